Context: an optimization exercise on an open-source flow, tuned for small area. The choices shown serve that exercise and are no tape-out recipe. RTL that was checked went through simulation tests only; none was proved equivalent to the original. Runs are listed by start time; runs that overlapped did not see each other's results, and the first one shown may already differ from the original design. Not every run is shown, and edits may drop behaviour that the tests do not exercise. Only the layout flow was run in runs 1 to 11 and 31; the RTL was not checked for function there. No activity file was given, so power comes from the tool's default toggle rates.

**design.v**
```verilog
module processor(
    input clk,
    input reset,
    input [24-1:0]  instruction,
    output reg[16-1:0] data,
    output[8-1:0]          pcCounter,
    output reg[2-1:0] rwToMem,
    output reg[16-1:0] addrToMem,
    output reg[16-1:0] dataToMem,
    input wire cacheEn,
    input wire[16-1:0] dataFromMem,
    output [2-1:0] cpuState,
    output [4-1:0] regId,
    output [16-1:0] r0,
    output [16-1:0] r1
);
reg[8-1:0]          counter;
reg[2-1:0] state;
reg[16-1:0]        regFile[4-1:0]; 
wire[4-1:0] op        = instruction[(24-1)-:4];
wire[4-1:0] regIdx   = instruction[(24-4-1)-:4];
wire[16-1:0] insData = instruction[24-4-4-1:0];
assign pcCounter = counter;
assign cpuState  = state;
assign r0        = regFile[0];
assign r1        = regFile[1];
assign regId     = regIdx;
reg [16-1:0] data_v;
reg [2-1:0] rwToMem_v;
reg [8-1:0] counter_v;
reg [2-1:0] state_v;
reg [16-1:0] addrToMem_v;
reg [16-1:0] dataToMem_v;
always @(posedge clk) begin 
    data_v = data;
    rwToMem_v = rwToMem;
    counter_v = counter;
    state_v = state;
    addrToMem_v = addrToMem;
    dataToMem_v = dataToMem;
    if(reset) begin 
        data_v       = 0;
        rwToMem_v    = 2'd2;
        counter_v    = 0;
        state_v      = 2'd0;
        regFile[0] <= 0;
        regFile[1] <= 0;
        regFile[2] <= 0;
        regFile[3] <= 0;
        addrToMem_v  = 0;
        dataToMem_v  = 0;
    end 
    else if(state_v == 2'd3) begin 
        state_v = 2'd3;
    end 
    else if(state_v == 2'd0) begin 
        state_v   = 2'd1;
        rwToMem_v = 2'd2;
    end 
    else if(state_v == 2'd1) begin 
        case(op) 
            4'd0 : begin 
                rwToMem_v = 2'd2;
                counter_v = counter_v + 1'b1;
                regFile[0] <= regFile[0];
                regFile[1] <= regFile[1];
                state_v   = 2'd0;
            end
            4'd3 : begin 
                rwToMem_v         = 2'd2;
                regFile[regIdx[1:0]] <= insData;
                counter_v         = counter_v + 1'b1;
                state_v           = 2'd0;
            end 
            4'd4 : begin
                rwToMem_v = 2'd2;
                data_v    = regFile[regIdx[1:0]];
                counter_v = counter_v + 1'b1;
                state_v   = 2'd0;
            end
            4'd1  : begin 
                rwToMem_v   = 2'd0;
                addrToMem_v = insData;
                state_v     = 2'd2;
            end 
            4'd2  : begin 
                rwToMem_v   = 2'd1;
                addrToMem_v = insData;
                dataToMem_v = regFile[regIdx[1:0]];
                state_v     = 2'd2;
            end
            default:
                state_v = 2'd3;
        endcase
    end 
    else if(state_v == 2'd2) begin 
        case(op) 
            4'd0,4'd3 : begin 
                state_v   = 2'd3;
            end
            4'd1  : begin 
                if(! cacheEn) 
                    state_v = 2'd2;
                else begin 
                    regFile[regIdx[1:0]] <= dataFromMem;
                    rwToMem_v         = 2'd2;
                    counter_v         = counter_v + 1'b1;
                    state_v           = 2'd0;
                end 
            end 
            4'd2  : begin 
                if(! cacheEn) 
                    state_v = 2'd2;
                else begin 
                    rwToMem_v = 2'd2;
                    counter_v = counter_v + 1'b1;
                    state_v   = 2'd0;
                end 
            end
            default:
                state_v = 2'd3;
        endcase
    end 
    data <= data_v;
    rwToMem <= rwToMem_v;
    counter <= counter_v;
    state <= state_v;
    addrToMem <= addrToMem_v;
    dataToMem <= dataToMem_v;
end 
endmodule
module cache(
    input clk,
    input reset,
    input[2-1:0] rwFromCPU,
    input[16-1:0]    addrFromCPU,
    input[16-1:0]    dataFromCPU,
    input[16-1:0]    dataFromMem,
    input                 memEn,
    input                 havMsgFromCache,
    input                 allowReadFromCache,
    input                 rmFromCache,
    input                 wmFromCache,
    input                 invFromCache,
    input[16-1:0] allowReadFromCacheAddr,
    input[16-1:0] addrFromCache,
    output reg                    cacheEnToCPU,
    output reg[16-1:0]    dataToCPU,
    output reg[2-1:0] rwToMem,
    output reg[16-1:0]    addrToMem,
    output reg[16-1:0]    dataToMem,
    output reg havMsgToCache,
    output reg allowReadToCache,
    output reg[16-1:0] allowReadToCacheAddr,
    output reg[16-1:0] addrToCache,
    output reg rmToCache,
    output reg wmToCache,
    output reg invToCache,
    output [4-1:0] debugState,
    output [16-1:0] debugCacheLine
);
reg [4-1:0] state;
reg [16-1:0]  addr;
reg [16-1:0]  cacheLine;
reg [4-1:0]   errReg;  
wire isInvalid = (state == 4'hb) || (state == 4'hc) || (state == 4'hd);
wire idel      = (rwFromCPU == 2'd2);
wire rm        = (rwFromCPU == 2'd0  ) && (isInvalid  || addrFromCPU != addr);
wire rh        = (rwFromCPU == 2'd0  ) && (!isInvalid && addrFromCPU == addr);
wire wm        = (rwFromCPU == 2'd1  ) && (isInvalid  || addrFromCPU != addr);
wire wh        = (rwFromCPU == 2'd1  ) && (!isInvalid && addrFromCPU == addr);
wire snoopRm   = havMsgFromCache && (addrFromCache == addr) && rmFromCache;
wire snoopWm   = havMsgFromCache && (addrFromCache == addr) && wmFromCache;
wire snoopInv  = havMsgFromCache && (addrFromCache == addr) && invFromCache;
assign debugState     = state;
assign debugCacheLine = cacheLine;
reg stall;
reg cacheEnToCPU_v;
reg [2-1:0] rwToMem_v;
reg havMsgToCache_v;
reg allowReadToCache_v;
reg rmToCache_v;
reg wmToCache_v;
reg invToCache_v;
reg [4-1:0] state_v;
reg [16-1:0] cacheLine_v;
reg stall_v;
reg [16-1:0] addr_v;
reg [16-1:0] dataToCPU_v;
reg [16-1:0] addrToMem_v;
reg [16-1:0] dataToMem_v;
reg [16-1:0] allowReadToCacheAddr_v;
reg [16-1:0] addrToCache_v;
reg [4-1:0] errReg_v;
always @(posedge clk) begin
    cacheEnToCPU_v = cacheEnToCPU;
    rwToMem_v = rwToMem;
    havMsgToCache_v = havMsgToCache;
    allowReadToCache_v = allowReadToCache;
    rmToCache_v = rmToCache;
    wmToCache_v = wmToCache;
    invToCache_v = invToCache;
    state_v = state;
    cacheLine_v = cacheLine;
    stall_v = stall;
    addr_v = addr;
    dataToCPU_v = dataToCPU;
    addrToMem_v = addrToMem;
    dataToMem_v = dataToMem;
    allowReadToCacheAddr_v = allowReadToCacheAddr;
    addrToCache_v = addrToCache;
    errReg_v = errReg;
    if(reset) begin 
        cacheEnToCPU_v     = 0;
        rwToMem_v          = 2'd2;
        havMsgToCache_v    = 0;
        allowReadToCache_v = 1;  
        rmToCache_v        = 0;
        wmToCache_v        = 0;
        invToCache_v       = 0;
        state_v            = 4'hb;
        cacheLine_v        = 0;
        stall_v            = 0;
        addr_v             = 0;
        dataToCPU_v          = 0;
        addrToMem_v          = 0;
        dataToMem_v          = 0;
        allowReadToCacheAddr_v = 0;
        addrToCache_v        = 0;
        errReg_v             = 4'd3;
    end
    else begin 
        cacheEnToCPU_v = 0;
        case(state_v) 
            4'h1: begin 
                if(snoopRm) begin 
                    cacheEnToCPU_v         = 0;
                    dataToCPU_v            = 0;
                    rwToMem_v              = 2'd1;
                    addrToMem_v            = addr_v;
                    dataToMem_v            = cacheLine_v;
                    havMsgToCache_v        = 0;
                    allowReadToCache_v     = 0;
                    allowReadToCacheAddr_v = addr_v;
                    rmToCache_v            = 0;
                    wmToCache_v            = 0;
                    invToCache_v           = 0;
                    stall_v                = 0;
                    state_v                = 4'h2;
                end 
                else if(snoopWm) begin
                    cacheEnToCPU_v         = 0;
                    dataToCPU_v            = 0;
                    rwToMem_v              = 2'd1;
                    addrToMem_v            = addr_v;
                    dataToMem_v            = cacheLine_v;
                    havMsgToCache_v        = 0;
                    allowReadToCache_v     = 0;
                    allowReadToCacheAddr_v = addr_v;
                    stall_v                = 0;
                    state_v                = 4'h3;
                end
                else if(rh) begin 
                    cacheEnToCPU_v         = 1;
                    dataToCPU_v            = cacheLine_v;
                    rwToMem_v              = 2'd2;
                    addrToMem_v            = 0;
                    dataToMem_v            = 0;
                    havMsgToCache_v        = 0;
                    allowReadToCache_v     = 1;
                    allowReadToCacheAddr_v = 0;
                    addrToMem_v            = 0;
                    rmToCache_v            = 0;
                    wmToCache_v            = 0;
                    invToCache_v           = 0;
                    stall_v                = 0;
                    addr_v                 = addr_v;
                    cacheLine_v            = cacheLine_v;
                    state_v                = state_v;
                end 
                else if(wh) begin 
                    cacheEnToCPU_v         = 1;
                    dataToCPU_v            = 0;
                    rwToMem_v              = 2'd2;
                    addrToMem_v            = 0;
                    dataToMem_v            = 0;
                    havMsgToCache_v        = 0;
                    allowReadToCache_v     = 0;
                    allowReadToCacheAddr_v = 0;
                    addrToCache_v          = 0;
                    rmToCache_v            = 0;
                    wmToCache_v            = 0;
                    invToCache_v           = 0;
                    stall_v                = 0;
                    state_v                = state_v;
                    addr_v                 = addr_v;
                    cacheLine_v            = dataFromCPU;
                end 
                else if(rm) begin 
                    cacheEnToCPU_v         = 0;
                    dataToCPU_v            = 0;
                    rwToMem_v              = 2'd1;
                    addrToMem_v            = addr_v;
                    dataToMem_v            = cacheLine_v;
                    havMsgToCache_v        = 1;
                    allowReadToCache_v     = 0;
                    allowReadToCacheAddr_v = addr_v;
                    addrToCache_v          = addrFromCPU;
                    rmToCache_v            = 1;
                    wmToCache_v            = 0;
                    invToCache_v           = 0;
                    stall_v                = 0;
                    state_v                = 4'h5;
                    addr_v                 = addr_v;
                    cacheLine_v            = dataFromCPU;
                end 
                else if(wm) begin 
                    cacheEnToCPU_v         = 0;
                    dataToCPU_v            = 0;
                    rwToMem_v              = 2'd1;
                    addrToMem_v            = addr_v;
                    dataToMem_v            = cacheLine_v;
                    havMsgToCache_v        = 1;
                    allowReadToCache_v     = 0;
                    allowReadToCacheAddr_v = addr_v;
                    addrToCache_v          = addrFromCPU;
                    rmToCache_v            = 0;
                    wmToCache_v            = 1;
                    invToCache_v           = 0;
                    stall_v                = 0;
                    addr_v                 = addr_v;
                    cacheLine_v            = dataFromCPU;
                    state_v                = 4'h4;
                end 
                else if(idel) begin 
                    cacheEnToCPU_v         = cacheEnToCPU_v;
                    dataToCPU_v            = dataToCPU_v;
                    rwToMem_v              = rwToMem_v;
                    addrToMem_v            = addrToMem_v;
                    dataToMem_v            = dataToMem_v;
                    havMsgToCache_v        = havMsgToCache_v;
                    allowReadToCache_v     = allowReadToCache_v;
                    allowReadToCacheAddr_v = allowReadToCacheAddr_v;
                    addrToCache_v          = addrFromCPU;
                    rmToCache_v            = rmToCache_v;
                    wmToCache_v            = wmToCache_v;
                    invToCache_v           = invToCache_v;
                    stall_v                = stall_v;
                    addr_v                 = addr_v;
                    cacheLine_v            = cacheLine_v;
                    state_v                = state_v;
                end 
                else begin 
                    errReg_v    = 4'd0;
                    state_v = 4'h0;
                end
            end
            4'h2: begin 
                if(memEn) begin 
                    rwToMem_v = 2'd2;
                    cacheEnToCPU_v = 0;
                    allowReadToCache_v = 1;
                    state_v            = 4'h8;
                end
                else begin 
                    cacheEnToCPU_v     = 0;
                    allowReadToCache_v = 0;
                    state_v            = 4'h2;
                end
            end
            4'h3: begin 
                if(memEn) begin 
                    rwToMem_v = 2'd2;
                    cacheEnToCPU_v = 0;
                    state_v            = 4'hb;
                    allowReadToCache_v = 1;
                    if(rwFromCPU != 2'd2) begin 
                        stall_v = 1;
                    end 
                    else begin 
                        stall_v = 0;
                    end
                end
                else begin 
                    state_v = 4'h3;
                end
            end
            4'h4: begin 
                if(memEn) begin 
                    if(allowReadFromCache || allowReadFromCacheAddr != addrFromCPU) begin
                        rwToMem_v              = 2'd0;
                        addrToMem_v            = addrFromCPU;
                        allowReadToCache_v     = 0;
                        allowReadToCacheAddr_v = addrFromCPU;
                        state_v                = 4'h6;
                    end
                    else 
                        state_v = 4'h4;
                end
                else begin 
                    state_v = 4'h4;
                end
            end
            4'h5:begin 
                if(memEn) begin 
                    if(allowReadFromCache || allowReadToCacheAddr_v != addrFromCPU) begin
                        rwToMem_v   = 2'd0;
                        addrToMem_v = addrFromCPU;
                        state_v     = 4'h7;
                    end
                    else
                        state_v = 4'h5;
                end 
                else  state_v = 4'h5; 
            end
            4'h6: begin 
                if(memEn) begin  
                    if(addrFromCPU == addrToMem_v) begin 
                        cacheLine_v     = dataFromMem;
                        addr_v          = addrToMem_v;
                        cacheLine_v     = dataFromCPU;
                        rwToMem_v       = 2'd2;
                        cacheEnToCPU_v  = 1;
                        havMsgToCache_v = 0;
                        wmToCache_v     = 0;
                        state_v         = 4'h1;
                    end 
                    else begin 
                        state_v = 4'h0;
                        errReg_v    = 4'd1;
                    end
                end
                else state_v = 4'h6;
            end
            4'h7: begin 
                if(memEn) begin  
                    if(addrFromCPU == addrToMem_v) begin
                        cacheLine_v        = dataFromMem;
                        addr_v             = addrToMem_v;
                        dataToCPU_v        = cacheLine_v;
                        rwToMem_v          = 2'd2;
                        cacheEnToCPU_v     = 1;
                        allowReadToCache_v = 1;
                        havMsgToCache_v    = 0;
                        rmToCache_v        = 0;
                        state_v            = 4'h8;
                    end 
                    else begin 
                        state_v = 4'h0;
                        errReg_v    = 4'd1;
                    end 
                end
                else state_v = 4'h7;
            end 
            4'h8:begin 
                if(snoopRm) begin 
                    state_v = 4'h8;
                end 
                else if(snoopWm) begin
                    state_v = 4'hb;
                end
                else if(snoopInv) begin 
                    state_v = 4'hb;
                end 
                else if(rh) begin 
                    dataToCPU_v    = cacheLine_v;
                    cacheEnToCPU_v = 1;
                    state_v        = 4'h8;
                end 
                else if(wh) begin 
                    cacheLine_v    = dataFromCPU;
                    cacheEnToCPU_v = 1;
                    state_v        = 4'h1;
                end 
                else if(rm) begin 
                    havMsgToCache_v = 1;
                    rmToCache_v     = 1;  
                    addrToCache_v   = addrFromCPU;
                    cacheEnToCPU_v  = 0;
                    if(allowReadFromCache || allowReadFromCacheAddr != addrFromCPU) begin 
                        rwToMem_v   = 2'd0;
                        addrToMem_v = addrFromCPU;
                        state_v     = 4'h9;
                    end
                    else begin 
                        state_v = 4'h8; 
                    end
                end 
                else if(wm) begin 
                    havMsgToCache_v = 1;
                    wmToCache_v     = 1;
                    addrToCache_v   = addrFromCPU;
                    cacheEnToCPU_v  = 0;
                    if(allowReadFromCache || allowReadToCacheAddr_v != addrFromCPU) begin 
                        rwToMem_v              = 2'd0;
                        addrToMem_v            = addrFromCPU;
                        state_v                = 4'ha;
                        allowReadToCache_v     = 0;
                        allowReadToCacheAddr_v = addrFromCPU;
                    end 
                    else begin 
                        state_v = 4'h8; 
                    end
                end 
                else if(idel) begin 
                    havMsgToCache_v = 0;
                    wmToCache_v     = 0;
                    rmToCache_v     = 0;
                    invToCache_v    = 0;
                    state_v     = 4'h8;
                end 
                else begin 
                    havMsgToCache_v = 0;
                    errReg_v        = 4'd0;
                    state_v     = 4'h0;
                end
            end
            4'h9: begin 
                havMsgToCache_v = 1;
                rmToCache_v     = 1;
                if(memEn) begin  
                    if(addrToMem_v == addrFromCPU) begin 
                        cacheLine_v     = dataFromMem;
                        addr_v          = addrToMem_v;
                        dataToCPU_v     = cacheLine_v;
                        rwToMem_v       = 2'd2;
                        cacheEnToCPU_v  = 1;
                        havMsgToCache_v = 0;
                        rmToCache_v     = 0;
                        state_v         = 4'h8;
                    end 
                    else begin 
                        state_v = 4'h0;
                        errReg_v    = 4'd1;
                    end 
                end
                else state_v = 4'h9;
            end
            4'ha: begin 
                havMsgToCache_v = 1;
                wmToCache_v     = 1;
                if(memEn) begin  
                    if(addrFromCPU == addrToMem_v) begin 
                        cacheLine_v     = dataFromMem;
                        addr_v          = addrToMem_v;
                        cacheLine_v     = dataFromCPU;
                        rwToMem_v       = 2'd2;
                        cacheEnToCPU_v  = 1;
                        havMsgToCache_v = 0;
                        rmToCache_v     = 0;
                        state_v         = 4'h1;
                    end 
                    else begin 
                        state_v = 4'h0;
                        errReg_v    = 4'd1;
                    end
                end
                else state_v = 4'ha;
            end
            4'hb: begin 
                if(rm) begin 
                    havMsgToCache_v = 1;
                    rmToCache_v     = 1;
                    addrToCache_v   = addrFromCPU;
                    cacheEnToCPU_v  = 0;
                    if(allowReadFromCache || allowReadToCacheAddr_v != addrFromCPU) begin 
                        if(stall_v == 0) begin 
                            rwToMem_v   = 2'd0;
                            addrToMem_v = addrFromCPU;
                            state_v = 4'hc;
                        end
                        else begin 
                            stall_v = 0;
                            state_v = 4'hb;
                        end
                    end 
                    else begin 
                        state_v = 4'hb;
                    end
                end 
                else if(wm) begin 
                    havMsgToCache_v = 1;
                    addrToCache_v   = addrFromCPU;
                    wmToCache_v     = 1;
                    cacheEnToCPU_v  = 0;
                    if(allowReadFromCache || allowReadFromCacheAddr != addrFromCPU) begin 
                        if(stall_v == 0) begin
                            rwToMem_v              = 2'd0;
                            addrToMem_v            = addrFromCPU;
                            state_v            = 4'hd;
                            allowReadToCache_v     = 0;
                            allowReadToCacheAddr_v = addrFromCPU;
                        end 
                        else begin 
                            stall_v     = 0;
                            state_v = 4'hb;
                        end
                    end 
                    else begin 
                        state_v = 4'hb;
                    end 
                end 
                else if(idel) begin 
                    havMsgToCache_v = 0;
                    state_v     = 4'hb;
                end 
                else begin 
                    state_v = 4'h0;
                    errReg_v    = 4'd0;
                end 
            end
            4'hc: begin   
                havMsgToCache_v = 1;
                if(memEn) begin  
                    if(addrToMem_v == addrFromCPU) begin 
                        cacheLine_v    = dataFromMem;
                        addr_v         = addrToMem_v;
                        dataToCPU_v    = cacheLine_v;
                        rwToMem_v      = 2'd2;
                        cacheEnToCPU_v = 1;
                        rmToCache_v    = 0;
                        state_v        = 4'h8;
                    end 
                    else begin 
                        state_v = 4'h0;
                        errReg_v    = 4'd1;
                    end 
                end
                else state_v = 4'hc;
            end 
            4'hd: begin 
                if(memEn) begin  
                    if(addrFromCPU == addrToMem_v) begin 
                        cacheLine_v     = dataFromMem;
                        addr_v          = addrToMem_v;
                        cacheLine_v     = dataFromCPU;
                        rwToMem_v       = 2'd2;
                        cacheEnToCPU_v  = 1;
                        havMsgToCache_v = 0;
                        wmToCache_v     = 0;
                        state_v         = 4'h1;
                    end 
                    else begin 
                        state_v = 4'h0;
                        errReg_v    = 4'd1;
                    end
                end
                else state_v = 4'hd;
            end
            default: 
                state_v = 4'h0;
        endcase
    end
    cacheEnToCPU <= cacheEnToCPU_v;
    rwToMem <= rwToMem_v;
    havMsgToCache <= havMsgToCache_v;
    allowReadToCache <= allowReadToCache_v;
    rmToCache <= rmToCache_v;
    wmToCache <= wmToCache_v;
    invToCache <= invToCache_v;
    state <= state_v;
    cacheLine <= cacheLine_v;
    stall <= stall_v;
    addr <= addr_v;
    dataToCPU <= dataToCPU_v;
    addrToMem <= addrToMem_v;
    dataToMem <= dataToMem_v;
    allowReadToCacheAddr <= allowReadToCacheAddr_v;
    addrToCache <= addrToCache_v;
    errReg <= errReg_v;
end
endmodule
module memBus(
    input clk,
    input reset,
    input wire[2-1:0] rwFromCacheA,
    input wire[16-1:0]    addrFromCacheA,
    input wire[16-1:0]    dataFromCacheA,
    output reg[16-1:0]    dataToCacheA,
    output reg memEnA,
    input wire[2-1:0] rwFromCacheB,
    input wire[16-1:0]    addrFromCacheB,
    input wire[16-1:0]    dataFromCacheB,
    output reg[16-1:0]    dataToCacheB,
    output reg memEnB,
    output reg[4-1:0] errReg,
    output[2-1:0] debugRwToMem,
    output[7:0] debugDelay
);
reg[2-1:0]  rwToMem; 
reg[16-1:0]     addrToMem;
reg[16-1:0]     dataToMem;
reg[7:0] delay; 
reg[16-1:0] mem[0:32-1];
integer i;
parameter MEMDELAY = 5;
parameter CA       = 1'b0;
parameter CB       = 1'b1;
reg chipSelect;
reg prefer;
assign debugRwToMem = rwToMem;
assign debugDelay   = delay;
reg stall;
reg memEnA_v;
reg memEnB_v;
reg [2-1:0] rwToMem_v;
reg [7:0] delay_v;
reg prefer_v;
reg stall_v;
reg chipSelect_v;
reg [16-1:0] addrToMem_v;
reg [16-1:0] dataToMem_v;
reg [16-1:0] dataToCacheA_v;
reg [16-1:0] dataToCacheB_v;
always @(posedge clk) begin 
    memEnA_v = memEnA;
    memEnB_v = memEnB;
    rwToMem_v = rwToMem;
    delay_v = delay;
    prefer_v = prefer;
    stall_v = stall;
    chipSelect_v = chipSelect;
    addrToMem_v = addrToMem;
    dataToMem_v = dataToMem;
    dataToCacheA_v = dataToCacheA;
    dataToCacheB_v = dataToCacheB;
    if(reset)begin 
        memEnA_v     = 0;
        memEnB_v     = 0;
        rwToMem_v    = 2'd2;
        delay_v      = MEMDELAY;
        for(i = 0; i < 32; i = i + 1)
            mem[i] <= 0;
        prefer_v     = CA;  
        stall_v = 0;
        dataToCacheA_v = 0;
        dataToCacheB_v = 0;
        chipSelect_v   = CA;
        addrToMem_v    = 0;
        dataToMem_v    = 0;
    end
    else begin 
        if(rwToMem_v == 2'd2) begin 
            if(stall_v > 0) begin 
                rwToMem_v = 2'd2;
                stall_v   = 0;
            end
            else begin 
                memEnA_v = 0;
                memEnB_v = 0;
                if(prefer_v == CA) begin
                    if(rwFromCacheA != 2'd2) begin 
                        chipSelect_v     = CA;
                        rwToMem_v        = rwFromCacheA;
                        addrToMem_v      = addrFromCacheA;
                        dataToMem_v      = dataFromCacheA;
                    end
                    else if(rwFromCacheB != 2'd2) begin 
                        chipSelect_v     = CB;
                        rwToMem_v        = rwFromCacheB;
                        addrToMem_v      = addrFromCacheB;
                        dataToMem_v      = dataFromCacheB;
                    end
                    else begin 
                        rwToMem_v = 2'd2;
                    end
                end
                else begin  
                    if(rwFromCacheB != 2'd2) begin 
                        chipSelect_v     = CB;
                        rwToMem_v        = rwFromCacheB;
                        addrToMem_v      = addrFromCacheB;
                        dataToMem_v      = dataFromCacheB;
                    end
                    else if(rwFromCacheA != 2'd2) begin 
                        chipSelect_v     = CA;
                        rwToMem_v        = rwFromCacheA;
                        addrToMem_v      = addrFromCacheA;
                        dataToMem_v      = dataFromCacheA;
                    end
                    else begin 
                        rwToMem_v = 2'd2;
                    end
                end
            end
        end
        else if(rwToMem_v ==2'd0) begin 
            if(delay_v == 0) begin 
                rwToMem_v = 2'd2;
                stall_v   = 1;
                delay_v   = MEMDELAY;
                if(chipSelect_v == CA) begin 
                    dataToCacheA_v = mem[addrToMem_v[4:0]];
                    memEnA_v       = 1;
                    memEnB_v       = 0;
                    prefer_v       = CB;
                end
                else begin 
                    dataToCacheB_v = mem[addrToMem_v[4:0]];
                    memEnB_v       = 1;
                    memEnA_v       = 0;
                    prefer_v       = CA;
                end
            end
            else begin 
                delay_v = delay_v -1;
            end
        end 
        else if(rwToMem_v == 2'd1) begin 
            if(delay_v == 0) begin 
                rwToMem_v = 2'd2;
                stall_v   = 1;
                delay_v   = MEMDELAY;
                mem[addrToMem_v[4:0]] <= dataToMem_v;
                if(chipSelect_v == CA) begin
                    memEnA_v = 1;
                    memEnB_v = 0;
                    prefer_v = CB;
                end
                else begin
                    memEnB_v = 1;
                    memEnA_v = 0;
                    prefer_v = CA;
                end
            end 
            else begin 
                delay_v = delay_v -1;
            end
        end
        else begin 
        end
    end
    memEnA <= memEnA_v;
    memEnB <= memEnB_v;
    rwToMem <= rwToMem_v;
    delay <= delay_v;
    prefer <= prefer_v;
    stall <= stall_v;
    chipSelect <= chipSelect_v;
    addrToMem <= addrToMem_v;
    dataToMem <= dataToMem_v;
    dataToCacheA <= dataToCacheA_v;
    dataToCacheB <= dataToCacheB_v;
end
endmodule
module dualcore(
    input clk,
    input reset,
    input  [24-1:0]  ins_code1_proc1,
    input  [24-1:0]  ins_code2_proc2,
    output [8-1:0]   pc_proc1_code1,
    output [8-1:0]   pc_proc2_code2,
    output [16-1:0] dataOut1,
    output [16-1:0] dataOut2
);
wire[2-1:0] rw_P1_C1,rw_P2_C2;
wire                  en_C1_P1,en_C2_P2;
wire [16-1:0] addr_P1_C1,addr_P2_C2;
wire [16-1:0] data_P1_C1,data_P2_C2;
wire [16-1:0] data_C1_P1,data_C2_P2;
wire[16-1:0]data_M_C1,data_M_C2;
wire en_M_C1,en_M_C2;
wire[2-1:0]rw_C1_M,rw_C2_M;
wire[16-1:0] addr_C1_M,addr_C2_M;
wire[16-1:0] data_C1_M,data_C2_M;
wire msg_C2_C1,msg_C1_C2;
wire allowRead_C2_C1,allowRead_C1_C2;
wire [16-1:0] allowReadAddr_C1_C2,allowReadAddr_C2_C1;
wire[16-1:0] addr_C2_C1,addr_C1_C2;
wire rm_C2_C1,rm_C1_C2,wm_C2_C1,wm_C1_C2,inv_C1_C2,inv_C2_C1;
wire[2-1:0] stateP1,stateP2;
wire[16-1:0]r0P1,r0P2,r1P1,r1P2;
wire[4-1:0] regIdxP1,regIdxP2;
wire [4-1:0] debugStateC1,debugStateC2;
wire [16-1:0] debugCacheLineC1,debugCacheLineC2;
wire[2-1:0] debugRwToMem;
wire[7:0] debugDelay;
wire[4-1:0] errMb;
processor P1(
    .clk(clk),
    .reset(reset),
    .instruction(ins_code1_proc1),
    .data(dataOut1),
    .pcCounter(pc_proc1_code1),
    .rwToMem(rw_P1_C1),
    .addrToMem(addr_P1_C1),
    .dataToMem(data_P1_C1),
    .cacheEn(en_C1_P1),
    .dataFromMem(data_C1_P1),
    .cpuState(stateP1),
    .r0(r0P1),
    .r1(r1P1),
    .regId(regIdxP1)
);
processor P2(
    .clk(clk),
    .reset(reset),
    .instruction(ins_code2_proc2),
    .data(dataOut2),
    .pcCounter(pc_proc2_code2),
    .rwToMem(rw_P2_C2),
    .addrToMem(addr_P2_C2),
    .dataToMem(data_P2_C2),
    .cacheEn(en_C2_P2),
    .dataFromMem(data_C2_P2),
    .cpuState(stateP2),
    .r0(r0P2),
    .r1(r1P2),
    .regId(regIdxP2)
);
cache C1(
    .clk(clk),
    .reset(reset),
    .rwFromCPU(rw_P1_C1),
    .addrFromCPU(addr_P1_C1),
    .dataFromCPU(data_P1_C1),
    .cacheEnToCPU(en_C1_P1),
    .dataToCPU(data_C1_P1),
    .dataFromMem(data_M_C1),
    .memEn(en_M_C1),
    .rwToMem(rw_C1_M),
    .addrToMem(addr_C1_M),
    .dataToMem(data_C1_M),
    .havMsgFromCache(msg_C2_C1),
    .allowReadFromCache(allowRead_C2_C1),
    .allowReadFromCacheAddr(allowReadAddr_C2_C1),
    .addrFromCache(addr_C2_C1),
    .rmFromCache(rm_C2_C1),
    .wmFromCache(wm_C2_C1),
    .invFromCache(inv_C2_C1),
    .havMsgToCache(msg_C1_C2),
    .allowReadToCache(allowRead_C1_C2),
    .allowReadToCacheAddr(allowReadAddr_C1_C2),
    .addrToCache(addr_C1_C2),
    .rmToCache(rm_C1_C2),
    .wmToCache(wm_C1_C2),
    .invToCache(inv_C1_C2),
    .debugState(debugStateC1),
    .debugCacheLine(debugCacheLineC1)
);
cache C2(
    .clk(clk),
    .reset(reset),
    .rwFromCPU(rw_P2_C2),
    .addrFromCPU(addr_P2_C2),
    .dataFromCPU(data_P2_C2),
    .cacheEnToCPU(en_C2_P2),
    .dataToCPU(data_C2_P2),
    .dataFromMem(data_M_C2),
    .memEn(en_M_C2),
    .rwToMem(rw_C2_M),
    .addrToMem(addr_C2_M),
    .dataToMem(data_C2_M),
    .havMsgFromCache(msg_C1_C2),
    .allowReadFromCache(allowRead_C1_C2),
    .allowReadFromCacheAddr(allowReadAddr_C1_C2),
    .addrFromCache(addr_C1_C2),
    .rmFromCache(rm_C1_C2),
    .wmFromCache(wm_C1_C2),
    .invFromCache(inv_C1_C2),
    .havMsgToCache(msg_C2_C1),
    .allowReadToCache(allowRead_C2_C1),
    .allowReadToCacheAddr(allowReadAddr_C2_C1),
    .addrToCache(addr_C2_C1),
    .rmToCache(rm_C2_C1),
    .wmToCache(wm_C2_C1),
    .invToCache(inv_C2_C1),
    .debugState(debugStateC2),
    .debugCacheLine(debugCacheLineC2)
);
memBus mb(
    .clk(clk),
    .reset(reset),
    .rwFromCacheA(rw_C1_M),
    .addrFromCacheA(addr_C1_M),
    .dataFromCacheA(data_C1_M),
    .dataToCacheA(data_M_C1),
    .memEnA(en_M_C1),
    .rwFromCacheB(rw_C2_M),
    .addrFromCacheB(addr_C2_M),
    .dataFromCacheB(data_C2_M),
    .dataToCacheB(data_M_C2),
    .memEnB(en_M_C2),
    .errReg(errMb),
    .debugRwToMem(debugRwToMem),
    .debugDelay(debugDelay)
);
endmodule
```
**run.sh**
```bash
#!/bin/bash
# synth_recipe.tcl (not shown) runs the flow's synth.tcl, then flattens the netlist and writes it again
# the make line also repeats each setting of config.mk as NAME=value (left out here)
make -C /OpenROAD-flow-scripts/flow DESIGN_CONFIG=/design/flow/config.mk WORK_HOME=/design/flow/orfs CLKGATE_MAP_FILE= SYNTH_SCRIPT=/design/flow/synth_recipe.tcl finish
```
**config.mk**
```make
export PLATFORM = sky130hd
export DESIGN_NAME = dualcore
export DESIGN_NICKNAME = dualcore
export VERILOG_FILES = /design/flow/design.v
export SDC_FILE = /design/flow/constraint.sdc
export NUM_CORES = 8
export LEC_CHECK = 0
export CAP_MARGIN = 20
export CORE_MARGIN = 2
export CORE_UTILIZATION = 40
export SLEW_MARGIN = 20
```
**constraint.sdc**
```tcl
create_clock -name core_clock -period 10.0 [get_ports {clk}]
set_input_delay 2.0000 -clock core_clock [delete_from_list [all_inputs] [get_ports {clk}]]
set_output_delay 2.0000 -clock core_clock [all_outputs]
set_load 0.01 [all_outputs]
```
==> results of run 1 <==
## power by group through the flow
stage | Clock, mW | Combinational (mW) | Sequential [mW]
CTS | 4.42 | 4.09 | 5.31
global placement | 0 | 4.04 | 5.39
floorplan | 0 | 2.90 | 5.21
global route | 4.60 | 4.46 | 5.32
finish | 4.35 | 4.20 | 5.28
detailed placement | 0 | 4.07 | 5.40
## worst max path at each step
stage          slack [ns]  cells past startpoint           endpoint           startpoint
5_1_grt              4.68                      8     mb.mem[19][11]                reset
3_5_place_dp         3.93                      7  P1.regFile[1][12]                reset
2_1_floorplan        5.41                      9   P1.regFile[1][0]  ins_code1_proc1[22]
3_3_place_gp         3.95                      7  P1.regFile[1][10]                reset
4_1_cts              4.69                      7  P1.regFile[1][12]                reset
6_report             4.81                      8      mb.mem[19][7]                reset
## Yosys cell counts, types with 8 or more instances
cell       instances  share of area
a2111oi_2         10         0.0029
a211oi_1          92          0.013
a21oi_1          200          0.020
a221oi_1          19         0.0033
a22o_1            33         0.0056
a311oi_1          13         0.0022
a31oi_1           46         0.0056
and2_1           521          0.064
buf_1             25         0.0018
buf_2             57         0.0056
buf_6              8         0.0018
clkbuf_1         288          0.021
dfxtp_1          441           0.17
edfxtp_1         640           0.38
ha_1              12         0.0029
inv_1             27         0.0020
mux2i_1          208          0.041
mux4_2           192          0.084
nand2_1          265          0.019
nand2b_1          32         0.0039
nand3_1          114          0.011
nand3b_1           9         0.0013
nand4_1           30         0.0037
nor2_1           463          0.034
nor2b_1           45         0.0055
nor3_1            53         0.0052
nor3b_1            8         0.0012
nor4_1            26         0.0032
o211ai_1          22         0.0032
o21a_1            12         0.0018
o21ai_0          144          0.014
o221ai_1          20         0.0034
o22ai_1            8        0.00098
o41ai_1           13         0.0022
or3_1             25         0.0031
xnor2_1           77          0.013
xor2_1            97          0.017
## kinds of logic (layout without fill, tap and decap cells)
family | count (synthesis) | in the layout | synth area share
fa+ha+maj | 12 | 12 | 0.00293
mux | 402 | 402 | 0.126
simple gates | 1635 | 1635 | 0.163
compound gates | 731 | 731 | 0.0975
flops | 1081 | 1081 | 0.548
buf+inv | 416 | 450 | 0.0336
xor+xnor | 174 | 174 | 0.0298
## routing by layer
metal  vias to the layer above  global-route usage
met3                       244              0.0322
met5                         -                   0
met2                      1146               0.365
met1                     17300               0.294
met4                         2              0.0602
li1                      16100                   -
## cells in the final DEF (no fill, tap or decap), drive strengths merged, types with 114 or more instances in the layout
cell type	netlist	routed
nand3	114	114
dfxtp	441	441
and2	522	522
edfxtp	640	640
o21ai	148	148
nor2	463	463
a21oi	203	203
nand2	265	265
mux2i	208	208
clkbuf	290	177
mux4	192	192
## area by class of cell
cell class,instances,area [µm²],share of cell area
Sequential cell,1081,28100,0.488
Inverter,30,115,0.00200
Clock buffer,177,3450,0.0600
Clock inverter,43,418,0.00727
Multi-Input combinational cell,2954,21600,0.375
Tap cell,1662,2080,0.0362
Timing Repair Buffer,200,1800,0.0314
## through the flow
stage               total power [mW]  hold slack (ns)  cells  utilization  setup slack (ns)
detailed placement              9.47            0.447   5922        0.420              3.93
finish                          13.8            0.454   6147        0.451              4.81
floorplan                       8.12            0.431   4451            -              5.41
global route                    14.4            0.468   6147        0.451              4.68
CTS                             13.8            0.455   6142        0.450              4.69
global placement                9.44            0.442   5919        0.420              3.95
## critical path, stage by stage
cell and delay, ns:
buf_8 0.23, inv_4 0.42, buf_4 0.43, nand3_1 0.33
inv_1 0.12, nand3_1 0.67, o21ai_1 1.02, buf_4 0.32
==> impl_metrics.csv, run 1 <==
group,metric,value,unit
run_status,status,"no timing/DRC/antenna violations",
drt,wl_per_cell,23.7,µm
worst_setup_path,end_kind,"register",
layout,regMostFlops,"mb.mem",
power_and_ir_drop,p_comb_frac,0.304,
logic_synthesis,synthFlopType,"edfxtp_1",
layout,largest_reg_flops,512,
drt,drt-initial-drc-count,3587,
layout,area_growth,12.3,%
worst_hold_path,hp-start,"P1.data[2]",
worst_setup_path,regToRegEndpoint,"C1.rwToMem[1]",
grt,globalRouteOverflowTotal,0,
place,dpl_cell_area,53500,µm²
timing,maxSlewViolCount,0,
drt,met3_length,8560,µm
cts,hold_buffers,0,
layout,drive_gt1_frac,0.126,
layout,fin_area,57500,µm²
cts,cts_resized,0,
drt,drc,0,
worst_hold_path,min_to,"P1.data[2]",
place,gp_congestion,0.910,
logic_synthesis,yosys_register_bits,1081,
cts,cts_inserted_buffers,115,
worst_setup_path,cp.required,10.40,ns
floorplanning,dieWidth,362,µm
power_and_ir_drop,power.leakage,20.8,nW
layout,fill_cells,11600,
floorplanning,fp.dieH,362,µm
grt,grt_pass1_vias,34000,
drt,via_count,34800,
worst_hold_path,hold_path_class,"reg2reg",
logic_synthesis,netlist_area,51200,µm²
place,port_buffers,93,
logic_synthesis,yosysSeqAreaShare,0.548,
floorplanning,core-area,127000,µm²
cts,cts_buffer_depth,3,
worst_setup_path,worstPathMaxFanout,76,
grt,grt_max_degree,179,
grt,grt_first_pass_wirelength,217000,µm
floorplanning,design.portCount,98,
power_and_ir_drop,share_seq_of_total_power,0.382,
timing,period_minus_slack,5.19,ns
worst_setup_path,r2r_cells,8,
worst_setup_path,crit_path_start_kind,"input pin",
timing,hold_viol_final,0,
logic_synthesis,synthArstFlopShare,0,
floorplanning,start_util,0.402,
drt,via_per_inst,5.67,
grt,antenna_found_initial,1,
cts,cts_sinks,1081,
power_and_ir_drop,pwr-share-clk,0.315,
worst_setup_path,cp.arrival,5.59,ns
power_and_ir_drop,powerDensity,241,nW/µm²
logic_synthesis,syn_inst,4451,
logic_synthesis,avgSynthCellArea,11.5,µm²
logic_synthesis,yosys_warnings,3,
flow_run,maxCapViolCount,0,
drt,postRouteAntennaNets,0,
timing,rsz0062_at_grt,"false",
grt,grtUsageTotal,0.218,
timing,maxSlewHeadroom,0.235,
drt,top_layer,"met5",
power_and_ir_drop,peakVddDrop,0.163,mV
drt,dr.pass1.iters,6,
floorplanning,die_area,131000,µm²
logic_synthesis,synth_edf_count,640,
layout,top_regs,"mb.mem (512), P1.regFile (64), P2.regFile (64)",
timing,fin_tns_setup,0,ns
worst_setup_path,critical_path.reg2reg.startpoint,"P1.addrToMem[1]",
cts,clkLatencyLatePin,0.71,ns
timing,fmax,0.193,GHz
timing,setup_viol,0,
timing,tightest_slew,1.14,ns
power_and_ir_drop,intPower,8.95,mW
cts,post-cts-setup-buffers,0,
layout,antennaDiodeCount,0,
worst_setup_path,r2r_slack,5.89,ns
power_and_ir_drop,swShare,0.353,
cts,cts.htree.levels,3,
drt,wl_met2,71500,µm
cts,path_clk_slew,0.06,ns
logic_synthesis,synthDistinctLibCells,94,
cts,root_buffer,"clkbuf_16",
timing,fin_worst_skew,0.0240,ns
layout,final_nets,4444,
place,dp_hpwl,94700,µm
timing,fin_crit_sh,0.519,
floorplanning,rows,131,
worst_setup_path,crit_type,"in2reg",
drt,wl_met1,61400,µm
logic_synthesis,syn_nets,4513,
power_and_ir_drop,p_sw,4.89,mW
drt,routed_wl,145000,µm
cts,tritoncts,"done",
worst_hold_path,min_path_cells,2,
==> inputs of run 2 (changes only) <==
==> design.v (replaced) <==
module processor(
    input clk,
    input reset,
    input [24-1:0]  instruction,
    output reg[16-1:0] data,
    output[8-1:0]          pcCounter,
    output [2-1:0] rwToMem,
    output [16-1:0] addrToMem,
    output [16-1:0] dataToMem,
    input wire cacheEn,
    input wire[16-1:0] dataFromMem
);
reg[8-1:0]          counter;
reg[2-1:0] state;
reg[16-1:0]        regFile[4-1:0];
wire[4-1:0] op        = instruction[23:20];
wire[1:0] ri                 = instruction[17:16];
wire[16-1:0] insData = instruction[15:0];
wire [16-1:0] rdata  = regFile[ri];
assign pcCounter = counter;
wire inMem = (state == 2'd2);
assign rwToMem   = inMem ? {1'b0, op[1]} : 2'd2;
assign addrToMem = insData;
assign dataToMem = rdata;
always @(posedge clk) begin
    if(reset) begin
        data       <= 0;
        counter    <= 0;
        state      <= 2'd0;
        regFile[0] <= 0;
        regFile[1] <= 0;
        regFile[2] <= 0;
        regFile[3] <= 0;
    end
    else case(state)
        2'd0: state <= 2'd1;
        2'd1: case(op)
            4'd0: begin counter <= counter + 1'b1; state <= 2'd0; end
            4'd3: begin regFile[ri] <= insData; counter <= counter + 1'b1; state <= 2'd0; end
            4'd4: begin data <= rdata; counter <= counter + 1'b1; state <= 2'd0; end
            4'd1, 4'd2: state <= 2'd2;
            default: state <= 2'd3;
        endcase
        2'd2: if(cacheEn) begin
            if(!op[1]) regFile[ri] <= dataFromMem;
            counter <= counter + 1'b1;
            state   <= 2'd0;
        end
        default: ;
    endcase
end
endmodule
module cache(
    input clk,
    input reset,
    input[2-1:0] rwFromCPU,
    input[16-1:0]    addrFromCPU,
    input[16-1:0]    dataFromCPU,
    input[16-1:0]    dataFromMem,
    input                 memEn,
    input                 havMsgFromCache,
    input                 allowReadFromCache,
    input                 rmFromCache,
    input                 wmFromCache,
    input[16-1:0] allowReadFromCacheAddr,
    input[16-1:0] addrFromCache,
    output reg                    cacheEnToCPU,
    output [16-1:0]    dataToCPU,
    output [2-1:0] rwToMem,
    output [16-1:0]    addrToMem,
    output [16-1:0]    dataToMem,
    output reg havMsgToCache,
    output reg allowReadToCache,
    output reg[16-1:0] allowReadToCacheAddr,
    output [16-1:0] addrToCache,
    output reg rmToCache,
    output reg wmToCache
);
reg [4-1:0] state;
reg [16-1:0]  addr;
reg [16-1:0]  cacheLine;
reg stall;
reg bcTag;    
wire isInvalid = (state == 4'hb) || (state == 4'hc) || (state == 4'hd);
wire idel      = (rwFromCPU == 2'd2);
wire match     = (addrFromCPU == addr);
wire rm        = (rwFromCPU == 2'd0  ) && (isInvalid  || !match);
wire rh        = (rwFromCPU == 2'd0  ) && (!isInvalid && match);
wire wm        = (rwFromCPU == 2'd1  ) && (isInvalid  || !match);
wire wh        = (rwFromCPU == 2'd1  ) && (!isInvalid && match);
wire snoop     = havMsgFromCache && (addrFromCache == addr);
wire snoopRm   = snoop && rmFromCache;
wire snoopWm   = snoop && wmFromCache;
wire okOther   = allowReadFromCache || allowReadFromCacheAddr != addrFromCPU;
wire okOwn     = allowReadFromCache || allowReadToCacheAddr   != addrFromCPU;
wire isWB = (state == 4'h2) || (state == 4'h3) ||
            (state == 4'h4)  || (state == 4'h5);
wire isRD = (state == 4'h6) || (state == 4'h7) || (state == 4'h9) ||
            (state == 4'ha) || (state == 4'hc) || (state == 4'hd);
assign rwToMem     = isWB ? 2'd1 : isRD ? 2'd0 : 2'd2;
assign addrToMem   = isWB ? addr : addrFromCPU;
assign dataToMem   = cacheLine;
assign dataToCPU   = cacheLine;
assign addrToCache = bcTag ? addr : addrFromCPU;
always @(posedge clk) begin
    if(reset) begin
        cacheEnToCPU         <= 0;
        havMsgToCache        <= 0;
        allowReadToCache     <= 1;
        rmToCache            <= 0;
        wmToCache            <= 0;
        state                <= 4'hb;
        cacheLine            <= 0;
        stall                <= 0;
        addr                 <= 0;
        allowReadToCacheAddr <= 0;
        bcTag                <= 1;
    end
    else begin
        cacheEnToCPU <= 0;
        case(state)
            4'h1: begin
                if(snoopRm) begin
                    havMsgToCache        <= 0;
                    allowReadToCache     <= 0;
                    allowReadToCacheAddr <= addr;
                    rmToCache            <= 0;
                    wmToCache            <= 0;
                    stall                <= 0;
                    state                <= 4'h2;
                end
                else if(snoopWm) begin
                    havMsgToCache        <= 0;
                    allowReadToCache     <= 0;
                    allowReadToCacheAddr <= addr;
                    stall                <= 0;
                    state                <= 4'h3;
                end
                else if(rh) begin
                    cacheEnToCPU         <= 1;
                    havMsgToCache        <= 0;
                    allowReadToCache     <= 1;
                    allowReadToCacheAddr <= 0;
                    rmToCache            <= 0;
                    wmToCache            <= 0;
                    stall                <= 0;
                end
                else if(wh) begin
                    cacheEnToCPU         <= 1;
                    havMsgToCache        <= 0;
                    allowReadToCache     <= 0;
                    allowReadToCacheAddr <= 0;
                    rmToCache            <= 0;
                    wmToCache            <= 0;
                    stall                <= 0;
                    cacheLine            <= dataFromCPU;
                end
                else if(rm) begin
                    havMsgToCache        <= 1;
                    allowReadToCache     <= 0;
                    allowReadToCacheAddr <= addr;
                    bcTag                <= 0;
                    rmToCache            <= 1;
                    wmToCache            <= 0;
                    stall                <= 0;
                    state                <= 4'h5;
                end
                else if(wm) begin
                    havMsgToCache        <= 1;
                    allowReadToCache     <= 0;
                    allowReadToCacheAddr <= addr;
                    bcTag                <= 0;
                    rmToCache            <= 0;
                    wmToCache            <= 1;
                    stall                <= 0;
                    state                <= 4'h4;
                end
            end
            4'h2: begin
                if(memEn) begin
                    allowReadToCache <= 1;
                    state            <= 4'h8;
                end
                else
                    allowReadToCache <= 0;
            end
            4'h3: begin
                if(memEn) begin
                    state            <= 4'hb;
                    allowReadToCache <= 1;
                    stall            <= !idel;
                end
            end
            4'h4: begin
                if(memEn && okOther) begin
                    allowReadToCache     <= 0;
                    allowReadToCacheAddr <= addrFromCPU;
                    state                <= 4'h6;
                end
            end
            4'h5: begin
                if(memEn)
                    state <= 4'h7;
            end
            4'h6: begin
                if(memEn) begin
                    addr          <= addrFromCPU;
                    cacheLine     <= dataFromCPU;
                    cacheEnToCPU  <= 1;
                    havMsgToCache <= 0;
                    wmToCache     <= 0;
                    bcTag         <= 1;
                    state         <= 4'h1;
                end
            end
            4'h7: begin
                if(memEn) begin
                    cacheLine        <= dataFromMem;
                    addr             <= addrFromCPU;
                    cacheEnToCPU     <= 1;
                    allowReadToCache <= 1;
                    havMsgToCache    <= 0;
                    rmToCache        <= 0;
                    bcTag            <= 1;
                    state            <= 4'h8;
                end
            end
            4'h8: begin
                if(snoopRm) begin
                end
                else if(snoopWm) begin
                    state <= 4'hb;
                end
                else if(rh) begin
                    cacheEnToCPU <= 1;
                end
                else if(wh) begin
                    cacheLine    <= dataFromCPU;
                    cacheEnToCPU <= 1;
                    state        <= 4'h1;
                end
                else if(rm) begin
                    havMsgToCache <= 1;
                    rmToCache     <= 1;
                    bcTag         <= 0;
                    if(okOther)
                        state <= 4'h9;
                end
                else if(wm) begin
                    havMsgToCache <= 1;
                    wmToCache     <= 1;
                    bcTag         <= 0;
                    if(okOwn) begin
                        state                <= 4'ha;
                        allowReadToCache     <= 0;
                        allowReadToCacheAddr <= addrFromCPU;
                    end
                end
                else begin
                    havMsgToCache <= 0;
                    wmToCache     <= 0;
                    rmToCache     <= 0;
                end
            end
            4'h9: begin
                if(memEn) begin
                    cacheLine     <= dataFromMem;
                    addr          <= addrFromCPU;
                    cacheEnToCPU  <= 1;
                    havMsgToCache <= 0;
                    rmToCache     <= 0;
                    bcTag         <= 1;
                    state         <= 4'h8;
                end
            end
            4'ha: begin
                if(memEn) begin
                    addr          <= addrFromCPU;
                    cacheLine     <= dataFromCPU;
                    cacheEnToCPU  <= 1;
                    havMsgToCache <= 0;
                    rmToCache     <= 0;
                    bcTag         <= 1;
                    state         <= 4'h1;
                end
            end
            4'hb: begin
                if(rm) begin
                    havMsgToCache <= 1;
                    rmToCache     <= 1;
                    bcTag         <= 0;
                    if(okOwn) begin
                        if(!stall)
                            state <= 4'hc;
                        else
                            stall <= 0;
                    end
                end
                else if(wm) begin
                    havMsgToCache <= 1;
                    wmToCache     <= 1;
                    bcTag         <= 0;
                    if(okOther) begin
                        if(!stall) begin
                            state                <= 4'hd;
                            allowReadToCache     <= 0;
                            allowReadToCacheAddr <= addrFromCPU;
                        end
                        else
                            stall <= 0;
                    end
                end
                else
                    havMsgToCache <= 0;
            end
            4'hc: begin
                if(memEn) begin
                    cacheLine    <= dataFromMem;
                    addr         <= addrFromCPU;
                    cacheEnToCPU <= 1;
                    rmToCache    <= 0;
                    bcTag        <= 1;
                    state        <= 4'h8;
                end
            end
            4'hd: begin
                if(memEn) begin
                    addr          <= addrFromCPU;
                    cacheLine     <= dataFromCPU;
                    cacheEnToCPU  <= 1;
                    havMsgToCache <= 0;
                    wmToCache     <= 0;
                    bcTag         <= 1;
                    state         <= 4'h1;
                end
            end
            default: ;
        endcase
    end
end
endmodule
module memBus(
    input clk,
    input reset,
    input wire[2-1:0] rwFromCacheA,
    input wire[16-1:0]    addrFromCacheA,
    input wire[16-1:0]    dataFromCacheA,
    output reg[16-1:0]    dataToCacheA,
    output memEnA,
    input wire[2-1:0] rwFromCacheB,
    input wire[16-1:0]    addrFromCacheB,
    input wire[16-1:0]    dataFromCacheB,
    output reg[16-1:0]    dataToCacheB,
    output memEnB
);
reg [2:0] phase;     
reg       isWr;
reg       prefer;    
reg       cs;        
reg       memEn;
reg [4:0] maddr;
reg [4:0] ph;
assign memEnA = memEn & ~cs;
assign memEnB = memEn &  cs;
wire reqA = (rwFromCacheA != 2'd2);
wire reqB = (rwFromCacheB != 2'd2);
wire selB = prefer ? reqB : !reqA;
always @(posedge clk) begin
    if(reset) begin
        phase  <= 0;
        isWr   <= 0;
        prefer <= 0;
        cs     <= 0;
        memEn  <= 0;
        maddr  <= 0;
    end
    else case(phase)
        3'd0: begin
            memEn <= 0;
            if(reqA || reqB) begin
                cs    <= selB;
                isWr  <= selB ? rwFromCacheB == 2'd1 : rwFromCacheA == 2'd1;
                maddr <= selB ? addrFromCacheB[4:0] : addrFromCacheA[4:0];
                phase <= 1;
            end
        end
        3'd6: begin
            memEn  <= 1;
            prefer <= ~cs;
            phase  <= 7;
        end
        3'd7: phase <= 0;
        default: phase <= phase + 1'b1;
    endcase
end
localparam integer NT = 6;
localparam [29:0] TAPS = {5'd27, 5'd22, 5'd16, 5'd11, 5'd6, 5'd0};
reg [16-1:0] ring [0:31];
reg [31:0] valid;
always @(posedge clk) begin
    if(reset) ph <= 0;
    else      ph <= ph + 1'b1;
end
wire busy = (phase != 0) && (phase != 7);
wire [4:0] pos  = maddr + ph;
wire [4:0] posw = pos + 1'b1;
wire [16-1:0] wdata = cs ? dataFromCacheB : dataFromCacheA;
reg [16-1:0] rdata;
reg hit;
integer j;
always @* begin
    rdata = 0;
    hit   = 0;
    for(j = 0; j < NT; j = j + 1)
        if(pos == TAPS[5*j +: 5]) begin
            hit = 1;
            rdata = valid[TAPS[5*j +: 5]] ? ring[TAPS[5*j +: 5]] : 0;
        end
end
genvar p;
generate for(p = 0; p < 32; p = p + 1) begin : g_ring
    localparam integer PREV = (p + 31) % 32;
    localparam IS_TAP = (p == 0) || (p == 6) || (p == 11) || (p == 16) || (p == 22) || (p == 27);
    wire ins = IS_TAP && busy && isWr && (posw == p);
    always @(posedge clk) begin
        ring[p]  <= ins ? wdata : ring[PREV];
        valid[p] <= reset ? 1'b0 : ins ? 1'b1 : valid[PREV];
    end
end endgenerate
always @(posedge clk) begin
    if(reset) begin
        dataToCacheA <= 0;
        dataToCacheB <= 0;
    end
    else if(busy && !isWr && hit) begin
        if(cs) dataToCacheB <= rdata;
        else   dataToCacheA <= rdata;
    end
end
endmodule
module dualcore(
    input clk,
    input reset,
    input  [24-1:0]  ins_code1_proc1,
    input  [24-1:0]  ins_code2_proc2,
    output [8-1:0]   pc_proc1_code1,
    output [8-1:0]   pc_proc2_code2,
    output [16-1:0] dataOut1,
    output [16-1:0] dataOut2
);
wire[2-1:0] rw_P1_C1,rw_P2_C2;
wire                  en_C1_P1,en_C2_P2;
wire [16-1:0] addr_P1_C1,addr_P2_C2;
wire [16-1:0] data_P1_C1,data_P2_C2;
wire [16-1:0] data_C1_P1,data_C2_P2;
wire[16-1:0]data_M_C1,data_M_C2;
wire en_M_C1,en_M_C2;
wire[2-1:0]rw_C1_M,rw_C2_M;
wire[16-1:0] addr_C1_M,addr_C2_M;
wire[16-1:0] data_C1_M,data_C2_M;
wire msg_C2_C1,msg_C1_C2;
wire allowRead_C2_C1,allowRead_C1_C2;
wire [16-1:0] allowReadAddr_C1_C2,allowReadAddr_C2_C1;
wire[16-1:0] addr_C2_C1,addr_C1_C2;
wire rm_C2_C1,rm_C1_C2,wm_C2_C1,wm_C1_C2;
processor P1(
    .clk(clk), .reset(reset),
    .instruction(ins_code1_proc1), .data(dataOut1), .pcCounter(pc_proc1_code1),
    .rwToMem(rw_P1_C1), .addrToMem(addr_P1_C1), .dataToMem(data_P1_C1),
    .cacheEn(en_C1_P1), .dataFromMem(data_C1_P1)
);
processor P2(
    .clk(clk), .reset(reset),
    .instruction(ins_code2_proc2), .data(dataOut2), .pcCounter(pc_proc2_code2),
    .rwToMem(rw_P2_C2), .addrToMem(addr_P2_C2), .dataToMem(data_P2_C2),
    .cacheEn(en_C2_P2), .dataFromMem(data_C2_P2)
);
cache C1(
    .clk(clk), .reset(reset),
    .rwFromCPU(rw_P1_C1), .addrFromCPU(addr_P1_C1), .dataFromCPU(data_P1_C1),
    .cacheEnToCPU(en_C1_P1), .dataToCPU(data_C1_P1),
    .dataFromMem(data_M_C1), .memEn(en_M_C1), .rwToMem(rw_C1_M),
    .addrToMem(addr_C1_M), .dataToMem(data_C1_M),
    .havMsgFromCache(msg_C2_C1), .allowReadFromCache(allowRead_C2_C1),
    .allowReadFromCacheAddr(allowReadAddr_C2_C1), .addrFromCache(addr_C2_C1),
    .rmFromCache(rm_C2_C1), .wmFromCache(wm_C2_C1),
    .havMsgToCache(msg_C1_C2), .allowReadToCache(allowRead_C1_C2),
    .allowReadToCacheAddr(allowReadAddr_C1_C2), .addrToCache(addr_C1_C2),
    .rmToCache(rm_C1_C2), .wmToCache(wm_C1_C2)
);
cache C2(
    .clk(clk), .reset(reset),
    .rwFromCPU(rw_P2_C2), .addrFromCPU(addr_P2_C2), .dataFromCPU(data_P2_C2),
    .cacheEnToCPU(en_C2_P2), .dataToCPU(data_C2_P2),
    .dataFromMem(data_M_C2), .memEn(en_M_C2), .rwToMem(rw_C2_M),
    .addrToMem(addr_C2_M), .dataToMem(data_C2_M),
    .havMsgFromCache(msg_C1_C2), .allowReadFromCache(allowRead_C1_C2),
    .allowReadFromCacheAddr(allowReadAddr_C1_C2), .addrFromCache(addr_C1_C2),
    .rmFromCache(rm_C1_C2), .wmFromCache(wm_C1_C2),
    .havMsgToCache(msg_C2_C1), .allowReadToCache(allowRead_C2_C1),
    .allowReadToCacheAddr(allowReadAddr_C2_C1), .addrToCache(addr_C2_C1),
    .rmToCache(rm_C2_C1), .wmToCache(wm_C2_C1)
);
memBus mb(
    .clk(clk), .reset(reset),
    .rwFromCacheA(rw_C1_M), .addrFromCacheA(addr_C1_M), .dataFromCacheA(data_C1_M),
    .dataToCacheA(data_M_C1), .memEnA(en_M_C1),
    .rwFromCacheB(rw_C2_M), .addrFromCacheB(addr_C2_M), .dataFromCacheB(data_C2_M),
    .dataToCacheB(data_M_C2), .memEnB(en_M_C2)
);
endmodule
==> impl_metrics.csv, run 2 <==
group,metric,value,unit
worst_setup_path,cp.arrival,6.02,ns
cts,cts_inserted_buffers,89,
logic_synthesis,synthSimpleGateAreaFrac,0.122,
worst_setup_path,crit_chain,"clkdlybuf4s50_1, mux2_2, nor3b_1, o2111ai_1, nor4_4, a211oi_1, nor4_1, and3_2, nor2_1, a311oi_1",
cts,cts_resized,0,
drt,wl_per_cell,21.5,µm
grt,grtUsageTotal,0.211,
grt,grt_max_degree,101,
drt,via_per_inst,5.39,
worst_hold_path,hold_path_class,"reg2reg",
logic_synthesis,syn_inst,2916,
timing,maxSlewViolCount,0,
layout,top_regs,"mb.ring (512), P1.regFile (64), P2.regFile (64)",
grt,grt_first_pass_wirelength,132000,µm
cts,cts_buffer_depth,3,
floorplanning,fp.dieH,285,µm
cts,clkLatencyLatePin,0.67,ns
grt,grt_pass1_vias,21600,
logic_synthesis,synth-compound-area-share,0.109,
worst_setup_path,end_kind,"register",
timing,fin_worst_skew,0.0699,ns
place,port_buffers,93,
logic_synthesis,avgSynthCellArea,10.8,µm²
place,dpl_cell_area,33500,µm²
floorplanning,rows,103,
logic_synthesis,synth_area_leaders,"dfxtp_1, edfxtp_1, mux2i_1",
grt,antenna_found_initial,4,
timing,period_minus_slack,5.50,ns
layout,fill_cells,7187,
power_and_ir_drop,power.leakage,13.8,nW
timing,whs,0.299,ns
layout,area_growth,15.1,%
logic_synthesis,synthTopCellsByCount,"dfxtp_1, nor2_1, nand2_1",
logic_synthesis,syn_nets,2986,
timing,fin_crit_sh,0.550,
worst_setup_path,cp.required,10.52,ns
place,dp_hpwl,59000,µm
logic_synthesis,netlist_area,31600,µm²
cts,cts.htree.levels,3,
cts,cts_sinks,891,
layout,fin_area,36400,µm²
floorplanning,design.portCount,98,
power_and_ir_drop,peakVddDrop,0.171,mV
layout,final_nets,3017,
layout,largest_reg_flops,512,
floorplanning,start_util,0.402,
logic_synthesis,yosys_register_bits,891,
layout,layout_common_cells,"dfxtp_1, nor2_1, nand2_1",
logic_synthesis,synth_top_family_by_area,"simple AND/OR/NAND/NOR gates",
timing,fin_tns_setup,0,ns
logic_synthesis,synth_top_area_share,0.483,
worst_setup_path,crit_path_start_kind,"input pin",
worst_setup_path,worstPathMaxFanout,32,
logic_synthesis,yosysSeqAreaShare,0.604,
cts,path_clk_slew,0.06,ns
logic_synthesis,synthDistinctLibCells,78,
cts,hold_buffers,0,
cts,tritoncts,"done",
logic_synthesis,synth_most_common_cell,"dfxtp_1",
logic_synthesis,synthFlopType,"dfxtp_1",
floorplanning,core-area,78600,µm²
timing,hold_viol_final,0,
logic_synthesis,synthXorXnorAreaFrac,0.0432,
logic_synthesis,yosys.area_share.adder,0.00815,
grt,globalRouteOverflowTotal,0,
timing,maxSlewHeadroom,0.211,
timing,setup_viol,0,
floorplanning,die_area,81300,µm²
drt,routed_wl,87500,µm
place,gp_congestion,0.879,
run_status,status,"no timing/DRC/antenna violations",
logic_synthesis,synth_edf_count,128,
cts,post-cts-setup-buffers,0,
logic_synthesis,yosys_warnings,4,
drt,dr.pass1.iters,5,
worst_setup_path,crit_type,"in2reg",
floorplanning,dieWidth,285,µm
timing,tightest_slew,1.18,ns
drt,drc,0,
layout,regMostFlops,"mb.ring",
flow_run,maxCapViolCount,0,
timing,rsz0062_at_grt,"false",
layout,final_common_cell,"dfxtp_1",
logic_synthesis,muxShareOfSynthArea,0.0826,
power_and_ir_drop,powerDensity,250,nW/µm²
timing,fmax,0.182,GHz
cts,root_buffer,"clkbuf_16",
logic_synthesis,synthArstFlopShare,0,
worst_setup_path,slowest_delay,0.70,ns
power_and_ir_drop,finalPower,9.10,mW
layout,drive_gt1_frac,0.0862,
drt,postRouteAntennaNets,0,
logic_synthesis,synth.largest_area_cell,"dfxtp_1",
drt,drt-initial-drc-count,1965,
worst_setup_path,slowest_stage,"clkdlybuf4s50_1",
layout,fin_util,0.463,
drt,via_count,21900,
[run 2: cell count changes after synthesis, moves of 49 or more]
cell	before	now
and2_1	521	7
buf_2	57	8
clkbuf_1	288	171
dfxtp_1	441	763
edfxtp_1	640	128
mux4_2	192	32
nand3_1	114	32
o21ai_0	144	88
[run 2: final timing paths]
check / slack, ns / to / cells after the start / start
hold reg to reg: 0.30 / mb.ring[14][5] / 0 / mb.ring[13][5]
setup / recovery: 4.50 / C2.allowReadToCacheAddr[4] / 10 / ins_code1_proc1[4]
setup reg to reg: 5.62 / C2.allowReadToCacheAddr[4] / 9 / C1.bcTag
hold / removal: 0.30 / mb.ring[14][5] / 0 / mb.ring[13][5]
[run 2: cells by family (layout without fill, tap and decap cells)]
kind of cell	after synthesis	after routing
flip-flops	891	891
AND/OR/NAND/NOR	882	882
AO/OA/AOI/OAI	511	511
XOR/XNOR	156	156
buffers and inverters	236	337
other	0	4
multiplexers	220	220
adder cells (fa/ha/maj)	20	20
[run 2: critical path: cells and delay by family]
family                 cells  cell delay (ns)
AND/OR/NAND/NOR            5             2.07
multiplexers               1             0.42
AO/OA/AOI/OAI              3             0.81
buffers and inverters      1             0.70
[run 2: cell type report]
cell class,count,area (µm²),area share
Antenna cell,4,10.0,0.000275
Sequential cell,891,19100,0.525
Inverter,36,135,0.00371
Timing Repair Buffer,140,1290,0.0354
Clock inverter,27,385,0.0106
Tap cell,1050,1310,0.0361
Clock buffer,134,2560,0.0702
Multi-Input combinational cell,1789,11600,0.319
[run 2: metal layers]
layer | global-route usage | wire [µm] | vias up
li1 | - | - | 10200
met1 | 0.297 | 40000 | 10900
met2 | 0.332 | 39700 | 694
met3 | 0.0303 | 4950 | 146
met4 | 0.0746 | 2720 | 0
met5 | 0 | 0 | -
[run 2: power by group]
group | leakage (nW) | total (mW) | switching, mW | internal, mW
clock | 1.42 | 3.28 | 1.41 | 1.87
combinational | 4.92 | 1.81 | 1.13 | 0.686
sequential | 7.48 | 4.00 | 0.181 | 3.82
[run 2: metrics by stage]
stage                     worst slack (ns)  cells
after global placement                3.77   3906
after floorplan                       5.33   2916
final                                 4.50   4071
after global routing                  4.37   4071
after detailed placement              3.60   3906
after CTS                             4.26   4067
==> inputs of run 3 (changes only) <==
--- a/config.mk
+++ b/config.mk
@@ -5,6 +5,7 @@
 export SDC_FILE = /design/flow/constraint.sdc
 export NUM_CORES = 8
 export LEC_CHECK = 0
+export ABC_AREA = 1
 export CAP_MARGIN = 20
 export CORE_MARGIN = 2
 export CORE_UTILIZATION = 40
==> impl_metrics.csv, run 3 <==
group,metric,value,unit
timing,fin_tns_setup,0,ns
logic_synthesis,synthTopCellsByCount,"nand2_1, dfxtp_1, nor2_1",
logic_synthesis,synth_area_leaders,"dfxtp_1, edfxtp_1, nand2_1",
floorplanning,design.portCount,98,
timing,fin_ws,4.92,ns
place,dpl_cell_area,34800,µm²
timing,setup_viol,0,
logic_synthesis,synth_edf_count,128,
layout,area_growth,14.2,%
cts,post-cts-setup-buffers,0,
drt,drt-initial-drc-count,2416,
timing,hold_viol_final,0,
floorplanning,dieWidth,291,µm
cts,root_buffer,"clkbuf_16",
floorplanning,rows,105,
cts,cts.htree.levels,3,
floorplanning,die_area,84900,µm²
layout,fin_area,37700,µm²
timing,fmax,0.197,GHz
worst_hold_path,hp-start,"mb.ring[18][2]",
timing,tightest_slew,1.16,ns
cts,cts_sinks,891,
worst_setup_path,end_kind,"register",
layout,layout_common_cells,"nand2_1, dfxtp_1, nor2_1",
layout,final_nets,4002,
timing,period_minus_slack,5.08,ns
floorplanning,start_util,0.403,
cts,hold_buffers,0,
logic_synthesis,syn_nets,3967,
worst_hold_path,hold_path_class,"reg2reg",
floorplanning,fp.dieH,291,µm
cts,clkLatencyLatePin,0.67,ns
drt,dr.pass1.iters,5,
worst_setup_path,crit_type,"in2reg",
timing,rsz0062_at_grt,"false",
floorplanning,core-area,82000,µm²
logic_synthesis,synthArstFlopShare,0,
logic_synthesis,yosys_warnings,4,
timing,fin_crit_sh,0.508,
layout,drive_gt1_frac,0.0580,
power_and_ir_drop,power.leakage,15.5,nW
layout,final_common_cell,"nand2_1",
logic_synthesis,yosysSeqAreaShare,0.579,
power_and_ir_drop,finalPower,9.70,mW
power_and_ir_drop,powerDensity,257,nW/µm²
drt,postRouteAntennaNets,0,
logic_synthesis,avgSynthCellArea,8.48,µm²
power_and_ir_drop,peakVddDrop,0.153,mV
worst_setup_path,cp.arrival,5.61,ns
logic_synthesis,syn_inst,3897,
timing,fin_worst_skew,0.0665,ns
cts,cts_resized,0,
cts,cts_inserted_buffers,88,
layout,top_regs,"mb.ring (512), P1.regFile (64), P2.regFile (64)",
worst_setup_path,cp.required,10.53,ns
grt,grtUsageTotal,0.215,
grt,antenna_found_initial,4,
place,port_buffers,93,
layout,largest_reg_flops,512,
drt,via_count,25800,
grt,grt_first_pass_wirelength,141000,µm
logic_synthesis,synth.largest_area_cell,"dfxtp_1",
worst_setup_path,worstPathMaxFanout,32,
drt,drc,0,
cts,path_clk_slew,0.06,ns
layout,antennaDiodeCount,0,
logic_synthesis,netlist_area,33000,µm²
drt,routed_wl,93100,µm
cts,tritoncts,"done",
drt,via_per_inst,5.10,
place,dp_hpwl,63600,µm
grt,globalRouteOverflowTotal,0,
logic_synthesis,synth_top_area_share,0.462,
cts,cts_buffer_depth,3,
worst_setup_path,crit_path_start_kind,"input pin",
layout,regMostFlops,"mb.ring",
drt,wl_per_cell,18.4,µm
worst_setup_path,critical_path.startpoint,"ins_code2_proc2[13]",
flow_run,maxCapViolCount,0,
logic_synthesis,yosys_register_bits,891,
logic_synthesis,synthDistinctLibCells,62,
logic_synthesis,synthFlopType,"dfxtp_1",
grt,grt_pass1_vias,23700,
place,pre_cts_slack,4.33,ns
worst_setup_path,critical_path.reg2reg.startpoint,"P2.state[1]",
grt,grt_max_degree,77,
place,gp_congestion,0.961,
timing,maxSlewHeadroom,0.224,
run_status,status,"no timing/DRC/antenna violations",
logic_synthesis,synth_most_common_cell,"nand2_1",
timing,maxSlewViolCount,0,
[run 3: area by class of cell]
cell class	count	area, µm²
clock buffer	130	2570
multi-input combinational	2460	11800
sequential	891	19100
clock inverter	28	369
tap	1070	1340
timing repair buffer	119	1120
inverter	372	1400
fill	8054	44200
[run 3: through the flow]
| step | utilization | hold WS (ns) | instances |
|---|---|---|---|
| 4_1_cts | 0.460 | 0.271 | 5070 |
| 5_1_grt | 0.460 | 0.282 | 5070 |
| 6_report | 0.460 | 0.280 | 5070 |
| 3_5_place_dp | 0.424 | 0.312 | 4912 |
| 3_3_place_gp | 0.424 | 0.310 | 4912 |
| 2_1_floorplan | - | 0.310 | 3897 |
[run 3: worst paths after layout]
| path | to | slack [ns] | cells past startpoint |
|---|---|---|---|
| worst max-delay path | C2.allowReadToCacheAddr[13] | 4.92 | 14 |
| worst min register to register | mb.ring[19][2] | 0.28 | 0 |
| worst min-delay path | mb.ring[19][2] | 0.28 | 0 |
| worst max register to register | P2.regFile[1][6] | 6.01 | 12 |
[run 3: critical path: stages]
cell and delay [ns]:
clkdlybuf4s50_1 0.86, inv_1 0.23, nand2_1 0.12, nand4_1 0.11, nor3_1 0.49, nand3_2 0.37
nand3_1 0.15, nand2_1 0.06, nor2_1 0.08, nand2_1 0.06, nor2_1 0.12, nand3_2 0.55
nor2_1 0.30, nor2_1 0.07
[run 3: power by group]
| group | internal, mW | switching [mW] |
|---|---|---|
| Combinational | 0.721 | 1.58 |
| Sequential | 3.89 | 0.224 |
| Clock | 1.86 | 1.44 |
| Total | 6.47 | 3.24 |
[run 3: cells by family after synthesis]
| family | synth area share |
|---|---|
| xor+xnor | 0.0135 |
| flops | 0.579 |
| fa+ha+maj | 0.00780 |
| compound gates | 0.122 |
| buf+inv | 0.0656 |
| simple gates | 0.212 |
[run 3: per-layer routing]
metal | GRT usage | up-vias | wire, µm
met5 | 0 | - | 12
met4 | 0.0636 | 2 | 2540
met3 | 0.0321 | 159 | 6250
met2 | 0.333 | 815 | 41000
met1 | 0.310 | 12100 | 43300
li1 | - | 12800 | -
==> inputs of run 4 (changes only) <==
--- a/config.mk
+++ b/config.mk
@@ -8,5 +8,6 @@
 export ABC_AREA = 1
 export CAP_MARGIN = 20
 export CORE_MARGIN = 2
-export CORE_UTILIZATION = 40
+export CORE_UTILIZATION = 60
+export CTS_BUF_LIST = sky130_fd_sc_hd__clkbuf_4
 export SLEW_MARGIN = 20
==> impl_metrics.csv, run 4 <==
group,metric,value,unit
grt,globalRouteOverflowTotal,0,
worst_setup_path,r2r_cells,13,
timing,fin_worst_skew,0.0688,ns
drt,drt-initial-drc-count,2724,
logic_synthesis,synth-compound-area-share,0.122,
logic_synthesis,yosys_register_bits,891,
drt,wl_per_cell,19.1,µm
worst_setup_path,regToRegEndpoint,"P2.regFile[0][1]",
cts,tritoncts,"done",
power_and_ir_drop,pwr-share-clk,0.304,
floorplanning,core-area,54800,µm²
cts,cts_inserted_buffers,207,
worst_setup_path,crit_path_start_kind,"input pin",
worst_hold_path,min_path_cells,0,
timing,period_minus_slack,4.72,ns
grt,grt_max_degree,71,
power_and_ir_drop,swShare,0.354,
worst_setup_path,slowest_stage,"nand2_1",
grt,grtUsageTotal,0.329,
timing,fin_crit_sh,0.472,
drt,via_count,27500,
worst_setup_path,cp.arrival,5.37,ns
logic_synthesis,yosys.area_share.adder,0.00780,
layout,layout_common_cells,"nand2_1, dfxtp_1, nor2_1",
logic_synthesis,syn_inst,3897,
timing,hold_viol_final,0,
timing,maxSlewViolCount,0,
floorplanning,die_area,56900,µm²
power_and_ir_drop,power.leakage,15.6,nW
logic_synthesis,synthXorXnorAreaFrac,0.0135,
layout,final_common_cell,"nand2_1",
cts,cts_sinks,891,
timing,rsz0062_at_grt,"false",
timing,setup_viol,0,
logic_synthesis,netlist_area,33000,µm²
floorplanning,start_util,0.603,
worst_setup_path,crit_chain,"clkdlybuf4s50_1, nor2_1, nand3_1, buf_4, nand2_1, inv_1, nor2_1, nand2_1, nand2_1",
logic_synthesis,syn_nets,3967,
cts,post-cts-setup-buffers,0,
logic_synthesis,avgSynthCellArea,8.48,µm²
layout,largest_reg_flops,512,
worst_setup_path,cpMostUsedCell,"nand2_1",
power_and_ir_drop,p_comb_frac,0.251,
logic_synthesis,synth_top_area_share,0.462,
cts,cts_resized,0,
timing,fin_ws,5.28,ns
cts,hold_buffers,0,
worst_setup_path,worstPathMaxFanout,33,
timing,tightest_slew,1.17,ns
drt,drc,0,
worst_hold_path,min_to,"mb.ring[9][8]",
floorplanning,design.portCount,98,
logic_synthesis,synthFlopType,"dfxtp_1",
cts,cts.htree.levels,4,
power_and_ir_drop,powerDensity,251,nW/µm²
power_and_ir_drop,share_seq_of_total_power,0.444,
power_and_ir_drop,intPower,6.00,mW
place,pre_cts_slack,4.33,ns
floorplanning,dieWidth,239,µm
flow_run,maxCapViolCount,0,
worst_hold_path,hold_path_class,"reg2reg",
power_and_ir_drop,peakVddDrop,0.164,mV
place,port_buffers,93,
logic_synthesis,synth_top_family_by_area,"simple AND/OR/NAND/NOR gates",
layout,regMostFlops,"mb.ring",
timing,maxSlewHeadroom,0.216,
worst_setup_path,end_kind,"register",
logic_synthesis,synth_area_leaders,"dfxtp_1, edfxtp_1, nand2_1",
floorplanning,rows,86,
logic_synthesis,yosys_warnings,4,
grt,grt_pass1_vias,26300,
worst_setup_path,crit_type,"in2reg",
cts,path_clk_slew,0.06,ns
worst_setup_path,cp.required,10.65,ns
logic_synthesis,synth.largest_area_cell,"dfxtp_1",
cts,cts_buffer_depth,3,
logic_synthesis,synthDistinctLibCells,62,
timing,fmax,0.212,GHz
cts,clkLatencyLatePin,1.07,ns
place,dp_hpwl,63700,µm
drt,postRouteAntennaNets,0,
worst_setup_path,r2r_slack,5.93,ns
timing,fin_tns_setup,0,ns
floorplanning,fp.dieH,239,µm
layout,top_regs,"mb.ring (512), P1.regFile (64), P2.regFile (64)",
logic_synthesis,synth_most_common_cell,"nand2_1",
layout,final_nets,4122,
logic_synthesis,yosysSeqAreaShare,0.579,
worst_setup_path,slowest_delay,0.81,ns
drt,dr.pass1.iters,6,
logic_synthesis,synthSimpleGateAreaFrac,0.212,
grt,grt_first_pass_wirelength,144000,µm
logic_synthesis,muxShareOfSynthArea,0,
place,gp_congestion,0.989,
logic_synthesis,synth_edf_count,128,
drt,via_per_inst,5.60,
drt,routed_wl,93700,µm
run_status,status,"no timing/DRC/antenna violations",
logic_synthesis,synthArstFlopShare,0,
layout,area_growth,11.8,%
worst_setup_path,critical_path.reg2reg.startpoint,"P2.state[0]",
cts,root_buffer,"clkbuf_4",
logic_synthesis,synthTopCellsByCount,"nand2_1, dfxtp_1, nor2_1",
power_and_ir_drop,p_sw,3.29,mW
grt,antenna_found_initial,3,
layout,drive_gt1_frac,0.0996,
worst_hold_path,hp-start,"mb.ring[8][8]",
[run 4: cell count changes in the layout (fill, tap and decap cells not counted), sizes merged]
| cell | change |
|---|---|
| clkinvlp | -1 |
| diode | +4 |
| clkbuf | +168 |
| bufinv | -2 |
| buf | +1 |
| clkinv | +25 |
| inv | +4 |
[run 4: worst max-delay path, delay by kind of cell]
family                 cells  cell delay, ns
buffers and inverters      3            1.05
AND/OR/NAND/NOR            6            2.26
[run 4: cell type report]
cell class	instances	area, µm²
timing repair buffer	120	1140
antenna	4	10.0
clock inverter	54	349
sequential	891	19100
multi-input combinational	2460	11800
tap	704	881
fill	4475	17800
clock buffer	298	2240
inverter	372	1400
[run 4: kinds of logic after synthesis]
family                     count (synthesis)
AOI/OAI and AO/OA                        711
xor gates and xnor gates                  50
adders and majority gates                 20
buffers and inverters                    546
DFF                                      891
and+or+nand+nor                         1679
[run 4: power groups by stage]
| stage | sequential (mW) | clock (mW) | combinational (mW) |
|---|---|---|---|
| floorplan | 4.10 | 0 | 1.69 |
| CTS | 4.13 | 2.87 | 2.27 |
| detailed placement | 4.20 | 0 | 2.26 |
| finish | 4.13 | 2.83 | 2.34 |
| global route | 4.15 | 3.06 | 2.58 |
| global placement | 4.19 | 0 | 2.21 |
[run 4: worst max-delay path by stage]
stage,startpoint,endpoint,slack (ns),cells after the start
finish,ins_code1_proc1[21],P1.regFile[1][15],5.28,9
global placement,ins_code2_proc2[21],P2.regFile[0][15],4.34,11
CTS,ins_code1_proc1[21],P1.regFile[1][15],5.47,9
global route,ins_code2_proc2[21],P2.regFile[1][0],5.18,11
detailed placement,ins_code1_proc1[21],P1.regFile[1][5],4.33,9
floorplan,reset,P1.regFile[1][0],5.89,9
[run 4: through the flow]
step | power [mW] | util | cell area, µm² | hold slack, ns | instances
floorplan | 5.79 | - | 33000 | 0.310 | 3897
global placement | 6.41 | 0.626 | 34300 | 0.310 | 4545
detailed placement | 6.47 | 0.627 | 34300 | 0.312 | 4546
CTS | 9.28 | 0.674 | 36900 | 0.284 | 4898
global route | 9.80 | 0.675 | 36900 | 0.281 | 4903
finish | 9.29 | 0.675 | 36900 | 0.285 | 4903
[run 4: routing by layer]
metal	GRT usage	up-vias	wire, µm
met5	0	-	0
met4	0.138	0	2940
met3	0.0777	187	8360
met2	0.512	1183	42400
met1	0.442	12900	40000
li1	-	13200	-
==> inputs of run 5 (changes only) <==
==> config.mk (replaced) <==
export PLATFORM = sky130hd
export DESIGN_NAME = dualcore
export DESIGN_NICKNAME = dualcore
export VERILOG_FILES = /design/flow/design.v
export SDC_FILE = /design/flow/constraint.sdc
export NUM_CORES = 8
export LEC_CHECK = 0
export CAP_MARGIN = 20
export CORE_MARGIN = 2
export CORE_UTILIZATION = 40
export CTS_BUF_LIST = sky130_fd_sc_hd__clkbuf_16
export CTS_CLUSTER_DIAMETER = 60
export CTS_CLUSTER_SIZE = 25
export SLEW_MARGIN = 20
==> impl_metrics.csv, run 5 <==
group,metric,value,unit
run_status,status,"no timing/DRC/antenna violations",
place,gp_congestion,0.879,
cts,post-cts-setup-buffers,0,
power_and_ir_drop,powerDensity,236,nW/µm²
logic_synthesis,yosys.area_share.adder,0.00815,
layout,area_growth,12.2,%
logic_synthesis,yosys_warnings,4,
logic_synthesis,synth.largest_area_cell,"dfxtp_1",
grt,grt_pass1_vias,21200,
floorplanning,design.portCount,98,
place,port_buffers,93,
layout,final_common_cell,"dfxtp_1",
worst_setup_path,cp.required,10.53,ns
worst_setup_path,cp_num_buf_inv,1,
logic_synthesis,yosysSeqAreaShare,0.604,
layout,regMostFlops,"mb.ring",
cts,clkLatencyLatePin,0.69,ns
cts,tritoncts,"done",
layout,final_nets,2988,
logic_synthesis,muxShareOfSynthArea,0.0826,
worst_setup_path,crit_family,"simple AND/OR/NAND/NOR gates",
grt,grtUsageMet3,0.0238,
layout,fill_cells,7288,
timing,fin_crit_sh,0.550,
cts,cts.htree.levels,2,
timing,fin_ws,4.50,ns
logic_synthesis,synthXorXnorAreaFrac,0.0432,
drt,postRouteAntennaNets,0,
logic_synthesis,avgSynthCellArea,10.8,µm²
worst_setup_path,slowest_stage,"clkdlybuf4s50_1",
drt,via_per_inst,5.41,
logic_synthesis,yosys_register_bits,891,
grt,grt_first_pass_wirelength,131000,µm
power_and_ir_drop,power.leakage,13.4,nW
worst_setup_path,worstPathMaxFanout,32,
logic_synthesis,synth_area_leaders,"dfxtp_1, edfxtp_1, mux2i_1",
drt,dr.pass1.iters,5,
logic_synthesis,synth_top_family_by_area,"simple AND/OR/NAND/NOR gates",
floorplanning,rows,103,
power_and_ir_drop,peakVddDrop,0.183,mV
worst_setup_path,crit_path_start_kind,"input pin",
logic_synthesis,synthTopCellsByCount,"dfxtp_1, nor2_1, nand2_1",
cts,cts_resized,0,
drt,routed_wl,86600,µm
worst_setup_path,end_kind,"register",
logic_synthesis,synth-compound-area-share,0.109,
drt,wl_per_cell,21.6,µm
timing,hold_viol_final,0,
logic_synthesis,synth_top_area_share,0.483,
logic_synthesis,syn_nets,2986,
floorplanning,dieWidth,285,µm
timing,maxSlewViolCount,0,
layout,top_regs,"mb.ring (512), P1.regFile (64), P2.regFile (64)",
floorplanning,die_area,81300,µm²
worst_setup_path,cp.arrival,6.03,ns
drt,drc,0,
flow_run,maxCapViolCount,0,
place,pre_cts_slack,3.60,ns
grt,grt_max_degree,101,
drt,drt-initial-drc-count,2070,
drt,via_count,21700,
logic_synthesis,synthArstFlopShare,0,
timing,rsz0062_at_grt,"false",
layout,drive_gt1_frac,0.0764,
worst_setup_path,crit_chain,"clkdlybuf4s50_1, mux2_2, nor3b_1, o2111ai_1, nor4_4, a211oi_1, nor4_1, and3_2, nor2_1, a311oi_1",
layout,fin_util,0.451,
timing,fin_tns_setup,0,ns
layout,largest_reg_flops,512,
grt,grt_busiest_layer,"met2",
timing,tightest_slew,1.20,ns
grt,gr-usage-met1,0.297,
cts,hold_buffers,0,
layout,layout_common_cells,"dfxtp_1, nor2_1, nand2_1",
logic_synthesis,synthFlopType,"dfxtp_1",
logic_synthesis,syn_inst,2916,
floorplanning,fp.dieH,285,µm
grt,grtUsageTotal,0.209,
cts,root_buffer,"clkbuf_16",
timing,period_minus_slack,5.50,ns
logic_synthesis,synth_most_common_cell,"dfxtp_1",
timing,setup_viol,0,
grt,globalRouteOverflowTotal,0,
logic_synthesis,synthDistinctLibCells,78,
cts,cts_inserted_buffers,60,
timing,fmax,0.182,GHz
worst_hold_path,hold_path_class,"reg2reg",
timing,fin_worst_skew,0.0689,ns
logic_synthesis,synthSimpleGateAreaFrac,0.122,
cts,cts_sinks,891,
worst_setup_path,slowest_delay,0.69,ns
logic_synthesis,netlist_area,31600,µm²
timing,maxSlewHeadroom,0.201,
grt,antenna_found_initial,4,
floorplanning,core-area,78600,µm²
grt,met2_usage,0.328,
floorplanning,start_util,0.402,
cts,path_clk_slew,0.10,ns
logic_synthesis,synth_edf_count,128,
cts,cts_buffer_depth,3,
worst_setup_path,crit_type,"in2reg",
place,dp_hpwl,59000,µm
-- run 5: cell type report --
cell class / instances / area (µm²) / area share
Antenna cell: 4 / 10.0 / 0.000282
Timing Repair Buffer: 140 / 1290 / 0.0363
Sequential cell: 891 / 19100 / 0.539
Inverter: 36 / 135 / 0.00381
Multi-Input combinational cell: 1789 / 11600 / 0.327
Tap cell: 1050 / 1310 / 0.0370
Clock buffer: 61 / 1530 / 0.0430
Clock inverter: 42 / 489 / 0.0138
-- run 5: per-layer routing --
metal  vias to the layer above  routed length, µm
met3                       152               4200
met1                     10700              40600
met4                         0               2740
met2                       645              39200
li1                      10200                  -
met5                         -                  0
-- run 5: kinds of logic after synthesis --
family | Yosys count
flops | 891
simple gates | 882
compound gates | 511
buf+inv | 236
mux | 220
xor+xnor | 156
fa+ha+maj | 20
-- run 5: metrics by stage --
step	area (µm²)	std cells	hold slack, ns	total power [mW]
after floorplan	31600	2916	0.310	5.42
after global placement	33500	3906	0.309	5.84
after detailed placement	33500	3906	0.312	5.87
after CTS	35500	4009	0.290	8.41
after global routing	35500	4013	0.298	8.75
final	35500	4013	0.295	8.37
-- run 5: final timing paths --
check                          endpoint               start  cells past startpoint  slack (ns)
max          C2.allowReadToCacheAddr[4]  ins_code1_proc1[4]                     10        4.50
min                      mb.ring[13][5]      mb.ring[12][5]                      0        0.30
max reg2reg  C2.allowReadToCacheAddr[4]            C1.bcTag                      9        5.59
min reg2reg              mb.ring[13][5]      mb.ring[12][5]                      0        0.30
-- run 5: report_power, final --
group          switching [mW]  internal (mW)
sequential              0.180           3.81
clock                    1.34           1.22
combinational            1.13          0.686
==> inputs of run 6 (changes only) <==
--- a/config.mk
+++ b/config.mk
@@ -8,7 +8,7 @@
 export CAP_MARGIN = 20
 export CORE_MARGIN = 2
 export CORE_UTILIZATION = 40
-export CTS_BUF_LIST = sky130_fd_sc_hd__clkbuf_16
-export CTS_CLUSTER_DIAMETER = 60
-export CTS_CLUSTER_SIZE = 25
+export CTS_BUF_LIST = sky130_fd_sc_hd__clkbuf_8
+export CTS_CLUSTER_DIAMETER = 50
+export CTS_CLUSTER_SIZE = 20
 export SLEW_MARGIN = 20
==> impl_metrics.csv, run 6 <==
group,metric,value,unit
floorplanning,die_area,81300,µm²
timing,fin_worst_skew,0.0961,ns
logic_synthesis,syn_nets,2986,
layout,fin_area,35600,µm²
layout,drive_gt1_frac,0.0951,
worst_hold_path,min_path_cells,0,
drt,wl_met2,39600,µm
grt,grtUsageTotal,0.211,
drt,met3_length,4850,µm
cts,cts_resized,0,
cts,cts_buffer_depth,3,
place,gp_congestion,0.879,
cts,hold_buffers,0,
timing,rsz0062_at_grt,"false",
logic_synthesis,yosysSeqAreaShare,0.604,
timing,setup_viol,0,
logic_synthesis,yosys_register_bits,891,
worst_setup_path,r2r_cells,10,
floorplanning,design.portCount,98,
drt,via_per_inst,5.40,
worst_setup_path,cp.depth,10,
floorplanning,start_util,0.402,
run_status,status,"no timing/DRC/antenna violations",
power_and_ir_drop,power.leakage,13.5,nW
grt,antenna_found_initial,5,
floorplanning,rows,103,
cts,post-cts-setup-buffers,0,
drt,drc,0,
worst_setup_path,cp.arrival,5.99,ns
grt,grt_pass1_vias,21600,
floorplanning,dieWidth,285,µm
worst_hold_path,hold_path_class,"reg2reg",
worst_setup_path,crit_path_start_kind,"input pin",
logic_synthesis,synth_edf_count,128,
cts,cts_sinks,891,
grt,grt_first_pass_wirelength,132000,µm
timing,maxSlewViolCount,0,
place,port_buffers,93,
floorplanning,core-area,78600,µm²
power_and_ir_drop,peakVddDrop,0.164,mV
timing,fmax,0.186,GHz
timing,period_minus_slack,5.36,ns
drt,drt-initial-drc-count,1947,
place,dp_hpwl,59000,µm
cts,cts.htree.levels,3,
layout,regMostFlops,"mb.ring",
logic_synthesis,synth_top_area_share,0.483,
drt,postRouteAntennaNets,0,
timing,hold_viol_final,0,
drt,wl_met1,40000,µm
timing,fin_crit_sh,0.536,
logic_synthesis,syn_inst,2916,
worst_setup_path,crit_type,"in2reg",
logic_synthesis,synth_area_leaders,"dfxtp_1, edfxtp_1, mux2i_1",
drt,wl_per_cell,21.5,µm
cts,cts_inserted_buffers,86,
drt,dr.pass1.iters,5,
drt,routed_wl,87400,µm
cts,root_buffer,"clkbuf_8",
cts,path_clk_slew,0.10,ns
grt,globalRouteOverflowTotal,0,
layout,final_nets,3014,
worst_setup_path,crit_family,"simple AND/OR/NAND/NOR gates",
logic_synthesis,synthTopCellsByCount,"dfxtp_1, nor2_1, nand2_1",
logic_synthesis,synth_most_common_cell,"dfxtp_1",
layout,area_growth,12.5,%
flow_run,maxCapViolCount,0,
drt,via_count,22000,
timing,whs,0.301,ns
logic_synthesis,netlist_area,31600,µm²
logic_synthesis,synthDistinctLibCells,78,
logic_synthesis,synth.largest_area_cell,"dfxtp_1",
floorplanning,fp.dieH,285,µm
layout,top_regs,"mb.ring (512), P1.regFile (64), P2.regFile (64)",
place,dpl_cell_area,33500,µm²
worst_setup_path,cp.required,10.62,ns
power_and_ir_drop,powerDensity,236,nW/µm²
worst_setup_path,worstPathMaxFanout,32,
timing,maxSlewHeadroom,0.224,
timing,tightest_slew,1.16,ns
logic_synthesis,avgSynthCellArea,10.8,µm²
worst_setup_path,cp_num_buf_inv,1,
logic_synthesis,synthArstFlopShare,0,
timing,fin_tns_setup,0,ns
logic_synthesis,synthFlopType,"dfxtp_1",
layout,layout_common_cells,"dfxtp_1, nor2_1, nand2_1",
layout,final_common_cell,"dfxtp_1",
drt,top_layer,"met4",
layout,largest_reg_flops,512,
worst_setup_path,slowest_delay,0.71,ns
worst_setup_path,crit_chain,"clkdlybuf4s50_1, mux2_2, nor3b_1, o2111ai_1, nor4_4, a211oi_1, nor4_1, and3_2, nor2_1, a311oi_1",
worst_setup_path,slowest_stage,"clkdlybuf4s50_1",
grt,grt_max_degree,101,
worst_setup_path,end_kind,"register",
cts,tritoncts,"done",
logic_synthesis,yosys_warnings,4,
cts,clkLatencyLatePin,0.76,ns
-- run 6: cells by family (layout without fill, tap and decap cells) --
logic type | after synthesis | after routing | synth area share
flops | 891 | 891 | 0.604
simple gates | 882 | 882 | 0.122
compound gates | 511 | 511 | 0.109
buf+inv | 236 | 338 | 0.0304
mux | 220 | 220 | 0.0826
xor+xnor | 156 | 156 | 0.0432
fa+ha+maj | 20 | 20 | 0.00815
other cells | 0 | 5 | 0
-- run 6: worst paths after layout --
kind,slack [ns],from,end
worst min register to register,0.30,mb.ring[25][12],mb.ring[26][12]
worst max-delay path,4.64,ins_code1_proc1[4],C2.allowReadToCacheAddr[6]
worst max register to register,5.67,C2.bcTag,C1.allowReadToCacheAddr[0]
worst min-delay path,0.30,mb.ring[25][12],mb.ring[26][12]
-- run 6: power by group --
group / total [mW] / switching [mW] / internal (mW)
combinational: 1.81 / 1.13 / 0.686
sequential: 3.99 / 0.180 / 3.81
clock: 2.59 / 1.43 / 1.16
-- run 6: per-layer routing --
layer | vias to the layer above | track usage
met3 | 167 | 0.0310
li1 | 10300 | -
met1 | 10900 | 0.297
met4 | 0 | 0.0749
met2 | 699 | 0.332
met5 | - | 0
-- run 6: area by class of cell --
class                      instances  area (µm²)
antenna                            5        12.5
clock buffer                      95        1310
clock inverter                    67         811
fill                            7287       43000
inverter                          36         135
multi-input combinational       1789       11600
sequential                       891       19100
tap                             1050        1310
timing repair buffer             140        1290
-- run 6: worst register-to-register path, cell delays in order, from the launching register on --
cell      delay (ns)
dfxtp_1         0.98
mux2i_1         0.37
mux2_1          0.36
or4_4           0.43
nor4_4          0.53
o21a_2          0.42
nor2_2          0.13
nor4_4          0.25
buf_4           0.40
nor2_1          0.08
a211oi_1        0.23
-- run 6: per-stage QoR --
step | utilization | cells | setup slack (ns) | total power [mW]
5_1_grt | 0.453 | 4073 | 4.49 | 8.79
3_5_place_dp | 0.426 | 3906 | 3.60 | 5.87
4_1_cts | 0.453 | 4068 | 4.38 | 8.44
2_1_floorplan | - | 2916 | 5.33 | 5.42
6_report | 0.453 | 4073 | 4.64 | 8.40
3_3_place_gp | 0.426 | 3906 | 3.77 | 5.84
==> inputs of run 7 (changes only) <==
--- a/design.v
+++ b/design.v
@@ -110,11 +110,8 @@
         rmToCache            <= 0;
         wmToCache            <= 0;
         state                <= 4'hb;
-        cacheLine            <= 0;
         stall                <= 0;
-        addr                 <= 0;
         allowReadToCacheAddr <= 0;
-        bcTag                <= 1;
     end
     else begin
         cacheEnToCPU <= 0;
@@ -362,25 +359,26 @@
 reg [4:0] ph;
 assign memEnA = memEn & ~cs;
 assign memEnB = memEn &  cs;
-wire reqA = (rwFromCacheA != 2'd2);
-wire reqB = (rwFromCacheB != 2'd2);
-wire selB = prefer ? reqB : !reqA;
+wire reqA  = (rwFromCacheA != 2'd2);
+wire reqB  = (rwFromCacheB != 2'd2);
+wire idle  = (phase == 0);
+wire grant = idle && (reqA || reqB);
+wire selB  = prefer ? reqB : !reqA;
+wire [2-1:0] rwSel = selB ? rwFromCacheB : rwFromCacheA;
+wire [4:0] addrSel = selB ? addrFromCacheB[4:0] : addrFromCacheA[4:0];
 always @(posedge clk) begin
     if(reset) begin
         phase  <= 0;
-        isWr   <= 0;
         prefer <= 0;
-        cs     <= 0;
         memEn  <= 0;
-        maddr  <= 0;
     end
     else case(phase)
         3'd0: begin
             memEn <= 0;
-            if(reqA || reqB) begin
+            if(grant) begin
                 cs    <= selB;
-                isWr  <= selB ? rwFromCacheB == 2'd1 : rwFromCacheA == 2'd1;
-                maddr <= selB ? addrFromCacheB[4:0] : addrFromCacheA[4:0];
+                isWr  <= rwSel == 2'd1;
+                maddr <= addrSel;
                 phase <= 1;
             end
         end
@@ -393,48 +391,52 @@
         default: phase <= phase + 1'b1;
     endcase
 end
-localparam integer NT = 6;
-localparam [29:0] TAPS = {5'd27, 5'd22, 5'd16, 5'd11, 5'd6, 5'd0};
-reg [16-1:0] ring [0:31];
-reg [31:0] valid;
 always @(posedge clk) begin
     if(reset) ph <= 0;
     else      ph <= ph + 1'b1;
 end
-wire busy = (phase != 0) && (phase != 7);
-wire [4:0] pos  = maddr + ph;
-wire [4:0] posw = pos + 1'b1;
-wire [16-1:0] wdata = cs ? dataFromCacheB : dataFromCacheA;
+wire       curB  = idle ? selB : cs;
+wire       curWr = idle ? (rwSel == 2'd1) : isWr;
+wire [4:0] pos   = (idle ? addrSel : maddr) + ph;
+wire       rdWin = !reset && (grant || (phase != 0 && phase != 7)) && !curWr;
+wire       wrWin = !reset && (grant || phase != 0) && curWr;
+wire [16-1:0] wdata = curB ? dataFromCacheB : dataFromCacheA;
+reg [16-1:0] ring [0:31];
+reg [31:0] valid;
 reg [16-1:0] rdata;
 reg hit;
-integer j;
 always @* begin
-    rdata = 0;
-    hit   = 0;
-    for(j = 0; j < NT; j = j + 1)
-        if(pos == TAPS[5*j +: 5]) begin
-            hit = 1;
-            rdata = valid[TAPS[5*j +: 5]] ? ring[TAPS[5*j +: 5]] : 0;
-        end
+    hit = 1'b1;
+    case(pos)
+        5'd0:  rdata = valid[0]  ? ring[0]  : 0;
+        5'd7:  rdata = valid[7]  ? ring[7]  : 0;
+        5'd14: rdata = valid[14] ? ring[14] : 0;
+        5'd21: rdata = valid[21] ? ring[21] : 0;
+        5'd27: rdata = valid[27] ? ring[27] : 0;
+        default: begin hit = 1'b0; rdata = {16{1'bx}}; end
+    endcase
 end
 genvar p;
 generate for(p = 0; p < 32; p = p + 1) begin : g_ring
     localparam integer PREV = (p + 31) % 32;
-    localparam IS_TAP = (p == 0) || (p == 6) || (p == 11) || (p == 16) || (p == 22) || (p == 27);
-    wire ins = IS_TAP && busy && isWr && (posw == p);
-    always @(posedge clk) begin
-        ring[p]  <= ins ? wdata : ring[PREV];
-        valid[p] <= reset ? 1'b0 : ins ? 1'b1 : valid[PREV];
+    if(p % 8 == 0) begin : g_tap
+        wire ins = wrWin && (pos == PREV);
+        always @(posedge clk) begin
+            ring[p]  <= ins ? wdata : ring[PREV];
+            valid[p] <= !reset && (ins || valid[PREV]);
+        end
+    end
+    else begin : g_pass
+        always @(posedge clk) begin
+            ring[p]  <= ring[PREV];
+            valid[p] <= !reset && valid[PREV];
+        end
     end
 end endgenerate
 always @(posedge clk) begin
-    if(reset) begin
-        dataToCacheA <= 0;
-        dataToCacheB <= 0;
-    end
-    else if(busy && !isWr && hit) begin
-        if(cs) dataToCacheB <= rdata;
-        else   dataToCacheA <= rdata;
+    if(rdWin && hit) begin
+        if(curB) dataToCacheB <= rdata;
+        else     dataToCacheA <= rdata;
     end
 end
 endmodule
--- a/config.mk
+++ b/config.mk
@@ -7,8 +7,8 @@
 export LEC_CHECK = 0
 export CAP_MARGIN = 20
 export CORE_MARGIN = 2
-export CORE_UTILIZATION = 40
-export CTS_BUF_LIST = sky130_fd_sc_hd__clkbuf_8
-export CTS_CLUSTER_DIAMETER = 50
-export CTS_CLUSTER_SIZE = 20
+export CORE_UTILIZATION = 65
+export CTS_BUF_LIST = sky130_fd_sc_hd__clkbuf_16
+export CTS_CLUSTER_DIAMETER = 60
+export CTS_CLUSTER_SIZE = 25
 export SLEW_MARGIN = 20
==> impl_metrics.csv, run 7 <==
group,metric,value,unit
run_status,status,"no timing/DRC/antenna violations",
layout,drive_gt1_frac,0.114,
grt,grt_first_pass_wirelength,125000,µm
layout,regArea,20200,µm²
cts,cts_sinks,891,
worst_setup_path,cp.required,10.39,ns
floorplanning,core-area,47900,µm²
grt,grt_pass1_vias,19900,
worst_setup_path,crit_type,"in2reg",
floorplanning,design.portCount,98,
cts,cts_inserted_buffers,50,
grt,grt_max_degree,81,
worst_setup_path,cp.arrival,6.96,ns
layout,final_common_cell,"dfxtp_1",
timing,maxSlewHeadroom,0.247,
logic_synthesis,yosys_warnings,4,
timing,tightest_slew,1.13,ns
cts,clkLatencyLatePin,0.65,ns
place,port_buffers,93,
timing,hold_viol_final,0,
worst_hold_path,hp-start,"mb.ring[29][1]",
timing,fin_crit_sh,0.657,
logic_synthesis,synthTopCellsByCount,"dfxtp_1, nor2_1, edfxtp_1",
worst_setup_path,slowest_stage,"clkdlybuf4s50_1",
logic_synthesis,synthFlopType,"dfxtp_1",
place,dp_hpwl,55400,µm
worst_setup_path,end_kind,"register",
logic_synthesis,synth_most_common_cell,"dfxtp_1",
grt,antenna_found_initial,4,
worst_setup_path,r2r_cells,20,
flow_run,maxCapViolCount,0,
cts,tritoncts,"done",
logic_synthesis,synthDistinctLibCells,87,
cts,cts_buffer_depth,3,
drt,routed_wl,83200,µm
drt,via_per_inst,6.28,
drt,postRouteAntennaNets,0,
floorplanning,die_area,50500,µm²
cts,cts.htree.levels,2,
logic_synthesis,syn_inst,2597,
timing,fin_tns_setup,0,ns
grt,globalRouteOverflowTotal,0,
worst_setup_path,regToRegEndpoint,"mb.dataToCacheB[3]",
logic_synthesis,synth_top_area_share,0.416,
worst_hold_path,min_to,"mb.ring[30][1]",
timing,fmax,0.152,GHz
logic_synthesis,synth_edf_count,233,
worst_hold_path,min_path_cells,0,
worst_setup_path,crit_chain,"clkdlybuf4s50_1, mux2_2, o21ai_0, o21ai_0, inv_1, fa_1, inv_1, a21o_1, a21oi_1, xnor2_1, xnor2_4, buf_4, nand2_1, nor2_2, a21oi_1, o21ai_0",
drt,via_count,20500,
timing,fin_worst_skew,0.0820,ns
timing,maxSlewViolCount,0,
place,gp_congestion,0.957,
floorplanning,start_util,0.660,
drt,dr.pass1.iters,6,
layout,area_growth,9.03,%
timing,period_minus_slack,6.57,ns
timing,whs,0.317,ns
drt,wl_per_cell,25.5,µm
cts,root_buffer,"clkbuf_16",
power_and_ir_drop,powerDensity,271,nW/µm²
worst_setup_path,critical_path.reg2reg.startpoint,"C2.state[1]",
drt,drt-initial-drc-count,2430,
worst_setup_path,slowest_delay,0.88,ns
layout,top_regs,"mb.ring (512), P1.regFile (64), P2.regFile (64)",
cts,hold_buffers,0,
worst_hold_path,hold_path_class,"reg2reg",
layout,multiInputGateArea,10700,µm²
layout,largest_reg_flops,512,
cts,post-cts-setup-buffers,0,
layout,final_nets,2683,
logic_synthesis,synth_area_leaders,"dfxtp_1, edfxtp_1, mux2_2",
logic_synthesis,synth.largest_area_cell,"dfxtp_1",
worst_setup_path,crit_path_start_kind,"input pin",
logic_synthesis,synthArstFlopShare,0,
logic_synthesis,avgSynthCellArea,12.2,µm²
grt,grtUsageTotal,0.330,
worst_setup_path,worstPathMaxFanout,42,
layout,layout_common_cells,"dfxtp_1, nor2_1, edfxtp_1",
floorplanning,dieWidth,225,µm
logic_synthesis,netlist_area,31700,µm²
logic_synthesis,yosysSeqAreaShare,0.637,
cts,path_clk_slew,0.10,ns
logic_synthesis,syn_nets,2667,
drt,drc,0,
logic_synthesis,yosys_register_bits,891,
timing,setup_viol,0,
floorplanning,rows,80,
timing,rsz0062_at_grt,"false",
power_and_ir_drop,power.leakage,12.9,nW
worst_setup_path,r2r_slack,4.22,ns
power_and_ir_drop,peakVddDrop,0.253,mV
floorplanning,fp.dieH,225,µm
worst_setup_path,cpMostUsedCell,"o21ai_0",
cts,cts_resized,0,
layout,regMostFlops,"mb.ring",
layout,fill_cells,3221,
## run 7: cell families (layout without fill, tap and decap cells)
kind of cell | Yosys count | count (layout) | synth area share
other cells | 0 | 3 | 0
compound gates | 411 | 411 | 0.0896
simple gates | 679 | 679 | 0.100
xor+xnor | 152 | 152 | 0.0423
fa+ha+maj | 20 | 20 | 0.00814
mux | 251 | 251 | 0.0972
flops | 891 | 891 | 0.637
buf+inv | 193 | 235 | 0.0255
## run 7: how the worst max path moves through the flow
| stage | startpoint | cells after the start | end |
|---|---|---|---|
| floorplan | ins_code2_proc2[0] | 17 | mb.dataToCacheB[0] |
| global placement | ins_code2_proc2[1] | 16 | mb.dataToCacheA[3] |
| detailed placement | ins_code1_proc1[1] | 17 | mb.dataToCacheB[3] |
| CTS | ins_code1_proc1[1] | 17 | mb.dataToCacheB[3] |
| global route | ins_code2_proc2[1] | 16 | mb.dataToCacheB[3] |
| finish | ins_code2_proc2[1] | 16 | mb.dataToCacheB[3] |
## run 7: layer usage
metal | vias to the layer above | wire length, µm | track usage
li1 | 9173 | - | -
met1 | 10200 | 35100 | 0.461
met2 | 920 | 39400 | 0.541
met3 | 167 | 6280 | 0.0477
met4 | 2 | 2450 | 0.0985
met5 | - | 18 | 0
## run 7: worst max-delay path: cells and delay by family
| kind | cells | cell delay, ns |
|---|---|---|
| AO/OA/AOI/OAI | 6 | 1.12 |
| XOR/XNOR | 2 | 0.49 |
| adder cells (fa/ha/maj) | 1 | 0.50 |
| buffers and inverters | 4 | 1.56 |
| multiplexers | 1 | 0.28 |
| AND/OR/NAND/NOR | 2 | 1.02 |
## run 7: area by class of cell
cell class / count / share of cell area
multi-input combinational: 1513 / 0.311
antenna: 3 / 0.000217
inverter: 33 / 0.00359
sequential: 891 / 0.584
tap: 615 / 0.0223
clock inverter: 28 / 0.00830
timing repair buffer: 124 / 0.0337
clock buffer: 50 / 0.0362
## run 7: stage by stage
| stage | setup WS, ns | util | power, mW | instances | cell area (µm²) |
|---|---|---|---|---|---|
| 6_report | 3.43 | 0.720 | 9.37 | 3257 | 34500 |
| 5_1_grt | 3.22 | 0.720 | 9.75 | 3256 | 34500 |
| 3_3_place_gp | 2.98 | 0.687 | 7.08 | 3176 | 33000 |
| 2_1_floorplan | 4.04 | - | 6.42 | 2597 | 31700 |
| 4_1_cts | 3.52 | 0.720 | 9.34 | 3254 | 34500 |
| 3_5_place_dp | 2.91 | 0.687 | 7.18 | 3176 | 33000 |
## run 7: power breakdown
group          total [mW]  internal [mW]  switching (mW)  leakage (nW)
clock                2.16          0.951            1.21         0.772
combinational        2.52          0.931            1.58          4.53
sequential           4.70           4.38           0.320          7.60
total                9.37           6.26            3.11          12.9
==> inputs of run 8 (changes only) <==
--- a/config.mk
+++ b/config.mk
@@ -7,7 +7,7 @@
 export LEC_CHECK = 0
 export CAP_MARGIN = 20
 export CORE_MARGIN = 2
-export CORE_UTILIZATION = 65
+export CORE_UTILIZATION = 40
 export CTS_BUF_LIST = sky130_fd_sc_hd__clkbuf_16
 export CTS_CLUSTER_DIAMETER = 60
 export CTS_CLUSTER_SIZE = 25
==> impl_metrics.csv, run 8 <==
group,metric,value,unit
drt,via_count,19800,
layout,regMostFlops,"mb.ring",
layout,area_growth,12.5,%
place,gp_congestion,0.901,
run_status,status,"no timing/DRC/antenna violations",
worst_hold_path,hp-start,"mb.ring[30][7]",
timing,fin_ws,3.54,ns
layout,final_nets,2694,
layout,layout_common_cells,"dfxtp_1, nor2_1, edfxtp_1",
grt,globalRouteOverflowTotal,0,
place,port_buffers,93,
grt,grtUsageTotal,0.198,
power_and_ir_drop,peakVddDrop,0.193,mV
layout,regArea,20200,µm²
cts,cts_resized,0,
logic_synthesis,syn_inst,2597,
drt,dr.pass1.iters,6,
cts,path_clk_slew,0.09,ns
timing,setup_viol,0,
worst_setup_path,crit_path_start_kind,"input pin",
layout,fill_cells,7175,
layout,drive_gt1_frac,0.123,
floorplanning,design.portCount,98,
layout,final_common_cell,"dfxtp_1",
place,dp_hpwl,55900,µm
timing,hold_viol_final,0,
drt,postRouteAntennaNets,0,
cts,root_buffer,"clkbuf_16",
cts,post-cts-setup-buffers,0,
logic_synthesis,synth.largest_area_cell,"dfxtp_1",
logic_synthesis,syn_nets,2667,
timing,rsz0062_at_grt,"false",
cts,hold_buffers,0,
floorplanning,fp.dieH,285,µm
worst_setup_path,cp.required,10.55,ns
cts,cts.htree.levels,2,
logic_synthesis,netlist_area,31700,µm²
power_and_ir_drop,powerDensity,273,nW/µm²
flow_run,maxCapViolCount,0,
logic_synthesis,synthDistinctLibCells,87,
timing,maxSlewHeadroom,0.223,
place,place_inst,3612,
grt,grt_first_pass_wirelength,124000,µm
drt,routed_wl,81700,µm
timing,tightest_slew,1.17,ns
logic_synthesis,synthTopCellsByCount,"dfxtp_1, nor2_1, edfxtp_1",
timing,fin_worst_skew,0.0517,ns
worst_hold_path,hold_path_class,"reg2reg",
layout,top_regs,"mb.ring (512), P1.regFile (64), P2.regFile (64)",
drt,drt-initial-drc-count,1769,
drt,drc,0,
logic_synthesis,synth_most_common_cell,"dfxtp_1",
layout,fin_area,35600,µm²
logic_synthesis,synth_top_area_share,0.416,
power_and_ir_drop,finalPower,9.71,mW
timing,fin_tns_setup,0,ns
floorplanning,dieWidth,285,µm
worst_setup_path,cp.arrival,7.01,ns
logic_synthesis,avgSynthCellArea,12.2,µm²
timing,maxSlewViolCount,0,
cts,cts_buffer_depth,3,
timing,period_minus_slack,6.46,ns
cts,clkLatencyLatePin,0.67,ns
floorplanning,core-area,78600,µm²
worst_setup_path,critical_path.reg2reg.startpoint,"C1.state[1]",
cts,cts_sinks,891,
layout,fin_util,0.453,
layout,largest_reg_flops,512,
floorplanning,rows,103,
logic_synthesis,synth_area_leaders,"dfxtp_1, edfxtp_1, mux2_2",
cts,cts_inserted_buffers,60,
logic_synthesis,synth_edf_count,233,
power_and_ir_drop,power.leakage,13.1,nW
floorplanning,die_area,81400,µm²
timing,fin_crit_sh,0.646,
layout,stdcell_count,3720,
place,pre_cts_slack,2.91,ns
grt,antenna_found_initial,3,
place,dpl_cell_area,33500,µm²
logic_synthesis,yosysSeqAreaShare,0.637,
layout,multiInputGateArea,10700,µm²
worst_setup_path,end_kind,"register",
timing,whs,0.326,ns
worst_setup_path,critical_path.startpoint,"ins_code1_proc1[1]",
timing,fmax,0.155,GHz
worst_setup_path,crit_type,"in2reg",
drt,wl_per_cell,22.0,µm
worst_setup_path,worstPathMaxFanout,42,
grt,grt_max_degree,83,
logic_synthesis,yosys_register_bits,891,
logic_synthesis,synthArstFlopShare,0,
drt,via_per_inst,5.31,
floorplanning,start_util,0.403,
logic_synthesis,yosys_warnings,4,
cts,tritoncts,"done",
grt,grt_pass1_vias,19700,
logic_synthesis,synthFlopType,"dfxtp_1",
-- run 8: logic make-up (layout without fill, tap and decap cells) --
logic type | after synthesis | in the layout | share of synthesized area
DFF | 891 | 891 | 0.637
other | 0 | 4 | 0
and+or+nand+nor | 679 | 679 | 0.100
xor gates and xnor gates | 152 | 152 | 0.0423
muxes | 251 | 251 | 0.0972
AOI/OAI and AO/OA | 411 | 411 | 0.0896
adders and majority gates | 20 | 20 | 0.00814
buffers and inverters | 193 | 262 | 0.0255
-- run 8: final cells by class --
cell class | instances | share of cell area
tap | 1050 | 0.0369
inverter | 33 | 0.00348
clock buffer | 62 | 0.0436
timing repair buffer | 125 | 0.0329
clock inverter | 42 | 0.0144
sequential | 891 | 0.567
antenna | 4 | 0.000281
multi-input combinational | 1513 | 0.302
-- run 8: where the power goes --
| group | switching (mW) | internal (mW) |
|---|---|---|
| clock | 1.35 | 1.22 |
| sequential | 0.266 | 4.37 |
| combinational | 1.56 | 0.932 |
-- run 8: path summary, 6_finish.rpt --
check / to / slack, ns / depth (start not counted)
min reg2reg: mb.ring[31][7] / 0.33 / 0
max reg2reg: mb.ring[16][4] / 4.27 / 17
min: mb.ring[31][7] / 0.33 / 0
max: mb.ring[16][4] / 3.54 / 15
-- run 8: worst max-delay path, stage by stage --
cell and delay [ns]:
clkdlybuf4s50_1 0.91, mux2i_1 0.21, nand2_1 0.11, o21ai_0 0.15, o21ai_0 0.34, inv_1 0.11, fa_1 0.49, inv_1 0.08
a21o_1 0.11, a21oi_1 0.08, xnor2_1 0.35, xnor2_4 0.15, buf_4 0.49, or3_1 0.98, mux2_2 0.43
-- run 8: layer usage --
layer	GRT usage	part of all wire	up-vias
met5	0	0.00012	-
met2	0.321	0.46	595
met3	0.0230	0.052	130
met1	0.277	0.45	9804
li1	-	-	9224
met4	0.0692	0.032	2
==> inputs of run 9 (changes only) <==
--- a/design.v
+++ b/design.v
@@ -22,27 +22,30 @@
 assign rwToMem   = inMem ? {1'b0, op[1]} : 2'd2;
 assign addrToMem = insData;
 assign dataToMem = rdata;
+wire setW = (state == 2'd1) && (op == 4'd3);
+wire ldW  = (state == 2'd2) && cacheEn && !op[1];
+wire [16-1:0] wd = ({16{setW && !reset}} & insData) |
+                           ({16{ldW  && !reset}} & dataFromMem);
+integer k;
+always @(posedge clk)
+    for(k = 0; k < 4; k = k + 1)
+        if(reset || ((setW || ldW) && ri == k))
+            regFile[k] <= wd;
 always @(posedge clk) begin
     if(reset) begin
         data       <= 0;
         counter    <= 0;
         state      <= 2'd0;
-        regFile[0] <= 0;
-        regFile[1] <= 0;
-        regFile[2] <= 0;
-        regFile[3] <= 0;
     end
     else case(state)
         2'd0: state <= 2'd1;
         2'd1: case(op)
-            4'd0: begin counter <= counter + 1'b1; state <= 2'd0; end
-            4'd3: begin regFile[ri] <= insData; counter <= counter + 1'b1; state <= 2'd0; end
+            4'd0, 4'd3: begin counter <= counter + 1'b1; state <= 2'd0; end
             4'd4: begin data <= rdata; counter <= counter + 1'b1; state <= 2'd0; end
             4'd1, 4'd2: state <= 2'd2;
             default: state <= 2'd3;
         endcase
         2'd2: if(cacheEn) begin
-            if(!op[1]) regFile[ri] <= dataFromMem;
             counter <= counter + 1'b1;
             state   <= 2'd0;
         end
@@ -402,35 +405,36 @@
 wire       wrWin = !reset && (grant || phase != 0) && curWr;
 wire [16-1:0] wdata = curB ? dataFromCacheB : dataFromCacheA;
 reg [16-1:0] ring [0:31];
-reg [31:0] valid;
+reg [2:0] zcnt;
+always @(posedge clk) begin
+    if(reset)              zcnt <= 0;
+    else if(zcnt != 3'd7)  zcnt <= zcnt + 1'b1;
+end
+wire zero = reset || (zcnt != 3'd7);
 reg [16-1:0] rdata;
 reg hit;
 always @* begin
     hit = 1'b1;
     case(pos)
-        5'd0:  rdata = valid[0]  ? ring[0]  : 0;
-        5'd7:  rdata = valid[7]  ? ring[7]  : 0;
-        5'd14: rdata = valid[14] ? ring[14] : 0;
-        5'd21: rdata = valid[21] ? ring[21] : 0;
-        5'd27: rdata = valid[27] ? ring[27] : 0;
+        5'd0:  rdata = ring[0];
+        5'd7:  rdata = ring[7];
+        5'd14: rdata = ring[14];
+        5'd21: rdata = ring[21];
+        5'd27: rdata = ring[27];
         default: begin hit = 1'b0; rdata = {16{1'bx}}; end
     endcase
 end
 genvar p;
 generate for(p = 0; p < 32; p = p + 1) begin : g_ring
     localparam integer PREV = (p + 31) % 32;
-    if(p % 8 == 0) begin : g_tap
+    if((p == 0) || (p == 7) || (p == 14) || (p == 21) || (p == 27)) begin : g_tap
         wire ins = wrWin && (pos == PREV);
-        always @(posedge clk) begin
-            ring[p]  <= ins ? wdata : ring[PREV];
-            valid[p] <= !reset && (ins || valid[PREV]);
-        end
+        always @(posedge clk)
+            ring[p] <= ins ? wdata : zero ? {16{1'b0}} : ring[PREV];
     end
     else begin : g_pass
-        always @(posedge clk) begin
-            ring[p]  <= ring[PREV];
-            valid[p] <= !reset && valid[PREV];
-        end
+        always @(posedge clk)
+            ring[p] <= ring[PREV];
     end
 end endgenerate
 always @(posedge clk) begin
==> impl_metrics.csv, run 9 <==
group,metric,value,unit
grt,grtUsageTotal,0.195,
floorplanning,dieWidth,278,µm
layout,fin_util,0.455,
floorplanning,fp.dieH,278,µm
worst_setup_path,worstPathMaxFanout,36,
layout,antennaDiodeCount,0,
worst_setup_path,end_kind,"register",
cts,clkLatencyLatePin,0.66,ns
layout,top_regs,"mb.ring (512), P1.regFile (64), P2.regFile (64)",
timing,period_minus_slack,6.53,ns
logic_synthesis,synth_top_area_share,0.418,
logic_synthesis,avgSynthCellArea,12.5,µm²
worst_setup_path,critical_path.startpoint,"ins_code2_proc2[0]",
floorplanning,die_area,77500,µm²
worst_setup_path,slowest_delay,0.82,ns
floorplanning,start_util,0.405,
timing,maxSlewViolCount,0,
place,dp_hpwl,52800,µm
logic_synthesis,syn_nets,2482,
logic_synthesis,synthFlopType,"dfxtp_1",
cts,path_clk_slew,0.10,ns
timing,fmax,0.153,GHz
logic_synthesis,synth_edf_count,233,
cts,cts_buffer_depth,3,
logic_synthesis,yosysSeqAreaShare,0.650,
worst_setup_path,cp.arrival,6.86,ns
timing,rsz0062_at_grt,"false",
floorplanning,core-area,74400,µm²
worst_hold_path,min_path_cells,0,
worst_setup_path,crit_chain,"clkdlybuf4s50_1, mux2i_1, o21ai_0, nand2_1, nand2_1, ha_1, inv_1, fa_1, inv_1, a21o_1, a21oi_1, xor2_1, xnor2_4, buf_4, mux2_2, a211o_1, nor2_1, buf_4",
drt,postRouteAntennaNets,0,
logic_synthesis,yosys_register_bits,862,
power_and_ir_drop,power.leakage,13.1,nW
cts,cts_inserted_buffers,56,
timing,tightest_slew,1.10,ns
timing,hold_viol_final,0,
timing,setup_viol,0,
worst_setup_path,r2r_slack,4.11,ns
worst_setup_path,cp.depth,18,
worst_setup_path,cp.required,10.33,ns
layout,stdcell_count,3460,
flow_run,maxCapViolCount,0,
power_and_ir_drop,powerDensity,271,nW/µm²
worst_setup_path,crit_path_start_kind,"input pin",
logic_synthesis,synth_area_leaders,"dfxtp_1, edfxtp_1, mux2i_1",
layout,regMostFlops,"mb.ring",
timing,fin_tns_setup,0,ns
place,port_buffers,93,
cts,hold_buffers,0,
layout,layout_common_cells,"dfxtp_1, nand2_1, edfxtp_1",
power_and_ir_drop,peakVddDrop,0.186,mV
cts,cts_sinks,862,
layout,area_growth,12.6,%
layout,final_nets,2522,
cts,tritoncts,"done",
grt,grt_first_pass_wirelength,116000,µm
logic_synthesis,synthArstFlopShare,0,
drt,drt-initial-drc-count,1715,
worst_hold_path,hold_path_class,"reg2reg",
layout,largest_reg_flops,512,
worst_setup_path,r2r_cells,20,
drt,dr.pass1.iters,6,
drt,drc,0,
logic_synthesis,synthTopCellsByCount,"dfxtp_1, nand2_1, edfxtp_1",
drt,routed_wl,76600,µm
cts,cts_resized,0,
run_status,status,"no timing/DRC/antenna violations",
grt,grt_max_degree,81,
drt,top_layer,"met4",
floorplanning,rows,100,
worst_setup_path,crit_family,"buffers and inverters",
drt,via_per_inst,5.39,
logic_synthesis,synthDistinctLibCells,88,
worst_setup_path,regToRegEndpoint,"mb.dataToCacheA[8]",
place,gp_congestion,0.900,
cts,cts.htree.levels,2,
grt,antenna_found_initial,0,
timing,fin_worst_skew,0.0405,ns
layout,final_common_cell,"dfxtp_1",
cts,root_buffer,"clkbuf_16",
logic_synthesis,syn_inst,2412,
place,place_inst,3363,
grt,globalRouteOverflowTotal,0,
grt,grt_pass1_vias,18600,
floorplanning,design.portCount,98,
cts,post-cts-setup-buffers,0,
worst_setup_path,critical_path.reg2reg.startpoint,"C2.state[1]",
worst_setup_path,crit_end,"mb.dataToCacheA[8]",
worst_setup_path,crit_type,"in2reg",
logic_synthesis,synth_most_common_cell,"dfxtp_1",
drt,wl_met1,34400,µm
drt,met3_length,3720,µm
drt,via_count,18600,
worst_setup_path,slowest_stage,"clkdlybuf4s50_1",
logic_synthesis,synth.largest_area_cell,"dfxtp_1",
layout,drive_gt1_frac,0.0967,
logic_synthesis,yosys_warnings,5,
logic_synthesis,netlist_area,30100,µm²
timing,maxSlewHeadroom,0.263,
timing,fin_crit_sh,0.653,
drt,wl_met2,36200,µm
worst_setup_path,cp_num_buf_inv,5,
drt,wl_per_cell,22.1,µm
==> run 9: cell types whose count changed after synthesis, sizes merged, moves of 26 or more <==
cell   previous run  this run
nor2b            42        16
a22oi            21        49
mux2i            98       151
mux2            121        37
nand2           209       242
dfxtp           658       629
nor2            256       131
==> run 9: kinds of logic (layout without fill, tap and decap cells) <==
group,after synthesis,count (layout),synth area share
DFF,862,862,0.650
muxes,220,220,0.0885
adders and majority gates,20,20,0.00856
buffers and inverters,180,259,0.0253
and+or+nand+nor,542,542,0.0826
xor gates and xnor gates,153,153,0.0451
AOI/OAI and AO/OA,435,435,0.0997
==> run 9: worst min-delay path by stage <==
| stage | endpoint | slack [ns] | from |
|---|---|---|---|
| 3_5_place_dp | mb.ring[31][10] | 0.31 | mb.ring[30][10] |
| 6_report | mb.ring[2][9] | 0.30 | mb.ring[1][9] |
| 3_3_place_gp | mb.ring[17][6] | 0.31 | mb.ring[16][6] |
| 4_1_cts | mb.ring[2][9] | 0.29 | mb.ring[1][9] |
| 2_1_floorplan | mb.ring[10][0] | 0.31 | mb.ring[9][0] |
| 5_1_grt | mb.ring[2][9] | 0.31 | mb.ring[1][9] |
==> run 9: power by group <==
part | internal (mW) | switching, mW | total, mW
combinational | 0.945 | 1.72 | 2.66
sequential | 3.89 | 0.195 | 4.09
clock | 1.13 | 1.31 | 2.44
==> run 9: layer usage <==
| metal | global-route usage | vias up |
|---|---|---|
| li1 | - | 8709 |
| met1 | 0.269 | 9247 |
| met2 | 0.319 | 556 |
| met3 | 0.0236 | 125 |
| met4 | 0.0626 | 0 |
| met5 | 0 | - |
==> run 9: layout make-up <==
class | count | area (µm²)
Clock buffer | 57 | 1430
Multi-Input combinational cell | 1370 | 9830
Timing Repair Buffer | 134 | 1240
Clock inverter | 40 | 502
Sequential cell | 862 | 19600
Inverter | 28 | 105
Fill cell | 6706 | 40500
Tap cell | 969 | 1210
==> run 9: per-stage QoR <==
stage               instance area, µm²  hold WS (ns)  setup slack, ns  power (mW)
CTS                              33900         0.295             3.53        9.22
detailed placement               32000         0.312             2.88        6.78
global route                     33900         0.313             3.20        9.63
finish                           33900         0.299             3.47        9.19
global placement                 32000         0.310             2.87        6.73
floorplan                        30100         0.310             4.13        5.98
==> inputs of run 10 (changes only) <==
==> flow/run.sh (new file) <==
#!/bin/bash
# Own layout flow: the standard ORFS flow (standard.sh), with two changes:
#  - synthesis maps logic with an area-oriented ABC script (abc_area.script
#    here) instead of ORFS's delay-driven one; everything else in synthesis,
#    including flip-flop mapping, is the standard synthesis script
#    (synth_recipe.tcl), which synth.tcl here sources;
#  - the input and output port buffers are the smallest buffer cell.
# Each tool's output is in the ORFS logs under orfs/logs; make's own output
# goes to make.log in this folder.
set -euo pipefail
WORK=$(pwd)
export OWN_ABC_SCRIPT="$WORK/flow/abc_area.script"
export FLOW_SYNTH_TCL="$WORK/synth_recipe.tcl"
sed -e "s#SYNTH_SCRIPT=[^ ]*#SYNTH_SCRIPT=$WORK/flow/synth.tcl#" standard.sh > standard_own.sh
bash standard_own.sh "BUFFER_PORTS_ARGS=-buffer_cell sky130_fd_sc_hd__buf_1" finish > make.log 2>&1
==> flow/abc_area.script (new file) <==
strash
ifraig
scorr
dc2
strash
&get -n
&dch -f
&nf -R 1000
&put
topo
==> flow/synth.tcl (new file) <==
# The standard synthesis (synth_recipe.tcl), with ABC run on our own
# script: the -script argument that ORFS passes to abc is replaced.
proc abc {args} {
  set i [lsearch -exact $args -script]
  if { $i >= 0 } {
    lset args [expr { $i + 1 }] $::env(OWN_ABC_SCRIPT)
  }
  yosys abc {*}$args
}
source $::env(FLOW_SYNTH_TCL)
==> standard.sh (new file) <==
#!/bin/bash
# synth_recipe.tcl (not shown) runs the flow's synth.tcl, then flattens the netlist and writes it again
# the make line also repeats each setting of config.mk as NAME=value (left out here)
make -C /OpenROAD-flow-scripts/flow DESIGN_CONFIG=/design/flow/config.mk WORK_HOME=/design/flow/orfs CLKGATE_MAP_FILE= SYNTH_SCRIPT=/design/flow/synth_recipe.tcl "${@:-finish}"
removed: run.sh
==> impl_metrics.csv, run 10 <==
group,metric,value,unit
cts,hold_buffers,0,
cts,cts_buffer_depth,3,
logic_synthesis,synth_area_leaders,"dfxtp_1, edfxtp_1, a21oi_1",
timing,fin_tns_setup,0,ns
cts,root_buffer,"clkbuf_16",
power_and_ir_drop,intPower,5.67,mW
logic_synthesis,synth_top_area_share,0.447,
cts,path_clk_slew,0.09,ns
layout,fill_cells,6264,
drt,dr.pass1.iters,8,
logic_synthesis,synth.largest_area_cell,"dfxtp_1",
floorplanning,core-area,69800,µm²
drt,routed_wl,79600,µm
logic_synthesis,syn_nets,2355,
worst_setup_path,slowest_stage,"xnor2_1",
grt,grt_first_pass_wirelength,119000,µm
power_and_ir_drop,powerDensity,269,nW/µm²
cts,cts.htree.levels,2,
worst_setup_path,crit_type,"reg2reg",
floorplanning,start_util,0.403,
run_status,status,"no timing/DRC/antenna violations",
cts,cts_sinks,862,
layout,area_growth,13.4,%
drt,drc,0,
grt,antenna_found_initial,5,
cts,tritoncts,"done",
floorplanning,design.portCount,98,
timing,rsz0062_at_grt,"false",
logic_synthesis,syn_inst,2285,
timing,maxSlewHeadroom,0.219,
worst_setup_path,worstPathMaxFanout,34,
timing,maxSlewViolCount,0,
place,gp_congestion,0.917,
timing,fin_worst_skew,0.0670,ns
floorplanning,die_area,72500,µm²
cts,post-cts-setup-buffers,0,
timing,fin_crit_sh,0.746,
grt,grtUsageTotal,0.214,
floorplanning,dieWidth,269,µm
power_and_ir_drop,power.leakage,11.9,nW
grt,grt_max_degree,68,
layout,regMostFlops,"mb.ring",
drt,via_per_inst,5.64,
cts,cts_inserted_buffers,52,
worst_setup_path,crit_path_start_kind,"register",
power_and_ir_drop,share_seq_of_total_power,0.492,
drt,wl_per_cell,23.0,µm
logic_synthesis,synth_edf_count,233,
layout,final_common_cell,"dfxtp_1",
logic_synthesis,yosysSeqAreaShare,0.696,
timing,fmax,0.134,GHz
worst_setup_path,slowest_delay,0.67,ns
drt,via_count,19500,
layout,drive_gt1_frac,0.0635,
logic_synthesis,yosys_warnings,5,
power_and_ir_drop,p_sw,2.90,mW
logic_synthesis,synthDistinctLibCells,55,
drt,postRouteAntennaNets,0,
logic_synthesis,avgSynthCellArea,12.3,µm²
flow_run,maxCapViolCount,0,
logic_synthesis,synthFlopType,"dfxtp_1",
logic_synthesis,yosys_register_bits,862,
cts,cts_resized,0,
logic_synthesis,netlist_area,28100,µm²
logic_synthesis,synth_most_common_cell,"dfxtp_1",
floorplanning,fp.dieH,269,µm
layout,layout_common_cells,"dfxtp_1, edfxtp_1, a21oi_1",
cts,clkLatencyLatePin,0.66,ns
layout,largest_reg_flops,512,
grt,grt_pass1_vias,18700,
power_and_ir_drop,p_comb_frac,0.243,
layout,top_regs,"mb.ring (512), P1.regFile (64), P2.regFile (64)",
logic_synthesis,synthArstFlopShare,0,
floorplanning,rows,97,
layout,final_nets,2557,
power_and_ir_drop,peakVddDrop,0.168,mV
worst_setup_path,cp.required,10.38,ns
timing,tightest_slew,1.16,ns
worst_setup_path,cp.arrival,7.84,ns
power_and_ir_drop,pwr-share-clk,0.265,
power_and_ir_drop,swShare,0.339,
place,dp_hpwl,53300,µm
worst_hold_path,hold_path_class,"reg2reg",
timing,setup_viol,0,
grt,globalRouteOverflowTotal,0,
timing,hold_viol_final,0,
place,port_buffers,93,
drt,drt-initial-drc-count,1861,
logic_synthesis,synthTopCellsByCount,"dfxtp_1, a21oi_1, edfxtp_1",
worst_setup_path,end_kind,"register",
timing,period_minus_slack,7.46,ns
timing,whs,0.323,ns
-- run 10: cell count changes after synthesis, sizes merged, moves of 32 or more --
cell,change
a222oi,+50
a21oi,+121
xor2,-79
clkinv,+56
clkbuf,-112
nor2,+79
mux2i,-91
mux2,-34
mux4,-32
a31oi,+59
nand2,-104
buf,-40
-- run 10: worst paths after layout --
| path | startpoint | endpoint | slack [ns] | cells past startpoint |
|---|---|---|---|---|
| max | C1.state[1] | mb.dataToCacheA[5] | 2.54 | 29 |
| min | mb.ring[3][5] | mb.ring[4][5] | 0.32 | 0 |
| max reg2reg | C1.state[1] | mb.dataToCacheA[5] | 2.54 | 29 |
| min reg2reg | mb.ring[3][5] | mb.ring[4][5] | 0.32 | 0 |
-- run 10: per-stage QoR --
step	total power, mW	setup slack [ns]	cell area, µm²	util	cells
6_report	8.58	2.54	31900	0.457	3461
3_5_place_dp	6.34	2.58	30200	0.433	3373
4_1_cts	8.61	2.57	31900	0.457	3460
5_1_grt	8.98	2.08	31900	0.457	3460
3_3_place_gp	6.31	2.68	30200	0.433	3373
2_1_floorplan	5.53	1.04	28100	-	2285
-- run 10: cells by family (layout without fill, tap and decap cells) --
logic type / count (synthesis) / in the layout / share of synthesized area
flops: 862 / 862 / 0.696
compound gates: 630 / 630 / 0.145
simple gates: 570 / 570 / 0.0935
xor+xnor: 83 / 83 / 0.0258
fa+ha+maj: 20 / 20 / 0.00916
buf+inv: 57 / 292 / 0.00760
other cells: 0 / 1 / 0
mux: 63 / 63 / 0.0225
-- run 10: power groups by stage --
| stage | Combinational, mW | Sequential (mW) | Clock [mW] |
|---|---|---|---|
| final | 2.09 | 4.22 | 2.27 |
| after global routing | 2.27 | 4.25 | 2.46 |
| after CTS | 2.07 | 4.21 | 2.33 |
| after detailed placement | 2.06 | 4.29 | 0 |
| after global placement | 2.03 | 4.28 | 0 |
| after floorplan | 1.35 | 4.18 | 0 |
-- run 10: final cells by class --
cell class                      instances  area, µm²  share of cell area
Multi-Input combinational cell       1366       8450               0.265
Tap cell                              940       1180              0.0369
Clock inverter                         34        387              0.0121
Timing Repair Buffer                  148        766              0.0240
Inverter                               57        214             0.00670
Sequential cell                       862      19600               0.614
Antenna cell                            1       2.50           0.0000784
Clock buffer                           53       1330              0.0416
-- run 10: worst max-delay path: cells and delay by family, from the launching register on --
| family | cells | cell delay [ns] |
|---|---|---|
| AO/OA/AOI/OAI | 7 | 1.27 |
| XOR/XNOR | 2 | 0.82 |
| buffers and inverters | 7 | 1.70 |
| AND/OR/NAND/NOR | 11 | 2.23 |
| adder cells (fa/ha/maj) | 2 | 0.63 |
| flip-flops | 1 | 0.59 |
-- run 10: per-layer routing --
metal	share of wire	track usage	vias to the layer above	routed length, µm
met5	0.00052	0	-	41
met4	0.027	0.0619	6	2110
met3	0.077	0.0395	130	6120
met2	0.46	0.342	756	36800
met1	0.43	0.296	9671	34500
li1	-	-	8946	-
==> inputs of run 11 (changes only) <==
--- a/design.v
+++ b/design.v
@@ -66,6 +66,8 @@
     input                 rmFromCache,
     input                 wmFromCache,
     input[16-1:0] allowReadFromCacheAddr,
+    input                 bcTagFromCache,
+    input                 tagsEqual,
     input[16-1:0] addrFromCache,
     output reg                    cacheEnToCPU,
     output [16-1:0]    dataToCPU,
@@ -75,15 +77,16 @@
     output reg havMsgToCache,
     output reg allowReadToCache,
     output reg[16-1:0] allowReadToCacheAddr,
-    output [16-1:0] addrToCache,
+    output [16-1:0] tag,
+    output reg bcTag,
     output reg rmToCache,
     output reg wmToCache
 );
 reg [4-1:0] state;
 reg [16-1:0]  addr;
+assign tag = addr;
 reg [16-1:0]  cacheLine;
 reg stall;
-reg bcTag;    
 wire isInvalid = (state == 4'hb) || (state == 4'hc) || (state == 4'hd);
 wire idel      = (rwFromCPU == 2'd2);
 wire match     = (addrFromCPU == addr);
@@ -91,7 +94,7 @@
 wire rh        = (rwFromCPU == 2'd0  ) && (!isInvalid && match);
 wire wm        = (rwFromCPU == 2'd1  ) && (isInvalid  || !match);
 wire wh        = (rwFromCPU == 2'd1  ) && (!isInvalid && match);
-wire snoop     = havMsgFromCache && (addrFromCache == addr);
+wire snoop     = havMsgFromCache && (bcTagFromCache ? tagsEqual : addrFromCache == addr);
 wire snoopRm   = snoop && rmFromCache;
 wire snoopWm   = snoop && wmFromCache;
 wire okOther   = allowReadFromCache || allowReadFromCacheAddr != addrFromCPU;
@@ -104,7 +107,6 @@
 assign addrToMem   = isWB ? addr : addrFromCPU;
 assign dataToMem   = cacheLine;
 assign dataToCPU   = cacheLine;
-assign addrToCache = bcTag ? addr : addrFromCPU;
 always @(posedge clk) begin
     if(reset) begin
         cacheEnToCPU         <= 0;
@@ -398,19 +400,19 @@
     if(reset) ph <= 0;
     else      ph <= ph + 1'b1;
 end
+reg [2:0] zcnt;
+always @(posedge clk) begin
+    if(reset)              zcnt <= 0;
+    else if(zcnt != 3'd7)  zcnt <= zcnt + 1'b1;
+end
 wire       curB  = idle ? selB : cs;
 wire       curWr = idle ? (rwSel == 2'd1) : isWr;
 wire [4:0] pos   = (idle ? addrSel : maddr) + ph;
+wire       zero  = reset || (zcnt != 3'd7);
 wire       rdWin = !reset && (grant || (phase != 0 && phase != 7)) && !curWr;
 wire       wrWin = !reset && (grant || phase != 0) && curWr;
-wire [16-1:0] wdata = curB ? dataFromCacheB : dataFromCacheA;
+wire [16-1:0] wdata = zero ? {16{1'b0}} : curB ? dataFromCacheB : dataFromCacheA;
 reg [16-1:0] ring [0:31];
-reg [2:0] zcnt;
-always @(posedge clk) begin
-    if(reset)              zcnt <= 0;
-    else if(zcnt != 3'd7)  zcnt <= zcnt + 1'b1;
-end
-wire zero = reset || (zcnt != 3'd7);
 reg [16-1:0] rdata;
 reg hit;
 always @* begin
@@ -428,9 +430,9 @@
 generate for(p = 0; p < 32; p = p + 1) begin : g_ring
     localparam integer PREV = (p + 31) % 32;
     if((p == 0) || (p == 7) || (p == 14) || (p == 21) || (p == 27)) begin : g_tap
-        wire ins = wrWin && (pos == PREV);
+        wire ins = zero || (wrWin && (pos == PREV));
         always @(posedge clk)
-            ring[p] <= ins ? wdata : zero ? {16{1'b0}} : ring[PREV];
+            ring[p] <= ins ? wdata : ring[PREV];
     end
     else begin : g_pass
         always @(posedge clk)
@@ -467,7 +469,9 @@
 wire msg_C2_C1,msg_C1_C2;
 wire allowRead_C2_C1,allowRead_C1_C2;
 wire [16-1:0] allowReadAddr_C1_C2,allowReadAddr_C2_C1;
-wire[16-1:0] addr_C2_C1,addr_C1_C2;
+wire[16-1:0] tag_C1,tag_C2;
+wire bcTag_C1,bcTag_C2;
+wire tagsEqual = (tag_C1 == tag_C2);
 wire rm_C2_C1,rm_C1_C2,wm_C2_C1,wm_C1_C2;
 processor P1(
     .clk(clk), .reset(reset),
@@ -488,10 +492,11 @@
     .dataFromMem(data_M_C1), .memEn(en_M_C1), .rwToMem(rw_C1_M),
     .addrToMem(addr_C1_M), .dataToMem(data_C1_M),
     .havMsgFromCache(msg_C2_C1), .allowReadFromCache(allowRead_C2_C1),
-    .allowReadFromCacheAddr(allowReadAddr_C2_C1), .addrFromCache(addr_C2_C1),
+    .allowReadFromCacheAddr(allowReadAddr_C2_C1), .addrFromCache(addr_P2_C2),
+    .bcTagFromCache(bcTag_C2), .tagsEqual(tagsEqual),
     .rmFromCache(rm_C2_C1), .wmFromCache(wm_C2_C1),
     .havMsgToCache(msg_C1_C2), .allowReadToCache(allowRead_C1_C2),
-    .allowReadToCacheAddr(allowReadAddr_C1_C2), .addrToCache(addr_C1_C2),
+    .allowReadToCacheAddr(allowReadAddr_C1_C2), .tag(tag_C1), .bcTag(bcTag_C1),
     .rmToCache(rm_C1_C2), .wmToCache(wm_C1_C2)
 );
 cache C2(
@@ -501,10 +506,11 @@
     .dataFromMem(data_M_C2), .memEn(en_M_C2), .rwToMem(rw_C2_M),
     .addrToMem(addr_C2_M), .dataToMem(data_C2_M),
     .havMsgFromCache(msg_C1_C2), .allowReadFromCache(allowRead_C1_C2),
-    .allowReadFromCacheAddr(allowReadAddr_C1_C2), .addrFromCache(addr_C1_C2),
+    .allowReadFromCacheAddr(allowReadAddr_C1_C2), .addrFromCache(addr_P1_C1),
+    .bcTagFromCache(bcTag_C1), .tagsEqual(tagsEqual),
     .rmFromCache(rm_C1_C2), .wmFromCache(wm_C1_C2),
     .havMsgToCache(msg_C2_C1), .allowReadToCache(allowRead_C2_C1),
-    .allowReadToCacheAddr(allowReadAddr_C2_C1), .addrToCache(addr_C2_C1),
+    .allowReadToCacheAddr(allowReadAddr_C2_C1), .tag(tag_C2), .bcTag(bcTag_C2),
     .rmToCache(rm_C2_C1), .wmToCache(wm_C2_C1)
 );
 memBus mb(
==> config.mk (replaced) <==
export PLATFORM = sky130hd
export DESIGN_NAME = dualcore
export DESIGN_NICKNAME = dualcore
export VERILOG_FILES = /design/flow/design.v
export SDC_FILE = /design/flow/constraint.sdc
export NUM_CORES = 8
export LEC_CHECK = 0
export CAP_MARGIN = 0
export CORE_MARGIN = 2
export CORE_UTILIZATION = 65
export CTS_BUF_LIST = sky130_fd_sc_hd__clkbuf_16
export CTS_CLUSTER_DIAMETER = 60
export CTS_CLUSTER_SIZE = 25
export SLEW_MARGIN = 0
==> impl_metrics.csv, run 11 <==
group,metric,value,unit
worst_setup_path,cpMostUsedCell,"nor2_1",
floorplanning,design.portCount,98,
logic_synthesis,yosys_warnings,5,
place,gp_congestion,0.937,
floorplanning,start_util,0.654,
layout,layout_common_cells,"dfxtp_1, nor2_1, nand2_1",
timing,setup_viol,0,
logic_synthesis,synth_area_leaders,"dfxtp_1, edfxtp_1, nor2_1",
worst_hold_path,hold_path_class,"reg2reg",
logic_synthesis,synth.largest_area_cell,"dfxtp_1",
worst_setup_path,cp.required,10.30,ns
power_and_ir_drop,powerDensity,258,nW/µm²
timing,fin_crit_sh,0.702,
layout,drive_gt1_frac,0.0498,
power_and_ir_drop,p_sw,2.61,mW
logic_synthesis,avgSynthCellArea,12.0,µm²
floorplanning,die_area,44700,µm²
worst_setup_path,crit_type,"reg2reg",
layout,regMostFlops,"mb.ring",
timing,maxSlewHeadroom,0.116,
logic_synthesis,netlist_area,28000,µm²
logic_synthesis,synth_edf_count,233,
logic_synthesis,yosysSeqAreaShare,0.700,
drt,drc,0,
cts,cts_inserted_buffers,48,
timing,period_minus_slack,7.02,ns
timing,rsz0062_at_grt,"false",
cts,clkLatencyLatePin,0.62,ns
grt,antenna_found_initial,6,
logic_synthesis,syn_inst,2335,
drt,via_per_inst,6.28,
layout,regArea,19600,µm²
drt,via_count,19400,
cts,cts_sinks,862,
cts,post-cts-setup-buffers,0,
timing,fmax,0.142,GHz
logic_synthesis,synthArstFlopShare,0,
timing,fin_worst_skew,0.0231,ns
drt,wl_per_cell,23.6,µm
flow_run,maxCapViolCount,0,
floorplanning,rows,76,
timing,maxSlewViolCount,0,
grt,globalRouteOverflowTotal,0,
logic_synthesis,synth_top_area_share,0.450,
layout,largest_reg_flops,512,
drt,postRouteAntennaNets,0,
grt,grt_max_degree,81,
worst_setup_path,crit_path_start_kind,"register",
logic_synthesis,synthDistinctLibCells,54,
worst_setup_path,cp.arrival,7.32,ns
logic_synthesis,synth_most_common_cell,"dfxtp_1",
worst_setup_path,slowest_delay,0.64,ns
grt,grt_first_pass_wirelength,110000,µm
floorplanning,dieWidth,211,µm
cts,root_buffer,"clkbuf_16",
cts,tritoncts,"done",
power_and_ir_drop,power.leakage,11.6,nW
layout,multiInputGateArea,8220,µm²
cts,path_clk_slew,0.10,ns
worst_setup_path,worstPathMaxFanout,35,
cts,cts_resized,0,
power_and_ir_drop,pwr-share-clk,0.266,
logic_synthesis,synthFlopType,"dfxtp_1",
worst_setup_path,slowest_stage,"xnor2_1",
layout,area_growth,10.6,%
logic_synthesis,synthTopCellsByCount,"dfxtp_1, nor2_1, nand2_1",
power_and_ir_drop,intPower,5.36,mW
floorplanning,core-area,42800,µm²
timing,hold_viol_final,0,
logic_synthesis,yosys_register_bits,862,
grt,grtUsageTotal,0.326,
layout,fin_util,0.723,
cts,cts_buffer_depth,3,
power_and_ir_drop,swShare,0.328,
timing,fin_tns_setup,0,ns
layout,fill_cells,2902,
place,dp_hpwl,48700,µm
drt,dr.pass1.iters,10,
grt,grt_pass1_vias,18700,
timing,tightest_slew,1.32,ns
drt,drt-initial-drc-count,2269,
cts,cts.htree.levels,2,
run_status,status,"no timing/DRC/antenna violations",
power_and_ir_drop,share_seq_of_total_power,0.509,
cts,hold_buffers,0,
floorplanning,fp.dieH,211,µm
layout,top_regs,"mb.ring (512), P1.regFile (64), P2.regFile (64)",
worst_setup_path,end_kind,"register",
power_and_ir_drop,peakVddDrop,0.232,mV
layout,final_nets,2595,
logic_synthesis,syn_nets,2405,
layout,final_common_cell,"dfxtp_1",
place,port_buffers,93,
drt,routed_wl,73100,µm
power_and_ir_drop,p_comb_frac,0.225,
[run 11: changes by cell type in the layout (fill, tap and decap cells not counted), moves of 29 or more]
cell	before	now
mux2i_1	60	14
a21oi_1	233	80
a211oi_1	43	13
nand2_1	138	234
nand3_1	19	64
a311oi_1	3	44
nor3_1	52	81
nor2_1	205	303
a31oi_1	74	45
[run 11: layer usage]
| layer | track usage | wire length, µm |
|---|---|---|
| met3 | 0.0561 | 6580 |
| met1 | 0.452 | 30200 |
| met4 | 0.118 | 2350 |
| met2 | 0.522 | 33900 |
| met5 | 0 | 60 |
[run 11: power by group through the flow]
stage                     logic, mW  clock network (mW)  registers (mW)
after floorplan                1.17                   0            4.04
after global placement         1.71                   0            4.12
after detailed placement       1.74                   0            4.13
after CTS                      1.75                2.13            4.05
after global routing           1.96                2.25            4.08
final                          1.80                2.12            4.06
[run 11: worst max-delay path: cells and delay by family, from the launching register on]
| family | cells | cell delay, ns |
|---|---|---|
| flops | 1 | 0.53 |
| simple gates | 11 | 1.83 |
| fa+ha+maj | 2 | 0.64 |
| xor+xnor | 2 | 0.80 |
| compound gates | 8 | 1.22 |
| buf+inv | 7 | 1.66 |
[run 11: layout make-up]
class	count	share of cell area
Inverter	61	0.00740
Clock buffer	49	0.0396
Multi-Input combinational cell	1412	0.266
Clock inverter	25	0.00922
Timing Repair Buffer	140	0.0228
Tap cell	546	0.0221
Sequential cell	862	0.633
Antenna cell	1	0.0000809
[run 11: final timing paths]
| kind | end | slack (ns) | from | cells after the start |
|---|---|---|---|---|
| max reg2reg | mb.dataToCacheB[3] | 2.98 | C1.state[3] | 30 |
| min reg2reg | mb.ring[2][13] | 0.32 | mb.ring[1][13] | 0 |
| min | mb.ring[2][13] | 0.32 | mb.ring[1][13] | 0 |
| max | mb.dataToCacheB[3] | 2.98 | C1.state[3] | 30 |
[run 11: kinds of logic after synthesis]
| family | Yosys count | synth area share |
|---|---|---|
| AO/OA/AOI/OAI | 463 | 0.118 |
| adder cells (fa/ha/maj) | 20 | 0.00921 |
| flip-flops | 862 | 0.700 |
| buffers and inverters | 61 | 0.00819 |
| multiplexers | 16 | 0.00581 |
| XOR/XNOR | 102 | 0.0319 |
| AND/OR/NAND/NOR | 811 | 0.127 |
[run 11: metrics by stage]
stage | worst slack (ns) | total power, mW | area, µm² | hold WS (ns) | instances
2_1_floorplan | 2.34 | 5.21 | 28000 | 0.310 | 2335
3_3_place_gp | 3.07 | 5.83 | 29400 | 0.310 | 3021
3_5_place_dp | 2.92 | 5.88 | 29400 | 0.312 | 3021
4_1_cts | 3.06 | 7.94 | 30900 | 0.325 | 3095
5_1_grt | 2.49 | 8.29 | 30900 | 0.331 | 3096
6_report | 2.98 | 7.98 | 30900 | 0.325 | 3096
==> inputs of run 12 (changes only) <==
--- a/design.v
+++ b/design.v
@@ -400,15 +400,15 @@
     if(reset) ph <= 0;
     else      ph <= ph + 1'b1;
 end
-reg [2:0] zcnt;
+reg zdone;
 always @(posedge clk) begin
-    if(reset)              zcnt <= 0;
-    else if(zcnt != 3'd7)  zcnt <= zcnt + 1'b1;
+    if(reset)          zdone <= 0;
+    else if(ph == 5'd7) zdone <= 1;
 end
+wire zero = reset || !zdone;
 wire       curB  = idle ? selB : cs;
 wire       curWr = idle ? (rwSel == 2'd1) : isWr;
 wire [4:0] pos   = (idle ? addrSel : maddr) + ph;
-wire       zero  = reset || (zcnt != 3'd7);
 wire       rdWin = !reset && (grant || (phase != 0 && phase != 7)) && !curWr;
 wire       wrWin = !reset && (grant || phase != 0) && curWr;
 wire [16-1:0] wdata = zero ? {16{1'b0}} : curB ? dataFromCacheB : dataFromCacheA;
@@ -429,7 +429,7 @@
 genvar p;
 generate for(p = 0; p < 32; p = p + 1) begin : g_ring
     localparam integer PREV = (p + 31) % 32;
-    if((p == 0) || (p == 7) || (p == 14) || (p == 21) || (p == 27)) begin : g_tap
+    if(p % 8 == 0) begin : g_tap
         wire ins = zero || (wrWin && (pos == PREV));
         always @(posedge clk)
             ring[p] <= ins ? wdata : ring[PREV];
@@ -439,10 +439,11 @@
             ring[p] <= ring[PREV];
     end
 end endgenerate
+wire [16-1:0] rword = zero ? {16{1'b0}} : rdata;
 always @(posedge clk) begin
     if(rdWin && hit) begin
-        if(curB) dataToCacheB <= rdata;
-        else     dataToCacheA <= rdata;
+        if(curB) dataToCacheB <= rword;
+        else     dataToCacheA <= rword;
     end
 end
 endmodule
--- a/config.mk
+++ b/config.mk
@@ -8,7 +8,7 @@
 export CAP_MARGIN = 0
 export CORE_MARGIN = 2
 export CORE_UTILIZATION = 65
-export CTS_BUF_LIST = sky130_fd_sc_hd__clkbuf_16
+export CTS_BUF_LIST = sky130_fd_sc_hd__clkbuf_8 sky130_fd_sc_hd__clkbuf_16
 export CTS_CLUSTER_DIAMETER = 60
 export CTS_CLUSTER_SIZE = 25
 export SLEW_MARGIN = 0
==> impl_metrics.csv, run 12 <==
group,metric,value,unit
worst_setup_path,crit_family,"compound AO/OA/AOI/OAI gates",
layout,largest_reg_flops,512,
power_and_ir_drop,powerDensity,261,nW/µm²
layout,area_growth,11.0,%
worst_setup_path,r2r_cells,24,
logic_synthesis,synth_area_leaders,"dfxtp_1, edfxtp_1, nand2_1",
cts,post-cts-setup-buffers,0,
floorplanning,fp.dieH,210,µm
layout,layout_common_cells,"dfxtp_1, edfxtp_1, nand2_1",
grt,grt_first_pass_wirelength,119000,µm
logic_synthesis,netlist_area,27600,µm²
worst_setup_path,cp.required,10.39,ns
timing,maxSlewHeadroom,0.133,
floorplanning,rows,75,
layout,final_nets,2481,
drt,drt-initial-drc-count,2489,
grt,globalRouteOverflowTotal,0,
worst_setup_path,cp_num_buf_inv,5,
cts,cts.htree.levels,2,
place,dp_hpwl,51200,µm
cts,path_clk_slew,0.11,ns
floorplanning,dieWidth,210,µm
drt,via_per_inst,6.60,
worst_setup_path,worstPathMaxFanout,17,
worst_setup_path,cpMostUsedCell,"nor2_1",
drt,routed_wl,80000,µm
worst_hold_path,hold_path_class,"reg2reg",
drt,drc,0,
place,gp_congestion,0.973,
logic_synthesis,synth_edf_count,233,
logic_synthesis,synthDistinctLibCells,55,
cts,tritoncts,"done",
timing,fin_tns_setup,0,ns
layout,regMostFlops,"mb.ring",
grt,grtUsageTotal,0.362,
power_and_ir_drop,power.leakage,11.3,nW
timing,fin_worst_skew,0.0347,ns
timing,fin_crit_sh,0.707,
logic_synthesis,synthArstFlopShare,0,
worst_setup_path,crit_path_start_kind,"register",
layout,top_regs,"mb.ring (512), P1.regFile (64), P2.regFile (64)",
worst_setup_path,slowest_stage,"a21oi_1",
floorplanning,start_util,0.658,
worst_setup_path,end_kind,"register",
logic_synthesis,synthFlopType,"dfxtp_1",
floorplanning,design.portCount,98,
cts,hold_buffers,0,
worst_setup_path,slowest_delay,0.72,ns
worst_hold_path,min_path_cells,0,
logic_synthesis,syn_inst,2219,
floorplanning,die_area,44100,µm²
logic_synthesis,synthTopCellsByCount,"dfxtp_1, edfxtp_1, nand2_1",
layout,drive_gt1_frac,0.0557,
timing,tightest_slew,1.30,ns
worst_setup_path,cp.arrival,7.46,ns
timing,hold_viol_final,0,
logic_synthesis,yosys_warnings,5,
cts,cts_buffer_depth,3,
grt,grt_pass1_vias,19100,
flow_run,maxCapViolCount,0,
timing,setup_viol,0,
logic_synthesis,yosys_register_bits,860,
logic_synthesis,synth.largest_area_cell,"dfxtp_1",
cts,cts_resized,0,
drt,dr.pass1.iters,8,
logic_synthesis,synth_most_common_cell,"dfxtp_1",
drt,postRouteAntennaNets,0,
grt,antenna_found_initial,1,
drt,via_count,19600,
logic_synthesis,syn_nets,2287,
power_and_ir_drop,finalPower,8.00,mW
cts,root_buffer,"clkbuf_16",
worst_setup_path,cp.depth,24,
grt,grt_max_degree,63,
timing,rsz0062_at_grt,"false",
timing,period_minus_slack,7.07,ns
timing,maxSlewViolCount,0,
worst_setup_path,crit_chain,"nand2b_1, nor2_1, a21oi_1, nand2_1, o21ai_0, buf_4, o211ai_1, o21ai_0, nor2_1, nor2_1, ha_1, clkinv_1, fa_1, clkinv_1, a21o_1, a21oi_1, xor2_1, xnor2_1, nor2_1, buf_4, nor4_2, buf_4, a222oi_1, a21oi_1",
logic_synthesis,avgSynthCellArea,12.4,µm²
cts,cts_inserted_buffers,48,
timing,fmax,0.141,GHz
run_status,status,"no timing/DRC/antenna violations",
floorplanning,core-area,41900,µm²
worst_setup_path,crit_type,"reg2reg",
power_and_ir_drop,peakVddDrop,0.196,mV
logic_synthesis,yosysSeqAreaShare,0.708,
layout,final_common_cell,"dfxtp_1",
logic_synthesis,synth_top_area_share,0.455,
cts,cts_sinks,860,
place,port_buffers,93,
layout,antennaDiodeCount,0,
drt,wl_per_cell,26.9,µm
cts,clkLatencyLatePin,0.65,ns
run 12: routing by layer:
metal / track usage / up-vias / share of wire
li1: - / 8619 / -
met4: 0.177 / 0 / 0.054
met5: 0 / - / 0
met2: 0.580 / 1335 / 0.47
met1: 0.483 / 9451 / 0.38
met3: 0.0617 / 244 / 0.10
run 12: through the flow:
step | setup slack (ns) | instances | util | area (µm²) | hold slack (ns)
floorplan | 1.95 | 2219 | - | 27600 | 0.310
global placement | 3.09 | 2902 | 0.693 | 29100 | 0.309
detailed placement | 3.02 | 2902 | 0.693 | 29100 | 0.312
CTS | 3.10 | 2979 | 0.731 | 30700 | 0.324
global route | 2.51 | 2979 | 0.731 | 30700 | 0.324
finish | 2.93 | 2979 | 0.731 | 30700 | 0.312
run 12: cell type report:
class / count / area [µm²]
clock buffers: 50 / 1240
inverters: 59 / 221
well taps: 539 / 674
fillers: 2609 / 11300
clock inverters: 27 / 324
multi-input cells: 1300 / 7910
repair buffers: 144 / 733
flip-flops and latches: 860 / 19500
run 12: logic make-up (layout without fill, tap and decap cells):
family                     after synthesis  count (layout)  share of synthesized area
muxes                                   16              16                    0.00594
DFF                                    860             860                      0.708
adders and majority gates               18              18                    0.00843
and+or+nand+nor                        630             630                      0.103
xor gates and xnor gates               104             104                     0.0330
buffers and inverters                   59             280                    0.00802
AOI/OAI and AO/OA                      532             532                      0.134
run 12: final timing paths:
path	startpoint	endpoint	slack, ns
setup / recovery	C1.state[3]	mb.dataToCacheA[3]	2.93
setup reg to reg	C1.state[3]	mb.dataToCacheA[3]	2.93
hold / removal	mb.ring[6][3]	mb.ring[7][3]	0.31
hold reg to reg	mb.ring[6][3]	mb.ring[7][3]	0.31
run 12: worst reg2reg max path, cell delays in order (launching register included):
cell	delay [ns]
dfxtp_1	0.53
nand2b_1	0.25
nor2_1	0.12
a21oi_1	0.73
nand2_1	0.35
o21ai_0	0.23
buf_4	0.21
o211ai_1	0.10
o21ai_0	0.16
nor2_1	0.07
nor2_1	0.18
ha_1	0.21
clkinv_1	0.09
fa_1	0.44
clkinv_1	0.08
a21o_1	0.14
a21oi_1	0.11
xor2_1	0.18
xnor2_1	0.60
nor2_1	0.12
buf_4	0.27
nor4_2	0.70
buf_4	0.39
a222oi_1	0.17
a21oi_1	0.40
run 12: power breakdown:
| group | total, mW | leakage (nW) | internal, mW | switching, mW |
|---|---|---|---|---|
| Sequential | 4.00 | 7.38 | 3.81 | 0.188 |
| Clock | 2.19 | 0.787 | 0.980 | 1.21 |
| Combinational | 1.81 | 3.12 | 0.565 | 1.25 |
==> inputs of run 13 (changes only) <==
--- a/config.mk
+++ b/config.mk
@@ -8,7 +8,7 @@
 export CAP_MARGIN = 0
 export CORE_MARGIN = 2
 export CORE_UTILIZATION = 65
-export CTS_BUF_LIST = sky130_fd_sc_hd__clkbuf_8 sky130_fd_sc_hd__clkbuf_16
+export CTS_BUF_LIST = sky130_fd_sc_hd__clkbuf_16
 export CTS_CLUSTER_DIAMETER = 60
-export CTS_CLUSTER_SIZE = 25
+export CTS_CLUSTER_SIZE = 30
 export SLEW_MARGIN = 0
==> impl_metrics.csv, run 13 <==
group,metric,value,unit
timing,setup_viol,0,
drt,routed_wl,80500,µm
logic_synthesis,synth_edf_count,233,
logic_synthesis,avgSynthCellArea,12.4,µm²
worst_setup_path,crit_path_start_kind,"register",
logic_synthesis,synthDistinctLibCells,55,
worst_setup_path,worstPathMaxFanout,17,
logic_synthesis,syn_nets,2287,
cts,cts_sinks,860,
floorplanning,core-area,41900,µm²
place,dp_hpwl,51200,µm
worst_setup_path,cp_num_buf_inv,6,
layout,drive_gt1_frac,0.0549,
layout,top_regs,"mb.ring (512), P1.regFile (64), P2.regFile (64)",
flow_run,maxCapViolCount,0,
timing,fmax,0.144,GHz
cts,path_clk_slew,0.12,ns
logic_synthesis,synth_area_leaders,"dfxtp_1, edfxtp_1, nand2_1",
place,place_inst,2902,
timing,fin_crit_sh,0.694,
power_and_ir_drop,finalPower,7.93,mW
worst_setup_path,slowest_stage,"nor4_2",
cts,root_buffer,"clkbuf_16",
logic_synthesis,synth_top_family_by_area,"compound AO/OA/AOI/OAI gates",
drt,top_layer,"met5",
logic_synthesis,synth.largest_area_cell,"dfxtp_1",
layout,fin_area,30600,µm²
drt,met3_length,8000,µm
floorplanning,rows,75,
power_and_ir_drop,peakVddDrop,0.237,mV
drt,via_count,19700,
layout,stdcell_count,2980,
timing,hold_viol_final,0,
cts,cts.htree.levels,2,
layout,area_growth,10.8,%
layout,layout_common_cells,"dfxtp_1, edfxtp_1, nand2_1",
logic_synthesis,synthSimpleGateAreaFrac,0.103,
drt,drc,0,
layout,fin_util,0.729,
logic_synthesis,yosysSeqAreaShare,0.708,
place,pre_cts_slack,3.02,ns
layout,regMostFlops,"mb.ring",
logic_synthesis,synthArstFlopShare,0,
cts,cts_resized,0,
drt,wl_met1,30700,µm
floorplanning,dieWidth,210,µm
logic_synthesis,synthTopCellsByCount,"dfxtp_1, edfxtp_1, nand2_1",
drt,drt-initial-drc-count,2574,
cts,cts_buffer_depth,3,
floorplanning,fp.dieH,210,µm
timing,fin_worst_skew,0.0412,ns
floorplanning,start_util,0.658,
cts,post-cts-setup-buffers,0,
grt,grtUsageTotal,0.363,
timing,fin_tns_setup,0,ns
worst_setup_path,cp.required,10.35,ns
drt,dr.pass1.iters,6,
grt,grt_max_degree,63,
logic_synthesis,synth_most_common_cell,"dfxtp_1",
floorplanning,design.portCount,98,
timing,fin_ws,3.06,ns
worst_setup_path,crit_family,"simple AND/OR/NAND/NOR gates",
grt,globalRouteOverflowTotal,0,
timing,whs,0.327,ns
layout,fill_cells,2614,
logic_synthesis,synthXorXnorAreaFrac,0.0330,
cts,cts_inserted_buffers,45,
cts,clkLatencyLatePin,0.62,ns
logic_synthesis,syn_inst,2219,
timing,maxSlewViolCount,0,
drt,wl_met2,37300,µm
cts,hold_buffers,0,
drt,via_per_inst,6.61,
timing,period_minus_slack,6.94,ns
place,dpl_cell_area,29100,µm²
worst_setup_path,cpMostUsedCell,"nor2_1",
place,gp_congestion,0.973,
run_status,status,"no timing/DRC/antenna violations",
place,port_buffers,93,
worst_setup_path,end_kind,"register",
logic_synthesis,synthFlopType,"dfxtp_1",
floorplanning,die_area,44100,µm²
layout,final_nets,2478,
logic_synthesis,yosys_register_bits,860,
timing,maxSlewHeadroom,0.0644,
logic_synthesis,yosys_warnings,5,
timing,rsz0062_at_grt,"false",
cts,tritoncts,"done",
layout,largest_reg_flops,512,
logic_synthesis,synth-compound-area-share,0.134,
worst_setup_path,slowest_delay,0.62,ns
drt,wl_per_cell,27.0,µm
grt,grt_first_pass_wirelength,119000,µm
layout,final_common_cell,"dfxtp_1",
logic_synthesis,synth_top_area_share,0.455,
worst_setup_path,crit_type,"reg2reg",
grt,antenna_found_initial,3,
timing,tightest_slew,1.40,ns
worst_hold_path,hold_path_class,"reg2reg",
grt,grt_pass1_vias,19000,
drt,postRouteAntennaNets,0,
power_and_ir_drop,power.leakage,11.3,nW
worst_setup_path,cp.arrival,7.29,ns
power_and_ir_drop,powerDensity,259,nW/µm²
logic_synthesis,muxShareOfSynthArea,0.00594,
logic_synthesis,netlist_area,27600,µm²
logic_synthesis,yosys.area_share.adder,0.00843,
[run 13: layout make-up]
cell class                 count  area, µm²  area share
multi-input combinational   1300       7910       0.258
timing repair buffer         144        733      0.0240
tap                          539        674      0.0220
sequential                   860      19500       0.639
clock inverter                29        328      0.0107
antenna                        2       5.00    0.000164
clock buffer                  47       1180      0.0384
inverter                      59        221     0.00724
[run 13: worst paths after layout]
check,startpoint,endpoint,slack (ns),cells past startpoint
min,mb.ring[16][12],mb.ring[17][12],0.33,0
max reg2reg,C2.state[2],mb.dataToCacheB[3],3.06,27
min reg2reg,mb.ring[16][12],mb.ring[17][12],0.33,0
max,C2.state[2],mb.dataToCacheB[3],3.06,27
[run 13: cells by family (layout without fill, tap and decap cells)]
| kind of cell | after synthesis | after routing |
|---|---|---|
| buffers and inverters | 59 | 279 |
| DFF | 860 | 860 |
| adders and majority gates | 18 | 18 |
| xor gates and xnor gates | 104 | 104 |
| and+or+nand+nor | 630 | 630 |
| other | 0 | 2 |
| muxes | 16 | 16 |
| AOI/OAI and AO/OA | 532 | 532 |
[run 13: power by group]
| part | switching (mW) | internal (mW) |
|---|---|---|
| Sequential | 0.188 | 3.81 |
| Combinational | 1.24 | 0.564 |
| Clock | 1.17 | 0.955 |
| Total | 2.60 | 5.33 |
[run 13: metal layers]
layer | global-route usage | up-vias
met5 | 0 | -
met2 | 0.581 | 1273
met1 | 0.487 | 9552
met3 | 0.0544 | 250
li1 | - | 8607
met4 | 0.183 | 2
==> inputs of run 14 (changes only) <==
--- a/flow/run.sh
+++ b/flow/run.sh
@@ -1,6 +1,7 @@
 #!/bin/bash
 # Own layout flow: the standard ORFS flow (standard.sh), with two changes:
-#  - synthesis maps logic with an area-oriented ABC script (abc_area.script
+#  - synthesis maps logic with an area-oriented ABC script (abc_area.script,
+#    which runs ABC's &deepsyn for five minutes
 #    here) instead of ORFS's delay-driven one; everything else in synthesis,
 #    including flip-flop mapping, is the standard synthesis script
 #    (synth_recipe.tcl), which synth.tcl here sources;
==> flow/abc_area.script (replaced) <==
strash
ifraig
scorr
dc2
strash
&get -n
&deepsyn -T 300
&dch -f
&nf -R 1000
&put
topo
--- a/config.mk
+++ b/config.mk
@@ -10,5 +10,5 @@
 export CORE_UTILIZATION = 65
 export CTS_BUF_LIST = sky130_fd_sc_hd__clkbuf_16
 export CTS_CLUSTER_DIAMETER = 60
-export CTS_CLUSTER_SIZE = 30
+export CTS_CLUSTER_SIZE = 25
 export SLEW_MARGIN = 0
==> impl_metrics.csv, run 14 <==
group,metric,value,unit
logic_synthesis,syn_inst,2042,
floorplanning,design.portCount,98,
cts,hold_buffers,0,
timing,fin_tns_setup,0,ns
floorplanning,rows,74,
worst_setup_path,crit_path_start_kind,"register",
layout,largest_reg_flops,512,
worst_setup_path,end_kind,"register",
timing,period_minus_slack,7.51,ns
grt,grt_pass1_vias,18200,
power_and_ir_drop,swShare,0.311,
worst_setup_path,slowest_stage,"nor2_2",
worst_setup_path,cp_num_buf_inv,5,
place,port_buffers,93,
worst_setup_path,slowest_delay,0.99,ns
power_and_ir_drop,power.leakage,11.0,nW
logic_synthesis,yosys.area_share.adder,0.00862,
cts,cts_inserted_buffers,49,
logic_synthesis,syn_nets,2110,
cts,post-cts-setup-buffers,0,
worst_setup_path,crit_family,"simple AND/OR/NAND/NOR gates",
flow_run,maxCapViolCount,0,
worst_setup_path,crit_type,"reg2reg",
cts,cts_resized,0,
layout,layout_common_cells,"dfxtp_1, edfxtp_1, a22o_1",
place,dp_hpwl,50400,µm
worst_hold_path,hold_path_class,"reg2reg",
cts,clkLatencyLatePin,0.63,ns
power_and_ir_drop,powerDensity,257,nW/µm²
drt,routed_wl,77800,µm
place,pre_cts_slack,3.07,ns
logic_synthesis,synth_top_area_share,0.465,
layout,regMostFlops,"mb.ring",
worst_setup_path,cpMostUsedCell,"clkinv_1",
floorplanning,start_util,0.659,
layout,multiInputGateArea,7010,µm²
power_and_ir_drop,finalPower,7.64,mW
place,place_inst,2695,
floorplanning,fp.dieH,208,µm
logic_synthesis,synthXorXnorAreaFrac,0.0117,
power_and_ir_drop,intPower,5.27,mW
layout,area_growth,10.4,%
logic_synthesis,synth_most_common_cell,"dfxtp_1",
floorplanning,core-area,40900,µm²
logic_synthesis,synthDistinctLibCells,57,
drt,drc,0,
logic_synthesis,yosysSeqAreaShare,0.724,
power_and_ir_drop,p_comb_frac,0.184,
run_status,status,"no timing/DRC/antenna violations",
logic_synthesis,synthArstFlopShare,0,
cts,path_clk_slew,0.10,ns
logic_synthesis,synthTopCellsByCount,"dfxtp_1, edfxtp_1, a22o_1",
place,gp_congestion,1.02,
logic_synthesis,synth.largest_area_cell,"dfxtp_1",
layout,top_regs,"mb.ring (512), P1.regFile (64), P2.regFile (64)",
grt,antenna_found_initial,7,
timing,fin_worst_skew,0.0318,ns
logic_synthesis,synthSimpleGateAreaFrac,0.0773,
power_and_ir_drop,pwr-share-clk,0.280,
worst_setup_path,worstPathMaxFanout,16,
floorplanning,dieWidth,208,µm
grt,grtUsageTotal,0.356,
worst_setup_path,cp.arrival,7.96,ns
drt,dr.pass1.iters,9,
logic_synthesis,synthFlopType,"dfxtp_1",
timing,hold_viol_final,0,
worst_setup_path,cp.required,10.45,ns
grt,grt_first_pass_wirelength,116000,µm
logic_synthesis,netlist_area,27000,µm²
timing,rsz0062_at_grt,"false",
cts,tritoncts,"done",
drt,via_count,18600,
power_and_ir_drop,share_seq_of_total_power,0.537,
layout,fill_cells,2526,
power_and_ir_drop,peakVddDrop,0.190,mV
logic_synthesis,synth_top_family_by_area,"compound AO/OA/AOI/OAI gates",
grt,globalRouteOverflowTotal,0,
floorplanning,die_area,43200,µm²
cts,cts_buffer_depth,3,
timing,fin_ws,2.49,ns
cts,root_buffer,"clkbuf_16",
cts,cts.htree.levels,2,
logic_synthesis,muxShareOfSynthArea,0.00668,
layout,drive_gt1_frac,0.0513,
drt,via_per_inst,6.71,
drt,postRouteAntennaNets,0,
layout,stdcell_count,2775,
logic_synthesis,yosys_register_bits,860,
layout,final_nets,2282,
power_and_ir_drop,p_sw,2.37,mW
timing,setup_viol,0,
cts,cts_sinks,860,
layout,fin_util,0.728,
logic_synthesis,synth_area_leaders,"dfxtp_1, edfxtp_1, a22o_1",
logic_synthesis,synth-compound-area-share,0.153,
timing,fin_crit_sh,0.751,
logic_synthesis,avgSynthCellArea,13.2,µm²
logic_synthesis,synth_edf_count,233,
timing,maxSlewViolCount,0,
timing,fmax,0.133,GHz
drt,drt-initial-drc-count,2670,
layout,final_common_cell,"dfxtp_1",
timing,maxSlewHeadroom,0.108,
layout,regArea,19500,µm²
timing,tightest_slew,1.34,ns
logic_synthesis,yosys_warnings,5,
grt,grt_max_degree,29,
drt,wl_per_cell,28.1,µm
-- run 14: cell types whose count changed after synthesis, moves of 16 or more --
cell / previous run / this run
nand2_1: 211 / 127
clkinv_1: 59 / 130
nor2_1: 189 / 114
nor3_1: 51 / 35
a21oi_1: 71 / 50
a31oi_1: 92 / 23
xor2_1: 55 / 24
a22o_1: 64 / 143
o21ai_0: 113 / 56
a222oi_1: 52 / 82
xnor2_1: 49 / 12
a311oi_1: 18 / 2
o22ai_1: 18 / 85
-- run 14: power groups by stage --
stage,Clock (mW),Sequential (mW),Combinational [mW]
2_1_floorplan,0,4.06,0.948
3_3_place_gp,0,4.17,1.31
3_5_place_dp,0,4.17,1.34
4_1_cts,2.15,4.09,1.37
5_1_grt,2.25,4.12,1.53
6_report,2.14,4.10,1.40
-- run 14: kinds of logic (layout without fill, tap and decap cells) --
kind of cell | count (synthesis) | count (layout)
DFF | 860 | 860
other | 0 | 2
xor gates and xnor gates | 36 | 36
buffers and inverters | 130 | 329
muxes | 16 | 16
AOI/OAI and AO/OA | 541 | 541
adders and majority gates | 18 | 18
and+or+nand+nor | 441 | 441
-- run 14: area by class of cell --
type / instances / share of cell area
well taps: 532 / 0.0223
inverters: 130 / 0.0164
clock inverters: 28 / 0.00915
repair buffers: 121 / 0.0188
diodes: 2 / 0.000168
clock buffers: 50 / 0.0420
flip-flops and latches: 860 / 0.656
multi-input cells: 1052 / 0.235
-- run 14: stage by stage --
step                      cell area (µm²)  hold slack (ns)
after floorplan                     27000            0.310
after global placement              28300            0.310
after detailed placement            28300            0.312
after CTS                           29800            0.328
after global routing                29800            0.331
final                               29800            0.328
-- run 14: final timing paths --
kind	from	end	slack [ns]	cells past startpoint
worst min register to register	mb.ring[20][1]	mb.ring[21][1]	0.33	0
worst min-delay path	mb.ring[20][1]	mb.ring[21][1]	0.33	0
worst max register to register	C2.state[1]	mb.dataToCacheB[12]	2.49	27
worst max-delay path	C2.state[1]	mb.dataToCacheB[12]	2.49	27
-- run 14: layer usage --
| metal | vias to the layer above | track usage | wire length [µm] |
|---|---|---|---|
| met5 | - | 0 | 41 |
| met4 | 6 | 0.158 | 3720 |
| met3 | 263 | 0.0658 | 7520 |
| met2 | 1199 | 0.580 | 36900 |
| met1 | 9091 | 0.469 | 29600 |
| li1 | 8063 | - | - |
==> inputs of run 15 (changes only) <==
--- a/flow/run.sh
+++ b/flow/run.sh
@@ -1,8 +1,8 @@
 #!/bin/bash
 # Own layout flow: the standard ORFS flow (standard.sh), with two changes:
-#  - synthesis maps logic with an area-oriented ABC script (abc_area.script,
-#    which runs ABC's &deepsyn for five minutes
-#    here) instead of ORFS's delay-driven one; everything else in synthesis,
+#  - synthesis maps logic with an area-oriented ABC script (abc_area.script
+#    here, which runs ABC's &deepsyn for five minutes) instead of ORFS's
+#    delay-driven one; everything else in synthesis,
 #    including flip-flop mapping, is the standard synthesis script
 #    (synth_recipe.tcl), which synth.tcl here sources;
 #  - the input and output port buffers are the smallest buffer cell.
==> impl_metrics.csv, run 15 <==
group,metric,value,unit
grt,grt_max_degree,29,
timing,rsz0062_at_grt,"false",
layout,layout_common_cells,"dfxtp_1, edfxtp_1, a22o_1",
timing,maxSlewViolCount,0,
timing,fin_ws,2.49,ns
worst_setup_path,critical_path.reg2reg.startpoint,"C2.state[1]",
worst_setup_path,r2r_slack,2.49,ns
grt,antenna_found_initial,7,
layout,area_growth,10.4,%
drt,wl_per_cell,28.1,µm
timing,whs,0.328,ns
timing,setup_viol,0,
timing,hold_viol_final,0,
power_and_ir_drop,swShare,0.311,
worst_setup_path,crit_path_start_kind,"register",
logic_synthesis,synth_area_leaders,"dfxtp_1, edfxtp_1, a22o_1",
logic_synthesis,yosysSeqAreaShare,0.724,
place,dpl_cell_area,28300,µm²
cts,root_buffer,"clkbuf_16",
cts,cts_resized,0,
logic_synthesis,synthArstFlopShare,0,
cts,cts_sinks,860,
floorplanning,core-area,40900,µm²
timing,maxSlewHeadroom,0.108,
worst_setup_path,worstPathMaxFanout,16,
logic_synthesis,syn_inst,2042,
place,gp_congestion,1.02,
layout,final_nets,2282,
power_and_ir_drop,p_sw,2.37,mW
floorplanning,start_util,0.659,
cts,cts_inserted_buffers,49,
drt,wl_met2,36900,µm
cts,cts.htree.levels,2,
place,place_inst,2695,
drt,postRouteAntennaNets,0,
layout,fin_area,29800,µm²
floorplanning,fp.dieH,208,µm
power_and_ir_drop,share_seq_of_total_power,0.537,
worst_setup_path,regToRegEndpoint,"mb.dataToCacheB[12]",
cts,tritoncts,"done",
power_and_ir_drop,power.leakage,11.0,nW
logic_synthesis,synth.largest_area_cell,"dfxtp_1",
layout,fill_cells,2526,
cts,clkLatencyLatePin,0.63,ns
drt,drt-initial-drc-count,2670,
grt,grtUsageTotal,0.356,
worst_setup_path,cp.required,10.45,ns
logic_synthesis,synthDistinctLibCells,57,
timing,fin_tns_setup,0,ns
cts,post-cts-setup-buffers,0,
grt,globalRouteOverflowTotal,0,
logic_synthesis,avgSynthCellArea,13.2,µm²
worst_setup_path,critical_path.startpoint,"C2.state[1]",
worst_setup_path,r2r_cells,27,
place,pre_cts_slack,3.07,ns
drt,routed_wl,77800,µm
floorplanning,rows,74,
worst_hold_path,hold_path_class,"reg2reg",
flow_run,maxCapViolCount,0,
place,dp_hpwl,50400,µm
logic_synthesis,yosys_warnings,5,
layout,drive_gt1_frac,0.0513,
power_and_ir_drop,intPower,5.27,mW
power_and_ir_drop,peakVddDrop,0.190,mV
drt,wl_met1,29600,µm
grt,grt_pass1_vias,18200,
layout,final_common_cell,"dfxtp_1",
run_status,status,"no timing/DRC/antenna violations",
floorplanning,die_area,43200,µm²
drt,via_per_inst,6.71,
place,port_buffers,93,
layout,stdcell_count,2775,
timing,tightest_slew,1.34,ns
worst_setup_path,end_kind,"register",
logic_synthesis,syn_nets,2110,
timing,period_minus_slack,7.51,ns
worst_setup_path,crit_end,"mb.dataToCacheB[12]",
drt,top_layer,"met5",
grt,grt_first_pass_wirelength,116000,µm
timing,fmax,0.133,GHz
layout,regMostFlops,"mb.ring",
worst_setup_path,crit_type,"reg2reg",
power_and_ir_drop,pwr-share-clk,0.280,
timing,fin_worst_skew,0.0318,ns
cts,path_clk_slew,0.10,ns
logic_synthesis,synthFlopType,"dfxtp_1",
drt,via_count,18600,
cts,cts_buffer_depth,3,
logic_synthesis,yosys_register_bits,860,
power_and_ir_drop,powerDensity,257,nW/µm²
cts,hold_buffers,0,
logic_synthesis,synth_edf_count,233,
power_and_ir_drop,p_comb_frac,0.184,
logic_synthesis,synth_most_common_cell,"dfxtp_1",
drt,dr.pass1.iters,9,
logic_synthesis,synthTopCellsByCount,"dfxtp_1, edfxtp_1, a22o_1",
floorplanning,dieWidth,208,µm
logic_synthesis,synth_top_area_share,0.465,
layout,top_regs,"mb.ring (512), P1.regFile (64), P2.regFile (64)",
layout,largest_reg_flops,512,
timing,fin_crit_sh,0.751,
drt,met3_length,7520,µm
drt,drc,0,
floorplanning,design.portCount,98,
worst_setup_path,cp.arrival,7.96,ns
logic_synthesis,netlist_area,27000,µm²
## run 15: logic make-up (layout without fill, tap and decap cells)
logic type	count (synthesis)	count (layout)	share of synthesized area
buffers and inverters	130	329	0.0181
xor gates and xnor gates	36	36	0.0117
other	0	2	0
AOI/OAI and AO/OA	541	541	0.153
adders and majority gates	18	18	0.00862
and+or+nand+nor	441	441	0.0773
muxes	16	16	0.00668
DFF	860	860	0.724
## run 15: worst min path at each step
stage	from	endpoint	slack (ns)	cells after the start
after floorplan	mb.ring[9][0]	mb.ring[10][0]	0.31	0
after global placement	mb.ring[10][5]	mb.ring[11][5]	0.31	0
after detailed placement	mb.ring[22][4]	mb.ring[23][4]	0.31	0
after global routing	mb.ring[20][2]	mb.ring[21][2]	0.33	0
after CTS	mb.ring[20][1]	mb.ring[21][1]	0.33	0
final	mb.ring[20][1]	mb.ring[21][1]	0.33	0
## run 15: per-layer routing
layer,track usage,vias to the layer above
li1,-,8063
met1,0.469,9091
met2,0.580,1199
met3,0.0658,263
met4,0.158,6
met5,0,-
## run 15: per-stage QoR
step | total power, mW | util
3_5_place_dp | 5.51 | 0.691
4_1_cts | 7.61 | 0.728
3_3_place_gp | 5.48 | 0.691
2_1_floorplan | 5.00 | -
6_report | 7.64 | 0.728
5_1_grt | 7.90 | 0.728
## run 15: critical path: stages, from the launching register on
cell and delay (ns):
dfxtp_1 0.59, clkinv_1 0.25, nor2_1 0.37, nand2_1 0.09
o21ai_0 0.11, a211oi_1 0.10, nor2_1 0.27, or2_0 0.30
nand2_1 0.11, o21a_1 0.15, clkinv_1 0.08, and2_0 0.33
a222oi_1 0.17, a31oi_1 0.34, ha_1 0.23, clkinv_1 0.08
fa_1 0.46, clkinv_1 0.07, a21o_1 0.11, a21oi_1 0.07
xnor2_1 0.14, xnor2_1 0.53, clkinv_1 0.33, nor2_1 0.27
nand3_1 0.14, nor2_2 0.99, a222oi_1 0.37, nand3_1 0.28
## run 15: final cells by class
class | count | area (µm²) | share of cell area
clock buffer | 50 | 1250 | 0.0420
multi-input combinational | 1052 | 7010 | 0.235
timing repair buffer | 121 | 561 | 0.0188
sequential | 860 | 19500 | 0.656
inverter | 130 | 488 | 0.0164
antenna | 2 | 5.00 | 0.000168
clock inverter | 28 | 273 | 0.00915
tap | 532 | 666 | 0.0223
## run 15: power groups by stage
stage | sequential [mW] | clock (mW) | combinational [mW]
global route | 4.12 | 2.25 | 1.53
global placement | 4.17 | 0 | 1.31
CTS | 4.09 | 2.15 | 1.37
floorplan | 4.06 | 0 | 0.948
finish | 4.10 | 2.14 | 1.40
detailed placement | 4.17 | 0 | 1.34
==> inputs of run 16 (changes only) <==
--- a/flow/run.sh
+++ b/flow/run.sh
@@ -1,8 +1,7 @@
 #!/bin/bash
 # Own layout flow: the standard ORFS flow (standard.sh), with two changes:
 #  - synthesis maps logic with an area-oriented ABC script (abc_area.script
-#    here, which runs ABC's &deepsyn for five minutes) instead of ORFS's
-#    delay-driven one; everything else in synthesis,
+#    here) instead of ORFS's delay-driven one; everything else in synthesis,
 #    including flip-flop mapping, is the standard synthesis script
 #    (synth_recipe.tcl), which synth.tcl here sources;
 #  - the input and output port buffers are the smallest buffer cell.
==> flow/abc_area.script (replaced) <==
strash
ifraig
scorr
dc2
strash
&get -n
&dch -f
&nf -R 1000
&put
topo
--- a/config.mk
+++ b/config.mk
@@ -8,7 +8,7 @@
 export CAP_MARGIN = 0
 export CORE_MARGIN = 2
 export CORE_UTILIZATION = 65
-export CTS_BUF_LIST = sky130_fd_sc_hd__clkbuf_16
-export CTS_CLUSTER_DIAMETER = 60
-export CTS_CLUSTER_SIZE = 25
+export CTS_BUF_LIST = sky130_fd_sc_hd__clkbuf_8
+export CTS_CLUSTER_DIAMETER = 45
+export CTS_CLUSTER_SIZE = 18
 export SLEW_MARGIN = 0
==> impl_metrics.csv, run 16 <==
group,metric,value,unit
layout,layout_common_cells,"dfxtp_1, edfxtp_1, nand2_1",
layout,largest_reg_flops,512,
logic_synthesis,avgSynthCellArea,12.4,µm²
power_and_ir_drop,peakVddDrop,0.255,mV
logic_synthesis,yosys_register_bits,860,
grt,grt_pass1_vias,19000,
logic_synthesis,netlist_area,27600,µm²
drt,wl_met2,36600,µm
power_and_ir_drop,power.leakage,11.3,nW
timing,maxSlewHeadroom,0.120,
timing,rsz0062_at_grt,"false",
worst_setup_path,cp.arrival,7.19,ns
worst_hold_path,hold_path_class,"reg2reg",
grt,grtUsageTotal,0.356,
floorplanning,fp.dieH,210,µm
floorplanning,dieWidth,210,µm
timing,fin_tns_setup,0,ns
layout,regMostFlops,"mb.ring",
drt,dr.pass1.iters,6,
floorplanning,core-area,41900,µm²
logic_synthesis,synth_top_area_share,0.455,
worst_setup_path,slowest_stage,"nor4_2",
drt,wl_per_cell,26.0,µm
place,dp_hpwl,51200,µm
cts,cts_buffer_depth,3,
place,gp_congestion,0.973,
cts,tritoncts,"done",
cts,cts.htree.levels,3,
drt,drt-initial-drc-count,2513,
logic_synthesis,yosysSeqAreaShare,0.708,
logic_synthesis,yosys_warnings,5,
cts,post-cts-setup-buffers,0,
logic_synthesis,synth_most_common_cell,"dfxtp_1",
worst_setup_path,slowest_delay,0.64,ns
grt,antenna_found_initial,2,
cts,clkLatencyLatePin,0.69,ns
drt,drc,0,
logic_synthesis,synthFlopType,"dfxtp_1",
worst_setup_path,end_kind,"register",
cts,root_buffer,"clkbuf_8",
timing,hold_viol_final,0,
logic_synthesis,synthDistinctLibCells,55,
grt,globalRouteOverflowTotal,0,
flow_run,maxCapViolCount,0,
drt,routed_wl,78300,µm
drt,wl_met1,30100,µm
layout,drive_gt1_frac,0.0670,
logic_synthesis,synthTopCellsByCount,"dfxtp_1, edfxtp_1, nand2_1",
drt,via_count,19600,
grt,grt_first_pass_wirelength,117000,µm
layout,top_regs,"mb.ring (512), P1.regFile (64), P2.regFile (64)",
worst_setup_path,crit_type,"reg2reg",
worst_setup_path,cp.required,10.42,ns
cts,cts_resized,0,
cts,cts_sinks,860,
floorplanning,start_util,0.658,
grt,grt_max_degree,63,
run_status,status,"no timing/DRC/antenna violations",
power_and_ir_drop,powerDensity,257,nW/µm²
logic_synthesis,syn_nets,2287,
drt,top_layer,"met4",
worst_setup_path,cpMostUsedCell,"nor2_1",
timing,fin_crit_sh,0.678,
timing,fin_worst_skew,0.0618,ns
layout,final_common_cell,"dfxtp_1",
layout,area_growth,10.7,%
cts,hold_buffers,0,
drt,postRouteAntennaNets,0,
floorplanning,die_area,44100,µm²
logic_synthesis,synth.largest_area_cell,"dfxtp_1",
timing,tightest_slew,1.32,ns
cts,cts_inserted_buffers,71,
logic_synthesis,syn_inst,2219,
floorplanning,design.portCount,98,
layout,fin_util,0.729,
drt,met3_length,7550,µm
timing,maxSlewViolCount,0,
cts,path_clk_slew,0.10,ns
place,port_buffers,93,
layout,final_nets,2504,
worst_setup_path,crit_path_start_kind,"register",
worst_setup_path,worstPathMaxFanout,17,
logic_synthesis,synth_area_leaders,"dfxtp_1, edfxtp_1, nand2_1",
logic_synthesis,synthArstFlopShare,0,
timing,period_minus_slack,6.78,ns
drt,via_per_inst,6.49,
floorplanning,rows,75,
timing,setup_viol,0,
logic_synthesis,synth_edf_count,233,
timing,fmax,0.148,GHz
==> run 16: changes by cell type after synthesis, moves of 37 or more <==
cell / change
a22o_1: -79
a31oi_1: +69
clkinv_1: -71
nand2_1: +84
nor2_1: +75
o21ai_0: +57
o22ai_1: -67
xnor2_1: +37
==> run 16: power by group <==
part / internal, mW / switching (mW) / total (mW)
sequential: 3.81 / 0.188 / 4.00
clock: 0.912 / 1.16 / 2.07
combinational: 0.564 / 1.22 / 1.78
total: 5.29 / 2.56 / 7.85
==> run 16: kinds of logic after synthesis <==
family	Yosys count	share of synthesized area
flip-flops	860	0.708
multiplexers	16	0.00594
buffers and inverters	59	0.00802
AND/OR/NAND/NOR	630	0.103
AO/OA/AOI/OAI	532	0.134
adder cells (fa/ha/maj)	18	0.00843
XOR/XNOR	104	0.0330
==> run 16: worst paths after layout <==
| check | start | end | slack (ns) | cells after the start |
|---|---|---|---|---|
| setup / recovery | C2.state[2] | mb.dataToCacheB[6] | 3.22 | 29 |
| hold / removal | mb.ring[26][14] | mb.ring[27][14] | 0.30 | 0 |
| setup reg to reg | C2.state[2] | mb.dataToCacheB[6] | 3.22 | 29 |
| hold reg to reg | mb.ring[26][14] | mb.ring[27][14] | 0.30 | 0 |
==> run 16: layer usage <==
| layer | track usage | vias up |
|---|---|---|
| met2 | 0.573 | 1260 |
| li1 | - | 8666 |
| met4 | 0.172 | 0 |
| met5 | 0 | - |
| met3 | 0.0684 | 239 |
| met1 | 0.468 | 9400 |
==> run 16: cell type report <==
type	count	area, µm²
Clock buffer	76	1050
Inverter	59	221
Tap cell	539	674
Antenna cell	1	2.50
Fill cell	2656	11400
Timing Repair Buffer	144	733
Multi-Input combinational cell	1300	7910
Clock inverter	37	432
Sequential cell	860	19500
==> run 16: critical path: cells and delay by family, from the launching register on <==
family | cells | cell delay [ns]
AO/OA/AOI/OAI | 7 | 1.17
XOR/XNOR | 2 | 0.66
adder cells (fa/ha/maj) | 2 | 0.65
buffers and inverters | 7 | 1.32
flip-flops | 1 | 0.52
AND/OR/NAND/NOR | 11 | 2.17
==> run 16: through the flow <==
step / power [mW] / hold slack [ns] / std cells / worst slack [ns] / cell area, µm²
floorplan: 5.13 / 0.310 / 2219 / 1.95 / 27600
global placement: 5.76 / 0.309 / 2902 / 3.09 / 29100
detailed placement: 5.80 / 0.312 / 2902 / 3.02 / 29100
CTS: 7.81 / 0.304 / 3015 / 3.39 / 30600
global route: 8.14 / 0.312 / 3015 / 2.75 / 30600
finish: 7.85 / 0.302 / 3016 / 3.22 / 30600
==> inputs of run 17 (changes only) <==
--- a/flow/run.sh
+++ b/flow/run.sh
@@ -1,7 +1,8 @@
 #!/bin/bash
 # Own layout flow: the standard ORFS flow (standard.sh), with two changes:
 #  - synthesis maps logic with an area-oriented ABC script (abc_area.script
-#    here) instead of ORFS's delay-driven one; everything else in synthesis,
+#    here, which runs ABC's &deepsyn for ten minutes) instead of ORFS's
+#    delay-driven one; everything else in synthesis,
 #    including flip-flop mapping, is the standard synthesis script
 #    (synth_recipe.tcl), which synth.tcl here sources;
 #  - the input and output port buffers are the smallest buffer cell.
==> flow/abc_area.script (replaced) <==
strash
ifraig
scorr
dc2
strash
&get -n
&deepsyn -T 600
&dch -f
&nf -R 1000
&put
topo
--- a/config.mk
+++ b/config.mk
@@ -8,7 +8,7 @@
 export CAP_MARGIN = 0
 export CORE_MARGIN = 2
 export CORE_UTILIZATION = 65
-export CTS_BUF_LIST = sky130_fd_sc_hd__clkbuf_8
-export CTS_CLUSTER_DIAMETER = 45
-export CTS_CLUSTER_SIZE = 18
+export CTS_BUF_LIST = sky130_fd_sc_hd__clkbuf_16
+export CTS_CLUSTER_DIAMETER = 60
+export CTS_CLUSTER_SIZE = 25
 export SLEW_MARGIN = 0
==> impl_metrics.csv, run 17 <==
group,metric,value,unit
logic_synthesis,synthTopCellsByCount,"dfxtp_1, edfxtp_1, a22o_1",
floorplanning,die_area,43200,µm²
worst_setup_path,crit_path_start_kind,"register",
logic_synthesis,synth_top_area_share,0.465,
drt,dr.pass1.iters,9,
cts,root_buffer,"clkbuf_16",
worst_setup_path,cp.required,10.45,ns
drt,via_per_inst,6.71,
drt,drc,0,
place,port_buffers,93,
worst_setup_path,end_kind,"register",
cts,path_clk_slew,0.10,ns
timing,setup_viol,0,
layout,top_regs,"mb.ring (512), P1.regFile (64), P2.regFile (64)",
worst_setup_path,cp.arrival,7.96,ns
power_and_ir_drop,swShare,0.311,
logic_synthesis,synth_most_common_cell,"dfxtp_1",
logic_synthesis,yosysSeqAreaShare,0.724,
logic_synthesis,synth.largest_area_cell,"dfxtp_1",
cts,clkLatencyLatePin,0.63,ns
logic_synthesis,synth_area_leaders,"dfxtp_1, edfxtp_1, a22o_1",
timing,fin_crit_sh,0.751,
timing,tightest_slew,1.34,ns
layout,regMostFlops,"mb.ring",
cts,cts_buffer_depth,3,
logic_synthesis,avgSynthCellArea,13.2,µm²
cts,cts.htree.levels,2,
power_and_ir_drop,pwr-share-clk,0.280,
place,gp_congestion,1.02,
logic_synthesis,syn_inst,2042,
layout,area_growth,10.4,%
logic_synthesis,synthDistinctLibCells,57,
timing,fin_tns_setup,0,ns
power_and_ir_drop,p_comb_frac,0.184,
worst_setup_path,crit_type,"reg2reg",
timing,hold_viol_final,0,
timing,rsz0062_at_grt,"false",
logic_synthesis,yosys_warnings,5,
floorplanning,core-area,40900,µm²
logic_synthesis,synthArstFlopShare,0,
drt,drt-initial-drc-count,2670,
place,place_inst,2695,
worst_hold_path,hold_path_class,"reg2reg",
worst_setup_path,r2r_slack,2.49,ns
cts,cts_inserted_buffers,49,
power_and_ir_drop,p_sw,2.37,mW
layout,largest_reg_flops,512,
floorplanning,fp.dieH,208,µm
power_and_ir_drop,powerDensity,257,nW/µm²
cts,cts_resized,0,
flow_run,maxCapViolCount,0,
timing,maxSlewHeadroom,0.108,
layout,layout_common_cells,"dfxtp_1, edfxtp_1, a22o_1",
power_and_ir_drop,power.leakage,11.0,nW
place,dp_hpwl,50400,µm
timing,fin_worst_skew,0.0318,ns
power_and_ir_drop,share_seq_of_total_power,0.537,
floorplanning,dieWidth,208,µm
layout,drive_gt1_frac,0.0513,
cts,cts_sinks,860,
power_and_ir_drop,peakVddDrop,0.190,mV
place,dpl_cell_area,28300,µm²
grt,antenna_found_initial,7,
grt,globalRouteOverflowTotal,0,
grt,grtUsageTotal,0.356,
logic_synthesis,synthFlopType,"dfxtp_1",
floorplanning,start_util,0.659,
layout,stdcell_count,2775,
grt,grt_first_pass_wirelength,116000,µm
grt,grt_pass1_vias,18200,
worst_setup_path,worstPathMaxFanout,16,
drt,wl_per_cell,28.1,µm
drt,postRouteAntennaNets,0,
timing,period_minus_slack,7.51,ns
layout,final_nets,2282,
logic_synthesis,synth_edf_count,233,
timing,fmax,0.133,GHz
logic_synthesis,yosys_register_bits,860,
floorplanning,rows,74,
run_status,status,"no timing/DRC/antenna violations",
cts,hold_buffers,0,
logic_synthesis,syn_nets,2110,
logic_synthesis,netlist_area,27000,µm²
layout,fin_area,29800,µm²
timing,fin_ws,2.49,ns
floorplanning,design.portCount,98,
cts,post-cts-setup-buffers,0,
place,pre_cts_slack,3.07,ns
layout,fill_cells,2526,
layout,final_common_cell,"dfxtp_1",
power_and_ir_drop,intPower,5.27,mW
drt,routed_wl,77800,µm
cts,tritoncts,"done",
grt,grt_max_degree,29,
timing,whs,0.328,ns
drt,via_count,18600,
timing,maxSlewViolCount,0,
run 17: layout make-up:
type	count	area [µm²]	area share
Sequential cell	860	19500	0.656
Timing Repair Buffer	121	561	0.0188
Multi-Input combinational cell	1052	7010	0.235
Clock buffer	50	1250	0.0420
Tap cell	532	666	0.0223
Inverter	130	488	0.0164
Antenna cell	2	5.00	0.000168
Clock inverter	28	273	0.00915
run 17: cell families after synthesis:
| family | share of synthesized area |
|---|---|
| flops | 0.724 |
| compound gates | 0.153 |
| simple gates | 0.0773 |
| buf+inv | 0.0181 |
| xor+xnor | 0.0117 |
| fa+ha+maj | 0.00862 |
| mux | 0.00668 |
run 17: path summary, 6_finish.rpt:
check,depth (start not counted),to,startpoint
worst max-delay path,27,mb.dataToCacheB[12],C2.state[1]
worst min-delay path,0,mb.ring[21][1],mb.ring[20][1]
worst max register to register,27,mb.dataToCacheB[12],C2.state[1]
worst min register to register,0,mb.ring[21][1],mb.ring[20][1]
run 17: layer usage:
| layer | routed length, µm | part of all wire | global-route usage |
|---|---|---|---|
| met5 | 41 | 0.00053 | 0 |
| met4 | 3720 | 0.048 | 0.158 |
| met3 | 7520 | 0.097 | 0.0658 |
| met2 | 36900 | 0.47 | 0.580 |
| met1 | 29600 | 0.38 | 0.469 |
run 17: power groups by stage:
| stage | sequential (mW) | clock [mW] | combinational, mW |
|---|---|---|---|
| final | 4.10 | 2.14 | 1.40 |
| after global routing | 4.12 | 2.25 | 1.53 |
| after CTS | 4.09 | 2.15 | 1.37 |
| after detailed placement | 4.17 | 0 | 1.34 |
| after global placement | 4.17 | 0 | 1.31 |
| after floorplan | 4.06 | 0 | 0.948 |
run 17: through the flow:
| step | util | total power, mW |
|---|---|---|
| CTS | 0.728 | 7.61 |
| global placement | 0.691 | 5.48 |
| global route | 0.728 | 7.90 |
| detailed placement | 0.691 | 5.51 |
| floorplan | - | 5.00 |
| finish | 0.728 | 7.64 |
run 17: critical path, cell delays in order, from the launching register on:
cell	delay (ns)
dfxtp_1	0.59
clkinv_1	0.25
nor2_1	0.37
nand2_1	0.09
o21ai_0	0.11
a211oi_1	0.10
nor2_1	0.27
or2_0	0.30
nand2_1	0.11
o21a_1	0.15
clkinv_1	0.08
and2_0	0.33
a222oi_1	0.17
a31oi_1	0.34
ha_1	0.23
clkinv_1	0.08
fa_1	0.46
clkinv_1	0.07
a21o_1	0.11
a21oi_1	0.07
xnor2_1	0.14
xnor2_1	0.53
clkinv_1	0.33
nor2_1	0.27
nand3_1	0.14
nor2_2	0.99
a222oi_1	0.37
nand3_1	0.28
==> inputs of run 18 (changes only) <==
--- a/flow/run.sh
+++ b/flow/run.sh
@@ -1,7 +1,7 @@
 #!/bin/bash
 # Own layout flow: the standard ORFS flow (standard.sh), with two changes:
 #  - synthesis maps logic with an area-oriented ABC script (abc_area.script
-#    here, which runs ABC's &deepsyn for ten minutes) instead of ORFS's
+#    here, which runs ABC's &deepsyn for five minutes) instead of ORFS's
 #    delay-driven one; everything else in synthesis,
 #    including flip-flop mapping, is the standard synthesis script
 #    (synth_recipe.tcl), which synth.tcl here sources;
==> flow/abc_area.script (replaced) <==
strash
ifraig
scorr
dc2
strash
&get -n
&deepsyn -T 300
&dch -f
&nf -R 1000
&put
topo
--- a/config.mk
+++ b/config.mk
@@ -7,7 +7,7 @@
 export LEC_CHECK = 0
 export CAP_MARGIN = 0
 export CORE_MARGIN = 2
-export CORE_UTILIZATION = 65
+export CORE_UTILIZATION = 70
 export CTS_BUF_LIST = sky130_fd_sc_hd__clkbuf_16
 export CTS_CLUSTER_DIAMETER = 60
 export CTS_CLUSTER_SIZE = 25
==> impl_metrics.csv, run 18 <==
group,metric,value,unit
drt,via_count,19500,
worst_setup_path,cp.required,10.49,ns
cts,cts.htree.levels,2,
logic_synthesis,muxShareOfSynthArea,0.00668,
grt,grtUsageTotal,0.406,
drt,routed_wl,81800,µm
layout,final_common_cell,"dfxtp_1",
logic_synthesis,yosysSeqAreaShare,0.724,
drt,via_per_inst,7.07,
logic_synthesis,synthArstFlopShare,0,
layout,largest_reg_flops,512,
layout,regMostFlops,"mb.ring",
timing,whs,0.322,ns
place,dp_hpwl,51300,µm
place,pre_cts_slack,2.89,ns
logic_synthesis,syn_nets,2110,
cts,post-cts-setup-buffers,0,
worst_setup_path,crit_path_start_kind,"register",
run_status,status,"no timing/DRC/antenna violations",
layout,final_nets,2281,
timing,fin_crit_sh,0.797,
drt,wl_per_cell,29.7,µm
power_and_ir_drop,powerDensity,261,nW/µm²
worst_hold_path,hold_path_class,"reg2reg",
logic_synthesis,yosys.area_share.adder,0.00862,
logic_synthesis,synth_top_area_share,0.465,
worst_setup_path,cp.arrival,8.46,ns
timing,fin_tns_setup,0,ns
logic_synthesis,yosys_register_bits,860,
grt,globalRouteOverflowTotal,0,
floorplanning,fp.dieH,200,µm
logic_synthesis,synth_most_common_cell,"dfxtp_1",
layout,regArea,19500,µm²
logic_synthesis,synth-compound-area-share,0.153,
logic_synthesis,yosys_warnings,5,
drt,drc,0,
logic_synthesis,synthDistinctLibCells,57,
floorplanning,start_util,0.713,
cts,path_clk_slew,0.10,ns
floorplanning,core-area,37800,µm²
timing,period_minus_slack,7.97,ns
worst_setup_path,worstPathMaxFanout,16,
logic_synthesis,synth_area_leaders,"dfxtp_1, edfxtp_1, a22o_1",
logic_synthesis,netlist_area,27000,µm²
cts,cts_buffer_depth,3,
cts,cts_inserted_buffers,48,
logic_synthesis,synthTopCellsByCount,"dfxtp_1, edfxtp_1, a22o_1",
logic_synthesis,synth.largest_area_cell,"dfxtp_1",
drt,drt-initial-drc-count,3227,
timing,fin_worst_skew,0.0598,ns
logic_synthesis,synth_edf_count,233,
layout,drive_gt1_frac,0.0495,
logic_synthesis,synthFlopType,"dfxtp_1",
cts,clkLatencyLatePin,0.66,ns
timing,fmax,0.125,GHz
power_and_ir_drop,finalPower,7.76,mW
grt,antenna_found_initial,3,
timing,setup_viol,0,
cts,cts_resized,0,
grt,grt_max_degree,51,
logic_synthesis,synthXorXnorAreaFrac,0.0117,
cts,root_buffer,"clkbuf_16",
layout,multiInputGateArea,7000,µm²
floorplanning,dieWidth,200,µm
layout,fill_cells,1980,
layout,area_growth,10.4,%
power_and_ir_drop,peakVddDrop,0.276,mV
layout,fin_util,0.787,
floorplanning,die_area,40100,µm²
grt,grt_pass1_vias,18800,
cts,cts_sinks,860,
place,gp_congestion,1.02,
cts,tritoncts,"done",
place,port_buffers,93,
logic_synthesis,synthSimpleGateAreaFrac,0.0773,
drt,dr.pass1.iters,10,
logic_synthesis,syn_inst,2042,
timing,maxSlewViolCount,0,
worst_setup_path,end_kind,"register",
timing,rsz0062_at_grt,"false",
cts,hold_buffers,0,
timing,maxSlewHeadroom,0.0664,
floorplanning,rows,71,
layout,top_regs,"mb.ring (512), P1.regFile (64), P2.regFile (64)",
power_and_ir_drop,power.leakage,11.0,nW
logic_synthesis,avgSynthCellArea,13.2,µm²
drt,postRouteAntennaNets,0,
layout,layout_common_cells,"dfxtp_1, edfxtp_1, a22o_1",
timing,hold_viol_final,0,
timing,fin_ws,2.03,ns
flow_run,maxCapViolCount,0,
floorplanning,design.portCount,98,
timing,tightest_slew,1.40,ns
grt,grt_first_pass_wirelength,122000,µm
logic_synthesis,synth_top_family_by_area,"compound AO/OA/AOI/OAI gates",
worst_setup_path,crit_type,"reg2reg",
run 18: layout make-up:
class	count	share of cell area
Antenna cell	3	0.000252
Clock buffer	49	0.0412
Clock inverter	29	0.0108
Inverter	130	0.0164
Multi-Input combinational cell	1052	0.235
Sequential cell	860	0.656
Tap cell	511	0.0215
Timing Repair Buffer	121	0.0188
run 18: report_power, final:
| group | leakage [nW] | total [mW] | internal, mW | switching, mW |
|---|---|---|---|---|
| logic | 2.83 | 1.49 | 0.490 | 1.00 |
| registers | 7.38 | 4.11 | 3.83 | 0.274 |
| clock network | 0.786 | 2.17 | 0.945 | 1.22 |
| total | 11.0 | 7.76 | 5.27 | 2.49 |
run 18: kinds of logic after synthesis:
group | after synthesis
flops | 860
buf+inv | 130
xor+xnor | 36
fa+ha+maj | 18
compound gates | 541
simple gates | 441
mux | 16
run 18: stage by stage:
step,cell area [µm²],instances
2_1_floorplan,27000,2042
3_3_place_gp,28200,2674
3_5_place_dp,28200,2674
4_1_cts,29800,2752
5_1_grt,29800,2752
6_report,29800,2755
run 18: layer usage:
layer,routed length [µm],GRT usage,vias up,share of wire
met2,37600,0.642,1764,0.46
met1,28600,0.525,9256,0.35
met3,10700,0.102,402,0.13
met5,0,0,-,0
met4,4990,0.207,0,0.061
li1,-,-,8055,-
run 18: path summary, 6_finish.rpt:
kind                   startpoint             endpoint  slack, ns  cells past startpoint
setup / recovery      C1.state[1]  mb.dataToCacheB[12]       2.03                     27
hold / removal    mb.ring[10][11]      mb.ring[11][11]       0.32                      0
setup reg to reg      C1.state[1]  mb.dataToCacheB[12]       2.03                     27
hold reg to reg   mb.ring[10][11]      mb.ring[11][11]       0.32                      0
run 18: critical path: stages, from the launching register on:
cell and delay, ns:
dfxtp_1 0.45, nor2_1 0.29, clkinv_1 0.19, o21ai_0 0.37, nor2_1 0.15, nor2_1 0.24
o21ai_0 0.13, buf_4 0.18, nand2b_1 0.14, o21a_1 0.22, clkinv_1 0.11, and2_0 0.25
a222oi_1 0.43, a31oi_1 0.25, ha_1 0.29, clkinv_1 0.07, fa_1 0.26, clkinv_1 0.10
a21o_1 0.20, a21oi_1 0.24, xnor2_1 0.14, xnor2_1 0.64, clkinv_1 0.32, nor2_1 0.38
nand3_1 0.19, nor2_2 0.91, a222oi_1 0.40, nand3_1 0.26
==> inputs of run 19 (changes only) <==
--- a/flow/run.sh
+++ b/flow/run.sh
@@ -13,4 +13,6 @@
 export OWN_ABC_SCRIPT="$WORK/flow/abc_area.script"
 export FLOW_SYNTH_TCL="$WORK/synth_recipe.tcl"
 sed -e "s#SYNTH_SCRIPT=[^ ]*#SYNTH_SCRIPT=$WORK/flow/synth.tcl#" standard.sh > standard_own.sh
-bash standard_own.sh "BUFFER_PORTS_ARGS=-buffer_cell sky130_fd_sc_hd__buf_1" finish > make.log 2>&1
+bash standard_own.sh "BUFFER_PORTS_ARGS=-buffer_cell sky130_fd_sc_hd__buf_1" \
+  "CTS_ARGS=-sink_clustering_enable -repair_clock_nets -buf_list sky130_fd_sc_hd__clkbuf_16 -sink_clustering_size 25 -sink_clustering_max_diameter 60 -dont_use_dummy_load" \
+  finish > make.log 2>&1
--- a/config.mk
+++ b/config.mk
@@ -7,7 +7,7 @@
 export LEC_CHECK = 0
 export CAP_MARGIN = 0
 export CORE_MARGIN = 2
-export CORE_UTILIZATION = 70
+export CORE_UTILIZATION = 65
 export CTS_BUF_LIST = sky130_fd_sc_hd__clkbuf_16
 export CTS_CLUSTER_DIAMETER = 60
 export CTS_CLUSTER_SIZE = 25
==> impl_metrics.csv, run 19 <==
group,metric,value,unit
layout,area_growth,9.34,%
logic_synthesis,yosysSeqAreaShare,0.724,
cts,root_buffer,"clkbuf_16",
logic_synthesis,avgSynthCellArea,13.2,µm²
flow_run,maxCapViolCount,0,
logic_synthesis,synth.largest_area_cell,"dfxtp_1",
logic_synthesis,synthTopCellsByCount,"dfxtp_1, edfxtp_1, a22o_1",
logic_synthesis,syn_nets,2110,
worst_setup_path,critical_path.startpoint,"C1.state[1]",
timing,fin_tns_setup,0,ns
drt,via_per_inst,6.70,
drt,routed_wl,77000,µm
floorplanning,rows,74,
timing,period_minus_slack,7.48,ns
logic_synthesis,synthArstFlopShare,0,
timing,tightest_slew,1.35,ns
worst_setup_path,crit_type,"reg2reg",
timing,maxSlewHeadroom,0.100,
logic_synthesis,netlist_area,27000,µm²
worst_setup_path,worstPathMaxFanout,16,
cts,post-cts-setup-buffers,0,
worst_setup_path,cp.arrival,7.93,ns
power_and_ir_drop,powerDensity,252,nW/µm²
logic_synthesis,yosys_warnings,5,
power_and_ir_drop,pwr-share-clk,0.258,
timing,setup_viol,0,
logic_synthesis,synth_top_area_share,0.465,
logic_synthesis,synthFlopType,"dfxtp_1",
layout,fin_area,29500,µm²
layout,largest_reg_flops,512,
power_and_ir_drop,p_sw,2.25,mW
place,gp_congestion,1.02,
floorplanning,die_area,43200,µm²
worst_setup_path,cp.required,10.44,ns
logic_synthesis,synth_edf_count,233,
timing,maxSlewViolCount,0,
layout,drive_gt1_frac,0.0425,
timing,fin_worst_skew,0.0885,ns
floorplanning,start_util,0.659,
drt,via_count,18400,
power_and_ir_drop,finalPower,7.44,mW
grt,globalRouteOverflowTotal,0,
layout,final_nets,2282,
layout,final_common_cell,"dfxtp_1",
cts,cts_sinks,860,
worst_setup_path,crit_path_start_kind,"register",
cts,hold_buffers,0,
power_and_ir_drop,p_comb_frac,0.191,
power_and_ir_drop,share_seq_of_total_power,0.552,
timing,hold_viol_final,0,
logic_synthesis,synth_most_common_cell,"dfxtp_1",
layout,regMostFlops,"mb.ring",
run_status,status,"no timing/DRC/antenna violations",
worst_hold_path,hp-start,"mb.ring[20][9]",
timing,rsz0062_at_grt,"false",
layout,fin_util,0.721,
layout,regArea,19500,µm²
layout,multiInputGateArea,7010,µm²
grt,grt_first_pass_wirelength,115000,µm
power_and_ir_drop,intPower,5.19,mW
cts,cts_inserted_buffers,49,
grt,grt_max_degree,29,
floorplanning,core-area,40900,µm²
timing,fin_crit_sh,0.748,
cts,cts_resized,0,
place,port_buffers,93,
place,dp_hpwl,50400,µm
floorplanning,dieWidth,208,µm
layout,fill_cells,2548,
place,pre_cts_slack,3.07,ns
worst_hold_path,hold_path_class,"reg2reg",
grt,grtUsageTotal,0.353,
power_and_ir_drop,peakVddDrop,0.192,mV
power_and_ir_drop,power.leakage,10.8,nW
layout,layout_common_cells,"dfxtp_1, edfxtp_1, a22o_1",
drt,wl_per_cell,28.0,µm
cts,cts_buffer_depth,3,
power_and_ir_drop,swShare,0.302,
floorplanning,design.portCount,98,
worst_setup_path,end_kind,"register",
drt,postRouteAntennaNets,0,
cts,tritoncts,"done",
layout,top_regs,"mb.ring (512), P1.regFile (64), P2.regFile (64)",
drt,drt-initial-drc-count,2740,
worst_setup_path,critical_path.reg2reg.startpoint,"C1.state[1]",
place,dpl_cell_area,28300,µm²
cts,path_clk_slew,0.09,ns
timing,fin_ws,2.52,ns
timing,fmax,0.134,GHz
floorplanning,fp.dieH,208,µm
logic_synthesis,synthDistinctLibCells,57,
logic_synthesis,yosys_register_bits,860,
logic_synthesis,syn_inst,2042,
cts,clkLatencyLatePin,0.63,ns
drt,dr.pass1.iters,9,
logic_synthesis,synth_area_leaders,"dfxtp_1, edfxtp_1, a22o_1",
drt,drc,0,
grt,antenna_found_initial,5,
cts,cts.htree.levels,2,
grt,grt_pass1_vias,18000,
-- run 19: cell counts after synthesis --
Identical to the previous run, type by type.
-- run 19: final cells by class --
class	count	share of cell area
inverter	130	0.0165
antenna	2	0.000170
clock buffer	49	0.0416
tap	532	0.0226
timing repair buffer	121	0.0190
multi-input combinational	1052	0.238
sequential	860	0.663
-- run 19: final timing paths --
path                               to  slack (ns)  cells after the start
setup / recovery  mb.dataToCacheB[14]        2.52                     26
hold / removal         mb.ring[21][9]        0.29                      0
setup reg to reg  mb.dataToCacheB[14]        2.52                     26
hold reg to reg        mb.ring[21][9]        0.29                      0
-- run 19: power by group through the flow --
stage	clock network, mW	logic [mW]	registers (mW)
after CTS	1.92	1.38	4.09
after detailed placement	0	1.34	4.17
after floorplan	0	0.948	4.06
after global placement	0	1.31	4.17
after global routing	2.03	1.54	4.12
final	1.92	1.42	4.10
-- run 19: cells by family (layout without fill, tap and decap cells) --
logic type	count (synthesis)	in the layout	synth area share
buffers and inverters	130	300	0.0181
other	0	2	0
DFF	860	860	0.724
muxes	16	16	0.00668
xor gates and xnor gates	36	36	0.0117
AOI/OAI and AO/OA	541	541	0.153
adders and majority gates	18	18	0.00862
and+or+nand+nor	441	441	0.0773
-- run 19: metal layers --
layer  routed length, µm  up-vias  track usage
met5                   0        -            0
met1               29800     8994        0.472
met2               36500     1117        0.570
met3                7350      235       0.0661
met4                3340        0        0.149
li1                    -     8052            -
-- run 19: through the flow --
stage | hold slack [ns] | std cells
6_report | 0.286 | 2746
5_1_grt | 0.291 | 2744
4_1_cts | 0.288 | 2744
3_5_place_dp | 0.312 | 2695
3_3_place_gp | 0.310 | 2695
2_1_floorplan | 0.310 | 2042
-- run 19: worst max-delay path, stage by stage, from the launching register on --
cell and delay [ns]:
dfxtp_1 0.45, nor2_1 0.29, clkinv_1 0.16, o21ai_0 0.40, nor2_1 0.16, nor2_1 0.27, o21ai_0 0.24, nand2b_1 0.18
o21a_1 0.19, clkinv_1 0.12, nor2_1 0.33, nand2_1 0.12, a31oi_1 0.36, ha_1 0.27, clkinv_1 0.10, fa_1 0.47
clkinv_1 0.07, a21o_1 0.11, a21oi_1 0.07, xnor2_1 0.14, xnor2_1 0.58, clkinv_1 0.30, nor2_1 0.26, nand3_1 0.12
nor2_2 0.94, a222oi_1 0.35, nand3_1 0.28
==> inputs of run 20 (changes only) <==
--- a/flow/run.sh
+++ b/flow/run.sh
@@ -14,5 +14,5 @@
 export FLOW_SYNTH_TCL="$WORK/synth_recipe.tcl"
 sed -e "s#SYNTH_SCRIPT=[^ ]*#SYNTH_SCRIPT=$WORK/flow/synth.tcl#" standard.sh > standard_own.sh
 bash standard_own.sh "BUFFER_PORTS_ARGS=-buffer_cell sky130_fd_sc_hd__buf_1" \
-  "CTS_ARGS=-sink_clustering_enable -repair_clock_nets -buf_list sky130_fd_sc_hd__clkbuf_16 -sink_clustering_size 25 -sink_clustering_max_diameter 60 -dont_use_dummy_load" \
+  "CTS_ARGS=-sink_clustering_enable -repair_clock_nets -buf_list sky130_fd_sc_hd__clkbuf_16 -sink_clustering_size 40 -sink_clustering_max_diameter 45 -dont_use_dummy_load" \
   finish > make.log 2>&1
==> impl_metrics.csv, run 20 <==
group,metric,value,unit
run_status,status,"no timing/DRC/antenna violations",
cts,root_buffer,"clkbuf_16",
worst_setup_path,cp.required,10.41,ns
power_and_ir_drop,p_sw,2.32,mW
cts,cts.htree.levels,3,
cts,cts_sinks,860,
place,dp_hpwl,50400,µm
power_and_ir_drop,share_seq_of_total_power,0.526,
drt,met3_length,7580,µm
layout,largest_reg_flops,512,
timing,setup_viol,0,
grt,antenna_found_initial,6,
grt,globalRouteOverflowTotal,0,
power_and_ir_drop,intPower,5.49,mW
logic_synthesis,yosys_warnings,5,
place,port_buffers,93,
worst_setup_path,critical_path.startpoint,"C2.state[1]",
timing,fin_ws,2.66,ns
power_and_ir_drop,power.leakage,11.0,nW
logic_synthesis,synthDistinctLibCells,57,
drt,wl_met1,29900,µm
drt,routed_wl,78300,µm
logic_synthesis,synthFlopType,"dfxtp_1",
floorplanning,core-area,40900,µm²
timing,fin_crit_sh,0.734,
cts,cts_buffer_depth,3,
timing,maxSlewViolCount,0,
worst_setup_path,crit_path_start_kind,"register",
worst_setup_path,critical_path.reg2reg.startpoint,"C2.state[1]",
cts,post-cts-setup-buffers,0,
timing,hold_viol_final,0,
logic_synthesis,syn_inst,2042,
logic_synthesis,synth_top_area_share,0.465,
worst_hold_path,hp-start,"mb.ring[9][0]",
power_and_ir_drop,peakVddDrop,0.183,mV
floorplanning,design.portCount,98,
floorplanning,rows,74,
worst_setup_path,worstPathMaxFanout,16,
grt,grt_pass1_vias,18400,
grt,grt_max_degree,32,
power_and_ir_drop,powerDensity,261,nW/µm²
layout,drive_gt1_frac,0.0498,
drt,drc,0,
cts,clkLatencyLatePin,0.64,ns
cts,path_clk_slew,0.11,ns
floorplanning,dieWidth,208,µm
timing,fmax,0.136,GHz
drt,postRouteAntennaNets,0,
timing,fin_worst_skew,0.106,ns
drt,via_per_inst,6.73,
logic_synthesis,synth_edf_count,233,
layout,top_regs,"mb.ring (512), P1.regFile (64), P2.regFile (64)",
floorplanning,start_util,0.659,
logic_synthesis,yosys_register_bits,860,
worst_setup_path,crit_type,"reg2reg",
timing,tightest_slew,1.35,ns
place,pre_cts_slack,3.07,ns
grt,grt_first_pass_wirelength,116000,µm
worst_setup_path,end_kind,"register",
cts,cts_inserted_buffers,66,
power_and_ir_drop,swShare,0.297,
layout,layout_common_cells,"dfxtp_1, edfxtp_1, a22o_1",
worst_setup_path,cp.arrival,7.75,ns
drt,wl_met2,37200,µm
place,gp_congestion,1.02,
cts,cts_resized,0,
logic_synthesis,syn_nets,2110,
logic_synthesis,synthArstFlopShare,0,
timing,maxSlewHeadroom,0.102,
logic_synthesis,synth_most_common_cell,"dfxtp_1",
logic_synthesis,yosysSeqAreaShare,0.724,
power_and_ir_drop,finalPower,7.81,mW
cts,hold_buffers,0,
logic_synthesis,synthTopCellsByCount,"dfxtp_1, edfxtp_1, a22o_1",
logic_synthesis,netlist_area,27000,µm²
power_and_ir_drop,p_comb_frac,0.181,
layout,final_nets,2299,
cts,tritoncts,"done",
drt,via_count,18600,
floorplanning,die_area,43200,µm²
timing,period_minus_slack,7.34,ns
logic_synthesis,synth_area_leaders,"dfxtp_1, edfxtp_1, a22o_1",
drt,wl_per_cell,28.3,µm
power_and_ir_drop,pwr-share-clk,0.293,
layout,regMostFlops,"mb.ring",
logic_synthesis,avgSynthCellArea,13.2,µm²
logic_synthesis,synth.largest_area_cell,"dfxtp_1",
drt,dr.pass1.iters,11,
floorplanning,fp.dieH,208,µm
layout,area_growth,10.9,%
timing,fin_tns_setup,0,ns
timing,rsz0062_at_grt,"false",
flow_run,maxCapViolCount,0,
drt,drt-initial-drc-count,2699,
grt,grtUsageTotal,0.359,
drt,top_layer,"met5",
layout,final_common_cell,"dfxtp_1",
worst_hold_path,hold_path_class,"reg2reg",
-- run 20: cell families after synthesis --
logic type,synth area share
AO/OA/AOI/OAI,0.153
multiplexers,0.00668
buffers and inverters,0.0181
adder cells (fa/ha/maj),0.00862
flip-flops,0.724
AND/OR/NAND/NOR,0.0773
XOR/XNOR,0.0117
-- run 20: path summary, 6_finish.rpt --
path | to | slack [ns] | cells past startpoint
worst max register to register | mb.dataToCacheB[12] | 2.66 | 27
worst min register to register | mb.ring[10][0] | 0.29 | 0
worst min-delay path | mb.ring[10][0] | 0.29 | 0
worst max-delay path | mb.dataToCacheB[12] | 2.66 | 27
-- run 20: metal layers --
layer,up-vias,GRT usage
met2,1159,0.580
met1,9125,0.468
met4,4,0.162
met5,-,0
li1,8075,-
met3,248,0.0785
-- run 20: worst max-delay path: stages, from the launching register on --
cell      delay [ns]
dfxtp_1         0.58
clkinv_1        0.24
nor2_1          0.36
nand2_1         0.10
o21ai_0         0.11
a211oi_1        0.10
nor2_1          0.31
or2_0           0.31
nand2_1         0.11
o21a_1          0.15
clkinv_1        0.08
and2_0          0.32
a222oi_1        0.18
a31oi_1         0.33
ha_1            0.23
clkinv_1        0.08
fa_1            0.46
clkinv_1        0.07
a21o_1          0.10
a21oi_1         0.07
xnor2_1         0.14
xnor2_1         0.51
clkinv_1        0.30
nor2_1          0.26
nand3_1         0.13
nor2_2          0.94
a222oi_1        0.36
nand3_1         0.25
-- run 20: power by group through the flow --
stage                     logic, mW  registers [mW]  clock network [mW]
final                          1.41            4.11                2.29
after global placement         1.31            4.17                   0
after floorplan               0.948            4.06                   0
after global routing           1.52            4.12                2.40
after detailed placement       1.34            4.17                   0
after CTS                      1.37            4.10                2.30
-- run 20: final cells by class --
class	count	area [µm²]
Inverter	130	488
Multi-Input combinational cell	1052	7010
Tap cell	532	666
Fill cell	2485	11000
Antenna cell	3	7.51
Timing Repair Buffer	121	561
Clock buffer	66	1650
Sequential cell	860	19500
-- run 20: through the flow --
| step | cells | utilization | area (µm²) | hold WS [ns] |
|---|---|---|---|---|
| floorplan | 2042 | - | 27000 | 0.310 |
| global placement | 2695 | 0.691 | 28300 | 0.310 |
| detailed placement | 2695 | 0.691 | 28300 | 0.312 |
| CTS | 2761 | 0.731 | 29900 | 0.292 |
| global route | 2761 | 0.731 | 29900 | 0.289 |
| finish | 2764 | 0.731 | 29900 | 0.287 |
==> inputs of run 21 (changes only) <==
--- a/flow/run.sh
+++ b/flow/run.sh
@@ -14,5 +14,5 @@
 export FLOW_SYNTH_TCL="$WORK/synth_recipe.tcl"
 sed -e "s#SYNTH_SCRIPT=[^ ]*#SYNTH_SCRIPT=$WORK/flow/synth.tcl#" standard.sh > standard_own.sh
 bash standard_own.sh "BUFFER_PORTS_ARGS=-buffer_cell sky130_fd_sc_hd__buf_1" \
-  "CTS_ARGS=-sink_clustering_enable -repair_clock_nets -buf_list sky130_fd_sc_hd__clkbuf_16 -sink_clustering_size 40 -sink_clustering_max_diameter 45 -dont_use_dummy_load" \
+  "CTS_ARGS=-sink_clustering_enable -repair_clock_nets -buf_list sky130_fd_sc_hd__clkbuf_16 -sink_clustering_size 32 -sink_clustering_max_diameter 50 -dont_use_dummy_load" \
   finish > make.log 2>&1
==> impl_metrics.csv, run 21 <==
group,metric,value,unit
run_status,status,"no timing/DRC/antenna violations",
layout,drive_gt1_frac,0.0429,
power_and_ir_drop,peakVddDrop,0.189,mV
cts,cts_buffer_depth,3,
floorplanning,die_area,43200,µm²
timing,maxSlewHeadroom,0.133,
layout,final_nets,2283,
grt,grt_first_pass_wirelength,113000,µm
drt,postRouteAntennaNets,0,
drt,via_count,18400,
logic_synthesis,synth_edf_count,233,
worst_setup_path,regToRegEndpoint,"mb.dataToCacheA[14]",
worst_setup_path,r2r_cells,27,
logic_synthesis,syn_inst,2042,
logic_synthesis,synthFlopType,"dfxtp_1",
logic_synthesis,syn_nets,2110,
cts,clkLatencyLatePin,0.64,ns
worst_setup_path,cp.required,10.45,ns
floorplanning,dieWidth,208,µm
power_and_ir_drop,power.leakage,10.8,nW
timing,fin_crit_sh,0.725,
logic_synthesis,yosysSeqAreaShare,0.724,
worst_hold_path,min_to,"mb.ring[20][10]",
logic_synthesis,synth_top_area_share,0.465,
logic_synthesis,avgSynthCellArea,13.2,µm²
layout,area_growth,9.43,%
layout,layout_common_cells,"dfxtp_1, edfxtp_1, a22o_1",
logic_synthesis,yosys_register_bits,860,
layout,final_common_cell,"dfxtp_1",
logic_synthesis,synthArstFlopShare,0,
worst_hold_path,min_path_cells,0,
drt,dr.pass1.iters,8,
grt,grt_pass1_vias,18000,
grt,antenna_found_initial,6,
worst_setup_path,critical_path.reg2reg.startpoint,"C2.state[1]",
logic_synthesis,synth.largest_area_cell,"dfxtp_1",
timing,fin_ws,2.75,ns
timing,rsz0062_at_grt,"false",
logic_synthesis,synth_most_common_cell,"dfxtp_1",
timing,whs,0.263,ns
worst_setup_path,worstPathMaxFanout,16,
layout,fin_area,29500,µm²
worst_hold_path,hp-start,"mb.ring[19][10]",
timing,maxSlewViolCount,0,
drt,wl_per_cell,27.7,µm
logic_synthesis,synthDistinctLibCells,57,
logic_synthesis,synth_area_leaders,"dfxtp_1, edfxtp_1, a22o_1",
grt,globalRouteOverflowTotal,0,
worst_setup_path,end_kind,"register",
floorplanning,fp.dieH,208,µm
place,dpl_cell_area,28300,µm²
power_and_ir_drop,powerDensity,252,nW/µm²
cts,hold_buffers,0,
floorplanning,design.portCount,98,
worst_setup_path,crit_type,"reg2reg",
place,dp_hpwl,50400,µm
floorplanning,rows,74,
floorplanning,core-area,40900,µm²
worst_setup_path,crit_path_start_kind,"register",
cts,cts_sinks,860,
timing,fin_tns_setup,0,ns
worst_setup_path,cp.arrival,7.70,ns
timing,period_minus_slack,7.25,ns
logic_synthesis,synthTopCellsByCount,"dfxtp_1, edfxtp_1, a22o_1",
logic_synthesis,yosys_warnings,5,
timing,hold_viol_final,0,
cts,cts_resized,0,
layout,regMostFlops,"mb.ring",
grt,grtUsageTotal,0.347,
layout,stdcell_count,2747,
drt,via_per_inst,6.69,
place,gp_congestion,1.02,
cts,cts.htree.levels,2,
drt,drt-initial-drc-count,2407,
worst_hold_path,hold_path_class,"reg2reg",
flow_run,maxCapViolCount,0,
drt,routed_wl,76000,µm
drt,drc,0,
cts,post-cts-setup-buffers,0,
timing,fmax,0.138,GHz
worst_setup_path,r2r_slack,2.75,ns
timing,setup_viol,0,
cts,path_clk_slew,0.11,ns
place,port_buffers,93,
cts,tritoncts,"done",
grt,grt_max_degree,33,
timing,tightest_slew,1.30,ns
cts,cts_inserted_buffers,50,
layout,largest_reg_flops,512,
logic_synthesis,netlist_area,27000,µm²
place,place_inst,2695,
timing,fin_worst_skew,0.0814,ns
cts,root_buffer,"clkbuf_16",
layout,top_regs,"mb.ring (512), P1.regFile (64), P2.regFile (64)",
place,pre_cts_slack,3.07,ns
floorplanning,start_util,0.659,
run 21: cell counts after synthesis:
Identical to the previous run, type by type.
run 21: power by group:
part	leakage (nW)	internal (mW)	switching (mW)
clock	0.616	0.885	1.05
sequential	7.38	3.84	0.269
combinational	2.83	0.485	0.903
total	10.8	5.21	2.23
run 21: worst max-delay path by stage:
stage	start	to	slack [ns]	cells after the start
after floorplan	C1.state[1]	mb.dataToCacheB[0]	4.19	27
after global placement	C1.state[1]	mb.dataToCacheA[14]	3.24	26
after detailed placement	C1.state[1]	mb.dataToCacheA[14]	3.07	26
after CTS	C1.state[1]	mb.dataToCacheA[14]	2.94	26
after global routing	C1.state[3]	mb.dataToCacheB[14]	2.20	26
final	C2.state[1]	mb.dataToCacheA[14]	2.75	27
run 21: layout make-up:
class / count / area [µm²]
antenna: 2 / 5.00
clock buffer: 50 / 1250
fill: 2585 / 11400
inverter: 130 / 488
multi-input combinational: 1052 / 7010
sequential: 860 / 19500
tap: 532 / 666
timing repair buffer: 121 / 561
run 21: cells by family (layout without fill, tap and decap cells):
kind of cell               after synthesis  after routing  synth area share
AOI/OAI and AO/OA                      541            541             0.153
xor gates and xnor gates                36             36            0.0117
adders and majority gates               18             18           0.00862
buffers and inverters                  130            301            0.0181
DFF                                    860            860             0.724
muxes                                   16             16           0.00668
other                                    0              2                 0
and+or+nand+nor                        441            441            0.0773
run 21: stage by stage:
stage,power (mW),util
final,7.43,0.722
after global placement,5.48,0.691
after global routing,7.69,0.721
after floorplan,5.00,-
after detailed placement,5.51,0.691
after CTS,7.39,0.721
run 21: worst max-delay path: stages, from the launching register on:
cell and delay [ns]:
dfxtp_1 0.58, clkinv_1 0.24, nor2_1 0.36, nand2_1 0.09, o21ai_0 0.11, a211oi_1 0.11, nor2_1 0.28, or2_0 0.30
nand2_1 0.11, o21a_1 0.15, clkinv_1 0.08, and2_0 0.34, a222oi_1 0.18, a31oi_1 0.34, ha_1 0.23, clkinv_1 0.08
fa_1 0.46, clkinv_1 0.07, a21o_1 0.10, a21oi_1 0.07, xnor2_1 0.14, xnor2_1 0.49, clkinv_1 0.25, nor2_1 0.23
nand3_1 0.12, nor2_2 0.94, a222oi_1 0.38, nand3_1 0.27
run 21: per-layer routing:
metal,share of wire,track usage
met5,0.00042,0
met4,0.045,0.156
met3,0.10,0.0750
met2,0.47,0.557
met1,0.38,0.457
==> inputs of run 22 (changes only) <==
--- a/flow/run.sh
+++ b/flow/run.sh
@@ -14,5 +14,5 @@
 export FLOW_SYNTH_TCL="$WORK/synth_recipe.tcl"
 sed -e "s#SYNTH_SCRIPT=[^ ]*#SYNTH_SCRIPT=$WORK/flow/synth.tcl#" standard.sh > standard_own.sh
 bash standard_own.sh "BUFFER_PORTS_ARGS=-buffer_cell sky130_fd_sc_hd__buf_1" \
-  "CTS_ARGS=-sink_clustering_enable -repair_clock_nets -buf_list sky130_fd_sc_hd__clkbuf_16 -sink_clustering_size 32 -sink_clustering_max_diameter 50 -dont_use_dummy_load" \
+  "CTS_ARGS=-sink_clustering_enable -repair_clock_nets -buf_list sky130_fd_sc_hd__clkbuf_8 -root_buf sky130_fd_sc_hd__clkbuf_16 -sink_clustering_size 18 -sink_clustering_max_diameter 45 -dont_use_dummy_load" \
   finish > make.log 2>&1
==> impl_metrics.csv, run 22 <==
group,metric,value,unit
layout,stdcell_count,2770,
drt,via_count,18300,
cts,cts_buffer_depth,3,
layout,final_common_cell,"dfxtp_1",
timing,setup_viol,0,
cts,cts_sinks,860,
drt,postRouteAntennaNets,0,
place,dpl_cell_area,28300,µm²
layout,regMostFlops,"mb.ring",
grt,grt_max_degree,29,
power_and_ir_drop,powerDensity,248,nW/µm²
floorplanning,rows,74,
place,place_inst,2695,
layout,fin_util,0.718,
run_status,status,"no timing/DRC/antenna violations",
cts,tritoncts,"done",
worst_setup_path,crit_type,"reg2reg",
timing,tightest_slew,1.28,ns
floorplanning,fp.dieH,208,µm
place,gp_congestion,1.02,
timing,period_minus_slack,7.14,ns
drt,drt-initial-drc-count,2474,
floorplanning,die_area,43200,µm²
worst_hold_path,hold_path_class,"reg2reg",
logic_synthesis,synth_most_common_cell,"dfxtp_1",
cts,root_buffer,"clkbuf_16",
layout,area_growth,8.89,%
power_and_ir_drop,finalPower,7.27,mW
logic_synthesis,syn_inst,2042,
place,port_buffers,93,
logic_synthesis,synthArstFlopShare,0,
cts,post-cts-setup-buffers,0,
worst_setup_path,crit_path_start_kind,"register",
floorplanning,start_util,0.659,
drt,top_layer,"met5",
layout,regArea,19500,µm²
floorplanning,design.portCount,98,
logic_synthesis,syn_nets,2110,
worst_setup_path,critical_path.startpoint,"C2.state[1]",
power_and_ir_drop,peakVddDrop,0.239,mV
worst_setup_path,critical_path.reg2reg.startpoint,"C2.state[1]",
grt,grt_first_pass_wirelength,111000,µm
floorplanning,dieWidth,208,µm
logic_synthesis,synthFlopType,"dfxtp_1",
drt,drc,0,
drt,dr.pass1.iters,9,
worst_setup_path,cp.arrival,7.55,ns
flow_run,maxCapViolCount,0,
layout,fin_area,29400,µm²
power_and_ir_drop,power.leakage,10.8,nW
worst_setup_path,cp.required,10.42,ns
logic_synthesis,avgSynthCellArea,13.2,µm²
layout,layout_common_cells,"dfxtp_1, edfxtp_1, a22o_1",
timing,fin_worst_skew,0.0926,ns
timing,fin_ws,2.86,ns
drt,routed_wl,74600,µm
cts,clkLatencyLatePin,0.60,ns
logic_synthesis,yosysSeqAreaShare,0.724,
drt,via_per_inst,6.60,
layout,final_nets,2306,
floorplanning,core-area,40900,µm²
logic_synthesis,synth_top_area_share,0.465,
layout,drive_gt1_frac,0.0528,
cts,cts_inserted_buffers,73,
grt,grt_pass1_vias,17800,
grt,globalRouteOverflowTotal,0,
timing,whs,0.307,ns
worst_setup_path,end_kind,"register",
cts,path_clk_slew,0.11,ns
timing,maxSlewHeadroom,0.147,
drt,met3_length,7160,µm
logic_synthesis,yosys_warnings,5,
cts,cts.htree.levels,3,
grt,antenna_found_initial,5,
worst_hold_path,hp-start,"mb.ring[25][6]",
place,pre_cts_slack,3.07,ns
drt,wl_met2,34800,µm
cts,hold_buffers,0,
logic_synthesis,synth_area_leaders,"dfxtp_1, edfxtp_1, a22o_1",
place,dp_hpwl,50400,µm
logic_synthesis,synthDistinctLibCells,57,
layout,largest_reg_flops,512,
layout,fill_cells,2639,
timing,maxSlewViolCount,0,
logic_synthesis,netlist_area,27000,µm²
timing,hold_viol_final,0,
logic_synthesis,synth_edf_count,233,
timing,rsz0062_at_grt,"false",
layout,top_regs,"mb.ring (512), P1.regFile (64), P2.regFile (64)",
drt,wl_per_cell,26.9,µm
cts,cts_resized,0,
timing,fmax,0.140,GHz
layout,multiInputGateArea,7010,µm²
logic_synthesis,synth.largest_area_cell,"dfxtp_1",
logic_synthesis,yosys_register_bits,860,
timing,fin_crit_sh,0.714,
drt,wl_met1,29200,µm
grt,grtUsageTotal,0.342,
worst_setup_path,worstPathMaxFanout,16,
logic_synthesis,synthTopCellsByCount,"dfxtp_1, edfxtp_1, a22o_1",
timing,fin_tns_setup,0,ns
==> run 22: cell counts after synthesis <==
Identical to the previous run, type by type.
==> run 22: kinds of logic (layout without fill, tap and decap cells) <==
group	count (synthesis)	after routing	share of synthesized area
xor gates and xnor gates	36	36	0.0117
DFF	860	860	0.724
other	0	2	0
muxes	16	16	0.00668
adders and majority gates	18	18	0.00862
buffers and inverters	130	324	0.0181
AOI/OAI and AO/OA	541	541	0.153
and+or+nand+nor	441	441	0.0773
==> run 22: final cells by class <==
| class | count | area share |
|---|---|---|
| diodes | 2 | 0.000170 |
| clock buffers | 73 | 0.0376 |
| inverters | 130 | 0.0166 |
| multi-input cells | 1052 | 0.239 |
| flip-flops and latches | 860 | 0.665 |
| well taps | 532 | 0.0227 |
| repair buffers | 121 | 0.0191 |
==> run 22: power by group <==
group	switching, mW	internal (mW)
Combinational	0.895	0.485
Clock	1.05	0.737
Sequential	0.267	3.84
==> run 22: final timing paths <==
path	endpoint	slack [ns]	cells after the start
setup reg to reg	mb.dataToCacheA[14]	2.86	27
setup / recovery	mb.dataToCacheA[14]	2.86	27
hold / removal	mb.ring[26][6]	0.31	0
hold reg to reg	mb.ring[26][6]	0.31	0
==> run 22: critical path, cell delays in order, from the launching register on <==
cell	delay [ns]
dfxtp_1	0.57
clkinv_1	0.24
nor2_1	0.36
nand2_1	0.09
o21ai_0	0.11
a211oi_1	0.11
nor2_1	0.28
or2_0	0.31
nand2_1	0.11
o21a_1	0.15
clkinv_1	0.08
and2_0	0.33
a222oi_1	0.18
a31oi_1	0.34
ha_1	0.23
clkinv_1	0.08
fa_1	0.46
clkinv_1	0.07
a21o_1	0.10
a21oi_1	0.07
xnor2_1	0.14
xnor2_1	0.47
clkinv_1	0.24
nor2_1	0.22
nand3_1	0.12
nor2_2	0.90
a222oi_1	0.35
nand3_1	0.26
==> run 22: routing by layer <==
layer  global-route usage  vias to the layer above
met3               0.0793                      249
met4                0.153                        2
met2                0.538                     1072
li1                     -                     8082
met1                0.457                     8879
met5                    0                        -
==> inputs of run 23 (changes only) <==
==> flow/run.sh (replaced) <==
#!/bin/bash
# Own layout flow: the standard ORFS flow (standard.sh), with these
# changes:
#  - synthesis maps logic with an area-oriented ABC script (abc_area.script
#    here, which runs ABC's &deepsyn for five minutes) instead of ORFS's
#    delay-driven one; everything else in synthesis, including flip-flop
#    mapping, is the standard synthesis script (synth_recipe.tcl), which
#    synth.tcl here sources;
#  - the input and output port buffers are the smallest buffer cell;
#  - clock tree synthesis uses clkbuf_8 sink buffers (clkbuf_16 at the root),
#    clusters of up to 18 sinks within 45 um, and no dummy loads.
# Each tool's output is in the ORFS logs under orfs/logs; make's own output
# goes to make.log in this folder.
set -euo pipefail
WORK=$(pwd)
export OWN_ABC_SCRIPT="$WORK/flow/abc_area.script"
export FLOW_SYNTH_TCL="$WORK/synth_recipe.tcl"
sed -e "s#SYNTH_SCRIPT=[^ ]*#SYNTH_SCRIPT=$WORK/flow/synth.tcl#" standard.sh > standard_own.sh
bash standard_own.sh "BUFFER_PORTS_ARGS=-buffer_cell sky130_fd_sc_hd__buf_1" \
  "CTS_ARGS=-sink_clustering_enable -repair_clock_nets -buf_list sky130_fd_sc_hd__clkbuf_4 -root_buf sky130_fd_sc_hd__clkbuf_16 -sink_clustering_size 10 -sink_clustering_max_diameter 30 -dont_use_dummy_load" \
  finish > make.log 2>&1
--- a/config.mk
+++ b/config.mk
@@ -8,7 +8,4 @@
 export CAP_MARGIN = 0
 export CORE_MARGIN = 2
 export CORE_UTILIZATION = 65
-export CTS_BUF_LIST = sky130_fd_sc_hd__clkbuf_16
-export CTS_CLUSTER_DIAMETER = 60
-export CTS_CLUSTER_SIZE = 25
 export SLEW_MARGIN = 0
==> impl_metrics.csv, run 23 <==
group,metric,value,unit
floorplanning,dieWidth,208,µm
timing,period_minus_slack,7.18,ns
logic_synthesis,synth_area_leaders,"dfxtp_1, edfxtp_1, a22o_1",
cts,path_clk_slew,0.11,ns
floorplanning,rows,74,
power_and_ir_drop,powerDensity,245,nW/µm²
worst_setup_path,worstPathMaxFanout,16,
logic_synthesis,synth.largest_area_cell,"dfxtp_1",
worst_setup_path,critical_path.startpoint,"C1.state[1]",
logic_synthesis,avgSynthCellArea,13.2,µm²
timing,fin_tns_setup,0,ns
cts,cts_resized,0,
worst_setup_path,cp.arrival,7.64,ns
worst_setup_path,crit_end,"mb.dataToCacheB[0]",
grt,globalRouteOverflowTotal,0,
cts,cts_sinks,860,
worst_setup_path,crit_type,"reg2reg",
timing,maxSlewHeadroom,0.140,
worst_setup_path,r2r_cells,26,
layout,largest_reg_flops,512,
logic_synthesis,synthDistinctLibCells,57,
drt,dr.pass1.iters,7,
layout,regMostFlops,"mb.ring",
drt,routed_wl,75800,µm
timing,setup_viol,0,
logic_synthesis,synthFlopType,"dfxtp_1",
drt,via_count,18800,
layout,fin_area,29300,µm²
worst_setup_path,regToRegEndpoint,"mb.dataToCacheB[0]",
place,dp_hpwl,50400,µm
logic_synthesis,synth_top_area_share,0.465,
logic_synthesis,synth_most_common_cell,"dfxtp_1",
floorplanning,die_area,43200,µm²
layout,top_regs,"mb.ring (512), P1.regFile (64), P2.regFile (64)",
timing,fin_crit_sh,0.718,
logic_synthesis,netlist_area,27000,µm²
flow_run,maxCapViolCount,0,
logic_synthesis,syn_nets,2110,
layout,drive_gt1_frac,0.0767,
timing,fin_worst_skew,0.108,ns
layout,area_growth,8.50,%
cts,cts_inserted_buffers,131,
cts,clkLatencyLatePin,0.65,ns
worst_setup_path,critical_path.reg2reg.startpoint,"C1.state[1]",
layout,stdcell_count,2828,
floorplanning,core-area,40900,µm²
worst_setup_path,r2r_slack,2.82,ns
logic_synthesis,yosys_register_bits,860,
place,pre_cts_slack,3.07,ns
place,dpl_cell_area,28300,µm²
grt,grtUsageTotal,0.349,
timing,rsz0062_at_grt,"false",
power_and_ir_drop,finalPower,7.18,mW
cts,post-cts-setup-buffers,0,
drt,via_per_inst,6.63,
layout,layout_common_cells,"dfxtp_1, edfxtp_1, a22o_1",
drt,postRouteAntennaNets,0,
power_and_ir_drop,peakVddDrop,0.184,mV
logic_synthesis,synth_edf_count,233,
drt,drc,0,
timing,hold_viol_final,0,
worst_setup_path,cp.required,10.46,ns
layout,final_common_cell,"dfxtp_1",
power_and_ir_drop,power.leakage,10.8,nW
timing,tightest_slew,1.29,ns
floorplanning,design.portCount,98,
cts,tritoncts,"done",
cts,root_buffer,"clkbuf_16",
logic_synthesis,syn_inst,2042,
floorplanning,start_util,0.659,
drt,wl_per_cell,26.8,µm
layout,final_nets,2364,
timing,fin_ws,2.82,ns
timing,fmax,0.139,GHz
timing,maxSlewViolCount,0,
drt,drt-initial-drc-count,2369,
place,gp_congestion,1.02,
cts,hold_buffers,0,
cts,cts_buffer_depth,3,
grt,antenna_found_initial,4,
grt,grt_first_pass_wirelength,113000,µm
worst_hold_path,hp-start,"mb.ring[1][8]",
logic_synthesis,yosys_warnings,5,
worst_hold_path,hold_path_class,"reg2reg",
logic_synthesis,synthTopCellsByCount,"dfxtp_1, edfxtp_1, a22o_1",
place,port_buffers,93,
place,place_inst,2695,
grt,grt_pass1_vias,18500,
worst_setup_path,crit_path_start_kind,"register",
logic_synthesis,synthArstFlopShare,0,
cts,cts.htree.levels,4,
worst_setup_path,end_kind,"register",
layout,fin_util,0.715,
logic_synthesis,yosysSeqAreaShare,0.724,
grt,grt_max_degree,29,
floorplanning,fp.dieH,208,µm
run_status,status,"no timing/DRC/antenna violations",
timing,whs,0.304,ns
-- run 23: final cells by class --
cell class,count,area (µm²)
Antenna cell,2,5.00
Clock buffer,131,1000
Fill cell,2690,11600
Inverter,130,488
Multi-Input combinational cell,1052,7010
Tap cell,532,666
Sequential cell,860,19500
Timing Repair Buffer,121,561
-- run 23: layer usage --
metal	wire, µm	share of wire	global-route usage	vias up
met5	11	0.00015	0	-
met4	3270	0.043	0.162	2
met3	7300	0.096	0.0785	238
met2	35900	0.47	0.558	1157
met1	29400	0.39	0.457	9139
li1	-	-	-	8219
-- run 23: where the power goes --
part	total, mW	switching [mW]	internal [mW]
registers	4.10	0.266	3.84
logic	1.38	0.900	0.485
clock network	1.69	1.07	0.617
-- run 23: cells by family (layout without fill, tap and decap cells) --
group / count (synthesis) / count (layout) / share of synthesized area
other: 0 / 2 / 0
adders and majority gates: 18 / 18 / 0.00862
xor gates and xnor gates: 36 / 36 / 0.0117
buffers and inverters: 130 / 382 / 0.0181
AOI/OAI and AO/OA: 541 / 541 / 0.153
DFF: 860 / 860 / 0.724
and+or+nand+nor: 441 / 441 / 0.0773
muxes: 16 / 16 / 0.00668
-- run 23: critical path, stage by stage, from the launching register on --
cell,delay [ns]
dfxtp_1,0.45
nor2_1,0.28
clkinv_1,0.15
o21ai_0,0.42
nor2_1,0.17
nor2_1,0.27
o21ai_0,0.24
nand2b_1,0.18
o21a_1,0.19
clkinv_1,0.12
and2_0,0.29
a222oi_1,0.41
a31oi_1,0.21
ha_1,0.25
clkinv_1,0.06
fa_1,0.24
clkinv_1,0.08
a21o_1,0.17
a21oi_1,0.17
xnor2_1,0.10
xnor2_1,0.50
clkinv_1,0.25
nor2_1,0.23
nand3_1,0.12
nor2_2,0.90
a222oi_1,0.38
nand3_1,0.23
-- run 23: how the worst min path moves through the flow --
stage	to	cells past startpoint	slack (ns)
4_1_cts	mb.ring[2][8]	0	0.30
5_1_grt	mb.ring[2][8]	0	0.31
3_3_place_gp	mb.ring[11][5]	0	0.31
3_5_place_dp	mb.ring[23][4]	0	0.31
6_report	mb.ring[2][8]	0	0.30
2_1_floorplan	mb.ring[10][0]	0	0.31
==> inputs of run 24 (changes only) <==
--- a/flow/run.sh
+++ b/flow/run.sh
@@ -7,8 +7,8 @@
 #    mapping, is the standard synthesis script (synth_recipe.tcl), which
 #    synth.tcl here sources;
 #  - the input and output port buffers are the smallest buffer cell;
-#  - clock tree synthesis uses clkbuf_8 sink buffers (clkbuf_16 at the root),
-#    clusters of up to 18 sinks within 45 um, and no dummy loads.
+#  - clock tree synthesis uses clkbuf_4 sink buffers (clkbuf_16 at the root),
+#    clusters of up to 10 sinks within 30 um, and no dummy loads.
 # Each tool's output is in the ORFS logs under orfs/logs; make's own output
 # goes to make.log in this folder.
 set -euo pipefail
==> impl_metrics.csv, run 24 <==
group,metric,value,unit
run_status,status,"no timing/DRC/antenna violations",
layout,top_regs,"mb.ring (512), P1.regFile (64), P2.regFile (64)",
logic_synthesis,netlist_area,27000,µm²
grt,grtUsageTotal,0.349,
worst_setup_path,worstPathMaxFanout,16,
timing,fin_ws,2.82,ns
grt,grt_max_degree,29,
logic_synthesis,synthArstFlopShare,0,
floorplanning,dieWidth,208,µm
place,gp_congestion,1.02,
logic_synthesis,synth_most_common_cell,"dfxtp_1",
logic_synthesis,yosysSeqAreaShare,0.724,
layout,regMostFlops,"mb.ring",
logic_synthesis,yosys_warnings,5,
worst_setup_path,crit_type,"reg2reg",
drt,dr.pass1.iters,7,
worst_setup_path,cpMostUsedCell,"clkinv_1",
cts,tritoncts,"done",
logic_synthesis,synthFlopType,"dfxtp_1",
place,dp_hpwl,50400,µm
power_and_ir_drop,share_seq_of_total_power,0.571,
timing,rsz0062_at_grt,"false",
timing,tightest_slew,1.29,ns
grt,globalRouteOverflowTotal,0,
worst_setup_path,cp.depth,26,
logic_synthesis,synth_area_leaders,"dfxtp_1, edfxtp_1, a22o_1",
floorplanning,die_area,43200,µm²
layout,fin_util,0.715,
logic_synthesis,avgSynthCellArea,13.2,µm²
power_and_ir_drop,peakVddDrop,0.184,mV
layout,layout_common_cells,"dfxtp_1, edfxtp_1, a22o_1",
worst_hold_path,hp-start,"mb.ring[1][8]",
power_and_ir_drop,intPower,4.94,mW
power_and_ir_drop,p_comb_frac,0.193,
power_and_ir_drop,p_sw,2.24,mW
cts,post-cts-setup-buffers,0,
grt,grt_pass1_vias,18500,
worst_setup_path,r2r_cells,26,
timing,whs,0.304,ns
timing,fmax,0.139,GHz
cts,root_buffer,"clkbuf_16",
worst_setup_path,cp_num_buf_inv,5,
floorplanning,design.portCount,98,
drt,wl_per_cell,26.8,µm
place,port_buffers,93,
worst_setup_path,crit_path_start_kind,"register",
logic_synthesis,synth_edf_count,233,
worst_setup_path,cp.required,10.46,ns
grt,antenna_found_initial,4,
floorplanning,rows,74,
grt,grt_first_pass_wirelength,113000,µm
worst_setup_path,r2r_slack,2.82,ns
cts,cts_inserted_buffers,131,
worst_setup_path,cp.arrival,7.64,ns
layout,drive_gt1_frac,0.0767,
floorplanning,core-area,40900,µm²
timing,fin_crit_sh,0.718,
drt,via_count,18800,
worst_setup_path,regToRegEndpoint,"mb.dataToCacheB[0]",
timing,fin_tns_setup,0,ns
logic_synthesis,yosys_register_bits,860,
floorplanning,fp.dieH,208,µm
worst_hold_path,min_path_cells,0,
drt,via_per_inst,6.63,
timing,period_minus_slack,7.18,ns
timing,setup_viol,0,
cts,path_clk_slew,0.11,ns
power_and_ir_drop,pwr-share-clk,0.236,
logic_synthesis,syn_nets,2110,
layout,final_nets,2364,
drt,routed_wl,75800,µm
drt,postRouteAntennaNets,0,
power_and_ir_drop,power.leakage,10.8,nW
logic_synthesis,synthDistinctLibCells,57,
worst_setup_path,end_kind,"register",
logic_synthesis,syn_inst,2042,
timing,hold_viol_final,0,
timing,maxSlewHeadroom,0.140,
worst_hold_path,hold_path_class,"reg2reg",
logic_synthesis,synthTopCellsByCount,"dfxtp_1, edfxtp_1, a22o_1",
layout,largest_reg_flops,512,
cts,hold_buffers,0,
worst_hold_path,min_to,"mb.ring[2][8]",
power_and_ir_drop,swShare,0.312,
cts,cts_resized,0,
floorplanning,start_util,0.659,
logic_synthesis,synth_top_area_share,0.465,
flow_run,maxCapViolCount,0,
drt,drc,0,
cts,cts_sinks,860,
layout,area_growth,8.50,%
drt,drt-initial-drc-count,2369,
worst_setup_path,slowest_delay,0.90,ns
timing,fin_worst_skew,0.108,ns
timing,maxSlewViolCount,0,
worst_setup_path,slowest_stage,"nor2_2",
worst_setup_path,crit_family,"simple AND/OR/NAND/NOR gates",
cts,cts_buffer_depth,3,
cts,clkLatencyLatePin,0.65,ns
place,pre_cts_slack,3.07,ns
worst_setup_path,critical_path.reg2reg.startpoint,"C1.state[1]",
cts,cts.htree.levels,4,
power_and_ir_drop,powerDensity,245,nW/µm²
logic_synthesis,synth.largest_area_cell,"dfxtp_1",
layout,final_common_cell,"dfxtp_1",
-- run 24: worst max path at each step --
| stage | from | end |
|---|---|---|
| floorplan | C1.state[1] | mb.dataToCacheB[0] |
| CTS | C1.state[1] | mb.dataToCacheB[0] |
| detailed placement | C1.state[1] | mb.dataToCacheA[14] |
| global placement | C1.state[1] | mb.dataToCacheA[14] |
| finish | C1.state[1] | mb.dataToCacheB[0] |
| global route | C1.state[1] | mb.dataToCacheB[14] |
-- run 24: area by class of cell --
cell class	instances	area, µm²
Fill cell	2690	11600
Antenna cell	2	5.00
Sequential cell	860	19500
Clock buffer	131	1000
Tap cell	532	666
Timing Repair Buffer	121	561
Multi-Input combinational cell	1052	7010
Inverter	130	488
-- run 24: power by group through the flow --
stage / clock network (mW) / logic (mW) / registers [mW]
3_3_place_gp: 0 / 1.31 / 4.17
4_1_cts: 1.71 / 1.35 / 4.09
6_report: 1.69 / 1.38 / 4.10
2_1_floorplan: 0 / 0.948 / 4.06
5_1_grt: 1.84 / 1.51 / 4.12
3_5_place_dp: 0 / 1.34 / 4.17
-- run 24: stage by stage --
step,std cells,power [mW],instance area (µm²)
4_1_cts,2826,7.15,29300
5_1_grt,2826,7.46,29300
2_1_floorplan,2042,5.00,27000
3_5_place_dp,2695,5.51,28300
3_3_place_gp,2695,5.48,28300
6_report,2828,7.18,29300
-- run 24: routing by layer --
layer,wire [µm],track usage,up-vias
met4,3270,0.162,2
met5,11,0,-
met2,35900,0.558,1157
met3,7300,0.0785,238
met1,29400,0.457,9139
li1,-,-,8219
-- run 24: logic make-up (layout without fill, tap and decap cells) --
group	after synthesis	in the layout	synth area share
XOR/XNOR	36	36	0.0117
AO/OA/AOI/OAI	541	541	0.153
buffers and inverters	130	382	0.0181
flip-flops	860	860	0.724
multiplexers	16	16	0.00668
adder cells (fa/ha/maj)	18	18	0.00862
AND/OR/NAND/NOR	441	441	0.0773
other	0	2	0
==> inputs of run 25 (changes only) <==
--- a/flow/run.sh
+++ b/flow/run.sh
@@ -8,7 +8,7 @@
 #    synth.tcl here sources;
 #  - the input and output port buffers are the smallest buffer cell;
 #  - clock tree synthesis uses clkbuf_4 sink buffers (clkbuf_16 at the root),
-#    clusters of up to 10 sinks within 30 um, and no dummy loads.
+#    clusters of up to 12 sinks within 35 um, and no dummy loads.
 # Each tool's output is in the ORFS logs under orfs/logs; make's own output
 # goes to make.log in this folder.
 set -euo pipefail
@@ -17,5 +17,5 @@
 export FLOW_SYNTH_TCL="$WORK/synth_recipe.tcl"
 sed -e "s#SYNTH_SCRIPT=[^ ]*#SYNTH_SCRIPT=$WORK/flow/synth.tcl#" standard.sh > standard_own.sh
 bash standard_own.sh "BUFFER_PORTS_ARGS=-buffer_cell sky130_fd_sc_hd__buf_1" \
-  "CTS_ARGS=-sink_clustering_enable -repair_clock_nets -buf_list sky130_fd_sc_hd__clkbuf_4 -root_buf sky130_fd_sc_hd__clkbuf_16 -sink_clustering_size 10 -sink_clustering_max_diameter 30 -dont_use_dummy_load" \
+  "CTS_ARGS=-sink_clustering_enable -repair_clock_nets -buf_list sky130_fd_sc_hd__clkbuf_4 -root_buf sky130_fd_sc_hd__clkbuf_16 -sink_clustering_size 12 -sink_clustering_max_diameter 35 -dont_use_dummy_load" \
   finish > make.log 2>&1
==> impl_metrics.csv, run 25 <==
group,metric,value,unit
logic_synthesis,synth-compound-area-share,0.153,
cts,cts_sinks,860,
drt,wl_met2,34900,µm
drt,met3_length,7520,µm
layout,final_nets,2340,
cts,cts_resized,0,
floorplanning,die_area,43200,µm²
logic_synthesis,synthArstFlopShare,0,
worst_setup_path,worstPathMaxFanout,16,
grt,grtUsageTotal,0.343,
worst_hold_path,hp-start,"mb.ring[2][10]",
power_and_ir_drop,power.leakage,10.8,nW
layout,stdcell_count,2804,
logic_synthesis,netlist_area,27000,µm²
layout,top_regs,"mb.ring (512), P1.regFile (64), P2.regFile (64)",
power_and_ir_drop,intPower,4.94,mW
worst_setup_path,crit_path_start_kind,"register",
grt,antenna_found_initial,4,
cts,cts_buffer_depth,3,
logic_synthesis,yosys_register_bits,860,
timing,fmax,0.138,GHz
timing,maxSlewViolCount,0,
layout,multiInputGateArea,7010,µm²
cts,cts_inserted_buffers,107,
logic_synthesis,synth_area_leaders,"dfxtp_1, edfxtp_1, a22o_1",
power_and_ir_drop,powerDensity,245,nW/µm²
layout,fill_cells,2703,
run_status,status,"no timing/DRC/antenna violations",
flow_run,maxCapViolCount,0,
logic_synthesis,avgSynthCellArea,13.2,µm²
layout,fin_util,0.714,
worst_hold_path,hold_path_class,"reg2reg",
power_and_ir_drop,p_sw,2.22,mW
drt,drt-initial-drc-count,2374,
logic_synthesis,synth_most_common_cell,"dfxtp_1",
cts,post-cts-setup-buffers,0,
logic_synthesis,yosysSeqAreaShare,0.724,
logic_synthesis,synth_top_area_share,0.465,
power_and_ir_drop,peakVddDrop,0.200,mV
drt,postRouteAntennaNets,0,
logic_synthesis,muxShareOfSynthArea,0.00668,
worst_setup_path,cp.required,10.43,ns
timing,maxSlewHeadroom,0.135,
timing,fin_worst_skew,0.0906,ns
worst_setup_path,critical_path.startpoint,"C1.state[1]",
timing,fin_tns_setup,0,ns
logic_synthesis,yosys.area_share.adder,0.00862,
layout,drive_gt1_frac,0.0670,
drt,via_per_inst,6.62,
worst_setup_path,end_kind,"register",
layout,layout_common_cells,"dfxtp_1, edfxtp_1, a22o_1",
logic_synthesis,syn_inst,2042,
drt,wl_met1,28800,µm
timing,fin_crit_sh,0.725,
floorplanning,core-area,40900,µm²
drt,via_count,18600,
worst_setup_path,critical_path.reg2reg.startpoint,"C1.state[1]",
power_and_ir_drop,pwr-share-clk,0.234,
cts,hold_buffers,0,
cts,root_buffer,"clkbuf_16",
layout,regMostFlops,"mb.ring",
logic_synthesis,synthXorXnorAreaFrac,0.0117,
grt,grt_pass1_vias,18200,
drt,routed_wl,74900,µm
logic_synthesis,synth.largest_area_cell,"dfxtp_1",
drt,dr.pass1.iters,8,
layout,regArea,19500,µm²
cts,clkLatencyLatePin,0.62,ns
timing,setup_viol,0,
drt,wl_per_cell,26.7,µm
layout,area_growth,8.36,%
timing,rsz0062_at_grt,"false",
logic_synthesis,yosys_warnings,5,
timing,hold_viol_final,0,
grt,globalRouteOverflowTotal,0,
floorplanning,dieWidth,208,µm
cts,tritoncts,"done",
layout,final_common_cell,"dfxtp_1",
grt,grt_max_degree,29,
floorplanning,start_util,0.659,
timing,period_minus_slack,7.25,ns
floorplanning,rows,74,
cts,cts.htree.levels,3,
worst_setup_path,crit_type,"reg2reg",
power_and_ir_drop,finalPower,7.16,mW
logic_synthesis,synthTopCellsByCount,"dfxtp_1, edfxtp_1, a22o_1",
power_and_ir_drop,share_seq_of_total_power,0.573,
logic_synthesis,synth_edf_count,233,
floorplanning,design.portCount,98,
floorplanning,fp.dieH,208,µm
power_and_ir_drop,p_comb_frac,0.193,
logic_synthesis,synth_top_family_by_area,"compound AO/OA/AOI/OAI gates",
power_and_ir_drop,swShare,0.310,
drt,drc,0,
place,place_inst,2695,
place,gp_congestion,1.02,
drt,top_layer,"met5",
worst_setup_path,cp.arrival,7.67,ns
logic_synthesis,syn_nets,2110,
logic_synthesis,synthSimpleGateAreaFrac,0.0773,
logic_synthesis,synthFlopType,"dfxtp_1",
place,port_buffers,93,
layout,largest_reg_flops,512,
cts,path_clk_slew,0.11,ns
place,dp_hpwl,50400,µm
timing,tightest_slew,1.30,ns
logic_synthesis,synthDistinctLibCells,57,
grt,grt_first_pass_wirelength,112000,µm
run 25: layout make-up:
cell class | instances | share of cell area
Antenna cell | 2 | 0.000171
Clock buffer | 107 | 0.0329
Inverter | 130 | 0.0167
Multi-Input combinational cell | 1052 | 0.240
Sequential cell | 860 | 0.669
Tap cell | 532 | 0.0228
Timing Repair Buffer | 121 | 0.0192
run 25: final timing paths:
check                                           end  slack [ns]  cells past startpoint
worst min register to register       mb.ring[3][10]        0.28                      0
worst max-delay path            mb.dataToCacheB[14]        2.75                     26
worst max register to register  mb.dataToCacheB[14]        2.75                     26
worst min-delay path                 mb.ring[3][10]        0.28                      0
run 25: power groups by stage:
stage                     registers [mW]  logic [mW]  clock network, mW
final                               4.10        1.38               1.67
after detailed placement            4.17        1.34                  0
after global placement              4.17        1.31                  0
after CTS                           4.09        1.35               1.70
after floorplan                     4.06       0.948                  0
after global routing                4.12        1.51               1.81
run 25: routing by layer:
layer,GRT usage,up-vias
met5,0,-
met4,0.162,2
met3,0.0790,265
met2,0.543,1143
met1,0.452,8979
li1,-,8175
run 25: through the flow:
| step | hold slack, ns | area [µm²] | setup slack, ns |
|---|---|---|---|
| finish | 0.281 | 29200 | 2.75 |
| global route | 0.277 | 29200 | 2.29 |
| CTS | 0.279 | 29200 | 2.95 |
| detailed placement | 0.312 | 28300 | 3.07 |
| global placement | 0.310 | 28300 | 3.24 |
| floorplan | 0.310 | 27000 | 4.19 |
run 25: cell families after synthesis:
| family | count (synthesis) |
|---|---|
| xor+xnor | 36 |
| buf+inv | 130 |
| mux | 16 |
| fa+ha+maj | 18 |
| compound gates | 541 |
| simple gates | 441 |
| flops | 860 |
run 25: critical path, cell delays in order (launching register included):
cell and delay [ns]:
dfxtp_1 0.47, nor2_1 0.29, clkinv_1 0.15, o21ai_0 0.40, nor2_1 0.17, nor2_1 0.27, o21ai_0 0.22, nand2b_1 0.17
o21a_1 0.19, clkinv_1 0.12, and2_0 0.28, a222oi_1 0.40, a31oi_1 0.22, ha_1 0.25, clkinv_1 0.06, fa_1 0.24
clkinv_1 0.08, a21o_1 0.18, a21oi_1 0.17, xnor2_1 0.11, xnor2_1 0.50, clkinv_1 0.25, nor2_1 0.22, nand3_1 0.12
nor2_2 0.92, a222oi_1 0.38, nand3_1 0.27
==> inputs of run 26 (changes only) <==
--- a/flow/run.sh
+++ b/flow/run.sh
@@ -8,7 +8,7 @@
 #    synth.tcl here sources;
 #  - the input and output port buffers are the smallest buffer cell;
 #  - clock tree synthesis uses clkbuf_4 sink buffers (clkbuf_16 at the root),
-#    clusters of up to 12 sinks within 35 um, and no dummy loads.
+#    clusters of up to 10 sinks within 30 um, and no dummy loads.
 # Each tool's output is in the ORFS logs under orfs/logs; make's own output
 # goes to make.log in this folder.
 set -euo pipefail
@@ -17,5 +17,5 @@
 export FLOW_SYNTH_TCL="$WORK/synth_recipe.tcl"
 sed -e "s#SYNTH_SCRIPT=[^ ]*#SYNTH_SCRIPT=$WORK/flow/synth.tcl#" standard.sh > standard_own.sh
 bash standard_own.sh "BUFFER_PORTS_ARGS=-buffer_cell sky130_fd_sc_hd__buf_1" \
-  "CTS_ARGS=-sink_clustering_enable -repair_clock_nets -buf_list sky130_fd_sc_hd__clkbuf_4 -root_buf sky130_fd_sc_hd__clkbuf_16 -sink_clustering_size 12 -sink_clustering_max_diameter 35 -dont_use_dummy_load" \
+  "CTS_ARGS=-sink_clustering_enable -repair_clock_nets -buf_list sky130_fd_sc_hd__clkbuf_4 -root_buf sky130_fd_sc_hd__clkbuf_16 -sink_clustering_size 10 -sink_clustering_max_diameter 30 -dont_use_dummy_load" \
   finish > make.log 2>&1
--- a/config.mk
+++ b/config.mk
@@ -7,5 +7,5 @@
 export LEC_CHECK = 0
 export CAP_MARGIN = 0
 export CORE_MARGIN = 2
-export CORE_UTILIZATION = 65
+export CORE_UTILIZATION = 60
 export SLEW_MARGIN = 0
==> impl_metrics.csv, run 26 <==
group,metric,value,unit
drt,dr.pass1.iters,7,
logic_synthesis,syn_nets,2110,
cts,post-cts-setup-buffers,0,
grt,grt_pass1_vias,18000,
floorplanning,fp.dieH,216,µm
logic_synthesis,yosysSeqAreaShare,0.724,
worst_setup_path,critical_path.reg2reg.startpoint,"C1.state[1]",
cts,cts.htree.levels,4,
place,dpl_cell_area,28400,µm²
place,dp_hpwl,49300,µm
drt,routed_wl,71700,µm
timing,fmax,0.140,GHz
timing,fin_tns_setup,0,ns
cts,root_buffer,"clkbuf_16",
timing,setup_viol,0,
power_and_ir_drop,powerDensity,243,nW/µm²
drt,drc,0,
cts,cts_resized,0,
floorplanning,dieWidth,216,µm
worst_setup_path,r2r_slack,2.86,ns
timing,maxSlewHeadroom,0.109,
drt,drt-initial-drc-count,2242,
logic_synthesis,syn_inst,2042,
floorplanning,rows,77,
cts,path_clk_slew,0.09,ns
logic_synthesis,synthArstFlopShare,0,
timing,tightest_slew,1.33,ns
flow_run,maxCapViolCount,0,
logic_synthesis,synth.largest_area_cell,"dfxtp_1",
logic_synthesis,synthDistinctLibCells,57,
cts,clkLatencyLatePin,0.71,ns
worst_setup_path,crit_type,"reg2reg",
layout,regMostFlops,"mb.ring",
worst_hold_path,min_path_cells,0,
floorplanning,core-area,44300,µm²
logic_synthesis,synth_top_area_share,0.465,
logic_synthesis,synthTopCellsByCount,"dfxtp_1, edfxtp_1, a22o_1",
worst_setup_path,crit_family,"simple AND/OR/NAND/NOR gates",
place,port_buffers,93,
place,gp_congestion,1.01,
timing,fin_crit_sh,0.714,
floorplanning,die_area,46700,µm²
drt,postRouteAntennaNets,0,
drt,via_per_inst,6.29,
logic_synthesis,avgSynthCellArea,13.2,µm²
cts,tritoncts,"done",
worst_setup_path,cp.arrival,7.58,ns
logic_synthesis,yosys_warnings,5,
layout,layout_common_cells,"dfxtp_1, edfxtp_1, a22o_1",
worst_setup_path,worstPathMaxFanout,16,
cts,cts_buffer_depth,3,
floorplanning,design.portCount,98,
floorplanning,start_util,0.609,
cts,hold_buffers,0,
layout,area_growth,9.01,%
drt,wl_per_cell,24.7,µm
worst_hold_path,min_to,"mb.ring[29][1]",
timing,period_minus_slack,7.14,ns
run_status,status,"no timing/DRC/antenna violations",
worst_hold_path,hold_path_class,"reg2reg",
grt,antenna_found_initial,7,
power_and_ir_drop,power.leakage,10.9,nW
power_and_ir_drop,peakVddDrop,0.216,mV
worst_setup_path,regToRegEndpoint,"mb.dataToCacheA[12]",
timing,whs,0.279,ns
logic_synthesis,synth_edf_count,233,
timing,fin_worst_skew,0.123,ns
layout,final_common_cell,"dfxtp_1",
layout,final_nets,2371,
grt,grtUsageTotal,0.308,
worst_setup_path,crit_path_start_kind,"register",
logic_synthesis,synth_most_common_cell,"dfxtp_1",
worst_setup_path,cpMostUsedCell,"clkinv_1",
layout,fin_area,29400,µm²
layout,drive_gt1_frac,0.0795,
grt,grt_max_degree,29,
logic_synthesis,synthFlopType,"dfxtp_1",
worst_setup_path,r2r_cells,27,
drt,via_count,18200,
logic_synthesis,yosys_register_bits,860,
worst_setup_path,cp_num_buf_inv,6,
grt,grt_first_pass_wirelength,108000,µm
logic_synthesis,synth_area_leaders,"dfxtp_1, edfxtp_1, a22o_1",
worst_setup_path,slowest_stage,"nor2_2",
timing,maxSlewViolCount,0,
layout,fin_util,0.664,
worst_setup_path,cp.required,10.44,ns
grt,globalRouteOverflowTotal,0,
layout,top_regs,"mb.ring (512), P1.regFile (64), P2.regFile (64)",
timing,rsz0062_at_grt,"false",
timing,hold_viol_final,0,
cts,cts_sinks,860,
logic_synthesis,netlist_area,27000,µm²
layout,largest_reg_flops,512,
worst_setup_path,end_kind,"register",
worst_hold_path,hp-start,"mb.ring[28][1]",
cts,cts_inserted_buffers,132,
worst_setup_path,slowest_delay,0.91,ns
run 26: changes by cell type in the layout (fill, tap and decap cells not counted), sizes merged:
cell    before  now
diode        2    5
buf        120  126
clkbuf     108  133
run 26: worst max-delay path by stage:
stage / start / endpoint / slack [ns] / cells past startpoint
2_1_floorplan: C1.state[1] / mb.dataToCacheB[0] / 4.19 / 27
3_3_place_gp: C1.state[1] / mb.dataToCacheA[14] / 3.24 / 27
3_5_place_dp: C2.state[1] / mb.dataToCacheA[12] / 3.11 / 27
4_1_cts: C1.state[1] / mb.dataToCacheA[12] / 3.07 / 27
5_1_grt: C1.state[1] / mb.dataToCacheA[12] / 2.38 / 27
6_report: C1.state[1] / mb.dataToCacheA[12] / 2.86 / 27
run 26: final cells by class:
cell class,count,area [µm²]
well taps,592,741
clock buffers,132,1010
fillers,3328,14900
diodes,5,12.5
flip-flops and latches,860,19500
multi-input cells,1052,7010
repair buffers,127,606
inverters,130,488
run 26: cell families (layout without fill, tap and decap cells):
family                   count (synthesis)  after routing  share of synthesized area
AND/OR/NAND/NOR                        441            441                     0.0773
buffers and inverters                  130            389                     0.0181
other                                    0              5                          0
adder cells (fa/ha/maj)                 18             18                    0.00862
XOR/XNOR                                36             36                     0.0117
flip-flops                             860            860                      0.724
AO/OA/AOI/OAI                          541            541                      0.153
multiplexers                            16             16                    0.00668
run 26: worst register-to-register path, delay by kind of cell, from the launching register on:
family                   cells  cell delay (ns)
XOR/XNOR                     2             0.56
AND/OR/NAND/NOR              9             2.63
AO/OA/AOI/OAI                8             1.98
adder cells (fa/ha/maj)      2             0.50
buffers and inverters        6             0.82
flip-flops                   1             0.47
run 26: power breakdown:
part	switching [mW]	internal [mW]	total [mW]
combinational	0.888	0.485	1.37
sequential	0.265	3.84	4.10
clock	1.05	0.621	1.67
run 26: through the flow:
stage | cells | setup WS, ns | power [mW]
floorplan | 2042 | 4.19 | 5.00
global placement | 2761 | 3.24 | 5.49
detailed placement | 2761 | 3.11 | 5.51
CTS | 2893 | 3.07 | 7.14
global route | 2895 | 2.38 | 7.47
finish | 2898 | 2.86 | 7.15
run 26: routing by layer:
layer  track usage  part of all wire  vias to the layer above
met3        0.0824             0.091                      193
met4         0.143             0.038                        6
met2         0.471              0.46                      926
met1         0.413              0.41                     8841
li1              -                 -                     8253
met5             0           0.00064                        -
==> inputs of run 27 (changes only) <==
--- a/flow/run.sh
+++ b/flow/run.sh
@@ -5,7 +5,8 @@
 #    here, which runs ABC's &deepsyn for five minutes) instead of ORFS's
 #    delay-driven one; everything else in synthesis, including flip-flop
 #    mapping, is the standard synthesis script (synth_recipe.tcl), which
-#    synth.tcl here sources;
+#    synth.tcl here sources, except that adders are left to ABC instead of
+#    being mapped to the platform's adder cells (ADDER_MAP_FILE empty);
 #  - the input and output port buffers are the smallest buffer cell;
 #  - clock tree synthesis uses clkbuf_4 sink buffers (clkbuf_16 at the root),
 #    clusters of up to 10 sinks within 30 um, and no dummy loads.
@@ -17,5 +18,6 @@
 export FLOW_SYNTH_TCL="$WORK/synth_recipe.tcl"
 sed -e "s#SYNTH_SCRIPT=[^ ]*#SYNTH_SCRIPT=$WORK/flow/synth.tcl#" standard.sh > standard_own.sh
 bash standard_own.sh "BUFFER_PORTS_ARGS=-buffer_cell sky130_fd_sc_hd__buf_1" \
+  "ADDER_MAP_FILE=" \
   "CTS_ARGS=-sink_clustering_enable -repair_clock_nets -buf_list sky130_fd_sc_hd__clkbuf_4 -root_buf sky130_fd_sc_hd__clkbuf_16 -sink_clustering_size 10 -sink_clustering_max_diameter 30 -dont_use_dummy_load" \
   finish > make.log 2>&1
--- a/config.mk
+++ b/config.mk
@@ -7,5 +7,5 @@
 export LEC_CHECK = 0
 export CAP_MARGIN = 0
 export CORE_MARGIN = 2
-export CORE_UTILIZATION = 60
+export CORE_UTILIZATION = 65
 export SLEW_MARGIN = 0
==> impl_metrics.csv, run 27 <==
group,metric,value,unit
timing,fin_worst_skew,0.0918,ns
timing,fin_tns_setup,0,ns
worst_hold_path,hold_path_class,"reg2reg",
grt,antenna_found_initial,1,
drt,postRouteAntennaNets,0,
drt,drc,0,
floorplanning,fp.dieH,207,µm
worst_setup_path,slowest_stage,"xnor2_1",
layout,area_growth,8.85,%
power_and_ir_drop,peakVddDrop,0.217,mV
floorplanning,start_util,0.657,
layout,regArea,19500,µm²
worst_setup_path,crit_chain,"nand2b_1, or2_0, o21ai_0, nor2b_1, nor2_1, nor2_1, a21o_1, clkinv_1, and2_0, a222oi_1, a31oi_1, xor2_1, a21oi_1, maj3_1, xnor2_1, nand3_1, or3b_1, nand3_1, o2111ai_1, nor2_1, buf_4",
layout,top_regs,"mb.ring (512), P1.regFile (64), P2.regFile (64)",
drt,dr.pass1.iters,9,
cts,path_clk_slew,0.10,ns
drt,via_count,18600,
worst_setup_path,r2r_cells,21,
layout,regMostFlops,"mb.ring",
cts,clkLatencyLatePin,0.64,ns
cts,hold_buffers,0,
worst_setup_path,cpMostUsedCell,"nor2_1",
timing,maxSlewViolCount,0,
logic_synthesis,synth_top_area_share,0.470,
logic_synthesis,synth.largest_area_cell,"dfxtp_1",
drt,via_per_inst,6.73,
timing,period_minus_slack,7.62,ns
layout,multiInputGateArea,6810,µm²
logic_synthesis,synthTopCellsByCount,"dfxtp_1, edfxtp_1, a22o_1",
worst_setup_path,r2r_slack,2.38,ns
layout,largest_reg_flops,512,
cts,cts_resized,0,
run_status,status,"no timing/DRC/antenna violations",
grt,globalRouteOverflowTotal,0,
timing,hold_viol_final,0,
logic_synthesis,syn_inst,1993,
place,place_inst,2653,
logic_synthesis,syn_nets,2043,
layout,drive_gt1_frac,0.0733,
logic_synthesis,synthFlopType,"dfxtp_1",
power_and_ir_drop,power.leakage,10.7,nW
grt,grt_max_degree,53,
drt,drt-initial-drc-count,2605,
timing,fin_crit_sh,0.762,
timing,fin_ws,2.38,ns
timing,rsz0062_at_grt,"false",
timing,tightest_slew,1.27,ns
logic_synthesis,synth_most_common_cell,"dfxtp_1",
worst_hold_path,min_path_cells,0,
power_and_ir_drop,powerDensity,261,nW/µm²
cts,cts_buffer_depth,3,
layout,final_nets,2290,
timing,setup_viol,0,
floorplanning,core-area,40600,µm²
worst_setup_path,critical_path.startpoint,"C1.state[2]",
logic_synthesis,yosys_warnings,5,
worst_setup_path,cp.arrival,7.94,ns
place,port_buffers,93,
layout,fill_cells,2524,
worst_setup_path,crit_type,"reg2reg",
drt,routed_wl,79600,µm
layout,layout_common_cells,"dfxtp_1, edfxtp_1, a22o_1",
logic_synthesis,synth_edf_count,233,
worst_hold_path,min_to,"mb.ring[25][9]",
logic_synthesis,synth_area_leaders,"dfxtp_1, edfxtp_1, a22o_1",
logic_synthesis,netlist_area,26700,µm²
place,dp_hpwl,52300,µm
cts,cts_sinks,860,
layout,stdcell_count,2770,
logic_synthesis,avgSynthCellArea,13.4,µm²
layout,final_common_cell,"dfxtp_1",
drt,wl_per_cell,28.7,µm
worst_setup_path,worstPathMaxFanout,17,
timing,maxSlewHeadroom,0.154,
logic_synthesis,yosys_register_bits,860,
worst_setup_path,slowest_delay,0.71,ns
logic_synthesis,synthArstFlopShare,0,
worst_setup_path,regToRegEndpoint,"mb.dataToCacheA[13]",
cts,tritoncts,"done",
place,pre_cts_slack,2.90,ns
worst_setup_path,cp.required,10.32,ns
floorplanning,rows,74,
flow_run,maxCapViolCount,0,
worst_hold_path,hp-start,"mb.ring[24][9]",
cts,cts_inserted_buffers,117,
grt,grt_first_pass_wirelength,117000,µm
place,gp_congestion,0.950,
cts,post-cts-setup-buffers,0,
floorplanning,dieWidth,207,µm
logic_synthesis,synthDistinctLibCells,57,
layout,antennaDiodeCount,0,
cts,cts.htree.levels,3,
worst_setup_path,crit_path_start_kind,"register",
grt,grt_pass1_vias,18600,
floorplanning,design.portCount,98,
cts,root_buffer,"clkbuf_16",
grt,grtUsageTotal,0.377,
logic_synthesis,yosysSeqAreaShare,0.732,
worst_setup_path,end_kind,"register",
timing,fmax,0.131,GHz
floorplanning,die_area,42700,µm²
worst_setup_path,critical_path.reg2reg.startpoint,"C1.state[2]",
-- run 27: changes by cell type in the layout (fill, tap and decap cells not counted), sizes merged, moves of 7 or more --
| cell | before | now |
|---|---|---|
| a21boi | 14 | 1 |
| a21oi | 50 | 40 |
| a222oi | 82 | 66 |
| a22o | 143 | 155 |
| a22oi | 6 | 36 |
| and2 | 11 | 18 |
| clkbuf | 133 | 118 |
| clkinv | 130 | 105 |
| ha | 17 | 0 |
| nor2b | 25 | 18 |
| o21ai | 56 | 25 |
| o22ai | 85 | 77 |
| or2 | 5 | 12 |
| xnor2 | 12 | 20 |
-- run 27: layout make-up --
cell class,instances,share of cell area
clock buffer,117,0.0356
inverter,105,0.0136
multi-input combinational,1028,0.234
sequential,860,0.673
tap,532,0.0229
timing repair buffer,128,0.0211
-- run 27: how the worst max path moves through the flow --
stage / to / slack (ns) / cells after the start
finish: mb.dataToCacheA[13] / 2.38 / 21
global route: mb.dataToCacheA[12] / 1.95 / 21
floorplan: mb.dataToCacheA[0] / 4.45 / 11
global placement: C2.allowReadToCacheAddr[4] / 2.92 / 15
detailed placement: mb.dataToCacheA[8] / 2.90 / 21
CTS: mb.dataToCacheA[12] / 2.71 / 21
-- run 27: kinds of logic (layout without fill, tap and decap cells) --
family,after synthesis,in the layout,share of synthesized area
AO/OA/AOI/OAI,518,518,0.151
XOR/XNOR,44,44,0.0144
adder cells (fa/ha/maj),2,2,0.000750
multiplexers,17,17,0.00708
AND/OR/NAND/NOR,447,447,0.0794
flip-flops,860,860,0.732
buffers and inverters,105,350,0.0148
-- run 27: critical path: cells and delay by family (launching register included) --
kind            cells  cell delay, ns
buf+inv             2            0.45
flops               1            0.64
xor+xnor            2            1.22
fa+ha+maj           1            0.43
simple gates       10            3.11
compound gates      6            1.52
-- run 27: report_power, final --
part	switching, mW	internal, mW	leakage, nW
clock network	1.08	0.663	0.608
registers	0.320	3.90	7.36
logic	1.09	0.537	2.73
total	2.49	5.10	10.7
-- run 27: stage by stage --
step / cell area [µm²] / power, mW / hold slack [ns] / util
final: 29100 / 7.59 / 0.296 / 0.715
after global routing: 29100 / 7.86 / 0.297 / 0.715
after CTS: 29100 / 7.52 / 0.294 / 0.715
after detailed placement: 28000 / 5.80 / 0.312 / 0.690
after global placement: 28000 / 5.76 / 0.310 / 0.690
after floorplan: 26700 / 5.19 / 0.310 / -
-- run 27: per-layer routing --
| metal | global-route usage | part of all wire | vias to the layer above |
|---|---|---|---|
| li1 | - | - | 8041 |
| met1 | 0.480 | 0.37 | 8976 |
| met2 | 0.596 | 0.47 | 1297 |
| met3 | 0.0860 | 0.098 | 315 |
| met4 | 0.223 | 0.062 | 2 |
| met5 | 0 | 0.000088 | - |
==> inputs of run 28 (changes only) <==
--- a/flow/run.sh
+++ b/flow/run.sh
@@ -9,7 +9,7 @@
 #    being mapped to the platform's adder cells (ADDER_MAP_FILE empty);
 #  - the input and output port buffers are the smallest buffer cell;
 #  - clock tree synthesis uses clkbuf_4 sink buffers (clkbuf_16 at the root),
-#    clusters of up to 10 sinks within 30 um, and no dummy loads.
+#    clusters of up to 9 sinks within 28 um, and no dummy loads.
 # Each tool's output is in the ORFS logs under orfs/logs; make's own output
 # goes to make.log in this folder.
 set -euo pipefail
@@ -19,5 +19,5 @@
 sed -e "s#SYNTH_SCRIPT=[^ ]*#SYNTH_SCRIPT=$WORK/flow/synth.tcl#" standard.sh > standard_own.sh
 bash standard_own.sh "BUFFER_PORTS_ARGS=-buffer_cell sky130_fd_sc_hd__buf_1" \
   "ADDER_MAP_FILE=" \
-  "CTS_ARGS=-sink_clustering_enable -repair_clock_nets -buf_list sky130_fd_sc_hd__clkbuf_4 -root_buf sky130_fd_sc_hd__clkbuf_16 -sink_clustering_size 10 -sink_clustering_max_diameter 30 -dont_use_dummy_load" \
+  "CTS_ARGS=-sink_clustering_enable -repair_clock_nets -buf_list sky130_fd_sc_hd__clkbuf_4 -root_buf sky130_fd_sc_hd__clkbuf_16 -sink_clustering_size 9 -sink_clustering_max_diameter 28 -dont_use_dummy_load" \
   finish > make.log 2>&1
==> impl_metrics.csv, run 28 <==
group,metric,value,unit
drt,postRouteAntennaNets,0,
floorplanning,dieWidth,207,µm
cts,hold_buffers,0,
layout,drive_gt1_frac,0.0815,
drt,drt-initial-drc-count,2775,
worst_setup_path,end_kind,"register",
power_and_ir_drop,peakVddDrop,0.185,mV
timing,fin_crit_sh,0.752,
timing,hold_viol_final,0,
logic_synthesis,synth_edf_count,233,
logic_synthesis,yosys_warnings,5,
layout,regMostFlops,"mb.ring",
layout,fin_util,0.715,
cts,post-cts-setup-buffers,0,
cts,cts_resized,0,
drt,wl_per_cell,28.3,µm
layout,final_nets,2310,
timing,fmax,0.133,GHz
power_and_ir_drop,finalPower,7.58,mW
place,place_inst,2653,
cts,cts_sinks,860,
cts,cts.htree.levels,4,
floorplanning,rows,74,
cts,cts_inserted_buffers,137,
logic_synthesis,syn_nets,2043,
cts,root_buffer,"clkbuf_16",
cts,clkLatencyLatePin,0.71,ns
worst_setup_path,slowest_stage,"xnor2_1",
run_status,status,"no timing/DRC/antenna violations",
layout,area_growth,8.90,%
drt,drc,0,
logic_synthesis,yosys_register_bits,860,
logic_synthesis,avgSynthCellArea,13.4,µm²
timing,fin_tns_setup,0,ns
logic_synthesis,netlist_area,26700,µm²
timing,setup_viol,0,
worst_setup_path,cp.required,10.36,ns
drt,routed_wl,79100,µm
grt,grt_max_degree,53,
power_and_ir_drop,power.leakage,10.7,nW
timing,maxSlewHeadroom,0.147,
timing,tightest_slew,1.28,ns
worst_hold_path,hold_path_class,"reg2reg",
worst_setup_path,cp_num_buf_inv,2,
worst_setup_path,slowest_delay,0.74,ns
logic_synthesis,synthArstFlopShare,0,
timing,period_minus_slack,7.52,ns
timing,fin_ws,2.48,ns
timing,fin_worst_skew,0.114,ns
logic_synthesis,synthDistinctLibCells,57,
worst_setup_path,crit_type,"reg2reg",
worst_setup_path,crit_chain,"nand2b_1, or2_0, o21ai_0, nor2b_1, nor2_1, nor2_1, a21o_1, clkinv_1, a21oi_1, nand2_1, a31oi_1, xor2_1, a21oi_1, maj3_1, xnor2_1, nand3_1, or3b_1, nand3_1, o2111ai_1, nor2_1, buf_4",
layout,largest_reg_flops,512,
floorplanning,design.portCount,98,
drt,via_per_inst,6.69,
layout,top_regs,"mb.ring (512), P1.regFile (64), P2.regFile (64)",
worst_setup_path,cp.arrival,7.88,ns
floorplanning,fp.dieH,207,µm
power_and_ir_drop,powerDensity,261,nW/µm²
logic_synthesis,synth_most_common_cell,"dfxtp_1",
timing,maxSlewViolCount,0,
layout,stdcell_count,2792,
logic_synthesis,synthFlopType,"dfxtp_1",
drt,dr.pass1.iters,8,
worst_setup_path,cpMostUsedCell,"nor2_1",
grt,grtUsageTotal,0.376,
worst_setup_path,crit_path_start_kind,"register",
grt,globalRouteOverflowTotal,0,
place,port_buffers,93,
grt,antenna_found_initial,1,
cts,path_clk_slew,0.10,ns
timing,rsz0062_at_grt,"false",
worst_setup_path,crit_family,"simple AND/OR/NAND/NOR gates",
logic_synthesis,synthTopCellsByCount,"dfxtp_1, edfxtp_1, a22o_1",
flow_run,maxCapViolCount,0,
layout,final_common_cell,"dfxtp_1",
logic_synthesis,syn_inst,1993,
cts,tritoncts,"done",
layout,layout_common_cells,"dfxtp_1, edfxtp_1, a22o_1",
grt,grt_pass1_vias,18600,
drt,via_count,18700,
logic_synthesis,synth_top_area_share,0.470,
place,dp_hpwl,52300,µm
logic_synthesis,yosysSeqAreaShare,0.732,
logic_synthesis,synth.largest_area_cell,"dfxtp_1",
grt,grt_first_pass_wirelength,116000,µm
floorplanning,die_area,42700,µm²
worst_setup_path,worstPathMaxFanout,17,
floorplanning,start_util,0.657,
place,gp_congestion,0.950,
cts,cts_buffer_depth,3,
floorplanning,core-area,40600,µm²
place,pre_cts_slack,2.90,ns
logic_synthesis,synth_area_leaders,"dfxtp_1, edfxtp_1, a22o_1",
==> run 28: cell counts after synthesis <==
No cell type changed its count.
==> run 28: cell families after synthesis <==
kind of cell,count (synthesis),synth area share
buf+inv,105,0.0148
flops,860,0.732
mux,17,0.00708
xor+xnor,44,0.0144
fa+ha+maj,2,0.000750
simple gates,447,0.0794
compound gates,518,0.151
==> run 28: per-layer routing <==
metal / GRT usage / vias to the layer above / part of all wire
li1: - / 8089 / -
met1: 0.484 / 9014 / 0.38
met2: 0.593 / 1320 / 0.47
met3: 0.0862 / 261 / 0.10
met4: 0.210 / 4 / 0.053
met5: 0 / - / 0.00078
==> run 28: through the flow <==
stage                     hold slack, ns  instance area (µm²)
after detailed placement           0.312                28000
after global placement             0.310                28000
after global routing               0.259                29100
after CTS                          0.256                29100
after floorplan                    0.310                26700
final                              0.253                29100
==> run 28: path summary, 6_finish.rpt <==
kind / start / end / slack [ns] / depth (start not counted)
max: C1.state[2] / mb.dataToCacheB[2] / 2.48 / 21
min: mb.ring[25][6] / mb.ring[26][6] / 0.25 / 0
max reg2reg: C1.state[2] / mb.dataToCacheB[2] / 2.48 / 21
min reg2reg: mb.ring[25][6] / mb.ring[26][6] / 0.25 / 0
==> run 28: cell type report <==
type                       count  area, µm²
timing repair buffer         128        613
tap                          532        666
inverter                     105        394
multi-input combinational   1028       6810
fill                        2580      11600
clock buffer                 137       1050
antenna                        2       5.00
sequential                   860      19500
==> run 28: report_power, final <==
| part | leakage [nW] | internal, mW | switching (mW) |
|---|---|---|---|
| clock network | 0.638 | 0.645 | 1.11 |
| logic | 2.73 | 0.537 | 1.07 |
| registers | 7.36 | 3.90 | 0.319 |
| total | 10.7 | 5.08 | 2.50 |
==> inputs of run 29 (changes only) <==
--- a/flow/run.sh
+++ b/flow/run.sh
@@ -8,8 +8,8 @@
 #    synth.tcl here sources, except that adders are left to ABC instead of
 #    being mapped to the platform's adder cells (ADDER_MAP_FILE empty);
 #  - the input and output port buffers are the smallest buffer cell;
-#  - clock tree synthesis uses clkbuf_4 sink buffers (clkbuf_16 at the root),
-#    clusters of up to 9 sinks within 28 um, and no dummy loads.
+#  - clock tree synthesis uses clkbuf_8 sink buffers (clkbuf_16 at the root),
+#    clusters of up to 18 sinks within 45 um, and no dummy loads.
 # Each tool's output is in the ORFS logs under orfs/logs; make's own output
 # goes to make.log in this folder.
 set -euo pipefail
@@ -19,5 +19,5 @@
 sed -e "s#SYNTH_SCRIPT=[^ ]*#SYNTH_SCRIPT=$WORK/flow/synth.tcl#" standard.sh > standard_own.sh
 bash standard_own.sh "BUFFER_PORTS_ARGS=-buffer_cell sky130_fd_sc_hd__buf_1" \
   "ADDER_MAP_FILE=" \
-  "CTS_ARGS=-sink_clustering_enable -repair_clock_nets -buf_list sky130_fd_sc_hd__clkbuf_4 -root_buf sky130_fd_sc_hd__clkbuf_16 -sink_clustering_size 9 -sink_clustering_max_diameter 28 -dont_use_dummy_load" \
+  "CTS_ARGS=-sink_clustering_enable -repair_clock_nets -buf_list sky130_fd_sc_hd__clkbuf_8 -root_buf sky130_fd_sc_hd__clkbuf_16 -sink_clustering_size 18 -sink_clustering_max_diameter 45 -dont_use_dummy_load" \
   finish > make.log 2>&1
==> impl_metrics.csv, run 29 <==
group,metric,value,unit
logic_synthesis,synth_area_leaders,"dfxtp_1, edfxtp_1, a22o_1",
worst_setup_path,crit_path_start_kind,"register",
worst_setup_path,slowest_stage,"nor2_1",
floorplanning,start_util,0.657,
layout,layout_common_cells,"dfxtp_1, edfxtp_1, a22o_1",
logic_synthesis,synth_top_family_by_area,"compound AO/OA/AOI/OAI gates",
worst_setup_path,crit_chain,"nand2b_1, or2_0, o21ai_0, nor2b_1, nor2_1, nor2_1, a21o_1, clkinv_1, a21oi_1, nand2_1, a31oi_1, xor2_1, a21oi_1, maj3_1, xnor2_1, nand3_1, or3b_1, nand3_1, o2111ai_1, nor2_1, buf_4",
cts,cts_sinks,860,
grt,grt_pass1_vias,18200,
logic_synthesis,syn_inst,1993,
worst_setup_path,worstPathMaxFanout,17,
worst_setup_path,cp.required,10.28,ns
logic_synthesis,netlist_area,26700,µm²
grt,antenna_found_initial,2,
worst_setup_path,cpMostUsedCell,"nor2_1",
worst_setup_path,cp.arrival,7.80,ns
timing,hold_viol_final,0,
worst_setup_path,r2r_cells,21,
layout,area_growth,8.97,%
cts,cts.htree.levels,3,
layout,fill_cells,2523,
logic_synthesis,syn_nets,2043,
logic_synthesis,synth_edf_count,233,
layout,regMostFlops,"mb.ring",
cts,clkLatencyLatePin,0.60,ns
floorplanning,die_area,42700,µm²
cts,hold_buffers,0,
drt,drc,0,
logic_synthesis,synth.largest_area_cell,"dfxtp_1",
layout,largest_reg_flops,512,
cts,cts_inserted_buffers,70,
layout,top_regs,"mb.ring (512), P1.regFile (64), P2.regFile (64)",
logic_synthesis,synth-compound-area-share,0.151,
logic_synthesis,yosys_register_bits,860,
power_and_ir_drop,finalPower,7.60,mW
power_and_ir_drop,peakVddDrop,0.223,mV
grt,grt_max_degree,53,
place,gp_congestion,0.950,
cts,cts_buffer_depth,3,
logic_synthesis,yosys_warnings,5,
timing,tightest_slew,1.22,ns
timing,fmax,0.133,GHz
logic_synthesis,synthTopCellsByCount,"dfxtp_1, edfxtp_1, a22o_1",
floorplanning,design.portCount,98,
drt,via_count,18400,
logic_synthesis,synthXorXnorAreaFrac,0.0144,
run_status,status,"no timing/DRC/antenna violations",
cts,path_clk_slew,0.10,ns
logic_synthesis,synthFlopType,"dfxtp_1",
drt,drt-initial-drc-count,2584,
floorplanning,core-area,40600,µm²
layout,final_common_cell,"dfxtp_1",
floorplanning,dieWidth,207,µm
grt,grtUsageTotal,0.376,
layout,final_nets,2243,
drt,routed_wl,79800,µm
drt,dr.pass1.iters,9,
logic_synthesis,avgSynthCellArea,13.4,µm²
timing,fin_crit_sh,0.751,
logic_synthesis,muxShareOfSynthArea,0.00708,
power_and_ir_drop,powerDensity,261,nW/µm²
layout,antennaDiodeCount,0,
logic_synthesis,yosys.area_share.adder,0.000750,
timing,rsz0062_at_grt,"false",
drt,wl_per_cell,29.3,µm
power_and_ir_drop,power.leakage,10.6,nW
worst_setup_path,slowest_delay,0.68,ns
timing,maxSlewHeadroom,0.165,
place,dp_hpwl,52300,µm
timing,fin_worst_skew,0.0758,ns
logic_synthesis,synthArstFlopShare,0,
logic_synthesis,synthDistinctLibCells,57,
drt,via_per_inst,6.77,
worst_setup_path,r2r_slack,2.49,ns
grt,grt_first_pass_wirelength,117000,µm
worst_hold_path,hold_path_class,"reg2reg",
cts,root_buffer,"clkbuf_16",
place,port_buffers,93,
floorplanning,rows,74,
floorplanning,fp.dieH,207,µm
worst_hold_path,min_path_cells,0,
logic_synthesis,yosysSeqAreaShare,0.732,
logic_synthesis,synth_top_area_share,0.470,
worst_setup_path,end_kind,"register",
logic_synthesis,synthSimpleGateAreaFrac,0.0794,
drt,postRouteAntennaNets,0,
timing,fin_tns_setup,0,ns
flow_run,maxCapViolCount,0,
cts,cts_resized,0,
cts,tritoncts,"done",
cts,post-cts-setup-buffers,0,
timing,period_minus_slack,7.51,ns
grt,globalRouteOverflowTotal,0,
logic_synthesis,synth_most_common_cell,"dfxtp_1",
layout,drive_gt1_frac,0.0539,
timing,maxSlewViolCount,0,
worst_setup_path,crit_type,"reg2reg",
timing,setup_viol,0,
## run 29: cell counts after synthesis
No cell type changed its count.
## run 29: logic make-up after synthesis
kind of cell | count (synthesis)
xor gates and xnor gates | 44
muxes | 17
adders and majority gates | 2
AOI/OAI and AO/OA | 518
buffers and inverters | 105
and+or+nand+nor | 447
DFF | 860
## run 29: cell type report
type,count,area (µm²),area share
Clock buffer,70,1060,0.0366
Inverter,105,394,0.0135
Multi-Input combinational cell,1028,6810,0.234
Sequential cell,860,19500,0.672
Tap cell,532,666,0.0229
Timing Repair Buffer,128,613,0.0211
## run 29: per-layer routing
layer  global-route usage  vias up  wire (µm)
met5                    0        -         21
met4                0.218        4       4640
met3               0.0677      277       7430
met2                0.604     1284      37600
met1                0.483     8952      30100
li1                     -     7913          -
## run 29: final timing paths
kind / startpoint / end
max: C1.state[2] / mb.dataToCacheA[13]
min: mb.ring[22][11] / mb.ring[23][11]
max reg2reg: C1.state[2] / mb.dataToCacheA[13]
min reg2reg: mb.ring[22][11] / mb.ring[23][11]
## run 29: per-stage QoR
step / instances / worst slack [ns] / utilization / cell area [µm²] / hold WS (ns)
after global routing: 2723 / 2.06 / 0.716 / 29100 / 0.321
final: 2723 / 2.49 / 0.716 / 29100 / 0.313
after floorplan: 1993 / 4.45 / - / 26700 / 0.310
after detailed placement: 2653 / 2.90 / 0.690 / 28000 / 0.312
after global placement: 2653 / 2.92 / 0.690 / 28000 / 0.310
after CTS: 2723 / 2.79 / 0.716 / 29100 / 0.312
## run 29: report_power, final
part / internal (mW) / switching, mW / leakage (nW) / total (mW)
Sequential: 3.90 / 0.318 / 7.36 / 4.22
Combinational: 0.538 / 1.07 / 2.73 / 1.61
Clock: 0.712 / 1.06 / 0.549 / 1.77
Total: 5.15 / 2.45 / 10.6 / 7.60
## run 29: critical path, delay by kind of cell, from the launching register on
kind                       cells  cell delay (ns)
adders and majority gates      1             0.42
buffers and inverters          2             0.45
and+or+nand+nor               10             3.01
AOI/OAI and AO/OA              6             1.58
DFF                            1             0.64
xor gates and xnor gates       2             1.14
==> inputs of run 30 (changes only) <==
--- a/design.v
+++ b/design.v
@@ -76,7 +76,7 @@
     output [16-1:0]    dataToMem,
     output reg havMsgToCache,
     output reg allowReadToCache,
-    output reg[16-1:0] allowReadToCacheAddr,
+    output [16-1:0] allowReadToCacheAddr,
     output [16-1:0] tag,
     output reg bcTag,
     output reg rmToCache,
@@ -84,6 +84,8 @@
 );
 reg [4-1:0] state;
 reg [16-1:0]  addr;
+reg [16-1:0]  allowReadAddrN;
+assign allowReadToCacheAddr = ~allowReadAddrN;
 assign tag = addr;
 reg [16-1:0]  cacheLine;
 reg stall;
@@ -116,7 +118,7 @@
         wmToCache            <= 0;
         state                <= 4'hb;
         stall                <= 0;
-        allowReadToCacheAddr <= 0;
+        allowReadAddrN <= {16{1'b1}};
     end
     else begin
         cacheEnToCPU <= 0;
@@ -125,7 +127,7 @@
                 if(snoopRm) begin
                     havMsgToCache        <= 0;
                     allowReadToCache     <= 0;
-                    allowReadToCacheAddr <= addr;
+                    allowReadAddrN <= ~addr;
                     rmToCache            <= 0;
                     wmToCache            <= 0;
                     stall                <= 0;
@@ -134,7 +136,7 @@
                 else if(snoopWm) begin
                     havMsgToCache        <= 0;
                     allowReadToCache     <= 0;
-                    allowReadToCacheAddr <= addr;
+                    allowReadAddrN <= ~addr;
                     stall                <= 0;
                     state                <= 4'h3;
                 end
@@ -142,7 +144,7 @@
                     cacheEnToCPU         <= 1;
                     havMsgToCache        <= 0;
                     allowReadToCache     <= 1;
-                    allowReadToCacheAddr <= 0;
+                    allowReadAddrN <= {16{1'b1}};
                     rmToCache            <= 0;
                     wmToCache            <= 0;
                     stall                <= 0;
@@ -151,7 +153,7 @@
                     cacheEnToCPU         <= 1;
                     havMsgToCache        <= 0;
                     allowReadToCache     <= 0;
-                    allowReadToCacheAddr <= 0;
+                    allowReadAddrN <= {16{1'b1}};
                     rmToCache            <= 0;
                     wmToCache            <= 0;
                     stall                <= 0;
@@ -160,7 +162,7 @@
                 else if(rm) begin
                     havMsgToCache        <= 1;
                     allowReadToCache     <= 0;
-                    allowReadToCacheAddr <= addr;
+                    allowReadAddrN <= ~addr;
                     bcTag                <= 0;
                     rmToCache            <= 1;
                     wmToCache            <= 0;
@@ -170,7 +172,7 @@
                 else if(wm) begin
                     havMsgToCache        <= 1;
                     allowReadToCache     <= 0;
-                    allowReadToCacheAddr <= addr;
+                    allowReadAddrN <= ~addr;
                     bcTag                <= 0;
                     rmToCache            <= 0;
                     wmToCache            <= 1;
@@ -196,7 +198,7 @@
             4'h4: begin
                 if(memEn && okOther) begin
                     allowReadToCache     <= 0;
-                    allowReadToCacheAddr <= addrFromCPU;
+                    allowReadAddrN <= ~addrFromCPU;
                     state                <= 4'h6;
                 end
             end
@@ -255,7 +257,7 @@
                     if(okOwn) begin
                         state                <= 4'ha;
                         allowReadToCache     <= 0;
-                        allowReadToCacheAddr <= addrFromCPU;
+                        allowReadAddrN <= ~addrFromCPU;
                     end
                 end
                 else begin
@@ -306,7 +308,7 @@
                         if(!stall) begin
                             state                <= 4'hd;
                             allowReadToCache     <= 0;
-                            allowReadToCacheAddr <= addrFromCPU;
+                            allowReadAddrN <= ~addrFromCPU;
                         end
                         else
                             stall <= 0;
==> impl_metrics.csv, run 30 <==
group,metric,value,unit
logic_synthesis,avgSynthCellArea,12.8,µm²
worst_hold_path,hold_path_class,"reg2reg",
drt,via_per_inst,6.46,
layout,final_nets,2328,
run_status,status,"no timing/DRC/antenna violations",
worst_setup_path,end_kind,"register",
power_and_ir_drop,share_seq_of_total_power,0.581,
layout,fin_area,29000,µm²
power_and_ir_drop,pwr-share-clk,0.251,
logic_synthesis,synthDistinctLibCells,52,
drt,routed_wl,69700,µm
layout,largest_reg_flops,512,
logic_synthesis,synth_area_leaders,"dfxtp_1, edfxtp_1, nand2_1",
worst_setup_path,cp.required,10.42,ns
floorplanning,design.portCount,98,
cts,cts_resized,0,
flow_run,maxCapViolCount,0,
floorplanning,core-area,40600,µm²
worst_setup_path,worstPathMaxFanout,16,
logic_synthesis,netlist_area,26500,µm²
worst_setup_path,crit_chain,"buf_1, clkinv_1, a222oi_1, o21ai_0, a2111oi_0, o2111ai_1, a2111oi_0, a22oi_1, nor2b_1, nand2_1, nand2_1, nor2_1, and2_0, a21oi_1, and4_1, a21boi_0, or2_0, nor2_1, a221oi_1",
drt,wl_per_cell,24.8,µm
timing,fin_worst_skew,0.0753,ns
power_and_ir_drop,p_comb_frac,0.168,
drt,via_count,18100,
logic_synthesis,synthArstFlopShare,0,
grt,grtUsageTotal,0.330,
drt,drc,0,
timing,maxSlewHeadroom,0.173,
logic_synthesis,synth.largest_area_cell,"dfxtp_1",
cts,path_clk_slew,0.11,ns
logic_synthesis,syn_inst,2067,
timing,fin_tns_setup,0,ns
power_and_ir_drop,powerDensity,239,nW/µm²
grt,grt_first_pass_wirelength,103000,µm
timing,fmax,0.139,GHz
power_and_ir_drop,power.leakage,10.6,nW
layout,top_regs,"mb.ring (512), P1.regFile (64), P2.regFile (64)",
worst_setup_path,crit_type,"in2reg",
logic_synthesis,synth_top_area_share,0.473,
timing,whs,0.292,ns
floorplanning,fp.dieH,206,µm
grt,antenna_found_initial,5,
timing,tightest_slew,1.23,ns
logic_synthesis,yosys_register_bits,860,
layout,layout_common_cells,"dfxtp_1, edfxtp_1, nand2_1",
drt,drt-initial-drc-count,2344,
power_and_ir_drop,finalPower,6.95,mW
drt,wl_met2,31600,µm
logic_synthesis,syn_nets,2117,
drt,postRouteAntennaNets,0,
timing,maxSlewViolCount,0,
layout,final_common_cell,"dfxtp_1",
drt,wl_met1,27900,µm
layout,fin_util,0.716,
timing,period_minus_slack,7.21,ns
place,port_buffers,93,
worst_setup_path,slowest_stage,"or2_0",
grt,grt_pass1_vias,17300,
timing,hold_viol_final,0,
drt,top_layer,"met5",
worst_setup_path,cp.arrival,7.63,ns
floorplanning,rows,74,
floorplanning,dieWidth,206,µm
cts,post-cts-setup-buffers,0,
place,dpl_cell_area,27900,µm²
cts,cts_buffer_depth,3,
cts,root_buffer,"clkbuf_16",
power_and_ir_drop,swShare,0.289,
cts,hold_buffers,0,
timing,fin_crit_sh,0.721,
logic_synthesis,synth_most_common_cell,"dfxtp_1",
drt,met3_length,7050,µm
cts,cts_sinks,860,
power_and_ir_drop,p_sw,2.01,mW
cts,tritoncts,"done",
grt,grt_max_degree,33,
worst_setup_path,cp_num_buf_inv,2,
place,dp_hpwl,46800,µm
worst_setup_path,crit_family,"compound AO/OA/AOI/OAI gates",
floorplanning,start_util,0.655,
logic_synthesis,synthTopCellsByCount,"dfxtp_1, edfxtp_1, nand2_1",
layout,area_growth,9.31,%
drt,dr.pass1.iters,8,
logic_synthesis,synth_edf_count,233,
grt,globalRouteOverflowTotal,0,
power_and_ir_drop,peakVddDrop,0.179,mV
power_and_ir_drop,intPower,4.94,mW
timing,rsz0062_at_grt,"false",
cts,cts_inserted_buffers,72,
floorplanning,die_area,42500,µm²
logic_synthesis,yosysSeqAreaShare,0.736,
cts,clkLatencyLatePin,0.59,ns
layout,regMostFlops,"mb.ring",
cts,cts.htree.levels,3,
worst_setup_path,slowest_delay,0.79,ns
worst_setup_path,crit_path_start_kind,"input pin",
logic_synthesis,synthFlopType,"dfxtp_1",
place,gp_congestion,0.959,
timing,setup_viol,0,
logic_synthesis,yosys_warnings,5,
layout,drive_gt1_frac,0.0545,
[run 30: metal layers]
metal,global-route usage,up-vias
li1,-,8103
met1,0.440,8815
met2,0.515,999
met3,0.0769,222
met4,0.153,4
met5,0,-
[run 30: final timing paths]
| kind | from | endpoint | slack (ns) | cells past startpoint |
|---|---|---|---|---|
| max | ins_code1_proc1[7] | C2.allowReadAddrN[8] | 2.79 | 19 |
| min | mb.ring[3][10] | mb.ring[4][10] | 0.29 | 0 |
| max reg2reg | C1.state[1] | mb.dataToCacheA[4] | 3.31 | 27 |
| min reg2reg | mb.ring[3][10] | mb.ring[4][10] | 0.29 | 0 |
[run 30: logic make-up (layout without fill, tap and decap cells)]
| group | Yosys count | after routing | synth area share |
|---|---|---|---|
| DFF | 860 | 860 | 0.736 |
| AOI/OAI and AO/OA | 546 | 546 | 0.145 |
| and+or+nand+nor | 542 | 542 | 0.0906 |
| buffers and inverters | 67 | 276 | 0.00947 |
| xor gates and xnor gates | 35 | 35 | 0.0115 |
| muxes | 17 | 17 | 0.00716 |
| other | 0 | 1 | 0 |
[run 30: area by class of cell]
| type | instances | area, µm² |
|---|---|---|
| clock buffer | 72 | 1090 |
| inverter | 67 | 251 |
| timing repair buffer | 137 | 681 |
| multi-input combinational | 1140 | 6780 |
| antenna | 1 | 2.50 |
| tap | 532 | 666 |
| sequential | 860 | 19500 |
| fill | 2695 | 11500 |
[run 30: power by group through the flow]
stage                     Clock, mW  Sequential (mW)  Combinational (mW)
after floorplan                   0             4.00               0.809
after global placement            0             4.10                1.11
after detailed placement          0             4.10                1.13
after CTS                      1.77             4.02                1.14
after global routing           1.88             4.05                1.29
final                          1.74             4.03                1.17
[run 30: through the flow]
stage	std cells	setup WS, ns
4_1_cts	2808	3.08
3_5_place_dp	2736	2.53
6_report	2809	2.79
2_1_floorplan	2067	4.14
5_1_grt	2808	2.29
3_3_place_gp	2736	2.75
==> inputs of run 31 (changes only) <==
--- a/design.v
+++ b/design.v
@@ -87,7 +87,8 @@
 reg [16-1:0]  allowReadAddrN;
 assign allowReadToCacheAddr = ~allowReadAddrN;
 assign tag = addr;
-reg [16-1:0]  cacheLine;
+reg [16-1:0]  cacheLineN;
+wire [16-1:0] cacheLine = ~cacheLineN;
 reg stall;
 wire isInvalid = (state == 4'hb) || (state == 4'hc) || (state == 4'hd);
 wire idel      = (rwFromCPU == 2'd2);
@@ -157,7 +158,7 @@
                     rmToCache            <= 0;
                     wmToCache            <= 0;
                     stall                <= 0;
-                    cacheLine            <= dataFromCPU;
+                    cacheLineN            <= ~dataFromCPU;
                 end
                 else if(rm) begin
                     havMsgToCache        <= 1;
@@ -209,7 +210,7 @@
             4'h6: begin
                 if(memEn) begin
                     addr          <= addrFromCPU;
-                    cacheLine     <= dataFromCPU;
+                    cacheLineN     <= ~dataFromCPU;
                     cacheEnToCPU  <= 1;
                     havMsgToCache <= 0;
                     wmToCache     <= 0;
@@ -219,7 +220,7 @@
             end
             4'h7: begin
                 if(memEn) begin
-                    cacheLine        <= dataFromMem;
+                    cacheLineN        <= ~dataFromMem;
                     addr             <= addrFromCPU;
                     cacheEnToCPU     <= 1;
                     allowReadToCache <= 1;
@@ -239,7 +240,7 @@
                     cacheEnToCPU <= 1;
                 end
                 else if(wh) begin
-                    cacheLine    <= dataFromCPU;
+                    cacheLineN    <= ~dataFromCPU;
                     cacheEnToCPU <= 1;
                     state        <= 4'h1;
                 end
@@ -268,7 +269,7 @@
             end
             4'h9: begin
                 if(memEn) begin
-                    cacheLine     <= dataFromMem;
+                    cacheLineN     <= ~dataFromMem;
                     addr          <= addrFromCPU;
                     cacheEnToCPU  <= 1;
                     havMsgToCache <= 0;
@@ -280,7 +281,7 @@
             4'ha: begin
                 if(memEn) begin
                     addr          <= addrFromCPU;
-                    cacheLine     <= dataFromCPU;
+                    cacheLineN     <= ~dataFromCPU;
                     cacheEnToCPU  <= 1;
                     havMsgToCache <= 0;
                     rmToCache     <= 0;
@@ -319,7 +320,7 @@
             end
             4'hc: begin
                 if(memEn) begin
-                    cacheLine    <= dataFromMem;
+                    cacheLineN    <= ~dataFromMem;
                     addr         <= addrFromCPU;
                     cacheEnToCPU <= 1;
                     rmToCache    <= 0;
@@ -330,7 +331,7 @@
             4'hd: begin
                 if(memEn) begin
                     addr          <= addrFromCPU;
-                    cacheLine     <= dataFromCPU;
+                    cacheLineN     <= ~dataFromCPU;
                     cacheEnToCPU  <= 1;
                     havMsgToCache <= 0;
                     wmToCache     <= 0;
==> impl_metrics.csv, run 31 <==
group,metric,value,unit
place,gp_congestion,0.984,
timing,hold_viol_final,0,
layout,fin_util,0.715,
logic_synthesis,synth_top_area_share,0.472,
cts,post-cts-setup-buffers,0,
worst_setup_path,worstPathMaxFanout,17,
layout,area_growth,9.23,%
grt,grt_first_pass_wirelength,110000,µm
timing,setup_viol,0,
place,dp_hpwl,49400,µm
logic_synthesis,synth.largest_area_cell,"dfxtp_1",
power_and_ir_drop,power.leakage,10.6,nW
flow_run,maxCapViolCount,0,
layout,top_regs,"mb.ring (512), P1.regFile (64), P2.regFile (64)",
logic_synthesis,synthArstFlopShare,0,
cts,cts_resized,0,
worst_setup_path,critical_path.reg2reg.startpoint,"C2.state[2]",
grt,antenna_found_initial,0,
logic_synthesis,netlist_area,26600,µm²
grt,grt_pass1_vias,18000,
floorplanning,design.portCount,98,
timing,rsz0062_at_grt,"false",
power_and_ir_drop,peakVddDrop,0.191,mV
logic_synthesis,synthDistinctLibCells,55,
cts,hold_buffers,0,
cts,cts_inserted_buffers,71,
drt,postRouteAntennaNets,0,
drt,wl_per_cell,26.5,µm
drt,via_count,18400,
logic_synthesis,synthTopCellsByCount,"dfxtp_1, nand2_1, edfxtp_1",
timing,fin_tns_setup,0,ns
logic_synthesis,synth_edf_count,233,
cts,cts_sinks,860,
grt,globalRouteOverflowTotal,0,
drt,routed_wl,74600,µm
logic_synthesis,syn_nets,2135,
cts,clkLatencyLatePin,0.63,ns
floorplanning,fp.dieH,206,µm
layout,regMostFlops,"mb.ring",
floorplanning,rows,74,
grt,grt_max_degree,41,
timing,maxSlewHeadroom,0.136,
drt,drc,0,
layout,final_common_cell,"dfxtp_1",
run_status,status,"no timing/DRC/antenna violations",
worst_setup_path,crit_path_start_kind,"register",
drt,dr.pass1.iters,8,
drt,drt-initial-drc-count,2295,
logic_synthesis,synth_area_leaders,"dfxtp_1, edfxtp_1, nand2_1",
timing,period_minus_slack,7.54,ns
power_and_ir_drop,powerDensity,237,nW/µm²
logic_synthesis,yosys_warnings,5,
timing,fmax,0.133,GHz
worst_setup_path,end_kind,"register",
floorplanning,core-area,40600,µm²
cts,cts_buffer_depth,3,
cts,root_buffer,"clkbuf_16",
layout,antennaDiodeCount,0,
cts,tritoncts,"done",
timing,fin_worst_skew,0.0994,ns
floorplanning,dieWidth,206,µm
worst_hold_path,hp-start,"mb.ring[4][7]",
timing,tightest_slew,1.29,ns
logic_synthesis,synth_most_common_cell,"dfxtp_1",
layout,drive_gt1_frac,0.0533,
timing,whs,0.279,ns
layout,layout_common_cells,"dfxtp_1, nand2_1, edfxtp_1",
floorplanning,start_util,0.654,
layout,largest_reg_flops,512,
worst_setup_path,critical_path.startpoint,"C2.state[2]",
drt,via_per_inst,6.51,
place,port_buffers,93,
worst_setup_path,crit_type,"reg2reg",
cts,path_clk_slew,0.10,ns
logic_synthesis,yosysSeqAreaShare,0.735,
timing,fin_crit_sh,0.754,
layout,final_nets,2341,
worst_hold_path,hold_path_class,"reg2reg",
grt,grtUsageTotal,0.353,
logic_synthesis,synthFlopType,"dfxtp_1",
logic_synthesis,avgSynthCellArea,12.8,µm²
worst_setup_path,cp.required,10.20,ns
worst_setup_path,cp.arrival,7.74,ns
timing,maxSlewViolCount,0,
cts,cts.htree.levels,3,
logic_synthesis,yosys_register_bits,860,
logic_synthesis,syn_inst,2085,
floorplanning,die_area,42500,µm²
run 31: changes by cell type after synthesis, sizes merged, moves of 12 or more:
| cell | change |
|---|---|
| a22oi | -34 |
| mux2 | -15 |
| o22a | +16 |
| nor2 | -31 |
| or2 | -12 |
| mux2i | +33 |
| nand2 | +50 |
| o21ai | +39 |
run 31: cells by family (layout without fill, tap and decap cells):
group / count (synthesis) / in the layout / share of synthesized area
flops: 860 / 860 / 0.735
compound gates: 537 / 537 / 0.138
fa+ha+maj: 3 / 3 / 0.00113
xor+xnor: 36 / 36 / 0.0119
mux: 35 / 35 / 0.0132
buf+inv: 57 / 261 / 0.00805
simple gates: 557 / 557 / 0.0922
run 31: layout make-up:
cell class | instances | area (µm²)
multi-input cells | 1168 | 6890
flip-flops and latches | 860 | 19500
clock buffers | 71 | 1080
well taps | 532 | 666
fillers | 2699 | 11600
repair buffers | 133 | 651
inverters | 57 | 214
run 31: final timing paths:
check	endpoint	slack (ns)	cells past startpoint
hold reg to reg	mb.ring[5][7]	0.28	0
hold / removal	mb.ring[5][7]	0.28	0
setup reg to reg	mb.dataToCacheB[0]	2.46	21
setup / recovery	mb.dataToCacheB[0]	2.46	21
run 31: metal layers:
metal / part of all wire / GRT usage / vias to the layer above
met5: 0 / 0 / -
met4: 0.059 / 0.194 / 0
met3: 0.097 / 0.0721 / 283
met2: 0.47 / 0.571 / 1177
met1: 0.37 / 0.449 / 8813
li1: - / - / 8100
run 31: critical path, stage by stage, from the launching register on:
cell      delay [ns]
dfxtp_1         0.67
or2_0           0.44
nor2_1          0.19
a311o_1         0.47
and2_0          0.21
a21oi_1         0.33
nor3_1          0.22
a222oi_1        0.56
nand3_1         0.14
o21ai_0         0.30
nor2b_1         0.18
maj3_1          0.43
maj3_1          0.40
maj3_1          0.35
xnor2_1         0.20
nand2b_1        0.22
nor3_2          0.18
buf_4           0.34
nor3_1          0.11
o21ai_0         0.12
and3_1          0.21
and2_0          0.91
run 31: power by group:
group / switching (mW) / total, mW / internal, mW
clock network: 1.05 / 1.76 / 0.719
logic: 0.851 / 1.26 / 0.413
registers: 0.126 / 3.85 / 3.72
total: 2.02 / 6.88 / 4.85
run 31: through the flow:
step	area, µm²	setup slack [ns]	power, mW	instances
after floorplan	26600	3.49	4.68	2085
after global placement	28000	2.87	5.10	2750
after detailed placement	28000	2.61	5.13	2750
after CTS	29000	2.60	6.85	2821
after global routing	29000	2.13	7.09	2821
final	29000	2.46	6.88	2821
==> inputs of run 32 (changes only) <==
==> design.v: back to that of run 30 <==
--- a/flow/run.sh
+++ b/flow/run.sh
@@ -19,5 +19,5 @@
 sed -e "s#SYNTH_SCRIPT=[^ ]*#SYNTH_SCRIPT=$WORK/flow/synth.tcl#" standard.sh > standard_own.sh
 bash standard_own.sh "BUFFER_PORTS_ARGS=-buffer_cell sky130_fd_sc_hd__buf_1" \
   "ADDER_MAP_FILE=" \
-  "CTS_ARGS=-sink_clustering_enable -repair_clock_nets -buf_list sky130_fd_sc_hd__clkbuf_8 -root_buf sky130_fd_sc_hd__clkbuf_16 -sink_clustering_size 18 -sink_clustering_max_diameter 45 -dont_use_dummy_load" \
+  "CTS_ARGS=-sink_clustering_enable -repair_clock_nets -buf_list sky130_fd_sc_hd__clkbuf_8 -root_buf sky130_fd_sc_hd__clkbuf_16 -tree_buf sky130_fd_sc_hd__clkbuf_8 -sink_clustering_size 18 -sink_clustering_max_diameter 45 -dont_use_dummy_load" \
   finish > make.log 2>&1
==> impl_metrics.csv, run 32 <==
group,metric,value,unit
layout,regMostFlops,"mb.ring",
drt,via_count,18100,
grt,antenna_found_initial,5,
logic_synthesis,synthTopCellsByCount,"dfxtp_1, edfxtp_1, nand2_1",
cts,clkLatencyLatePin,0.59,ns
logic_synthesis,yosys_warnings,5,
worst_hold_path,hold_path_class,"reg2reg",
drt,routed_wl,69700,µm
cts,post-cts-setup-buffers,0,
power_and_ir_drop,powerDensity,239,nW/µm²
timing,setup_viol,0,
drt,wl_per_cell,24.8,µm
cts,hold_buffers,0,
floorplanning,fp.dieH,206,µm
logic_synthesis,synth_edf_count,233,
timing,fin_worst_skew,0.0753,ns
drt,postRouteAntennaNets,0,
grt,grtUsageTotal,0.330,
cts,root_buffer,"clkbuf_16",
logic_synthesis,avgSynthCellArea,12.8,µm²
logic_synthesis,synth_area_leaders,"dfxtp_1, edfxtp_1, nand2_1",
drt,drc,0,
layout,top_regs,"mb.ring (512), P1.regFile (64), P2.regFile (64)",
timing,period_minus_slack,7.21,ns
timing,rsz0062_at_grt,"false",
drt,drt-initial-drc-count,2344,
layout,drive_gt1_frac,0.0545,
place,dp_hpwl,46800,µm
worst_setup_path,slowest_delay,0.79,ns
layout,final_nets,2328,
drt,dr.pass1.iters,8,
logic_synthesis,yosys_register_bits,860,
cts,cts_buffer_depth,3,
timing,whs,0.292,ns
layout,layout_common_cells,"dfxtp_1, edfxtp_1, nand2_1",
cts,cts_sinks,860,
power_and_ir_drop,peakVddDrop,0.179,mV
timing,hold_viol_final,0,
floorplanning,start_util,0.655,
layout,final_common_cell,"dfxtp_1",
logic_synthesis,yosysSeqAreaShare,0.736,
timing,maxSlewHeadroom,0.173,
logic_synthesis,syn_nets,2117,
place,port_buffers,93,
grt,grt_first_pass_wirelength,103000,µm
cts,cts.htree.levels,3,
floorplanning,design.portCount,98,
floorplanning,dieWidth,206,µm
worst_setup_path,cp.required,10.42,ns
floorplanning,rows,74,
worst_setup_path,crit_path_start_kind,"input pin",
worst_setup_path,worstPathMaxFanout,16,
worst_setup_path,cp.arrival,7.63,ns
drt,via_per_inst,6.46,
flow_run,maxCapViolCount,0,
logic_synthesis,syn_inst,2067,
grt,globalRouteOverflowTotal,0,
floorplanning,core-area,40600,µm²
logic_synthesis,synthArstFlopShare,0,
logic_synthesis,synth_top_area_share,0.473,
floorplanning,die_area,42500,µm²
grt,grt_max_degree,33,
logic_synthesis,synth_most_common_cell,"dfxtp_1",
timing,fmax,0.139,GHz
layout,area_growth,9.31,%
timing,tightest_slew,1.23,ns
cts,path_clk_slew,0.11,ns
logic_synthesis,netlist_area,26500,µm²
run_status,status,"no timing/DRC/antenna violations",
worst_setup_path,crit_chain,"buf_1, clkinv_1, a222oi_1, o21ai_0, a2111oi_0, o2111ai_1, a2111oi_0, a22oi_1, nor2b_1, nand2_1, nand2_1, nor2_1, and2_0, a21oi_1, and4_1, a21boi_0, or2_0, nor2_1, a221oi_1",
logic_synthesis,synthFlopType,"dfxtp_1",
cts,tritoncts,"done",
place,gp_congestion,0.959,
power_and_ir_drop,power.leakage,10.6,nW
timing,maxSlewViolCount,0,
layout,largest_reg_flops,512,
worst_setup_path,crit_type,"in2reg",
worst_setup_path,end_kind,"register",
logic_synthesis,synthDistinctLibCells,52,
timing,fin_tns_setup,0,ns
cts,cts_resized,0,
grt,grt_pass1_vias,17300,
cts,cts_inserted_buffers,72,
timing,fin_crit_sh,0.721,
worst_setup_path,slowest_stage,"or2_0",
logic_synthesis,synth.largest_area_cell,"dfxtp_1",
run 32: cell types whose count changed in the layout (fill, tap and decap cells not counted), sizes merged, moves of 16 or more:
cell / change
o21ai: -39
nor2: +31
a22oi: +34
o22a: -16
nand2: -50
mux2i: -33
run 32: where the power goes:
| group | switching, mW | leakage, nW | internal (mW) |
|---|---|---|---|
| Combinational | 0.761 | 2.61 | 0.409 |
| Clock | 1.01 | 0.564 | 0.728 |
| Sequential | 0.231 | 7.37 | 3.80 |
run 32: path summary, 6_finish.rpt:
check	cells past startpoint	start	slack (ns)	to
worst min register to register	0	mb.ring[3][10]	0.29	mb.ring[4][10]
worst max-delay path	19	ins_code1_proc1[7]	2.79	C2.allowReadAddrN[8]
worst max register to register	27	C1.state[1]	3.31	mb.dataToCacheA[4]
worst min-delay path	0	mb.ring[3][10]	0.29	mb.ring[4][10]
run 32: area by class of cell:
cell class,count,area [µm²]
Sequential cell,860,19500
Fill cell,2695,11500
Multi-Input combinational cell,1140,6780
Clock buffer,72,1090
Timing Repair Buffer,137,681
Tap cell,532,666
Inverter,67,251
Antenna cell,1,2.50
run 32: cells by family (layout without fill, tap and decap cells):
| logic type | count (synthesis) | count (layout) | synth area share |
|---|---|---|---|
| other cells | 0 | 1 | 0 |
| mux | 17 | 17 | 0.00716 |
| compound gates | 546 | 546 | 0.145 |
| simple gates | 542 | 542 | 0.0906 |
| xor+xnor | 35 | 35 | 0.0115 |
| flops | 860 | 860 | 0.736 |
| buf+inv | 67 | 276 | 0.00947 |
run 32: per-stage QoR:
step           instances  area, µm²  setup WS [ns]  utilization  total power, mW
6_report            2809      29000           2.79        0.716             6.95
5_1_grt             2808      29000           2.29        0.716             7.22
4_1_cts             2808      29000           3.08        0.716             6.94
3_5_place_dp        2736      27900           2.53        0.689             5.23
3_3_place_gp        2736      27900           2.75        0.689             5.21
2_1_floorplan       2067      26500           4.14            -             4.81
run 32: critical path: cells and delay by family:
kind / cells / cell delay [ns]
compound gates: 9 / 2.53
buf+inv: 2 / 0.84
simple gates: 8 / 2.26
run 32: layer usage:
layer / global-route usage / share of wire / routed length (µm) / up-vias
li1: - / - / - / 8103
met3: 0.0769 / 0.10 / 7050 / 222
met2: 0.515 / 0.45 / 31600 / 999
met5: 0 / 0.00037 / 26 / -
met1: 0.440 / 0.40 / 27900 / 8815
met4: 0.153 / 0.044 / 3090 / 4
==> inputs of run 33 (changes only) <==
--- a/flow/run.sh
+++ b/flow/run.sh
@@ -19,5 +19,5 @@
 sed -e "s#SYNTH_SCRIPT=[^ ]*#SYNTH_SCRIPT=$WORK/flow/synth.tcl#" standard.sh > standard_own.sh
 bash standard_own.sh "BUFFER_PORTS_ARGS=-buffer_cell sky130_fd_sc_hd__buf_1" \
   "ADDER_MAP_FILE=" \
-  "CTS_ARGS=-sink_clustering_enable -repair_clock_nets -buf_list sky130_fd_sc_hd__clkbuf_8 -root_buf sky130_fd_sc_hd__clkbuf_16 -tree_buf sky130_fd_sc_hd__clkbuf_8 -sink_clustering_size 18 -sink_clustering_max_diameter 45 -dont_use_dummy_load" \
+  "CTS_ARGS=-sink_clustering_enable -repair_clock_nets -buf_list sky130_fd_sc_hd__clkbuf_4 -root_buf sky130_fd_sc_hd__clkbuf_16 -tree_buf sky130_fd_sc_hd__clkbuf_8 -sink_clustering_size 10 -sink_clustering_max_diameter 30 -dont_use_dummy_load" \
   finish > make.log 2>&1
==> impl_metrics.csv, run 33 <==
group,metric,value,unit
worst_setup_path,r2r_cells,26,
worst_setup_path,cp.arrival,7.70,ns
cts,cts_sinks,860,
floorplanning,dieWidth,206,µm
timing,period_minus_slack,7.23,ns
power_and_ir_drop,powerDensity,239,nW/µm²
logic_synthesis,yosys_warnings,5,
power_and_ir_drop,finalPower,6.92,mW
logic_synthesis,yosys_register_bits,860,
timing,tightest_slew,1.26,ns
grt,gr-usage-met1,0.438,
floorplanning,start_util,0.655,
cts,cts_buffer_depth,3,
timing,fin_worst_skew,0.0640,ns
floorplanning,design.portCount,98,
logic_synthesis,synth.largest_area_cell,"dfxtp_1",
power_and_ir_drop,power.leakage,10.6,nW
logic_synthesis,yosysSeqAreaShare,0.736,
layout,fill_cells,2745,
layout,antennaDiodeCount,0,
cts,path_clk_slew,0.10,ns
cts,cts.htree.levels,3,
drt,drt-initial-drc-count,2454,
drt,routed_wl,69700,µm
timing,fmax,0.138,GHz
timing,hold_viol_final,0,
logic_synthesis,synth_area_leaders,"dfxtp_1, edfxtp_1, nand2_1",
layout,area_growth,9.17,%
grt,grt_first_pass_wirelength,103000,µm
worst_hold_path,hold_path_class,"reg2reg",
logic_synthesis,synth_most_common_cell,"dfxtp_1",
worst_setup_path,cp.required,10.46,ns
drt,drc,0,
power_and_ir_drop,p_comb_frac,0.169,
layout,layout_common_cells,"dfxtp_1, edfxtp_1, nand2_1",
cts,tritoncts,"done",
cts,root_buffer,"clkbuf_16",
timing,maxSlewViolCount,0,
floorplanning,fp.dieH,206,µm
worst_hold_path,min_path_cells,0,
logic_synthesis,synthArstFlopShare,0,
place,dp_hpwl,46800,µm
grt,grt_pass1_vias,17600,
floorplanning,core-area,40600,µm²
power_and_ir_drop,intPower,4.89,mW
timing,setup_viol,0,
place,port_buffers,93,
worst_setup_path,r2r_slack,3.31,ns
worst_setup_path,crit_path_start_kind,"input pin",
drt,wl_per_cell,24.4,µm
worst_setup_path,end_kind,"register",
power_and_ir_drop,p_sw,2.03,mW
logic_synthesis,synthDistinctLibCells,52,
worst_setup_path,critical_path.reg2reg.startpoint,"C1.state[2]",
cts,post-cts-setup-buffers,0,
timing,maxSlewHeadroom,0.153,
layout,final_common_cell,"dfxtp_1",
grt,grtUsageMet3,0.0833,
logic_synthesis,syn_nets,2117,
logic_synthesis,synthFlopType,"dfxtp_1",
timing,rsz0062_at_grt,"false",
timing,fin_tns_setup,0,ns
floorplanning,die_area,42500,µm²
place,dpl_cell_area,27900,µm²
grt,antenna_found_initial,5,
drt,dr.pass1.iters,8,
worst_setup_path,worstPathMaxFanout,16,
drt,postRouteAntennaNets,0,
cts,hold_buffers,0,
worst_hold_path,min_to,"mb.ring[31][10]",
layout,fin_util,0.715,
worst_setup_path,crit_type,"in2reg",
grt,grt_busiest_layer,"met2",
grt,grtUsageTotal,0.330,
grt,globalRouteOverflowTotal,0,
layout,regMostFlops,"mb.ring",
cts,cts_resized,0,
power_and_ir_drop,swShare,0.293,
drt,via_count,18200,
drt,via_per_inst,6.39,
layout,fin_area,29000,µm²
worst_hold_path,hp-start,"mb.ring[30][10]",
timing,whs,0.303,ns
cts,clkLatencyLatePin,0.60,ns
logic_synthesis,avgSynthCellArea,12.8,µm²
grt,met2_usage,0.511,
logic_synthesis,syn_inst,2067,
place,gp_congestion,0.959,
layout,top_regs,"mb.ring (512), P1.regFile (64), P2.regFile (64)",
run_status,status,"no timing/DRC/antenna violations",
flow_run,maxCapViolCount,0,
power_and_ir_drop,share_seq_of_total_power,0.584,
logic_synthesis,synthTopCellsByCount,"dfxtp_1, edfxtp_1, nand2_1",
layout,largest_reg_flops,512,
layout,final_nets,2376,
timing,fin_crit_sh,0.723,
grt,grt_max_degree,33,
logic_synthesis,netlist_area,26500,µm²
logic_synthesis,synth_top_area_share,0.473,
power_and_ir_drop,pwr-share-clk,0.247,
cts,cts_inserted_buffers,120,
power_and_ir_drop,peakVddDrop,0.182,mV
worst_setup_path,regToRegEndpoint,"mb.dataToCacheA[8]",
floorplanning,rows,74,
logic_synthesis,synth_edf_count,233,
layout,drive_gt1_frac,0.0740,
-- run 33: through the flow --
| stage | setup WS [ns] | cells |
|---|---|---|
| floorplan | 4.14 | 2067 |
| global placement | 2.75 | 2736 |
| detailed placement | 2.53 | 2736 |
| CTS | 3.12 | 2856 |
| global route | 2.41 | 2856 |
| finish | 2.77 | 2856 |
-- run 33: kinds of logic (layout without fill, tap and decap cells) --
kind of cell	count (synthesis)	in the layout	synth area share
mux	17	17	0.00716
xor+xnor	35	35	0.0115
flops	860	860	0.736
buf+inv	67	324	0.00947
simple gates	542	542	0.0906
compound gates	546	546	0.145
-- run 33: area by class of cell --
cell class | instances | area, µm² | area share
Clock buffer | 120 | 1060 | 0.0365
Inverter | 67 | 251 | 0.00868
Multi-Input combinational cell | 1140 | 6780 | 0.234
Sequential cell | 860 | 19500 | 0.674
Tap cell | 532 | 666 | 0.0230
Timing Repair Buffer | 137 | 681 | 0.0235
-- run 33: worst max path at each step --
stage | from | end | slack [ns] | cells past startpoint
final | ins_code1_proc1[7] | C2.allowReadAddrN[8] | 2.77 | 19
after global routing | ins_code1_proc1[7] | C2.allowReadAddrN[8] | 2.41 | 19
after CTS | ins_code1_proc1[7] | C2.allowReadAddrN[8] | 3.12 | 19
after detailed placement | ins_code1_proc1[7] | C2.allowReadAddrN[8] | 2.53 | 19
after global placement | ins_code1_proc1[7] | C2.allowReadAddrN[15] | 2.75 | 19
after floorplan | ins_code1_proc1[7] | C2.allowReadAddrN[0] | 4.14 | 17
-- run 33: critical path, stage by stage --
cell and delay (ns):
buf_1 0.51, clkinv_1 0.33, a222oi_1 0.38, o21ai_0 0.16, a2111oi_0 0.38, o2111ai_1 0.18, a2111oi_0 0.65, a22oi_1 0.19
nor2b_1 0.42, nand2_1 0.27, nand2_1 0.15, nor2_1 0.06, and2_0 0.20, a21oi_1 0.19, and4_1 0.22, a21boi_0 0.28
or2_0 0.77, nor2_1 0.10, a221oi_1 0.25
-- run 33: power groups by stage --
stage	sequential, mW	combinational (mW)	clock [mW]
after global placement	4.10	1.11	0
after detailed placement	4.10	1.13	0
after floorplan	4.00	0.809	0
after CTS	4.02	1.14	1.74
after global routing	4.05	1.29	1.88
final	4.04	1.17	1.71
-- run 33: metal layers --
layer | vias up | part of all wire
met2 | 1072 | 0.45
met1 | 8720 | 0.40
met5 | - | 0.00055
met3 | 207 | 0.11
li1 | 8244 | -
met4 | 6 | 0.041
==> inputs of run 34 (changes only) <==
==> flow/run.sh (replaced) <==
#!/bin/bash
# Own layout flow: the standard ORFS flow (standard.sh), with these
# changes:
#  - synthesis maps logic with an area-oriented ABC script (abc_area.script
#    here, which runs ABC's &deepsyn for five minutes) instead of ORFS's
#    delay-driven one; everything else in synthesis, including flip-flop
#    mapping, is the standard synthesis script (synth_recipe.tcl), which
#    synth.tcl here sources, except that adders are left to ABC instead of
#    being mapped to the platform's adder cells (ADDER_MAP_FILE empty);
#  - the input and output port buffers are the smallest buffer cell, and the
#    larger plain buffers are not used;
#  - clock tree synthesis uses clkbuf_8 sink buffers (clkbuf_16 at the root),
#    clusters of up to 18 sinks within 45 um, and no dummy loads.
# Each tool's output is in the ORFS logs under orfs/logs; make's own output
# goes to make.log in this folder.
set -euo pipefail
WORK=$(pwd)
export OWN_ABC_SCRIPT="$WORK/flow/abc_area.script"
export FLOW_SYNTH_TCL="$WORK/synth_recipe.tcl"
# the platform's don't-use cells, plus the larger plain buffers, so that
# repair_design buffers high-fanout nets with small buffers
DONT_USE="$(awk '/^export DONT_USE_CELLS/{on=1} on{print; if ($0 !~ /\\$/) exit}' $FLOW_HOME/platforms/sky130hd/config.mk | tr -s ' \\\n' '\n' | grep '^sky130_' | tr '\n' ' ')"
DONT_USE="$DONT_USE sky130_fd_sc_hd__buf_4 sky130_fd_sc_hd__buf_6 sky130_fd_sc_hd__buf_8 sky130_fd_sc_hd__buf_12 sky130_fd_sc_hd__buf_16 sky130_fd_sc_hd__bufbuf_8 sky130_fd_sc_hd__bufbuf_16 sky130_fd_sc_hd__clkbuf_4"
echo "DONT_USE_CELLS=$DONT_USE" > dont_use.txt
sed -e "s#SYNTH_SCRIPT=[^ ]*#SYNTH_SCRIPT=$WORK/flow/synth.tcl#" standard.sh > standard_own.sh
bash standard_own.sh "BUFFER_PORTS_ARGS=-buffer_cell sky130_fd_sc_hd__buf_1" \
  "ADDER_MAP_FILE=" \
  "DONT_USE_CELLS=$DONT_USE" \
  "CTS_ARGS=-sink_clustering_enable -repair_clock_nets -buf_list sky130_fd_sc_hd__clkbuf_8 -root_buf sky130_fd_sc_hd__clkbuf_16 -sink_clustering_size 18 -sink_clustering_max_diameter 45 -dont_use_dummy_load" \
  finish > make.log 2>&1
==> impl_metrics.csv, run 34 <==
group,metric,value,unit
timing,fmax,0.137,GHz
power_and_ir_drop,power.leakage,10.4,nW
logic_synthesis,yosys_register_bits,860,
floorplanning,design.portCount,98,
layout,final_common_cell,"dfxtp_1",
power_and_ir_drop,peakVddDrop,0.186,mV
run_status,status,"no timing/DRC/antenna violations",
logic_synthesis,netlist_area,26500,µm²
worst_setup_path,cp_num_buf_inv,3,
timing,fin_worst_skew,0.0757,ns
layout,fin_util,0.711,
logic_synthesis,syn_inst,2067,
cts,cts_inserted_buffers,71,
logic_synthesis,synth_edf_count,233,
worst_hold_path,hold_path_class,"reg2reg",
logic_synthesis,syn_nets,2117,
logic_synthesis,yosysSeqAreaShare,0.736,
worst_setup_path,worstPathMaxFanout,18,
cts,clkLatencyLatePin,0.59,ns
power_and_ir_drop,powerDensity,242,nW/µm²
floorplanning,fp.dieH,206,µm
worst_setup_path,crit_family,"compound AO/OA/AOI/OAI gates",
logic_synthesis,avgSynthCellArea,12.8,µm²
logic_synthesis,synth.largest_area_cell,"dfxtp_1",
place,place_inst,2735,
floorplanning,rows,74,
logic_synthesis,synth-compound-area-share,0.145,
drt,routed_wl,75000,µm
logic_synthesis,yosys.area_share.adder,0,
worst_setup_path,cpMostUsedCell,"nand2_1",
place,dpl_cell_area,27800,µm²
timing,whs,0.288,ns
cts,cts_buffer_depth,3,
power_and_ir_drop,finalPower,6.98,mW
worst_setup_path,critical_path.reg2reg.startpoint,"C1.state[2]",
worst_setup_path,slowest_stage,"dfxtp_1",
place,gp_congestion,0.987,
layout,top_regs,"mb.ring (512), P1.regFile (64), P2.regFile (64)",
grt,antenna_found_initial,4,
place,pre_cts_slack,2.76,ns
timing,tightest_slew,1.30,ns
place,port_buffers,93,
logic_synthesis,synthSimpleGateAreaFrac,0.0906,
worst_setup_path,cp.required,10.43,ns
worst_setup_path,crit_path_start_kind,"register",
grt,grt_pass1_vias,18200,
cts,cts.htree.levels,3,
worst_setup_path,r2r_slack,2.72,ns
worst_setup_path,crit_type,"reg2reg",
timing,fin_tns_setup,0,ns
cts,hold_buffers,0,
timing,hold_viol_final,0,
drt,via_count,18400,
timing,period_minus_slack,7.28,ns
layout,largest_reg_flops,512,
worst_setup_path,cp.arrival,7.71,ns
timing,setup_viol,0,
place,dp_hpwl,51000,µm
floorplanning,dieWidth,206,µm
worst_setup_path,critical_path.startpoint,"C1.state[2]",
logic_synthesis,synth_top_family_by_area,"compound AO/OA/AOI/OAI gates",
grt,globalRouteOverflowTotal,0,
logic_synthesis,synthArstFlopShare,0,
floorplanning,core-area,40600,µm²
worst_setup_path,cp.depth,26,
drt,drc,0,
drt,postRouteAntennaNets,0,
grt,grt_max_degree,37,
logic_synthesis,synthDistinctLibCells,52,
logic_synthesis,muxShareOfSynthArea,0.00716,
timing,rsz0062_at_grt,"false",
cts,cts_sinks,860,
drt,drt-initial-drc-count,2306,
timing,maxSlewHeadroom,0.132,
logic_synthesis,synth_area_leaders,"dfxtp_1, edfxtp_1, nand2_1",
layout,stdcell_count,2808,
layout,regMostFlops,"mb.ring",
cts,tritoncts,"done",
worst_setup_path,regToRegEndpoint,"mb.dataToCacheB[4]",
layout,layout_common_cells,"dfxtp_1, edfxtp_1, nand2_1",
timing,maxSlewViolCount,0,
grt,grt_first_pass_wirelength,111000,µm
cts,cts_resized,0,
logic_synthesis,synth_top_area_share,0.473,
logic_synthesis,synthTopCellsByCount,"dfxtp_1, edfxtp_1, nand2_1",
cts,path_clk_slew,0.10,ns
logic_synthesis,synthXorXnorAreaFrac,0.0115,
logic_synthesis,synth_most_common_cell,"dfxtp_1",
flow_run,maxCapViolCount,0,
drt,wl_per_cell,26.7,µm
floorplanning,die_area,42500,µm²
drt,via_per_inst,6.55,
layout,fin_area,28800,µm²
timing,fin_ws,2.72,ns
cts,root_buffer,"clkbuf_16",
layout,drive_gt1_frac,0.0356,
drt,dr.pass1.iters,10,
floorplanning,start_util,0.655,
worst_setup_path,slowest_delay,0.74,ns
layout,fill_cells,2678,
layout,final_nets,2326,
timing,fin_crit_sh,0.728,
logic_synthesis,yosys_warnings,5,
cts,post-cts-setup-buffers,0,
logic_synthesis,synthFlopType,"dfxtp_1",
worst_setup_path,r2r_cells,26,
worst_setup_path,crit_end,"mb.dataToCacheB[4]",
grt,grtUsageTotal,0.356,
worst_setup_path,end_kind,"register",
layout,area_growth,8.64,%
==> run 34: cell counts after synthesis <==
No cell type changed its count.
==> run 34: how the worst min path moves through the flow <==
stage	startpoint	endpoint	slack, ns	cells after the start
after floorplan	mb.ring[9][0]	mb.ring[10][0]	0.31	0
after global placement	mb.ring[4][1]	mb.ring[5][1]	0.31	0
after detailed placement	mb.ring[10][14]	mb.ring[11][14]	0.31	0
after CTS	mb.ring[29][7]	mb.ring[30][7]	0.29	0
after global routing	mb.ring[29][7]	mb.ring[30][7]	0.30	0
final	mb.ring[29][7]	mb.ring[30][7]	0.29	0
==> run 34: kinds of logic after synthesis <==
group	count (synthesis)
flops	860
compound gates	546
simple gates	542
buf+inv	67
xor+xnor	35
mux	17
==> run 34: layout make-up <==
class | count | area [µm²] | share of cell area
repair buffers | 136 | 514 | 0.0178
diodes | 2 | 5.00 | 0.000174
well taps | 532 | 666 | 0.0231
inverters | 67 | 251 | 0.00872
clock buffers | 71 | 1080 | 0.0374
flip-flops and latches | 860 | 19500 | 0.678
multi-input cells | 1140 | 6780 | 0.235
==> run 34: routing by layer <==
metal	wire [µm]	vias to the layer above	global-route usage
met5	26	-	0
met4	4420	6	0.198
met1	28900	8892	0.459
li1	-	8089	-
met3	7710	259	0.0847
met2	34000	1156	0.557
==> run 34: worst register-to-register path, cell delays in order (launching register included) <==
cell and delay [ns]:
dfxtp_1 0.74, or2_0 0.43, nand2_1 0.17, o21ai_0 0.30, a21oi_1 0.13, o21ai_0 0.34
o21a_1 0.30, clkinv_1 0.13, a21oi_1 0.32, a221o_1 0.26, nand2_1 0.07, nand2_1 0.14
xor2_1 0.11, a32o_1 0.30, nand2_1 0.07, o21ai_0 0.14, nand2_1 0.09, o21ai_0 0.09
xnor2_1 0.46, clkinv_1 0.13, a221oi_1 0.26, o21ai_0 0.17, or2_0 0.27, nor2_1 0.71
buf_1 0.64, a22oi_1 0.21, nand2_1 0.19
==> run 34: report_power, final <==
group | leakage [nW] | internal (mW) | switching, mW | total, mW
logic | 2.45 | 0.398 | 0.778 | 1.18
registers | 7.37 | 3.80 | 0.248 | 4.05
clock network | 0.557 | 0.719 | 1.04 | 1.75
==> inputs of run 35 (changes only) <==
--- a/flow/run.sh
+++ b/flow/run.sh
@@ -9,7 +9,7 @@
 #    being mapped to the platform's adder cells (ADDER_MAP_FILE empty);
 #  - the input and output port buffers are the smallest buffer cell, and the
 #    larger plain buffers are not used;
-#  - clock tree synthesis uses clkbuf_8 sink buffers (clkbuf_16 at the root),
+#  - clock tree synthesis uses clkbuf_8 buffers throughout,
 #    clusters of up to 18 sinks within 45 um, and no dummy loads.
 # Each tool's output is in the ORFS logs under orfs/logs; make's own output
 # goes to make.log in this folder.
@@ -26,5 +26,5 @@
 bash standard_own.sh "BUFFER_PORTS_ARGS=-buffer_cell sky130_fd_sc_hd__buf_1" \
   "ADDER_MAP_FILE=" \
   "DONT_USE_CELLS=$DONT_USE" \
-  "CTS_ARGS=-sink_clustering_enable -repair_clock_nets -buf_list sky130_fd_sc_hd__clkbuf_8 -root_buf sky130_fd_sc_hd__clkbuf_16 -sink_clustering_size 18 -sink_clustering_max_diameter 45 -dont_use_dummy_load" \
+  "CTS_ARGS=-sink_clustering_enable -repair_clock_nets -buf_list sky130_fd_sc_hd__clkbuf_8 -root_buf sky130_fd_sc_hd__clkbuf_8 -sink_clustering_size 18 -sink_clustering_max_diameter 45 -dont_use_dummy_load" \
   finish > make.log 2>&1
==> impl_metrics.csv, run 35 <==
group,metric,value,unit
logic_synthesis,synthFlopType,"dfxtp_1",
drt,wl_met1,29000,µm
worst_setup_path,end_kind,"register",
worst_setup_path,cp.required,10.53,ns
cts,cts.htree.levels,3,
power_and_ir_drop,p_comb_frac,0.171,
drt,postRouteAntennaNets,0,
power_and_ir_drop,power.leakage,10.3,nW
drt,dr.pass1.iters,10,
layout,fill_cells,2689,
timing,tightest_slew,1.31,ns
power_and_ir_drop,intPower,4.84,mW
drt,wl_per_cell,26.3,µm
cts,path_clk_slew,0.10,ns
timing,maxSlewHeadroom,0.120,
timing,fin_worst_skew,0.0848,ns
worst_setup_path,cpMostUsedCell,"nand2_1",
logic_synthesis,syn_inst,2067,
timing,hold_viol_final,0,
logic_synthesis,synth_edf_count,233,
run_status,status,"no timing/DRC/antenna violations",
logic_synthesis,synth_most_common_cell,"dfxtp_1",
grt,globalRouteOverflowTotal,0,
grt,antenna_found_initial,5,
floorplanning,fp.dieH,206,µm
layout,top_regs,"mb.ring (512), P1.regFile (64), P2.regFile (64)",
drt,drc,0,
place,dp_hpwl,51000,µm
timing,maxSlewViolCount,0,
cts,cts_sinks,860,
timing,rsz0062_at_grt,"false",
drt,routed_wl,73900,µm
timing,fin_crit_sh,0.722,
layout,drive_gt1_frac,0.0356,
grt,grtUsageTotal,0.352,
logic_synthesis,avgSynthCellArea,12.8,µm²
worst_hold_path,hold_path_class,"reg2reg",
cts,cts_buffer_depth,3,
logic_synthesis,syn_nets,2117,
logic_synthesis,synthTopCellsByCount,"dfxtp_1, edfxtp_1, nand2_1",
worst_hold_path,hp-start,"mb.ring[29][7]",
floorplanning,dieWidth,206,µm
floorplanning,start_util,0.655,
grt,grt_first_pass_wirelength,109000,µm
logic_synthesis,synthDistinctLibCells,52,
layout,area_growth,8.25,%
grt,grt_max_degree,37,
cts,hold_buffers,0,
power_and_ir_drop,powerDensity,239,nW/µm²
timing,fin_ws,2.78,ns
timing,fmax,0.139,GHz
logic_synthesis,yosys_register_bits,860,
floorplanning,design.portCount,98,
logic_synthesis,synth.largest_area_cell,"dfxtp_1",
power_and_ir_drop,swShare,0.297,
drt,top_layer,"met5",
logic_synthesis,yosysSeqAreaShare,0.736,
place,port_buffers,93,
logic_synthesis,synthArstFlopShare,0,
floorplanning,rows,74,
cts,clkLatencyLatePin,0.69,ns
worst_setup_path,cp.arrival,7.74,ns
drt,via_count,18300,
layout,layout_common_cells,"dfxtp_1, edfxtp_1, nand2_1",
cts,cts_inserted_buffers,71,
place,pre_cts_slack,2.76,ns
flow_run,maxCapViolCount,0,
worst_setup_path,crit_path_start_kind,"register",
floorplanning,die_area,42500,µm²
worst_setup_path,crit_family,"simple AND/OR/NAND/NOR gates",
drt,via_per_inst,6.52,
layout,final_common_cell,"dfxtp_1",
drt,wl_met2,33300,µm
timing,fin_tns_setup,0,ns
logic_synthesis,netlist_area,26500,µm²
timing,period_minus_slack,7.22,ns
worst_setup_path,slowest_stage,"nor2_1",
layout,largest_reg_flops,512,
cts,root_buffer,"clkbuf_8",
drt,drt-initial-drc-count,2131,
cts,cts_resized,0,
logic_synthesis,yosys_warnings,5,
worst_setup_path,worstPathMaxFanout,12,
power_and_ir_drop,p_sw,2.04,mW
logic_synthesis,synth_top_area_share,0.473,
logic_synthesis,synth_area_leaders,"dfxtp_1, edfxtp_1, nand2_1",
power_and_ir_drop,peakVddDrop,0.238,mV
layout,fin_util,0.709,
place,gp_congestion,0.987,
worst_setup_path,crit_type,"reg2reg",
cts,tritoncts,"done",
drt,met3_length,7300,µm
timing,setup_viol,0,
layout,final_nets,2326,
worst_setup_path,critical_path.startpoint,"C2.state[3]",
cts,post-cts-setup-buffers,0,
floorplanning,core-area,40600,µm²
worst_setup_path,slowest_delay,0.66,ns
layout,regMostFlops,"mb.ring",
power_and_ir_drop,share_seq_of_total_power,0.589,
power_and_ir_drop,pwr-share-clk,0.241,
worst_setup_path,cp_num_buf_inv,3,
worst_setup_path,critical_path.reg2reg.startpoint,"C2.state[3]",
grt,grt_pass1_vias,18100,
## run 35: changes by cell type in the layout (fill, tap and decap cells not counted), sizes merged
cell and change:
diode -1
## run 35: area by class of cell
type,instances,area (µm²),area share
Antenna cell,1,2.50,0.0000871
Clock buffer,71,977,0.0340
Inverter,67,251,0.00875
Multi-Input combinational cell,1140,6780,0.236
Sequential cell,860,19500,0.680
Tap cell,532,666,0.0232
Timing Repair Buffer,136,514,0.0179
## run 35: kinds of logic (layout without fill, tap and decap cells)
logic type,Yosys count,count (layout),synth area share
other,0,1,0
and+or+nand+nor,542,542,0.0906
AOI/OAI and AO/OA,546,546,0.145
buffers and inverters,67,274,0.00947
DFF,860,860,0.736
xor gates and xnor gates,35,35,0.0115
muxes,17,17,0.00716
## run 35: metrics by stage
step,hold slack [ns],instances,total power [mW],area (µm²)
2_1_floorplan,0.310,2067,4.81,26500
3_3_place_gp,0.310,2735,5.23,27800
3_5_place_dp,0.312,2735,5.25,27800
4_1_cts,0.278,2806,6.85,28700
5_1_grt,0.292,2807,7.13,28700
6_report,0.287,2807,6.88,28700
## run 35: power by group through the flow
stage	registers (mW)	clock network (mW)	logic (mW)
finish	4.05	1.66	1.17
global route	4.07	1.78	1.28
CTS	4.04	1.68	1.14
detailed placement	4.11	0	1.13
global placement	4.11	0	1.12
floorplan	4.00	0	0.809
## run 35: final timing paths
check	slack (ns)	end	cells past startpoint
worst min register to register	0.29	mb.ring[30][7]	0
worst max-delay path	2.78	mb.dataToCacheA[12]	26
worst min-delay path	0.29	mb.ring[30][7]	0
worst max register to register	2.78	mb.dataToCacheA[12]	26
## run 35: routing by layer
metal | up-vias | global-route usage
met1 | 8873 | 0.454
met2 | 1068 | 0.543
li1 | 8096 | -
met4 | 4 | 0.198
met3 | 264 | 0.0911
met5 | - | 0
==> inputs of run 36 (changes only) <==
--- a/design.v
+++ b/design.v
@@ -68,6 +68,8 @@
     input[16-1:0] allowReadFromCacheAddr,
     input                 bcTagFromCache,
     input                 tagsEqual,
+    output                addrFromCacheIsTag,
+    output                tagLoad,
     input[16-1:0] addrFromCache,
     output reg                    cacheEnToCPU,
     output [16-1:0]    dataToCPU,
@@ -77,7 +79,6 @@
     output reg havMsgToCache,
     output reg allowReadToCache,
     output [16-1:0] allowReadToCacheAddr,
-    output [16-1:0] tag,
     output reg bcTag,
     output reg rmToCache,
     output reg wmToCache
@@ -96,7 +97,8 @@
 wire rh        = (rwFromCPU == 2'd0  ) && (!isInvalid && match);
 wire wm        = (rwFromCPU == 2'd1  ) && (isInvalid  || !match);
 wire wh        = (rwFromCPU == 2'd1  ) && (!isInvalid && match);
-wire snoop     = havMsgFromCache && (bcTagFromCache ? tagsEqual : addrFromCache == addr);
+assign addrFromCacheIsTag = (addrFromCache == addr);
+wire snoop     = havMsgFromCache && (bcTagFromCache ? tagsEqual : addrFromCacheIsTag);
 wire snoopRm   = snoop && rmFromCache;
 wire snoopWm   = snoop && wmFromCache;
 wire okOther   = allowReadFromCache || allowReadFromCacheAddr != addrFromCPU;
@@ -106,6 +108,7 @@
 wire isRD = (state == 4'h6) || (state == 4'h7) || (state == 4'h9) ||
             (state == 4'ha) || (state == 4'hc) || (state == 4'hd);
 assign rwToMem     = isWB ? 2'd1 : isRD ? 2'd0 : 2'd2;
+assign tagLoad     = memEn && isRD;
 assign addrToMem   = isWB ? addr : addrFromCPU;
 assign dataToMem   = cacheLine;
 assign dataToCPU   = cacheLine;
@@ -472,9 +475,14 @@
 wire msg_C2_C1,msg_C1_C2;
 wire allowRead_C2_C1,allowRead_C1_C2;
 wire [16-1:0] allowReadAddr_C1_C2,allowReadAddr_C2_C1;
-wire[16-1:0] tag_C1,tag_C2;
 wire bcTag_C1,bcTag_C2;
-wire tagsEqual = (tag_C1 == tag_C2);
+wire tagLoad_C1,tagLoad_C2;
+wire p2IsTag1,p1IsTag2;    
+reg tagsEqual;
+always @(posedge clk) begin
+    if(tagLoad_C1)      tagsEqual <= p1IsTag2;
+    else if(tagLoad_C2) tagsEqual <= p2IsTag1;
+end
 wire rm_C2_C1,rm_C1_C2,wm_C2_C1,wm_C1_C2;
 processor P1(
     .clk(clk), .reset(reset),
@@ -499,7 +507,8 @@
     .bcTagFromCache(bcTag_C2), .tagsEqual(tagsEqual),
     .rmFromCache(rm_C2_C1), .wmFromCache(wm_C2_C1),
     .havMsgToCache(msg_C1_C2), .allowReadToCache(allowRead_C1_C2),
-    .allowReadToCacheAddr(allowReadAddr_C1_C2), .tag(tag_C1), .bcTag(bcTag_C1),
+    .allowReadToCacheAddr(allowReadAddr_C1_C2), .bcTag(bcTag_C1),
+    .addrFromCacheIsTag(p2IsTag1), .tagLoad(tagLoad_C1),
     .rmToCache(rm_C1_C2), .wmToCache(wm_C1_C2)
 );
 cache C2(
@@ -513,7 +522,8 @@
     .bcTagFromCache(bcTag_C1), .tagsEqual(tagsEqual),
     .rmFromCache(rm_C1_C2), .wmFromCache(wm_C1_C2),
     .havMsgToCache(msg_C2_C1), .allowReadToCache(allowRead_C2_C1),
-    .allowReadToCacheAddr(allowReadAddr_C2_C1), .tag(tag_C2), .bcTag(bcTag_C2),
+    .allowReadToCacheAddr(allowReadAddr_C2_C1), .bcTag(bcTag_C2),
+    .addrFromCacheIsTag(p1IsTag2), .tagLoad(tagLoad_C2),
     .rmToCache(rm_C2_C1), .wmToCache(wm_C2_C1)
 );
 memBus mb(
==> impl_metrics.csv, run 36 <==
group,metric,value,unit
drt,via_count,17500,
drt,wl_per_cell,26.7,µm
cts,clkLatencyLatePin,0.66,ns
logic_synthesis,yosys_warnings,7,
floorplanning,core-area,39900,µm²
flow_run,maxCapViolCount,0,
grt,grt_pass1_vias,17000,
worst_setup_path,cp_num_buf_inv,3,
logic_synthesis,synthTopCellsByCount,"dfxtp_1, edfxtp_1, nand2_1",
logic_synthesis,yosysSeqAreaShare,0.742,
cts,post-cts-setup-buffers,0,
layout,final_common_cell,"dfxtp_1",
layout,top_regs,"mb.ring (512), P1.regFile (64), P2.regFile (64)",
worst_setup_path,end_kind,"register",
timing,fin_tns_setup,0,ns
drt,postRouteAntennaNets,0,
cts,cts_resized,0,
timing,setup_viol,0,
logic_synthesis,synth-compound-area-share,0.145,
logic_synthesis,synthXorXnorAreaFrac,0.0199,
logic_synthesis,yosys.area_share.adder,0.00114,
timing,tightest_slew,1.27,ns
worst_setup_path,crit_family,"simple AND/OR/NAND/NOR gates",
worst_setup_path,cp.required,10.44,ns
logic_synthesis,synthFlopType,"dfxtp_1",
drt,dr.pass1.iters,8,
place,gp_congestion,1.01,
logic_synthesis,synth_most_common_cell,"dfxtp_1",
logic_synthesis,netlist_area,26400,µm²
power_and_ir_drop,finalPower,6.86,mW
layout,regMostFlops,"mb.ring",
layout,layout_common_cells,"dfxtp_1, edfxtp_1, nand2_1",
timing,maxSlewViolCount,0,
logic_synthesis,avgSynthCellArea,13.5,µm²
grt,grt_first_pass_wirelength,106000,µm
place,dp_hpwl,48600,µm
place,port_buffers,93,
grt,grtUsageTotal,0.341,
logic_synthesis,synth_top_area_share,0.476,
cts,cts_buffer_depth,3,
worst_setup_path,worstPathMaxFanout,15,
logic_synthesis,synthSimpleGateAreaFrac,0.0772,
worst_hold_path,hold_path_class,"reg2reg",
drt,routed_wl,71800,µm
power_and_ir_drop,swShare,0.297,
worst_setup_path,crit_chain,"or2_0, nor2_1, nor2_1, nand2_1, a21oi_1, a21o_1, clkinv_1, nor2_1, a222oi_1, nand3_1, o21ai_0, clkinv_1, nand2_1, maj3_1, maj3_1, maj3_1, xnor2_1, nor2b_1, nand3_1, nor2_1, buf_1, a22oi_1, nand3_1",
timing,hold_viol_final,0,
layout,final_nets,2211,
layout,stdcell_count,2686,
worst_setup_path,crit_path_start_kind,"register",
logic_synthesis,synth_edf_count,234,
logic_synthesis,synthArstFlopShare,0,
power_and_ir_drop,pwr-share-clk,0.240,
drt,drc,0,
logic_synthesis,yosys_register_bits,861,
cts,root_buffer,"clkbuf_8",
logic_synthesis,synth.largest_area_cell,"dfxtp_1",
timing,fin_crit_sh,0.713,
layout,drive_gt1_frac,0.0366,
grt,globalRouteOverflowTotal,0,
worst_setup_path,cp.arrival,7.57,ns
logic_synthesis,synth_area_leaders,"dfxtp_1, edfxtp_1, a22o_1",
timing,rsz0062_at_grt,"false",
cts,tritoncts,"done",
logic_synthesis,muxShareOfSynthArea,0.00593,
power_and_ir_drop,powerDensity,241,nW/µm²
layout,area_growth,8.09,%
run_status,status,"no timing/DRC/antenna violations",
worst_setup_path,crit_type,"reg2reg",
logic_synthesis,syn_inst,1958,
layout,largest_reg_flops,512,
drt,via_per_inst,6.51,
floorplanning,design.portCount,98,
cts,cts_sinks,861,
timing,fin_worst_skew,0.0949,ns
power_and_ir_drop,p_comb_frac,0.183,
logic_synthesis,syn_nets,2008,
power_and_ir_drop,power.leakage,10.4,nW
worst_setup_path,cpMostUsedCell,"nor2_1",
timing,fin_ws,2.87,ns
timing,maxSlewHeadroom,0.147,
cts,cts.htree.levels,3,
power_and_ir_drop,peakVddDrop,0.238,mV
floorplanning,die_area,42200,µm²
place,pre_cts_slack,3.04,ns
logic_synthesis,synth_top_family_by_area,"compound AO/OA/AOI/OAI gates",
power_and_ir_drop,share_seq_of_total_power,0.577,
place,place_inst,2615,
timing,fmax,0.140,GHz
cts,path_clk_slew,0.10,ns
power_and_ir_drop,p_sw,2.04,mW
drt,drt-initial-drc-count,1912,
grt,antenna_found_initial,1,
grt,grt_max_degree,32,
cts,hold_buffers,0,
floorplanning,rows,73,
floorplanning,fp.dieH,206,µm
cts,cts_inserted_buffers,69,
floorplanning,dieWidth,206,µm
worst_setup_path,slowest_delay,0.93,ns
worst_setup_path,slowest_stage,"nor2_1",
timing,period_minus_slack,7.13,ns
logic_synthesis,synthDistinctLibCells,52,
floorplanning,start_util,0.661,
layout,fin_util,0.715,
power_and_ir_drop,intPower,4.82,mW
run 36: cell count changes in the layout (fill, tap and decap cells not counted), sizes merged, moves of 22 or more:
cell    previous run  this run
o22ai             75        51
a221oi            54        30
nor2             159       137
nand2            216       149
o21ai            112        40
xnor2             18        40
a22o              62       148
run 36: worst reg2reg max path: cells and delay by family (launching register included):
| kind | cells | cell delay, ns |
|---|---|---|
| compound gates | 5 | 1.03 |
| buf+inv | 3 | 0.80 |
| fa+ha+maj | 3 | 1.13 |
| xor+xnor | 1 | 0.46 |
| flops | 1 | 0.62 |
| simple gates | 11 | 2.97 |
run 36: per-layer routing:
metal / GRT usage / routed length, µm / vias to the layer above
met4: 0.159 / 3380 / 2
met2: 0.545 / 33200 / 1031
met3: 0.0624 / 6730 / 222
met5: 0 / 16 / -
li1: - / - / 7715
met1: 0.455 / 28400 / 8507
run 36: through the flow:
stage                     cell area (µm²)  hold WS, ns
after global routing                28500        0.294
after floorplan                     26400        0.310
final                               28500        0.294
after global placement              27600        0.310
after CTS                           28500        0.297
after detailed placement            27600        0.312
run 36: final timing paths:
check | start | end | slack, ns | cells past startpoint
max | C1.state[1] | mb.dataToCacheA[3] | 2.87 | 23
min reg2reg | mb.ring[18][12] | mb.ring[19][12] | 0.29 | 0
min | mb.ring[18][12] | mb.ring[19][12] | 0.29 | 0
max reg2reg | C1.state[1] | mb.dataToCacheA[3] | 2.87 | 23
run 36: cells by family (layout without fill, tap and decap cells):
kind of cell | Yosys count | count (layout)
muxes | 14 | 14
DFF | 861 | 861
buffers and inverters | 65 | 266
other | 0 | 2
and+or+nand+nor | 452 | 452
adders and majority gates | 3 | 3
AOI/OAI and AO/OA | 503 | 503
xor gates and xnor gates | 60 | 60
run 36: power by group through the flow:
stage / registers (mW) / clock network, mW / logic [mW]
detailed placement: 4.03 / 0 / 1.21
CTS: 3.95 / 1.66 / 1.22
global placement: 4.03 / 0 / 1.18
floorplan: 3.96 / 0 / 0.852
global route: 3.98 / 1.78 / 1.36
finish: 3.96 / 1.65 / 1.26
run 36: final cells by class:
class / instances / area (µm²)
inverter: 65 / 244
timing repair buffer: 132 / 499
fill: 2531 / 11400
clock buffer: 69 / 950
antenna: 2 / 5.00
sequential: 861 / 19600
multi-input combinational: 1032 / 6600
tap: 525 / 657
==> inputs of run 37 (changes only) <==
==> flow/run.sh (replaced) <==
#!/bin/bash
# Own layout flow: the standard ORFS flow (standard.sh), with these
# changes:
#  - synthesis maps logic with an area-oriented ABC script (abc_area.script
#    here, which runs ABC's &deepsyn for five minutes) instead of ORFS's
#    delay-driven one; everything else in synthesis, including flip-flop
#    mapping, is the standard synthesis script (synth_recipe.tcl), which
#    synth.tcl here sources, except that adders are left to ABC instead of
#    being mapped to the platform's adder cells (ADDER_MAP_FILE empty);
#  - the input and output port buffers are the smallest buffer cell, and the
#    larger plain buffers are not used;
#  - clock tree synthesis uses clkbuf_4 sink buffers (clkbuf_8 at the root),
#    clusters of up to 10 sinks within 30 um, and no dummy loads.
# Each tool's output is in the ORFS logs under orfs/logs; make's own output
# goes to make.log in this folder.
set -euo pipefail
WORK=$(pwd)
export OWN_ABC_SCRIPT="$WORK/flow/abc_area.script"
export FLOW_SYNTH_TCL="$WORK/synth_recipe.tcl"
# the platform's don't-use cells, plus the larger plain buffers, so that
# repair_design buffers high-fanout nets with small buffers
DONT_USE="$(awk '/^export DONT_USE_CELLS/{on=1} on{print; if ($0 !~ /\\$/) exit}' $FLOW_HOME/platforms/sky130hd/config.mk | tr -s ' \\\n' '\n' | grep '^sky130_' | tr '\n' ' ')"
DONT_USE="$DONT_USE sky130_fd_sc_hd__buf_4 sky130_fd_sc_hd__buf_6 sky130_fd_sc_hd__buf_8 sky130_fd_sc_hd__buf_12 sky130_fd_sc_hd__buf_16 sky130_fd_sc_hd__bufbuf_8 sky130_fd_sc_hd__bufbuf_16"
echo "DONT_USE_CELLS=$DONT_USE" > dont_use.txt
sed -e "s#SYNTH_SCRIPT=[^ ]*#SYNTH_SCRIPT=$WORK/flow/synth.tcl#" standard.sh > standard_own.sh
bash standard_own.sh "BUFFER_PORTS_ARGS=-buffer_cell sky130_fd_sc_hd__buf_1" \
  "ADDER_MAP_FILE=" \
  "DONT_USE_CELLS=$DONT_USE" \
  "CTS_ARGS=-sink_clustering_enable -repair_clock_nets -buf_list sky130_fd_sc_hd__clkbuf_4 -root_buf sky130_fd_sc_hd__clkbuf_8 -sink_clustering_size 10 -sink_clustering_max_diameter 30 -dont_use_dummy_load" \
  finish > make.log 2>&1
==> impl_metrics.csv, run 37 <==
group,metric,value,unit
timing,fmax,0.141,GHz
grt,grt_pass1_vias,17300,
worst_hold_path,hold_path_class,"reg2reg",
power_and_ir_drop,powerDensity,241,nW/µm²
drt,via_count,17600,
layout,layout_common_cells,"dfxtp_1, edfxtp_1, nand2_1",
worst_setup_path,slowest_stage,"nor2_1",
floorplanning,design.portCount,98,
grt,antenna_found_initial,3,
timing,fin_tns_setup,0,ns
cts,clkLatencyLatePin,0.83,ns
floorplanning,core-area,39900,µm²
power_and_ir_drop,p_sw,2.07,mW
layout,largest_reg_flops,512,
worst_setup_path,cp_num_buf_inv,2,
cts,cts_resized,0,
floorplanning,fp.dieH,206,µm
timing,fin_crit_sh,0.711,
cts,cts.htree.levels,4,
drt,postRouteAntennaNets,0,
logic_synthesis,avgSynthCellArea,13.5,µm²
worst_setup_path,crit_family,"simple AND/OR/NAND/NOR gates",
worst_setup_path,crit_type,"reg2reg",
logic_synthesis,synth_area_leaders,"dfxtp_1, edfxtp_1, a22o_1",
worst_setup_path,cpMostUsedCell,"nor2_1",
cts,post-cts-setup-buffers,0,
layout,area_growth,8.35,%
timing,rsz0062_at_grt,"false",
logic_synthesis,yosysSeqAreaShare,0.742,
power_and_ir_drop,p_comb_frac,0.182,
logic_synthesis,synthArstFlopShare,0,
cts,hold_buffers,0,
floorplanning,dieWidth,206,µm
timing,tightest_slew,1.30,ns
timing,period_minus_slack,7.11,ns
logic_synthesis,synthFlopType,"dfxtp_1",
drt,via_per_inst,6.40,
floorplanning,start_util,0.661,
place,gp_congestion,1.01,
layout,final_nets,2276,
power_and_ir_drop,share_seq_of_total_power,0.574,
worst_setup_path,crit_chain,"or2_0, nor2_1, nor3_1, nor2_1, a21o_1, nor2_1, a222oi_1, nand3_1, o21ai_0, clkinv_1, nand2_1, maj3_1, maj3_1, maj3_1, xnor2_1, nor2b_1, nand3_1, nor2_1, buf_1, a22oi_1, nand3_1",
layout,regMostFlops,"mb.ring",
drt,routed_wl,71300,µm
drt,drt-initial-drc-count,1978,
worst_setup_path,cp.arrival,7.66,ns
floorplanning,die_area,42200,µm²
layout,final_common_cell,"dfxtp_1",
flow_run,maxCapViolCount,0,
cts,path_clk_slew,0.10,ns
layout,fin_util,0.717,
worst_setup_path,crit_path_start_kind,"register",
timing,setup_viol,0,
worst_setup_path,slowest_delay,0.89,ns
grt,gr-usage-met1,0.442,
logic_synthesis,syn_inst,1958,
power_and_ir_drop,swShare,0.301,
run_status,status,"no timing/DRC/antenna violations",
timing,hold_viol_final,0,
timing,maxSlewHeadroom,0.128,
cts,cts_buffer_depth,3,
place,port_buffers,93,
cts,cts_sinks,861,
logic_synthesis,synth.largest_area_cell,"dfxtp_1",
grt,grt_busiest_layer,"met2",
grt,grt_first_pass_wirelength,105000,µm
logic_synthesis,yosys_register_bits,861,
worst_setup_path,worstPathMaxFanout,14,
grt,met2_usage,0.532,
grt,grtUsageTotal,0.343,
layout,drive_gt1_frac,0.0647,
drt,dr.pass1.iters,7,
place,dp_hpwl,48600,µm
cts,root_buffer,"clkbuf_8",
power_and_ir_drop,power.leakage,10.5,nW
logic_synthesis,synthTopCellsByCount,"dfxtp_1, edfxtp_1, nand2_1",
drt,drc,0,
cts,cts_inserted_buffers,134,
logic_synthesis,synth_edf_count,234,
grt,globalRouteOverflowTotal,0,
logic_synthesis,synthDistinctLibCells,52,
logic_synthesis,syn_nets,2008,
power_and_ir_drop,intPower,4.82,mW
floorplanning,rows,73,
logic_synthesis,synth_top_area_share,0.476,
worst_setup_path,end_kind,"register",
power_and_ir_drop,peakVddDrop,0.192,mV
timing,maxSlewViolCount,0,
timing,fin_worst_skew,0.135,ns
grt,grtUsageMet3,0.0960,
grt,grt_max_degree,32,
layout,top_regs,"mb.ring (512), P1.regFile (64), P2.regFile (64)",
drt,wl_per_cell,25.9,µm
worst_setup_path,cp.required,10.55,ns
logic_synthesis,yosys_warnings,7,
cts,tritoncts,"done",
logic_synthesis,netlist_area,26400,µm²
power_and_ir_drop,pwr-share-clk,0.244,
logic_synthesis,synth_most_common_cell,"dfxtp_1",
## run 37: cell counts after synthesis
No cell type changed its count.
## run 37: layer usage
| layer | up-vias | routed length, µm |
|---|---|---|
| li1 | 7895 | - |
| met4 | 2 | 3160 |
| met2 | 1003 | 32700 |
| met3 | 210 | 7410 |
| met5 | - | 9 |
| met1 | 8516 | 28000 |
## run 37: kinds of logic (layout without fill, tap and decap cells)
kind of cell / count (synthesis) / count (layout) / synth area share
flops: 861 / 861 / 0.742
compound gates: 503 / 503 / 0.145
simple gates: 452 / 452 / 0.0772
buf+inv: 65 / 331 / 0.00924
xor+xnor: 60 / 60 / 0.0199
mux: 14 / 14 / 0.00593
fa+ha+maj: 3 / 3 / 0.00114
other cells: 0 / 5 / 0
## run 37: worst register-to-register path: stages (launching register included)
cell      delay, ns
dfxtp_1        0.64
or2_0          0.31
nor2_1         0.16
nor3_1         0.64
nor2_1         0.08
a21o_1         0.23
nor2_1         0.26
a222oi_1       0.17
nand3_1        0.12
o21ai_0        0.21
clkinv_1       0.10
nand2_1        0.09
maj3_1         0.40
maj3_1         0.38
maj3_1         0.35
xnor2_1        0.42
nor2b_1        0.24
nand3_1        0.12
nor2_1         0.89
buf_1          0.62
a22oi_1        0.23
nand3_1        0.32
## run 37: layout make-up
class                   instances  area, µm²
multi-input cells            1032       6600
diodes                          5       12.5
clock buffers                 134       1010
repair buffers                132        499
flip-flops and latches        861      19600
fillers                      2572      11300
well taps                     525        657
inverters                      65        244
## run 37: stage by stage
step	instance area [µm²]	hold WS, ns	std cells	setup slack (ns)	power, mW
after global routing	28600	0.282	2752	2.57	7.18
after floorplan	26400	0.310	1958	4.43	4.81
after global placement	27600	0.310	2615	3.06	5.21
after CTS	28600	0.265	2749	3.14	6.88
final	28600	0.267	2754	2.89	6.90
after detailed placement	27600	0.312	2615	3.04	5.24
## run 37: worst paths after layout
check                                    from                  to  slack, ns  cells past startpoint
worst min-delay path            mb.ring[3][0]       mb.ring[4][0]       0.27                      0
worst min register to register  mb.ring[3][0]       mb.ring[4][0]       0.27                      0
worst max register to register    C2.state[0]  mb.dataToCacheB[3]       2.89                     21
worst max-delay path              C2.state[0]  mb.dataToCacheB[3]       2.89                     21
## run 37: power groups by stage
stage	Sequential [mW]	Combinational [mW]	Clock, mW
floorplan	3.96	0.852	0
global placement	4.03	1.18	0
detailed placement	4.03	1.21	0
CTS	3.95	1.22	1.71
global route	3.98	1.36	1.85
finish	3.96	1.25	1.69

## separate check: timing with driven ports
In the flow no input, the clock included, has a driving cell. The finished layouts below were timed again as built, in two steps. Step 1 (the two cells are an assumption about what drives the block):
set clk [get_ports {clk}]
set_driving_cell -lib_cell sky130_fd_sc_hd__clkbuf_16 $clk
set_driving_cell -lib_cell sky130_fd_sc_hd__buf_2 [delete_from_list [all_inputs] $clk]
Step 2, shift: input delay + t, output delay - t, t = (earliest + latest rising clock arrival at the registers) / 2. This alone moves slack from input paths to output paths. a / b / c = no drivers / after step 1 / after step 2; a / b = the first two.
| run | t, ns | setup slack, ns | worst setup path after step 2 |
|---|---|---|---|
| run 1 | 0.771 | 4.812 / 4.841 / 4.070 | input to register |
| run 2 | 0.711 | 4.502 / 4.492 / 3.781 | input to register |
| run 3 | 0.702 | 4.918 / 4.955 / 4.253 | input to register |
| run 4 | 1.090 | 5.285 / 5.320 / 4.231 | input to register |
| run 5 | 0.722 | 4.500 / 4.486 / 3.765 | input to register |
| run 6 | 0.788 | 4.636 / 4.622 / 3.833 | input to register |
| run 7 | 0.671 | 3.425 / 3.401 / 2.730 | input to register |
| run 8 | 0.708 | 3.540 / 3.520 / 2.813 | input to register |
| run 9 | 0.701 | 3.466 / 3.503 / 2.802 | input to register |
| run 10 | 0.694 | 2.541 / 2.541 / 2.541 | register to register |
| run 11 | 0.666 | 2.977 / 2.977 / 2.754 | input to register |
| run 12 | 0.683 | 2.930 / 2.930 / 2.541 | input to register |
| run 13 | 0.653 | 3.061 / 3.061 / 2.627 | input to register |
| run 14 | 0.676 | 2.486 / 2.486 / 2.486 | register to register |
| run 15 | 0.676 | 2.486 / 2.486 / 2.486 | register to register |
| run 16 | 0.718 | 3.223 / 3.223 / 2.869 | input to register |
| run 17 | 0.676 | 2.486 / 2.486 / 2.486 | register to register |
| run 18 | 0.686 | 2.027 / 2.027 / 2.027 | register to register |
| run 19 | 0.649 | 2.515 / 2.515 / 2.515 | register to register |
| run 20 | 0.649 | 2.658 / 2.658 / 2.658 | register to register |
| run 21 | 0.663 | 2.749 / 2.748 / 2.748 | register to register |
| run 22 | 0.621 | 2.865 / 2.865 / 2.865 | register to register |
| run 23 | 0.655 | 2.821 / 2.821 / 2.821 | register to register |
| run 24 | 0.655 | 2.821 / 2.821 / 2.821 | register to register |
| run 25 | 0.634 | 2.751 / 2.751 / 2.751 | register to register |
| run 26 | 0.718 | 2.859 / 2.859 / 2.859 | register to register |
| run 27 | 0.651 | 2.384 / 2.384 / 2.384 | register to register |
| run 28 | 0.706 | 2.480 / 2.480 / 2.480 | register to register |
| run 29 | 0.621 | 2.488 / 2.488 / 2.488 | register to register |
| run 30 | 0.612 | 2.794 / 2.828 / 2.216 | input to register |
| run 31 | 0.632 | 2.458 / 2.458 / 2.458 | register to register |
| run 32 | 0.612 | 2.794 / 2.828 / 2.216 | input to register |
| run 33 | 0.619 | 2.769 / 2.800 / 2.181 | input to register |
| run 34 | 0.615 | 2.717 / 2.717 / 2.427 | input to register |
| run 35 | 0.695 | 2.783 / 2.783 / 2.389 | input to register |
| run 36 | 0.667 | 2.868 / 2.868 / 2.707 | input to register |
| run 37 | 0.809 | 2.891 / 2.891 / 2.719 | input to register |
After both steps every run listed still meets setup and hold. The setup slack of run 4, which loses most, moves by +0.035 ns with the drivers and by -1.054 ns with both steps.
